Source: an optimization exercise on an open RTL-to-GDS flow (aim: small area, a short achievable clock period and few clock cycles). Production flows keep margins and buffers that such runs may drop. At most, simulation tests tie the RTL to the original design; equivalence was not proved. Runs are listed by start time; runs that overlapped did not see each other's results, and the first one shown may already differ from the original design. Some runs may be left out. An edit can pass the tests and still lose a function that they never use. No functional check of the RTL was part of runs 2 to 7, 9 to 11, 13, 15, 19 to 21, 23, 24 and 27. No driver is modelled on the clock port, so clocking that relies on it looks cheaper here than on a real chip.

$ cat design.v
`timescale 1ns/1ps
module PC(clk, rst, PCNext, PC);
	input clk, rst;
	input [31:0] PCNext;
	output reg [31:0] PC;
	always @ (posedge clk or posedge rst)
	begin
		if (rst) PC <= 0;
		else 
		begin
			PC <= PCNext;
		end
	end
endmodule
`timescale 1ns/1ps
module mainDecoder(RegWrite, ImmSrc, ALUSrc, MemWrite, ResultSrc, Branch, jump, ALUOp, opcode);
	input [6:0] opcode;	
	output reg RegWrite;
	output reg [1:0] ALUOp;
	output reg [1:0] ImmSrc;
	output reg ALUSrc;
	output reg MemWrite;
	output reg [1:0] ResultSrc;
	output reg Branch;
	output reg jump;
	always @ (*)    
	begin
	RegWrite = 1'b0;
	ImmSrc = 2'b00;
	ALUSrc = 1'b0;
	MemWrite = 1'b0;
	ResultSrc = 2'b00;
	Branch = 1'b0;
	jump = 1'b0;
	ALUOp = 2'b00;
	if (opcode == 7'b0000011)   
	begin
		RegWrite = 1;
		ImmSrc = 2'b00;
		ALUSrc = 1'b1;
		MemWrite = 1'b0;
		ResultSrc = 2'b01;
		ALUOp = 2'b00;
	end
	else if (opcode == 7'b0100011)   
	begin
		RegWrite = 0;
		ImmSrc = 2'b01;
		ALUSrc = 1'b1;
		MemWrite = 1'b1;
		ALUOp = 2'b00;
	end	
	else if (opcode == 7'b0110011)   
	begin
		RegWrite = 1;
		ALUSrc = 1'b0;
		MemWrite = 1'b0;
		ResultSrc = 2'b00;
		ALUOp = 2'b10;
	end
	else if (opcode == 7'b1100011)   
	begin 
		RegWrite = 0;
		ImmSrc = 2'b10;
		ALUSrc = 1'b0;
		MemWrite = 1'b0;
		Branch = 1'b1;
		ALUOp = 2'b01;
	end
	else if (opcode == 7'b0010011)   
	begin
		RegWrite = 1;
		ImmSrc = 2'b00;
		ALUSrc = 1'b1;
		MemWrite = 1'b0;
		ResultSrc = 2'b00;
		ALUOp = 2'b10;
	end
	else if (opcode == 7'b1101111)   
	begin
		RegWrite = 1;
		ImmSrc = 2'b11;
		MemWrite = 1'b0;
		ResultSrc = 2'b10;
		ALUOp = 2'b10;     
		jump = 1'b1;
		Branch = 1'b0;
	end
	end
endmodule
`timescale 1ns/1ps
module signExt(in, out, ImmSrc);
	input [31:0] in;    
	input [1:0] ImmSrc;
	output reg [31:0] out;
	always @ (*)
	begin
	case (ImmSrc)
	2'b00:           
		out = {{20{in[31]}}, in[31:20]};
	2'b01:             
		out = {{20{in[31]}}, in[31:25], in[11:7]};
	2'b10:     
		out = {{20{in[31]}}, in[7], in[30:25], in[11:8], 1'b1};
	default:  
		out = {{12{in[31]}}, in[19:12], in[20], in[30:21], 1'b0};
	endcase
	end
endmodule
`timescale 1ns/1ps
module ALUDecoder(ALUop, func3, op5, func7_5, ALUControl);
	input [1:0] ALUop;
	input [2:0] func3;
	input op5;
	input func7_5;
	output reg [2:0] ALUControl;
	always @ (*)
	begin
	if (ALUop == 2'b10) 
	begin
		if (func3 == 3'b000)
		begin
			if ({op5, func7_5} == 2'b11)
				ALUControl = 3'b001;   
			else
				ALUControl = 3'b000;    
		end	
		else if (func3 == 3'b010)
		begin
			ALUControl = 3'b101;   
		end	
		else if (func3 == 3'b100)
		begin
			ALUControl = 3'b110;   
		end	
		else if (func3 == 3'b110)
		begin
			ALUControl = 3'b011;   
		end	
		else if (func3 == 3'b111)
		begin
			ALUControl = 3'b010;   
		end	
		else
		begin
			ALUControl = 3'b111;   
		end
	end
	else 
	begin
		ALUControl = 3'b111;   
	end
	end
endmodule
`timescale 1ns/1ps
module RegFile(clk, rst, data_in, writeEn, addr, data_out1, data_out2, readAddr1, readAddr2);       
	input clk, rst, writeEn;
	input [4:0] addr, readAddr1, readAddr2;             
	input [31:0] data_in;
	output reg [31:0] data_out1, data_out2;
	parameter noOfReg = 32;
	parameter sizeofOneReg = 32;        
	wire [0:sizeofOneReg - 1] GPRs [0:noOfReg - 1];
	genvar j;
	always @ (*)
	begin
		data_out1 = GPRs[readAddr1];
		data_out2 = GPRs[readAddr2];
	end
	generate
	for (j = 0; j < noOfReg; j = j + 1)
	begin : gpr
		reg [0:sizeofOneReg - 1] r;
		assign GPRs[j] = r;
		always @ (posedge clk or posedge rst)
		begin
			if (rst == 1) 
			begin
				r <= 32'b0;
			end
			else
			begin
				if (writeEn) 
				begin 
					if (addr != 5'b00000 && addr == j)     
						r <= data_in;
				end
			end
		end
	end
	endgenerate
endmodule
`timescale 1ns/1ps
module ALU(ALUout, ALUin1, ALUin2, control, zFlag);
	input [2:0] control;
	input [31:0] ALUin1, ALUin2;
	output reg [31:0] ALUout;
	output reg zFlag;
	always @ (*)
	begin
		zFlag = (ALUin1 == ALUin2);
		case (control)
			3'b000: begin
					ALUout <= ALUin1 + ALUin2;     
			end
			3'b001: begin                           
					ALUout <= ALUin1 - ALUin2;
			end			
			3'b010: begin
			       ALUout <= ALUin1 & ALUin2;      
			end
			3'b011: begin
					ALUout <= ALUin1 | ALUin2;      
			end
			3'b101: begin  
					if((ALUin1 - ALUin2) >= 32'h80000000) ALUout <= 32'b1; 			                 
					else ALUout <= 32'b0;                  
			end
			3'b100: begin
					if ((ALUin1 - ALUin2) >= 32'b0) ALUout <= 32'b0;
					else ALUout <= 32'b1;
			end
			3'b110: begin
					ALUout <= ALUin1 ^ ALUin2;            
			end 
			default: begin ALUout <= ALUin1 + ALUin2; end
		endcase
	end
endmodule
`timescale 1ns/1ps
module mux_2x1(in0, in1, out, s);
	input [31:0] in0, in1;
	input s;
	output [31:0] out;
	assign out = (s) ? in1 : in0;
endmodule
`timescale 1ns/1ps
module mux_2x1_2_bit(in0, in1, in2, out, s);
	input [31:0] in0, in1, in2;
	input [1:0] s;
	output reg [31:0] out;
	always @ (*)
	begin
		if (s == 2'b00) out = in0;
		else if (s == 2'b01) out = in1;
		else out = in2;     
	end
endmodule
`timescale 1ns/1ps
module adder(in, out);
	input [31:0] in;
	output [31:0] out;
	assign out = in + 1;
endmodule
`timescale 1ns/1ps
module normalAdder(in1, in2, out);
	input [31:0] in1, in2;
	output [31:0] out;
	assign out = in1 + in2;
endmodule
`timescale 1ns/1ps
module RISC(clk, rst, imem_addr, imem_rdata, dmem_addr, dmem_wdata, dmem_we, dmem_rdata);
	input clk, rst;
	output [31:0] imem_addr;     
	input  [31:0] imem_rdata;    
	output [31:0] dmem_addr;     
	output [31:0] dmem_wdata;    
	output        dmem_we;       
	input  [31:0] dmem_rdata;    
	wire [31:0] ALUout;    
	wire PCSrc;
	wire [31:0] PCNext;
	wire [31:0] PC;
	wire [31:0] PCPlus4;
	wire [31:0] PCTarget;
	wire [31:0] InsOut;   
	wire [31:0] ALUin2;
	wire [6:0] opcode;
	wire op5;
	wire RegWrite;    
	wire [2:0] func3;
	wire func7_5;
	wire [2:0] ALUControl;
	assign func3 = InsOut[14:12];
	assign opcode = InsOut[6:0];
	assign op5 = InsOut[5];
	assign func7_5 = InsOut[30];
	wire [1:0] ALUOp;
	wire [31:0] ImmExt;
	wire [1:0] ImmSrc;
	wire [31:0] RD1;    
	wire [31:0] RD2;	 
	wire [31:0] WD3;    
	wire ALUSrc;
	wire [31:0] RD;     
	wire MemWrite;
	wire [1:0] ResultSrc;
	wire Branch;
	wire jump;
	wire zFlag;
	PC pc1(clk, rst, PCNext, PC);
	assign imem_addr = PC;
	assign InsOut = rst ? 32'b0 : imem_rdata;    
	mainDecoder main_decoder(.RegWrite(RegWrite), .ImmSrc(ImmSrc), .ALUSrc(ALUSrc), .MemWrite(MemWrite), .ResultSrc(ResultSrc), .Branch(Branch), .jump(jump), .ALUOp(ALUOp), .opcode(opcode));
	assign PCSrc = (Branch & zFlag) | jump;    
	signExt extend(.in(InsOut), .out(ImmExt), .ImmSrc(ImmSrc));
	ALUDecoder aluDecod(.ALUop(ALUOp), .func3(func3), .op5(op5), .func7_5(func7_5), .ALUControl(ALUControl));
	assign dmem_addr = ALUout;     
	assign dmem_wdata = RD2;
	assign dmem_we = MemWrite;
	assign RD = dmem_rdata;
	RegFile regFile(.clk(clk), .rst(rst), .data_in(WD3), .writeEn(RegWrite), .addr(InsOut[11:7]), .data_out1(RD1), .data_out2(RD2), .readAddr1(InsOut[19:15]), .readAddr2(InsOut[24:20]));
	ALU alu(.ALUout(ALUout), .ALUin1(RD1), .ALUin2(ALUin2), .control(ALUControl), .zFlag(zFlag));
	mux_2x1 mux1(.in0(RD2), .in1(ImmExt), .out(ALUin2), .s(ALUSrc));
	mux_2x1_2_bit mux2(.in0(ALUout), .in1(RD), .in2(PCPlus4), .out(WD3), .s(ResultSrc));
	adder ADDER_for_PC(.in(PC), .out(PCPlus4));    
	normalAdder adder_beq(.in1(PC), .in2(ImmExt), .out(PCTarget));         
	mux_2x1 mux3(.in0(PCPlus4), .in1(PCTarget), .out(PCNext), .s(PCSrc));    
endmodule
$ cat run.sh
#!/bin/bash
# synth_recipe.tcl (not shown) runs the flow's synth.tcl, then flattens the netlist and writes it again
# the make line also repeats each setting of config.mk as NAME=value (left out here)
make -C /OpenROAD-flow-scripts/flow DESIGN_CONFIG=/design/flow/config.mk WORK_HOME=/design/flow/orfs CLKGATE_MAP_FILE= SYNTH_SCRIPT=/design/flow/synth_recipe.tcl finish
$ cat config.mk
export PLATFORM = sky130hd
export DESIGN_NAME = RISC
export DESIGN_NICKNAME = RISC
export VERILOG_FILES = /design/flow/design.v
export SDC_FILE = /design/flow/constraint.sdc
export NUM_CORES = 8
export LEC_CHECK = 0
export CAP_MARGIN = 20
export CORE_MARGIN = 2
export CORE_UTILIZATION = 40
export SETUP_SLACK_MARGIN = 1.0
export SLEW_MARGIN = 20
$ cat constraint.sdc
create_clock -name core_clock -period 11.0 [get_ports {clk}]
set_input_delay 2.2000 -clock core_clock [delete_from_list [all_inputs] [get_ports {clk}]]
set_output_delay 2.2000 -clock core_clock [all_outputs]
set_load 0.01 [all_outputs]
==> metrics.md, run 1 <==
| Metric | Value |
|---|---|
| Crit end category | output pin |
| CTS root buf | clkbuf_16 |
| Wirelength, routed | 326 mm |
| Register Area | 25600 um^2 |
| Slew Viols, Final | 0 |
| Mean Syn Cell Area | 8.87 um^2 |
| Post-synth EDFFs | 0 |
| Clk latency of the worst-skew pair | 800 ps |
| Routed Antenna Nets | 0 |
| Core Region | 140000 um^2 |
| RSZ-0062 raised after global routing | false |
| Vias/cell | 6.92 |
| Post-detail-place hpwl | 214 mm |
| # rows | 137 |
| Clock buffer depth | 3 |
| Worst-path clk slew | 60 ps |
| Worst path most repeated cell | buf_4 |
| Buf/Inv on CP | 7 |
| Finished Layout Cells | 8752 |
| FF-to-FF End | regFile.gpr[14].r[2] |
| # port buffers | 162 |
| Reg-to-reg slack, setup | 5220 ps |
| Crit Path Category | primary input to output pin |
| CP max stage delay | 780 ps |
| Top cell family by delay on the critical path | buffers and inverters |
| CTS tree | done |
| GRT overflow | 0 |
| Cell count after synthesis | 6371 |
| # IOs | 163 |
| Top_reg_cell synth | dfrtp_1 |
| Residual DRC | 0 |
| Dpl cells | 8411 |
| R2R cell count | 23 |
| Setup TNS | 0 ps |
| Outcome | no timing/DRC/antenna violations |
| CTS sink count | 1024 |
| Vert. Die Dim | 380 um |
| Worst EP arrival | 7770 ps |
| Count of final setup violators | 0 |
| Layout fillers | 13300 |
| Crit-path slowest cell | nor2_4 |
| Max cap viols | 0 |
| Setup WS pre-CTS | 58.1 ps |
| End-of-flow core utilization | 0.502 |
| Fmax | 0.100 GHz |
| Synth area leaders | dfrtp_1, a22oi_1, o21ai_0, nand2_1, a221oi_1 |
| Tcrit/Tclk final | 0.906 |
| Vias in the first global route | 56800 |
| Layout area overhead | 24.3% |
| Final #Nets | 6964 |
| Critical path launch point type | primary input |
| Starting Density | 0.404 |
| Largest net degree at the start of global routing | 161 |
| Initial drt markers | 10700 |
| First-pass GRT wire length | 449 mm |
| Slew headroom | 0.166 |
| RePlAce Congestion | 1.03 |
| Die ar. | 144000 um^2 |
| Synth Register Bits | 1024 |
| H-tree depth | 3 |
| Pre-antenna DRT Iters | 10 |
| Reg2reg start | regFile.gpr[31].r[27] |
| Area of the multi-input gates | 30000 um^2 |
| Post-synth ARST share | 1.00 |
| Cells on Worst Hold Path | 2 |
| Area leader, netlist | dfrtp_1 |
| Post-synth cell types | 85 |
| Critical-path cell list | clkbuf_2, inv_1, or3_4, nor2_4, buf_4, a22oi_1, nand3_1, buf_12, mux2i_2, ha_1, buf_4, nand2_1, o21bai_1, a211oi_2, nor2_1, o21ai_0, buf_4, mux2i_1, o21ai_1, clkdlybuf4s50_1 |
| Worst hold path endpoint | regFile.gpr[27].r[29] |
| Worst-path maximum fanout | 12 |
| CTS hold repair buffers | 0 |
| Hold Vio Cnt, Final | 0 |
| Min cycle time layout | 9970 ps |
| CTS buffer count | 112 |
| Skew final | 65.6 ps |
| Hold path start | regFile.gpr[27].r[29] |
| Initial antenna violation count | 9 |
| Seq/Total Area, Yosys | 0.453 |
| Yosys Warn Count | 7 |
| Overall routing resource usage | 0.437 |
| Per-cell routed wire length | 37.2 um |
| Layout cells sized above 1 | 0.195 |
| Final setup margin | 1030 ps |
| Worst path required time | 8800 ps |
| Synth top area share | 0.453 |
| Worst-Margin Slew | 1250 ps |
| Routed via count | 60600 |
| Die width | 380 um |
| Hold WC Path Type | flop to flop |
| Synthesized area | 56500 um^2 |
-- layer usage --
metal | global-route usage | routed length (um)
met1 | 0.579 | 126000
met2 | 0.592 | 126000
met3 | 0.176 | 47800
met4 | 0.267 | 25800
met5 | 0.00397 | 109
-- flip-flops by register name (all words and copies together), names as in the netlist --
signal,count
regFile.gpr.r,992
pc1.PC,32
-- kinds of logic after synthesis --
family / Yosys count / share of synthesized area
XOR/XNOR: 72 / 0.0112
AO/OA/AOI/OAI: 2438 / 0.290
flip-flops: 1024 / 0.453
AND/OR/NAND/NOR: 1908 / 0.146
buffers and inverters: 679 / 0.0470
multiplexers: 120 / 0.0235
adder cells (fa/ha/maj): 130 / 0.0292
-- worst max-delay path by stage --
stage | from | endpoint | slack [ps] | cells past startpoint
after floorplan | rst | dmem_addr[27] | -730 | 22
after detailed placement | imem_rdata[24] | dmem_addr[25] | 60 | 24
final | imem_rdata[20] | dmem_addr[13] | 1030 | 20
after CTS | rst | dmem_addr[25] | 970 | 26
after global routing | imem_rdata[20] | dmem_addr[27] | 1000 | 29
after global placement | imem_rdata[24] | dmem_addr[25] | -20 | 24
-- final cells by class --
cell class	instances	share of cell area
antenna	11	0.000392
clock buffer	152	0.0455
clock inverter	59	0.0111
inverter	117	0.00666
multi-input combinational	4668	0.428
sequential	1024	0.365
tap	1876	0.0334
timing repair buffer	844	0.110
timing repair inverter	1	0.000232
-- timing repair --
action | 4_1_cts | 5_1_grt
endpoints found under the hold margin | 0 | 0
gates cloned | 1 | 0
endpoints found under the setup margin | 26 | 22
resized for setup | 125 | 103
pin swaps | 59 | 37
setup buffers | 101 | 16
-- synthesized netlist by cell type (all sizes together) (102+ instances only) --
master and instances:
a221oi 274, clkbuf 478, a21oi 504, dfrtp 1024
mux2 102, a22oi 442, a22o 269, inv 117
nor2 628, nand3 204, o21ai 663, ha 127
nand2 747
-- through the flow --
step                cell area (um^2)  hold WS (ps)
finish                         70200           515
global route                   70200           535
CTS                            69600           510
detailed placement             64100           495
global placement               64100           487
floorplan                      57200           471
-- worst reg2reg max path: stages, from the launching register on --
cell,delay (ps)
dfrtp_1,420
a22o_1,230
a221oi_2,260
nand4_1,160
nor3_2,300
nand3_2,210
o21ai_2,200
ha_1,280
buf_4,170
nor2_4,150
o211ai_1,110
buf_4,170
a211oi_4,290
nor4_4,70
buf_4,170
a211oi_4,280
buf_6,150
nand3_2,120
o41ai_4,270
buf_4,170
nand3b_1,90
o211a_1,790
buf_4,420
a21oi_1,100
-- cell usage in the layout, fill, tap and decap left out, types with 22 or more instances in the layout --
cell type / instances
a21oi_1: 459
nor2b_1: 23
buf_4: 586
clkdlybuf4s50_1: 149
nor3_1: 43
a21oi_2: 45
nor2_4: 68
nand3_1: 171
xor2_1: 24
a22o_1: 269
nand2_2: 23
a21o_1: 37
buf_12: 71
nand4_1: 97
nand3_2: 28
mux2_4: 30
ha_1: 115
nor3_2: 23
clkbuf_8: 22
o21ai_1: 32
mux2_2: 72
inv_1: 112
dfrtp_1: 1024
xnor2_1: 48
a22oi_1: 436
buf_6: 24
a221oi_1: 250
clkbuf_16: 113
nor2_2: 27
nor2_1: 533
o21ai_0: 615
clkinv_2: 25
nand2_1: 719
o31ai_1: 67
and3_1: 53
Testbench counts, summed over its fixed seeds: cycles 96,876.
Power of run 1 is not shown: the default activity estimate is doubtful for this run.
==> inputs of run 2 (changes only) <==
==> design.v (replaced) <==
`timescale 1ns/1ps
module RegFile(clk, rst, we, wa, wd, ra1, ra2, rd1, rd2);
	input clk, rst, we;
	input [4:0] wa, ra1, ra2;
	input [31:0] wd;
	output reg [31:0] rd1, rd2;
	wire [31:0] r [0:31];
	assign r[0] = 32'b0;
	genvar i;
	generate
	for (i = 1; i < 32; i = i + 1)
	begin : gpr
		reg [31:0] q;
		always @(posedge clk)
			if (rst | (we & (wa == i)))
				q <= wd;
		assign r[i] = q;
	end
	endgenerate
	integer k;
	always @(*)
	begin
		rd1 = 32'b0;
		rd2 = 32'b0;
		for (k = 1; k < 32; k = k + 1)
		begin
			rd1 = rd1 | (r[k] & {32{ra1 == k}});
			rd2 = rd2 | (r[k] & {32{ra2 == k}});
		end
	end
endmodule
`timescale 1ns/1ps
module RISC(clk, rst, imem_addr, imem_rdata, dmem_addr, dmem_wdata, dmem_we, dmem_rdata);
	input clk, rst;
	output [31:0] imem_addr;
	input  [31:0] imem_rdata;
	output [31:0] dmem_addr;
	output [31:0] dmem_wdata;
	output        dmem_we;
	input  [31:0] dmem_rdata;
	localparam [6:0] OP_LOAD = 7'b0000011, OP_STORE = 7'b0100011, OP_R = 7'b0110011,
	                 OP_I = 7'b0010011, OP_B = 7'b1100011, OP_J = 7'b1101111;
	reg  [9:0]  fpc;           
	reg         e_valid;       
	reg  [31:0] e_pc;          
	reg  [31:0] e_a, e_b;      
	reg  [24:0] e_ins;         
	reg         e_load, e_store, e_br, e_jal, e_wr, e_pt, e_imm;
	reg         e_sub, e_slt, e_xor, e_or, e_and;
	reg         e_fa, e_fb;    
	reg  [31:0] m_res;         
	reg  [31:0] m_sd;          
	reg  [4:0]  m_rd;
	reg         m_we, m_wr, m_load;
	wire [31:0] ins = imem_rdata;
	wire [6:0]  f_op  = ins[6:0];
	wire [4:0]  f_rd  = ins[11:7];
	wire [2:0]  f_f3  = ins[14:12];
	wire [4:0]  f_rs1 = ins[19:15];
	wire [4:0]  f_rs2 = ins[24:20];
	wire f_load  = (f_op == OP_LOAD);
	wire f_store = (f_op == OP_STORE);
	wire f_r     = (f_op == OP_R);
	wire f_i     = (f_op == OP_I);
	wire f_br    = (f_op == OP_B);
	wire f_jal   = (f_op == OP_J);
	wire f_use1  = f_load | f_store | f_r | f_i | f_br;
	wire f_use2  = f_store | f_r | f_br;
	wire f_wr    = (f_load | f_r | f_i | f_jal) & (f_rd != 5'd0);
	wire f_pt    = f_jal | (f_br & (f_rs1 == f_rs2));    
	wire f_alu   = f_r | f_i;
	wire [4:0]  e_rd = e_ins[4:0];
	wire        e_w  = e_valid & e_wr;                   
	wire stall = e_valid & e_load & e_wr &
	             ((f_use1 & (f_rs1 == e_rd)) | (f_use2 & (f_rs2 == e_rd)));
	wire        e_mis;
	wire [31:0] e_tgt;
	wire [9:0] fpc_seq = fpc + 10'd1;
	wire [9:0] fpc_jal = fpc + {ins[29:21], 1'b0};
	wire [9:0] fpc_br  = fpc + {ins[29:25], ins[11:8], 1'b1};
	always @(posedge clk or posedge rst)
		if (rst)
			fpc <= 10'd0;
		else if (e_mis)
			fpc <= e_tgt[9:0];
		else if (!stall)
			fpc <= f_jal ? fpc_jal : (f_pt ? fpc_br : fpc_seq);
	assign imem_addr = {22'd0, fpc};
	wire [31:0] m_wd = m_load ? dmem_rdata : m_res;
	wire [31:0] rf1, rf2;
	RegFile regFile(.clk(clk), .rst(rst), .we(m_wr), .wa(m_rd), .wd(m_wd),
	                .ra1(f_rs1), .ra2(f_rs2), .rd1(rf1), .rd2(rf2));
	wire [31:0] f_a = (m_wr & (m_rd == f_rs1)) ? m_wd : rf1;
	wire [31:0] f_b = (m_wr & (m_rd == f_rs2)) ? m_wd : rf2;
	always @(posedge clk or posedge rst)
		if (rst)
			e_valid <= 1'b0;
		else
			e_valid <= ~e_mis & ~stall;
	always @(posedge clk)
	begin
		e_a     <= f_a;
		e_b     <= f_b;
		e_ins   <= ins[31:7];
		e_load  <= f_load;
		e_store <= f_store;
		e_br    <= f_br;
		e_jal   <= f_jal;
		e_wr    <= f_wr;
		e_pt    <= f_pt;
		e_imm   <= f_i | f_load | f_store;
		e_sub   <= (f_r & (f_f3 == 3'b000) & ins[30]) | (f_alu & (f_f3 == 3'b010));
		e_slt   <= f_alu & (f_f3 == 3'b010);
		e_xor   <= f_alu & (f_f3 == 3'b100);
		e_or    <= f_alu & (f_f3 == 3'b110);
		e_and   <= f_alu & (f_f3 == 3'b111);
		e_fa    <= e_w & (e_rd == f_rs1);
		e_fb    <= e_w & (e_rd == f_rs2);
	end
	wire [31:0] immI = {{20{e_ins[24]}}, e_ins[24:13]};
	wire [31:0] immS = {{20{e_ins[24]}}, e_ins[24:18], e_ins[4:0]};
	wire [31:0] immB = {{20{e_ins[24]}}, e_ins[0], e_ins[23:18], e_ins[4:1], 1'b1};
	wire [31:0] immJ = {{12{e_ins[24]}}, e_ins[12:5], e_ins[13], e_ins[23:14], 1'b0};
	wire [31:0] A   = e_fa ? m_res : e_a;
	wire [31:0] Bv  = e_fb ? m_res : e_b;
	wire [31:0] B   = e_imm ? (e_store ? immS : immI) : Bv;
	wire [31:0] sum = A + (e_sub ? ~B : B) + {31'd0, e_sub};
	wire        eq  = (A == Bv);
	wire [31:0] pc_inc = e_pc + 32'd1;
	assign      e_tgt  = e_pc + (e_jal ? immJ : immB);
	wire        taken  = e_jal | (e_br & eq);
	assign      e_mis  = e_valid & e_br & ~e_pt & eq;
	wire [31:0] res = e_jal ? pc_inc :
	                  e_xor ? (A ^ B) :
	                  e_or  ? (A | B) :
	                  e_and ? (A & B) :
	                  e_slt ? {31'd0, sum[31]} : sum;
	always @(posedge clk or posedge rst)
		if (rst)
			e_pc <= 32'd0;
		else if (e_valid)
			e_pc <= taken ? e_tgt : pc_inc;
	always @(posedge clk or posedge rst)
		if (rst)
		begin
			m_res  <= 32'd0;       
			m_we   <= 1'b0;
			m_wr   <= 1'b0;
			m_load <= 1'b0;
		end
		else
		begin
			m_res  <= res;
			m_we   <= e_valid & e_store;
			m_wr   <= e_w;
			m_load <= e_load;
		end
	always @(posedge clk)
	begin
		m_sd <= Bv;
		m_rd <= e_rd;
	end
	assign dmem_addr  = m_res;
	assign dmem_wdata = m_sd;
	assign dmem_we    = m_we;
endmodule
==> run 2 against run 1 <==
Critical path depth is 3 lower. Non-clock buffer count is 578 lower. Critical path type is now primary input to flop. First-iteration DRC count is 5.8% higher. Global-route usage is 8.1 points lower. Sequential cell count is 186 higher. Still clean on timing, DRC and antenna. Area after synthesis is 0.66% higher. Maximum frequency is 68% higher. Register-to-register slack better by 600 ps. Largest cell class is now flip-flops and latches. Clock skew is 21 ps lower. Utilization is 4.0 points lower. Cell count is 26% lower. Sequential share of layout area is 16 points higher.
==> metrics.md, run 2 <==
| Metric | Value |
|---|---|
| Per-cell routed wire length | 41.5 um (+12%) |
| Tcrit/Tclk final | 0.540 (-0.366) |
| Synth area leaders | edfxtp_1, a221oi_1, a22o_1, dfxtp_1, dfrtp_1 |
| Worst-Margin Slew | 1210 ps (-37.1 ps) |
| Layout area overhead | 14.8% |
| Setup Buffers After CTS | 0 (-100%) |
| Fmax | 0.168 GHz (+68%) |
| Overall routing resource usage | 0.357 (-0.0808) |
| Crit Path Category | primary input to flop |
| RSZ-0062 raised after global routing | false |
| Synth Register Bits | 1210 (+18%) |
| Post-synth ARST share | 0.0645 (-0.936) |
| # rows | 138 (+0.73%) |
| Synthesized area | 56900 um^2 (+0.66%) |
| # IOs | 163 (unchanged) |
| Most frequent cells in the layout | edfxtp_1, a221oi_1, a22o_1 |
| Routed via count | 47600 (-21%) |
| Max cap viols | 0 (unchanged) |
| Post-synth EDFFs | 992 (+992) |
| Commonest cells post-synth | edfxtp_1, a221oi_1, a22o_1 |
| Setup TNS | 0 ps (unchanged) |
| Slew Viols, Final | 0 (unchanged) |
| Vert. Die Dim | 381 um (+0.32%) |
| Die width | 381 um (+0.32%) |
| # port buffers | 140 (-14%) |
| Clock buffer depth | 3 (unchanged) |
| Critical path launch point type | primary input |
| Count of final setup violators | 0 (unchanged) |
| Skew final | 44.2 ps (-21.4 ps) |
| Outcome | no timing/DRC/antenna violations |
| Layout cells sized above 1 | 0.112 (-0.0832) |
| Vias/cell | 7.37 (+6.4%) |
| CTS hold repair buffers | 0 (unchanged) |
| Area leader, netlist | edfxtp_1 |
| Post-detail-place hpwl | 145 mm (-32%) |
| Count leader, synth | edfxtp_1 |
| RePlAce Congestion | 0.952 (-7.7%) |
| CTS root buf | clkbuf_16 |
| Yosys Warn Count | 2 (-5) |
| Clk latency of the worst-skew pair | 790 ps (about the same) |
| Post-synth cell types | 83 (-2.4%) |
| Commonest non-fill, non-tap cell in the layout | edfxtp_1 |
| GRT overflow | 0 (unchanged) |
| Initial drt markers | 11400 (+5.8%) |
| Vias in the first global route | 44200 (-22%) |
| Starting Density | 0.402 (-0.00178) |
| Crit end category | flop |
| First-pass GRT wire length | 361 mm (-20%) |
| Pre-antenna DRT Iters | 13 (+3) |
| Core Region | 141000 um^2 (+1.1%) |
| Max reg flops | 992 (unchanged) |
| Slew headroom | 0.169 (+0.00331) |
| Mean Syn Cell Area | 13.0 um^2 (+47%) |
| Cell count after synthesis | 4363 (-32%) |
| Worst-path maximum fanout | 13 (+1) |
| Hold WC Path Type | flop to flop |
| CTS buffer count | 120 (+7.1%) |
| Top_reg_cell synth | edfxtp_1 |
| CTS sink count | 1210 (+18%) |
| Routed Antenna Nets | 0 (unchanged) |
| Initial antenna violation count | 10 (+1) |
| Seq/Total Area, Yosys | 0.607 (+0.154) |
| Layout fillers | 12500 (-6.1%) |
| Residual DRC | 0 (unchanged) |
| Worst EP arrival | 6590 ps (-1180 ps) |
| Reg with most FFs | regFile.gpr.q |
| Wirelength, routed | 268 mm (-18%) |
| Worst path required time | 11640 ps (+2840 ps) |
| CTS tree | done |
| H-tree depth | 3 (unchanged) |
| Synth top area share | 0.524 (+0.0703) |
| Hold Vio Cnt, Final | 0 (unchanged) |
| Min cycle time layout | 5940 ps (-4020 ps) |
| PostCTS Resize Cnt | 0 (-100%) |
| Largest net degree at the start of global routing | 75 (-53%) |
| Die ar. | 145000 um^2 (+0.65%) |
| Final #Nets | 4662 (-33%) |
| Worst-path clk slew | 70 ps (about the same) |
-- run 2: changes by cell type in the layout (fill, tap and decap cells not counted), moves of 69 or more --
cell	previous run	this run
nand3_1	171	40
buf_12	71	2
a221oi_1	250	470
o21ai_0	615	93
edfxtp_1	0	992
nor2_1	533	99
a21oi_1	459	231
dfrtp_1	1024	76
nand2_1	719	144
a22oi_1	436	6
mux2i_1	12	88
a22o_1	269	454
buf_4	586	123
dfxtp_1	0	133
-- run 2: logic make-up after synthesis --
group | synth area share
and+or+nand+nor | 0.0642
AOI/OAI and AO/OA | 0.208
other | 0.0000659
adders and majority gates | 0.0326
DFF | 0.607
muxes | 0.0268
xor gates and xnor gates | 0.0285
buffers and inverters | 0.0329
-- run 2: final timing paths --
check / startpoint / endpoint / slack [ps] / cells after the start
worst max-delay path: imem_rdata[21] / fpc[9] / 5060 / 17
worst min-delay path: e_load / m_load / 370 / 0
worst max register to register: e_fb / m_res[27] / 5820 / 15
worst min register to register: e_load / m_load / 370 / 0
max in group asynchronous: rst / m_res[21] / 7640 / 3
min in group asynchronous: rst / fpc[5] / 2190 / 2
-- run 2: layer usage --
metal / vias up / share of wire / track usage
met2: 5119 / 0.40 / 0.510
met5: - / 0.0010 / 0.00893
met4: 19 / 0.092 / 0.246
met3: 1525 / 0.17 / 0.160
met1: 22900 / 0.33 / 0.428
li1: 18000 / - / -
-- run 2: worst max-delay path: stages --
cell and delay [ps]:
clkdlybuf4s50_1 820, xor2_1 220, nor3_1 80, nand4_1 130, nor2b_1 680, nor2b_1 170, ha_1 310, a21o_1 170
a21oi_1 240, o21bai_1 120, a2111oi_0 570, o31ai_1 260, nor2_1 140, o21ai_0 70, a31oi_1 180, xnor2_1 140
a21oi_1 90
-- run 2: layout make-up --
class / count / area, um^2 / area share
Timing Repair Buffer: 266 / 2390 / 0.0366
Clock buffer: 167 / 3390 / 0.0519
Multi-Input combinational cell: 2715 / 21300 / 0.326
Sequential cell: 1210 / 34600 / 0.529
Antenna cell: 11 / 27.5 / 0.000422
Clock inverter: 63 / 769 / 0.0118
Tap cell: 1890 / 2360 / 0.0362
Inverter: 137 / 519 / 0.00795
-- run 2: per-stage QoR --
step / hold slack [ps] / utilization / worst slack (ps) / area, um^2 / cells
2_1_floorplan: 332 / - / 3960 / 57000 / 4384
3_3_place_gp: 351 / 0.432 / 4380 / 61000 / 6215
3_5_place_dp: 365 / 0.432 / 4330 / 61000 / 6215
4_1_cts: 369 / 0.461 / 5140 / 65200 / 6445
5_1_grt: 371 / 0.462 / 4680 / 65300 / 6452
6_report: 369 / 0.462 / 5060 / 65300 / 6459
Power of run 2 is not shown: the default activity estimate is doubtful for this run.
==> inputs of run 3 (changes only) <==
--- a/design.v
+++ b/design.v
@@ -1,33 +1,61 @@
 `timescale 1ns/1ps
-module RegFile(clk, rst, we, wa, wd, ra1, ra2, rd1, rd2);
-	input clk, rst, we;
+module aoi222(a0, s0, a1, s1, a2, s2, y);
+	input a0, s0, a1, s1, a2, s2;
+	output y;
+	assign y = ~((a0 & s0) | (a1 & s1) | (a2 & s2));
+endmodule
+module nand2c(a, b, y);
+	input a, b;
+	output y;
+	assign y = ~(a & b);
+endmodule
+module or_nand11(y, z);
+	input [10:0] y;
+	output z;
+	assign z = ~(y[0] & y[1] & y[2] & y[3]) | ~(y[4] & y[5] & y[6] & y[7]) | ~(y[8] & y[9] & y[10]);
+endmodule
+module rdport(q, sel, d);
+	input [31*32-1:0] q;     
+	input [31:1] sel;        
+	output [31:0] d;
+	genvar b, g;
+	generate
+	for (b = 0; b < 32; b = b + 1)
+	begin : bt
+		wire [10:0] y;
+		for (g = 0; g < 10; g = g + 1)
+		begin : grp
+			aoi222 u(.a0(q[32*(3*g) + b]),   .s0(sel[3*g+1]),
+			         .a1(q[32*(3*g+1) + b]), .s1(sel[3*g+2]),
+			         .a2(q[32*(3*g+2) + b]), .s2(sel[3*g+3]), .y(y[g]));
+		end
+		nand2c u31(.a(q[32*30 + b]), .b(sel[31]), .y(y[10]));
+		or_nand11 o(.y(y), .z(d[b]));
+	end
+	endgenerate
+endmodule
+module RegFile(clk, clr, we, wa, wd, ra1, ra2, rd1, rd2);
+	input clk, clr, we;
 	input [4:0] wa, ra1, ra2;
 	input [31:0] wd;
-	output reg [31:0] rd1, rd2;
-	wire [31:0] r [0:31];
-	assign r[0] = 32'b0;
+	output [31:0] rd1, rd2;
+	wire [31*32-1:0] q;
+	wire [31:1] s1, s2;
 	genvar i;
 	generate
 	for (i = 1; i < 32; i = i + 1)
 	begin : gpr
-		reg [31:0] q;
+		reg [31:0] r;
 		always @(posedge clk)
-			if (rst | (we & (wa == i)))
-				q <= wd;
-		assign r[i] = q;
+			if (clr | (we & (wa == i)))
+				r <= wd;
+		assign q[32*(i-1) +: 32] = r;
+		assign s1[i] = (ra1 == i);
+		assign s2[i] = (ra2 == i);
 	end
 	endgenerate
-	integer k;
-	always @(*)
-	begin
-		rd1 = 32'b0;
-		rd2 = 32'b0;
-		for (k = 1; k < 32; k = k + 1)
-		begin
-			rd1 = rd1 | (r[k] & {32{ra1 == k}});
-			rd2 = rd2 | (r[k] & {32{ra2 == k}});
-		end
-	end
+	rdport p1(.q(q), .sel(s1), .d(rd1));
+	rdport p2(.q(q), .sel(s2), .d(rd2));
 endmodule
 `timescale 1ns/1ps
 module RISC(clk, rst, imem_addr, imem_rdata, dmem_addr, dmem_wdata, dmem_we, dmem_rdata);
@@ -88,7 +116,13 @@
 	assign imem_addr = {22'd0, fpc};
 	wire [31:0] m_wd = m_load ? dmem_rdata : m_res;
 	wire [31:0] rf1, rf2;
-	RegFile regFile(.clk(clk), .rst(rst), .we(m_wr), .wa(m_rd), .wd(m_wd),
+	reg rf_clr;
+	always @(posedge clk or posedge rst)
+		if (rst)
+			rf_clr <= 1'b1;
+		else
+			rf_clr <= 1'b0;
+	RegFile regFile(.clk(clk), .clr(rf_clr), .we(m_wr), .wa(m_rd), .wd(m_wd),
 	                .ra1(f_rs1), .ra2(f_rs2), .rd1(rf1), .rd2(rf2));
 	wire [31:0] f_a = (m_wr & (m_rd == f_rs1)) ? m_wd : rf1;
 	wire [31:0] f_b = (m_wr & (m_rd == f_rs2)) ? m_wd : rf2;
--- a/config.mk
+++ b/config.mk
@@ -5,8 +5,10 @@
 export SDC_FILE = /design/flow/constraint.sdc
 export NUM_CORES = 8
 export LEC_CHECK = 0
+export ABC_CLOCK_PERIOD_IN_PS = 3000
 export CAP_MARGIN = 20
 export CORE_MARGIN = 2
 export CORE_UTILIZATION = 40
-export SETUP_SLACK_MARGIN = 1.0
+export SETUP_SLACK_MARGIN = 5
 export SLEW_MARGIN = 20
+export SYNTH_HIERARCHICAL = 1
==> run 3 against run 2 <==
Still clean on timing, DRC and antenna. Register-to-register slack better by 100 ps. Critical path type unchanged. Global-route usage down 6.0 points. Critical path depth down 1. Hold slack worse by 7.4 ps. Non-clock buffer count down 7. Die area down 2.0%. Clock-buffer cell count up 3. Cell count down 2.3%. Area after synthesis down 2.0%.
==> metrics.md, run 3 <==
| Metric | Value |
|---|---|
| Outcome | no timing/DRC/antenna violations |
| Overall routing resource usage | 0.296 (-0.0605) |
| Layout fillers | 12100 (-3.2%) |
| Min cycle time layout | 5660 ps (-280 ps) |
| Residual DRC | 0 (unchanged) |
| Vias/cell | 6.88 (-6.6%) |
| CTS hold repair buffers | 0 (unchanged) |
| Yosys Warn Count | 8 (+6) |
| Slew headroom | 0.161 (-0.00798) |
| RSZ-0062 raised after global routing | false |
| Post-detail-place hpwl | 135 mm (-6.6%) |
| Initial drt markers | 9447 (-17%) |
| Commonest cells post-synth | edfxtp_1, a222oi_1, nor2_1 |
| Clock buffer depth | 3 (unchanged) |
| Most frequent cells in the layout | edfxtp_1, a222oi_1, a21oi_1 |
| Layout cells sized above 1 | 0.109 (-0.00255) |
| Synth top area share | 0.535 (+0.0109) |
| Final #Nets | 4623 (-0.84%) |
| Crit end category | flop |
| Post-synth EDFFs | 992 (unchanged) |
| Tcrit/Tclk final | 0.515 (-0.0254) |
| Synth Register Bits | 1211 (+0.083%) |
| H-tree depth | 4 (+1) |
| CTS buffer count | 133 (+11%) |
| Routed Antenna Nets | 0 (unchanged) |
| M1 wire length | 79.7 mm (-9.9%) |
| Vias in the first global route | 40700 (-7.8%) |
| Met2 wire len | 94.7 mm (-13%) |
| First-pass GRT wire length | 301 mm (-17%) |
| Highest metal used | met5 |
| Cell count after synthesis | 4125 (-5.5%) |
| Setup TNS | 0 ps (unchanged) |
| # rows | 136 (-1.4%) |
| Layout area overhead | 16.3% |
| Hold WC Path Type | flop to flop |
| Skew final | 44.3 ps (+0.0726 ps) |
| RePlAce Congestion | 0.974 (+2.3%) |
| # IOs | 163 (unchanged) |
| Reg with most FFs | regFile.gpr.r |
| Synthesized area | 55700 um^2 (-2.0%) |
| Clk latency of the worst-skew pair | 800 ps (about the same) |
| Met3 wire len | 30.1 mm (-35%) |
| Count leader, synth | edfxtp_1 |
| Worst-Margin Slew | 1240 ps (+27.1 ps) |
| End-of-flow core utilization | 0.470 (+0.00827) |
| Worst-path maximum fanout | 12 (-1) |
| Fmax | 0.177 GHz (+4.9%) |
| Initial antenna violation count | 14 (+4) |
| Routed via count | 43400 (-8.8%) |
| GRT overflow | 0 (unchanged) |
| Area leader, netlist | edfxtp_1 |
| Max cap viols | 0 (unchanged) |
| Worst-path clk slew | 60 ps (about the same) |
| CTS sink count | 1211 (+0.083%) |
| Largest net degree at the start of global routing | 66 (-12%) |
| Post-synth ARST share | 0.0652 (+0.000773) |
| Commonest non-fill, non-tap cell in the layout | edfxtp_1 |
| Mean Syn Cell Area | 13.5 um^2 (+3.6%) |
| Top_reg_cell synth | edfxtp_1 |
| Finished Layout Cells | 6309 (-2.3%) |
| Worst path required time | 11680 ps (+40 ps) |
| Worst EP arrival | 6350 ps (-240 ps) |
| Post-synth cell types | 86 (+3.6%) |
| Die width | 377 um (-1.0%) |
| Dpl cells | 6058 (-2.5%) |
| Hold Vio Cnt, Final | 0 (unchanged) |
| Per-cell routed wire length | 34.5 um (-17%) |
| Register Area | 34600 um^2 (about the same) |
| Wirelength, routed | 218 mm (-19%) |
| Crit Path Category | primary input to flop |
| CTS root buf | clkbuf_16 |
| Count of final setup violators | 0 (unchanged) |
| Starting Density | 0.404 (+0.00204) |
| # port buffers | 140 (unchanged) |
| Seq/Total Area, Yosys | 0.620 (+0.0131) |
| Core Region | 138000 um^2 (-2.5%) |
| Pre-antenna DRT Iters | 17 (+4) |
| Synth area leaders | edfxtp_1, a222oi_1, dfxtp_1, dfrtp_1, ha_1 |
| Critical path launch point type | primary input |
| CTS tree | done |
| Setup Buffers After CTS | 0 (unchanged) |
| Die ar. | 142000 um^2 (-2.0%) |
| Vert. Die Dim | 377 um (-1.0%) |
| Slew Viols, Final | 0 (unchanged) |
| Max reg flops | 992 (unchanged) |
| Area of the multi-input gates | 20600 um^2 (-3.2%) |
## run 3: cell count changes in the layout (fill, tap and decap cells not counted), sizes merged, moves of 44 or more
cell	before	now
nand2	153	197
a22o	454	7
a222oi	64	641
nand3	40	104
nor2	162	212
or3	11	74
a221oi	470	23
nor3	93	41
## run 3: what timing repair did
action | CTS | global route
endpoints found under the hold margin | 0 | 0
endpoints found under the setup margin | 0 | 1
gates resized for setup | 0 | 1
## run 3: routing by layer
layer,track usage,vias to the layer above
met5,0,-
met1,0.384,21400
met2,0.440,3319
met3,0.0884,551
met4,0.170,10
li1,-,18200
## run 3: modules after synthesis, one instance, submodules excluded, a selection
| module | area, um^2 | cells | flops+latches |
|---|---|---|---|
| RISC | 16900 | 2029 | 219 |
| RegFile | 30600 | 1136 | 992 |
| aoi222 | 10.0 | 1 | 0 |
| nand2c | 3.75 | 1 | 0 |
| or_nand11 | 23.8 | 4 | 0 |
## run 3: path summary, 6_finish.rpt
kind	from	endpoint	slack, ps	depth (start not counted)
worst max-delay path	imem_rdata[16]	fpc[9]	5340	16
worst min-delay path	e_load	m_load	360	0
worst max register to register	e_fb	m_res[31]	5920	14
worst min register to register	e_load	m_load	360	0
max in group asynchronous	rst	m_load	7880	3
min in group asynchronous	rst	fpc[5]	1860	2
## run 3: area by class of cell
class                           count  area share
Sequential cell                  1211       0.534
Multi-Input combinational cell   2644       0.318
Clock buffer                      170      0.0551
Timing Repair Buffer              259      0.0381
Tap cell                         1794      0.0346
Clock inverter                     68      0.0111
Inverter                          157     0.00912
Antenna cell                        6    0.000232
## run 3: stage by stage
| stage | setup slack (ps) | area [um^2] | hold WS, ps |
|---|---|---|---|
| 5_1_grt | 5100 | 64800 | 371 |
| 4_1_cts | 5320 | 64600 | 358 |
| 6_report | 5340 | 64800 | 362 |
| 3_5_place_dp | 4490 | 60300 | 350 |
| 3_3_place_gp | 4430 | 60200 | 350 |
| 2_1_floorplan | 5770 | 55800 | 332 |
## run 3: worst max-delay path, stage by stage
cell,delay [ps]
clkdlybuf4s50_1,690
xor2_1,280
nor3_1,250
a41oi_1,180
buf_4,210
nor2b_1,160
ha_1,270
a211oi_1,260
o21ai_0,190
a2111oi_1,590
o31ai_1,230
nand2_1,110
nor2_1,50
a311oi_1,320
xnor2_1,100
mux2_4,250
## run 3: cell families after synthesis
group	synth area share
xor+xnor	0.0319
flops	0.620
buf+inv	0.0222
compound gates	0.182
other cells	0.0000673
fa+ha+maj	0.0344
mux	0.0258
simple gates	0.0828
Power of run 3 is not shown: the default activity estimate is doubtful for this run.
==> inputs of run 4 (changes only) <==
--- a/design.v
+++ b/design.v
@@ -70,7 +70,8 @@
 	                 OP_I = 7'b0010011, OP_B = 7'b1100011, OP_J = 7'b1101111;
 	reg  [9:0]  fpc;           
 	reg         e_valid;       
-	reg  [31:0] e_pc;          
+	reg  [31:0] e_pcn;         
+	reg  [9:0]  e_btgt;        
 	reg  [31:0] e_a, e_b;      
 	reg  [24:0] e_ins;         
 	reg         e_load, e_store, e_br, e_jal, e_wr, e_pt, e_imm;
@@ -102,17 +103,15 @@
 	wire stall = e_valid & e_load & e_wr &
 	             ((f_use1 & (f_rs1 == e_rd)) | (f_use2 & (f_rs2 == e_rd)));
 	wire        e_mis;
-	wire [31:0] e_tgt;
 	wire [9:0] fpc_seq = fpc + 10'd1;
-	wire [9:0] fpc_jal = fpc + {ins[29:21], 1'b0};
-	wire [9:0] fpc_br  = fpc + {ins[29:25], ins[11:8], 1'b1};
+	wire [9:0] fpc_tgt = fpc + {ins[29:25], (f_jal ? {ins[24:21], 1'b0} : {ins[11:8], 1'b1})};
 	always @(posedge clk or posedge rst)
 		if (rst)
 			fpc <= 10'd0;
 		else if (e_mis)
-			fpc <= e_tgt[9:0];
+			fpc <= e_btgt;
 		else if (!stall)
-			fpc <= f_jal ? fpc_jal : (f_pt ? fpc_br : fpc_seq);
+			fpc <= f_pt ? fpc_tgt : fpc_seq;
 	assign imem_addr = {22'd0, fpc};
 	wire [31:0] m_wd = m_load ? dmem_rdata : m_res;
 	wire [31:0] rf1, rf2;
@@ -136,6 +135,7 @@
 		e_a     <= f_a;
 		e_b     <= f_b;
 		e_ins   <= ins[31:7];
+		e_btgt  <= fpc_tgt;
 		e_load  <= f_load;
 		e_store <= f_store;
 		e_br    <= f_br;
@@ -160,20 +160,19 @@
 	wire [31:0] B   = e_imm ? (e_store ? immS : immI) : Bv;
 	wire [31:0] sum = A + (e_sub ? ~B : B) + {31'd0, e_sub};
 	wire        eq  = (A == Bv);
-	wire [31:0] pc_inc = e_pc + 32'd1;
-	assign      e_tgt  = e_pc + (e_jal ? immJ : immB);
 	wire        taken  = e_jal | (e_br & eq);
+	wire [31:0] pcn_next = e_pcn + (taken ? (e_jal ? immJ : immB) : 32'd1);
 	assign      e_mis  = e_valid & e_br & ~e_pt & eq;
-	wire [31:0] res = e_jal ? pc_inc :
+	wire [31:0] res = e_jal ? e_pcn :
 	                  e_xor ? (A ^ B) :
 	                  e_or  ? (A | B) :
 	                  e_and ? (A & B) :
 	                  e_slt ? {31'd0, sum[31]} : sum;
 	always @(posedge clk or posedge rst)
 		if (rst)
-			e_pc <= 32'd0;
+			e_pcn <= 32'd1;
 		else if (e_valid)
-			e_pc <= taken ? e_tgt : pc_inc;
+			e_pcn <= pcn_next;
 	always @(posedge clk or posedge rst)
 		if (rst)
 		begin
==> flow/run.sh (new file) <==
#!/bin/bash
# Layout flow: the standard synthesis, then the standard ORFS steps with
# timing repair aimed below the clock period (SETUP_SLACK_MARGIN, in ns) and
# plain buffers on the ports, and standard.sh to write out/final.def.
# Each tool's output goes to a log file here; ORFS's per-step logs are under
# orfs/logs.
set -euo pipefail
MARGIN=$(cat flow/margin.txt)
bash standard.sh synth > synth_standard.log 2>&1
make -C "$FLOW_HOME" DESIGN_CONFIG="$FLOW_CONFIG" WORK_HOME="$PWD/orfs" \
  CLKGATE_MAP_FILE= SYNTH_SCRIPT="$PWD/synth_recipe.tcl" \
  SETUP_SLACK_MARGIN="$MARGIN" \
  BUFFER_PORTS_ARGS="-buffer_cell sky130_fd_sc_hd__buf_2" \
  finish > make_finish.log 2>&1
bash standard.sh finish > write_def.log 2>&1
==> flow/margin.txt (new file) <==
7.5
==> standard.sh (new file) <==
#!/bin/bash
# synth_recipe.tcl (not shown) runs the flow's synth.tcl, then flattens the netlist and writes it again
# the make line also repeats each setting of config.mk as NAME=value (left out here)
make -C /OpenROAD-flow-scripts/flow DESIGN_CONFIG=/design/flow/config.mk WORK_HOME=/design/flow/orfs CLKGATE_MAP_FILE= SYNTH_SCRIPT=/design/flow/synth_recipe.tcl "${@:-finish}"
==> config.mk (replaced) <==
export PLATFORM = sky130hd
export DESIGN_NAME = RISC
export DESIGN_NICKNAME = RISC
export VERILOG_FILES = /design/flow/design.v
export SDC_FILE = /design/flow/constraint.sdc
export NUM_CORES = 8
export LEC_CHECK = 0
export CAP_MARGIN = 20
export CORE_MARGIN = 2
export CORE_UTILIZATION = 40
export CTS_CLUSTER_DIAMETER = 80
export CTS_CLUSTER_SIZE = 25
export SETUP_SLACK_MARGIN = 1.0
export SLEW_MARGIN = 20
export SYNTH_HIERARCHICAL = 1
removed: run.sh
==> run 4 against run 3 <==
Critical path type is now flop to flop. Critical endpoint is now e_pcn[26]. Area after synthesis fell by 2.2%. First-iteration DRC count rose by 28%. Clock skew rose by 7.4 ps.
==> metrics.md, run 4 <==
| Metric | Value |
|---|---|
| Setup WS pre-CTS | 5420 ps (+933 ps) |
| Crit Path Category | flop to flop |
| Initial antenna violation count | 17 (+3) |
| Synth Register Bits | 1221 (+0.83%) |
| # IOs | 163 (unchanged) |
| Synth area leaders | edfxtp_1, a222oi_1, dfxtp_1, dfrtp_1, ha_1 |
| Seq/Total Area, Yosys | 0.638 (+0.0173) |
| CTS tree | done |
| Initial drt markers | 12100 (+28%) |
| Layout area overhead | 26.5% |
| GRT overflow | 0 (unchanged) |
| Synth top area share | 0.546 (+0.0118) |
| Largest net degree at the start of global routing | 65 (-1.5%) |
| Max cap viols | 0 (unchanged) |
| Post-synth ARST share | 0.0647 (-0.000534) |
| Outcome | no timing/DRC/antenna violations |
| Hold Vio Cnt, Final | 0 (unchanged) |
| Worst EP arrival | 5490 ps (-860 ps) |
| RSZ-0062 raised after global routing | true |
| Hold_ws | 431 ps (+69.3 ps) |
| H-tree depth | 3 (-1) |
| Hold WC Path Type | flop to flop |
| Pre-antenna DRT Iters | 13 (-4) |
| Crit end category | flop |
| Skew final | 51.7 ps (+7.42 ps) |
| Post-synth cell types | 85 (-1.2%) |
| Cell count after synthesis | 3913 (-5.1%) |
| CTS buffer count | 70 (-47%) |
| RePlAce Congestion | 0.989 (+1.5%) |
| Per-cell routed wire length | 38.1 um (+10%) |
| Slew headroom | 0.127 (-0.0341) |
| Max reg flops | 992 (unchanged) |
| Commonest non-fill, non-tap cell in the layout | edfxtp_1 |
| Top_reg_cell synth | edfxtp_1 |
| Area leader, netlist | edfxtp_1 |
| Setup TNS | 0 ps (unchanged) |
| Most frequent cells in the layout | edfxtp_1, a222oi_1, buf_4 |
| Worst-path clk slew | 100 ps (+40 ps) |
| Commonest cells post-synth | edfxtp_1, a222oi_1, nor2_1 |
| Die width | 373 um (-1.1%) |
| Reg with most FFs | regFile.gpr.r |
| CTS root buf | clkbuf_16 |
| Starting Density | 0.403 (-0.00129) |
| Post-synth EDFFs | 992 (unchanged) |
| Count of final setup violators | 0 (unchanged) |
| Final #Nets | 4727 (+2.2%) |
| Count leader, synth | edfxtp_1 |
| Residual DRC | 0 (unchanged) |
| Vert. Die Dim | 373 um (-1.1%) |
| Min cycle time layout | 4910 ps (-753 ps) |
| Mean Syn Cell Area | 13.9 um^2 (+3.1%) |
| Die ar. | 139000 um^2 (-2.1%) |
| Core Region | 135000 um^2 (-1.8%) |
| Clock buffer depth | 3 (unchanged) |
| First-pass GRT wire length | 322 mm (+6.9%) |
| Worst-path maximum fanout | 4 (-8) |
| Overall routing resource usage | 0.324 (+0.0275) |
| Vias in the first global route | 42100 (+3.3%) |
| Post-detail-place hpwl | 131 mm (-3.4%) |
| Clk latency of the worst-skew pair | 730 ps (-70 ps) |
| Routed Antenna Nets | 0 (unchanged) |
| # port buffers | 140 (unchanged) |
| Slew Viols, Final | 0 (unchanged) |
| Yosys Warn Count | 8 (unchanged) |
| Synthesized area | 54500 um^2 (-2.2%) |
| Worst-Margin Slew | 1310 ps (+69.4 ps) |
| Worst path required time | 11580 ps (-100 ps) |
| Vias/cell | 7.20 (+4.7%) |
| CTS hold repair buffers | 0 (unchanged) |
| CTS sink count | 1221 (+0.83%) |
| Routed via count | 45900 (+5.8%) |
| # rows | 135 (-0.74%) |
| Final setup margin | 6090 ps (+753 ps) |
| Fmax | 0.204 GHz (+15%) |
| Wirelength, routed | 243 mm (+11%) |
| Layout cells sized above 1 | 0.274 (+0.165) |
| Tcrit/Tclk final | 0.447 (-0.0685) |
| Critical path launch point type | flop |
[run 4: cell count changes in the layout (fill, tap and decap cells not counted), moves of 36 or more]
cell and delta:
a21oi_1 -49, buf_12 +77, buf_16 +46, buf_2 +117, buf_4 +141, buf_6 +84, clkbuf_16 -50, clkdlybuf4s50_1 -140
clkinv_1 -36, dfrtp_1 -41, dfrtp_2 +40, nand2_1 -55, o21ai_0 -71, xnor2_1 -44
[run 4: timing repair]
action                     4_1_cts  5_1_grt
pin swaps                      312      226
resized for setup              512      208
setup endpoints to repair      235      471
cloned                          60       15
buffers inserted               179      132
[run 4: area by class of cell]
cell class	instances	area [um^2]
clock buffer	97	1990
tap	1781	2230
sequential	1221	34800
clock inverter	33	427
inverter	158	637
multi-input combinational	2451	21600
antenna	15	37.5
fill	11200	66400
timing repair buffer	615	7190
timing repair inverter	6	42.5
[run 4: cell families (layout without fill, tap and decap cells)]
family	count (synthesis)	after routing	synth area share
buffers and inverters	275	909	0.0215
AOI/OAI and AO/OA	1195	1198	0.184
and+or+nand+nor	796	805	0.0740
xor gates and xnor gates	160	160	0.0257
DFF	1221	1221	0.638
adders and majority gates	138	138	0.0321
other	1	38	0.0000688
muxes	127	127	0.0252
[run 4: path summary, 6_finish.rpt]
check	from	to	slack, ps	cells after the start
setup / recovery	e_fb	e_pcn[26]	6090	21
min in group asynchronous	rst	e_pcn[26]	1680	2
max in group asynchronous	rst	fpc[2]	8050	3
setup reg to reg	e_fb	e_pcn[26]	6090	21
hold reg to reg	e_btgt[1]	fpc[1]	430	2
hold / removal	e_btgt[1]	fpc[1]	430	2
[run 4: per-stage QoR]
| stage | instances | cell area (um^2) | utilization |
|---|---|---|---|
| floorplan | 3935 | 55600 | - |
| global placement | 5832 | 58800 | 0.435 |
| detailed placement | 5834 | 58900 | 0.435 |
| CTS | 6203 | 66300 | 0.490 |
| global route | 6364 | 68900 | 0.509 |
| finish | 6377 | 68900 | 0.510 |
[run 4: metal layers]
layer,track usage,vias up,share of wire
li1,-,18000,-
met1,0.410,22600,0.34
met2,0.473,4384,0.42
met3,0.118,868,0.16
met4,0.193,16,0.073
met5,0.00480,-,0.00091
[run 4: modules after synthesis, one instance, submodules excluded, excerpt]
module	cell area [um^2]	times used	flip-flops and latches
RISC	15700	1	229
aoi222	10.0	640	0
or_nand11	23.8	64	0
nand2c	3.75	64	0
RegFile	30600	1	992
[run 4: worst max-delay path, cell delays in order, from the launching register on]
cell and delay, ps:
dfxtp_4 390, buf_12 130, buf_12 120, buf_4 140, mux2_4 330, a2111oi_4 290
nand4_2 200, a2111oi_4 460, buf_4 210, o221ai_4 120, o21a_1 240, fa_2 390
nor2b_4 140, o31a_1 210, o21ai_2 110, a211oi_2 320, nor2_4 100, o221ai_4 180
a41oi_4 160, nor2b_4 160, xnor2_1 120, mux2_2 260
Power of run 4 is not shown: the default activity estimate is doubtful for this run.
==> inputs of run 5 (changes only) <==
--- a/design.v
+++ b/design.v
@@ -56,6 +56,45 @@
 	endgenerate
 	rdport p1(.q(q), .sel(s1), .d(rd1));
 	rdport p2(.q(q), .sel(s2), .d(rd2));
+endmodule
+`timescale 1ns/1ps
+module addc32(a, b, ci, s);
+	input  [31:0] a, b;
+	input         ci;
+	output [31:0] s;
+	wire   [32:0] t = {a, 1'b1} + {b, ci};
+	assign s = t[32:1];
+endmodule
+module add32(a, b, s);
+	input  [31:0] a, b;
+	output [31:0] s;
+	assign s = a + b;
+endmodule
+module sel32(s, x, y, r);
+	input         s;
+	input  [31:0] x, y;
+	output [31:0] r;
+	assign r = s ? x : y;
+endmodule
+module inc32(a, s);
+	input  [31:0] a;
+	output [31:0] s;
+	assign s = a + 32'd1;
+endmodule
+module add10(a, b, s);
+	input  [9:0] a, b;
+	output [9:0] s;
+	assign s = a + b;
+endmodule
+module inc10(a, s);
+	input  [9:0] a;
+	output [9:0] s;
+	assign s = a + 10'd1;
+endmodule
+module eq32(a, b, eq);
+	input  [31:0] a, b;
+	output        eq;
+	assign eq = (a == b);
 endmodule
 `timescale 1ns/1ps
 module RISC(clk, rst, imem_addr, imem_rdata, dmem_addr, dmem_wdata, dmem_we, dmem_rdata);
@@ -103,15 +142,17 @@
 	wire stall = e_valid & e_load & e_wr &
 	             ((f_use1 & (f_rs1 == e_rd)) | (f_use2 & (f_rs2 == e_rd)));
 	wire        e_mis;
-	wire [9:0] fpc_seq = fpc + 10'd1;
-	wire [9:0] fpc_tgt = fpc + {ins[29:25], (f_jal ? {ins[24:21], 1'b0} : {ins[11:8], 1'b1})};
+	wire [9:0] fpc_seq, fpc_jal, fpc_br;
+	inc10 u_fseq(.a(fpc), .s(fpc_seq));
+	add10 u_fjal(.a(fpc), .b({ins[29:21], 1'b0}), .s(fpc_jal));
+	add10 u_fbr (.a(fpc), .b({ins[29:25], ins[11:8], 1'b1}), .s(fpc_br));
 	always @(posedge clk or posedge rst)
 		if (rst)
 			fpc <= 10'd0;
 		else if (e_mis)
 			fpc <= e_btgt;
 		else if (!stall)
-			fpc <= f_pt ? fpc_tgt : fpc_seq;
+			fpc <= f_jal ? fpc_jal : (f_pt ? fpc_br : fpc_seq);
 	assign imem_addr = {22'd0, fpc};
 	wire [31:0] m_wd = m_load ? dmem_rdata : m_res;
 	wire [31:0] rf1, rf2;
@@ -135,7 +176,7 @@
 		e_a     <= f_a;
 		e_b     <= f_b;
 		e_ins   <= ins[31:7];
-		e_btgt  <= fpc_tgt;
+		e_btgt  <= fpc_br;
 		e_load  <= f_load;
 		e_store <= f_store;
 		e_br    <= f_br;
@@ -158,16 +199,23 @@
 	wire [31:0] A   = e_fa ? m_res : e_a;
 	wire [31:0] Bv  = e_fb ? m_res : e_b;
 	wire [31:0] B   = e_imm ? (e_store ? immS : immI) : Bv;
-	wire [31:0] sum = A + (e_sub ? ~B : B) + {31'd0, e_sub};
-	wire        eq  = (A == Bv);
+	wire [31:0] sum;
+	wire        eq;
+	addc32 u_alu(.a(A), .b(B ^ {32{e_sub}}), .ci(e_sub), .s(sum));
+	eq32  u_eq(.a(A), .b(Bv), .eq(eq));
 	wire        taken  = e_jal | (e_br & eq);
-	wire [31:0] pcn_next = e_pcn + (taken ? (e_jal ? immJ : immB) : 32'd1);
+	wire [31:0] pcn_off, pcn_inc;
+	add32 u_pcoff(.a(e_pcn), .b(e_jal ? immJ : immB), .s(pcn_off));
+	inc32 u_pcinc(.a(e_pcn), .s(pcn_inc));
+	wire [31:0] pcn_next = taken ? pcn_off : pcn_inc;
 	assign      e_mis  = e_valid & e_br & ~e_pt & eq;
-	wire [31:0] res = e_jal ? e_pcn :
-	                  e_xor ? (A ^ B) :
-	                  e_or  ? (A | B) :
-	                  e_and ? (A & B) :
-	                  e_slt ? {31'd0, sum[31]} : sum;
+	wire        e_logic = e_jal | e_xor | e_or | e_and;
+	wire [31:0] lres = e_jal ? e_pcn :
+	                   e_xor ? (A ^ B) :
+	                   e_or  ? (A | B) : (A & B);
+	wire [31:0] ares = e_slt ? {31'd0, sum[31]} : sum;
+	wire [31:0] res;
+	sel32 u_res(.s(e_logic), .x(lres), .y(ares), .r(res));
 	always @(posedge clk or posedge rst)
 		if (rst)
 			e_pcn <= 32'd1;
==> run 5 against run 4 <==
Area after synthesis rose by 3.2%. Register-to-register slack improved by 980 ps. Cell count rose by 3.7%. Critical path type unchanged.
==> metrics.md, run 5 <==
| Metric | Value |
|---|---|
| Pre-antenna DRT Iters | 14 (+1) |
| Layout area overhead | 22.8% |
| Top_reg_cell synth | edfxtp_1 |
| Commonest cells post-synth | edfxtp_1, a222oi_1, nor2_1 |
| Yosys Warn Count | 8 (unchanged) |
| Vias/cell | 7.10 (-1.4%) |
| Fmax | 0.254 GHz (+25%) |
| Synth area leaders | edfxtp_1, a222oi_1, dfxtp_1, dfrtp_1, ha_1 |
| CTS buffer count | 60 (-14%) |
| Tcrit/Tclk final | 0.357 (-0.0892) |
| Xor and xnor area share after synthesis | 0.0319 (+0.00621) |
| Cell count after synthesis | 4117 (+5.2%) |
| Wirelength, routed | 250 mm (+2.9%) |
| Routed Antenna Nets | 0 (unchanged) |
| Die ar. | 144000 um^2 (+3.1%) |
| Vert. Die Dim | 379 um (+1.6%) |
| First-pass GRT wire length | 333 mm (+3.6%) |
| Worst-path clk slew | 100 ps (about the same) |
| CTS tree | done |
| Combinational family with the most area after synthesis | compound AO/OA/AOI/OAI gates |
| Largest net degree at the start of global routing | 70 (+7.7%) |
| Min cycle time layout | 3930 ps (-981 ps) |
| Post-synth ARST share | 0.0647 (unchanged) |
| Commonest non-fill, non-tap cell in the layout | edfxtp_1 |
| # port buffers | 140 (unchanged) |
| CTS sink count | 1221 (unchanged) |
| M1 wire length | 83.0 mm (-0.19%) |
| Compound-Gate Fraction of Synth Area | 0.167 (-0.0168) |
| Top cell family by delay on the critical path | compound AO/OA/AOI/OAI gates |
| Vias in the first global route | 42900 (+2.0%) |
| Worst path most repeated cell | mux2_4 |
| Setup WS pre-CTS | 5720 ps (+301 ps) |
| Fin area | 69100 um^2 (+0.20%) |
| Post-synth cell types | 105 (+24%) |
| # rows | 137 (+1.5%) |
| Dpl cell area | 60300 um^2 (+2.4%) |
| End-of-flow core utilization | 0.495 (-0.0145) |
| Slew Viols, Final | 0 (unchanged) |
| Final setup margin | 7070 ps (+981 ps) |
| RSZ-0062 raised after global routing | true |
| Max cap viols | 0 (unchanged) |
| Reg with most FFs | regFile.gpr.r |
| Outcome | no timing/DRC/antenna violations |
| Portion of netlist area occupied by mux cells | 0.0399 (+0.0147) |
| Post-Synth Simple-Gate Area | 0.0855 (+0.0114) |
| Max reg flops | 992 (unchanged) |
| Critical-path cell list | buf_12, buf_12, mux2_4, o21ai_2, xnor2_1, ha_2, nand4_1, nor2_4, a221oi_2, nand3_2, a31o_4, a21oi_4, o21ai_2, xnor2_2, mux2_4, mux2_4 |
| Residual DRC | 0 (unchanged) |
| Synth Register Bits | 1221 (unchanged) |
| Critical path launch point type | flop |
| Overall routing resource usage | 0.328 (+0.00489) |
| # IOs | 163 (unchanged) |
| Met2 wire len | 109 mm (+6.2%) |
| Die width | 379 um (+1.6%) |
| Hold WC Path Type | flop to flop |
| Mean Syn Cell Area | 13.7 um^2 (-1.9%) |
| Area leader, netlist | edfxtp_1 |
| Adder-cell share of the synthesized area | 0.0339 (+0.00181) |
| Final #Nets | 4888 (+3.4%) |
| Count of final setup violators | 0 (unchanged) |
| RePlAce Congestion | 0.968 (-2.2%) |
| Setup TNS | 0 ps (unchanged) |
| Per-cell routed wire length | 37.8 um (-0.78%) |
| Synth top area share | 0.530 (-0.0168) |
| Most frequent cells in the layout | edfxtp_1, a222oi_1, buf_4 |
| Count leader, synth | edfxtp_1 |
| Hold Vio Cnt, Final | 0 (unchanged) |
| Worst path required time | 11600 ps (+20 ps) |
| Starting Density | 0.403 (about the same) |
| H-tree depth | 2 (-1) |
| Initial drt markers | 12100 (+0.31%) |
| Buf/Inv on CP | 2 (-2) |
| Post-detail-place hpwl | 133 mm (+1.5%) |
| CP max stage delay | 410 ps (-50 ps) |
| Crit-path slowest cell | dfxtp_4 |
| GRT overflow | 0 (unchanged) |
| Routed via count | 47000 (+2.2%) |
| CTS root buf | clkbuf_16 |
| Layout cells sized above 1 | 0.240 (-0.0342) |
| Clock buffer depth | 3 (unchanged) |
| Crit end category | flop |
| Seq/Total Area, Yosys | 0.618 (-0.0197) |
| Highest metal used | met5 |
| Core Region | 140000 um^2 (+3.1%) |
| Clk latency of the worst-skew pair | 750 ps (+20 ps) |
| Slew headroom | 0.237 (+0.110) |
| Met3 wire len | 38.8 mm (-1.7%) |
| Post-synth EDFFs | 992 (unchanged) |
| Worst-path maximum fanout | 7 (+3) |
| Worst EP arrival | 4530 ps (-960 ps) |
| Skew final | 62.6 ps (+10.9 ps) |
| Initial antenna violation count | 23 (+6) |
| Synthesized area | 56300 um^2 (+3.2%) |
| Crit Path Category | flop to flop |
| Worst-Margin Slew | 1120 ps (-186 ps) |
run 5: worst reg2reg max path, cell delays in order (launching register included):
cell,delay (ps)
dfxtp_4,410
buf_12,170
buf_12,170
mux2_4,360
o21ai_2,180
xnor2_1,150
ha_2,340
nand4_1,200
nor2_4,70
a221oi_2,290
nand3_2,190
a31o_4,290
a21oi_4,150
o21ai_2,100
xnor2_2,210
mux2_4,280
mux2_4,260
run 5: area by class of cell:
class	instances	area [um^2]
antenna	13	32.5
clock buffer	97	1670
clock inverter	15	228
fill	11900	70500
inverter	164	642
multi-input combinational	2621	22200
sequential	1221	34800
tap	1876	2350
timing repair buffer	599	7050
timing repair inverter	5	35.0
run 5: cell families after synthesis:
group / Yosys count
and+or+nand+nor: 930
xor gates and xnor gates: 205
buffers and inverters: 299
DFF: 1221
adders and majority gates: 150
other: 2
muxes: 204
AOI/OAI and AO/OA: 1106
run 5: through the flow:
stage / cells / hold WS [ps]
after CTS: 6515 / 375
after detailed placement: 6127 / 355
after floorplan: 4140 / 332
after global routing: 6599 / 391
final: 6611 / 382
after global placement: 6127 / 362
run 5: Yosys stat by module (local to each module, per instance), excerpt:
module     flip-flops and latches  times used
or_nand11                       0          64
inc10                           0           1
inc32                           0           1
sel32                           0           1
RegFile                       992           1
add32                           0           1
addc32                          0           1
eq32                            0           1
nand2c                          0          64
aoi222                          0         640
add10                           0           2
RISC                          229           1
run 5: repair_timing:
item | CTS | global route
hold buffers | 0 | 0
setup buffers | 230 | 73
pin swaps | 293 | 188
resized for setup | 534 | 116
cloned | 46 | 10
endpoints found under the setup margin | 250 | 266
run 5: path summary, 6_finish.rpt:
| kind | depth (start not counted) | to | slack, ps | from |
|---|---|---|---|---|
| hold reg to reg | 0 | m_load | 380 | e_load |
| hold / removal | 0 | m_load | 380 | e_load |
| setup / recovery | 16 | m_res[0] | 7070 | e_fb |
| setup reg to reg | 16 | m_res[0] | 7070 | e_fb |
| min in group asynchronous | 2 | m_res[22] | 1580 | rst |
| max in group asynchronous | 3 | fpc[8] | 8060 | rst |
run 5: per-layer routing:
metal	vias up	global-route usage
li1	18500	-
met1	23000	0.404
met2	4481	0.496
met3	939	0.110
met4	20	0.206
met5	-	0
Power of run 5 is not shown: the default activity estimate is doubtful for this run.
==> inputs of run 6 (changes only) <==
--- a/design.v
+++ b/design.v
@@ -9,15 +9,15 @@
 	output y;
 	assign y = ~(a & b);
 endmodule
-module or_nand11(y, z);
+module and11(y, zn);
 	input [10:0] y;
-	output z;
-	assign z = ~(y[0] & y[1] & y[2] & y[3]) | ~(y[4] & y[5] & y[6] & y[7]) | ~(y[8] & y[9] & y[10]);
-endmodule
-module rdport(q, sel, d);
+	output zn;
+	assign zn = ~(~(y[0] & y[1] & y[2] & y[3]) | ~(y[4] & y[5] & y[6] & y[7]) | ~(y[8] & y[9] & y[10]));
+endmodule
+module rdport(q, sel, dn);
 	input [31*32-1:0] q;     
 	input [31:1] sel;        
-	output [31:0] d;
+	output [31:0] dn;        
 	genvar b, g;
 	generate
 	for (b = 0; b < 32; b = b + 1)
@@ -30,15 +30,15 @@
 			         .a2(q[32*(3*g+2) + b]), .s2(sel[3*g+3]), .y(y[g]));
 		end
 		nand2c u31(.a(q[32*30 + b]), .b(sel[31]), .y(y[10]));
-		or_nand11 o(.y(y), .z(d[b]));
+		and11 o(.y(y), .zn(dn[b]));
 	end
 	endgenerate
 endmodule
-module RegFile(clk, clr, we, wa, wd, ra1, ra2, rd1, rd2);
+module RegFile(clk, clr, we, wa, wd, ra1, ra2, rd1n, rd2n);
 	input clk, clr, we;
 	input [4:0] wa, ra1, ra2;
 	input [31:0] wd;
-	output [31:0] rd1, rd2;
+	output [31:0] rd1n, rd2n;    
 	wire [31*32-1:0] q;
 	wire [31:1] s1, s2;
 	genvar i;
@@ -54,8 +54,8 @@
 		assign s2[i] = (ra2 == i);
 	end
 	endgenerate
-	rdport p1(.q(q), .sel(s1), .d(rd1));
-	rdport p2(.q(q), .sel(s2), .d(rd2));
+	rdport p1(.q(q), .sel(s1), .dn(rd1n));
+	rdport p2(.q(q), .sel(s2), .dn(rd2n));
 endmodule
 `timescale 1ns/1ps
 module addc32(a, b, ci, s);
@@ -70,12 +70,6 @@
 	output [31:0] s;
 	assign s = a + b;
 endmodule
-module sel32(s, x, y, r);
-	input         s;
-	input  [31:0] x, y;
-	output [31:0] r;
-	assign r = s ? x : y;
-endmodule
 module inc32(a, s);
 	input  [31:0] a;
 	output [31:0] s;
@@ -95,6 +89,13 @@
 	input  [31:0] a, b;
 	output        eq;
 	assign eq = (a == b);
+endmodule
+module resmux(lg, slt, lres, sum, res);
+	input         lg, slt;
+	input  [31:0] lres, sum;
+	output [31:0] res;
+	assign res[0]    = lg ? lres[0] : (slt ? sum[31] : sum[0]);
+	assign res[31:1] = lg ? lres[31:1] : (sum[31:1] & {31{~slt}});
 endmodule
 `timescale 1ns/1ps
 module RISC(clk, rst, imem_addr, imem_rdata, dmem_addr, dmem_wdata, dmem_we, dmem_rdata);
@@ -111,11 +112,15 @@
 	reg         e_valid;       
 	reg  [31:0] e_pcn;         
 	reg  [9:0]  e_btgt;        
-	reg  [31:0] e_a, e_b;      
-	reg  [24:0] e_ins;         
-	reg         e_load, e_store, e_br, e_jal, e_wr, e_pt, e_imm;
-	reg         e_sub, e_slt, e_xor, e_or, e_and;
-	reg         e_fa, e_fb;    
+	reg  [31:0] e_a;           
+	reg  [31:0] e_b;           
+	reg         e_binv;        
+	reg  [31:0] e_s;           
+	reg  [20:0] e_off;         
+	reg  [4:0]  e_rd;
+	reg         e_load, e_store, e_br, e_jal, e_wr, e_pt;
+	reg         e_sub, e_slt, e_xor, e_or, e_and, e_logic;
+	reg         e_fa, e_fb, e_fs;  
 	reg  [31:0] m_res;         
 	reg  [31:0] m_sd;          
 	reg  [4:0]  m_rd;
@@ -134,11 +139,13 @@
 	wire f_jal   = (f_op == OP_J);
 	wire f_use1  = f_load | f_store | f_r | f_i | f_br;
 	wire f_use2  = f_store | f_r | f_br;
+	wire f_imm   = f_i | f_load | f_store;
 	wire f_wr    = (f_load | f_r | f_i | f_jal) & (f_rd != 5'd0);
 	wire f_pt    = f_jal | (f_br & (f_rs1 == f_rs2));    
 	wire f_alu   = f_r | f_i;
-	wire [4:0]  e_rd = e_ins[4:0];
-	wire        e_w  = e_valid & e_wr;                   
+	wire f_slt   = f_alu & (f_f3 == 3'b010);
+	wire f_sub   = (f_r & (f_f3 == 3'b000) & ins[30]) | f_slt;
+	wire        e_w = e_valid & e_wr;                    
 	wire stall = e_valid & e_load & e_wr &
 	             ((f_use1 & (f_rs1 == e_rd)) | (f_use2 & (f_rs2 == e_rd)));
 	wire        e_mis;
@@ -155,7 +162,7 @@
 			fpc <= f_jal ? fpc_jal : (f_pt ? fpc_br : fpc_seq);
 	assign imem_addr = {22'd0, fpc};
 	wire [31:0] m_wd = m_load ? dmem_rdata : m_res;
-	wire [31:0] rf1, rf2;
+	wire [31:0] rf1n, rf2n;    
 	reg rf_clr;
 	always @(posedge clk or posedge rst)
 		if (rst)
@@ -163,9 +170,12 @@
 		else
 			rf_clr <= 1'b0;
 	RegFile regFile(.clk(clk), .clr(rf_clr), .we(m_wr), .wa(m_rd), .wd(m_wd),
-	                .ra1(f_rs1), .ra2(f_rs2), .rd1(rf1), .rd2(rf2));
-	wire [31:0] f_a = (m_wr & (m_rd == f_rs1)) ? m_wd : rf1;
-	wire [31:0] f_b = (m_wr & (m_rd == f_rs2)) ? m_wd : rf2;
+	                .ra1(f_rs1), .ra2(f_rs2), .rd1n(rf1n), .rd2n(rf2n));
+	wire [31:0] f_a = (m_wr & (m_rd == f_rs1)) ? m_wd : ~rf1n;
+	wire [31:0] f_b = (m_wr & (m_rd == f_rs2)) ? m_wd : ~rf2n;
+	wire [31:0] f_immI = {{20{ins[31]}}, ins[31:20]};
+	wire [31:0] f_immS = {{20{ins[31]}}, ins[31:25], ins[11:7]};
+	wire [31:0] f_imm32 = f_store ? f_immS : f_immI;
 	always @(posedge clk or posedge rst)
 		if (rst)
 			e_valid <= 1'b0;
@@ -174,8 +184,12 @@
 	always @(posedge clk)
 	begin
 		e_a     <= f_a;
-		e_b     <= f_b;
-		e_ins   <= ins[31:7];
+		e_b     <= f_imm ? (f_imm32 ^ {32{f_sub}}) : f_b;
+		e_binv  <= f_sub & ~f_imm;
+		e_s     <= f_b;
+		e_off   <= f_jal ? {ins[31], ins[19:12], ins[20], ins[30:21], 1'b0}
+		                 : {{9{ins[31]}}, ins[7], ins[30:25], ins[11:8], 1'b1};
+		e_rd    <= f_rd;
 		e_btgt  <= fpc_br;
 		e_load  <= f_load;
 		e_store <= f_store;
@@ -183,39 +197,34 @@
 		e_jal   <= f_jal;
 		e_wr    <= f_wr;
 		e_pt    <= f_pt;
-		e_imm   <= f_i | f_load | f_store;
-		e_sub   <= (f_r & (f_f3 == 3'b000) & ins[30]) | (f_alu & (f_f3 == 3'b010));
-		e_slt   <= f_alu & (f_f3 == 3'b010);
+		e_sub   <= f_sub;
+		e_slt   <= f_slt;
 		e_xor   <= f_alu & (f_f3 == 3'b100);
 		e_or    <= f_alu & (f_f3 == 3'b110);
 		e_and   <= f_alu & (f_f3 == 3'b111);
+		e_logic <= f_jal | (f_alu & f_f3[2] & (f_f3 != 3'b101));
 		e_fa    <= e_w & (e_rd == f_rs1);
-		e_fb    <= e_w & (e_rd == f_rs2);
-	end
-	wire [31:0] immI = {{20{e_ins[24]}}, e_ins[24:13]};
-	wire [31:0] immS = {{20{e_ins[24]}}, e_ins[24:18], e_ins[4:0]};
-	wire [31:0] immB = {{20{e_ins[24]}}, e_ins[0], e_ins[23:18], e_ins[4:1], 1'b1};
-	wire [31:0] immJ = {{12{e_ins[24]}}, e_ins[12:5], e_ins[13], e_ins[23:14], 1'b0};
-	wire [31:0] A   = e_fa ? m_res : e_a;
-	wire [31:0] Bv  = e_fb ? m_res : e_b;
-	wire [31:0] B   = e_imm ? (e_store ? immS : immI) : Bv;
+		e_fb    <= e_w & (e_rd == f_rs2) & ~f_imm;
+		e_fs    <= e_w & (e_rd == f_rs2);
+	end
+	wire [31:0] A  = e_fa ? m_res : e_a;
+	wire [31:0] B  = e_fb ? (m_res ^ {32{e_sub}}) : (e_b ^ {32{e_binv}});    
+	wire [31:0] R2 = e_fs ? m_res : e_s;                     
 	wire [31:0] sum;
 	wire        eq;
-	addc32 u_alu(.a(A), .b(B ^ {32{e_sub}}), .ci(e_sub), .s(sum));
-	eq32  u_eq(.a(A), .b(Bv), .eq(eq));
+	addc32 u_alu(.a(A), .b(B), .ci(e_sub), .s(sum));
+	eq32  u_eq(.a(A), .b(R2), .eq(eq));
 	wire        taken  = e_jal | (e_br & eq);
 	wire [31:0] pcn_off, pcn_inc;
-	add32 u_pcoff(.a(e_pcn), .b(e_jal ? immJ : immB), .s(pcn_off));
+	add32 u_pcoff(.a(e_pcn), .b({{11{e_off[20]}}, e_off}), .s(pcn_off));
 	inc32 u_pcinc(.a(e_pcn), .s(pcn_inc));
 	wire [31:0] pcn_next = taken ? pcn_off : pcn_inc;
 	assign      e_mis  = e_valid & e_br & ~e_pt & eq;
-	wire        e_logic = e_jal | e_xor | e_or | e_and;
 	wire [31:0] lres = e_jal ? e_pcn :
 	                   e_xor ? (A ^ B) :
 	                   e_or  ? (A | B) : (A & B);
-	wire [31:0] ares = e_slt ? {31'd0, sum[31]} : sum;
 	wire [31:0] res;
-	sel32 u_res(.s(e_logic), .x(lres), .y(ares), .r(res));
+	resmux u_res(.lg(e_logic), .slt(e_slt), .lres(lres), .sum(sum), .res(res));
 	always @(posedge clk or posedge rst)
 		if (rst)
 			e_pcn <= 32'd1;
@@ -238,7 +247,7 @@
 		end
 	always @(posedge clk)
 	begin
-		m_sd <= Bv;
+		m_sd <= R2;
 		m_rd <= e_rd;
 	end
 	assign dmem_addr  = m_res;
==> run 6 against run 5 <==
Die area is 2.2% higher. Sequential cell count is 34 higher. Synthesized cell count is 1.5% higher. Utilization is 1.3 points lower. Still clean. Clock skew is 16 ps lower. Clock-buffer cell count is 15 lower. Maximum frequency is 0.82% higher. Worst setup slack better by 32 ps.
==> metrics.md, run 6 <==
| Metric | Value |
|---|---|
| Pre-antenna DRT Iters | 15 (+1) |
| Min cycle time layout | 3900 ps (-31.8 ps) |
| RSZ-0062 raised after global routing | true |
| Worst EP arrival | 4450 ps (-80 ps) |
| Max reg flops | 992 (unchanged) |
| Synth area leaders | edfxtp_1, a222oi_1, dfxtp_1, dfrtp_1, mux2i_1 |
| Die ar. | 147000 um^2 (+2.2%) |
| Fmax | 0.257 GHz (+0.82%) |
| # rows | 139 (+1.5%) |
| CTS sink count | 1255 (+2.8%) |
| Outcome | no timing/DRC/antenna violations |
| Slew Viols, Final | 0 (unchanged) |
| Crit-path slowest cell | nand3_1 |
| Crit Path Category | primary input to flop |
| Layout area overhead | 19.9% |
| Mean Syn Cell Area | 13.8 um^2 (+0.81%) |
| Starting Density | 0.402 (-0.00120) |
| First-pass GRT wire length | 306 mm (-8.1%) |
| Synth Register Bits | 1255 (+2.8%) |
| Critical-path cell list | buf_12, nand2b_4, buf_4, nor3_4, buf_4, a222oi_1, nand3_1, nor3_2, mux2i_1, nand2_1, o21ai_1 |
| RePlAce Congestion | 0.927 (-4.2%) |
| # port buffers | 140 (unchanged) |
| Per-cell routed wire length | 34.5 um (-8.6%) |
| Post-synth cell types | 104 (-0.95%) |
| Post-synth EDFFs | 992 (unchanged) |
| Synthesized area | 57500 um^2 (+2.3%) |
| Clk latency of the worst-skew pair | 700 ps (-50 ps) |
| Post-detail-place hpwl | 129 mm (-2.4%) |
| Crit end category | flop |
| Tcrit/Tclk final | 0.354 (-0.00289) |
| Wirelength, routed | 227 mm (-9.0%) |
| Worst-path maximum fanout | 11 (+4) |
| Count of final setup violators | 0 (unchanged) |
| Commonest cells post-synth | edfxtp_1, a222oi_1, nand2_1 |
| Final #Nets | 4857 (-0.63%) |
| GRT overflow | 0 (unchanged) |
| Reg-to-reg slack, setup | 7510 ps (+440 ps) |
| Hold path start | e_load |
| CP max stage delay | 400 ps (about the same) |
| Initial drt markers | 10900 (-10%) |
| Vias/cell | 6.84 (-3.7%) |
| Synth top area share | 0.518 (-0.0118) |
| Residual DRC | 0 (unchanged) |
| Largest net degree at the start of global routing | 69 (-1.4%) |
| Count leader, synth | edfxtp_1 |
| Vert. Die Dim | 383 um (+1.1%) |
| Clock buffer depth | 3 (unchanged) |
| CTS root buf | clkbuf_16 |
| Cells on Worst Hold Path | 0 (unchanged) |
| Reg with most FFs | regFile.gpr.r |
| FF-to-FF End | m_res[0] |
| Routed via count | 45000 (-4.1%) |
| Skew final | 46.3 ps (-16.3 ps) |
| Max cap viols | 0 (unchanged) |
| Seq/Total Area, Yosys | 0.616 (-0.00192) |
| Initial antenna violation count | 2 (-91%) |
| Cell count after synthesis | 4177 (+1.5%) |
| Area leader, netlist | edfxtp_1 |
| Most frequent cells in the layout | edfxtp_1, a222oi_1, nand2_1 |
| CTS buffer count | 67 (+12%) |
| CTS tree | done |
| H-tree depth | 3 (+1) |
| Setup TNS | 0 ps (unchanged) |
| Layout cells sized above 1 | 0.221 (-0.0184) |
| Post-synth ARST share | 0.0629 (-0.00175) |
| Vias in the first global route | 41500 (-3.2%) |
| Die width | 383 um (+1.1%) |
| Worst path most repeated cell | buf_4 |
| Worst-Margin Slew | 1100 ps (-17.9 ps) |
| Yosys Warn Count | 8 (unchanged) |
| Overall routing resource usage | 0.288 (-0.0407) |
| # IOs | 163 (unchanged) |
| Routed Antenna Nets | 0 (unchanged) |
| R2R cell count | 15 (-1) |
| Commonest non-fill, non-tap cell in the layout | edfxtp_1 |
| Reg2reg start | e_fa |
| Worst hold path endpoint | m_load |
| Hold_ws | 348 ps (-33.8 ps) |
| Hold WC Path Type | flop to flop |
| Worst-path clk slew | 100 ps (about the same) |
| Slew headroom | 0.263 (+0.0260) |
| Core Region | 143000 um^2 (+2.6%) |
| Top_reg_cell synth | edfxtp_1 |
| Critical path launch point type | primary input |
| Hold Vio Cnt, Final | 0 (unchanged) |
| Worst path required time | 11550 ps (-50 ps) |
run 6: cell types whose count changed after synthesis, sizes merged, moves of 34 or more:
cell	change
nand2	+80
nor2	-73
a21oi	-67
nor3	+67
or3	-64
mux2i	+56
dfxtp	+34
run 6: cell families (layout without fill, tap and decap cells):
family | count (synthesis) | after routing | share of synthesized area
fa+ha+maj | 150 | 150 | 0.0331
simple gates | 883 | 884 | 0.0826
compound gates | 1102 | 1102 | 0.166
mux | 231 | 231 | 0.0411
flops | 1255 | 1255 | 0.616
buf+inv | 306 | 781 | 0.0229
other cells | 2 | 27 | 0.000131
xor+xnor | 248 | 248 | 0.0379
run 6: worst max-delay path, delay by kind of cell:
kind	cells	cell delay, ps
AO/OA/AOI/OAI	2	450
buffers and inverters	3	510
multiplexers	1	150
AND/OR/NAND/NOR	5	1120
run 6: layout make-up:
type	instances	area, um^2
Antenna cell	2	5.00
Tap cell	1903	2380
Multi-Input combinational cell	2640	22500
Inverter	163	643
Clock inverter	22	335
Fill cell	12300	74100
Clock buffer	82	1820
Timing Repair Buffer	511	5720
Timing Repair inverter	3	20.0
Sequential cell	1255	35500
run 6: timing repair:
action                     4_1_cts  5_1_grt
hold endpoints to repair         0        0
hold buffers                     0        0
gates resized for setup        325      173
gates cloned                    31       20
setup endpoints to repair      229      208
pin swaps                      191      135
buffers inserted               122       90
run 6: metrics by stage:
stage               setup slack, ps  utilization  cells  area, um^2
detailed placement             5700        0.431   6210       61700
floorplan                      6970            -   4200       58200
global route                   7110        0.482   6580       69000
CTS                            7300        0.468   6467       67000
finish                         7100        0.482   6581       69000
global placement               5730        0.431   6210       61700
run 6: metal layers:
| layer | up-vias | track usage | part of all wire |
|---|---|---|---|
| met2 | 3656 | 0.457 | 0.46 |
| met5 | - | 0 | 0 |
| met1 | 22200 | 0.373 | 0.36 |
| met3 | 698 | 0.0684 | 0.13 |
| li1 | 18500 | - | - |
| met4 | 0 | 0.129 | 0.057 |
run 6: how the worst max path moves through the flow:
| stage | endpoint | slack [ps] | start | depth (start not counted) |
|---|---|---|---|---|
| after global placement | e_b[12] | 5730 | imem_rdata[23] | 10 |
| after floorplan | e_b[10] | 6970 | imem_rdata[23] | 8 |
| after global routing | e_b[5] | 7110 | imem_rdata[20] | 11 |
| after CTS | e_b[31] | 7300 | imem_rdata[20] | 11 |
| final | e_b[6] | 7100 | imem_rdata[22] | 11 |
| after detailed placement | e_b[30] | 5700 | imem_rdata[23] | 10 |
run 6: per-module statistics from Yosys, one instance, submodules excluded, excerpt:
module	flops+latches	cell area, um^2	times used
inc32	0	611	1
eq32	0	347	1
add32	0	1710	1
and11	0	27.5	64
aoi222	0	10.0	640
nand2c	0	3.75	64
RegFile	992	30600	1
RISC	263	12800	1
resmux	0	364	1
inc10	0	164	1
add10	0	404	2
Power of run 6 is not shown: the default activity estimate is doubtful for this run.
==> inputs of run 7 (changes only) <==
--- a/design.v
+++ b/design.v
@@ -4,32 +4,74 @@
 	output y;
 	assign y = ~((a0 & s0) | (a1 & s1) | (a2 & s2));
 endmodule
-module nand2c(a, b, y);
-	input a, b;
+module aoi22(a0, s0, a1, s1, y);
+	input a0, s0, a1, s1;
 	output y;
-	assign y = ~(a & b);
+	assign y = ~((a0 & s0) | (a1 & s1));
 endmodule
 module and11(y, zn);
 	input [10:0] y;
 	output zn;
 	assign zn = ~(~(y[0] & y[1] & y[2] & y[3]) | ~(y[4] & y[5] & y[6] & y[7]) | ~(y[8] & y[9] & y[10]));
 endmodule
-module rdport(q, sel, dn);
-	input [31*32-1:0] q;     
-	input [31:1] sel;        
-	output [31:0] dn;        
+module dec2(a, y);
+	input  [1:0] a;
+	output [3:0] y;
+	assign y[0] = ~a[1] & ~a[0];
+	assign y[1] = ~a[1] &  a[0];
+	assign y[2] =  a[1] & ~a[0];
+	assign y[3] =  a[1] &  a[0];
+endmodule
+module dec3(a, y);
+	input  [2:0] a;
+	output [7:0] y;
+	genvar k;
+	generate
+	for (k = 0; k < 8; k = k + 1)
+	begin : d
+		assign y[k] = (a == k);
+	end
+	endgenerate
+endmodule
+module selx(lo, hi, x, sel);
+	input  [3:0] lo;
+	input  [7:0] hi;
+	input  [31:1] x;
+	output [31:1] sel;
+	genvar k;
+	generate
+	for (k = 1; k < 32; k = k + 1)
+	begin : s
+		assign sel[k] = lo[k % 4] & hi[k / 4] & ~x[k];
+	end
+	endgenerate
+endmodule
+module rdgrp(q, ra, wen, we, wa, wd, dn);
+	input [31*8-1:0] q;      
+	input [4:0] ra, wa;
+	input [31:1] wen;        
+	input we;
+	input [7:0] wd;
+	output [7:0] dn;
+	wire [3:0] lo;
+	wire [7:0] hi;
+	wire [31:1] sel;
+	dec2 dl(.a(ra[1:0]), .y(lo));
+	dec3 dh(.a(ra[4:2]), .y(hi));
+	selx dx(.lo(lo), .hi(hi), .x(wen), .sel(sel));
+	wire xs = we & (ra == wa);
 	genvar b, g;
 	generate
-	for (b = 0; b < 32; b = b + 1)
+	for (b = 0; b < 8; b = b + 1)
 	begin : bt
 		wire [10:0] y;
 		for (g = 0; g < 10; g = g + 1)
 		begin : grp
-			aoi222 u(.a0(q[32*(3*g) + b]),   .s0(sel[3*g+1]),
-			         .a1(q[32*(3*g+1) + b]), .s1(sel[3*g+2]),
-			         .a2(q[32*(3*g+2) + b]), .s2(sel[3*g+3]), .y(y[g]));
+			aoi222 u(.a0(q[8*(3*g) + b]),   .s0(sel[3*g+1]),
+			         .a1(q[8*(3*g+1) + b]), .s1(sel[3*g+2]),
+			         .a2(q[8*(3*g+2) + b]), .s2(sel[3*g+3]), .y(y[g]));
 		end
-		nand2c u31(.a(q[32*30 + b]), .b(sel[31]), .y(y[10]));
+		aoi22 u31(.a0(q[8*30 + b]), .s0(sel[31]), .a1(wd[b]), .s1(xs), .y(y[10]));
 		and11 o(.y(y), .zn(dn[b]));
 	end
 	endgenerate
@@ -40,22 +82,32 @@
 	input [31:0] wd;
 	output [31:0] rd1n, rd2n;    
 	wire [31*32-1:0] q;
-	wire [31:1] s1, s2;
+	wire [31:1] wen;
 	genvar i;
 	generate
 	for (i = 1; i < 32; i = i + 1)
 	begin : gpr
 		reg [31:0] r;
+		assign wen[i] = we & (wa == i);
 		always @(posedge clk)
-			if (clr | (we & (wa == i)))
+			if (clr | wen[i])
 				r <= wd;
 		assign q[32*(i-1) +: 32] = r;
-		assign s1[i] = (ra1 == i);
-		assign s2[i] = (ra2 == i);
-	end
-	endgenerate
-	rdport p1(.q(q), .sel(s1), .dn(rd1n));
-	rdport p2(.q(q), .sel(s2), .dn(rd2n));
+	end
+	endgenerate
+	genvar g2, k2;
+	generate
+	for (g2 = 0; g2 < 4; g2 = g2 + 1)
+	begin : rg
+		wire [31*8-1:0] qg;
+		for (k2 = 1; k2 < 32; k2 = k2 + 1)
+		begin : rk
+			assign qg[8*(k2-1) +: 8] = q[32*(k2-1) + 8*g2 +: 8];
+		end
+		rdgrp p1(.q(qg), .ra(ra1), .wen(wen), .we(we), .wa(wa), .wd(wd[8*g2 +: 8]), .dn(rd1n[8*g2 +: 8]));
+		rdgrp p2(.q(qg), .ra(ra2), .wen(wen), .we(we), .wa(wa), .wd(wd[8*g2 +: 8]), .dn(rd2n[8*g2 +: 8]));
+	end
+	endgenerate
 endmodule
 `timescale 1ns/1ps
 module addc32(a, b, ci, s);
@@ -96,6 +148,12 @@
 	output [31:0] res;
 	assign res[0]    = lg ? lres[0] : (slt ? sum[31] : sum[0]);
 	assign res[31:1] = lg ? lres[31:1] : (sum[31:1] & {31{~slt}});
+endmodule
+module sel5x10(s0, d0, s1, d1, s2, d2, s3, d3, s4, d4, y);
+	input        s0, s1, s2, s3, s4;
+	input  [9:0] d0, d1, d2, d3, d4;
+	output [9:0] y;
+	assign y = (d0 & {10{s0}}) | (d1 & {10{s1}}) | (d2 & {10{s2}}) | (d3 & {10{s3}}) | (d4 & {10{s4}});
 endmodule
 `timescale 1ns/1ps
 module RISC(clk, rst, imem_addr, imem_rdata, dmem_addr, dmem_wdata, dmem_we, dmem_rdata);
@@ -115,8 +173,8 @@
 	reg  [31:0] e_a;           
 	reg  [31:0] e_b;           
 	reg         e_binv;        
-	reg  [31:0] e_s;           
 	reg  [20:0] e_off;         
+	reg         e_imm;         
 	reg  [4:0]  e_rd;
 	reg         e_load, e_store, e_br, e_jal, e_wr, e_pt;
 	reg         e_sub, e_slt, e_xor, e_or, e_and, e_logic;
@@ -141,26 +199,38 @@
 	wire f_use2  = f_store | f_r | f_br;
 	wire f_imm   = f_i | f_load | f_store;
 	wire f_wr    = (f_load | f_r | f_i | f_jal) & (f_rd != 5'd0);
-	wire f_pt    = f_jal | (f_br & (f_rs1 == f_rs2));    
+	wire f_same  = (f_rs1 == f_rs2);
+	wire f_pt    = f_jal | (f_br & f_same);              
 	wire f_alu   = f_r | f_i;
 	wire f_slt   = f_alu & (f_f3 == 3'b010);
 	wire f_sub   = (f_r & (f_f3 == 3'b000) & ins[30]) | f_slt;
 	wire        e_w = e_valid & e_wr;                    
 	wire stall = e_valid & e_load & e_wr &
-	             ((f_use1 & (f_rs1 == e_rd)) | (f_use2 & (f_rs2 == e_rd)));
+	             ((f_rs1 == e_rd) | (f_rs2 == e_rd));
 	wire        e_mis;
 	wire [9:0] fpc_seq, fpc_jal, fpc_br;
 	inc10 u_fseq(.a(fpc), .s(fpc_seq));
 	add10 u_fjal(.a(fpc), .b({ins[29:21], 1'b0}), .s(fpc_jal));
 	add10 u_fbr (.a(fpc), .b({ins[29:25], ins[11:8], 1'b1}), .s(fpc_br));
+	wire       s_mis  = e_mis;
+	wire       s_hold = ~e_mis & stall;
+	wire       s_go   = ~e_mis & ~stall;
+	wire [9:0] fpc_next;
+	sel5x10 u_fnext(.s0(s_mis), .d0(e_btgt), .s1(s_hold), .d1(fpc),
+	                .s2(s_go & f_jal), .d2(fpc_jal), .s3(s_go & f_br & f_same), .d3(fpc_br),
+	                .s4(s_go & ~f_pt), .d4(fpc_seq), .y(fpc_next));
 	always @(posedge clk or posedge rst)
 		if (rst)
 			fpc <= 10'd0;
-		else if (e_mis)
-			fpc <= e_btgt;
-		else if (!stall)
-			fpc <= f_jal ? fpc_jal : (f_pt ? fpc_br : fpc_seq);
-	assign imem_addr = {22'd0, fpc};
+		else
+			fpc <= fpc_next;
+	reg  [9:0]  fpc_o;
+	always @(posedge clk)
+		if (rst)
+			fpc_o <= 10'd0;
+		else
+			fpc_o <= fpc_next;
+	assign imem_addr = {22'd0, fpc_o};
 	wire [31:0] m_wd = m_load ? dmem_rdata : m_res;
 	wire [31:0] rf1n, rf2n;    
 	reg rf_clr;
@@ -171,11 +241,6 @@
 			rf_clr <= 1'b0;
 	RegFile regFile(.clk(clk), .clr(rf_clr), .we(m_wr), .wa(m_rd), .wd(m_wd),
 	                .ra1(f_rs1), .ra2(f_rs2), .rd1n(rf1n), .rd2n(rf2n));
-	wire [31:0] f_a = (m_wr & (m_rd == f_rs1)) ? m_wd : ~rf1n;
-	wire [31:0] f_b = (m_wr & (m_rd == f_rs2)) ? m_wd : ~rf2n;
-	wire [31:0] f_immI = {{20{ins[31]}}, ins[31:20]};
-	wire [31:0] f_immS = {{20{ins[31]}}, ins[31:25], ins[11:7]};
-	wire [31:0] f_imm32 = f_store ? f_immS : f_immI;
 	always @(posedge clk or posedge rst)
 		if (rst)
 			e_valid <= 1'b0;
@@ -183,12 +248,14 @@
 			e_valid <= ~e_mis & ~stall;
 	always @(posedge clk)
 	begin
-		e_a     <= f_a;
-		e_b     <= f_imm ? (f_imm32 ^ {32{f_sub}}) : f_b;
+		e_a     <= ~rf1n;
+		e_b     <= ~rf2n;
 		e_binv  <= f_sub & ~f_imm;
-		e_s     <= f_b;
-		e_off   <= f_jal ? {ins[31], ins[19:12], ins[20], ins[30:21], 1'b0}
-		                 : {{9{ins[31]}}, ins[7], ins[30:25], ins[11:8], 1'b1};
+		e_off   <= f_jal   ? {ins[31], ins[19:12], ins[20], ins[30:21], 1'b0} :
+		           f_store ? {{9{ins[31]}}, ins[31:25], ins[11:7]} :
+		           f_imm   ? {{9{ins[31]}}, ins[31:20]} ^ {21{f_sub}}
+		                   : {{9{ins[31]}}, ins[7], ins[30:25], ins[11:8], 1'b1};
+		e_imm   <= f_imm;
 		e_rd    <= f_rd;
 		e_btgt  <= fpc_br;
 		e_load  <= f_load;
@@ -208,8 +275,9 @@
 		e_fs    <= e_w & (e_rd == f_rs2);
 	end
 	wire [31:0] A  = e_fa ? m_res : e_a;
-	wire [31:0] B  = e_fb ? (m_res ^ {32{e_sub}}) : (e_b ^ {32{e_binv}});    
-	wire [31:0] R2 = e_fs ? m_res : e_s;                     
+	wire [31:0] B  = e_imm   ? {{11{e_off[20]}}, e_off} :
+	                 e_fb    ? (m_res ^ {32{e_sub}}) : (e_b ^ {32{e_binv}});
+	wire [31:0] R2 = e_fs ? m_res : e_b;                     
 	wire [31:0] sum;
 	wire        eq;
 	addc32 u_alu(.a(A), .b(B), .ci(e_sub), .s(sum));
@@ -245,12 +313,14 @@
 			m_wr   <= e_w;
 			m_load <= e_load;
 		end
+	reg  [31:0] m_addr;
 	always @(posedge clk)
 	begin
-		m_sd <= R2;
-		m_rd <= e_rd;
-	end
-	assign dmem_addr  = m_res;
+		m_sd   <= R2;
+		m_rd   <= e_rd;
+		m_addr <= res;
+	end
+	assign dmem_addr  = m_addr;
 	assign dmem_wdata = m_sd;
 	assign dmem_we    = m_we;
 endmodule
==> run 7 against run 6 <==
Maximum frequency increased by 3.4%. First-iteration DRC count up 10%. Utilization is 0.16 points lower. Clock-buffer cell count rose by 13. Critical path depth shrank 3. Worst setup slack better by 130 ps. Hold slack improved by 13 ps. Clock skew up 31 ps. Global-route usage grew 2.4 points. Register-to-register slack worse by 200 ps. Sequential share of layout area is 2.0 points lower. Via count grew 10%. Critical path type unchanged. Largest cell class unchanged. Highest routed layer is now met5.
==> metrics.md, run 7 <==
| Metric | Value |
|---|---|
| Clock buffer depth | 3 (unchanged) |
| RePlAce Congestion | 1.01 (+9.2%) |
| # port buffers | 140 (unchanged) |
| Per-cell routed wire length | 36.2 um (+4.9%) |
| Worst-path clk slew | 100 ps (about the same) |
| Clk latency of the worst-skew pair | 760 ps (+60 ps) |
| Routed via count | 49600 (+10%) |
| Die width | 393 um (+2.7%) |
| Crit Path Category | primary input to flop |
| Most frequent cells in the layout | edfxtp_1, a222oi_1, buf_4 |
| Top_reg_cell synth | edfxtp_1 |
| Commonest non-fill, non-tap cell in the layout | edfxtp_1 |
| Post-synth ARST share | 0.0624 (-0.000547) |
| Hold_ws | 361 ps (+13.3 ps) |
| H-tree depth | 3 (unchanged) |
| Overall routing resource usage | 0.312 (+0.0241) |
| # rows | 142 (+2.2%) |
| Synthesized area | 60700 um^2 (+5.5%) |
| GRT overflow | 0 (unchanged) |
| Count leader, synth | edfxtp_1 |
| Synth area leaders | edfxtp_1, a222oi_1, dfxtp_1, and3b_1, dfrtp_1 |
| CTS buffer count | 75 (+12%) |
| # IOs | 163 (unchanged) |
| Core Region | 150000 um^2 (+5.0%) |
| Slew Viols, Final | 0 (unchanged) |
| Hold Vio Cnt, Final | 0 (unchanged) |
| Area leader, netlist | edfxtp_1 |
| Reg with most FFs | regFile.gpr.r |
| Skew final | 77.4 ps (+31.1 ps) |
| Final #Nets | 5122 (+5.5%) |
| Post-synth cell types | 108 (+3.8%) |
| Hold WC Path Type | flop to flop |
| Initial drt markers | 12000 (+10%) |
| Crit end category | flop |
| Layout area overhead | 19.0% |
| Vias/cell | 7.03 (+2.8%) |
| Max cap viols | 0 (unchanged) |
| Commonest cells post-synth | edfxtp_1, a222oi_1, and3b_1 |
| Count of final setup violators | 0 (unchanged) |
| Critical path launch point type | primary input |
| Tcrit/Tclk final | 0.343 (-0.0117) |
| Vias in the first global route | 44500 (+7.1%) |
| Initial antenna violation count | 43 (+41) |
| Vert. Die Dim | 393 um (+2.7%) |
| Die ar. | 155000 um^2 (+5.4%) |
| Max reg flops | 992 (unchanged) |
| First-pass GRT wire length | 345 mm (+13%) |
| Post-synth EDFFs | 992 (unchanged) |
| Post-detail-place hpwl | 161 mm (+24%) |
| Pre-antenna DRT Iters | 20 (+5) |
| CTS root buf | clkbuf_16 |
| Slew headroom | 0.319 (+0.0563) |
| Worst-path maximum fanout | 7 (-4) |
| Residual DRC | 0 (unchanged) |
| Worst EP arrival | 4400 ps (-50 ps) |
| Seq/Total Area, Yosys | 0.588 (-0.0283) |
| Mean Syn Cell Area | 13.5 um^2 (-1.6%) |
| Starting Density | 0.404 (+0.00173) |
| Fmax | 0.265 GHz (+3.4%) |
| Layout cells sized above 1 | 0.253 (+0.0313) |
| Wirelength, routed | 255 mm (+12%) |
| Synth Register Bits | 1266 (+0.88%) |
| CTS hold repair buffers | 0 (unchanged) |
| CTS tree | done |
| Yosys Warn Count | 8 (unchanged) |
| Worst-Margin Slew | 1020 ps (-85.7 ps) |
| Outcome | no timing/DRC/antenna violations |
| Worst path required time | 11640 ps (+90 ps) |
| Min cycle time layout | 3770 ps (-129 ps) |
| RSZ-0062 raised after global routing | true |
| Largest net degree at the start of global routing | 68 (-1.4%) |
| CTS sink count | 1266 (+0.88%) |
| Setup TNS | 0 ps (unchanged) |
| Routed Antenna Nets | 0 (unchanged) |
| Synth top area share | 0.491 (-0.0268) |
| Cell count after synthesis | 4478 (+7.2%) |
## run 7: changes by cell type after synthesis, sizes merged, moves of 13 or more
cell | previous run | this run
mux2i | 189 | 83
inv | 161 | 201
a22oi | 7 | 75
and3b | 0 | 272
nor2b | 11 | 24
mux2 | 42 | 64
a21oi | 139 | 172
nor3b | 1 | 25
o21bai | 24 | 39
nand2 | 241 | 108
nor2 | 173 | 196
xor2 | 118 | 137
## run 7: critical path: stages
cell      delay [ps]
buf_16           140
buf_16           160
and2_4           200
and3b_2          280
a222oi_1         800
nand4_1          320
nor3_2           230
inv_1             60
## run 7: per-module statistics from Yosys (local to each module, per instance), excerpt
module,cells,area (um^2)
inc10,24,164
dec3,8,65.1
sel5x10,35,246
RegFile,1084,30300
selx,31,272
aoi22,1,12.5
## run 7: routing by layer
metal / track usage / part of all wire / vias to the layer above
met5: 0.00246 / 0.00025 / -
met4: 0.178 / 0.071 / 4
met3: 0.112 / 0.15 / 955
met2: 0.451 / 0.42 / 4337
met1: 0.403 / 0.36 / 24500
li1: - / - / 19800
## run 7: final timing paths
path                                start  slack, ps   endpoint  depth (start not counted)
hold reg to reg                    e_load        360     m_load                          0
hold / removal                     e_load        360     m_load                          0
setup reg to reg                     m_wr       7310     e_a[8]                          8
max in group asynchronous             rst       7970  e_pcn[31]                          4
setup / recovery           imem_rdata[15]       7230     e_a[4]                          8
min in group asynchronous             rst       1760     fpc[1]                          3
## run 7: kinds of logic (layout without fill, tap and decap cells)
family                   after synthesis  in the layout  synth area share
other                                  2             93          0.000124
buffers and inverters                340            806            0.0241
flip-flops                          1266           1266             0.588
XOR/XNOR                             275            275            0.0397
multiplexers                         147            147            0.0256
adder cells (fa/ha/maj)              150            150            0.0314
AO/OA/AOI/OAI                       1202           1202             0.174
AND/OR/NAND/NOR                     1096           1097             0.117
## run 7: area by class of cell
| cell class | instances | area [um^2] |
|---|---|---|
| well taps | 2016 | 2520 |
| diodes | 68 | 170 |
| multi-input cells | 2896 | 25700 |
| clock inverters | 44 | 536 |
| inverters | 201 | 762 |
| repair buffers | 466 | 4820 |
| flip-flops and latches | 1266 | 35700 |
| fillers | 13000 | 78100 |
| clock buffers | 95 | 1990 |
## run 7: stage by stage
step | setup WS [ps] | utilization | cell area (um^2) | std cells
floorplan | 7030 | - | 60800 | 4501
global placement | 5990 | 0.427 | 64200 | 6587
detailed placement | 5860 | 0.427 | 64200 | 6587
CTS | 7390 | 0.467 | 70200 | 6878
global route | 7280 | 0.479 | 72100 | 6995
finish | 7230 | 0.480 | 72200 | 7052
## run 7: repair_timing
action,CTS,global route
buffers inserted,120,99
resized for setup,422,185
endpoints found under the setup margin,174,132
cloned,32,7
pin swaps,155,265
Power of run 7 is not shown: the default activity estimate is doubtful for this run.
==> inputs of run 8 (changes only) <==
--- a/design.v
+++ b/design.v
@@ -14,64 +14,24 @@
 	output zn;
 	assign zn = ~(~(y[0] & y[1] & y[2] & y[3]) | ~(y[4] & y[5] & y[6] & y[7]) | ~(y[8] & y[9] & y[10]));
 endmodule
-module dec2(a, y);
-	input  [1:0] a;
-	output [3:0] y;
-	assign y[0] = ~a[1] & ~a[0];
-	assign y[1] = ~a[1] &  a[0];
-	assign y[2] =  a[1] & ~a[0];
-	assign y[3] =  a[1] &  a[0];
-endmodule
-module dec3(a, y);
-	input  [2:0] a;
-	output [7:0] y;
-	genvar k;
-	generate
-	for (k = 0; k < 8; k = k + 1)
-	begin : d
-		assign y[k] = (a == k);
-	end
-	endgenerate
-endmodule
-module selx(lo, hi, x, sel);
-	input  [3:0] lo;
-	input  [7:0] hi;
-	input  [31:1] x;
-	output [31:1] sel;
-	genvar k;
-	generate
-	for (k = 1; k < 32; k = k + 1)
-	begin : s
-		assign sel[k] = lo[k % 4] & hi[k / 4] & ~x[k];
-	end
-	endgenerate
-endmodule
-module rdgrp(q, ra, wen, we, wa, wd, dn);
-	input [31*8-1:0] q;      
-	input [4:0] ra, wa;
-	input [31:1] wen;        
-	input we;
-	input [7:0] wd;
-	output [7:0] dn;
-	wire [3:0] lo;
-	wire [7:0] hi;
-	wire [31:1] sel;
-	dec2 dl(.a(ra[1:0]), .y(lo));
-	dec3 dh(.a(ra[4:2]), .y(hi));
-	selx dx(.lo(lo), .hi(hi), .x(wen), .sel(sel));
-	wire xs = we & (ra == wa);
+module rdport1(q, sel, xd, xs, dn);
+	input [31*32-1:0] q;     
+	input [31:1] sel;        
+	input [31:0] xd;
+	input xs;
+	output [31:0] dn;
 	genvar b, g;
 	generate
-	for (b = 0; b < 8; b = b + 1)
+	for (b = 0; b < 32; b = b + 1)
 	begin : bt
 		wire [10:0] y;
 		for (g = 0; g < 10; g = g + 1)
 		begin : grp
-			aoi222 u(.a0(q[8*(3*g) + b]),   .s0(sel[3*g+1]),
-			         .a1(q[8*(3*g+1) + b]), .s1(sel[3*g+2]),
-			         .a2(q[8*(3*g+2) + b]), .s2(sel[3*g+3]), .y(y[g]));
+			aoi222 u(.a0(q[32*(3*g) + b]),   .s0(sel[3*g+1]),
+			         .a1(q[32*(3*g+1) + b]), .s1(sel[3*g+2]),
+			         .a2(q[32*(3*g+2) + b]), .s2(sel[3*g+3]), .y(y[g]));
 		end
-		aoi22 u31(.a0(q[8*30 + b]), .s0(sel[31]), .a1(wd[b]), .s1(xs), .y(y[10]));
+		aoi22 u31(.a0(q[32*30 + b]), .s0(sel[31]), .a1(xd[b]), .s1(xs), .y(y[10]));
 		and11 o(.y(y), .zn(dn[b]));
 	end
 	endgenerate
@@ -82,7 +42,7 @@
 	input [31:0] wd;
 	output [31:0] rd1n, rd2n;    
 	wire [31*32-1:0] q;
-	wire [31:1] wen;
+	wire [31:1] s1, s2, wen;
 	genvar i;
 	generate
 	for (i = 1; i < 32; i = i + 1)
@@ -93,21 +53,14 @@
 			if (clr | wen[i])
 				r <= wd;
 		assign q[32*(i-1) +: 32] = r;
+		assign s1[i] = (ra1 == i) & ~wen[i];
+		assign s2[i] = (ra2 == i) & ~wen[i];
 	end
 	endgenerate
-	genvar g2, k2;
-	generate
-	for (g2 = 0; g2 < 4; g2 = g2 + 1)
-	begin : rg
-		wire [31*8-1:0] qg;
-		for (k2 = 1; k2 < 32; k2 = k2 + 1)
-		begin : rk
-			assign qg[8*(k2-1) +: 8] = q[32*(k2-1) + 8*g2 +: 8];
-		end
-		rdgrp p1(.q(qg), .ra(ra1), .wen(wen), .we(we), .wa(wa), .wd(wd[8*g2 +: 8]), .dn(rd1n[8*g2 +: 8]));
-		rdgrp p2(.q(qg), .ra(ra2), .wen(wen), .we(we), .wa(wa), .wd(wd[8*g2 +: 8]), .dn(rd2n[8*g2 +: 8]));
-	end
-	endgenerate
+	wire byp1 = we & (ra1 == wa);
+	wire byp2 = we & (ra2 == wa);
+	rdport1 p1(.q(q), .sel(s1), .xd(wd), .xs(byp1), .dn(rd1n));
+	rdport1 p2(.q(q), .sel(s2), .xd(wd), .xs(byp2), .dn(rd2n));
 endmodule
 `timescale 1ns/1ps
 module addc32(a, b, ci, s);
@@ -148,12 +101,6 @@
 	output [31:0] res;
 	assign res[0]    = lg ? lres[0] : (slt ? sum[31] : sum[0]);
 	assign res[31:1] = lg ? lres[31:1] : (sum[31:1] & {31{~slt}});
-endmodule
-module sel5x10(s0, d0, s1, d1, s2, d2, s3, d3, s4, d4, y);
-	input        s0, s1, s2, s3, s4;
-	input  [9:0] d0, d1, d2, d3, d4;
-	output [9:0] y;
-	assign y = (d0 & {10{s0}}) | (d1 & {10{s1}}) | (d2 & {10{s2}}) | (d3 & {10{s3}}) | (d4 & {10{s4}});
 endmodule
 `timescale 1ns/1ps
 module RISC(clk, rst, imem_addr, imem_rdata, dmem_addr, dmem_wdata, dmem_we, dmem_rdata);
@@ -199,38 +146,26 @@
 	wire f_use2  = f_store | f_r | f_br;
 	wire f_imm   = f_i | f_load | f_store;
 	wire f_wr    = (f_load | f_r | f_i | f_jal) & (f_rd != 5'd0);
-	wire f_same  = (f_rs1 == f_rs2);
-	wire f_pt    = f_jal | (f_br & f_same);              
+	wire f_pt    = f_jal | (f_br & (f_rs1 == f_rs2));    
 	wire f_alu   = f_r | f_i;
 	wire f_slt   = f_alu & (f_f3 == 3'b010);
 	wire f_sub   = (f_r & (f_f3 == 3'b000) & ins[30]) | f_slt;
 	wire        e_w = e_valid & e_wr;                    
 	wire stall = e_valid & e_load & e_wr &
-	             ((f_rs1 == e_rd) | (f_rs2 == e_rd));
+	             ((f_use1 & (f_rs1 == e_rd)) | (f_use2 & (f_rs2 == e_rd)));
 	wire        e_mis;
 	wire [9:0] fpc_seq, fpc_jal, fpc_br;
 	inc10 u_fseq(.a(fpc), .s(fpc_seq));
 	add10 u_fjal(.a(fpc), .b({ins[29:21], 1'b0}), .s(fpc_jal));
 	add10 u_fbr (.a(fpc), .b({ins[29:25], ins[11:8], 1'b1}), .s(fpc_br));
-	wire       s_mis  = e_mis;
-	wire       s_hold = ~e_mis & stall;
-	wire       s_go   = ~e_mis & ~stall;
-	wire [9:0] fpc_next;
-	sel5x10 u_fnext(.s0(s_mis), .d0(e_btgt), .s1(s_hold), .d1(fpc),
-	                .s2(s_go & f_jal), .d2(fpc_jal), .s3(s_go & f_br & f_same), .d3(fpc_br),
-	                .s4(s_go & ~f_pt), .d4(fpc_seq), .y(fpc_next));
 	always @(posedge clk or posedge rst)
 		if (rst)
 			fpc <= 10'd0;
-		else
-			fpc <= fpc_next;
-	reg  [9:0]  fpc_o;
-	always @(posedge clk)
-		if (rst)
-			fpc_o <= 10'd0;
-		else
-			fpc_o <= fpc_next;
-	assign imem_addr = {22'd0, fpc_o};
+		else if (e_mis)
+			fpc <= e_btgt;
+		else if (!stall)
+			fpc <= f_jal ? fpc_jal : (f_pt ? fpc_br : fpc_seq);
+	assign imem_addr = {22'd0, fpc};
 	wire [31:0] m_wd = m_load ? dmem_rdata : m_res;
 	wire [31:0] rf1n, rf2n;    
 	reg rf_clr;
@@ -313,14 +248,12 @@
 			m_wr   <= e_w;
 			m_load <= e_load;
 		end
-	reg  [31:0] m_addr;
 	always @(posedge clk)
 	begin
-		m_sd   <= R2;
-		m_rd   <= e_rd;
-		m_addr <= res;
-	end
-	assign dmem_addr  = m_addr;
+		m_sd <= R2;
+		m_rd <= e_rd;
+	end
+	assign dmem_addr  = m_res;
 	assign dmem_wdata = m_sd;
 	assign dmem_we    = m_we;
 endmodule
==> run 8 against run 7 <==
Area after synthesis fell by 5.9%. Non-clock buffer count rose by 89. Via count fell by 7.8%. Cell count fell by 6.7%. Utilization rose by 0.64 points. Die area fell by 5.8%. Sequential cell count fell by 42. Sequential share of layout area rose by 1.2 points. Clock-buffer cell count rose by 1. Critical path type unchanged.
==> metrics.md, run 8 <==
| Metric | Value |
|---|---|
| Count leader, synth | edfxtp_1 |
| Core Region | 142000 um^2 (-5.8%) |
| R2R cell count | 17 (+9) |
| Worst EP arrival | 4380 ps (-20 ps) |
| Met2 wire len | 106 mm (-1.5%) |
| Die ar. | 146000 um^2 (-5.8%) |
| Commonest non-fill, non-tap cell in the layout | edfxtp_1 |
| Starting Density | 0.403 (about the same) |
| Routed Antenna Nets | 0 (unchanged) |
| Crit Path Category | primary input to flop |
| Post-synth ARST share | 0.0645 (+0.00214) |
| Die width | 382 um (-3.0%) |
| Worst Setup SP | imem_rdata[16] |
| Vert. Die Dim | 382 um (-3.0%) |
| Critical path launch point type | primary input |
| H-tree depth | 3 (unchanged) |
| Overall routing resource usage | 0.303 (-0.00922) |
| Cell count after synthesis | 4131 (-7.7%) |
| Reg with most FFs | regFile.gpr.r |
| Seq/Total Area, Yosys | 0.610 (+0.0221) |
| Setup TNS | 0 ps (unchanged) |
| Worst-Margin Slew | 1140 ps (+125 ps) |
| Layout area overhead | 20.7% |
| # IOs | 163 (unchanged) |
| Crit end category | flop |
| Outcome | no timing/DRC/antenna violations |
| Max cap viols | 0 (unchanged) |
| Cells on Worst Hold Path | 0 (unchanged) |
| Fmax | 0.262 GHz (-1.4%) |
| CTS sink count | 1224 (-3.3%) |
| Worst hold path endpoint | m_load |
| M1 wire length | 82.4 mm (-10%) |
| Yosys Warn Count | 8 (unchanged) |
| Highest metal used | met5 |
| Met3 wire len | 32.6 mm (-14%) |
| Post-detail-place hpwl | 128 mm (-20%) |
| RSZ-0062 raised after global routing | true |
| RePlAce Congestion | 0.928 (-8.3%) |
| Layout cells sized above 1 | 0.257 (+0.00442) |
| Largest net degree at the start of global routing | 66 (-2.9%) |
| Synth area leaders | edfxtp_1, a222oi_1, dfxtp_1, dfrtp_1, ha_1 |
| FF-to-FF End | m_res[0] |
| First-pass GRT wire length | 317 mm (-8.1%) |
| Post-synth EDFFs | 992 (unchanged) |
| Tcrit/Tclk final | 0.347 (+0.00484) |
| Worst-path clk slew | 100 ps (about the same) |
| Initial antenna violation count | 5 (-88%) |
| Slew Viols, Final | 0 (unchanged) |
| Count of final setup violators | 0 (unchanged) |
| Vias in the first global route | 42800 (-3.9%) |
| Mean Syn Cell Area | 13.8 um^2 (+2.0%) |
| Clk latency of the worst-skew pair | 680 ps (-80 ps) |
| Final #Nets | 4852 (-5.3%) |
| Pre-antenna DRT Iters | 14 (-30%) |
| End-of-flow core utilization | 0.487 (+0.00645) |
| # rows | 138 (-2.8%) |
| Per-cell routed wire length | 36.1 um (-0.44%) |
| Post-synth cell types | 107 (-0.93%) |
| Clock buffer depth | 3 (unchanged) |
| Skew final | 35.1 ps (-42.3 ps) |
| Synthesized area | 57100 um^2 (-5.9%) |
| CTS buffer count | 66 (-12%) |
| Hold path start | e_load |
| Hold WC Path Type | flop to flop |
| Area leader, netlist | edfxtp_1 |
| Slew headroom | 0.237 (-0.0815) |
| Initial drt markers | 10500 (-12%) |
| Most frequent cells in the layout | edfxtp_1, a222oi_1, buf_4 |
| Vias/cell | 6.95 (-1.2%) |
| Synth top area share | 0.522 (+0.0308) |
| Residual DRC | 0 (unchanged) |
| Top_reg_cell synth | edfxtp_1 |
| Reg2reg start | e_binv |
| Reg-to-reg slack, setup | 7470 ps (+160 ps) |
| GRT overflow | 0 (unchanged) |
| Hold Vio Cnt, Final | 0 (unchanged) |
| CTS tree | done |
| # port buffers | 140 (unchanged) |
| Wirelength, routed | 237 mm (-7.1%) |
| Worst-path maximum fanout | 6 (-1) |
| Max reg flops | 992 (unchanged) |
| Commonest cells post-synth | edfxtp_1, a222oi_1, inv_1 |
| Min cycle time layout | 3820 ps (+53.3 ps) |
| Routed via count | 45700 (-7.8%) |
| CTS root buf | clkbuf_16 |
| Worst path required time | 11560 ps (-80 ps) |
| Synth Register Bits | 1224 (-3.3%) |
run 8: cell count changes after synthesis, sizes merged, moves of 15 or more:
cell / delta
dfxtp: -42
nor2b: -15
nor3: +44
or2: +38
o21bai: -30
xor2: -19
nor3b: -23
and3b: -272
run 8: kinds of logic after synthesis:
logic type,synth area share
flip-flops,0.610
AO/OA/AOI/OAI,0.180
AND/OR/NAND/NOR,0.0837
buffers and inverters,0.0252
XOR/XNOR,0.0382
multiplexers,0.0292
adder cells (fa/ha/maj),0.0334
other,0.000132
run 8: worst max-delay path: stages:
cell and delay [ps]:
buf_16 110, nand2b_4 150, or2_4 160, buf_6 120
nor3_4 40, buf_12 150, buf_12 150, a222oi_1 340
nand4_1 490, nor3_4 380, inv_1 60
run 8: modules after synthesis, one instance, submodules excluded, a selection:
module,area [um^2],copies in the design
add32,1710,1
aoi22,12.5,64
inc10,164,1
RISC,11500,1
eq32,347,1
inc32,611,1
aoi222,10.0,640
add10,404,2
addc32,1680,1
RegFile,30900,1
and11,27.5,64
resmux,364,1
run 8: layout make-up:
class	count	area, um^2
Tap cell	1890	2360
Antenna cell	1	2.50
Clock inverter	24	282
Inverter	198	763
Sequential cell	1224	34900
Multi-Input combinational cell	2591	22800
Fill cell	12100	72700
Clock buffer	96	1850
Timing Repair Buffer	555	6000
run 8: worst max path at each step:
stage	slack, ps	cells after the start	to
after floorplan	6730	8	e_a[0]
after global placement	5990	9	e_b[25]
after detailed placement	5980	9	e_b[25]
after CTS	7440	1	dmem_addr[9]
after global routing	7250	11	e_a[25]
final	7180	11	e_a[25]
run 8: timing repair:
item,in CTS,in global routing
endpoints found under the setup margin,195,94
buffers inserted,151,108
hold buffers,0,0
hold endpoints to repair,0,0
pin swaps,69,196
gates resized for setup,322,164
gates cloned,23,16
run 8: per-layer routing:
| layer | vias to the layer above | track usage |
|---|---|---|
| li1 | 18500 | - |
| met2 | 3818 | 0.472 |
| met1 | 22500 | 0.379 |
| met3 | 847 | 0.0809 |
| met4 | 4 | 0.173 |
| met5 | - | 0.00331 |
run 8: metrics by stage:
step           instance area, um^2  cells  hold WS (ps)  setup slack [ps]
5_1_grt                      68900   6578           374              7250
2_1_floorplan                58300   4154           332              6730
3_3_place_gp                 61600   6159           332              5990
4_1_cts                      66900   6453           357              7440
3_5_place_dp                 61600   6159           335              5980
6_report                     68900   6579           359              7180
Testbench counts for the RTL of run 8, summed over its fixed seeds: cycles 102,949.
Power of run 8 is not shown: the default activity estimate is doubtful for this run.
==> inputs of run 9 (changes only) <==
--- a/design.v
+++ b/design.v
@@ -14,24 +14,64 @@
 	output zn;
 	assign zn = ~(~(y[0] & y[1] & y[2] & y[3]) | ~(y[4] & y[5] & y[6] & y[7]) | ~(y[8] & y[9] & y[10]));
 endmodule
-module rdport1(q, sel, xd, xs, dn);
-	input [31*32-1:0] q;     
-	input [31:1] sel;        
-	input [31:0] xd;
-	input xs;
-	output [31:0] dn;
+module dec2(a, y);
+	input  [1:0] a;
+	output [3:0] y;
+	assign y[0] = ~a[1] & ~a[0];
+	assign y[1] = ~a[1] &  a[0];
+	assign y[2] =  a[1] & ~a[0];
+	assign y[3] =  a[1] &  a[0];
+endmodule
+module dec3(a, y);
+	input  [2:0] a;
+	output [7:0] y;
+	genvar k;
+	generate
+	for (k = 0; k < 8; k = k + 1)
+	begin : d
+		assign y[k] = (a == k);
+	end
+	endgenerate
+endmodule
+module selx(lo, hi, x, sel);
+	input  [3:0] lo;
+	input  [7:0] hi;
+	input  [31:1] x;
+	output [31:1] sel;
+	genvar k;
+	generate
+	for (k = 1; k < 32; k = k + 1)
+	begin : s
+		assign sel[k] = lo[k % 4] & hi[k / 4] & ~x[k];
+	end
+	endgenerate
+endmodule
+module rdgrp(q, ra, wen, we, wa, wd, dn);
+	input [31*8-1:0] q;      
+	input [4:0] ra, wa;
+	input [31:1] wen;        
+	input we;
+	input [7:0] wd;
+	output [7:0] dn;
+	wire [3:0] lo;
+	wire [7:0] hi;
+	wire [31:1] sel;
+	dec2 dl(.a(ra[1:0]), .y(lo));
+	dec3 dh(.a(ra[4:2]), .y(hi));
+	selx dx(.lo(lo), .hi(hi), .x(wen), .sel(sel));
+	wire xs = we & (ra == wa);
 	genvar b, g;
 	generate
-	for (b = 0; b < 32; b = b + 1)
+	for (b = 0; b < 8; b = b + 1)
 	begin : bt
 		wire [10:0] y;
 		for (g = 0; g < 10; g = g + 1)
 		begin : grp
-			aoi222 u(.a0(q[32*(3*g) + b]),   .s0(sel[3*g+1]),
-			         .a1(q[32*(3*g+1) + b]), .s1(sel[3*g+2]),
-			         .a2(q[32*(3*g+2) + b]), .s2(sel[3*g+3]), .y(y[g]));
+			aoi222 u(.a0(q[8*(3*g) + b]),   .s0(sel[3*g+1]),
+			         .a1(q[8*(3*g+1) + b]), .s1(sel[3*g+2]),
+			         .a2(q[8*(3*g+2) + b]), .s2(sel[3*g+3]), .y(y[g]));
 		end
-		aoi22 u31(.a0(q[32*30 + b]), .s0(sel[31]), .a1(xd[b]), .s1(xs), .y(y[10]));
+		aoi22 u31(.a0(q[8*30 + b]), .s0(sel[31]), .a1(wd[b]), .s1(xs), .y(y[10]));
 		and11 o(.y(y), .zn(dn[b]));
 	end
 	endgenerate
@@ -42,7 +82,7 @@
 	input [31:0] wd;
 	output [31:0] rd1n, rd2n;    
 	wire [31*32-1:0] q;
-	wire [31:1] s1, s2, wen;
+	wire [31:1] wen;
 	genvar i;
 	generate
 	for (i = 1; i < 32; i = i + 1)
@@ -53,14 +93,21 @@
 			if (clr | wen[i])
 				r <= wd;
 		assign q[32*(i-1) +: 32] = r;
-		assign s1[i] = (ra1 == i) & ~wen[i];
-		assign s2[i] = (ra2 == i) & ~wen[i];
-	end
-	endgenerate
-	wire byp1 = we & (ra1 == wa);
-	wire byp2 = we & (ra2 == wa);
-	rdport1 p1(.q(q), .sel(s1), .xd(wd), .xs(byp1), .dn(rd1n));
-	rdport1 p2(.q(q), .sel(s2), .xd(wd), .xs(byp2), .dn(rd2n));
+	end
+	endgenerate
+	genvar g2, k2;
+	generate
+	for (g2 = 0; g2 < 4; g2 = g2 + 1)
+	begin : rg
+		wire [31*8-1:0] qg;
+		for (k2 = 1; k2 < 32; k2 = k2 + 1)
+		begin : rk
+			assign qg[8*(k2-1) +: 8] = q[32*(k2-1) + 8*g2 +: 8];
+		end
+		rdgrp p1(.q(qg), .ra(ra1), .wen(wen), .we(we), .wa(wa), .wd(wd[8*g2 +: 8]), .dn(rd1n[8*g2 +: 8]));
+		rdgrp p2(.q(qg), .ra(ra2), .wen(wen), .we(we), .wa(wa), .wd(wd[8*g2 +: 8]), .dn(rd2n[8*g2 +: 8]));
+	end
+	endgenerate
 endmodule
 `timescale 1ns/1ps
 module addc32(a, b, ci, s);
@@ -101,6 +148,27 @@
 	output [31:0] res;
 	assign res[0]    = lg ? lres[0] : (slt ? sum[31] : sum[0]);
 	assign res[31:1] = lg ? lres[31:1] : (sum[31:1] & {31{~slt}});
+endmodule
+module sel5x10(s0, d0, s1, d1, s2, d2, s3, d3, s4, d4, y);
+	input        s0, s1, s2, s3, s4;
+	input  [9:0] d0, d1, d2, d3, d4;
+	output [9:0] y;
+	assign y = (d0 & {10{s0}}) | (d1 & {10{s1}}) | (d2 & {10{s2}}) | (d3 & {10{s3}}) | (d4 & {10{s4}});
+endmodule
+module fctl(op, rs1, rs2, e_rd, e_ld, e_mis, stall, s_mis, s_hold, s_jal, s_br, s_seq, go);
+	input  [6:0] op;
+	input  [4:0] rs1, rs2, e_rd;
+	input        e_ld, e_mis;
+	output       stall, s_mis, s_hold, s_jal, s_br, s_seq, go;
+	wire jal  = (op == 7'b1101111);
+	wire br   = (op == 7'b1100011) & (rs1 == rs2);
+	assign stall  = e_ld & ((rs1 == e_rd) | (rs2 == e_rd));
+	assign go     = ~e_mis & ~stall;
+	assign s_mis  = e_mis;
+	assign s_hold = ~e_mis & stall;
+	assign s_jal  = go & jal;
+	assign s_br   = go & br;
+	assign s_seq  = go & ~jal & ~br;
 endmodule
 `timescale 1ns/1ps
 module RISC(clk, rst, imem_addr, imem_rdata, dmem_addr, dmem_wdata, dmem_we, dmem_rdata);
@@ -146,25 +214,31 @@
 	wire f_use2  = f_store | f_r | f_br;
 	wire f_imm   = f_i | f_load | f_store;
 	wire f_wr    = (f_load | f_r | f_i | f_jal) & (f_rd != 5'd0);
-	wire f_pt    = f_jal | (f_br & (f_rs1 == f_rs2));    
+	wire f_same  = (f_rs1 == f_rs2);
+	wire f_pt    = f_jal | (f_br & f_same);              
 	wire f_alu   = f_r | f_i;
 	wire f_slt   = f_alu & (f_f3 == 3'b010);
 	wire f_sub   = (f_r & (f_f3 == 3'b000) & ins[30]) | f_slt;
 	wire        e_w = e_valid & e_wr;                    
-	wire stall = e_valid & e_load & e_wr &
-	             ((f_use1 & (f_rs1 == e_rd)) | (f_use2 & (f_rs2 == e_rd)));
+	wire stall, s_mis, s_hold, s_jal, s_br, s_seq, s_go;
 	wire        e_mis;
 	wire [9:0] fpc_seq, fpc_jal, fpc_br;
 	inc10 u_fseq(.a(fpc), .s(fpc_seq));
 	add10 u_fjal(.a(fpc), .b({ins[29:21], 1'b0}), .s(fpc_jal));
-	add10 u_fbr (.a(fpc), .b({ins[29:25], ins[11:8], 1'b1}), .s(fpc_br));
+	add10 u_fbr (.a(fpc_seq), .b({ins[29:25], ins[11:8], 1'b0}), .s(fpc_br));
+	fctl u_fctl(.op(f_op), .rs1(f_rs1), .rs2(f_rs2), .e_rd(e_rd),
+	            .e_ld(e_valid & e_load & e_wr), .e_mis(e_mis),
+	            .stall(stall), .s_mis(s_mis), .s_hold(s_hold), .s_jal(s_jal),
+	            .s_br(s_br), .s_seq(s_seq), .go(s_go));
+	wire [9:0] fpc_next;
+	sel5x10 u_fnext(.s0(s_mis), .d0(e_btgt), .s1(s_hold), .d1(fpc),
+	                .s2(s_jal), .d2(fpc_jal), .s3(s_br), .d3(fpc_br),
+	                .s4(s_seq), .d4(fpc_seq), .y(fpc_next));
 	always @(posedge clk or posedge rst)
 		if (rst)
 			fpc <= 10'd0;
-		else if (e_mis)
-			fpc <= e_btgt;
-		else if (!stall)
-			fpc <= f_jal ? fpc_jal : (f_pt ? fpc_br : fpc_seq);
+		else
+			fpc <= fpc_next;
 	assign imem_addr = {22'd0, fpc};
 	wire [31:0] m_wd = m_load ? dmem_rdata : m_res;
 	wire [31:0] rf1n, rf2n;    
@@ -180,7 +254,7 @@
 		if (rst)
 			e_valid <= 1'b0;
 		else
-			e_valid <= ~e_mis & ~stall;
+			e_valid <= s_go;
 	always @(posedge clk)
 	begin
 		e_a     <= ~rf1n;
@@ -248,12 +322,14 @@
 			m_wr   <= e_w;
 			m_load <= e_load;
 		end
+	reg  [31:0] m_addr;
 	always @(posedge clk)
 	begin
-		m_sd <= R2;
-		m_rd <= e_rd;
-	end
-	assign dmem_addr  = m_res;
+		m_sd   <= R2;
+		m_rd   <= e_rd;
+		m_addr <= res;
+	end
+	assign dmem_addr  = m_addr;
 	assign dmem_wdata = m_sd;
 	assign dmem_we    = m_we;
 endmodule
==> run 9 against run 8 <==
Still clean. Hold slack gained 77 ps. Maximum frequency is 1.3% higher. Area after synthesis rose by 6.4%. Cell count up 5.9%. Clock-buffer cell count rose by 3. Sequential share of layout area decreased by 0.96 points. First-iteration DRC count fell by 3.1%. Critical path depth down 3. Non-clock buffer count shrank 130. Die area is 6.3% higher. Wire length rose by 6.0%. Clock skew increased by 2.6 ps. Critical endpoint is now e_b[2].
==> metrics.md, run 9 <==
| Metric | Value |
|---|---|
| Hold WC Path Type | flop to flop |
| Xor and xnor area share after synthesis | 0.0412 (+0.00304) |
| Clk latency of the worst-skew pair | 740 ps (+60 ps) |
| # rows | 143 (+3.6%) |
| Synth Register Bits | 1256 (+2.6%) |
| Register Area | 35500 um^2 (+1.8%) |
| Die ar. | 155000 um^2 (+6.3%) |
| Synth area leaders | edfxtp_1, a222oi_1, dfxtp_1, and3b_1, dfrtp_1 |
| Routed Antenna Nets | 0 (unchanged) |
| CTS sink count | 1256 (+2.6%) |
| Critical path launch point type | flop |
| Seq/Total Area, Yosys | 0.584 (-0.0261) |
| Outcome | no timing/DRC/antenna violations |
| Critical-path cell list | nand4bb_2, nor2_2, buf_4, and3b_2, a222oi_1, nand4_1, nor3_2, inv_1 |
| Count of final setup violators | 0 (unchanged) |
| Crit end category | flop |
| Layout area overhead | 17.7% |
| Post-synth cell types | 112 (+4.7%) |
| Synthesized area | 60800 um^2 (+6.4%) |
| Synth top area share | 0.490 (-0.0314) |
| Initial antenna violation count | 25 (+20) |
| Crit-path slowest cell | dfrtp_2 |
| Pre-antenna DRT Iters | 17 (+3) |
| Layout fillers | 13300 (+10%) |
| Skew final | 37.8 ps (+2.65 ps) |
| Fmax | 0.265 GHz (+1.3%) |
| CTS root buf | clkbuf_16 |
| First-pass GRT wire length | 345 mm (+8.8%) |
| Layout cells sized above 1 | 0.244 (-0.0132) |
| Area leader, netlist | edfxtp_1 |
| Yosys Warn Count | 8 (unchanged) |
| GRT overflow | 0 (unchanged) |
| Reg with most FFs | regFile.gpr.r |
| Largest net degree at the start of global routing | 69 (+4.5%) |
| Tcrit/Tclk final | 0.343 (-0.00451) |
| Vias/cell | 6.99 (+0.56%) |
| Wirelength, routed | 251 mm (+6.0%) |
| Max cap viols | 0 (unchanged) |
| # IOs | 163 (unchanged) |
| Hold_ws | 436 ps (+76.6 ps) |
| H-tree depth | 3 (unchanged) |
| Routed via count | 48700 (+6.5%) |
| Top cell family by delay on the critical path | simple AND/OR/NAND/NOR gates |
| Area of the multi-input gates | 25800 um^2 (+13%) |
| Top_reg_cell synth | edfxtp_1 |
| Hold Vio Cnt, Final | 0 (unchanged) |
| Vias in the first global route | 45200 (+5.6%) |
| Setup TNS | 0 ps (unchanged) |
| CP max stage delay | 710 ps (+220 ps) |
| Crit Path Category | flop to flop |
| Initial drt markers | 10200 (-3.1%) |
| Commonest cells post-synth | edfxtp_1, a222oi_1, and3b_1 |
| Count leader, synth | edfxtp_1 |
| Die width | 394 um (+3.1%) |
| Post-synth ARST share | 0.0629 (-0.00164) |
| Most frequent cells in the layout | edfxtp_1, a222oi_1, buf_4 |
| RePlAce Congestion | 1.06 (+15%) |
| Final #Nets | 5075 (+4.6%) |
| Worst-path maximum fanout | 16 (+10) |
| RSZ-0062 raised after global routing | true |
| Portion of netlist area occupied by mux cells | 0.0229 (-0.00626) |
| Slew Viols, Final | 0 (unchanged) |
| CTS hold repair buffers | 0 (unchanged) |
| Per-cell routed wire length | 36.1 um (about the same) |
| Compound-Gate Fraction of Synth Area | 0.179 (-0.000701) |
| Post-synth EDFFs | 992 (unchanged) |
| Cell count after synthesis | 4474 (+8.3%) |
| Max reg flops | 992 (unchanged) |
| Post-detail-place hpwl | 165 mm (+29%) |
| Commonest non-fill, non-tap cell in the layout | edfxtp_1 |
| Worst-path clk slew | 100 ps (about the same) |
| Starting Density | 0.401 (-0.00192) |
| Slew headroom | 0.238 (+0.000540) |
| Buf/Inv on CP | 2 (-3) |
| Overall routing resource usage | 0.309 (+0.00643) |
| Post-Synth Simple-Gate Area | 0.120 (+0.0360) |
| Adder-cell share of the synthesized area | 0.0314 (-0.00201) |
| CTS buffer count | 78 (+18%) |
| Core Region | 151000 um^2 (+6.9%) |
| Residual DRC | 0 (unchanged) |
| Vert. Die Dim | 394 um (+3.1%) |
| Worst EP arrival | 4400 ps (+20 ps) |
| Mean Syn Cell Area | 13.6 um^2 (-1.8%) |
| Worst path required time | 11630 ps (+70 ps) |
| Worst-Margin Slew | 1140 ps (-0.811 ps) |
| # port buffers | 140 (unchanged) |
| Clock buffer depth | 3 (unchanged) |
| Combinational family with the most area after synthesis | compound AO/OA/AOI/OAI gates |
| Min cycle time layout | 3770 ps (-49.6 ps) |
| CTS tree | done |
-- run 9: cell count changes after synthesis, sizes merged, moves of 24 or more --
cell    previous run  this run
o21a               7        37
and3b              0       272
nor3b              2        26
mux2i             92        67
dfxtp            153       185
inv              197       152
or2               40         2
nor3             134        91
o21bai             9        39
nand2b            17        43
-- run 9: what timing repair did --
action	4_1_cts	5_1_grt
buffers inserted	109	52
endpoints found under the setup margin	173	107
cloned	25	6
pin swaps	181	240
resized for setup	395	165
-- run 9: worst paths after layout --
kind	slack [ps]	start	cells past startpoint	endpoint
worst max-delay path	7230	m_wr	8	e_b[2]
worst min-delay path	440	e_load	0	m_load
worst max register to register	7230	m_wr	8	e_b[2]
worst min register to register	440	e_load	0	m_load
max in group asynchronous	8780	rst	3	m_res[2]
min in group asynchronous	1660	rst	3	m_we
-- run 9: Yosys stat by module, one instance, submodules excluded, a selection --
module | cell area [um^2] | copies in the design
RISC | 11900 | 1
inc10 | 164 | 1
rdgrp | 56.3 | 8
selx | 272 | 8
aoi222 | 10.0 | 640
aoi22 | 12.5 | 64
-- run 9: area by class of cell --
type                    count  share of cell area
clock inverters            44             0.00872
well taps                2030              0.0355
repair buffers            425              0.0608
inverters                 152             0.00807
diodes                     15            0.000525
multi-input cells        2946               0.360
flip-flops and latches   1256               0.497
clock buffers              99              0.0293
-- run 9: cells by family (layout without fill, tap and decap cells) --
family	count (synthesis)	after routing
flip-flops	1256	1256
XOR/XNOR	286	286
AO/OA/AOI/OAI	1245	1245
other	1	40
AND/OR/NAND/NOR	1108	1109
buffers and inverters	297	720
adder cells (fa/ha/maj)	150	150
multiplexers	131	131
-- run 9: per-stage QoR --
stage / util / worst slack (ps) / cell area, um^2 / std cells
after floorplan: - / 7440 / 60900 / 4498
after global placement: 0.426 / 5730 / 64500 / 6617
after detailed placement: 0.426 / 5850 / 64500 / 6617
after CTS: 0.465 / 7400 / 70300 / 6894
after global routing: 0.472 / 7310 / 71500 / 6953
final: 0.472 / 7230 / 71500 / 6967
-- run 9: routing by layer --
metal | global-route usage | vias up | share of wire
li1 | - | 19800 | -
met1 | 0.406 | 24300 | 0.38
met2 | 0.459 | 3845 | 0.43
met3 | 0.0973 | 719 | 0.14
met4 | 0.154 | 25 | 0.060
met5 | 0.00400 | - | 0.00094
Power of run 9 is not shown: the default activity estimate is doubtful for this run.
==> inputs of run 10 (changes only) <==
==> design.v (replaced) <==
`timescale 1ns/1ps
module aoi222(a0, s0, a1, s1, a2, s2, y);
	input a0, s0, a1, s1, a2, s2;
	output y;
	assign y = ~((a0 & s0) | (a1 & s1) | (a2 & s2));
endmodule
module aoi22(a0, s0, a1, s1, y);
	input a0, s0, a1, s1;
	output y;
	assign y = ~((a0 & s0) | (a1 & s1));
endmodule
module and11(y, zn);
	input [10:0] y;
	output zn;
	assign zn = ~(~(y[0] & y[1] & y[2] & y[3]) | ~(y[4] & y[5] & y[6] & y[7]) | ~(y[8] & y[9] & y[10]));
endmodule
module rdport1(q, sel, xd, xs, dn);
	input [31*32-1:0] q;     
	input [31:1] sel;        
	input [31:0] xd;
	input xs;
	output [31:0] dn;
	genvar b, g;
	generate
	for (b = 0; b < 32; b = b + 1)
	begin : bt
		wire [10:0] y;
		for (g = 0; g < 10; g = g + 1)
		begin : grp
			aoi222 u(.a0(q[32*(3*g) + b]),   .s0(sel[3*g+1]),
			         .a1(q[32*(3*g+1) + b]), .s1(sel[3*g+2]),
			         .a2(q[32*(3*g+2) + b]), .s2(sel[3*g+3]), .y(y[g]));
		end
		aoi22 u31(.a0(q[32*30 + b]), .s0(sel[31]), .a1(xd[b]), .s1(xs), .y(y[10]));
		and11 o(.y(y), .zn(dn[b]));
	end
	endgenerate
endmodule
module RegFile(clk, clr, we, wa, wd, ra1, ra2, rd1n, rd2n);
	input clk, clr, we;
	input [4:0] wa, ra1, ra2;
	input [31:0] wd;
	output [31:0] rd1n, rd2n;    
	wire [31*32-1:0] q;
	wire [31:1] s1, s2, wen;
	genvar i;
	generate
	for (i = 1; i < 32; i = i + 1)
	begin : gpr
		reg [31:0] r;
		assign wen[i] = we & (wa == i);
		always @(posedge clk)
			if (clr | wen[i])
				r <= wd;
		assign q[32*(i-1) +: 32] = r;
		assign s1[i] = (ra1 == i) & ~wen[i];
		assign s2[i] = (ra2 == i) & ~wen[i];
	end
	endgenerate
	wire byp1 = we & (ra1 == wa);
	wire byp2 = we & (ra2 == wa);
	rdport1 p1(.q(q), .sel(s1), .xd(wd), .xs(byp1), .dn(rd1n));
	rdport1 p2(.q(q), .sel(s2), .xd(wd), .xs(byp2), .dn(rd2n));
endmodule
`timescale 1ns/1ps
module g_xor2(a, b, y);
	input a, b;
	output y;
	assign y = a ^ b;
endmodule
module g_xnor2(a, b, y);
	input a, b;
	output y;
	assign y = ~(a ^ b);
endmodule
module g_and2(a, b, y);
	input a, b;
	output y;
	assign y = a & b;
endmodule
module g_a21o(a1, a2, b1, y);
	input a1, a2, b1;
	output y;
	assign y = (a1 & a2) | b1;
endmodule
module g_a21oi(a1, a2, b1, y);
	input a1, a2, b1;
	output y;
	assign y = ~((a1 & a2) | b1);
endmodule
module g_o21ai(a1, a2, b1, y);
	input a1, a2, b1;
	output y;
	assign y = ~((a1 | a2) & b1);
endmodule
module g_nand2(a, b, y);
	input a, b;
	output y;
	assign y = ~(a & b);
endmodule
module g_nor2(a, b, y);
	input a, b;
	output y;
	assign y = ~(a | b);
endmodule
module g_inv(a, y);
	input a;
	output y;
	assign y = ~a;
endmodule
module addc32(a, b, ci, s);
	input  [31:0] a, b;
	input         ci;
	output [31:0] s;
	wire p0_0, p0_1, p0_2, p0_3, p0_4, p0_5, p0_6, p0_7, p0_8, p0_9, p0_10, p0_11, p0_12, p0_13, p0_14, p0_15, p0_16, p0_17, p0_18, p0_19, p0_20, p0_21, p0_22, p0_23, p0_24, p0_25, p0_26, p0_27, p0_28, p0_29, p0_30, p0_31, g0_0, g0_1, g0_2, g0_3, g0_4, g0_5, g0_6, g0_7, g0_8, g0_9, g0_10, g0_11, g0_12, g0_13, g0_14, g0_15, g0_16, g0_17, g0_18, g0_19, g0_20, g0_21, g0_22, g0_23, g0_24, g0_25, g0_26, g0_27, g0_28, g0_29, g0_30, g0_31, g0c, g1_0, g1_1, g1_2, p1_2, g1_3, p1_3, g1_4, p1_4, g1_5, p1_5, g1_6, p1_6, g1_7, p1_7, g1_8, p1_8, g1_9, p1_9, g1_10, p1_10, g1_11, p1_11, g1_12, p1_12, g1_13, p1_13, g1_14, p1_14, g1_15, p1_15, g1_16, p1_16, g1_17, p1_17, g1_18, p1_18, g1_19, p1_19, g1_20, p1_20, g1_21, p1_21, g1_22, p1_22, g1_23, p1_23, g1_24, p1_24, g1_25, p1_25, g1_26, p1_26, g1_27, p1_27, g1_28, p1_28, g1_29, p1_29, g1_30, p1_30, g1_31, p1_31, g2_0, g2_1, g2_2, g2_3, g2_4, p2_4, g2_5, p2_5, g2_6, p2_6, g2_7, p2_7, g2_8, p2_8, g2_9, p2_9, g2_10, p2_10, g2_11, p2_11, g2_12, p2_12, g2_13, p2_13, g2_14, p2_14, g2_15, p2_15, g2_16, p2_16, g2_17, p2_17, g2_18, p2_18, g2_19, p2_19, g2_20, p2_20, g2_21, p2_21, g2_22, p2_22, g2_23, p2_23, g2_24, p2_24, g2_25, p2_25, g2_26, p2_26, g2_27, p2_27, g2_28, p2_28, g2_29, p2_29, g2_30, p2_30, g2_31, p2_31, g3_0, g3_1, g3_2, g3_3, g3_4, g3_5, g3_6, g3_7, g3_8, p3_8, g3_9, p3_9, g3_10, p3_10, g3_11, p3_11, g3_12, p3_12, g3_13, p3_13, g3_14, p3_14, g3_15, p3_15, g3_16, p3_16, g3_17, p3_17, g3_18, p3_18, g3_19, p3_19, g3_20, p3_20, g3_21, p3_21, g3_22, p3_22, g3_23, p3_23, g3_24, p3_24, g3_25, p3_25, g3_26, p3_26, g3_27, p3_27, g3_28, p3_28, g3_29, p3_29, g3_30, p3_30, g3_31, p3_31, g4_0, g4_1, g4_2, g4_3, g4_4, g4_5, g4_6, g4_7, g4_8, g4_9, g4_10, g4_11, g4_12, g4_13, g4_14, g4_15, g4_16, p4_16, g4_17, p4_17, g4_18, p4_18, g4_19, p4_19, g4_20, p4_20, g4_21, p4_21, g4_22, p4_22, g4_23, p4_23, g4_24, p4_24, g4_25, p4_25, g4_26, p4_26, g4_27, p4_27, g4_28, p4_28, g4_29, p4_29, g4_30, p4_30, g4_31, p4_31, g5_0, g5_1, g5_2, g5_3, g5_4, g5_5, g5_6, g5_7, g5_8, g5_9, g5_10, g5_11, g5_12, g5_13, g5_14, g5_15, g5_16, g5_17, g5_18, g5_19, g5_20, g5_21, g5_22, g5_23, g5_24, g5_25, g5_26, g5_27, g5_28, g5_29, g5_30, g5_31;
	g_xor2 u1(.a(a[0]), .b(b[0]), .y(p0_0));
	g_and2 u2(.a(a[0]), .b(b[0]), .y(g0_0));
	g_xor2 u3(.a(a[1]), .b(b[1]), .y(p0_1));
	g_and2 u4(.a(a[1]), .b(b[1]), .y(g0_1));
	g_xor2 u5(.a(a[2]), .b(b[2]), .y(p0_2));
	g_and2 u6(.a(a[2]), .b(b[2]), .y(g0_2));
	g_xor2 u7(.a(a[3]), .b(b[3]), .y(p0_3));
	g_and2 u8(.a(a[3]), .b(b[3]), .y(g0_3));
	g_xor2 u9(.a(a[4]), .b(b[4]), .y(p0_4));
	g_and2 u10(.a(a[4]), .b(b[4]), .y(g0_4));
	g_xor2 u11(.a(a[5]), .b(b[5]), .y(p0_5));
	g_and2 u12(.a(a[5]), .b(b[5]), .y(g0_5));
	g_xor2 u13(.a(a[6]), .b(b[6]), .y(p0_6));
	g_and2 u14(.a(a[6]), .b(b[6]), .y(g0_6));
	g_xor2 u15(.a(a[7]), .b(b[7]), .y(p0_7));
	g_and2 u16(.a(a[7]), .b(b[7]), .y(g0_7));
	g_xor2 u17(.a(a[8]), .b(b[8]), .y(p0_8));
	g_and2 u18(.a(a[8]), .b(b[8]), .y(g0_8));
	g_xor2 u19(.a(a[9]), .b(b[9]), .y(p0_9));
	g_and2 u20(.a(a[9]), .b(b[9]), .y(g0_9));
	g_xor2 u21(.a(a[10]), .b(b[10]), .y(p0_10));
	g_and2 u22(.a(a[10]), .b(b[10]), .y(g0_10));
	g_xor2 u23(.a(a[11]), .b(b[11]), .y(p0_11));
	g_and2 u24(.a(a[11]), .b(b[11]), .y(g0_11));
	g_xor2 u25(.a(a[12]), .b(b[12]), .y(p0_12));
	g_and2 u26(.a(a[12]), .b(b[12]), .y(g0_12));
	g_xor2 u27(.a(a[13]), .b(b[13]), .y(p0_13));
	g_and2 u28(.a(a[13]), .b(b[13]), .y(g0_13));
	g_xor2 u29(.a(a[14]), .b(b[14]), .y(p0_14));
	g_and2 u30(.a(a[14]), .b(b[14]), .y(g0_14));
	g_xor2 u31(.a(a[15]), .b(b[15]), .y(p0_15));
	g_and2 u32(.a(a[15]), .b(b[15]), .y(g0_15));
	g_xor2 u33(.a(a[16]), .b(b[16]), .y(p0_16));
	g_and2 u34(.a(a[16]), .b(b[16]), .y(g0_16));
	g_xor2 u35(.a(a[17]), .b(b[17]), .y(p0_17));
	g_and2 u36(.a(a[17]), .b(b[17]), .y(g0_17));
	g_xor2 u37(.a(a[18]), .b(b[18]), .y(p0_18));
	g_and2 u38(.a(a[18]), .b(b[18]), .y(g0_18));
	g_xor2 u39(.a(a[19]), .b(b[19]), .y(p0_19));
	g_and2 u40(.a(a[19]), .b(b[19]), .y(g0_19));
	g_xor2 u41(.a(a[20]), .b(b[20]), .y(p0_20));
	g_and2 u42(.a(a[20]), .b(b[20]), .y(g0_20));
	g_xor2 u43(.a(a[21]), .b(b[21]), .y(p0_21));
	g_and2 u44(.a(a[21]), .b(b[21]), .y(g0_21));
	g_xor2 u45(.a(a[22]), .b(b[22]), .y(p0_22));
	g_and2 u46(.a(a[22]), .b(b[22]), .y(g0_22));
	g_xor2 u47(.a(a[23]), .b(b[23]), .y(p0_23));
	g_and2 u48(.a(a[23]), .b(b[23]), .y(g0_23));
	g_xor2 u49(.a(a[24]), .b(b[24]), .y(p0_24));
	g_and2 u50(.a(a[24]), .b(b[24]), .y(g0_24));
	g_xor2 u51(.a(a[25]), .b(b[25]), .y(p0_25));
	g_and2 u52(.a(a[25]), .b(b[25]), .y(g0_25));
	g_xor2 u53(.a(a[26]), .b(b[26]), .y(p0_26));
	g_and2 u54(.a(a[26]), .b(b[26]), .y(g0_26));
	g_xor2 u55(.a(a[27]), .b(b[27]), .y(p0_27));
	g_and2 u56(.a(a[27]), .b(b[27]), .y(g0_27));
	g_xor2 u57(.a(a[28]), .b(b[28]), .y(p0_28));
	g_and2 u58(.a(a[28]), .b(b[28]), .y(g0_28));
	g_xor2 u59(.a(a[29]), .b(b[29]), .y(p0_29));
	g_and2 u60(.a(a[29]), .b(b[29]), .y(g0_29));
	g_xor2 u61(.a(a[30]), .b(b[30]), .y(p0_30));
	g_and2 u62(.a(a[30]), .b(b[30]), .y(g0_30));
	g_xor2 u63(.a(a[31]), .b(b[31]), .y(p0_31));
	g_and2 u64(.a(a[31]), .b(b[31]), .y(g0_31));
	g_a21o u65(.a1(p0_0), .a2(ci), .b1(g0_0), .y(g0c));
	g_inv u66(.a(g0c), .y(g1_0));
	g_a21oi u67(.a1(p0_1), .a2(g0c), .b1(g0_1), .y(g1_1));
	g_a21oi u68(.a1(p0_2), .a2(g0_1), .b1(g0_2), .y(g1_2));
	g_nand2 u69(.a(p0_2), .b(p0_1), .y(p1_2));
	g_a21oi u70(.a1(p0_3), .a2(g0_2), .b1(g0_3), .y(g1_3));
	g_nand2 u71(.a(p0_3), .b(p0_2), .y(p1_3));
	g_a21oi u72(.a1(p0_4), .a2(g0_3), .b1(g0_4), .y(g1_4));
	g_nand2 u73(.a(p0_4), .b(p0_3), .y(p1_4));
	g_a21oi u74(.a1(p0_5), .a2(g0_4), .b1(g0_5), .y(g1_5));
	g_nand2 u75(.a(p0_5), .b(p0_4), .y(p1_5));
	g_a21oi u76(.a1(p0_6), .a2(g0_5), .b1(g0_6), .y(g1_6));
	g_nand2 u77(.a(p0_6), .b(p0_5), .y(p1_6));
	g_a21oi u78(.a1(p0_7), .a2(g0_6), .b1(g0_7), .y(g1_7));
	g_nand2 u79(.a(p0_7), .b(p0_6), .y(p1_7));
	g_a21oi u80(.a1(p0_8), .a2(g0_7), .b1(g0_8), .y(g1_8));
	g_nand2 u81(.a(p0_8), .b(p0_7), .y(p1_8));
	g_a21oi u82(.a1(p0_9), .a2(g0_8), .b1(g0_9), .y(g1_9));
	g_nand2 u83(.a(p0_9), .b(p0_8), .y(p1_9));
	g_a21oi u84(.a1(p0_10), .a2(g0_9), .b1(g0_10), .y(g1_10));
	g_nand2 u85(.a(p0_10), .b(p0_9), .y(p1_10));
	g_a21oi u86(.a1(p0_11), .a2(g0_10), .b1(g0_11), .y(g1_11));
	g_nand2 u87(.a(p0_11), .b(p0_10), .y(p1_11));
	g_a21oi u88(.a1(p0_12), .a2(g0_11), .b1(g0_12), .y(g1_12));
	g_nand2 u89(.a(p0_12), .b(p0_11), .y(p1_12));
	g_a21oi u90(.a1(p0_13), .a2(g0_12), .b1(g0_13), .y(g1_13));
	g_nand2 u91(.a(p0_13), .b(p0_12), .y(p1_13));
	g_a21oi u92(.a1(p0_14), .a2(g0_13), .b1(g0_14), .y(g1_14));
	g_nand2 u93(.a(p0_14), .b(p0_13), .y(p1_14));
	g_a21oi u94(.a1(p0_15), .a2(g0_14), .b1(g0_15), .y(g1_15));
	g_nand2 u95(.a(p0_15), .b(p0_14), .y(p1_15));
	g_a21oi u96(.a1(p0_16), .a2(g0_15), .b1(g0_16), .y(g1_16));
	g_nand2 u97(.a(p0_16), .b(p0_15), .y(p1_16));
	g_a21oi u98(.a1(p0_17), .a2(g0_16), .b1(g0_17), .y(g1_17));
	g_nand2 u99(.a(p0_17), .b(p0_16), .y(p1_17));
	g_a21oi u100(.a1(p0_18), .a2(g0_17), .b1(g0_18), .y(g1_18));
	g_nand2 u101(.a(p0_18), .b(p0_17), .y(p1_18));
	g_a21oi u102(.a1(p0_19), .a2(g0_18), .b1(g0_19), .y(g1_19));
	g_nand2 u103(.a(p0_19), .b(p0_18), .y(p1_19));
	g_a21oi u104(.a1(p0_20), .a2(g0_19), .b1(g0_20), .y(g1_20));
	g_nand2 u105(.a(p0_20), .b(p0_19), .y(p1_20));
	g_a21oi u106(.a1(p0_21), .a2(g0_20), .b1(g0_21), .y(g1_21));
	g_nand2 u107(.a(p0_21), .b(p0_20), .y(p1_21));
	g_a21oi u108(.a1(p0_22), .a2(g0_21), .b1(g0_22), .y(g1_22));
	g_nand2 u109(.a(p0_22), .b(p0_21), .y(p1_22));
	g_a21oi u110(.a1(p0_23), .a2(g0_22), .b1(g0_23), .y(g1_23));
	g_nand2 u111(.a(p0_23), .b(p0_22), .y(p1_23));
	g_a21oi u112(.a1(p0_24), .a2(g0_23), .b1(g0_24), .y(g1_24));
	g_nand2 u113(.a(p0_24), .b(p0_23), .y(p1_24));
	g_a21oi u114(.a1(p0_25), .a2(g0_24), .b1(g0_25), .y(g1_25));
	g_nand2 u115(.a(p0_25), .b(p0_24), .y(p1_25));
	g_a21oi u116(.a1(p0_26), .a2(g0_25), .b1(g0_26), .y(g1_26));
	g_nand2 u117(.a(p0_26), .b(p0_25), .y(p1_26));
	g_a21oi u118(.a1(p0_27), .a2(g0_26), .b1(g0_27), .y(g1_27));
	g_nand2 u119(.a(p0_27), .b(p0_26), .y(p1_27));
	g_a21oi u120(.a1(p0_28), .a2(g0_27), .b1(g0_28), .y(g1_28));
	g_nand2 u121(.a(p0_28), .b(p0_27), .y(p1_28));
	g_a21oi u122(.a1(p0_29), .a2(g0_28), .b1(g0_29), .y(g1_29));
	g_nand2 u123(.a(p0_29), .b(p0_28), .y(p1_29));
	g_a21oi u124(.a1(p0_30), .a2(g0_29), .b1(g0_30), .y(g1_30));
	g_nand2 u125(.a(p0_30), .b(p0_29), .y(p1_30));
	g_a21oi u126(.a1(p0_31), .a2(g0_30), .b1(g0_31), .y(g1_31));
	g_nand2 u127(.a(p0_31), .b(p0_30), .y(p1_31));
	g_inv u128(.a(g1_0), .y(g2_0));
	g_inv u129(.a(g1_1), .y(g2_1));
	g_o21ai u130(.a1(p1_2), .a2(g1_0), .b1(g1_2), .y(g2_2));
	g_o21ai u131(.a1(p1_3), .a2(g1_1), .b1(g1_3), .y(g2_3));
	g_o21ai u132(.a1(p1_4), .a2(g1_2), .b1(g1_4), .y(g2_4));
	g_nor2 u133(.a(p1_4), .b(p1_2), .y(p2_4));
	g_o21ai u134(.a1(p1_5), .a2(g1_3), .b1(g1_5), .y(g2_5));
	g_nor2 u135(.a(p1_5), .b(p1_3), .y(p2_5));
	g_o21ai u136(.a1(p1_6), .a2(g1_4), .b1(g1_6), .y(g2_6));
	g_nor2 u137(.a(p1_6), .b(p1_4), .y(p2_6));
	g_o21ai u138(.a1(p1_7), .a2(g1_5), .b1(g1_7), .y(g2_7));
	g_nor2 u139(.a(p1_7), .b(p1_5), .y(p2_7));
	g_o21ai u140(.a1(p1_8), .a2(g1_6), .b1(g1_8), .y(g2_8));
	g_nor2 u141(.a(p1_8), .b(p1_6), .y(p2_8));
	g_o21ai u142(.a1(p1_9), .a2(g1_7), .b1(g1_9), .y(g2_9));
	g_nor2 u143(.a(p1_9), .b(p1_7), .y(p2_9));
	g_o21ai u144(.a1(p1_10), .a2(g1_8), .b1(g1_10), .y(g2_10));
	g_nor2 u145(.a(p1_10), .b(p1_8), .y(p2_10));
	g_o21ai u146(.a1(p1_11), .a2(g1_9), .b1(g1_11), .y(g2_11));
	g_nor2 u147(.a(p1_11), .b(p1_9), .y(p2_11));
	g_o21ai u148(.a1(p1_12), .a2(g1_10), .b1(g1_12), .y(g2_12));
	g_nor2 u149(.a(p1_12), .b(p1_10), .y(p2_12));
	g_o21ai u150(.a1(p1_13), .a2(g1_11), .b1(g1_13), .y(g2_13));
	g_nor2 u151(.a(p1_13), .b(p1_11), .y(p2_13));
	g_o21ai u152(.a1(p1_14), .a2(g1_12), .b1(g1_14), .y(g2_14));
	g_nor2 u153(.a(p1_14), .b(p1_12), .y(p2_14));
	g_o21ai u154(.a1(p1_15), .a2(g1_13), .b1(g1_15), .y(g2_15));
	g_nor2 u155(.a(p1_15), .b(p1_13), .y(p2_15));
	g_o21ai u156(.a1(p1_16), .a2(g1_14), .b1(g1_16), .y(g2_16));
	g_nor2 u157(.a(p1_16), .b(p1_14), .y(p2_16));
	g_o21ai u158(.a1(p1_17), .a2(g1_15), .b1(g1_17), .y(g2_17));
	g_nor2 u159(.a(p1_17), .b(p1_15), .y(p2_17));
	g_o21ai u160(.a1(p1_18), .a2(g1_16), .b1(g1_18), .y(g2_18));
	g_nor2 u161(.a(p1_18), .b(p1_16), .y(p2_18));
	g_o21ai u162(.a1(p1_19), .a2(g1_17), .b1(g1_19), .y(g2_19));
	g_nor2 u163(.a(p1_19), .b(p1_17), .y(p2_19));
	g_o21ai u164(.a1(p1_20), .a2(g1_18), .b1(g1_20), .y(g2_20));
	g_nor2 u165(.a(p1_20), .b(p1_18), .y(p2_20));
	g_o21ai u166(.a1(p1_21), .a2(g1_19), .b1(g1_21), .y(g2_21));
	g_nor2 u167(.a(p1_21), .b(p1_19), .y(p2_21));
	g_o21ai u168(.a1(p1_22), .a2(g1_20), .b1(g1_22), .y(g2_22));
	g_nor2 u169(.a(p1_22), .b(p1_20), .y(p2_22));
	g_o21ai u170(.a1(p1_23), .a2(g1_21), .b1(g1_23), .y(g2_23));
	g_nor2 u171(.a(p1_23), .b(p1_21), .y(p2_23));
	g_o21ai u172(.a1(p1_24), .a2(g1_22), .b1(g1_24), .y(g2_24));
	g_nor2 u173(.a(p1_24), .b(p1_22), .y(p2_24));
	g_o21ai u174(.a1(p1_25), .a2(g1_23), .b1(g1_25), .y(g2_25));
	g_nor2 u175(.a(p1_25), .b(p1_23), .y(p2_25));
	g_o21ai u176(.a1(p1_26), .a2(g1_24), .b1(g1_26), .y(g2_26));
	g_nor2 u177(.a(p1_26), .b(p1_24), .y(p2_26));
	g_o21ai u178(.a1(p1_27), .a2(g1_25), .b1(g1_27), .y(g2_27));
	g_nor2 u179(.a(p1_27), .b(p1_25), .y(p2_27));
	g_o21ai u180(.a1(p1_28), .a2(g1_26), .b1(g1_28), .y(g2_28));
	g_nor2 u181(.a(p1_28), .b(p1_26), .y(p2_28));
	g_o21ai u182(.a1(p1_29), .a2(g1_27), .b1(g1_29), .y(g2_29));
	g_nor2 u183(.a(p1_29), .b(p1_27), .y(p2_29));
	g_o21ai u184(.a1(p1_30), .a2(g1_28), .b1(g1_30), .y(g2_30));
	g_nor2 u185(.a(p1_30), .b(p1_28), .y(p2_30));
	g_o21ai u186(.a1(p1_31), .a2(g1_29), .b1(g1_31), .y(g2_31));
	g_nor2 u187(.a(p1_31), .b(p1_29), .y(p2_31));
	g_inv u188(.a(g2_0), .y(g3_0));
	g_inv u189(.a(g2_1), .y(g3_1));
	g_inv u190(.a(g2_2), .y(g3_2));
	g_inv u191(.a(g2_3), .y(g3_3));
	g_a21oi u192(.a1(p2_4), .a2(g2_0), .b1(g2_4), .y(g3_4));
	g_a21oi u193(.a1(p2_5), .a2(g2_1), .b1(g2_5), .y(g3_5));
	g_a21oi u194(.a1(p2_6), .a2(g2_2), .b1(g2_6), .y(g3_6));
	g_a21oi u195(.a1(p2_7), .a2(g2_3), .b1(g2_7), .y(g3_7));
	g_a21oi u196(.a1(p2_8), .a2(g2_4), .b1(g2_8), .y(g3_8));
	g_nand2 u197(.a(p2_8), .b(p2_4), .y(p3_8));
	g_a21oi u198(.a1(p2_9), .a2(g2_5), .b1(g2_9), .y(g3_9));
	g_nand2 u199(.a(p2_9), .b(p2_5), .y(p3_9));
	g_a21oi u200(.a1(p2_10), .a2(g2_6), .b1(g2_10), .y(g3_10));
	g_nand2 u201(.a(p2_10), .b(p2_6), .y(p3_10));
	g_a21oi u202(.a1(p2_11), .a2(g2_7), .b1(g2_11), .y(g3_11));
	g_nand2 u203(.a(p2_11), .b(p2_7), .y(p3_11));
	g_a21oi u204(.a1(p2_12), .a2(g2_8), .b1(g2_12), .y(g3_12));
	g_nand2 u205(.a(p2_12), .b(p2_8), .y(p3_12));
	g_a21oi u206(.a1(p2_13), .a2(g2_9), .b1(g2_13), .y(g3_13));
	g_nand2 u207(.a(p2_13), .b(p2_9), .y(p3_13));
	g_a21oi u208(.a1(p2_14), .a2(g2_10), .b1(g2_14), .y(g3_14));
	g_nand2 u209(.a(p2_14), .b(p2_10), .y(p3_14));
	g_a21oi u210(.a1(p2_15), .a2(g2_11), .b1(g2_15), .y(g3_15));
	g_nand2 u211(.a(p2_15), .b(p2_11), .y(p3_15));
	g_a21oi u212(.a1(p2_16), .a2(g2_12), .b1(g2_16), .y(g3_16));
	g_nand2 u213(.a(p2_16), .b(p2_12), .y(p3_16));
	g_a21oi u214(.a1(p2_17), .a2(g2_13), .b1(g2_17), .y(g3_17));
	g_nand2 u215(.a(p2_17), .b(p2_13), .y(p3_17));
	g_a21oi u216(.a1(p2_18), .a2(g2_14), .b1(g2_18), .y(g3_18));
	g_nand2 u217(.a(p2_18), .b(p2_14), .y(p3_18));
	g_a21oi u218(.a1(p2_19), .a2(g2_15), .b1(g2_19), .y(g3_19));
	g_nand2 u219(.a(p2_19), .b(p2_15), .y(p3_19));
	g_a21oi u220(.a1(p2_20), .a2(g2_16), .b1(g2_20), .y(g3_20));
	g_nand2 u221(.a(p2_20), .b(p2_16), .y(p3_20));
	g_a21oi u222(.a1(p2_21), .a2(g2_17), .b1(g2_21), .y(g3_21));
	g_nand2 u223(.a(p2_21), .b(p2_17), .y(p3_21));
	g_a21oi u224(.a1(p2_22), .a2(g2_18), .b1(g2_22), .y(g3_22));
	g_nand2 u225(.a(p2_22), .b(p2_18), .y(p3_22));
	g_a21oi u226(.a1(p2_23), .a2(g2_19), .b1(g2_23), .y(g3_23));
	g_nand2 u227(.a(p2_23), .b(p2_19), .y(p3_23));
	g_a21oi u228(.a1(p2_24), .a2(g2_20), .b1(g2_24), .y(g3_24));
	g_nand2 u229(.a(p2_24), .b(p2_20), .y(p3_24));
	g_a21oi u230(.a1(p2_25), .a2(g2_21), .b1(g2_25), .y(g3_25));
	g_nand2 u231(.a(p2_25), .b(p2_21), .y(p3_25));
	g_a21oi u232(.a1(p2_26), .a2(g2_22), .b1(g2_26), .y(g3_26));
	g_nand2 u233(.a(p2_26), .b(p2_22), .y(p3_26));
	g_a21oi u234(.a1(p2_27), .a2(g2_23), .b1(g2_27), .y(g3_27));
	g_nand2 u235(.a(p2_27), .b(p2_23), .y(p3_27));
	g_a21oi u236(.a1(p2_28), .a2(g2_24), .b1(g2_28), .y(g3_28));
	g_nand2 u237(.a(p2_28), .b(p2_24), .y(p3_28));
	g_a21oi u238(.a1(p2_29), .a2(g2_25), .b1(g2_29), .y(g3_29));
	g_nand2 u239(.a(p2_29), .b(p2_25), .y(p3_29));
	g_a21oi u240(.a1(p2_30), .a2(g2_26), .b1(g2_30), .y(g3_30));
	g_nand2 u241(.a(p2_30), .b(p2_26), .y(p3_30));
	g_a21oi u242(.a1(p2_31), .a2(g2_27), .b1(g2_31), .y(g3_31));
	g_nand2 u243(.a(p2_31), .b(p2_27), .y(p3_31));
	g_inv u244(.a(g3_0), .y(g4_0));
	g_inv u245(.a(g3_1), .y(g4_1));
	g_inv u246(.a(g3_2), .y(g4_2));
	g_inv u247(.a(g3_3), .y(g4_3));
	g_inv u248(.a(g3_4), .y(g4_4));
	g_inv u249(.a(g3_5), .y(g4_5));
	g_inv u250(.a(g3_6), .y(g4_6));
	g_inv u251(.a(g3_7), .y(g4_7));
	g_o21ai u252(.a1(p3_8), .a2(g3_0), .b1(g3_8), .y(g4_8));
	g_o21ai u253(.a1(p3_9), .a2(g3_1), .b1(g3_9), .y(g4_9));
	g_o21ai u254(.a1(p3_10), .a2(g3_2), .b1(g3_10), .y(g4_10));
	g_o21ai u255(.a1(p3_11), .a2(g3_3), .b1(g3_11), .y(g4_11));
	g_o21ai u256(.a1(p3_12), .a2(g3_4), .b1(g3_12), .y(g4_12));
	g_o21ai u257(.a1(p3_13), .a2(g3_5), .b1(g3_13), .y(g4_13));
	g_o21ai u258(.a1(p3_14), .a2(g3_6), .b1(g3_14), .y(g4_14));
	g_o21ai u259(.a1(p3_15), .a2(g3_7), .b1(g3_15), .y(g4_15));
	g_o21ai u260(.a1(p3_16), .a2(g3_8), .b1(g3_16), .y(g4_16));
	g_nor2 u261(.a(p3_16), .b(p3_8), .y(p4_16));
	g_o21ai u262(.a1(p3_17), .a2(g3_9), .b1(g3_17), .y(g4_17));
	g_nor2 u263(.a(p3_17), .b(p3_9), .y(p4_17));
	g_o21ai u264(.a1(p3_18), .a2(g3_10), .b1(g3_18), .y(g4_18));
	g_nor2 u265(.a(p3_18), .b(p3_10), .y(p4_18));
	g_o21ai u266(.a1(p3_19), .a2(g3_11), .b1(g3_19), .y(g4_19));
	g_nor2 u267(.a(p3_19), .b(p3_11), .y(p4_19));
	g_o21ai u268(.a1(p3_20), .a2(g3_12), .b1(g3_20), .y(g4_20));
	g_nor2 u269(.a(p3_20), .b(p3_12), .y(p4_20));
	g_o21ai u270(.a1(p3_21), .a2(g3_13), .b1(g3_21), .y(g4_21));
	g_nor2 u271(.a(p3_21), .b(p3_13), .y(p4_21));
	g_o21ai u272(.a1(p3_22), .a2(g3_14), .b1(g3_22), .y(g4_22));
	g_nor2 u273(.a(p3_22), .b(p3_14), .y(p4_22));
	g_o21ai u274(.a1(p3_23), .a2(g3_15), .b1(g3_23), .y(g4_23));
	g_nor2 u275(.a(p3_23), .b(p3_15), .y(p4_23));
	g_o21ai u276(.a1(p3_24), .a2(g3_16), .b1(g3_24), .y(g4_24));
	g_nor2 u277(.a(p3_24), .b(p3_16), .y(p4_24));
	g_o21ai u278(.a1(p3_25), .a2(g3_17), .b1(g3_25), .y(g4_25));
	g_nor2 u279(.a(p3_25), .b(p3_17), .y(p4_25));
	g_o21ai u280(.a1(p3_26), .a2(g3_18), .b1(g3_26), .y(g4_26));
	g_nor2 u281(.a(p3_26), .b(p3_18), .y(p4_26));
	g_o21ai u282(.a1(p3_27), .a2(g3_19), .b1(g3_27), .y(g4_27));
	g_nor2 u283(.a(p3_27), .b(p3_19), .y(p4_27));
	g_o21ai u284(.a1(p3_28), .a2(g3_20), .b1(g3_28), .y(g4_28));
	g_nor2 u285(.a(p3_28), .b(p3_20), .y(p4_28));
	g_o21ai u286(.a1(p3_29), .a2(g3_21), .b1(g3_29), .y(g4_29));
	g_nor2 u287(.a(p3_29), .b(p3_21), .y(p4_29));
	g_o21ai u288(.a1(p3_30), .a2(g3_22), .b1(g3_30), .y(g4_30));
	g_nor2 u289(.a(p3_30), .b(p3_22), .y(p4_30));
	g_o21ai u290(.a1(p3_31), .a2(g3_23), .b1(g3_31), .y(g4_31));
	g_nor2 u291(.a(p3_31), .b(p3_23), .y(p4_31));
	g_inv u292(.a(g4_0), .y(g5_0));
	g_inv u293(.a(g4_1), .y(g5_1));
	g_inv u294(.a(g4_2), .y(g5_2));
	g_inv u295(.a(g4_3), .y(g5_3));
	g_inv u296(.a(g4_4), .y(g5_4));
	g_inv u297(.a(g4_5), .y(g5_5));
	g_inv u298(.a(g4_6), .y(g5_6));
	g_inv u299(.a(g4_7), .y(g5_7));
	g_inv u300(.a(g4_8), .y(g5_8));
	g_inv u301(.a(g4_9), .y(g5_9));
	g_inv u302(.a(g4_10), .y(g5_10));
	g_inv u303(.a(g4_11), .y(g5_11));
	g_inv u304(.a(g4_12), .y(g5_12));
	g_inv u305(.a(g4_13), .y(g5_13));
	g_inv u306(.a(g4_14), .y(g5_14));
	g_inv u307(.a(g4_15), .y(g5_15));
	g_a21oi u308(.a1(p4_16), .a2(g4_0), .b1(g4_16), .y(g5_16));
	g_a21oi u309(.a1(p4_17), .a2(g4_1), .b1(g4_17), .y(g5_17));
	g_a21oi u310(.a1(p4_18), .a2(g4_2), .b1(g4_18), .y(g5_18));
	g_a21oi u311(.a1(p4_19), .a2(g4_3), .b1(g4_19), .y(g5_19));
	g_a21oi u312(.a1(p4_20), .a2(g4_4), .b1(g4_20), .y(g5_20));
	g_a21oi u313(.a1(p4_21), .a2(g4_5), .b1(g4_21), .y(g5_21));
	g_a21oi u314(.a1(p4_22), .a2(g4_6), .b1(g4_22), .y(g5_22));
	g_a21oi u315(.a1(p4_23), .a2(g4_7), .b1(g4_23), .y(g5_23));
	g_a21oi u316(.a1(p4_24), .a2(g4_8), .b1(g4_24), .y(g5_24));
	g_a21oi u317(.a1(p4_25), .a2(g4_9), .b1(g4_25), .y(g5_25));
	g_a21oi u318(.a1(p4_26), .a2(g4_10), .b1(g4_26), .y(g5_26));
	g_a21oi u319(.a1(p4_27), .a2(g4_11), .b1(g4_27), .y(g5_27));
	g_a21oi u320(.a1(p4_28), .a2(g4_12), .b1(g4_28), .y(g5_28));
	g_a21oi u321(.a1(p4_29), .a2(g4_13), .b1(g4_29), .y(g5_29));
	g_a21oi u322(.a1(p4_30), .a2(g4_14), .b1(g4_30), .y(g5_30));
	g_a21oi u323(.a1(p4_31), .a2(g4_15), .b1(g4_31), .y(g5_31));
	g_xor2 u324(.a(p0_0), .b(ci), .y(s[0]));
	g_xnor2 u325(.a(p0_1), .b(g5_0), .y(s[1]));
	g_xnor2 u326(.a(p0_2), .b(g5_1), .y(s[2]));
	g_xnor2 u327(.a(p0_3), .b(g5_2), .y(s[3]));
	g_xnor2 u328(.a(p0_4), .b(g5_3), .y(s[4]));
	g_xnor2 u329(.a(p0_5), .b(g5_4), .y(s[5]));
	g_xnor2 u330(.a(p0_6), .b(g5_5), .y(s[6]));
	g_xnor2 u331(.a(p0_7), .b(g5_6), .y(s[7]));
	g_xnor2 u332(.a(p0_8), .b(g5_7), .y(s[8]));
	g_xnor2 u333(.a(p0_9), .b(g5_8), .y(s[9]));
	g_xnor2 u334(.a(p0_10), .b(g5_9), .y(s[10]));
	g_xnor2 u335(.a(p0_11), .b(g5_10), .y(s[11]));
	g_xnor2 u336(.a(p0_12), .b(g5_11), .y(s[12]));
	g_xnor2 u337(.a(p0_13), .b(g5_12), .y(s[13]));
	g_xnor2 u338(.a(p0_14), .b(g5_13), .y(s[14]));
	g_xnor2 u339(.a(p0_15), .b(g5_14), .y(s[15]));
	g_xnor2 u340(.a(p0_16), .b(g5_15), .y(s[16]));
	g_xnor2 u341(.a(p0_17), .b(g5_16), .y(s[17]));
	g_xnor2 u342(.a(p0_18), .b(g5_17), .y(s[18]));
	g_xnor2 u343(.a(p0_19), .b(g5_18), .y(s[19]));
	g_xnor2 u344(.a(p0_20), .b(g5_19), .y(s[20]));
	g_xnor2 u345(.a(p0_21), .b(g5_20), .y(s[21]));
	g_xnor2 u346(.a(p0_22), .b(g5_21), .y(s[22]));
	g_xnor2 u347(.a(p0_23), .b(g5_22), .y(s[23]));
	g_xnor2 u348(.a(p0_24), .b(g5_23), .y(s[24]));
	g_xnor2 u349(.a(p0_25), .b(g5_24), .y(s[25]));
	g_xnor2 u350(.a(p0_26), .b(g5_25), .y(s[26]));
	g_xnor2 u351(.a(p0_27), .b(g5_26), .y(s[27]));
	g_xnor2 u352(.a(p0_28), .b(g5_27), .y(s[28]));
	g_xnor2 u353(.a(p0_29), .b(g5_28), .y(s[29]));
	g_xnor2 u354(.a(p0_30), .b(g5_29), .y(s[30]));
	g_xnor2 u355(.a(p0_31), .b(g5_30), .y(s[31]));
endmodule
module add10(a, b, s);
	input  [9:0] a, b;
	output [9:0] s;
	wire p0_0, p0_1, p0_2, p0_3, p0_4, p0_5, p0_6, p0_7, p0_8, p0_9, g0_0, g0_1, g0_2, g0_3, g0_4, g0_5, g0_6, g0_7, g0_8, g0_9, g1_0, g1_1, g1_2, p1_2, g1_3, p1_3, g1_4, p1_4, g1_5, p1_5, g1_6, p1_6, g1_7, p1_7, g1_8, p1_8, g1_9, p1_9, g2_0, g2_1, g2_2, g2_3, g2_4, p2_4, g2_5, p2_5, g2_6, p2_6, g2_7, p2_7, g2_8, p2_8, g2_9, p2_9, g3_0, g3_1, g3_2, g3_3, g3_4, g3_5, g3_6, g3_7, g3_8, p3_8, g3_9, p3_9, g4_0, g4_1, g4_2, g4_3, g4_4, g4_5, g4_6, g4_7, g4_8, g4_9;
	g_xor2 u1(.a(a[0]), .b(b[0]), .y(p0_0));
	g_and2 u2(.a(a[0]), .b(b[0]), .y(g0_0));
	g_xor2 u3(.a(a[1]), .b(b[1]), .y(p0_1));
	g_and2 u4(.a(a[1]), .b(b[1]), .y(g0_1));
	g_xor2 u5(.a(a[2]), .b(b[2]), .y(p0_2));
	g_and2 u6(.a(a[2]), .b(b[2]), .y(g0_2));
	g_xor2 u7(.a(a[3]), .b(b[3]), .y(p0_3));
	g_and2 u8(.a(a[3]), .b(b[3]), .y(g0_3));
	g_xor2 u9(.a(a[4]), .b(b[4]), .y(p0_4));
	g_and2 u10(.a(a[4]), .b(b[4]), .y(g0_4));
	g_xor2 u11(.a(a[5]), .b(b[5]), .y(p0_5));
	g_and2 u12(.a(a[5]), .b(b[5]), .y(g0_5));
	g_xor2 u13(.a(a[6]), .b(b[6]), .y(p0_6));
	g_and2 u14(.a(a[6]), .b(b[6]), .y(g0_6));
	g_xor2 u15(.a(a[7]), .b(b[7]), .y(p0_7));
	g_and2 u16(.a(a[7]), .b(b[7]), .y(g0_7));
	g_xor2 u17(.a(a[8]), .b(b[8]), .y(p0_8));
	g_and2 u18(.a(a[8]), .b(b[8]), .y(g0_8));
	g_xor2 u19(.a(a[9]), .b(b[9]), .y(p0_9));
	g_and2 u20(.a(a[9]), .b(b[9]), .y(g0_9));
	g_inv u21(.a(g0_0), .y(g1_0));
	g_a21oi u22(.a1(p0_1), .a2(g0_0), .b1(g0_1), .y(g1_1));
	g_a21oi u23(.a1(p0_2), .a2(g0_1), .b1(g0_2), .y(g1_2));
	g_nand2 u24(.a(p0_2), .b(p0_1), .y(p1_2));
	g_a21oi u25(.a1(p0_3), .a2(g0_2), .b1(g0_3), .y(g1_3));
	g_nand2 u26(.a(p0_3), .b(p0_2), .y(p1_3));
	g_a21oi u27(.a1(p0_4), .a2(g0_3), .b1(g0_4), .y(g1_4));
	g_nand2 u28(.a(p0_4), .b(p0_3), .y(p1_4));
	g_a21oi u29(.a1(p0_5), .a2(g0_4), .b1(g0_5), .y(g1_5));
	g_nand2 u30(.a(p0_5), .b(p0_4), .y(p1_5));
	g_a21oi u31(.a1(p0_6), .a2(g0_5), .b1(g0_6), .y(g1_6));
	g_nand2 u32(.a(p0_6), .b(p0_5), .y(p1_6));
	g_a21oi u33(.a1(p0_7), .a2(g0_6), .b1(g0_7), .y(g1_7));
	g_nand2 u34(.a(p0_7), .b(p0_6), .y(p1_7));
	g_a21oi u35(.a1(p0_8), .a2(g0_7), .b1(g0_8), .y(g1_8));
	g_nand2 u36(.a(p0_8), .b(p0_7), .y(p1_8));
	g_a21oi u37(.a1(p0_9), .a2(g0_8), .b1(g0_9), .y(g1_9));
	g_nand2 u38(.a(p0_9), .b(p0_8), .y(p1_9));
	g_inv u39(.a(g1_0), .y(g2_0));
	g_inv u40(.a(g1_1), .y(g2_1));
	g_o21ai u41(.a1(p1_2), .a2(g1_0), .b1(g1_2), .y(g2_2));
	g_o21ai u42(.a1(p1_3), .a2(g1_1), .b1(g1_3), .y(g2_3));
	g_o21ai u43(.a1(p1_4), .a2(g1_2), .b1(g1_4), .y(g2_4));
	g_nor2 u44(.a(p1_4), .b(p1_2), .y(p2_4));
	g_o21ai u45(.a1(p1_5), .a2(g1_3), .b1(g1_5), .y(g2_5));
	g_nor2 u46(.a(p1_5), .b(p1_3), .y(p2_5));
	g_o21ai u47(.a1(p1_6), .a2(g1_4), .b1(g1_6), .y(g2_6));
	g_nor2 u48(.a(p1_6), .b(p1_4), .y(p2_6));
	g_o21ai u49(.a1(p1_7), .a2(g1_5), .b1(g1_7), .y(g2_7));
	g_nor2 u50(.a(p1_7), .b(p1_5), .y(p2_7));
	g_o21ai u51(.a1(p1_8), .a2(g1_6), .b1(g1_8), .y(g2_8));
	g_nor2 u52(.a(p1_8), .b(p1_6), .y(p2_8));
	g_o21ai u53(.a1(p1_9), .a2(g1_7), .b1(g1_9), .y(g2_9));
	g_nor2 u54(.a(p1_9), .b(p1_7), .y(p2_9));
	g_inv u55(.a(g2_0), .y(g3_0));
	g_inv u56(.a(g2_1), .y(g3_1));
	g_inv u57(.a(g2_2), .y(g3_2));
	g_inv u58(.a(g2_3), .y(g3_3));
	g_a21oi u59(.a1(p2_4), .a2(g2_0), .b1(g2_4), .y(g3_4));
	g_a21oi u60(.a1(p2_5), .a2(g2_1), .b1(g2_5), .y(g3_5));
	g_a21oi u61(.a1(p2_6), .a2(g2_2), .b1(g2_6), .y(g3_6));
	g_a21oi u62(.a1(p2_7), .a2(g2_3), .b1(g2_7), .y(g3_7));
	g_a21oi u63(.a1(p2_8), .a2(g2_4), .b1(g2_8), .y(g3_8));
	g_nand2 u64(.a(p2_8), .b(p2_4), .y(p3_8));
	g_a21oi u65(.a1(p2_9), .a2(g2_5), .b1(g2_9), .y(g3_9));
	g_nand2 u66(.a(p2_9), .b(p2_5), .y(p3_9));
	g_inv u67(.a(g3_0), .y(g4_0));
	g_inv u68(.a(g3_1), .y(g4_1));
	g_inv u69(.a(g3_2), .y(g4_2));
	g_inv u70(.a(g3_3), .y(g4_3));
	g_inv u71(.a(g3_4), .y(g4_4));
	g_inv u72(.a(g3_5), .y(g4_5));
	g_inv u73(.a(g3_6), .y(g4_6));
	g_inv u74(.a(g3_7), .y(g4_7));
	g_o21ai u75(.a1(p3_8), .a2(g3_0), .b1(g3_8), .y(g4_8));
	g_o21ai u76(.a1(p3_9), .a2(g3_1), .b1(g3_9), .y(g4_9));
	assign s[0] = p0_0;
	g_xor2 u77(.a(p0_1), .b(g4_0), .y(s[1]));
	g_xor2 u78(.a(p0_2), .b(g4_1), .y(s[2]));
	g_xor2 u79(.a(p0_3), .b(g4_2), .y(s[3]));
	g_xor2 u80(.a(p0_4), .b(g4_3), .y(s[4]));
	g_xor2 u81(.a(p0_5), .b(g4_4), .y(s[5]));
	g_xor2 u82(.a(p0_6), .b(g4_5), .y(s[6]));
	g_xor2 u83(.a(p0_7), .b(g4_6), .y(s[7]));
	g_xor2 u84(.a(p0_8), .b(g4_7), .y(s[8]));
	g_xor2 u85(.a(p0_9), .b(g4_8), .y(s[9]));
endmodule
`timescale 1ns/1ps
module add32(a, b, s);
	input  [31:0] a, b;
	output [31:0] s;
	assign s = a + b;
endmodule
module inc32(a, s);
	input  [31:0] a;
	output [31:0] s;
	assign s = a + 32'd1;
endmodule
module inc10(a, s);
	input  [9:0] a;
	output [9:0] s;
	assign s = a + 10'd1;
endmodule
module eq32(a, b, eq);
	input  [31:0] a, b;
	output        eq;
	assign eq = (a == b);
endmodule
module resmux(lg, slt, lres, sum, res);
	input         lg, slt;
	input  [31:0] lres, sum;
	output [31:0] res;
	assign res[0]    = lg ? lres[0] : (slt ? sum[31] : sum[0]);
	assign res[31:1] = lg ? lres[31:1] : (sum[31:1] & {31{~slt}});
endmodule
module sel4x10(s0, d0, s1, d1, s2, d2, s3, d3, y);
	input        s0, s1, s2, s3;
	input  [9:0] d0, d1, d2, d3;
	output [9:0] y;
	assign y = (d0 & {10{s0}}) | (d1 & {10{s1}}) | (d2 & {10{s2}}) | (d3 & {10{s3}});
endmodule
module mux10(s, d1, d0, y);
	input        s;
	input  [9:0] d1, d0;
	output [9:0] y;
	assign y = s ? d1 : d0;
endmodule
`timescale 1ns/1ps
module RISC(clk, rst, imem_addr, imem_rdata, dmem_addr, dmem_wdata, dmem_we, dmem_rdata);
	input clk, rst;
	output [31:0] imem_addr;
	input  [31:0] imem_rdata;
	output [31:0] dmem_addr;
	output [31:0] dmem_wdata;
	output        dmem_we;
	input  [31:0] dmem_rdata;
	localparam [6:0] OP_LOAD = 7'b0000011, OP_STORE = 7'b0100011, OP_R = 7'b0110011,
	                 OP_I = 7'b0010011, OP_B = 7'b1100011, OP_J = 7'b1101111;
	reg  [9:0]  fpc;           
	reg         d_valid;       
	reg  [31:0] d_ins;         
	reg  [9:0]  d_btgt;        
	reg         d_pt;          
	reg         e_valid;       
	reg  [31:0] e_pcn;         
	reg  [9:0]  e_btgt;        
	reg  [31:0] e_a;           
	reg  [31:0] e_b;           
	reg         e_binv;        
	reg  [20:0] e_off;         
	reg         e_imm;         
	reg  [4:0]  e_rd;
	reg         e_load, e_store, e_br, e_jal, e_wr, e_pt;
	reg         e_sub, e_slt, e_xor, e_or, e_and, e_logic;
	reg         e_fa, e_fb, e_fs;  
	reg  [31:0] m_res;         
	reg  [31:0] m_addr;        
	reg  [31:0] m_sd;          
	reg  [4:0]  m_rd;
	reg         m_we, m_wr, m_load;
	wire        e_mis;         
	wire        stall;         
	wire [31:0] ins = imem_rdata;
	wire f_jal = (ins[6:0] == OP_J);
	wire f_bs  = (ins[6:0] == OP_B) & (ins[19:15] == ins[24:20]);
	wire [9:0] fpc_seq, fpc_jal, fpc_br;
	inc10 u_fseq(.a(fpc), .s(fpc_seq));
	add10 u_fjal(.a(fpc), .b({ins[29:21], 1'b0}), .s(fpc_jal));
	add10 u_fbr (.a(fpc_seq), .b({ins[29:25], ins[11:8], 1'b0}), .s(fpc_br));
	wire [9:0] fpc_pred, fpc_next;
	sel4x10 u_fpred(.s0(stall), .d0(fpc),
	                .s1(~stall & f_jal), .d1(fpc_jal), .s2(~stall & f_bs), .d2(fpc_br),
	                .s3(~stall & ~f_jal & ~f_bs), .d3(fpc_seq), .y(fpc_pred));
	mux10 u_fnext(.s(e_mis), .d1(e_btgt), .d0(fpc_pred), .y(fpc_next));
	always @(posedge clk or posedge rst)
		if (rst)
			fpc <= 10'd0;
		else
			fpc <= fpc_next;
	assign imem_addr = {22'd0, fpc};
	always @(posedge clk or posedge rst)
		if (rst)
			d_valid <= 1'b0;
		else if (e_mis | ~stall)
			d_valid <= ~e_mis;
	always @(posedge clk)
		if (!stall)
		begin
			d_ins  <= ins;
			d_btgt <= fpc_br;
			d_pt   <= f_jal | f_bs;
		end
	wire [6:0]  d_op  = d_ins[6:0];
	wire [4:0]  d_rd  = d_ins[11:7];
	wire [2:0]  d_f3  = d_ins[14:12];
	wire [4:0]  d_rs1 = d_ins[19:15];
	wire [4:0]  d_rs2 = d_ins[24:20];
	wire d_load  = (d_op == OP_LOAD);
	wire d_store = (d_op == OP_STORE);
	wire d_r     = (d_op == OP_R);
	wire d_i     = (d_op == OP_I);
	wire d_br    = (d_op == OP_B);
	wire d_jal   = (d_op == OP_J);
	wire d_imm   = d_i | d_load | d_store;
	wire d_wr    = (d_load | d_r | d_i | d_jal) & (d_rd != 5'd0);
	wire d_alu   = d_r | d_i;
	wire d_slt   = d_alu & (d_f3 == 3'b010);
	wire d_sub   = (d_r & (d_f3 == 3'b000) & d_ins[30]) | d_slt;
	wire        e_w = e_valid & e_wr;                    
	assign stall = d_valid & e_valid & e_load & e_wr &
	               ((d_rs1 == e_rd) | (d_rs2 == e_rd));
	wire [31:0] m_wd = m_load ? dmem_rdata : m_res;
	wire [31:0] rf1n, rf2n;    
	reg rf_clr;
	always @(posedge clk or posedge rst)
		if (rst)
			rf_clr <= 1'b1;
		else
			rf_clr <= 1'b0;
	RegFile regFile(.clk(clk), .clr(rf_clr), .we(m_wr), .wa(m_rd), .wd(m_wd),
	                .ra1(d_rs1), .ra2(d_rs2), .rd1n(rf1n), .rd2n(rf2n));
	always @(posedge clk or posedge rst)
		if (rst)
			e_valid <= 1'b0;
		else
			e_valid <= d_valid & ~e_mis & ~stall;
	always @(posedge clk)
	begin
		e_a     <= ~rf1n;
		e_b     <= ~rf2n;
		e_binv  <= d_sub & ~d_imm;
		e_off   <= d_jal   ? {d_ins[31], d_ins[19:12], d_ins[20], d_ins[30:21], 1'b0} :
		           d_store ? {{9{d_ins[31]}}, d_ins[31:25], d_ins[11:7]} :
		           d_imm   ? {{9{d_ins[31]}}, d_ins[31:20]} ^ {21{d_sub}}
		                   : {{9{d_ins[31]}}, d_ins[7], d_ins[30:25], d_ins[11:8], 1'b1};
		e_imm   <= d_imm;
		e_rd    <= d_rd;
		e_btgt  <= d_btgt;
		e_load  <= d_load;
		e_store <= d_store;
		e_br    <= d_br;
		e_jal   <= d_jal;
		e_wr    <= d_wr;
		e_pt    <= d_pt;
		e_sub   <= d_sub;
		e_slt   <= d_slt;
		e_xor   <= d_alu & (d_f3 == 3'b100);
		e_or    <= d_alu & (d_f3 == 3'b110);
		e_and   <= d_alu & (d_f3 == 3'b111);
		e_logic <= d_jal | (d_alu & d_f3[2] & (d_f3 != 3'b101));
		e_fa    <= e_w & (e_rd == d_rs1);
		e_fb    <= e_w & (e_rd == d_rs2) & ~d_imm;
		e_fs    <= e_w & (e_rd == d_rs2);
	end
	wire [31:0] A  = e_fa ? m_res : e_a;
	wire [31:0] B  = e_imm   ? {{11{e_off[20]}}, e_off} :
	                 e_fb    ? (m_res ^ {32{e_sub}}) : (e_b ^ {32{e_binv}});
	wire [31:0] R2 = e_fs ? m_res : e_b;                     
	wire [31:0] sum;
	wire        eq;
	addc32 u_alu(.a(A), .b(B), .ci(e_sub), .s(sum));
	wire        eq_ab, eq_mb, eq_am;
	eq32  u_eqab(.a(e_a), .b(e_b), .eq(eq_ab));
	eq32  u_eqmb(.a(m_res), .b(e_b), .eq(eq_mb));
	eq32  u_eqam(.a(e_a), .b(m_res), .eq(eq_am));
	assign eq = e_fa ? (e_fs | eq_mb) : (e_fs ? eq_am : eq_ab);
	wire        taken  = e_jal | (e_br & eq);
	wire [31:0] pcn_off, pcn_inc;
	add32 u_pcoff(.a(e_pcn), .b({{11{e_off[20]}}, e_off}), .s(pcn_off));
	inc32 u_pcinc(.a(e_pcn), .s(pcn_inc));
	wire [31:0] pcn_next = taken ? pcn_off : pcn_inc;
	assign      e_mis  = e_valid & e_br & ~e_pt & eq;
	wire [31:0] lres = e_jal ? e_pcn :
	                   e_xor ? (A ^ B) :
	                   e_or  ? (A | B) : (A & B);
	wire [31:0] res;
	resmux u_res(.lg(e_logic), .slt(e_slt), .lres(lres), .sum(sum), .res(res));
	always @(posedge clk or posedge rst)
		if (rst)
			e_pcn <= 32'd1;
		else if (e_valid)
			e_pcn <= pcn_next;
	always @(posedge clk or posedge rst)
		if (rst)
		begin
			m_res  <= 32'd0;       
			m_we   <= 1'b0;
			m_wr   <= 1'b0;
			m_load <= 1'b0;
		end
		else
		begin
			m_res  <= res;
			m_we   <= e_valid & e_store;
			m_wr   <= e_w;
			m_load <= e_load;
		end
	always @(posedge clk)
	begin
		m_sd   <= R2;
		m_rd   <= e_rd;
		m_addr <= res;
	end
	assign dmem_addr  = m_addr;
	assign dmem_wdata = m_sd;
	assign dmem_we    = m_we;
endmodule
==> flow/run.sh (replaced) <==
#!/bin/bash
# Layout flow: the standard synthesis, then the standard ORFS steps with
# timing repair aimed below the clock period (SETUP_SLACK_MARGIN, in ns),
# one more repair pass after CTS (flow/post_cts.tcl), plain buffers on the
# ports, and standard.sh to write out/final.def. Each tool's output
# goes to a log file here; ORFS's per-step logs are under orfs/logs.
set -euo pipefail
MARGIN=$(cat flow/margin.txt)
EXTRA=$(cat flow/extra_margin.txt)
bash standard.sh synth > synth_standard.log 2>&1
make -C "$FLOW_HOME" DESIGN_CONFIG="$FLOW_CONFIG" WORK_HOME="$PWD/orfs" \
  CLKGATE_MAP_FILE= SYNTH_SCRIPT="$PWD/synth_recipe.tcl" \
  SETUP_SLACK_MARGIN="$MARGIN" \
  BUFFER_PORTS_ARGS="-buffer_cell sky130_fd_sc_hd__buf_2" \
  POST_CTS_TCL="$PWD/flow/post_cts.tcl" EXTRA_MARGIN="$EXTRA" \
  finish > make_finish.log 2>&1
bash standard.sh finish > write_def.log 2>&1
==> flow/extra_margin.txt (new file) <==
7.7
==> flow/post_cts.tcl (new file) <==
# One more setup-repair pass after CTS, aimed EXTRA_MARGIN ns below the
# clock period: the standard pass stops early on this design.
set_propagated_clock [all_clocks]
estimate_parasitics -placement
repair_timing -setup -setup_margin $::env(EXTRA_MARGIN) -verbose
detailed_placement
check_placement -verbose
==> run 10 against run 9 <==
Critical endpoint is now e_a[13]. Sequential cell count rose by 44. Still clean on timing, DRC and antenna. Largest cell class unchanged. Die area is 0.26% lower. Sequential share of layout area increased by 4.4 points.
==> metrics.md, run 10 <==
| Metric | Value |
|---|---|
| Fmax | 0.285 GHz (+7.7%) |
| Residual DRC | 0 (unchanged) |
| Post-synth cell types | 89 (-21%) |
| Layout area overhead | 12.5% |
| Worst-path clk slew | 100 ps (about the same) |
| Hold Vio Cnt, Final | 0 (unchanged) |
| Crit end category | flop |
| RSZ-0062 raised after global routing | true |
| Layout cells sized above 1 | 0.196 (-0.0474) |
| Worst path required time | 11590 ps (-40 ps) |
| Worst-Margin Slew | 1130 ps (-15.7 ps) |
| Outcome | no timing/DRC/antenna violations |
| Yosys Warn Count | 8 (unchanged) |
| # IOs | 163 (unchanged) |
| Min cycle time layout | 3500 ps (-270 ps) |
| Synth area leaders | edfxtp_1, a222oi_1, dfxtp_1, xor2_1, dfrtp_1 |
| Count of final setup violators | 0 (unchanged) |
| Met3 usage | 0.0624 (-0.0349) |
| Vias in the first global route | 43700 (-3.3%) |
| Cell count after synthesis | 4519 (+1.0%) |
| Grt met2 use | 0.437 (-0.0218) |
| Core Region | 150000 um^2 (-0.82%) |
| First-pass GRT wire length | 316 mm (-8.4%) |
| Synth top area share | 0.513 (+0.0226) |
| M1 GR Usage | 0.383 (-0.0234) |
| Vias/cell | 6.70 (-4.1%) |
| Synth Register Bits | 1300 (+3.5%) |
| Peak-usage layer in the global routing report | met2 |
| R2R cell count | 8 (unchanged) |
| Reg2reg start | m_rd[3] |
| Initial drt markers | 9188 (-10%) |
| Worst Setup SP | m_rd[3] |
| Hold WC Path Type | flop to flop |
| Wirelength, routed | 227 mm (-9.6%) |
| Pre-antenna DRT Iters | 14 (-3) |
| Max cap viols | 0 (unchanged) |
| CTS tree | done |
| # port buffers | 140 (unchanged) |
| Tcrit/Tclk final | 0.318 (-0.0245) |
| Mean Syn Cell Area | 13.4 um^2 (-1.3%) |
| Routed Antenna Nets | 0 (unchanged) |
| Overall routing resource usage | 0.285 (-0.0238) |
| Cells on Worst Hold Path | 0 (unchanged) |
| Skew final | 45.5 ps (+7.72 ps) |
| Per-cell routed wire length | 33.1 um (-8.2%) |
| Die ar. | 155000 um^2 (-0.26%) |
| Commonest cells post-synth | edfxtp_1, a222oi_1, xor2_1 |
| Count leader, synth | edfxtp_1 |
| Top_reg_cell synth | edfxtp_1 |
| Commonest non-fill, non-tap cell in the layout | edfxtp_1 |
| Largest net degree at the start of global routing | 68 (-1.4%) |
| Hold path start | d_btgt[3] |
| Crit Path Category | flop to flop |
| Most frequent cells in the layout | edfxtp_1, a222oi_1, nand2_1 |
| Die width | 393 um (-0.13%) |
| Clk latency of the worst-skew pair | 740 ps (about the same) |
| Post-synth ARST share | 0.0615 (-0.00136) |
| Seq/Total Area, Yosys | 0.607 (+0.0233) |
| Max reg flops | 992 (unchanged) |
| Worst-path maximum fanout | 32 (+16) |
| Area leader, netlist | edfxtp_1 |
| Post-synth EDFFs | 1035 (+4.3%) |
| Initial antenna violation count | 10 (-60%) |
| Slew Viols, Final | 0 (unchanged) |
| Vert. Die Dim | 393 um (-0.13%) |
| Final #Nets | 4952 (-2.4%) |
| Worst EP arrival | 4090 ps (-310 ps) |
| Slew headroom | 0.248 (+0.0105) |
| Starting Density | 0.404 (+0.00225) |
| Reg with most FFs | regFile.gpr.r |
| # rows | 142 (-0.70%) |
| GRT overflow | 0 (unchanged) |
| Setup TNS | 0 ps (unchanged) |
| Synthesized area | 60600 um^2 (-0.26%) |
| Critical path launch point type | flop |
| Post-detail-place hpwl | 143 mm (-13%) |
| CTS sink count | 1300 (+3.5%) |
| Routed via count | 46000 (-5.6%) |
| RePlAce Congestion | 0.941 (-11%) |
==> run 10: worst paths after layout <==
path / to / slack, ps
worst max-delay path: e_a[13] / 7500
worst min-delay path: e_btgt[3] / 350
worst max register to register: e_a[13] / 7500
worst min register to register: e_btgt[3] / 350
max in group asynchronous: fpc[2] / 8080
min in group asynchronous: m_we / 1630
==> run 10: worst max-delay path: stages (launching register included) <==
cell,delay [ps]
dfxtp_1,540
nand4b_1,580
nor2_1,460
nor3_2,60
buf_4,290
a222oi_1,400
nand4_1,410
nor3_2,430
inv_1,170
==> run 10: per-module statistics from Yosys, one instance, submodules excluded, a selection <==
module	cells	times used	area [um^2]
eq32	43	3	347
g_xor2	1	71	8.76
inc10	24	1	164
resmux	46	1	364
RegFile	1192	1	30900
g_and2	1	49	6.26
g_o21ai	1	68	5.00
aoi222	1	640	10.0
mux10	11	1	161
g_nor2	1	52	3.75
g_a21oi	1	98	8.76
g_a21o	1	1	7.51
inc32	86	1	611
sel4x10	34	1	233
RISC	1304	1	13400
==> run 10: area by class of cell <==
class	instances	area, um^2
Fill cell	13400	82000
Clock buffer	90	2000
Clock inverter	40	522
Multi-Input combinational cell	2907	23200
Tap cell	2016	2520
Antenna cell	2	5.00
Inverter	195	739
Timing Repair Buffer	309	2340
Sequential cell	1300	36900
==> run 10: logic make-up (layout without fill, tap and decap cells) <==
| logic type | count (synthesis) | after routing | share of synthesized area |
|---|---|---|---|
| xor+xnor | 363 | 363 | 0.0525 |
| buf+inv | 338 | 634 | 0.0245 |
| other cells | 1 | 29 | 0.0000619 |
| mux | 109 | 109 | 0.0202 |
| flops | 1300 | 1300 | 0.607 |
| fa+ha+maj | 98 | 98 | 0.0204 |
| compound gates | 1270 | 1270 | 0.182 |
| simple gates | 1040 | 1040 | 0.0929 |
==> run 10: metrics by stage <==
stage	hold slack [ps]	instance area [um^2]	worst slack [ps]	instances	utilization
floorplan	323	60800	7360	4545	-
global placement	323	64500	6470	6669	0.430
detailed placement	328	64600	6420	6671	0.430
global route	351	68200	7470	6858	0.454
finish	349	68200	7500	6859	0.454
==> run 10: routing by layer <==
layer,part of all wire,vias up
met1,0.38,23000
met5,0.00018,-
met3,0.12,467
met4,0.050,6
li1,-,19300
met2,0.44,3233
Power of run 10 is not shown: the default activity estimate is doubtful for this run.
==> inputs of run 11 (changes only) <==
--- a/design.v
+++ b/design.v
@@ -734,11 +734,7 @@
 	wire [31:0] sum;
 	wire        eq;
 	addc32 u_alu(.a(A), .b(B), .ci(e_sub), .s(sum));
-	wire        eq_ab, eq_mb, eq_am;
-	eq32  u_eqab(.a(e_a), .b(e_b), .eq(eq_ab));
-	eq32  u_eqmb(.a(m_res), .b(e_b), .eq(eq_mb));
-	eq32  u_eqam(.a(e_a), .b(m_res), .eq(eq_am));
-	assign eq = e_fa ? (e_fs | eq_mb) : (e_fs ? eq_am : eq_ab);
+	eq32  u_eq(.a(A), .b(R2), .eq(eq));
 	wire        taken  = e_jal | (e_br & eq);
 	wire [31:0] pcn_off, pcn_inc;
 	add32 u_pcoff(.a(e_pcn), .b({{11{e_off[20]}}, e_off}), .s(pcn_off));
==> run 11 against run 10 <==
Die area fell by 1.2%. Still clean on timing, DRC and antenna. Worst setup slack improved by 6.8 ps. Wire length fell by 1.0%. Critical path type is now flop to output pin. Area after synthesis fell by 1.2%. Sequential cell count did not move.
==> metrics.md, run 11 <==
| Metric | Value |
|---|---|
| Synth area leaders | edfxtp_1, a222oi_1, dfxtp_1, dfrtp_1, xor2_1 |
| Initial antenna violation count | 9 (-1) |
| Synthesized area | 59900 um^2 (-1.2%) |
| Critical path launch point type | flop |
| Slew headroom | 0.318 (+0.0697) |
| Starting Density | 0.404 (about the same) |
| First-pass GRT wire length | 313 mm (-0.89%) |
| Largest net degree at the start of global routing | 67 (-1.5%) |
| Outcome | no timing/DRC/antenna violations |
| Routed via count | 45500 (-1.1%) |
| Top cell family by delay on the critical path | flip-flops |
| Count leader, synth | edfxtp_1 |
| Layout fillers | 13200 (-1.8%) |
| Crit Path Category | flop to output pin |
| Reg-to-reg slack, setup | 7540 ps (+40 ps) |
| Area leader, netlist | edfxtp_1 |
| Wirelength, routed | 225 mm (-1.0%) |
| Hold_ws | 346 ps (-2.29 ps) |
| Clk latency of the worst-skew pair | 730 ps (about the same) |
| Crit-path slowest cell | dfrtp_2 |
| Post-synth cell types | 91 (+2.2%) |
| Most frequent cells in the layout | edfxtp_1, a222oi_1, nor2_1 |
| Layout cells sized above 1 | 0.205 (+0.00823) |
| Worst hold path endpoint | e_btgt[3] |
| Post-detail-place hpwl | 141 mm (-1.5%) |
| Tcrit/Tclk final | 0.318 (-0.000618) |
| Slew Viols, Final | 0 (unchanged) |
| Reg2reg start | d_ins[18] |
| Synth Register Bits | 1300 (unchanged) |
| Top_reg_cell synth | edfxtp_1 |
| Mean Syn Cell Area | 13.6 um^2 (+1.7%) |
| Residual DRC | 0 (unchanged) |
| Commonest cells post-synth | edfxtp_1, a222oi_1, nor2_1 |
| Skew final | 68.0 ps (+22.5 ps) |
| Vias/cell | 6.85 (+2.3%) |
| # port buffers | 140 (unchanged) |
| Cells on Worst Hold Path | 0 (unchanged) |
| Hold path start | d_btgt[3] |
| Setup TNS | 0 ps (unchanged) |
| Layout area overhead | 12.5% (about the same) |
| Die width | 391 um (-0.61%) |
| Worst-Margin Slew | 1020 ps (-105 ps) |
| Fmax | 0.286 GHz (+0.19%) |
| Pre-antenna DRT Iters | 14 (unchanged) |
| Routed Antenna Nets | 0 (unchanged) |
| Buf/Inv on CP | 1 (-1) |
| Worst path required time | 8800 ps (-2790 ps) |
| Crit end category | output pin |
| CTS sink count | 1300 (unchanged) |
| Commonest non-fill, non-tap cell in the layout | edfxtp_1 |
| Hold WC Path Type | flop to flop |
| Synth top area share | 0.519 (+0.00635) |
| Per-cell routed wire length | 33.9 um (+2.3%) |
| Post-synth EDFFs | 1035 (unchanged) |
| Worst-path maximum fanout | 2 (-94%) |
| CP max stage delay | 460 ps (-120 ps) |
| Vias in the first global route | 43400 (-0.65%) |
| Vert. Die Dim | 391 um (-0.61%) |
| # IOs | 163 (unchanged) |
| Post-synth ARST share | 0.0615 (unchanged) |
| Critical-path cell list | buf_6 |
| Reg with most FFs | regFile.gpr.r |
| Yosys Warn Count | 8 (unchanged) |
| Worst EP arrival | 1300 ps (-2790 ps) |
| Seq/Total Area, Yosys | 0.615 (+0.00751) |
| CTS tree | done |
| GRT overflow | 0 (unchanged) |
| R2R cell count | 7 (-1) |
| Min cycle time layout | 3500 ps (-6.80 ps) |
| Max reg flops | 992 (unchanged) |
| Initial drt markers | 9739 (+6.0%) |
| Count of final setup violators | 0 (unchanged) |
| Area of the multi-input gates | 22500 um^2 (-3.0%) |
| # rows | 141 (-0.70%) |
| Core Region | 148000 um^2 (-1.3%) |
| Die ar. | 153000 um^2 (-1.2%) |
| Hold Vio Cnt, Final | 0 (unchanged) |
| Final #Nets | 4819 (-2.7%) |
| Cell count after synthesis | 4389 (-2.9%) |
| Worst-path clk slew | 90 ps (about the same) |
| Overall routing resource usage | 0.284 (-0.00111) |
| RSZ-0062 raised after global routing | true |
| RePlAce Congestion | 0.996 (+5.9%) |
| Max cap viols | 0 (unchanged) |
| Register Area | 36900 um^2 (+0.12%) |
| FF-to-FF End | e_a[14] |
[run 11: cell types whose count changed in the layout (fill, tap and decap cells not counted), moves of 13 or more]
cell | previous run | this run
a21oi_1 | 105 | 139
a31oi_1 | 35 | 3
buf_2 | 108 | 85
buf_6 | 34 | 57
dfxtp_1 | 148 | 131
mux2i_1 | 34 | 60
nand2_1 | 221 | 160
nor4_1 | 22 | 9
xor2_1 | 218 | 147
[run 11: area by class of cell]
class	count	area share
tap	1930	0.0358
inverter	194	0.0109
clock buffer	88	0.0301
timing repair buffer	303	0.0349
sequential	1300	0.548
antenna	2	0.0000743
multi-input combinational	2781	0.334
clock inverter	34	0.00646
[run 11: cells by family after synthesis]
logic type               count (synthesis)  share of synthesized area
AO/OA/AOI/OAI                         1265                      0.183
XOR/XNOR                               299                     0.0438
adder cells (fa/ha/maj)                 98                     0.0206
buffers and inverters                  334                     0.0245
flip-flops                            1300                      0.615
multiplexers                           140                     0.0256
other                                    1                  0.0000627
AND/OR/NAND/NOR                        952                     0.0874
[run 11: how the worst max path moves through the flow]
stage          slack (ps)  depth (start not counted)     startpoint            to
6_report             7500                          1         fpc[7]  imem_addr[7]
5_1_grt              7450                         12          e_sub     m_res[13]
3_5_place_dp         6900                         10           e_fa        fpc[5]
3_3_place_gp         6870                         10           e_fa        fpc[2]
2_1_floorplan        7430                          9  imem_rdata[9]        fpc[7]
[run 11: modules after synthesis (local to each module, per instance), a selection]
module   cells  copies in the design  area (um^2)  flip-flops and latches
g_o21ai      1                    68         5.00                       0
g_and2       1                    49         6.26                       0
resmux      46                     1          364                       0
RegFile   1192                     1        30900                     992
inc32       86                     1          611                       0
add10        1                     2         7.51                       0
g_a21oi      1                    98         8.76                       0
and11        4                    64         27.5                       0
g_nor2       1                    52         3.75                       0
g_a21o       1                     1         7.51                       0
sel4x10     34                     1          233                       0
mux10       11                     1          161                       0
add32      232                     1         1690                       0
[run 11: through the flow]
stage	area, um^2	instances	utilization	setup WS, ps
6_report	67400	6632	0.455	7500
5_1_grt	67400	6631	0.455	7450
3_5_place_dp	63800	6461	0.431	6900
3_3_place_gp	63800	6461	0.431	6870
2_1_floorplan	60200	4415	-	7430
[run 11: per-layer routing]
layer | vias to the layer above | global-route usage | part of all wire
met5 | - | 0 | 0.00023
met2 | 3450 | 0.416 | 0.43
met1 | 22700 | 0.394 | 0.38
met4 | 8 | 0.153 | 0.057
li1 | 18800 | - | -
met3 | 504 | 0.0605 | 0.13
Power of run 11 is not shown: the default activity estimate is doubtful for this run.
==> inputs of run 12 (changes only) <==
--- a/design.v
+++ b/design.v
@@ -108,6 +108,21 @@
 	output y;
 	assign y = ~a;
 endmodule
+module g_or2(a, b, y);
+	input a, b;
+	output y;
+	assign y = a | b;
+endmodule
+module g_nor4(a, b, c, d, y);
+	input a, b, c, d;
+	output y;
+	assign y = ~(a | b | c | d);
+endmodule
+module g_nand4(a, b, c, d, y);
+	input a, b, c, d;
+	output y;
+	assign y = ~(a & b & c & d);
+endmodule
 module addc32(a, b, ci, s);
 	input  [31:0] a, b;
 	input         ci;
@@ -600,6 +615,43 @@
 	output [9:0] y;
 	assign y = s ? d1 : d0;
 endmodule
+module zero32(a, b, ci, an, z);
+	input  [31:0] a, b;
+	input         ci, an;
+	output        z;
+	wire   [31:0] x, o, d, c;
+	wire   [7:0]  n, nc;
+	wire   [1:0]  m, mc;
+	wire          za, zc;
+	genvar i;
+	generate
+	for (i = 0; i < 32; i = i + 1)
+	begin : bt
+		g_xor2 ux(.a(a[i]), .b(b[i]), .y(x[i]));
+		g_and2 uc(.a(a[i]), .b(b[i]), .y(c[i]));
+		if (i < 31)
+			g_or2 uo(.a(a[i]), .b(b[i]), .y(o[i]));
+		if (i == 0)
+			g_xor2 ud(.a(x[0]), .b(ci), .y(d[0]));
+		else
+			g_xor2 ud(.a(x[i]), .b(o[i-1]), .y(d[i]));
+	end
+	for (i = 0; i < 8; i = i + 1)
+	begin : r1
+		g_nor4 un(.a(d[4*i]), .b(d[4*i+1]), .c(d[4*i+2]), .d(d[4*i+3]), .y(n[i]));
+		g_nor4 uc(.a(c[4*i]), .b(c[4*i+1]), .c(c[4*i+2]), .d(c[4*i+3]), .y(nc[i]));
+	end
+	for (i = 0; i < 2; i = i + 1)
+	begin : r2
+		g_nand4 un(.a(n[4*i]), .b(n[4*i+1]), .c(n[4*i+2]), .d(n[4*i+3]), .y(m[i]));
+		g_nand4 uc(.a(nc[4*i]), .b(nc[4*i+1]), .c(nc[4*i+2]), .d(nc[4*i+3]), .y(mc[i]));
+	end
+	endgenerate
+	g_nor2 uza(.a(m[0]), .b(m[1]), .y(za));
+	g_nor2 uzc(.a(mc[0]), .b(mc[1]), .y(zc));
+	assign o[31] = 1'b0;
+	assign z = an ? zc : za;
+endmodule
 `timescale 1ns/1ps
 module RISC(clk, rst, imem_addr, imem_rdata, dmem_addr, dmem_wdata, dmem_we, dmem_rdata);
 	input clk, rst;
@@ -635,6 +687,9 @@
 	reg         m_we, m_wr, m_load;
 	wire        e_mis;         
 	wire        stall;         
+	wire        d_take;        
+	wire        e_zero;        
+	reg         e_zok;         
 	wire [31:0] ins = imem_rdata;
 	wire f_jal = (ins[6:0] == OP_J);
 	wire f_bs  = (ins[6:0] == OP_B) & (ins[19:15] == ins[24:20]);
@@ -646,7 +701,11 @@
 	sel4x10 u_fpred(.s0(stall), .d0(fpc),
 	                .s1(~stall & f_jal), .d1(fpc_jal), .s2(~stall & f_bs), .d2(fpc_br),
 	                .s3(~stall & ~f_jal & ~f_bs), .d3(fpc_seq), .y(fpc_pred));
-	mux10 u_fnext(.s(e_mis), .d1(e_btgt), .d0(fpc_pred), .y(fpc_next));
+	wire [9:0] fpc_alt;
+	wire       f_own;
+	mux10 u_falt(.s(e_mis), .d1(e_btgt), .d0(d_btgt), .y(fpc_alt));
+	g_nor2 u_fown(.a(e_mis), .b(d_take), .y(f_own));
+	mux10 u_fnext(.s(f_own), .d1(fpc_pred), .d0(fpc_alt), .y(fpc_next));
 	always @(posedge clk or posedge rst)
 		if (rst)
 			fpc <= 10'd0;
@@ -657,7 +716,7 @@
 		if (rst)
 			d_valid <= 1'b0;
 		else if (e_mis | ~stall)
-			d_valid <= ~e_mis;
+			d_valid <= ~e_mis & ~d_take;
 	always @(posedge clk)
 		if (!stall)
 		begin
@@ -682,6 +741,10 @@
 	wire d_slt   = d_alu & (d_f3 == 3'b010);
 	wire d_sub   = (d_r & (d_f3 == 3'b000) & d_ins[30]) | d_slt;
 	wire        e_w = e_valid & e_wr;                    
+	wire [4:0]  d_rz  = (d_rs2 == 5'd0) ? d_rs1 : d_rs2;
+	wire        d_bz  = d_valid & d_br & ~d_pt & ((d_rs1 == 5'd0) | (d_rs2 == 5'd0)) &
+	                    e_w & e_zok & (e_rd == d_rz);
+	g_and2 u_dtake(.a(d_bz), .b(e_zero), .y(d_take));    
 	assign stall = d_valid & e_valid & e_load & e_wr &
 	               ((d_rs1 == e_rd) | (d_rs2 == e_rd));
 	wire [31:0] m_wd = m_load ? dmem_rdata : m_res;
@@ -716,7 +779,8 @@
 		e_br    <= d_br;
 		e_jal   <= d_jal;
 		e_wr    <= d_wr;
-		e_pt    <= d_pt;
+		e_pt    <= d_pt | d_take;
+		e_zok   <= d_alu & ((d_f3 == 3'b111) | ((d_f3 != 3'b010) & ~d_f3[2]));    
 		e_sub   <= d_sub;
 		e_slt   <= d_slt;
 		e_xor   <= d_alu & (d_f3 == 3'b100);
@@ -731,17 +795,18 @@
 	wire [31:0] B  = e_imm   ? {{11{e_off[20]}}, e_off} :
 	                 e_fb    ? (m_res ^ {32{e_sub}}) : (e_b ^ {32{e_binv}});
 	wire [31:0] R2 = e_fs ? m_res : e_b;                     
-	wire [31:0] sum;
+	wire [31:0] sum, lres;
 	wire        eq;
 	addc32 u_alu(.a(A), .b(B), .ci(e_sub), .s(sum));
 	eq32  u_eq(.a(A), .b(R2), .eq(eq));
+	zero32 u_zero(.a(A), .b(B), .ci(e_sub), .an(e_and), .z(e_zero));
 	wire        taken  = e_jal | (e_br & eq);
 	wire [31:0] pcn_off, pcn_inc;
 	add32 u_pcoff(.a(e_pcn), .b({{11{e_off[20]}}, e_off}), .s(pcn_off));
 	inc32 u_pcinc(.a(e_pcn), .s(pcn_inc));
 	wire [31:0] pcn_next = taken ? pcn_off : pcn_inc;
-	assign      e_mis  = e_valid & e_br & ~e_pt & eq;
-	wire [31:0] lres = e_jal ? e_pcn :
+	g_and2 u_emis(.a(e_valid & e_br & ~e_pt), .b(eq), .y(e_mis));    
+	assign      lres = e_jal ? e_pcn :
 	                   e_xor ? (A ^ B) :
 	                   e_or  ? (A | B) : (A & B);
 	wire [31:0] res;
==> run 12 against run 11 <==
Maximum frequency fell by 0.14%. Clock skew fell by 12 ps. Clock-buffer cell count did not move. Sequential share of layout area fell by 1.6 points. Utilization rose by 0.22 points. Still clean. Via count rose by 3.9%. Non-clock buffer count rose by 18. Hold slack improved by 29 ps. Synthesized cell count rose by 4.4%.
==> metrics.md, run 12 <==
| Metric | Value |
|---|---|
| Outcome | no timing/DRC/antenna violations |
| Skew final | 55.8 ps (-12.2 ps) |
| Top cell family by delay on the critical path | flip-flops |
| CP max stage delay | 460 ps (about the same) |
| Post-synth EDFFs | 1035 (unchanged) |
| Pre-antenna DRT Iters | 13 (-1) |
| Largest net degree at the start of global routing | 69 (+3.0%) |
| Routed Antenna Nets | 0 (unchanged) |
| Vias/cell | 6.79 (-0.94%) |
| RePlAce Congestion | 0.973 (-2.4%) |
| Reg2reg start | e_sub |
| RSZ-0062 raised after global routing | true |
| Layout fillers | 13600 (+3.2%) |
| Hold WC Path Type | flop to flop |
| Vias in the first global route | 45300 (+4.4%) |
| Area of the multi-input gates | 23900 um^2 (+6.1%) |
| Count of final setup violators | 0 (unchanged) |
| Worst-path clk slew | 100 ps (about the same) |
| # port buffers | 140 (unchanged) |
| Worst-path maximum fanout | 2 (unchanged) |
| Vert. Die Dim | 395 um (+1.2%) |
| Fmax | 0.286 GHz (-0.14%) |
| Layout area overhead | 13.4% |
| Post-synth cell types | 94 (+3.3%) |
| Yosys Warn Count | 8 (unchanged) |
| Hold path start | d_btgt[1] |
| # rows | 143 (+1.4%) |
| GRT overflow | 0 (unchanged) |
| Clk latency of the worst-skew pair | 740 ps (about the same) |
| Synth top area share | 0.507 (-0.0119) |
| Crit Path Category | flop to output pin |
| CTS sink count | 1302 (+0.15%) |
| Wirelength, routed | 236 mm (+4.9%) |
| Post-detail-place hpwl | 146 mm (+3.5%) |
| Die ar. | 156000 um^2 (+2.3%) |
| Commonest non-fill, non-tap cell in the layout | edfxtp_1 |
| End-of-flow core utilization | 0.457 (+0.00220) |
| Initial drt markers | 9763 (+0.25%) |
| Synth Register Bits | 1302 (+0.15%) |
| Core Region | 152000 um^2 (+2.6%) |
| Die width | 395 um (+1.2%) |
| Worst EP arrival | 1300 ps (about the same) |
| Residual DRC | 0 (unchanged) |
| Setup TNS | 0 ps (unchanged) |
| Crit-path slowest cell | dfrtp_2 |
| Register Area | 36900 um^2 (about the same) |
| Synth area leaders | edfxtp_1, a222oi_1, dfxtp_1, xor2_1, dfrtp_1 |
| Hold_ws | 375 ps (+28.9 ps) |
| First-pass GRT wire length | 328 mm (+4.8%) |
| Critical-path cell list | buf_6 |
| Worst path required time | 8800 ps (about the same) |
| Top_reg_cell synth | edfxtp_1 |
| Crit end category | output pin |
| Cell count after synthesis | 4581 (+4.4%) |
| Layout cells sized above 1 | 0.215 (+0.00987) |
| Slew headroom | 0.274 (-0.0441) |
| Hold Vio Cnt, Final | 0 (unchanged) |
| Critical path launch point type | flop |
| Routed via count | 47200 (+3.9%) |
| # IOs | 163 (unchanged) |
| Commonest cells post-synth | edfxtp_1, a222oi_1, inv_1 |
| Max cap viols | 0 (unchanged) |
| Final #Nets | 5036 (+4.5%) |
| Per-cell routed wire length | 33.9 um (about the same) |
| Most frequent cells in the layout | edfxtp_1, a222oi_1, inv_1 |
| Mean Syn Cell Area | 13.4 um^2 (-1.9%) |
| Synthesized area | 61300 um^2 (+2.3%) |
| Tcrit/Tclk final | 0.318 (+0.000434) |
| Overall routing resource usage | 0.290 (+0.00577) |
| Starting Density | 0.403 (-0.00111) |
| Seq/Total Area, Yosys | 0.601 (-0.0134) |
| CP Depth | 1 (unchanged) |
| Worst Setup SP | fpc[6] |
| Max reg flops | 992 (unchanged) |
| Min cycle time layout | 3500 ps (+4.77 ps) |
| CTS tree | done |
| Post-synth ARST share | 0.0614 (-0.0000945) |
| Initial antenna violation count | 9 (unchanged) |
| Worst-Margin Slew | 1090 ps (+66.1 ps) |
| Buf/Inv on CP | 1 (unchanged) |
| Count leader, synth | edfxtp_1 |
| Cells on Worst Hold Path | 0 (unchanged) |
| Reg with most FFs | regFile.gpr.r |
| R2R cell count | 15 (+8) |
| Area leader, netlist | edfxtp_1 |
| Slew Viols, Final | 0 (unchanged) |
## run 12: changes by cell type in the layout (fill, tap and decap cells not counted), moves of 20 or more
| cell | before | now |
|---|---|---|
| o21a_1 | 41 | 3 |
| xor2_1 | 147 | 210 |
| inv_1 | 192 | 238 |
| nor2_1 | 200 | 220 |
| and2_1 | 55 | 86 |
| o21ai_0 | 53 | 28 |
| or2_1 | 1 | 31 |
| o21ai_2 | 6 | 27 |
## run 12: final cells by class
| class | count | area share |
|---|---|---|
| Inverter | 254 | 0.0138 |
| Clock buffer | 88 | 0.0283 |
| Antenna cell | 3 | 0.000108 |
| Clock inverter | 40 | 0.00895 |
| Multi-Input combinational cell | 2917 | 0.343 |
| Sequential cell | 1302 | 0.532 |
| Tap cell | 2030 | 0.0366 |
| Timing Repair Buffer | 321 | 0.0374 |
## run 12: path summary, 6_finish.rpt
| kind | slack, ps | end |
|---|---|---|
| max | 7500 | imem_addr[6] |
| max reg2reg | 7530 | fpc[0] |
| min | 380 | e_btgt[1] |
| min in group asynchronous | 1490 | m_wr |
| min reg2reg | 380 | e_btgt[1] |
| max in group asynchronous | 8440 | e_valid |
## run 12: per-stage QoR
| step | setup slack (ps) | instance area (um^2) | std cells |
|---|---|---|---|
| floorplan | 7420 | 61600 | 4607 |
| global placement | 6430 | 65400 | 6758 |
| detailed placement | 6400 | 65400 | 6758 |
| global route | 7480 | 69500 | 6952 |
| finish | 7500 | 69500 | 6955 |
## run 12: modules after synthesis, one instance, submodules excluded, excerpt
module	copies in the design	cell area, um^2	flops+latches
inc32	1	611	0
eq32	1	347	0
sel4x10	1	233	0
inc10	1	164	0
mux10	2	161	0
zero32	1	15.0	0
aoi222	640	10.0	0
g_a21o	1	7.51	0
g_nand4	4	6.26	0
g_o21ai	68	5.00	0
g_inv	61	3.75	0
g_nand2	68	3.75	0
## run 12: logic make-up after synthesis
family / Yosys count / synth area share
flip-flops: 1302 / 0.601
AO/OA/AOI/OAI: 1232 / 0.176
AND/OR/NAND/NOR: 1042 / 0.0950
buffers and inverters: 389 / 0.0274
XOR/XNOR: 355 / 0.0508
multiplexers: 162 / 0.0296
adder cells (fa/ha/maj): 98 / 0.0201
other: 1 / 0.0000612
## run 12: routing by layer
| layer | share of wire | wire length, um | up-vias | global-route usage |
|---|---|---|---|---|
| li1 | - | - | 19400 | - |
| met1 | 0.38 | 90100 | 23500 | 0.402 |
| met2 | 0.43 | 102000 | 3741 | 0.432 |
| met3 | 0.13 | 31100 | 511 | 0.0578 |
| met4 | 0.053 | 12500 | 2 | 0.145 |
| met5 | 0.000055 | 13 | - | 0 |
Testbench counts for the RTL of run 12, summed over its fixed seeds: cycles 103,618.
Power of run 12 is not shown: the default activity estimate is doubtful for this run.
==> inputs of run 13 (changes only) <==
--- a/design.v
+++ b/design.v
@@ -36,6 +36,50 @@
 	end
 	endgenerate
 endmodule
+module dec2(a, y);
+	input  [1:0] a;
+	output [3:0] y;
+	assign y[0] = ~a[1] & ~a[0];
+	assign y[1] = ~a[1] &  a[0];
+	assign y[2] =  a[1] & ~a[0];
+	assign y[3] =  a[1] &  a[0];
+endmodule
+module dec3(a, y);
+	input  [2:0] a;
+	output [7:0] y;
+	genvar k;
+	generate
+	for (k = 0; k < 8; k = k + 1)
+	begin : d
+		assign y[k] = (a == k);
+	end
+	endgenerate
+endmodule
+module wdec(lo, hi, wen);
+	input  [3:0] lo;
+	input  [7:0] hi;
+	output [31:1] wen;
+	genvar k;
+	generate
+	for (k = 1; k < 32; k = k + 1)
+	begin : w
+		assign wen[k] = lo[k % 4] & hi[k / 4];
+	end
+	endgenerate
+endmodule
+module selx(lo, hi, x, sel);
+	input  [3:0] lo;
+	input  [7:0] hi;
+	input  [31:1] x;
+	output [31:1] sel;
+	genvar k;
+	generate
+	for (k = 1; k < 32; k = k + 1)
+	begin : s
+		assign sel[k] = lo[k % 4] & hi[k / 4] & ~x[k];
+	end
+	endgenerate
+endmodule
 module RegFile(clk, clr, we, wa, wd, ra1, ra2, rd1n, rd2n);
 	input clk, clr, we;
 	input [4:0] wa, ra1, ra2;
@@ -43,20 +87,31 @@
 	output [31:0] rd1n, rd2n;    
 	wire [31*32-1:0] q;
 	wire [31:1] s1, s2, wen;
+	wire [3:0] wlo, wlo_d;
+	wire [7:0] whi;
+	dec2 wdl(.a(wa[1:0]), .y(wlo_d));
+	dec3 wdh(.a(wa[4:2]), .y(whi));
+	assign wlo = wlo_d & {4{we}};
+	wdec wd0(.lo(wlo), .hi(whi), .wen(wen));
 	genvar i;
 	generate
 	for (i = 1; i < 32; i = i + 1)
 	begin : gpr
 		reg [31:0] r;
-		assign wen[i] = we & (wa == i);
 		always @(posedge clk)
 			if (clr | wen[i])
 				r <= wd;
 		assign q[32*(i-1) +: 32] = r;
-		assign s1[i] = (ra1 == i) & ~wen[i];
-		assign s2[i] = (ra2 == i) & ~wen[i];
 	end
 	endgenerate
+	wire [3:0] lo1, lo2;
+	wire [7:0] hi1, hi2;
+	dec2 d1l(.a(ra1[1:0]), .y(lo1));
+	dec3 d1h(.a(ra1[4:2]), .y(hi1));
+	dec2 d2l(.a(ra2[1:0]), .y(lo2));
+	dec3 d2h(.a(ra2[4:2]), .y(hi2));
+	selx x1(.lo(lo1), .hi(hi1), .x(wen), .sel(s1));
+	selx x2(.lo(lo2), .hi(hi2), .x(wen), .sel(s2));
 	wire byp1 = we & (ra1 == wa);
 	wire byp2 = we & (ra2 == wa);
 	rdport1 p1(.q(q), .sel(s1), .xd(wd), .xs(byp1), .dn(rd1n));
==> run 13 against run 12 <==
Sequential share of layout area is 0.53 points higher. Non-clock buffer count is 43 lower. Register-to-register slack worse by 20 ps. Die area is 0.43% higher. Cell area is 1.0% lower. Critical endpoint is now imem_addr[2]. Critical path depth stayed put. Clock skew is 24 ps higher. Critical path type unchanged. Hold slack better by 2.8 ps. Highest routed layer unchanged. Synthesized cell count is 0.44% lower. Global-route usage is 0.10 points lower. Area after synthesis is 0.44% higher. First-iteration DRC count is 4.1% higher.
==> metrics.md, run 13 <==
| Metric | Value |
|---|---|
| Max cap viols | 0 (unchanged) |
| Critical-path cell list | buf_6 |
| Finished Layout Cells | 6906 (-0.70%) |
| Hold Vio Cnt, Final | 0 (unchanged) |
| Setup TNS | 0 ps (unchanged) |
| # rows | 143 (unchanged) |
| Die ar. | 157000 um^2 (+0.43%) |
| # port buffers | 140 (unchanged) |
| Layout fillers | 13600 (-0.23%) |
| Yosys Warn Count | 8 (unchanged) |
| Post-synth EDFFs | 1035 (unchanged) |
| CTS tree | done |
| Worst-path clk slew | 100 ps (about the same) |
| Fin area | 68700 um^2 (-1.0%) |
| Worst path required time | 8800 ps (about the same) |
| Xor and xnor area share after synthesis | 0.0505 (-0.000221) |
| Top_reg_cell synth | edfxtp_1 |
| Synth top area share | 0.505 (-0.00221) |
| Portion of netlist area occupied by mux cells | 0.0299 (+0.000298) |
| Wirelength, routed | 236 mm (-0.12%) |
| Crit-path slowest cell | dfrtp_2 |
| First-pass GRT wire length | 326 mm (-0.79%) |
| Worst EP arrival | 1310 ps (about the same) |
| RSZ-0062 raised after global routing | true |
| Reg with most FFs | regFile.gpr.r |
| Mean Syn Cell Area | 13.5 um^2 (+0.88%) |
| Clk latency of the worst-skew pair | 750 ps (about the same) |
| Max reg flops | 992 (unchanged) |
| Area of the multi-input gates | 23700 um^2 (-0.81%) |
| Starting Density | 0.404 (+0.00129) |
| Critical path launch point type | flop |
| Tcrit/Tclk final | 0.319 (+0.00108) |
| RePlAce Congestion | 0.955 (-1.8%) |
| Adder-cell share of the synthesized area | 0.0201 (-0.0000877) |
| Worst-Margin Slew | 1160 ps (+75.5 ps) |
| Slew Viols, Final | 0 (unchanged) |
| Commonest non-fill, non-tap cell in the layout | edfxtp_1 |
| Synthesized area | 61500 um^2 (+0.44%) |
| Vias in the first global route | 44100 (-2.7%) |
| CTS sink count | 1302 (unchanged) |
| CP max stage delay | 470 ps (about the same) |
| Outcome | no timing/DRC/antenna violations |
| Commonest cells post-synth | edfxtp_1, a222oi_1, inv_1 |
| Overall routing resource usage | 0.289 (-0.00101) |
| Per-cell routed wire length | 34.1 um (+0.59%) |
| Largest net degree at the start of global routing | 68 (-1.4%) |
| Buf/Inv on CP | 1 (unchanged) |
| Synth area leaders | edfxtp_1, a222oi_1, dfxtp_1, xor2_1, dfrtp_1 |
| Min cycle time layout | 3510 ps (+11.9 ps) |
| Initial drt markers | 10200 (+4.1%) |
| Worst-path maximum fanout | 2 (unchanged) |
| Layout area overhead | 11.7% |
| Area leader, netlist | edfxtp_1 |
| Routed via count | 46400 (-1.7%) |
| Layout cells sized above 1 | 0.194 (-0.0209) |
| Skew final | 79.6 ps (+23.9 ps) |
| Count leader, synth | edfxtp_1 |
| Seq/Total Area, Yosys | 0.599 (-0.00262) |
| Vias/cell | 6.73 (-0.96%) |
| Routed Antenna Nets | 0 (unchanged) |
| Cell count after synthesis | 4561 (-0.44%) |
| Pre-antenna DRT Iters | 13 (unchanged) |
| Synth Register Bits | 1302 (unchanged) |
| GRT overflow | 0 (unchanged) |
| Compound-Gate Fraction of Synth Area | 0.175 (-0.00125) |
| Post-detail-place hpwl | 147 mm (+0.40%) |
| Dpl cell area | 65200 um^2 (-0.31%) |
| Most frequent cells in the layout | edfxtp_1, a222oi_1, inv_1 |
| Crit Path Category | flop to output pin |
| Post-synth cell types | 97 (+3.2%) |
| Top cell family by delay on the critical path | flip-flops |
| # IOs | 163 (unchanged) |
| Slew headroom | 0.224 (-0.0504) |
| Die width | 396 um (+0.22%) |
| Combinational family with the most area after synthesis | compound AO/OA/AOI/OAI gates |
| Vert. Die Dim | 396 um (+0.22%) |
| Post-synth ARST share | 0.0614 (unchanged) |
| Final #Nets | 4989 (-0.93%) |
| Fmax | 0.285 GHz (-0.34%) |
| Residual DRC | 0 (unchanged) |
| Dpl cells | 6743 (-0.22%) |
| Hold WC Path Type | flop to flop |
| Register Area | 36900 um^2 (about the same) |
| Count of final setup violators | 0 (unchanged) |
| Core Region | 152000 um^2 (+0.12%) |
| Post-Synth Simple-Gate Area | 0.100 (+0.00542) |
| Initial antenna violation count | 14 (+5) |
| Crit end category | output pin |
[run 13: cell types whose count changed in the layout (fill, tap and decap cells not counted), moves of 14 or more]
cell	before	now
and3b_1	0	57
nor3_2	106	59
buf_4	162	122
and2_1	86	117
nor2_1	220	191
and3b_2	0	14
nor4_4	16	2
[run 13: cell type report]
class,count,share of cell area
Clock inverter,33,0.00728
Tap cell,2030,0.0370
Clock buffer,94,0.0296
Sequential cell,1302,0.537
Inverter,252,0.0140
Timing Repair Buffer,278,0.0311
Multi-Input combinational cell,2916,0.344
Antenna cell,1,0.0000364
[run 13: final timing paths]
path	from	to	slack, ps	depth (start not counted)
setup / recovery	fpc[2]	imem_addr[2]	7490	1
hold / removal	d_btgt[2]	e_btgt[2]	380	0
setup reg to reg	m_rd[4]	e_a[25]	7510	8
hold reg to reg	d_btgt[2]	e_btgt[2]	380	0
max in group asynchronous	rst	e_pcn[31]	7980	3
min in group asynchronous	rst	fpc[8]	1660	2
[run 13: logic make-up (layout without fill, tap and decap cells)]
family,Yosys count,after routing
multiplexers,165,165
XOR/XNOR,355,355
flip-flops,1302,1302
adder cells (fa/ha/maj),98,98
AND/OR/NAND/NOR,1043,1044
other,1,28
buffers and inverters,370,657
AO/OA/AOI/OAI,1227,1227
[run 13: Yosys stat by module, one instance, submodules excluded, excerpt]
| module | flip-flops and latches | copies in the design | area (um^2) | cells inside |
|---|---|---|---|---|
| inc10 | 0 | 1 | 164 | 24 |
| resmux | 0 | 1 | 364 | 46 |
| dec2 | 0 | 3 | 26.3 | 4 |
| g_xnor2 | 0 | 31 | 8.76 | 1 |
| selx | 0 | 2 | 272 | 31 |
| aoi22 | 0 | 64 | 12.5 | 1 |
| g_xor2 | 0 | 135 | 8.76 | 1 |
[run 13: through the flow]
step | utilization | hold WS, ps | setup slack, ps
detailed placement | 0.428 | 359 | 6490
floorplan | - | 332 | 7420
global placement | 0.428 | 352 | 6140
global route | 0.451 | 396 | 7470
finish | 0.451 | 378 | 7490
[run 13: per-layer routing]
layer  GRT usage  part of all wire
met1       0.387              0.38
met5           0           0.00032
met2       0.435              0.44
met3      0.0928              0.14
met4       0.110             0.041
Power of run 13 is not shown: the default activity estimate is doubtful for this run.
==> inputs of run 14 (changes only) <==
--- a/design.v
+++ b/design.v
@@ -36,50 +36,6 @@
 	end
 	endgenerate
 endmodule
-module dec2(a, y);
-	input  [1:0] a;
-	output [3:0] y;
-	assign y[0] = ~a[1] & ~a[0];
-	assign y[1] = ~a[1] &  a[0];
-	assign y[2] =  a[1] & ~a[0];
-	assign y[3] =  a[1] &  a[0];
-endmodule
-module dec3(a, y);
-	input  [2:0] a;
-	output [7:0] y;
-	genvar k;
-	generate
-	for (k = 0; k < 8; k = k + 1)
-	begin : d
-		assign y[k] = (a == k);
-	end
-	endgenerate
-endmodule
-module wdec(lo, hi, wen);
-	input  [3:0] lo;
-	input  [7:0] hi;
-	output [31:1] wen;
-	genvar k;
-	generate
-	for (k = 1; k < 32; k = k + 1)
-	begin : w
-		assign wen[k] = lo[k % 4] & hi[k / 4];
-	end
-	endgenerate
-endmodule
-module selx(lo, hi, x, sel);
-	input  [3:0] lo;
-	input  [7:0] hi;
-	input  [31:1] x;
-	output [31:1] sel;
-	genvar k;
-	generate
-	for (k = 1; k < 32; k = k + 1)
-	begin : s
-		assign sel[k] = lo[k % 4] & hi[k / 4] & ~x[k];
-	end
-	endgenerate
-endmodule
 module RegFile(clk, clr, we, wa, wd, ra1, ra2, rd1n, rd2n);
 	input clk, clr, we;
 	input [4:0] wa, ra1, ra2;
@@ -87,31 +43,20 @@
 	output [31:0] rd1n, rd2n;    
 	wire [31*32-1:0] q;
 	wire [31:1] s1, s2, wen;
-	wire [3:0] wlo, wlo_d;
-	wire [7:0] whi;
-	dec2 wdl(.a(wa[1:0]), .y(wlo_d));
-	dec3 wdh(.a(wa[4:2]), .y(whi));
-	assign wlo = wlo_d & {4{we}};
-	wdec wd0(.lo(wlo), .hi(whi), .wen(wen));
 	genvar i;
 	generate
 	for (i = 1; i < 32; i = i + 1)
 	begin : gpr
 		reg [31:0] r;
+		assign wen[i] = we & (wa == i);
 		always @(posedge clk)
 			if (clr | wen[i])
 				r <= wd;
 		assign q[32*(i-1) +: 32] = r;
+		assign s1[i] = (ra1 == i) & ~wen[i];
+		assign s2[i] = (ra2 == i) & ~wen[i];
 	end
 	endgenerate
-	wire [3:0] lo1, lo2;
-	wire [7:0] hi1, hi2;
-	dec2 d1l(.a(ra1[1:0]), .y(lo1));
-	dec3 d1h(.a(ra1[4:2]), .y(hi1));
-	dec2 d2l(.a(ra2[1:0]), .y(lo2));
-	dec3 d2h(.a(ra2[4:2]), .y(hi2));
-	selx x1(.lo(lo1), .hi(hi1), .x(wen), .sel(s1));
-	selx x2(.lo(lo2), .hi(hi2), .x(wen), .sel(s2));
 	wire byp1 = we & (ra1 == wa);
 	wire byp2 = we & (ra2 == wa);
 	rdport1 p1(.q(q), .sel(s1), .xd(wd), .xs(byp1), .dn(rd1n));
--- a/config.mk
+++ b/config.mk
@@ -7,9 +7,10 @@
 export LEC_CHECK = 0
 export CAP_MARGIN = 20
 export CORE_MARGIN = 2
-export CORE_UTILIZATION = 40
+export CORE_UTILIZATION = 50
 export CTS_CLUSTER_DIAMETER = 80
 export CTS_CLUSTER_SIZE = 25
+export PLACE_DENSITY = 0.7
 export SETUP_SLACK_MARGIN = 1.0
 export SLEW_MARGIN = 20
 export SYNTH_HIERARCHICAL = 1
==> run 14 against run 13 <==
Maximum frequency up 0.12%. Non-clock buffer count rose by 20. Sequential cell count unchanged. Register-to-register slack worse by 20 ps. Utilization is 11 points higher. Highest routed layer unchanged. Worst setup slack improved by 4.2 ps. First-iteration DRC count rose by 17%. Critical endpoint is now e_b[25]. Clock-buffer cell count shrank 3. Critical path depth rose by 7. Global-route usage increased by 6.1 points. Still clean. Hold slack worse by 11 ps. Cell area is 0.60% lower.
==> metrics.md, run 14 <==
| Metric | Value |
|---|---|
| Pre-antenna DRT Iters | 14 (+1) |
| Hold_ws | 367 ps (-10.8 ps) |
| Crit Path Category | flop to flop |
| Synth area leaders | edfxtp_1, a222oi_1, dfxtp_1, xor2_1, dfrtp_1 |
| # port buffers | 140 (unchanged) |
| Routed Antenna Nets | 0 (unchanged) |
| Slew headroom | 0.217 (-0.00699) |
| Hold WC Path Type | flop to flop |
| Area leader, netlist | edfxtp_1 |
| First-pass GRT wire length | 318 mm (-2.4%) |
| Post-detail-place hpwl | 137 mm (-6.4%) |
| Residual DRC | 0 (unchanged) |
| Crit end category | flop |
| Vert. Die Dim | 354 um (-11%) |
| Post-synth cell types | 94 (-3.1%) |
| Yosys Warn Count | 8 (unchanged) |
| Clk latency of the worst-skew pair | 710 ps (-40 ps) |
| Worst Setup SP | m_wr |
| Count of final setup violators | 0 (unchanged) |
| Post-synth ARST share | 0.0614 (unchanged) |
| Commonest non-fill, non-tap cell in the layout | edfxtp_1 |
| Worst-path clk slew | 100 ps (about the same) |
| Min cycle time layout | 3510 ps (-4.22 ps) |
| Outcome | no timing/DRC/antenna violations |
| Worst path required time | 11580 ps (+2780 ps) |
| End-of-flow core utilization | 0.561 (+0.110) |
| RePlAce Congestion | 0.996 (+4.3%) |
| Fmax | 0.285 GHz (+0.12%) |
| Starting Density | 0.503 (+0.0992) |
| Seq/Total Area, Yosys | 0.601 (+0.00262) |
| Worst EP arrival | 4090 ps (+2780 ps) |
| Commonest cells post-synth | edfxtp_1, a222oi_1, inv_1 |
| Post-synth EDFFs | 1035 (unchanged) |
| CTS tree | done |
| M1 GR Usage | 0.458 (+0.0707) |
| Max reg flops | 992 (unchanged) |
| Per-cell routed wire length | 34.8 um (+2.1%) |
| Die width | 354 um (-11%) |
| Met3 usage | 0.120 (+0.0275) |
| Skew final | 48.3 ps (-31.3 ps) |
| Hold path start | d_btgt[0] |
| Initial drt markers | 11900 (+17%) |
| Setup TNS | 0 ps (unchanged) |
| Tcrit/Tclk final | 0.319 (-0.000384) |
| Most frequent cells in the layout | edfxtp_1, a222oi_1, inv_1 |
| Vias/cell | 7.30 (+8.6%) |
| Synth top area share | 0.507 (+0.00221) |
| Mean Syn Cell Area | 13.4 um^2 (-0.87%) |
| Final #Nets | 5006 (+0.34%) |
| Grt met2 use | 0.517 (+0.0819) |
| Core Region | 122000 um^2 (-20%) |
| Top_reg_cell synth | edfxtp_1 |
| Synthesized area | 61300 um^2 (-0.44%) |
| Peak-usage layer in the global routing report | met2 |
| Initial antenna violation count | 8 (-6) |
| Largest net degree at the start of global routing | 67 (-1.5%) |
| Routed via count | 47600 (+2.4%) |
| Max cap viols | 0 (unchanged) |
| GRT overflow | 0 (unchanged) |
| Worst-path maximum fanout | 32 (+30) |
| Hold Vio Cnt, Final | 0 (unchanged) |
| Synth Register Bits | 1302 (unchanged) |
| Worst-Margin Slew | 1170 ps (+10.5 ps) |
| Count leader, synth | edfxtp_1 |
| Critical path launch point type | flop |
| Reg2reg start | m_wr |
| # rows | 128 (-10%) |
| Overall routing resource usage | 0.349 (+0.0605) |
| RSZ-0062 raised after global routing | true |
| CTS sink count | 1302 (unchanged) |
| Slew Viols, Final | 0 (unchanged) |
| Layout area overhead | 11.5% |
| Reg with most FFs | regFile.gpr.r |
| Die ar. | 125000 um^2 (-20%) |
| Wirelength, routed | 227 mm (-3.8%) |
| Vias in the first global route | 45200 (+2.5%) |
| Layout cells sized above 1 | 0.204 (+0.0101) |
| # IOs | 163 (unchanged) |
| Cell count after synthesis | 4581 (+0.44%) |
[run 14: changes by cell type in the layout (fill, tap and decap cells not counted), moves of 14 or more]
cell,change
xor2_1,-22
nor3_2,+47
and3b_2,-14
nor2_1,+28
and2_1,-31
and3b_1,-57
buf_4,+18
[run 14: stage by stage]
stage,worst slack [ps],cells,area [um^2]
floorplan,7420,4607,61600
global placement,6500,6342,64800
detailed placement,6650,6343,64800
finish,7490,6511,68300
global route,7480,6508,68300
[run 14: path summary, 6_finish.rpt]
check | slack [ps] | to | cells past startpoint
worst min-delay path | 370 | e_btgt[0] | 0
min in group asynchronous | 1690 | m_res[13] | 2
max in group asynchronous | 7960 | m_res[28] | 3
worst max register to register | 7490 | e_b[25] | 8
worst max-delay path | 7490 | e_b[25] | 8
worst min register to register | 370 | e_btgt[0] | 0
[run 14: area by class of cell]
type	instances	area, um^2
well taps	1625	2030
inverters	254	961
diodes	3	7.51
fillers	9822	53400
multi-input cells	2916	24000
clock buffers	91	1890
repair buffers	298	2280
clock inverters	21	304
repair inverters	1	5.00
flip-flops and latches	1302	36900
[run 14: logic make-up after synthesis]
group	count (synthesis)	share of synthesized area
DFF	1302	0.601
and+or+nand+nor	1042	0.0950
AOI/OAI and AO/OA	1232	0.176
other	1	0.0000612
buffers and inverters	389	0.0274
xor gates and xnor gates	355	0.0508
adders and majority gates	98	0.0201
muxes	162	0.0296
[run 14: modules after synthesis (local to each module, per instance), a selection]
module / flip-flops and latches / cells inside
add10: 0 / 1
aoi22: 0 / 1
aoi222: 0 / 1
g_a21o: 0 / 1
g_a21oi: 0 / 1
g_inv: 0 / 1
g_xnor2: 0 / 1
mux10: 0 / 11
resmux: 0 / 46
zero32: 0 / 1
[run 14: critical path: stages (launching register included)]
cell and delay, ps:
dfrtp_1 530, or4b_4 530, nor2_1 350, nor4_4 70, buf_4 290, a222oi_1 370, nand4_1 510, nor3_2 610
inv_1 70
[run 14: metal layers]
metal	wire length (um)	part of all wire
met1	79400	0.35
met2	96400	0.43
met3	36700	0.16
met4	14100	0.062
met5	134	0.00059
Testbench counts for the RTL of run 14, summed over its fixed seeds: cycles 103,618.
Power of run 14 is not shown: the default activity estimate is doubtful for this run.
==> inputs of run 15 (changes only) <==
--- a/design.v
+++ b/design.v
@@ -745,8 +745,10 @@
 	wire        d_bz  = d_valid & d_br & ~d_pt & ((d_rs1 == 5'd0) | (d_rs2 == 5'd0)) &
 	                    e_w & e_zok & (e_rd == d_rz);
 	g_and2 u_dtake(.a(d_bz), .b(e_zero), .y(d_take));    
+	wire d_use1 = d_load | d_store | d_r | d_i | d_br;
+	wire d_use2 = d_store | d_r | d_br;
 	assign stall = d_valid & e_valid & e_load & e_wr &
-	               ((d_rs1 == e_rd) | (d_rs2 == e_rd));
+	               ((d_use1 & (d_rs1 == e_rd)) | (d_use2 & (d_rs2 == e_rd)));
 	wire [31:0] m_wd = m_load ? dmem_rdata : m_res;
 	wire [31:0] rf1n, rf2n;    
 	reg rf_clr;
--- a/config.mk
+++ b/config.mk
@@ -7,10 +7,9 @@
 export LEC_CHECK = 0
 export CAP_MARGIN = 20
 export CORE_MARGIN = 2
-export CORE_UTILIZATION = 50
+export CORE_UTILIZATION = 40
 export CTS_CLUSTER_DIAMETER = 80
 export CTS_CLUSTER_SIZE = 25
-export PLACE_DENSITY = 0.7
 export SETUP_SLACK_MARGIN = 1.0
 export SLEW_MARGIN = 20
 export SYNTH_HIERARCHICAL = 1
==> run 15 against run 14 <==
Maximum frequency fell by 2.0%. Clock skew increased by 37 ps. Non-clock buffer count is 37 higher. Critical path type unchanged. Still clean. Critical path depth shrank 1. Cell count up 7.2%.
==> metrics.md, run 15 <==
| Metric | Value |
|---|---|
| Outcome | no timing/DRC/antenna violations |
| Commonest cells post-synth | edfxtp_1, a222oi_1, inv_1 |
| Tcrit/Tclk final | 0.326 (+0.00657) |
| Vias/cell | 6.68 (-8.5%) |
| Setup WS pre-CTS | 6370 ps (-280 ps) |
| Worst EP arrival | 4240 ps (+150 ps) |
| Die width | 396 um (+12%) |
| # IOs | 163 (unchanged) |
| Worst Setup SP | d_ins[19] |
| Worst path required time | 11660 ps (+80 ps) |
| M1 GR Usage | 0.392 (-0.0654) |
| Synth area leaders | edfxtp_1, a222oi_1, dfxtp_1, xor2_1, dfrtp_1 |
| First-pass GRT wire length | 326 mm (+2.5%) |
| Final #Nets | 5065 (+1.2%) |
| Per-cell routed wire length | 33.2 um (-4.6%) |
| Pre-antenna DRT Iters | 14 (unchanged) |
| Grt met2 use | 0.437 (-0.0804) |
| Count leader, synth | edfxtp_1 |
| Starting Density | 0.403 (-0.100) |
| Die ar. | 157000 um^2 (+25%) |
| RePlAce Congestion | 0.976 (-2.0%) |
| Initial antenna violation count | 13 (+5) |
| GRT overflow | 0 (unchanged) |
| Layout cells sized above 1 | 0.220 (+0.0163) |
| CTS tree | done |
| Mean Syn Cell Area | 13.3 um^2 (-0.21%) |
| R2R cell count | 7 (-1) |
| Core Region | 152000 um^2 (+25%) |
| Final antenna diode count | 0 (-3) |
| Hold Vio Cnt, Final | 0 (unchanged) |
| Post-synth cell types | 95 (+1.1%) |
| Post-synth ARST share | 0.0614 (unchanged) |
| FF-to-FF End | e_a[29] |
| Worst-Margin Slew | 1340 ps (+169 ps) |
| Overall routing resource usage | 0.287 (-0.0625) |
| Post-synth EDFFs | 1035 (unchanged) |
| Max cap viols | 0 (unchanged) |
| Fmax | 0.279 GHz (-2.0%) |
| Hold_ws | 345 ps (-22.1 ps) |
| Wirelength, routed | 232 mm (+2.2%) |
| Min cycle time layout | 3580 ps (+72.3 ps) |
| Reg-to-reg slack, setup | 7420 ps (-70 ps) |
| Setup TNS | 0 ps (unchanged) |
| Post-detail-place hpwl | 150 mm (+9.2%) |
| Area leader, netlist | edfxtp_1 |
| Slew headroom | 0.0977 (-0.119) |
| Reg with most FFs | regFile.gpr.r |
| Max reg flops | 992 (unchanged) |
| Crit Path Category | flop to flop |
| CTS sink count | 1302 (unchanged) |
| Hold path start | e_load |
| Vias in the first global route | 44800 (-0.88%) |
| Peak-usage layer in the global routing report | met2 |
| RSZ-0062 raised after global routing | true |
| Synth Register Bits | 1302 (unchanged) |
| Count of final setup violators | 0 (unchanged) |
| Slew Viols, Final | 0 (unchanged) |
| Vert. Die Dim | 396 um (+12%) |
| Routed via count | 46600 (-2.0%) |
| Cells on Worst Hold Path | 0 (unchanged) |
| Most frequent cells in the layout | edfxtp_1, a222oi_1, inv_1 |
| Skew final | 85.8 ps (+37.5 ps) |
| Worst-path clk slew | 100 ps (about the same) |
| Cell count after synthesis | 4602 (+0.46%) |
| # rows | 143 (+12%) |
| Seq/Total Area, Yosys | 0.600 (-0.00147) |
| Routed Antenna Nets | 0 (unchanged) |
| Clk latency of the worst-skew pair | 760 ps (+50 ps) |
| Top_reg_cell synth | edfxtp_1 |
| Worst hold path endpoint | m_load |
| Crit end category | flop |
| Final setup margin | 7420 ps (-72.3 ps) |
| Residual DRC | 0 (unchanged) |
| Initial drt markers | 9788 (-18%) |
| Worst-path maximum fanout | 22 (-31%) |
| # port buffers | 140 (unchanged) |
| Synth top area share | 0.506 (-0.00124) |
| Met3 usage | 0.0588 (-0.0615) |
| Hold WC Path Type | flop to flop |
| Yosys Warn Count | 8 (unchanged) |
| Commonest non-fill, non-tap cell in the layout | edfxtp_1 |
| Layout area overhead | 13.5% |
| Critical path launch point type | flop |
| Largest net degree at the start of global routing | 68 (+1.5%) |
| Reg2reg start | d_ins[19] |
| Synthesized area | 61400 um^2 (+0.25%) |
## run 15: cell types whose count changed in the layout (fill, tap and decap cells not counted), moves of 11 or more
cell | previous run | this run
dfxtp_1 | 161 | 141
buf_6 | 31 | 54
mux2i_1 | 72 | 55
buf_4 | 140 | 175
inv_1 | 244 | 226
buf_2 | 112 | 92
xor2_1 | 193 | 204
## run 15: worst max path at each step
| stage | endpoint | slack [ps] | depth (start not counted) |
|---|---|---|---|
| finish | e_a[29] | 7420 | 7 |
| detailed placement | fpc[4] | 6370 | 11 |
| global placement | fpc[1] | 6390 | 11 |
| floorplan | fpc[2] | 7420 | 8 |
| global route | fpc[7] | 7390 | 17 |
## run 15: area by class of cell
type	count	area (um^2)
clock inverter	39	512
multi-input combinational	2942	24200
sequential	1302	36900
fill	13500	82600
tap	2030	2540
clock buffer	84	1890
timing repair buffer	335	2680
inverter	246	930
## run 15: modules after synthesis, one instance, submodules excluded, a selection
module	cell area [um^2]	cells
sel4x10	233	34
inc10	164	24
mux10	161	11
zero32	15.0	1
aoi222	10.0	1
g_xor2	8.76	1
g_xnor2	8.76	1
add10	7.51	1
g_and2	6.26	1
g_nand4	6.26	1
## run 15: metrics by stage
step            util  cells  instance area [um^2]
6_report       0.458   6978                 69700
5_1_grt        0.458   6978                 69700
3_5_place_dp   0.431   6787                 65600
3_3_place_gp   0.431   6787                 65500
2_1_floorplan      -   4628                 61700
## run 15: logic make-up after synthesis
group | Yosys count | synth area share
compound gates | 1237 | 0.176
xor+xnor | 359 | 0.0512
flops | 1302 | 0.600
fa+ha+maj | 98 | 0.0201
other cells | 1 | 0.0000611
simple gates | 1060 | 0.0968
mux | 160 | 0.0291
buf+inv | 385 | 0.0271
## run 15: metal layers
| metal | part of all wire | wire [um] |
|---|---|---|
| met1 | 0.38 | 89100 |
| met2 | 0.44 | 102000 |
| met3 | 0.12 | 28300 |
| met4 | 0.052 | 12100 |
| met5 | 0.000095 | 22 |
## run 15: worst max-delay path: stages (launching register included)
cell and delay, ps:
edfxtp_1 850, nand3b_1 390, nor4_4 1100, buf_4 580, a222oi_1 160, nand4_1 190
nor3_4 90, inv_1 150
Power of run 15 is not shown: the default activity estimate is doubtful for this run.
==> inputs of run 16 (changes only) <==
--- a/design.v
+++ b/design.v
@@ -615,13 +615,11 @@
 	output [9:0] y;
 	assign y = s ? d1 : d0;
 endmodule
-module zero32(a, b, ci, an, z);
+module zero32(a, b, an, z);
 	input  [31:0] a, b;
-	input         ci, an;
+	input         an;
 	output        z;
 	wire   [31:0] x, o, d, c;
-	wire   [7:0]  n, nc;
-	wire   [1:0]  m, mc;
 	wire          za, zc;
 	genvar i;
 	generate
@@ -632,25 +630,43 @@
 		if (i < 31)
 			g_or2 uo(.a(a[i]), .b(b[i]), .y(o[i]));
 		if (i == 0)
-			g_xor2 ud(.a(x[0]), .b(ci), .y(d[0]));
+			assign d[0] = x[0];
 		else
 			g_xor2 ud(.a(x[i]), .b(o[i-1]), .y(d[i]));
 	end
+	endgenerate
+	nor32 tza(.x(d), .z(za));
+	nor32 tzc(.x(c), .z(zc));
+	assign o[31] = 1'b0;
+	assign z = an ? zc : za;
+endmodule
+module nor32(x, z);
+	input  [31:0] x;
+	output        z;
+	wire   [15:0] l1;
+	wire   [7:0]  l2;
+	wire   [3:0]  l3;
+	wire   [1:0]  l4;
+	genvar i;
+	generate
+	for (i = 0; i < 16; i = i + 1)
+	begin : a
+		g_nor2 u(.a(x[2*i]), .b(x[2*i+1]), .y(l1[i]));
+	end
 	for (i = 0; i < 8; i = i + 1)
-	begin : r1
-		g_nor4 un(.a(d[4*i]), .b(d[4*i+1]), .c(d[4*i+2]), .d(d[4*i+3]), .y(n[i]));
-		g_nor4 uc(.a(c[4*i]), .b(c[4*i+1]), .c(c[4*i+2]), .d(c[4*i+3]), .y(nc[i]));
+	begin : b
+		g_nand2 u(.a(l1[2*i]), .b(l1[2*i+1]), .y(l2[i]));
+	end
+	for (i = 0; i < 4; i = i + 1)
+	begin : c
+		g_nor2 u(.a(l2[2*i]), .b(l2[2*i+1]), .y(l3[i]));
 	end
 	for (i = 0; i < 2; i = i + 1)
-	begin : r2
-		g_nand4 un(.a(n[4*i]), .b(n[4*i+1]), .c(n[4*i+2]), .d(n[4*i+3]), .y(m[i]));
-		g_nand4 uc(.a(nc[4*i]), .b(nc[4*i+1]), .c(nc[4*i+2]), .d(nc[4*i+3]), .y(mc[i]));
+	begin : d
+		g_nand2 u(.a(l3[2*i]), .b(l3[2*i+1]), .y(l4[i]));
 	end
 	endgenerate
-	g_nor2 uza(.a(m[0]), .b(m[1]), .y(za));
-	g_nor2 uzc(.a(mc[0]), .b(mc[1]), .y(zc));
-	assign o[31] = 1'b0;
-	assign z = an ? zc : za;
+	g_nor2 ue(.a(l4[0]), .b(l4[1]), .y(z));
 endmodule
 `timescale 1ns/1ps
 module RISC(clk, rst, imem_addr, imem_rdata, dmem_addr, dmem_wdata, dmem_we, dmem_rdata);
@@ -782,7 +798,7 @@
 		e_jal   <= d_jal;
 		e_wr    <= d_wr;
 		e_pt    <= d_pt | d_take;
-		e_zok   <= d_alu & ((d_f3 == 3'b111) | ((d_f3 != 3'b010) & ~d_f3[2]));    
+		e_zok   <= d_i & ((d_f3 == 3'b111) | ((d_f3 != 3'b010) & ~d_f3[2]));    
 		e_sub   <= d_sub;
 		e_slt   <= d_slt;
 		e_xor   <= d_alu & (d_f3 == 3'b100);
@@ -801,7 +817,7 @@
 	wire        eq;
 	addc32 u_alu(.a(A), .b(B), .ci(e_sub), .s(sum));
 	eq32  u_eq(.a(A), .b(R2), .eq(eq));
-	zero32 u_zero(.a(A), .b(B), .ci(e_sub), .an(e_and), .z(e_zero));
+	zero32 u_zero(.a(A), .b({{11{e_off[20]}}, e_off}), .an(e_and), .z(e_zero));
 	wire        taken  = e_jal | (e_br & eq);
 	wire [31:0] pcn_off, pcn_inc;
 	add32 u_pcoff(.a(e_pcn), .b({{11{e_off[20]}}, e_off}), .s(pcn_off));
==> run 16 against run 15 <==
Sequential cell count unchanged. Non-clock buffer count decreased by 55. Utilization down 0.49 points. Wire length down 0.86%. Hold slack gained 14 ps. Clock-buffer cell count grew 5. Maximum frequency grew 1.1%. Via count down 0.88%. Die area down 0.19%. Register-to-register slack improved by 100 ps. Critical endpoint is now dmem_addr[11]. Largest cell class unchanged.
==> metrics.md, run 16 <==
| Metric | Value |
|---|---|
| Post-synth cell types | 90 (-5.3%) |
| Yosys Warn Count | 8 (unchanged) |
| CTS tree | done |
| Die ar. | 156000 um^2 (-0.19%) |
| Post-synth EDFFs | 1035 (unchanged) |
| Crit end category | output pin |
| CTS sink count | 1302 (unchanged) |
| Per-cell routed wire length | 33.1 um (-0.45%) |
| # rows | 143 (unchanged) |
| Hold path start | d_btgt[6] |
| Layout area overhead | 12.4% |
| Worst-path clk slew | 100 ps (about the same) |
| Cell count after synthesis | 4629 (+0.59%) |
| Hold_ws | 360 ps (+14.4 ps) |
| Buf/Inv on CP | 1 (-1) |
| Area of the multi-input gates | 23800 um^2 (-1.5%) |
| Skew final | 73.0 ps (-12.8 ps) |
| Register Area | 37000 um^2 (+0.14%) |
| RePlAce Congestion | 0.969 (-0.66%) |
| Critical-path cell list | buf_6 |
| Worst EP arrival | 1340 ps (-2900 ps) |
| Crit-path slowest cell | dfxtp_4 |
| Seq/Total Area, Yosys | 0.601 (+0.00114) |
| Worst hold path endpoint | e_btgt[6] |
| Layout fillers | 13700 (+1.3%) |
| Tcrit/Tclk final | 0.322 (-0.00355) |
| Worst-Margin Slew | 1200 ps (-140 ps) |
| Post-detail-place hpwl | 147 mm (-1.7%) |
| GRT overflow | 0 (unchanged) |
| Largest net degree at the start of global routing | 67 (-1.5%) |
| Routed via count | 46200 (-0.88%) |
| Clk latency of the worst-skew pair | 750 ps (about the same) |
| Pre-antenna DRT Iters | 13 (-1) |
| Vias in the first global route | 43600 (-2.7%) |
| Final setup margin | 7460 ps (+39.1 ps) |
| Fmax | 0.282 GHz (+1.1%) |
| Setup TNS | 0 ps (unchanged) |
| Vert. Die Dim | 395 um (about the same) |
| Routed Antenna Nets | 0 (unchanged) |
| Cells on Worst Hold Path | 0 (unchanged) |
| Wirelength, routed | 230 mm (-0.86%) |
| Most frequent cells in the layout | edfxtp_1, a222oi_1, nor2_1 |
| Commonest non-fill, non-tap cell in the layout | edfxtp_1 |
| Reg2reg start | m_rd[1] |
| Synth Register Bits | 1302 (unchanged) |
| Mean Syn Cell Area | 13.2 um^2 (-0.77%) |
| Worst-path maximum fanout | 1 (-95%) |
| Hold WC Path Type | flop to flop |
| Synth top area share | 0.507 (+0.000961) |
| Top cell family by delay on the critical path | flip-flops |
| Crit Path Category | flop to output pin |
| Count of final setup violators | 0 (unchanged) |
| Commonest cells post-synth | edfxtp_1, a222oi_1, nor2_1 |
| Reg with most FFs | regFile.gpr.r |
| Top_reg_cell synth | edfxtp_1 |
| Initial drt markers | 9305 (-4.9%) |
| Hold Vio Cnt, Final | 0 (unchanged) |
| Worst path required time | 8800 ps (-2860 ps) |
| # IOs | 163 (unchanged) |
| Initial antenna violation count | 3 (-10) |
| Residual DRC | 0 (unchanged) |
| Post-synth ARST share | 0.0614 (unchanged) |
| Critical path launch point type | flop |
| Core Region | 152000 um^2 (-0.12%) |
| Layout cells sized above 1 | 0.197 (-0.0231) |
| Min cycle time layout | 3540 ps (-39.1 ps) |
| Final antenna diode count | 0 (unchanged) |
| FF-to-FF End | e_b[15] |
| First-pass GRT wire length | 321 mm (-1.5%) |
| Max reg flops | 992 (unchanged) |
| Area leader, netlist | edfxtp_1 |
| Starting Density | 0.403 (about the same) |
| Die width | 395 um (about the same) |
| Setup WS pre-CTS | 6560 ps (+184 ps) |
| CP max stage delay | 460 ps (-640 ps) |
| R2R cell count | 8 (+1) |
| Final #Nets | 5036 (-0.57%) |
| Vias/cell | 6.65 (-0.47%) |
| Max cap viols | 0 (unchanged) |
| Outcome | no timing/DRC/antenna violations |
| Overall routing resource usage | 0.284 (-0.00300) |
| RSZ-0062 raised after global routing | true |
| Count leader, synth | edfxtp_1 |
| Synthesized area | 61300 um^2 (-0.19%) |
| Reg-to-reg slack, setup | 7520 ps (+100 ps) |
| Slew Viols, Final | 0 (unchanged) |
| Synth area leaders | edfxtp_1, a222oi_1, dfxtp_1, xor2_1, dfrtp_1 |
| Slew headroom | 0.194 (+0.0959) |
| # port buffers | 140 (unchanged) |
[run 16: cell types whose count changed in the layout (fill, tap and decap cells not counted), moves of 14 or more]
cell | before | now
buf_2 | 92 | 78
buf_4 | 175 | 132
dfxtp_1 | 141 | 125
dfxtp_4 | 14 | 28
inv_1 | 226 | 245
inv_2 | 18 | 0
mux2i_1 | 55 | 73
nor2_1 | 219 | 265
nor4_2 | 18 | 2
[run 16: worst max-delay path by stage]
| stage | startpoint | end | cells past startpoint |
|---|---|---|---|
| floorplan | imem_rdata[15] | fpc[3] | 9 |
| detailed placement | e_fs | fpc[1] | 8 |
| global placement | e_fs | fpc[5] | 8 |
| finish | m_addr[11] | dmem_addr[11] | 1 |
| global route | m_addr[11] | dmem_addr[11] | 1 |
[run 16: cell type report]
class                           instances  share of cell area
Sequential cell                      1302               0.537
Multi-Input combinational cell       2968               0.346
Tap cell                             2030              0.0369
Timing Repair Buffer                  280              0.0321
Clock buffer                           89              0.0279
Inverter                              247              0.0136
Clock inverter                         33             0.00643
[run 16: cell families (layout without fill, tap and decap cells)]
group,count (synthesis),after routing,share of synthesized area
multiplexers,158,158,0.0288
other,1,27,0.0000612
flip-flops,1302,1302,0.601
buffers and inverters,385,649,0.0270
AO/OA/AOI/OAI,1234,1234,0.176
AND/OR/NAND/NOR,1089,1089,0.0956
adder cells (fa/ha/maj),98,98,0.0201
XOR/XNOR,362,362,0.0519
[run 16: metrics by stage]
stage          instance area, um^2  utilization  std cells
3_5_place_dp                 65400        0.430       6812
2_1_floorplan                61500            -       4655
6_report                     68900        0.453       6949
5_1_grt                      68900        0.453       6949
3_3_place_gp                 65400        0.430       6812
[run 16: layer usage]
metal | vias up | GRT usage | wire length (um)
li1 | 19400 | - | -
met1 | 23000 | 0.387 | 89400
met3 | 475 | 0.0553 | 26400
met5 | - | 0 | 0
met4 | 0 | 0.131 | 11700
met2 | 3272 | 0.437 | 102000
[run 16: Yosys stat by module, one instance, submodules excluded, a selection]
module | flops+latches | copies in the design | cells
zero32 | 0 | 1 | 1
g_a21oi | 0 | 98 | 1
RegFile | 992 | 1 | 1192
g_nand2 | 0 | 88 | 1
g_o21ai | 0 | 68 | 1
add32 | 0 | 1 | 232
and11 | 0 | 64 | 4
g_inv | 0 | 61 | 1
g_a21o | 0 | 1 | 1
RISC | 310 | 1 | 1297
Testbench counts for the RTL of run 16, summed over its fixed seeds: cycles 103,493.
Power of run 16 is not shown: the default activity estimate is doubtful for this run.
==> inputs of run 17 (changes only) <==
==> flow/extra_margin.txt (replaced) <==
8.2
==> flow/margin.txt (replaced) <==
8.0
==> run 17 against run 16 <==
Still clean. Clock skew fell by 5.7 ps. Die area did not move. Register-to-register slack improved by 230 ps. Cell count rose by 2.7%. Hold slack improved by 20 ps. Worst setup slack improved by 45 ps. Critical path type unchanged.
==> metrics.md, run 17 <==
| Metric | Value |
|---|---|
| Outcome | no timing/DRC/antenna violations |
| RSZ-0062 raised after global routing | true |
| Slew Viols, Final | 0 (unchanged) |
| Hold Vio Cnt, Final | 0 (unchanged) |
| Count leader, synth | edfxtp_1 |
| Per-cell routed wire length | 32.9 um (-0.59%) |
| Routed via count | 47500 (+2.8%) |
| CTS tree | done |
| Layout cells sized above 1 | 0.292 (+0.0948) |
| Wirelength, routed | 235 mm (+2.1%) |
| Largest net degree at the start of global routing | 67 (unchanged) |
| Post-detail-place hpwl | 142 mm (-3.6%) |
| Buf/Inv on CP | 1 (unchanged) |
| Yosys Warn Count | 8 (unchanged) |
| Slew headroom | 0.232 (+0.0384) |
| Layout fillers | 13100 (-4.4%) |
| Min cycle time layout | 3500 ps (-44.5 ps) |
| Residual DRC | 0 (unchanged) |
| Post-synth EDFFs | 1035 (unchanged) |
| Critical path launch point type | flop |
| Worst-Margin Slew | 1150 ps (-51.0 ps) |
| # port buffers | 140 (unchanged) |
| Synth Register Bits | 1302 (unchanged) |
| Vert. Die Dim | 395 um (unchanged) |
| Final antenna diode count | 0 (unchanged) |
| Top cell family by delay on the critical path | flip-flops |
| Commonest non-fill, non-tap cell in the layout | edfxtp_1 |
| Die width | 395 um (unchanged) |
| Max reg flops | 992 (unchanged) |
| Setup TNS | 0 ps (unchanged) |
| Pre-antenna DRT Iters | 13 (unchanged) |
| Max cap viols | 0 (unchanged) |
| Starting Density | 0.403 (unchanged) |
| Top_reg_cell synth | edfxtp_1 |
| Worst-path clk slew | 90 ps (about the same) |
| Synthesized area | 61300 um^2 (unchanged) |
| Final setup margin | 7500 ps (+44.5 ps) |
| Overall routing resource usage | 0.287 (+0.00307) |
| Count of final setup violators | 0 (unchanged) |
| Tcrit/Tclk final | 0.318 (-0.00405) |
| Vias in the first global route | 45200 (+3.7%) |
| # IOs | 163 (unchanged) |
| Final #Nets | 5225 (+3.8%) |
| Synth area leaders | edfxtp_1, a222oi_1, dfxtp_1, xor2_1, dfrtp_1 |
| Worst EP arrival | 1300 ps (-40 ps) |
| Seq/Total Area, Yosys | 0.601 (unchanged) |
| Synth top area share | 0.507 (unchanged) |
| Cell count after synthesis | 4629 (unchanged) |
| Skew final | 67.3 ps (-5.72 ps) |
| Mean Syn Cell Area | 13.2 um^2 (unchanged) |
| RePlAce Congestion | 0.965 (-0.42%) |
| Commonest cells post-synth | edfxtp_1, a222oi_1, nor2_1 |
| Setup WS pre-CTS | 6620 ps (+63.0 ps) |
| Vias/cell | 6.66 (about the same) |
| CP max stage delay | 450 ps (about the same) |
| Crit-path slowest cell | dfrtp_2 |
| Layout area overhead | 21.1% |
| Worst-path maximum fanout | 2 (+1) |
| Clk latency of the worst-skew pair | 740 ps (about the same) |
| Post-synth ARST share | 0.0614 (unchanged) |
| Crit end category | output pin |
| Core Region | 152000 um^2 (unchanged) |
| Hold WC Path Type | flop to flop |
| Routed Antenna Nets | 0 (unchanged) |
| Reg with most FFs | regFile.gpr.r |
| Initial antenna violation count | 9 (+6) |
| GRT overflow | 0 (unchanged) |
| # rows | 143 (unchanged) |
| Post-synth cell types | 90 (unchanged) |
| Initial drt markers | 9417 (+1.2%) |
| Die ar. | 156000 um^2 (unchanged) |
| Critical-path cell list | buf_6 |
| CTS sink count | 1302 (unchanged) |
| Fmax | 0.286 GHz (+1.3%) |
| Worst path required time | 8800 ps (about the same) |
| Crit Path Category | flop to output pin |
| Hold_ws | 379 ps (+19.8 ps) |
| Most frequent cells in the layout | edfxtp_1, a222oi_1, buf_4 |
| Area leader, netlist | edfxtp_1 |
| First-pass GRT wire length | 326 mm (+1.6%) |
-- run 17: cell count changes in the layout (fill, tap and decap cells not counted), moves of 49 or more --
| cell | before | now |
|---|---|---|
| nor2_1 | 265 | 202 |
| o21ai_1 | 81 | 32 |
| nor3_4 | 11 | 64 |
| buf_6 | 64 | 114 |
| buf_4 | 132 | 217 |
| nor3_2 | 103 | 50 |
-- run 17: layout make-up --
| class | instances | area [um^2] | share of cell area |
|---|---|---|---|
| Inverter | 247 | 981 | 0.0132 |
| Sequential cell | 1302 | 37000 | 0.499 |
| Clock inverter | 42 | 632 | 0.00851 |
| Timing Repair Buffer | 460 | 4380 | 0.0591 |
| Tap cell | 2030 | 2540 | 0.0342 |
| Timing Repair inverter | 1 | 5.00 | 0.0000674 |
| Multi-Input combinational cell | 2972 | 26600 | 0.359 |
| Clock buffer | 85 | 2020 | 0.0272 |
-- run 17: kinds of logic after synthesis --
kind of cell	count (synthesis)	share of synthesized area
adders and majority gates	98	0.0201
buffers and inverters	385	0.0270
AOI/OAI and AO/OA	1234	0.176
xor gates and xnor gates	362	0.0519
and+or+nand+nor	1089	0.0956
DFF	1302	0.601
muxes	158	0.0288
other	1	0.0000612
-- run 17: per-module statistics from Yosys, one instance, submodules excluded, excerpt --
module | flip-flops and latches | area [um^2]
RegFile | 992 | 30900
add10 | 0 | 7.51
add32 | 0 | 1690
and11 | 0 | 27.5
g_a21o | 0 | 7.51
g_a21oi | 0 | 8.76
g_and2 | 0 | 6.26
g_inv | 0 | 3.75
g_nor2 | 0 | 3.75
g_or2 | 0 | 6.26
g_xnor2 | 0 | 8.76
g_xor2 | 0 | 8.76
inc32 | 0 | 611
mux10 | 0 | 161
resmux | 0 | 364
zero32 | 0 | 15.0
-- run 17: final timing paths --
| path | from | end | cells after the start | slack (ps) |
|---|---|---|---|---|
| setup / recovery | fpc[3] | imem_addr[3] | 1 | 7500 |
| hold / removal | d_btgt[6] | e_btgt[6] | 0 | 380 |
| setup reg to reg | e_fa | fpc[2] | 18 | 7750 |
| hold reg to reg | d_btgt[6] | e_btgt[6] | 0 | 380 |
| max in group asynchronous | rst | e_pcn[24] | 3 | 8380 |
| min in group asynchronous | rst | m_load | 2 | 1610 |
-- run 17: through the flow --
step	util	std cells	cell area, um^2
floorplan	-	4655	62100
finish	0.488	7139	74200
detailed placement	0.433	6791	65800
global placement	0.432	6790	65800
global route	0.488	7139	74200
-- run 17: metal layers --
metal  GRT usage  up-vias  wire [um]
met2       0.431     3313     103000
met4       0.148        8      13400
met1       0.395    23900      90900
met5           0        -         54
li1            -    19800          -
met3      0.0554      476      26800
-- run 17: worst register-to-register path, cell delays in order, from the launching register on --
cell	delay [ps]
dfxtp_4	390
buf_12	140
buf_16	150
buf_4	130
mux2i_4	290
inv_4	70
buf_4	130
or2_1	210
xor2_1	190
nor2_1	60
nand2_1	70
nor2_1	50
nand2_2	150
nor2_2	60
mux2_4	280
and2_4	160
nor2_4	120
buf_6	160
mux2_4	300
Power of run 17 is not shown: the default activity estimate is doubtful for this run.
==> inputs of run 18 (changes only) <==
==> flow/extra_margin.txt (replaced) <==
7.9
==> flow/margin.txt (replaced) <==
7.7
==> run 18 against run 17 <==
Still clean on timing, DRC and antenna. Wire length down 0.75%. First-iteration DRC count down 1.1%. Worst setup slack better by 5.3 ps. Clock-buffer cell count up 4. Cell count down 2.4%. Utilization down 2.9 points. Die area unchanged. Via count down 2.2%. Hold slack worse by 4.2 ps. Cell area down 6.0%. Clock skew down 11 ps. Non-clock buffer count down 161. Critical endpoint unchanged.
==> metrics.md, run 18 <==
| Metric | Value |
|---|---|
| Top_reg_cell synth | edfxtp_1 |
| End-of-flow core utilization | 0.459 (-0.0294) |
| Post-synth cell types | 90 (unchanged) |
| Vert. Die Dim | 395 um (unchanged) |
| Critical-path cell list | buf_6 |
| Crit Path Category | flop to output pin |
| Final #Nets | 5054 (-3.3%) |
| Vias/cell | 6.67 (+0.23%) |
| Per-cell routed wire length | 33.4 um (+1.7%) |
| Tcrit/Tclk final | 0.317 (-0.000478) |
| Fmax | 0.286 GHz (+0.15%) |
| Post-synth EDFFs | 1035 (unchanged) |
| # rows | 143 (unchanged) |
| Hold WC Path Type | flop to flop |
| Critical path launch point type | flop |
| GRT overflow | 0 (unchanged) |
| CTS tree | done |
| Initial drt markers | 9318 (-1.1%) |
| Worst-path maximum fanout | 2 (unchanged) |
| Routed via count | 46500 (-2.2%) |
| Worst path required time | 8800 ps (about the same) |
| CTS sink count | 1302 (unchanged) |
| Wirelength, routed | 233 mm (-0.75%) |
| RePlAce Congestion | 0.976 (+1.1%) |
| Synth Register Bits | 1302 (unchanged) |
| Top cell family by delay on the critical path | flip-flops |
| Worst EP arrival | 1290 ps (about the same) |
| Setup TNS | 0 ps (unchanged) |
| Commonest cells post-synth | edfxtp_1, a222oi_1, nor2_1 |
| Synth top area share | 0.507 (unchanged) |
| Mean Syn Cell Area | 13.2 um^2 (unchanged) |
| Max reg flops | 992 (unchanged) |
| Buf/Inv on CP | 1 (unchanged) |
| Layout fillers | 13600 (+3.7%) |
| Worst-Margin Slew | 1200 ps (+47.0 ps) |
| Slew headroom | 0.201 (-0.0313) |
| Most frequent cells in the layout | edfxtp_1, a222oi_1, nor2_1 |
| Crit end category | output pin |
| Yosys Warn Count | 8 (unchanged) |
| CP max stage delay | 450 ps (about the same) |
| Pre-antenna DRT Iters | 14 (+1) |
| Synthesized area | 61300 um^2 (unchanged) |
| Starting Density | 0.403 (unchanged) |
| M1 GR Usage | 0.383 (-0.0113) |
| Met3 usage | 0.0628 (+0.00737) |
| Core Region | 152000 um^2 (unchanged) |
| Count leader, synth | edfxtp_1 |
| Count of final setup violators | 0 (unchanged) |
| # port buffers | 140 (unchanged) |
| RSZ-0062 raised after global routing | true |
| Reg with most FFs | regFile.gpr.r |
| Hold Vio Cnt, Final | 0 (unchanged) |
| Seq/Total Area, Yosys | 0.601 (unchanged) |
| Slew Viols, Final | 0 (unchanged) |
| Residual DRC | 0 (unchanged) |
| Synth area leaders | edfxtp_1, a222oi_1, dfxtp_1, xor2_1, dfrtp_1 |
| Skew final | 55.9 ps (-11.4 ps) |
| Commonest non-fill, non-tap cell in the layout | edfxtp_1 |
| First-pass GRT wire length | 324 mm (-0.64%) |
| Grt met2 use | 0.436 (+0.00516) |
| Worst-path clk slew | 100 ps (about the same) |
| Finished Layout Cells | 6966 (-2.4%) |
| # IOs | 163 (unchanged) |
| Layout cells sized above 1 | 0.214 (-0.0776) |
| Die ar. | 156000 um^2 (unchanged) |
| Largest net degree at the start of global routing | 67 (unchanged) |
| Layout area overhead | 13.8% |
| Peak-usage layer in the global routing report | met2 |
| Initial antenna violation count | 5 (-4) |
| Outcome | no timing/DRC/antenna violations |
| Vias in the first global route | 44400 (-1.6%) |
| Min cycle time layout | 3490 ps (-5.26 ps) |
| Dpl cells | 6799 (+0.12%) |
| Die width | 395 um (unchanged) |
| Overall routing resource usage | 0.287 (about the same) |
| Crit-path slowest cell | dfrtp_2 |
| Clk latency of the worst-skew pair | 750 ps (about the same) |
| Routed Antenna Nets | 0 (unchanged) |
| Reg-to-reg slack, setup | 7670 ps (-80 ps) |
| Area leader, netlist | edfxtp_1 |
| Post-detail-place hpwl | 147 mm (+3.1%) |
| Cell count after synthesis | 4629 (unchanged) |
| Max cap viols | 0 (unchanged) |
| Post-synth ARST share | 0.0614 (unchanged) |
run 18: per-stage QoR:
step	setup slack (ps)	area (um^2)	hold slack (ps)
detailed placement	6570	65400	360
global route	7480	69700	386
finish	7510	69700	375
floorplan	7400	61600	333
global placement	6550	65400	353
run 18: kinds of logic (layout without fill, tap and decap cells):
logic type               Yosys count  count (layout)  synth area share
AND/OR/NAND/NOR                 1089            1091            0.0956
AO/OA/AOI/OAI                   1234            1234             0.176
adder cells (fa/ha/maj)           98              98            0.0201
other                              1              30         0.0000612
flip-flops                      1302            1302             0.601
buffers and inverters            385             661            0.0270
multiplexers                     158             158            0.0288
XOR/XNOR                         362             362            0.0519
run 18: routing by layer:
| metal | vias up | share of wire |
|---|---|---|
| met5 | - | 0.000056 |
| met4 | 2 | 0.060 |
| met3 | 568 | 0.12 |
| met2 | 3372 | 0.44 |
| met1 | 23000 | 0.38 |
| li1 | 19500 | - |
run 18: area by class of cell:
class / count / area, um^2 / share of cell area
Tap cell: 2030 / 2540 / 0.0364
Sequential cell: 1302 / 37000 / 0.531
Timing Repair Buffer: 299 / 2590 / 0.0372
Antenna cell: 3 / 7.51 / 0.000108
Multi-Input combinational cell: 2970 / 24400 / 0.350
Inverter: 247 / 932 / 0.0134
Clock buffer: 89 / 1900 / 0.0272
Clock inverter: 26 / 374 / 0.00536
run 18: path summary, 6_finish.rpt:
check / from / to / cells after the start
hold / removal: d_btgt[0] / e_btgt[0] / 0
max in group asynchronous: rst / e_pcn[29] / 3
hold reg to reg: d_btgt[0] / e_btgt[0] / 0
min in group asynchronous: rst / m_we / 2
setup reg to reg: d_ins[24] / e_b[4] / 7
setup / recovery: fpc[3] / imem_addr[3] / 1
run 18: modules after synthesis (local to each module, per instance), a selection:
| module | times used | cells inside | cell area [um^2] | flip-flops and latches |
|---|---|---|---|---|
| eq32 | 1 | 43 | 347 | 0 |
| g_a21o | 1 | 1 | 7.51 | 0 |
| RISC | 1 | 1297 | 13400 | 310 |
| zero32 | 1 | 1 | 15.0 | 0 |
| g_nor2 | 95 | 1 | 3.75 | 0 |
| resmux | 1 | 46 | 364 | 0 |
| g_o21ai | 68 | 1 | 5.00 | 0 |
| sel4x10 | 1 | 34 | 233 | 0 |
| g_and2 | 83 | 1 | 6.26 | 0 |
| g_or2 | 31 | 1 | 6.26 | 0 |
| mux10 | 2 | 11 | 161 | 0 |
Power of run 18 is not shown: the default activity estimate is doubtful for this run.
==> inputs of run 19 (changes only) <==
--- a/design.v
+++ b/design.v
@@ -727,7 +727,13 @@
 			fpc <= 10'd0;
 		else
 			fpc <= fpc_next;
-	assign imem_addr = {22'd0, fpc};
+	reg  [9:0]  fpc_o;
+	always @(posedge clk)
+		if (rst)
+			fpc_o <= 10'd0;
+		else
+			fpc_o <= fpc_next;
+	assign imem_addr = {22'd0, fpc_o};
 	always @(posedge clk or posedge rst)
 		if (rst)
 			d_valid <= 1'b0;
==> run 19 against run 18 <==
Utilization is 0.88 points higher. Clock skew is 12 ps lower. Non-clock buffer count is 33 higher. Area after synthesis is 0.45% higher. Cell area is 2.2% higher. Wire length is 1.3% lower. Sequential share of layout area is 0.86 points lower. Clock-buffer cell count is 3 lower. Worst setup slack better by 14 ps. Global-route usage is 0.45 points lower. Via count is 1.3% higher. Highest routed layer unchanged.
==> metrics.md, run 19 <==
| Metric | Value |
|---|---|
| Buf/Inv on CP | 1 (unchanged) |
| Skew final | 43.7 ps (-12.2 ps) |
| Clk latency of the worst-skew pair | 730 ps (-20 ps) |
| Slew headroom | 0.196 (-0.00441) |
| CTS tree | done |
| Routed Antenna Nets | 0 (unchanged) |
| Seq/Total Area, Yosys | 0.601 (about the same) |
| Overall routing resource usage | 0.283 (-0.00452) |
| Vert. Die Dim | 396 um (+0.22%) |
| Residual DRC | 0 (unchanged) |
| Crit Path Category | flop to output pin |
| Die ar. | 157000 um^2 (+0.45%) |
| First-pass GRT wire length | 324 mm (about the same) |
| Synthesized area | 61600 um^2 (+0.45%) |
| Commonest cells post-synth | edfxtp_1, a222oi_1, nor2_1 |
| Critical path launch point type | flop |
| Core Region | 152000 um^2 (+0.24%) |
| Worst-Margin Slew | 1210 ps (+6.62 ps) |
| Layout cells sized above 1 | 0.241 (+0.0263) |
| Die width | 396 um (+0.22%) |
| Worst EP arrival | 1280 ps (about the same) |
| Slew Viols, Final | 0 (unchanged) |
| Starting Density | 0.404 (+0.000860) |
| Hold WC Path Type | flop to flop |
| CP max stage delay | 430 ps (-20 ps) |
| Tcrit/Tclk final | 0.316 (-0.00125) |
| RePlAce Congestion | 0.954 (-2.2%) |
| Initial antenna violation count | 13 (+8) |
| Final #Nets | 5107 (+1.0%) |
| Post-synth cell types | 90 (unchanged) |
| Hold path start | d_btgt[6] |
| Layout fillers | 13500 (-0.77%) |
| Yosys Warn Count | 8 (unchanged) |
| GRT overflow | 0 (unchanged) |
| Wirelength, routed | 230 mm (-1.3%) |
| Crit end category | output pin |
| Routed via count | 47100 (+1.3%) |
| Max cap viols | 0 (unchanged) |
| Count of final setup violators | 0 (unchanged) |
| Largest net degree at the start of global routing | 67 (unchanged) |
| Layout area overhead | 15.7% |
| Synth Register Bits | 1312 (+0.77%) |
| Post-synth EDFFs | 1035 (unchanged) |
| Initial drt markers | 9832 (+5.5%) |
| Reg with most FFs | regFile.gpr.r |
| Mean Syn Cell Area | 13.3 um^2 (+0.21%) |
| # port buffers | 140 (unchanged) |
| Per-cell routed wire length | 32.7 um (-2.2%) |
| Worst-path clk slew | 100 ps (about the same) |
| Post-synth ARST share | 0.0610 (-0.000468) |
| # rows | 143 (unchanged) |
| Pre-antenna DRT Iters | 14 (unchanged) |
| Max reg flops | 992 (unchanged) |
| RSZ-0062 raised after global routing | true |
| Critical-path cell list | buf_6 |
| Hold Vio Cnt, Final | 0 (unchanged) |
| Fmax | 0.287 GHz (+0.40%) |
| Outcome | no timing/DRC/antenna violations |
| Setup TNS | 0 ps (unchanged) |
| Vias/cell | 6.69 (+0.33%) |
| Setup WS pre-CTS | 6430 ps (-141 ps) |
| Worst path required time | 8800 ps (about the same) |
| Vias in the first global route | 45100 (+1.6%) |
| CTS sink count | 1312 (+0.77%) |
| Final setup margin | 7520 ps (+13.8 ps) |
| Commonest non-fill, non-tap cell in the layout | edfxtp_1 |
| Crit-path slowest cell | dfxtp_4 |
| Worst-path maximum fanout | 1 (-1) |
| Worst Setup SP | m_sd[7] |
| Top cell family by delay on the critical path | flip-flops |
| Synth area leaders | edfxtp_1, a222oi_1, dfxtp_1, xor2_1, dfrtp_1 |
| Reg2reg start | m_rd[3] |
| Synth top area share | 0.505 (-0.00227) |
| Top_reg_cell synth | edfxtp_1 |
| # IOs | 163 (unchanged) |
| Count leader, synth | edfxtp_1 |
| Area leader, netlist | edfxtp_1 |
| Min cycle time layout | 3480 ps (-13.8 ps) |
| Most frequent cells in the layout | edfxtp_1, a222oi_1, nor2_1 |
| Post-detail-place hpwl | 143 mm (-2.1%) |
| Cell count after synthesis | 4640 (+0.24%) |
run 19: cell count changes after synthesis, sizes merged, moves of 2 or more:
cell    change
nor2b      +11
dfxtp      +10
nor2        -9
a211oi      -4
o221a       +4
clkbuf      -3
buf         +2
inv         -2
nand2       +2
nor3        -2
o21ai       +2
run 19: logic make-up after synthesis:
group	synth area share
compound gates	0.175
xor+xnor	0.0516
mux	0.0287
fa+ha+maj	0.0200
flops	0.601
buf+inv	0.0268
simple gates	0.0961
other cells	0.0000609
run 19: final cells by class:
cell class,instances,area (um^2),area share
tap,2030,2540,0.0357
multi-input combinational,2974,25000,0.351
antenna,3,7.51,0.000105
sequential,1312,37200,0.522
clock buffer,86,2000,0.0281
timing repair buffer,332,2890,0.0405
inverter,245,953,0.0134
clock inverter,48,638,0.00896
run 19: worst paths after layout:
path,end,slack [ps],cells past startpoint
max reg2reg,e_a[6],7680,8
max,dmem_wdata[7],7520,1
min reg2reg,e_btgt[6],370,0
max in group asynchronous,e_pcn[14],7930,4
min in group asynchronous,m_wr,1680,2
min,e_btgt[6],370,0
run 19: modules after synthesis, one instance, submodules excluded, a selection:
| module | cell area (um^2) | cells | flops+latches | times used |
|---|---|---|---|---|
| g_nor2 | 3.75 | 1 | 0 | 95 |
| g_or2 | 6.26 | 1 | 0 | 31 |
| g_a21oi | 8.76 | 1 | 0 | 98 |
| and11 | 27.5 | 4 | 0 | 64 |
| aoi222 | 10.0 | 1 | 0 | 640 |
| g_xnor2 | 8.76 | 1 | 0 | 31 |
| aoi22 | 12.5 | 1 | 0 | 64 |
| sel4x10 | 233 | 34 | 0 | 1 |
| g_o21ai | 5.00 | 1 | 0 | 68 |
| add10 | 7.51 | 1 | 0 | 2 |
run 19: metal layers:
metal / part of all wire / vias up / track usage
li1: - / 19700 / -
met1: 0.38 / 23500 / 0.391
met2: 0.45 / 3378 / 0.430
met3: 0.12 / 485 / 0.0489
met4: 0.053 / 12 / 0.140
met5: 0.00033 / - / 0
run 19: per-stage QoR:
stage | area (um^2) | hold WS [ps] | instances | utilization
6_report | 71200 | 367 | 7030 | 0.467
3_3_place_gp | 65800 | 352 | 6815 | 0.431
5_1_grt | 71200 | 368 | 7027 | 0.467
3_5_place_dp | 65800 | 357 | 6816 | 0.432
2_1_floorplan | 62000 | 333 | 4666 | -
Power of run 19 is not shown: the default activity estimate is doubtful for this run.
==> inputs of run 20 (changes only) <==
--- a/design.v
+++ b/design.v
@@ -581,11 +581,6 @@
 	output [31:0] s;
 	assign s = a + b;
 endmodule
-module inc32(a, s);
-	input  [31:0] a;
-	output [31:0] s;
-	assign s = a + 32'd1;
-endmodule
 module inc10(a, s);
 	input  [9:0] a;
 	output [9:0] s;
@@ -727,13 +722,7 @@
 			fpc <= 10'd0;
 		else
 			fpc <= fpc_next;
-	reg  [9:0]  fpc_o;
-	always @(posedge clk)
-		if (rst)
-			fpc_o <= 10'd0;
-		else
-			fpc_o <= fpc_next;
-	assign imem_addr = {22'd0, fpc_o};
+	assign imem_addr = {22'd0, fpc};
 	always @(posedge clk or posedge rst)
 		if (rst)
 			d_valid <= 1'b0;
@@ -791,10 +780,11 @@
 		e_a     <= ~rf1n;
 		e_b     <= ~rf2n;
 		e_binv  <= d_sub & ~d_imm;
-		e_off   <= d_jal   ? {d_ins[31], d_ins[19:12], d_ins[20], d_ins[30:21], 1'b0} :
-		           d_store ? {{9{d_ins[31]}}, d_ins[31:25], d_ins[11:7]} :
-		           d_imm   ? {{9{d_ins[31]}}, d_ins[31:20]} ^ {21{d_sub}}
-		                   : {{9{d_ins[31]}}, d_ins[7], d_ins[30:25], d_ins[11:8], 1'b1};
+		if (!e_mis)    
+			e_off <= d_jal   ? {d_ins[31], d_ins[19:12], d_ins[20], d_ins[30:21], 1'b0} :
+			         d_store ? {{9{d_ins[31]}}, d_ins[31:25], d_ins[11:7]} :
+			         d_imm   ? {{9{d_ins[31]}}, d_ins[31:20]} ^ {21{d_sub}}
+			                 : {{9{d_ins[31]}}, d_ins[7], d_ins[30:25], d_ins[11:8], 1'b1};
 		e_imm   <= d_imm;
 		e_rd    <= d_rd;
 		e_btgt  <= d_btgt;
@@ -824,11 +814,11 @@
 	addc32 u_alu(.a(A), .b(B), .ci(e_sub), .s(sum));
 	eq32  u_eq(.a(A), .b(R2), .eq(eq));
 	zero32 u_zero(.a(A), .b({{11{e_off[20]}}, e_off}), .an(e_and), .z(e_zero));
-	wire        taken  = e_jal | (e_br & eq);
-	wire [31:0] pcn_off, pcn_inc;
-	add32 u_pcoff(.a(e_pcn), .b({{11{e_off[20]}}, e_off}), .s(pcn_off));
-	inc32 u_pcinc(.a(e_pcn), .s(pcn_inc));
-	wire [31:0] pcn_next = taken ? pcn_off : pcn_inc;
+	reg         e_fix;
+	wire [31:0] pcn_add = e_fix ? {{11{e_off[20]}}, e_off[20:1], 1'b0} :
+	                      e_pt  ? {{11{e_off[20]}}, e_off} : 32'd1;
+	wire [31:0] pcn_next;
+	add32 u_pcadd(.a(e_pcn), .b(pcn_add), .s(pcn_next));
 	g_and2 u_emis(.a(e_valid & e_br & ~e_pt), .b(eq), .y(e_mis));    
 	assign      lres = e_jal ? e_pcn :
 	                   e_xor ? (A ^ B) :
@@ -837,9 +827,16 @@
 	resmux u_res(.lg(e_logic), .slt(e_slt), .lres(lres), .sum(sum), .res(res));
 	always @(posedge clk or posedge rst)
 		if (rst)
+		begin
 			e_pcn <= 32'd1;
-		else if (e_valid)
-			e_pcn <= pcn_next;
+			e_fix <= 1'b0;
+		end
+		else
+		begin
+			if (e_valid | e_fix)
+				e_pcn <= pcn_next;
+			e_fix <= e_mis;
+		end
 	always @(posedge clk or posedge rst)
 		if (rst)
 		begin
==> run 20 against run 19 <==
Utilization down 0.62 points. Cell area shrank 2.0%. First-iteration DRC count fell by 5.1%. Sequential share of layout area up 1.0 points. Largest cell class unchanged. Worst setup slack lost 34 ps. Hold slack improved by 8.5 ps.
==> metrics.md, run 20 <==
| Metric | Value |
|---|---|
| Dpl cells | 6674 (-2.1%) |
| Hold_ws | 375 ps (+8.47 ps) |
| Slew headroom | 0.226 (+0.0301) |
| Die width | 394 um (-0.62%) |
| Skew final | 52.5 ps (+8.83 ps) |
| Min cycle time layout | 3510 ps (+34.1 ps) |
| Starting Density | 0.402 (-0.00219) |
| # rows | 143 (unchanged) |
| Worst-Margin Slew | 1160 ps (-45.2 ps) |
| Residual DRC | 0 (unchanged) |
| Worst EP arrival | 1310 ps (+30 ps) |
| Initial drt markers | 9331 (-5.1%) |
| Crit end category | output pin |
| Vias in the first global route | 44100 (-2.3%) |
| # IOs | 163 (unchanged) |
| Synth Register Bits | 1303 (-0.69%) |
| Cell count after synthesis | 4490 (-3.2%) |
| Area leader, netlist | edfxtp_1 |
| Most frequent cells in the layout | edfxtp_1, a222oi_1, inv_1 |
| CP endpoint | imem_addr[0] |
| Finished Layout Cells | 6884 (-2.1%) |
| Crit-path slowest cell | dfrtp_2 |
| Seq/Total Area, Yosys | 0.610 (+0.00814) |
| Top_reg_cell synth | edfxtp_1 |
| First-pass GRT wire length | 327 mm (+0.85%) |
| RSZ-0062 raised after global routing | true |
| R2R cell count | 7 (-1) |
| Critical path launch point type | flop |
| Worst Setup SP | fpc[0] |
| Post-synth EDFFs | 1056 (+2.0%) |
| Vert. Die Dim | 394 um (-0.62%) |
| Die ar. | 155000 um^2 (-1.2%) |
| Setup TNS | 0 ps (unchanged) |
| CTS sink count | 1303 (-0.69%) |
| Area of the multi-input gates | 23800 um^2 (-4.8%) |
| Register Area | 37200 um^2 (about the same) |
| Synth top area share | 0.522 (+0.0167) |
| Synthesized area | 60800 um^2 (-1.2%) |
| Critical-path cell list | buf_6 |
| End-of-flow core utilization | 0.461 (-0.00622) |
| Overall routing resource usage | 0.293 (+0.00988) |
| Hold WC Path Type | flop to flop |
| Initial antenna violation count | 17 (+4) |
| Top cell family by delay on the critical path | flip-flops |
| GRT overflow | 0 (unchanged) |
| Buf/Inv on CP | 1 (unchanged) |
| # port buffers | 140 (unchanged) |
| Synth area leaders | edfxtp_1, a222oi_1, dfxtp_1, xor2_1, dfrtp_1 |
| Slew Viols, Final | 0 (unchanged) |
| Hold path start | e_load |
| CTS tree | done |
| Yosys Warn Count | 8 (unchanged) |
| Reg with most FFs | regFile.gpr.r |
| Fmax | 0.285 GHz (-0.97%) |
| Reg-to-reg slack, setup | 7710 ps (+30 ps) |
| Pre-antenna DRT Iters | 13 (-1) |
| Count of final setup violators | 0 (unchanged) |
| Post-synth cell types | 88 (-2.2%) |
| Final #Nets | 4965 (-2.8%) |
| Post-synth ARST share | 0.0622 (+0.00119) |
| Wirelength, routed | 235 mm (+2.3%) |
| Tcrit/Tclk final | 0.319 (+0.00310) |
| Vias/cell | 6.66 (-0.52%) |
| Layout cells sized above 1 | 0.238 (-0.00250) |
| CP max stage delay | 460 ps (+30 ps) |
| FF-to-FF End | e_a[16] |
| Layout fillers | 13500 (+0.12%) |
| Commonest cells post-synth | edfxtp_1, a222oi_1, inv_1 |
| Worst-path clk slew | 100 ps (about the same) |
| Crit Path Category | flop to output pin |
| Routed via count | 45800 (-2.6%) |
| Max cap viols | 0 (unchanged) |
| Layout area overhead | 14.8% |
| Post-detail-place hpwl | 147 mm (+2.4%) |
| RePlAce Congestion | 1.02 (+7.1%) |
| Mean Syn Cell Area | 13.5 um^2 (+2.1%) |
| Routed Antenna Nets | 0 (unchanged) |
| Hold Vio Cnt, Final | 0 (unchanged) |
| Worst path required time | 8800 ps (about the same) |
| Worst-path maximum fanout | 2 (+1) |
| Core Region | 151000 um^2 (-0.70%) |
| Per-cell routed wire length | 34.2 um (+4.4%) |
| Outcome | no timing/DRC/antenna violations |
| Commonest non-fill, non-tap cell in the layout | edfxtp_1 |
| Max reg flops | 992 (unchanged) |
| Clk latency of the worst-skew pair | 750 ps (+20 ps) |
| Reg2reg start | d_ins[18] |
| CP Depth | 1 (unchanged) |
| Count leader, synth | edfxtp_1 |
| Largest net degree at the start of global routing | 65 (-3.0%) |
## run 20: cell types whose count changed after synthesis, sizes merged, moves of 29 or more
cell and delta:
mux2 +32, dfxtp -31, mux2i -31, nor2 -31, a21oi -30, xnor2 -29
## run 20: logic make-up (layout without fill, tap and decap cells)
kind of cell	after synthesis	count (layout)	share of synthesized area
other cells	1	29	0.0000617
flops	1303	1303	0.610
compound gates	1200	1200	0.175
xor+xnor	330	330	0.0475
buf+inv	378	713	0.0268
mux	159	159	0.0299
simple gates	1022	1023	0.0915
fa+ha+maj	97	97	0.0201
## run 20: metal layers
layer	track usage	wire length [um]
met1	0.381	87800
met2	0.445	104000
met3	0.0928	31300
met4	0.133	12000
met5	0.00123	77
## run 20: per-stage QoR
| stage | worst slack (ps) | area (um^2) |
|---|---|---|
| finish | 7490 | 69800 |
| global route | 7460 | 69800 |
| detailed placement | 6670 | 65100 |
| global placement | 6220 | 65000 |
| floorplan | 7420 | 61200 |
## run 20: worst min-delay path by stage
stage	end	slack, ps	cells after the start
global placement	e_btgt[6]	350	0
floorplan	m_load	330	0
global route	m_load	380	0
detailed placement	e_btgt[6]	360	0
finish	m_load	380	0
## run 20: final cells by class
cell class / count / share of cell area
Timing Repair inverter: 1 / 0.000108
Antenna cell: 2 / 0.0000717
Timing Repair Buffer: 338 / 0.0402
Tap cell: 2030 / 0.0364
Inverter: 247 / 0.0134
Sequential cell: 1303 / 0.532
Clock inverter: 42 / 0.00825
Multi-Input combinational cell: 2836 / 0.341
Clock buffer: 85 / 0.0279
## run 20: modules after synthesis, one instance, submodules excluded, a selection
| module | flops+latches | cells |
|---|---|---|
| g_a21oi | 0 | 1 |
| g_nor2 | 0 | 1 |
| g_nand2 | 0 | 1 |
| g_and2 | 0 | 1 |
| add32 | 0 | 232 |
| g_xor2 | 0 | 1 |
| aoi22 | 0 | 1 |
| mux10 | 0 | 11 |
| g_a21o | 0 | 1 |
| g_o21ai | 0 | 1 |
| and11 | 0 | 4 |
| add10 | 0 | 1 |
| RegFile | 992 | 1192 |
| resmux | 0 | 46 |
| g_xnor2 | 0 | 1 |
| zero32 | 0 | 1 |
Power of run 20 is not shown: the default activity estimate is doubtful for this run.
==> inputs of run 21 (changes only) <==
--- a/design.v
+++ b/design.v
@@ -36,11 +36,13 @@
 	end
 	endgenerate
 endmodule
-module RegFile(clk, clr, we, wa, wd, ra1, ra2, rd1n, rd2n);
+module RegFile(clk, clr, we, wa, wd, ra1, ra2, rd1n, rd2n, one);
 	input clk, clr, we;
 	input [4:0] wa, ra1, ra2;
 	input [31:0] wd;
 	output [31:0] rd1n, rd2n;    
+	output [31:1] one;           
+	wire wd1 = (wd == 32'd1);
 	wire [31*32-1:0] q;
 	wire [31:1] s1, s2, wen;
 	genvar i;
@@ -48,11 +50,16 @@
 	for (i = 1; i < 32; i = i + 1)
 	begin : gpr
 		reg [31:0] r;
+		reg        r1;
 		assign wen[i] = we & (wa == i);
 		always @(posedge clk)
 			if (clr | wen[i])
-				r <= wd;
+			begin
+				r  <= wd;
+				r1 <= wd1;
+			end
 		assign q[32*(i-1) +: 32] = r;
+		assign one[i] = r1;
 		assign s1[i] = (ra1 == i) & ~wen[i];
 		assign s2[i] = (ra2 == i) & ~wen[i];
 	end
@@ -113,6 +120,16 @@
 	output y;
 	assign y = a | b;
 endmodule
+module g_or3(a, b, c, y);
+	input a, b, c;
+	output y;
+	assign y = a | b | c;
+endmodule
+module g_nand3(a, b, c, y);
+	input a, b, c;
+	output y;
+	assign y = ~(a & b & c);
+endmodule
 module g_nor4(a, b, c, d, y);
 	input a, b, c, d;
 	output y;
@@ -581,6 +598,11 @@
 	output [31:0] s;
 	assign s = a + b;
 endmodule
+module inc32(a, s);
+	input  [31:0] a;
+	output [31:0] s;
+	assign s = a + 32'd1;
+endmodule
 module inc10(a, s);
 	input  [9:0] a;
 	output [9:0] s;
@@ -663,6 +685,33 @@
 	endgenerate
 	g_nor2 ue(.a(l4[0]), .b(l4[1]), .y(z));
 endmodule
+module fbt(op, rs1, rs2, drd, lp, bt);
+	input  [6:0] op;
+	input  [4:0] rs1, rs2, drd;
+	input        lp;
+	output       bt;
+	wire [4:0] x1, x2;
+	wire a1, a2, e1, b1, b2, c1, c2, c3, e2, isb, n1, n2;
+	genvar i;
+	generate
+	for (i = 0; i < 5; i = i + 1)
+	begin : x
+		g_xnor2 u1(.a(rs1[i]), .b(rs2[i]), .y(x1[i]));
+		g_xnor2 u2(.a(rs1[i]), .b(drd[i]), .y(x2[i]));
+	end
+	endgenerate
+	g_nand3 ua1(.a(x1[0]), .b(x1[1]), .c(x1[2]), .y(a1));
+	g_nand2 ua2(.a(x1[3]), .b(x1[4]), .y(a2));
+	g_nor2  ue1(.a(a1), .b(a2), .y(e1));                        
+	g_nand3 ub1(.a(x2[0]), .b(x2[1]), .c(x2[2]), .y(b1));
+	g_nand3 ub2(.a(x2[3]), .b(x2[4]), .c(lp), .y(b2));
+	g_or3   uc1(.a(rs2[0]), .b(rs2[1]), .c(rs2[2]), .y(c1));
+	g_or2   uc2(.a(rs2[3]), .b(rs2[4]), .y(c2));
+	g_nor4  ue2(.a(b1), .b(b2), .c(c1), .d(c2), .y(e2));       
+	assign isb = (op == 7'b1100011);
+	g_nor2  un1(.a(e1), .b(e2), .y(n1));
+	g_nor2  un2(.a(n1), .b(~isb), .y(bt));
+endmodule
 `timescale 1ns/1ps
 module RISC(clk, rst, imem_addr, imem_rdata, dmem_addr, dmem_wdata, dmem_we, dmem_rdata);
 	input clk, rst;
@@ -679,6 +728,7 @@
 	reg  [31:0] d_ins;         
 	reg  [9:0]  d_btgt;        
 	reg         d_pt;          
+	reg         d_lp;          
 	reg         e_valid;       
 	reg  [31:0] e_pcn;         
 	reg  [9:0]  e_btgt;        
@@ -697,13 +747,16 @@
 	reg  [4:0]  m_rd;
 	reg         m_we, m_wr, m_load;
 	wire        e_mis;         
+	wire [31:1] rf_one;        
 	wire        stall;         
 	wire        d_take;        
 	wire        e_zero;        
 	reg         e_zok;         
 	wire [31:0] ins = imem_rdata;
 	wire f_jal = (ins[6:0] == OP_J);
-	wire f_bs  = (ins[6:0] == OP_B) & (ins[19:15] == ins[24:20]);
+	wire f_bs;
+	fbt u_fbt(.op(ins[6:0]), .rs1(ins[19:15]), .rs2(ins[24:20]), .drd(d_ins[11:7]),
+	          .lp(d_valid & d_lp), .bt(f_bs));
 	wire [9:0] fpc_seq, fpc_jal, fpc_br;
 	inc10 u_fseq(.a(fpc), .s(fpc_seq));
 	add10 u_fjal(.a(fpc), .b({ins[29:21], 1'b0}), .s(fpc_jal));
@@ -714,7 +767,8 @@
 	                .s3(~stall & ~f_jal & ~f_bs), .d3(fpc_seq), .y(fpc_pred));
 	wire [9:0] fpc_alt;
 	wire       f_own;
-	mux10 u_falt(.s(e_mis), .d1(e_btgt), .d0(d_btgt), .y(fpc_alt));
+	wire [9:0] e_redir = e_pt ? e_pcn[9:0] : e_btgt;
+	mux10 u_falt(.s(e_mis), .d1(e_redir), .d0(d_btgt), .y(fpc_alt));
 	g_nor2 u_fown(.a(e_mis), .b(d_take), .y(f_own));
 	mux10 u_fnext(.s(f_own), .d1(fpc_pred), .d0(fpc_alt), .y(fpc_next));
 	always @(posedge clk or posedge rst)
@@ -734,6 +788,7 @@
 			d_ins  <= ins;
 			d_btgt <= fpc_br;
 			d_pt   <= f_jal | f_bs;
+			d_lp   <= f_lp;
 		end
 	wire [6:0]  d_op  = d_ins[6:0];
 	wire [4:0]  d_rd  = d_ins[11:7];
@@ -752,6 +807,11 @@
 	wire d_slt   = d_alu & (d_f3 == 3'b010);
 	wire d_sub   = (d_r & (d_f3 == 3'b000) & d_ins[30]) | d_slt;
 	wire        e_w = e_valid & e_wr;                    
+	wire [4:0]  f_rd = ins[11:7];
+	wire        f_lp = (ins[6:0] == OP_I) & (ins[14:12] == 3'b000) & (ins[31:20] == 12'hfff) &
+	                   (ins[19:15] == f_rd) & (f_rd != 5'd0) & rf_one[f_rd] &
+	                   ~(d_valid & d_wr & (d_rd == f_rd)) & ~(e_w & (e_rd == f_rd)) &
+	                   ~(m_wr & (m_rd == f_rd));
 	wire [4:0]  d_rz  = (d_rs2 == 5'd0) ? d_rs1 : d_rs2;
 	wire        d_bz  = d_valid & d_br & ~d_pt & ((d_rs1 == 5'd0) | (d_rs2 == 5'd0)) &
 	                    e_w & e_zok & (e_rd == d_rz);
@@ -769,7 +829,7 @@
 		else
 			rf_clr <= 1'b0;
 	RegFile regFile(.clk(clk), .clr(rf_clr), .we(m_wr), .wa(m_rd), .wd(m_wd),
-	                .ra1(d_rs1), .ra2(d_rs2), .rd1n(rf1n), .rd2n(rf2n));
+	                .ra1(d_rs1), .ra2(d_rs2), .rd1n(rf1n), .rd2n(rf2n), .one(rf_one));
 	always @(posedge clk or posedge rst)
 		if (rst)
 			e_valid <= 1'b0;
@@ -780,11 +840,10 @@
 		e_a     <= ~rf1n;
 		e_b     <= ~rf2n;
 		e_binv  <= d_sub & ~d_imm;
-		if (!e_mis)    
-			e_off <= d_jal   ? {d_ins[31], d_ins[19:12], d_ins[20], d_ins[30:21], 1'b0} :
-			         d_store ? {{9{d_ins[31]}}, d_ins[31:25], d_ins[11:7]} :
-			         d_imm   ? {{9{d_ins[31]}}, d_ins[31:20]} ^ {21{d_sub}}
-			                 : {{9{d_ins[31]}}, d_ins[7], d_ins[30:25], d_ins[11:8], 1'b1};
+		e_off   <= d_jal   ? {d_ins[31], d_ins[19:12], d_ins[20], d_ins[30:21], 1'b0} :
+		           d_store ? {{9{d_ins[31]}}, d_ins[31:25], d_ins[11:7]} :
+		           d_imm   ? {{9{d_ins[31]}}, d_ins[31:20]} ^ {21{d_sub}}
+		                   : {{9{d_ins[31]}}, d_ins[7], d_ins[30:25], d_ins[11:8], 1'b1};
 		e_imm   <= d_imm;
 		e_rd    <= d_rd;
 		e_btgt  <= d_btgt;
@@ -814,12 +873,14 @@
 	addc32 u_alu(.a(A), .b(B), .ci(e_sub), .s(sum));
 	eq32  u_eq(.a(A), .b(R2), .eq(eq));
 	zero32 u_zero(.a(A), .b({{11{e_off[20]}}, e_off}), .an(e_and), .z(e_zero));
-	reg         e_fix;
-	wire [31:0] pcn_add = e_fix ? {{11{e_off[20]}}, e_off[20:1], 1'b0} :
-	                      e_pt  ? {{11{e_off[20]}}, e_off} : 32'd1;
-	wire [31:0] pcn_next;
-	add32 u_pcadd(.a(e_pcn), .b(pcn_add), .s(pcn_next));
-	g_and2 u_emis(.a(e_valid & e_br & ~e_pt), .b(eq), .y(e_mis));    
+	wire        taken  = e_jal | (e_br & eq);
+	wire [31:0] pcn_off, pcn_inc;
+	add32 u_pcoff(.a(e_pcn), .b({{11{e_off[20]}}, e_off}), .s(pcn_off));
+	inc32 u_pcinc(.a(e_pcn), .s(pcn_inc));
+	wire [31:0] pcn_next = taken ? pcn_off : pcn_inc;
+	wire eqx;    
+	g_xor2 u_eqx(.a(eq), .b(e_pt), .y(eqx));
+	g_and2 u_emis(.a(e_valid & e_br), .b(eqx), .y(e_mis));    
 	assign      lres = e_jal ? e_pcn :
 	                   e_xor ? (A ^ B) :
 	                   e_or  ? (A | B) : (A & B);
@@ -827,16 +888,9 @@
 	resmux u_res(.lg(e_logic), .slt(e_slt), .lres(lres), .sum(sum), .res(res));
 	always @(posedge clk or posedge rst)
 		if (rst)
-		begin
 			e_pcn <= 32'd1;
-			e_fix <= 1'b0;
-		end
-		else
-		begin
-			if (e_valid | e_fix)
-				e_pcn <= pcn_next;
-			e_fix <= e_mis;
-		end
+		else if (e_valid)
+			e_pcn <= pcn_next;
 	always @(posedge clk or posedge rst)
 		if (rst)
 		begin
==> run 21 against run 20 <==
Via count increased by 4.8%. Critical path depth unchanged. Die area increased by 4.5%. Global-route usage decreased by 1.5 points. Hold slack improved by 1.2 ps. First-iteration DRC count increased by 1.1%. Wire length about the same. Cell area increased by 4.9%.
==> metrics.md, run 21 <==
| Metric | Value |
|---|---|
| Outcome | no timing/DRC/antenna violations |
| Yosys Warn Count | 8 (unchanged) |
| Synth top area share | 0.504 (-0.0175) |
| Critical-path cell list | buf_6 |
| Area of the multi-input gates | 26100 um^2 (+9.6%) |
| Worst-Margin Slew | 1080 ps (-83.7 ps) |
| Worst Setup SP | fpc[5] |
| Synth Register Bits | 1334 (+2.4%) |
| Final #Nets | 5293 (+6.6%) |
| CTS sink count | 1334 (+2.4%) |
| Fmax | 0.286 GHz (+0.47%) |
| CP endpoint | imem_addr[5] |
| Commonest non-fill, non-tap cell in the layout | edfxtp_1 |
| R2R cell count | 12 (+5) |
| Core Region | 158000 um^2 (+4.4%) |
| CTS tree | done |
| Commonest cells post-synth | edfxtp_1, a222oi_1, nor2_1 |
| Register Area | 38000 um^2 (+2.1%) |
| # rows | 146 (+2.1%) |
| Max cap viols | 0 (unchanged) |
| Worst-path maximum fanout | 2 (unchanged) |
| Skew final | 51.9 ps (-0.673 ps) |
| Starting Density | 0.402 (+0.000644) |
| Tcrit/Tclk final | 0.318 (-0.00149) |
| Count of final setup violators | 0 (unchanged) |
| Largest net degree at the start of global routing | 67 (+3.1%) |
| Max reg flops | 992 (unchanged) |
| Per-cell routed wire length | 32.5 um (-5.0%) |
| Reg2reg start | e_fa |
| GRT overflow | 0 (unchanged) |
| Crit Path Category | flop to output pin |
| Mean Syn Cell Area | 13.2 um^2 (-2.6%) |
| Synthesized area | 63600 um^2 (+4.6%) |
| Routed via count | 48000 (+4.8%) |
| Post-synth cell types | 104 (+18%) |
| Layout fillers | 13900 (+2.7%) |
| End-of-flow core utilization | 0.463 (+0.00206) |
| Residual DRC | 0 (unchanged) |
| RSZ-0062 raised after global routing | true |
| Initial antenna violation count | 7 (-10) |
| Setup TNS | 0 ps (unchanged) |
| CP Depth | 1 (unchanged) |
| Synth area leaders | edfxtp_1, a222oi_1, dfxtp_1, xor2_1, dfrtp_1 |
| Reg-to-reg slack, setup | 7720 ps (about the same) |
| Pre-antenna DRT Iters | 13 (unchanged) |
| Post-detail-place hpwl | 146 mm (-0.86%) |
| Seq/Total Area, Yosys | 0.594 (-0.0152) |
| RePlAce Congestion | 0.941 (-7.9%) |
| Layout cells sized above 1 | 0.239 (+0.00112) |
| First-pass GRT wire length | 329 mm (+0.48%) |
| Crit end category | output pin |
| Wirelength, routed | 235 mm (about the same) |
| Top_reg_cell synth | edfxtp_1 |
| Die ar. | 162000 um^2 (+4.5%) |
| Reg with most FFs | regFile.gpr.r |
| Post-synth EDFFs | 1067 (+1.0%) |
| Worst EP arrival | 1300 ps (about the same) |
| Hold Vio Cnt, Final | 0 (unchanged) |
| Vias in the first global route | 46000 (+4.3%) |
| Setup WS pre-CTS | 6160 ps (-508 ps) |
| Post-synth ARST share | 0.0600 (-0.00219) |
| Final setup margin | 7500 ps (+16.3 ps) |
| Overall routing resource usage | 0.278 (-0.0147) |
| # port buffers | 140 (unchanged) |
| CP max stage delay | 450 ps (about the same) |
| Vias/cell | 6.63 (-0.40%) |
| Count leader, synth | edfxtp_1 |
| FF-to-FF End | fpc[1] |
| Routed Antenna Nets | 0 (unchanged) |
| Clk latency of the worst-skew pair | 730 ps (-20 ps) |
| Die width | 403 um (+2.2%) |
| Vert. Die Dim | 403 um (+2.2%) |
| Cell count after synthesis | 4819 (+7.3%) |
| Crit-path slowest cell | dfrtp_2 |
| Min cycle time layout | 3500 ps (-16.3 ps) |
| Buf/Inv on CP | 1 (unchanged) |
| Hold WC Path Type | flop to flop |
| Layout area overhead | 15.1% |
| Most frequent cells in the layout | edfxtp_1, a222oi_1, nor2_1 |
| Top cell family by delay on the critical path | flip-flops |
| Slew headroom | 0.282 (+0.0558) |
| Area leader, netlist | edfxtp_1 |
| Initial drt markers | 9431 (+1.1%) |
| Worst path required time | 8800 ps (about the same) |
| Worst-path clk slew | 100 ps (about the same) |
| Critical path launch point type | flop |
| Slew Viols, Final | 0 (unchanged) |
| # IOs | 163 (unchanged) |
[run 21: changes by cell type in the layout (fill, tap and decap cells not counted), moves of 19 or more]
| cell | delta |
|---|---|
| a21oi_1 | +38 |
| buf_4 | +32 |
| mux2_2 | -40 |
| mux2_4 | +27 |
| mux2i_4 | +26 |
| nand4_1 | +19 |
| nor2_1 | +48 |
| xnor2_1 | +54 |
[run 21: through the flow]
step	cell area (um^2)	cells	hold WS, ps
global route	73200	7240	377
detailed placement	67600	7002	356
global placement	67600	7002	353
floorplan	64100	4845	329
finish	73200	7241	376
[run 21: cell families (layout without fill, tap and decap cells)]
| kind of cell | after synthesis | after routing | share of synthesized area |
|---|---|---|---|
| flops | 1334 | 1334 | 0.594 |
| compound gates | 1252 | 1252 | 0.172 |
| simple gates | 1136 | 1138 | 0.0973 |
| buf+inv | 425 | 737 | 0.0305 |
| xor+xnor | 388 | 388 | 0.0535 |
| mux | 184 | 193 | 0.0331 |
| fa+ha+maj | 99 | 99 | 0.0196 |
| other cells | 1 | 28 | 0.0000590 |
[run 21: layer usage]
| metal | vias to the layer above | global-route usage | routed length [um] |
|---|---|---|---|
| met3 | 524 | 0.0598 | 25900 |
| li1 | 20300 | - | - |
| met1 | 24100 | 0.358 | 88900 |
| met5 | - | 0 | 40 |
| met2 | 3146 | 0.453 | 110000 |
| met4 | 6 | 0.118 | 9810 |
[run 21: final cells by class]
| cell class | instances | area share |
|---|---|---|
| Sequential cell | 1334 | 0.519 |
| Multi-Input combinational cell | 3097 | 0.357 |
| Timing Repair Buffer | 373 | 0.0434 |
| Tap cell | 2072 | 0.0354 |
| Clock buffer | 88 | 0.0266 |
| Inverter | 250 | 0.0136 |
| Clock inverter | 26 | 0.00578 |
| Antenna cell | 1 | 0.0000342 |
[run 21: worst min path at each step]
stage / endpoint / slack [ps] / startpoint / cells past startpoint
after floorplan: m_rd[1] / 330 / e_rd[1] / 0
final: e_btgt[5] / 380 / d_btgt[5] / 0
after detailed placement: e_btgt[7] / 360 / d_btgt[7] / 0
after global routing: m_load / 380 / e_load / 0
after global placement: e_btgt[3] / 350 / d_btgt[3] / 0
[run 21: per-module statistics from Yosys (local to each module, per instance), excerpt]
module	cell area (um^2)	copies in the design
g_xor2	8.76	135
g_o21ai	5.00	68
g_or3	6.26	1
g_a21oi	8.76	98
inc32	611	1
aoi222	10.0	640
g_and2	6.26	83
g_or2	6.26	32
g_nor2	3.75	98
RegFile	32100	1
zero32	15.0	1
resmux	364	1
g_a21o	7.51	1
eq32	347	1
Power of run 21 is not shown: the default activity estimate is doubtful for this run.
==> inputs of run 22 (changes only) <==
==> design.v: back to that of run 16 <==
--- a/config.mk
+++ b/config.mk
@@ -7,9 +7,10 @@
 export LEC_CHECK = 0
 export CAP_MARGIN = 20
 export CORE_MARGIN = 2
-export CORE_UTILIZATION = 40
+export CORE_UTILIZATION = 50
 export CTS_CLUSTER_DIAMETER = 80
 export CTS_CLUSTER_SIZE = 25
+export PLACE_DENSITY = 0.7
 export SETUP_SLACK_MARGIN = 1.0
 export SLEW_MARGIN = 20
 export SYNTH_HIERARCHICAL = 1
==> run 22 against run 21 <==
Synthesized cell count fell by 3.9%. First-iteration DRC count grew 17%. Sequential share of layout area up 1.7 points. Sequential cell count decreased by 32. Critical path depth did not move. Non-clock buffer count decreased by 67.
==> metrics.md, run 22 <==
| Metric | Value |
|---|---|
| Outcome | no timing/DRC/antenna violations |
| Commonest non-fill, non-tap cell in the layout | edfxtp_1 |
| GRT overflow | 0 (unchanged) |
| Core Region | 122000 um^2 (-23%) |
| Area leader, netlist | edfxtp_1 |
| Vias/cell | 7.24 (+9.2%) |
| Reg-to-reg slack, setup | 7660 ps (-60 ps) |
| Slew Viols, Final | 0 (unchanged) |
| Max reg flops | 992 (unchanged) |
| Wirelength, routed | 226 mm (-4.0%) |
| Vert. Die Dim | 354 um (-12%) |
| Largest net degree at the start of global routing | 66 (-1.5%) |
| Synth Register Bits | 1302 (-2.4%) |
| Count leader, synth | edfxtp_1 |
| Worst path required time | 8800 ps (about the same) |
| Per-cell routed wire length | 34.4 um (+5.9%) |
| Seq/Total Area, Yosys | 0.601 (+0.00646) |
| Critical path launch point type | flop |
| Starting Density | 0.504 (+0.101) |
| Initial drt markers | 11000 (+17%) |
| Min cycle time layout | 3480 ps (-20.4 ps) |
| CTS sink count | 1302 (-2.4%) |
| Yosys Warn Count | 8 (unchanged) |
| Count of final setup violators | 0 (unchanged) |
| Reg2reg start | d_ins[16] |
| Mean Syn Cell Area | 13.2 um^2 (+0.37%) |
| Slew headroom | 0.212 (-0.0698) |
| CTS tree | done |
| Layout cells sized above 1 | 0.213 (-0.0257) |
| R2R cell count | 9 (-3) |
| Clk latency of the worst-skew pair | 720 ps (about the same) |
| Hold WC Path Type | flop to flop |
| Register Area | 36900 um^2 (-2.7%) |
| Crit-path slowest cell | dfrtp_2 |
| Residual DRC | 0 (unchanged) |
| Initial antenna violation count | 8 (+1) |
| Buf/Inv on CP | 1 (unchanged) |
| Commonest cells post-synth | edfxtp_1, a222oi_1, nor2_1 |
| Layout fillers | 9915 (-29%) |
| Post-synth ARST share | 0.0614 (+0.00147) |
| CP endpoint | imem_addr[2] |
| Worst-path maximum fanout | 2 (unchanged) |
| Post-synth EDFFs | 1035 (-3.0%) |
| Hold Vio Cnt, Final | 0 (unchanged) |
| Overall routing resource usage | 0.347 (+0.0697) |
| Area of the multi-input gates | 24300 um^2 (-6.8%) |
| Crit Path Category | flop to output pin |
| Setup TNS | 0 ps (unchanged) |
| Max cap viols | 0 (unchanged) |
| # IOs | 163 (unchanged) |
| RePlAce Congestion | 1.01 (+7.1%) |
| Synth top area share | 0.507 (+0.00309) |
| Skew final | 60.0 ps (+8.14 ps) |
| RSZ-0062 raised after global routing | true |
| Synthesized area | 61300 um^2 (-3.6%) |
| Most frequent cells in the layout | edfxtp_1, a222oi_1, nor2_1 |
| Die width | 354 um (-12%) |
| First-pass GRT wire length | 317 mm (-3.5%) |
| Routed Antenna Nets | 0 (unchanged) |
| Cell count after synthesis | 4629 (-3.9%) |
| Die ar. | 125000 um^2 (-23%) |
| Post-detail-place hpwl | 139 mm (-4.5%) |
| Routed via count | 47500 (-1.0%) |
| Vias in the first global route | 45600 (-0.84%) |
| Worst-Margin Slew | 1180 ps (+105 ps) |
| Tcrit/Tclk final | 0.316 (-0.00186) |
| Fmax | 0.288 GHz (+0.59%) |
| Worst EP arrival | 1280 ps (-20 ps) |
| Post-synth cell types | 90 (-13%) |
| Worst-path clk slew | 90 ps (about the same) |
| CP Depth | 1 (unchanged) |
| Reg with most FFs | regFile.gpr.r |
| Synth area leaders | edfxtp_1, a222oi_1, dfxtp_1, xor2_1, dfrtp_1 |
| Pre-antenna DRT Iters | 13 (unchanged) |
| Layout area overhead | 12.5% |
| Top_reg_cell synth | edfxtp_1 |
| # port buffers | 140 (unchanged) |
| Worst Setup SP | fpc[2] |
| Critical-path cell list | buf_6 |
| Crit end category | output pin |
| Top cell family by delay on the critical path | flip-flops |
| Final #Nets | 5060 (-4.4%) |
| FF-to-FF End | e_a[21] |
| CP max stage delay | 460 ps (about the same) |
| # rows | 128 (-12%) |
==> run 22: per-layer routing <==
metal  GRT usage  part of all wire  vias to the layer above
met1       0.449              0.35                    23200
met4       0.168             0.056                        4
met3       0.130              0.16                      740
li1            -                 -                    19500
met5     0.00189          0.000098                        -
met2       0.517              0.43                     4082
==> run 22: cells by family (layout without fill, tap and decap cells) <==
family                     Yosys count  in the layout  synth area share
buffers and inverters              385            665            0.0270
adders and majority gates           98             98            0.0201
muxes                              158            158            0.0288
DFF                               1302           1302             0.601
and+or+nand+nor                   1089           1091            0.0956
AOI/OAI and AO/OA                 1234           1234             0.176
other                                1             29         0.0000612
xor gates and xnor gates           362            362            0.0519
==> run 22: metrics by stage <==
step | area (um^2) | utilization | hold slack [ps] | setup WS [ps] | instances
6_report | 69000 | 0.567 | 355 | 7520 | 6564
5_1_grt | 69000 | 0.567 | 364 | 7500 | 6563
3_5_place_dp | 64900 | 0.533 | 341 | 6570 | 6394
3_3_place_gp | 64900 | 0.533 | 345 | 6680 | 6393
2_1_floorplan | 61600 | - | 333 | 7400 | 4655
==> run 22: area by class of cell <==
class,count,area share
antenna,2,0.0000726
clock buffer,83,0.0261
clock inverter,29,0.00600
inverter,247,0.0136
multi-input combinational,2970,0.353
sequential,1302,0.536
tap,1625,0.0295
timing repair buffer,306,0.0365
==> run 22: Yosys stat by module, one instance, submodules excluded, a selection <==
module,flip-flops and latches,cell area [um^2],cells inside
sel4x10,0,233,34
g_xor2,0,8.76,1
g_nand2,0,3.75,1
g_and2,0,6.26,1
g_a21o,0,7.51,1
zero32,0,15.0,1
g_a21oi,0,8.76,1
RegFile,992,30900,1192
g_nor2,0,3.75,1
g_inv,0,3.75,1
g_or2,0,6.26,1
==> run 22: worst min-delay path by stage <==
| stage | from | end | slack (ps) | cells past startpoint |
|---|---|---|---|---|
| 3_5_place_dp | e_load | m_load | 340 | 0 |
| 3_3_place_gp | e_load | m_load | 350 | 0 |
| 5_1_grt | e_load | m_load | 360 | 0 |
| 2_1_floorplan | e_load | m_load | 330 | 0 |
| 6_report | e_load | m_load | 350 | 0 |
Testbench counts for the RTL of run 22, summed over its fixed seeds: cycles 103,493.
Power of run 22 is not shown: the default activity estimate is doubtful for this run.
==> inputs of run 23 (changes only) <==
--- a/design.v
+++ b/design.v
@@ -722,7 +722,7 @@
 	mux10 u_falt(.s(e_mis), .d1(e_btgt), .d0(d_btgt), .y(fpc_alt));
 	g_nor2 u_fown(.a(e_mis), .b(d_take), .y(f_own));
 	mux10 u_fnext(.s(f_own), .d1(fpc_pred), .d0(fpc_alt), .y(fpc_next));
-	always @(posedge clk or posedge rst)
+	always @(posedge clk)
 		if (rst)
 			fpc <= 10'd0;
 		else
==> run 23 against run 22 <==
Synthesized cell count about the same. Utilization down 0.18 points. Hold slack improved by 25 ps. First-iteration DRC count is 5.0% lower. Area after synthesis grew 0.11%. Highest routed layer unchanged. Cell area down 0.32%. Non-clock buffer count fell by 13. Cell count is 0.11% lower.
==> metrics.md, run 23 <==
| Metric | Value |
|---|---|
| Cell count after synthesis | 4633 (+0.086%) |
| Post-synth ARST share | 0.0538 (-0.00768) |
| Min cycle time layout | 3400 ps (-78.3 ps) |
| Max cap viols | 0 (unchanged) |
| Layout cells sized above 1 | 0.207 (-0.00692) |
| Final #Nets | 5052 (-0.16%) |
| Buf/Inv on CP | 1 (unchanged) |
| Starting Density | 0.504 (+0.000576) |
| Tcrit/Tclk final | 0.309 (-0.00712) |
| Pre-antenna DRT Iters | 15 (+2) |
| Fmax | 0.294 GHz (+2.3%) |
| Hold Vio Cnt, Final | 0 (unchanged) |
| Worst-Margin Slew | 1190 ps (+4.53 ps) |
| # IOs | 163 (unchanged) |
| Outcome | no timing/DRC/antenna violations |
| End-of-flow core utilization | 0.565 (-0.00179) |
| # port buffers | 140 (unchanged) |
| Die width | 354 um (about the same) |
| Area leader, netlist | edfxtp_1 |
| Post-synth cell types | 97 (+7.8%) |
| Commonest non-fill, non-tap cell in the layout | edfxtp_1 |
| Mean Syn Cell Area | 13.2 um^2 (about the same) |
| Count of final setup violators | 0 (unchanged) |
| Synthesized area | 61400 um^2 (+0.11%) |
| Hold WC Path Type | flop to flop |
| Layout area overhead | 12.0% |
| Critical-path cell list | buf_6, a222oi_1, nand4_1, a21oi_4, nor2_4, a22oi_2, nand2_1, mux2_4, nor2b_1 |
| Top cell family by delay on the critical path | compound AO/OA/AOI/OAI gates |
| Top_reg_cell synth | edfxtp_1 |
| Finished Layout Cells | 6557 (-0.11%) |
| Synth Register Bits | 1302 (unchanged) |
| CTS tree | done |
| Worst-path clk slew | 100 ps (about the same) |
| Post-detail-place hpwl | 140 mm (+0.59%) |
| Max reg flops | 992 (unchanged) |
| Die ar. | 126000 um^2 (+0.11%) |
| CTS sink count | 1302 (unchanged) |
| Vert. Die Dim | 354 um (about the same) |
| Routed via count | 47300 (-0.56%) |
| Worst EP arrival | 3950 ps (+2670 ps) |
| Initial antenna violation count | 6 (-2) |
| Residual DRC | 0 (unchanged) |
| CP max stage delay | 330 ps (-130 ps) |
| GRT overflow | 0 (unchanged) |
| Core Region | 122000 um^2 (unchanged) |
| Overall routing resource usage | 0.344 (-0.00325) |
| Routed Antenna Nets | 0 (unchanged) |
| RSZ-0062 raised after global routing | true |
| Most frequent cells in the layout | edfxtp_1, a222oi_1, nor2_1 |
| Reg with most FFs | regFile.gpr.r |
| # rows | 128 (unchanged) |
| Crit Path Category | primary input to flop |
| Wirelength, routed | 225 mm (-0.26%) |
| Clk latency of the worst-skew pair | 710 ps (about the same) |
| Worst path required time | 11550 ps (+2750 ps) |
| Slew Viols, Final | 0 (unchanged) |
| Crit end category | flop |
| Synth top area share | 0.507 (-0.000579) |
| Vias in the first global route | 44700 (-2.0%) |
| Vias/cell | 7.21 (-0.46%) |
| Crit-path slowest cell | a222oi_1 |
| Skew final | 67.7 ps (+7.69 ps) |
| Synth area leaders | edfxtp_1, a222oi_1, dfxtp_1, xor2_1, dfrtp_1 |
| First-pass GRT wire length | 313 mm (-1.4%) |
| Worst-path maximum fanout | 5 (+3) |
| Slew headroom | 0.209 (-0.00302) |
| Critical path launch point type | primary input |
| Post-synth EDFFs | 1035 (unchanged) |
| Largest net degree at the start of global routing | 67 (+1.5%) |
| Setup TNS | 0 ps (unchanged) |
| Initial drt markers | 10500 (-5.0%) |
| Yosys Warn Count | 8 (unchanged) |
| Commonest cells post-synth | edfxtp_1, a222oi_1, nor2_1 |
| Seq/Total Area, Yosys | 0.599 (-0.00150) |
| Dpl cells | 6397 (+0.047%) |
| Count leader, synth | edfxtp_1 |
| RePlAce Congestion | 1.02 (+0.88%) |
| Per-cell routed wire length | 34.3 um (-0.15%) |
-- run 23: routing by layer --
layer / track usage / vias up / part of all wire / routed length [um]
met5: 0.0155 / - / 0.0019 / 429
met4: 0.158 / 16 / 0.052 / 11600
met3: 0.135 / 657 / 0.16 / 36300
met2: 0.512 / 3963 / 0.43 / 97600
met1: 0.443 / 23200 / 0.35 / 79100
li1: - / 19500 / - / -
-- run 23: cell type report --
cell class                 instances  area [um^2]
antenna                            4         10.0
clock inverter                    23          307
multi-input combinational       2975        24400
tap                             1625         2030
sequential                      1302        36900
clock buffer                      88         1840
inverter                         247          936
timing repair buffer             293         2340
fill                            9892        53000
-- run 23: cell families (layout without fill, tap and decap cells) --
family	after synthesis	after routing	share of synthesized area
compound gates	1235	1235	0.176
xor+xnor	359	359	0.0512
fa+ha+maj	98	98	0.0201
buf+inv	384	651	0.0273
flops	1302	1302	0.599
mux	159	159	0.0290
other cells	1	31	0.0000611
simple gates	1095	1097	0.0966
-- run 23: worst paths after layout --
check / start / endpoint / slack (ps) / cells after the start
setup / recovery: imem_rdata[20] / fpc[6] / 7600 / 9
hold / removal: e_load / m_load / 380 / 0
setup reg to reg: d_ins[21] / e_b[3] / 7620 / 9
hold reg to reg: e_load / m_load / 380 / 0
max in group asynchronous: rst / m_res[31] / 8050 / 3
min in group asynchronous: rst / m_res[18] / 1720 / 2
-- run 23: worst register-to-register path: stages, from the launching register on --
cell,delay [ps]
edfxtp_1,350
buf_4,300
nand2b_2,330
or2_2,310
nor3_4,60
buf_4,320
a222oi_1,520
nand4_1,480
nor3_2,520
inv_1,80
-- run 23: per-stage QoR --
| step | setup slack, ps | cell area [um^2] | hold slack (ps) |
|---|---|---|---|
| after global routing | 7520 | 68700 | 391 |
| after detailed placement | 6240 | 64900 | 360 |
| after floorplan | 7300 | 61700 | 333 |
| after global placement | 6340 | 64900 | 355 |
| final | 7600 | 68800 | 380 |
-- run 23: Yosys stat by module (local to each module, per instance), a selection --
module	cell area, um^2	times used	cells
RISC	13400	1	1301
RegFile	30900	1	1192
add10	7.51	2	1
add32	1690	1	232
and11	27.5	64	4
aoi22	12.5	64	1
eq32	347	1	43
g_a21oi	8.76	98	1
g_and2	6.26	83	1
g_inv	3.75	61	1
g_o21ai	5.00	68	1
g_xor2	8.76	134	1
inc10	164	1	24
mux10	161	2	11
sel4x10	233	1	34
zero32	15.0	1	1
Power of run 23 is not shown: the default activity estimate is doubtful for this run.
==> inputs of run 24 (changes only) <==
--- a/config.mk
+++ b/config.mk
@@ -7,10 +7,10 @@
 export LEC_CHECK = 0
 export CAP_MARGIN = 20
 export CORE_MARGIN = 2
-export CORE_UTILIZATION = 50
+export CORE_UTILIZATION = 55
 export CTS_CLUSTER_DIAMETER = 80
 export CTS_CLUSTER_SIZE = 25
-export PLACE_DENSITY = 0.7
+export PLACE_DENSITY = 0.75
 export SETUP_SLACK_MARGIN = 1.0
 export SLEW_MARGIN = 20
 export SYNTH_HIERARCHICAL = 1
==> run 24 against run 23 <==
Critical path depth is 1 lower. Synthesized cell count unchanged. Wire length fell by 1.2%. Cell area up 0.22%. Die area is 9.0% lower. Clock skew decreased by 8.5 ps. Sequential cell count is the same. Sequential share of layout area is 0.13 points lower.
==> metrics.md, run 24 <==
| Metric | Value |
|---|---|
| Outcome | no timing/DRC/antenna violations |
| RePlAce Congestion | 1.02 (+0.27%) |
| Crit end category | flop |
| Tcrit/Tclk final | 0.316 (+0.00712) |
| Overall routing resource usage | 0.380 (+0.0360) |
| Slew headroom | 0.170 (-0.0392) |
| Routed Antenna Nets | 0 (unchanged) |
| Critical path launch point type | flop |
| Slew Viols, Final | 0 (unchanged) |
| Worst-path clk slew | 90 ps (about the same) |
| CTS sink count | 1302 (unchanged) |
| Layout area overhead | 12.3% |
| Wirelength, routed | 222 mm (-1.2%) |
| Per-cell routed wire length | 34.5 um (+0.47%) |
| Worst EP arrival | 4030 ps (+80 ps) |
| Worst-path maximum fanout | 18 (+13) |
| Reg with most FFs | regFile.gpr.r |
| Synthesized area | 61400 um^2 (unchanged) |
| Initial antenna violation count | 5 (-1) |
| Max reg flops | 992 (unchanged) |
| Hold WC Path Type | flop to flop |
| Synth top area share | 0.507 (unchanged) |
| First-pass GRT wire length | 313 mm (about the same) |
| Post-synth ARST share | 0.0538 (unchanged) |
| Most frequent cells in the layout | edfxtp_1, a222oi_1, nor2_1 |
| Skew final | 59.2 ps (-8.51 ps) |
| Mean Syn Cell Area | 13.2 um^2 (unchanged) |
| Vias/cell | 7.47 (+3.6%) |
| Reg-to-reg slack, setup | 7520 ps (-100 ps) |
| Worst-Margin Slew | 1240 ps (+58.8 ps) |
| Layout cells sized above 1 | 0.213 (+0.00614) |
| Cells on Worst Hold Path | 0 (unchanged) |
| Setup TNS | 0 ps (unchanged) |
| Vias in the first global route | 45900 (+2.6%) |
| # port buffers | 140 (unchanged) |
| Die ar. | 114000 um^2 (-9.0%) |
| R2R cell count | 8 (-1) |
| Final #Nets | 5078 (+0.51%) |
| Clk latency of the worst-skew pair | 710 ps (about the same) |
| Seq/Total Area, Yosys | 0.599 (unchanged) |
| Post-detail-place hpwl | 137 mm (-1.9%) |
| RSZ-0062 raised after global routing | true |
| Min cycle time layout | 3480 ps (+78.3 ps) |
| Worst path required time | 11550 ps (about the same) |
| Top_reg_cell synth | edfxtp_1 |
| GRT overflow | 0 (unchanged) |
| Hold Vio Cnt, Final | 0 (unchanged) |
| Count of final setup violators | 0 (unchanged) |
| Synth area leaders | edfxtp_1, a222oi_1, dfxtp_1, xor2_1, dfrtp_1 |
| Largest net degree at the start of global routing | 67 (unchanged) |
| Post-synth EDFFs | 1035 (unchanged) |
| Synth Register Bits | 1302 (unchanged) |
| Initial drt markers | 12200 (+16%) |
| Vert. Die Dim | 338 um (-4.6%) |
| Commonest non-fill, non-tap cell in the layout | edfxtp_1 |
| # IOs | 163 (unchanged) |
| Die width | 338 um (-4.6%) |
| # rows | 122 (-4.7%) |
| Count leader, synth | edfxtp_1 |
| Area leader, netlist | edfxtp_1 |
| Residual DRC | 0 (unchanged) |
| CTS tree | done |
| Routed via count | 48100 (+1.8%) |
| Layout fillers | 8202 (-17%) |
| Crit Path Category | flop to flop |
| Starting Density | 0.554 (+0.0503) |
| Yosys Warn Count | 8 (unchanged) |
| Commonest cells post-synth | edfxtp_1, a222oi_1, nor2_1 |
| Cell count after synthesis | 4633 (unchanged) |
| Core Region | 111000 um^2 (-9.1%) |
| Fmax | 0.288 GHz (-2.3%) |
| Pre-antenna DRT Iters | 17 (+2) |
| Post-synth cell types | 97 (unchanged) |
| Max cap viols | 0 (unchanged) |
## run 24: path summary, 6_finish.rpt
check                           startpoint        end
worst max-delay path               m_rd[1]    e_a[21]
worst min-delay path             d_btgt[3]  e_btgt[3]
min in group asynchronous              rst    d_valid
max in group asynchronous              rst  m_res[18]
worst min register to register   d_btgt[3]  e_btgt[3]
worst max register to register     m_rd[1]    e_a[21]
## run 24: final cells by class
cell class	count	area [um^2]	area share
repair buffers	321	2630	0.0382
multi-input cells	2974	24400	0.355
flip-flops and latches	1302	36900	0.535
clock buffers	89	1820	0.0265
well taps	1488	1860	0.0270
clock inverters	22	305	0.00443
diodes	4	10.0	0.000145
inverters	247	936	0.0136
## run 24: Yosys stat by module (local to each module, per instance), a selection
module | flops+latches | times used | cells inside
RegFile | 992 | 1 | 1192
add32 | 0 | 1 | 232
inc32 | 0 | 1 | 86
sel4x10 | 0 | 1 | 34
mux10 | 0 | 2 | 11
and11 | 0 | 64 | 4
zero32 | 0 | 1 | 1
aoi22 | 0 | 64 | 1
g_xnor2 | 0 | 31 | 1
g_a21o | 0 | 1 | 1
g_o21ai | 0 | 68 | 1
g_nor2 | 0 | 95 | 1
## run 24: cells by family after synthesis
kind of cell    share of synthesized area
xor+xnor                           0.0512
simple gates                       0.0966
compound gates                      0.176
other cells                     0.0000611
mux                                0.0290
fa+ha+maj                          0.0201
buf+inv                            0.0273
flops                               0.599
## run 24: worst max-delay path, cell delays in order (launching register included)
cell and delay, ps:
dfxtp_1 490, nand2b_1 370, nor2_1 480, nor3_4 110, buf_4 270, a222oi_1 330
nand4_1 650, nor3_4 490, inv_1 140
## run 24: layer usage
metal  global-route usage  wire [um]
met5               0.0106        196
met2                0.551      94500
met3                0.156      37500
met4                0.214      14700
met1                0.482      75400
## run 24: metrics by stage
stage               std cells  utilization  worst slack [ps]  hold slack [ps]  instance area (um^2)
floorplan                4659            -              7300              333                 61700
global placement         6253        0.585              6590              352                 64700
detailed placement       6254        0.585              6560              362                 64700
global route             6443        0.622              7530              360                 68900
finish                   6447        0.623              7520              360                 68900
Power of run 24 is not shown: the default activity estimate is doubtful for this run.
==> inputs of run 25 (changes only) <==
--- a/design.v
+++ b/design.v
@@ -36,19 +36,19 @@
 	end
 	endgenerate
 endmodule
-module RegFile(clk, clr, we, wa, wd, ra1, ra2, rd1n, rd2n);
+module RegFile(clk, clr, wen, we, wa, wd, ra1, ra2, rd1n, rd2n);
 	input clk, clr, we;
+	input [31:1] wen;            
 	input [4:0] wa, ra1, ra2;
 	input [31:0] wd;
 	output [31:0] rd1n, rd2n;    
 	wire [31*32-1:0] q;
-	wire [31:1] s1, s2, wen;
+	wire [31:1] s1, s2;
 	genvar i;
 	generate
 	for (i = 1; i < 32; i = i + 1)
 	begin : gpr
 		reg [31:0] r;
-		assign wen[i] = we & (wa == i);
 		always @(posedge clk)
 			if (clr | wen[i])
 				r <= wd;
@@ -113,6 +113,21 @@
 	output y;
 	assign y = a | b;
 endmodule
+module g_nor3(a, b, c, y);
+	input a, b, c;
+	output y;
+	assign y = ~(a | b | c);
+endmodule
+module g_or3(a, b, c, y);
+	input a, b, c;
+	output y;
+	assign y = a | b | c;
+endmodule
+module g_nand3(a, b, c, y);
+	input a, b, c;
+	output y;
+	assign y = ~(a & b & c);
+endmodule
 module g_nor4(a, b, c, d, y);
 	input a, b, c, d;
 	output y;
@@ -719,14 +734,11 @@
 	                .s3(~stall & ~f_jal & ~f_bs), .d3(fpc_seq), .y(fpc_pred));
 	wire [9:0] fpc_alt;
 	wire       f_own;
-	mux10 u_falt(.s(e_mis), .d1(e_btgt), .d0(d_btgt), .y(fpc_alt));
-	g_nor2 u_fown(.a(e_mis), .b(d_take), .y(f_own));
+	mux10 u_falt(.s(e_mis), .d1(e_btgt), .d0(d_btgt & {10{~rst}}), .y(fpc_alt));
+	g_nor3 u_fown(.a(e_mis), .b(d_take), .c(rst), .y(f_own));
 	mux10 u_fnext(.s(f_own), .d1(fpc_pred), .d0(fpc_alt), .y(fpc_next));
 	always @(posedge clk)
-		if (rst)
-			fpc <= 10'd0;
-		else
-			fpc <= fpc_next;
+		fpc <= fpc_next;
 	assign imem_addr = {22'd0, fpc};
 	always @(posedge clk or posedge rst)
 		if (rst)
@@ -773,7 +785,16 @@
 			rf_clr <= 1'b1;
 		else
 			rf_clr <= 1'b0;
-	RegFile regFile(.clk(clk), .clr(rf_clr), .we(m_wr), .wa(m_rd), .wd(m_wd),
+	reg  [31:1] m_wen;
+	genvar wk;
+	generate
+	for (wk = 1; wk < 32; wk = wk + 1)
+	begin : mw
+		always @(posedge clk)
+			m_wen[wk] <= e_w & (e_rd == wk);
+	end
+	endgenerate
+	RegFile regFile(.clk(clk), .clr(rf_clr), .wen(m_wen), .we(m_wr), .wa(m_rd), .wd(m_wd),
 	                .ra1(d_rs1), .ra2(d_rs2), .rd1n(rf1n), .rd2n(rf2n));
 	always @(posedge clk or posedge rst)
 		if (rst)
--- a/config.mk
+++ b/config.mk
@@ -7,10 +7,10 @@
 export LEC_CHECK = 0
 export CAP_MARGIN = 20
 export CORE_MARGIN = 2
-export CORE_UTILIZATION = 55
+export CORE_UTILIZATION = 50
 export CTS_CLUSTER_DIAMETER = 80
 export CTS_CLUSTER_SIZE = 25
-export PLACE_DENSITY = 0.75
+export PLACE_DENSITY = 0.7
 export SETUP_SLACK_MARGIN = 1.0
 export SLEW_MARGIN = 20
 export SYNTH_HIERARCHICAL = 1
==> run 25 against run 24 <==
Still clean. Die area up 11%. Clock skew shrank 14 ps. Hold slack got worse by 1.2 ps. Sequential share of layout area is 0.65 points higher. Synthesized cell count grew 0.63%. Critical path depth down 7. Non-clock buffer count is 36 lower. Critical path type is now flop to output pin. Highest routed layer unchanged.
==> metrics.md, run 25 <==
| Metric | Value |
|---|---|
| Seq/Total Area, Yosys | 0.603 (+0.00349) |
| # rows | 129 (+5.7%) |
| Vert. Die Dim | 356 um (+5.4%) |
| Cell count after synthesis | 4662 (+0.63%) |
| Initial drt markers | 11000 (-9.4%) |
| Most frequent cells in the layout | edfxtp_1, a222oi_1, nor2_1 |
| Area leader, netlist | edfxtp_1 |
| Post-detail-place hpwl | 138 mm (+0.94%) |
| Top cell family by delay on the critical path | flip-flops |
| Clk latency of the worst-skew pair | 710 ps (about the same) |
| Min cycle time layout | 3380 ps (-91.8 ps) |
| Max cap viols | 0 (unchanged) |
| Post-synth ARST share | 0.0525 (-0.00125) |
| Count leader, synth | edfxtp_1 |
| Crit end category | output pin |
| Die ar. | 127000 um^2 (+11%) |
| Core Region | 123000 um^2 (+12%) |
| Wirelength, routed | 226 mm (+1.8%) |
| Initial antenna violation count | 12 (+7) |
| Crit-path slowest cell | dfrtp_1 |
| Starting Density | 0.502 (-0.0520) |
| # IOs | 163 (unchanged) |
| Hold Vio Cnt, Final | 0 (unchanged) |
| Crit Path Category | flop to output pin |
| Synth Register Bits | 1333 (+2.4%) |
| Fin area | 69200 um^2 (+0.44%) |
| GRT overflow | 0 (unchanged) |
| Highest metal used | met5 |
| Critical-path cell list | buf_2 |
| Buf/Inv on CP | 1 (-1) |
| Commonest cells post-synth | edfxtp_1, a222oi_1, nor2_1 |
| Top_reg_cell synth | edfxtp_1 |
| Skew final | 45.3 ps (-13.8 ps) |
| Count of final setup violators | 0 (unchanged) |
| Mean Syn Cell Area | 13.3 um^2 (+0.47%) |
| Post-synth EDFFs | 1035 (unchanged) |
| Final #Nets | 5072 (-0.12%) |
| Worst-path clk slew | 90 ps (about the same) |
| Layout cells sized above 1 | 0.205 (-0.00763) |
| Commonest non-fill, non-tap cell in the layout | edfxtp_1 |
| Worst-Margin Slew | 1220 ps (-24.1 ps) |
| First-pass GRT wire length | 316 mm (+0.91%) |
| Worst path required time | 8800 ps (-2750 ps) |
| Reg-to-reg slack, setup | 7710 ps (+190 ps) |
| Met2 wire len | 95.7 mm (+1.3%) |
| Die width | 356 um (+5.4%) |
| Max reg flops | 992 (unchanged) |
| Post-synth cell types | 94 (-3.1%) |
| Pre-antenna DRT Iters | 15 (-2) |
| Yosys Warn Count | 8 (unchanged) |
| M1 wire length | 80.7 mm (+7.0%) |
| Routed Antenna Nets | 0 (unchanged) |
| Synth area leaders | edfxtp_1, a222oi_1, dfxtp_1, xor2_1, dfrtp_1 |
| Routed via count | 47700 (-0.97%) |
| Slew Viols, Final | 0 (unchanged) |
| Synth top area share | 0.501 (-0.00551) |
| Residual DRC | 0 (unchanged) |
| Hold WC Path Type | flop to flop |
| CP max stage delay | 370 ps (-280 ps) |
| Setup TNS | 0 ps (unchanged) |
| RePlAce Congestion | 0.964 (-5.5%) |
| RSZ-0062 raised after global routing | true |
| Vias in the first global route | 45500 (-0.97%) |
| End-of-flow core utilization | 0.560 (-0.0621) |
| Overall routing resource usage | 0.345 (-0.0355) |
| Fmax | 0.296 GHz (+2.7%) |
| Outcome | no timing/DRC/antenna violations |
| Slew headroom | 0.186 (+0.0161) |
| Critical path launch point type | flop |
| Layout area overhead | 11.6% |
| CTS tree | done |
| Reg with most FFs | regFile.gpr.r |
| Per-cell routed wire length | 34.3 um (-0.56%) |
| Tcrit/Tclk final | 0.308 (-0.00835) |
| Worst EP arrival | 1180 ps (-2850 ps) |
| Vias/cell | 7.22 (-3.2%) |
| CTS sink count | 1333 (+2.4%) |
| Met3 wire len | 36.6 mm (-2.3%) |
| Synthesized area | 62000 um^2 (+1.1%) |
| Largest net degree at the start of global routing | 67 (unchanged) |
| Dpl cell area | 65400 um^2 (+0.98%) |
| Worst-path maximum fanout | 1 (-17) |
| # port buffers | 140 (unchanged) |
## run 25: cell count changes in the layout (fill, tap and decap cells not counted), sizes merged, moves of 3 or more
cell / previous run / this run
dfxtp: 197 / 228
a21boi: 3 / 0
clkbuf: 91 / 98
nand4b: 3 / 0
nand2b: 19 / 14
nor4: 31 / 25
buf: 319 / 285
nand2: 180 / 184
nor3: 128 / 138
## run 25: stage by stage
| stage | std cells | hold WS [ps] | setup slack [ps] |
|---|---|---|---|
| 5_1_grt | 6597 | 380 | 7560 |
| 3_3_place_gp | 6427 | 344 | 6530 |
| 2_1_floorplan | 4688 | 326 | 7260 |
| 3_5_place_dp | 6427 | 347 | 6420 |
| 6_report | 6598 | 359 | 7620 |
## run 25: path summary, 6_finish.rpt
path	start	end	cells past startpoint
min in group asynchronous	rst	m_res[31]	2
hold / removal	d_btgt[9]	e_btgt[9]	0
max in group asynchronous	rst	m_res[25]	3
setup / recovery	m_we	dmem_we	1
setup reg to reg	d_ins[23]	e_b[7]	7
hold reg to reg	d_btgt[9]	e_btgt[9]	0
## run 25: cell type report
type                            count  area (um^2)
Clock buffer                       98         1890
Tap cell                         1637         2050
Clock inverter                     25          322
Inverter                          242          915
Timing Repair Buffer              285         2290
Sequential cell                  1333        37500
Multi-Input combinational cell   2976        24200
Fill cell                       10000        54300
Antenna cell                        2         5.00
## run 25: worst register-to-register path, stage by stage, from the launching register on
cell and delay (ps):
edfxtp_1 720, nand2b_1 610, nor3_2 60, buf_4 390, a222oi_1 520, nand4_1 270
nor3_4 500, inv_1 110
## run 25: per-layer routing
| layer | track usage | vias up |
|---|---|---|
| met4 | 0.168 | 4 |
| met5 | 0.00963 | - |
| met3 | 0.135 | 761 |
| met2 | 0.503 | 3958 |
| li1 | - | 19500 |
| met1 | 0.448 | 23400 |
## run 25: cell families (layout without fill, tap and decap cells)
group	after synthesis	in the layout	share of synthesized area
other cells	1	29	0.0000605
xor+xnor	360	360	0.0509
fa+ha+maj	98	98	0.0199
compound gates	1231	1231	0.174
simple gates	1097	1099	0.0966
buf+inv	381	650	0.0270
flops	1333	1333	0.603
mux	161	161	0.0290
## run 25: modules after synthesis (local to each module, per instance), a selection
module	flops+latches	copies in the design	cells	cell area (um^2)
g_nor3	0	1	1	10.0
sel4x10	0	1	34	233
g_a21o	0	1	1	7.51
mux10	0	2	11	161
and11	0	64	4	27.5
resmux	0	1	46	364
g_xor2	0	134	1	8.76
Testbench counts for the RTL of run 25, summed over its fixed seeds: cycles 103,493.
Power of run 25 is not shown: the default activity estimate is doubtful for this run.
==> inputs of run 26 (changes only) <==
==> flow/extra_margin.txt (replaced) <==
8.0
==> flow/margin.txt (replaced) <==
7.8
==> run 26 against run 25 <==
Area after synthesis stayed put. Critical path type unchanged. Die area stayed put. Wire length is 1.8% higher. Hold slack worse by 11 ps. First-iteration DRC count is 1.7% lower. Clock-buffer cell count is 9 lower. Clock skew is 3.8 ps lower. Register-to-register slack better by 40 ps. Largest cell class unchanged.
==> metrics.md, run 26 <==
| Metric | Value |
|---|---|
| Outcome | no timing/DRC/antenna violations |
| Starting Density | 0.502 (unchanged) |
| Setup TNS | 0 ps (unchanged) |
| Min cycle time layout | 3410 ps (+27.4 ps) |
| Critical path launch point type | flop |
| Worst-path clk slew | 100 ps (about the same) |
| Overall routing resource usage | 0.349 (+0.00438) |
| Slew Viols, Final | 0 (unchanged) |
| # IOs | 163 (unchanged) |
| Fmax | 0.293 GHz (-0.80%) |
| Largest net degree at the start of global routing | 67 (unchanged) |
| Tcrit/Tclk final | 0.310 (+0.00250) |
| FF-to-FF End | e_b[27] |
| Per-cell routed wire length | 34.8 um (+1.4%) |
| Top cell family by delay on the critical path | flip-flops |
| R2R cell count | 10 (+3) |
| CP Depth | 1 (unchanged) |
| Portion of netlist area occupied by mux cells | 0.0290 (unchanged) |
| Buf/Inv on CP | 1 (unchanged) |
| Count of final setup violators | 0 (unchanged) |
| M1 GR Usage | 0.443 (-0.00513) |
| Reg-to-reg slack, setup | 7750 ps (+40 ps) |
| Synthesized area | 62000 um^2 (unchanged) |
| Area leader, netlist | edfxtp_1 |
| RePlAce Congestion | 1.01 (+4.9%) |
| Worst EP arrival | 1210 ps (+30 ps) |
| Synth area leaders | edfxtp_1, a222oi_1, dfxtp_1, xor2_1, dfrtp_1 |
| Setup WS pre-CTS | 6420 ps (+4.22 ps) |
| RSZ-0062 raised after global routing | true |
| Xor and xnor area share after synthesis | 0.0509 (unchanged) |
| Synth Register Bits | 1333 (unchanged) |
| Commonest cells post-synth | edfxtp_1, a222oi_1, nor2_1 |
| Yosys Warn Count | 8 (unchanged) |
| Vert. Die Dim | 356 um (unchanged) |
| Wirelength, routed | 230 mm (+1.8%) |
| Combinational family with the most area after synthesis | compound AO/OA/AOI/OAI gates |
| Initial drt markers | 10800 (-1.7%) |
| Reg2reg start | d_ins[20] |
| CTS tree | done |
| Reg with most FFs | regFile.gpr.r |
| Grt met2 use | 0.505 (+0.00151) |
| Slew headroom | 0.236 (+0.0499) |
| Layout fillers | 9942 (-0.65%) |
| Worst path required time | 8800 ps (about the same) |
| Post-Synth Simple-Gate Area | 0.0966 (unchanged) |
| Mean Syn Cell Area | 13.3 um^2 (unchanged) |
| Worst-Margin Slew | 1150 ps (-74.9 ps) |
| Initial antenna violation count | 6 (-6) |
| Max reg flops | 992 (unchanged) |
| Crit end category | output pin |
| Met3 usage | 0.150 (+0.0150) |
| Post-detail-place hpwl | 137 mm (-1.0%) |
| Hold Vio Cnt, Final | 0 (unchanged) |
| Compound-Gate Fraction of Synth Area | 0.174 (unchanged) |
| Layout area overhead | 12.4% |
| Commonest non-fill, non-tap cell in the layout | edfxtp_1 |
| Vias/cell | 7.22 (about the same) |
| Most frequent cells in the layout | edfxtp_1, a222oi_1, nor2_1 |
| Hold WC Path Type | flop to flop |
| Clk latency of the worst-skew pair | 710 ps (about the same) |
| Pre-antenna DRT Iters | 15 (unchanged) |
| Vias in the first global route | 45400 (-0.15%) |
| Die width | 356 um (unchanged) |
| CTS sink count | 1333 (unchanged) |
| Count leader, synth | edfxtp_1 |
| Critical-path cell list | buf_6 |
| CP endpoint | imem_addr[7] |
| Residual DRC | 0 (unchanged) |
| Cell count after synthesis | 4662 (unchanged) |
| Crit-path slowest cell | dfxtp_4 |
| CP max stage delay | 410 ps (+40 ps) |
| Seq/Total Area, Yosys | 0.603 (unchanged) |
| Final setup margin | 7590 ps (-27.4 ps) |
| Worst Setup SP | fpc[7] |
| Die ar. | 127000 um^2 (unchanged) |
| Peak-usage layer in the global routing report | met2 |
| First-pass GRT wire length | 317 mm (+0.59%) |
| Routed via count | 47900 (+0.39%) |
| GRT overflow | 0 (unchanged) |
| Skew final | 41.6 ps (-3.79 ps) |
| Post-synth cell types | 94 (unchanged) |
| Worst-path maximum fanout | 6 (+5) |
| Routed Antenna Nets | 0 (unchanged) |
| Synth top area share | 0.501 (unchanged) |
| Post-synth ARST share | 0.0525 (unchanged) |
| Core Region | 123000 um^2 (unchanged) |
| Layout cells sized above 1 | 0.215 (+0.00961) |
| Post-synth EDFFs | 1035 (unchanged) |
| Crit Path Category | flop to output pin |
| Adder-cell share of the synthesized area | 0.0199 (unchanged) |
| # rows | 129 (unchanged) |
| Final #Nets | 5107 (+0.69%) |
| Max cap viols | 0 (unchanged) |
| # port buffers | 140 (unchanged) |
| Top_reg_cell synth | edfxtp_1 |
## run 26: cell counts after synthesis
No cell type changed its count.
## run 26: final cells by class
class,count,area [um^2],area share
Sequential cell,1333,37500,0.538
Multi-Input combinational cell,2978,24500,0.352
Timing Repair Buffer,320,2630,0.0378
Tap cell,1637,2050,0.0294
Clock buffer,89,1780,0.0255
Inverter,242,917,0.0132
Clock inverter,22,290,0.00416
Antenna cell,3,7.51,0.000108
## run 26: how the worst min path moves through the flow
stage	startpoint	to	slack, ps	cells past startpoint
after floorplan	e_rd[1]	m_rd[1]	330	0
after global placement	d_btgt[4]	e_btgt[4]	340	0
after detailed placement	d_btgt[6]	e_btgt[6]	350	0
after global routing	d_btgt[6]	e_btgt[6]	370	0
final	d_btgt[6]	e_btgt[6]	350	0
## run 26: cells by family (layout without fill, tap and decap cells)
group           after synthesis  after routing
compound gates             1231           1231
xor+xnor                    360            360
fa+ha+maj                    98             98
buf+inv                     381            673
flops                      1333           1333
mux                         161            163
other cells                   1             30
simple gates               1097           1099
## run 26: per-stage QoR
stage	hold slack (ps)	area, um^2	cells	utilization
6_report	348	69700	6624	0.565
5_1_grt	370	69700	6621	0.565
3_5_place_dp	350	65400	6419	0.530
3_3_place_gp	344	65400	6418	0.529
2_1_floorplan	326	62300	4688	-
## run 26: Yosys stat by module, one instance, submodules excluded, excerpt
| module | times used | area [um^2] | flip-flops and latches |
|---|---|---|---|
| resmux | 1 | 364 | 0 |
| g_and2 | 83 | 6.26 | 0 |
| g_inv | 61 | 3.75 | 0 |
| g_nand2 | 88 | 3.75 | 0 |
| g_nor3 | 1 | 10.0 | 0 |
| g_or2 | 31 | 6.26 | 0 |
| eq32 | 1 | 347 | 0 |
| RISC | 1 | 14200 | 341 |
| g_xor2 | 134 | 8.76 | 0 |
| add10 | 2 | 7.51 | 0 |
| aoi222 | 640 | 10.0 | 0 |
| g_a21oi | 98 | 8.76 | 0 |
| g_nor2 | 94 | 3.75 | 0 |
| mux10 | 2 | 161 | 0 |
## run 26: metal layers
metal	part of all wire	wire length (um)
met1	0.35	79900
met2	0.42	97400
met3	0.17	38800
met4	0.062	14200
met5	0.00025	58
Power of run 26 is not shown: the default activity estimate is doubtful for this run.
==> inputs of run 27 (changes only) <==
--- a/design.v
+++ b/design.v
@@ -859,19 +859,18 @@
 		if (rst)
 		begin
 			m_res  <= 32'd0;       
-			m_we   <= 1'b0;
 			m_wr   <= 1'b0;
 			m_load <= 1'b0;
 		end
 		else
 		begin
 			m_res  <= res;
-			m_we   <= e_valid & e_store;
 			m_wr   <= e_w;
 			m_load <= e_load;
 		end
 	always @(posedge clk)
 	begin
+		m_we   <= e_valid & e_store;
 		m_sd   <= R2;
 		m_rd   <= e_rd;
 		m_addr <= res;
==> flow/extra_margin.txt (replaced) <==
7.9
==> flow/margin.txt (replaced) <==
7.7
==> run 27 against run 26 <==
Global-route usage is 0.074 points higher. Clock skew grew 2.6 ps. Cell area down 0.29%. Critical path type unchanged. Critical endpoint is now dmem_addr[0]. Largest cell class unchanged. Highest routed layer unchanged.
==> metrics.md, run 27 <==
| Metric | Value |
|---|---|
| Worst path required time | 8800 ps (about the same) |
| Overall routing resource usage | 0.350 (+0.000745) |
| Max cap viols | 0 (unchanged) |
| Synth area leaders | edfxtp_1, a222oi_1, dfxtp_1, xor2_1, dfrtp_1 |
| Worst-Margin Slew | 1160 ps (+14.5 ps) |
| Yosys Warn Count | 8 (unchanged) |
| Residual DRC | 0 (unchanged) |
| Worst Setup SP | m_addr[0] |
| Critical path launch point type | flop |
| Hold WC Path Type | flop to flop |
| Hold path start | d_btgt[2] |
| Top cell family by delay on the critical path | flip-flops |
| Commonest non-fill, non-tap cell in the layout | edfxtp_1 |
| Post-synth ARST share | 0.0518 (-0.000750) |
| Initial drt markers | 11200 (+3.7%) |
| # port buffers | 140 (unchanged) |
| # rows | 129 (unchanged) |
| Max reg flops | 992 (unchanged) |
| Hold_ws | 354 ps (+5.41 ps) |
| Largest net degree at the start of global routing | 67 (unchanged) |
| Clk latency of the worst-skew pair | 710 ps (about the same) |
| Hold Vio Cnt, Final | 0 (unchanged) |
| Routed via count | 47900 (+0.021%) |
| Routed Antenna Nets | 0 (unchanged) |
| Reg-to-reg slack, setup | 7690 ps (-60 ps) |
| Reg2reg start | d_ins[19] |
| Mean Syn Cell Area | 13.3 um^2 (about the same) |
| Count leader, synth | edfxtp_1 |
| Commonest cells post-synth | edfxtp_1, a222oi_1, nor2_1 |
| Count of final setup violators | 0 (unchanged) |
| Crit end category | output pin |
| Post-synth cell types | 94 (unchanged) |
| Vias/cell | 7.24 (+0.23%) |
| # IOs | 163 (unchanged) |
| Critical-path cell list | buf_6 |
| Min cycle time layout | 3410 ps (+1.32 ps) |
| Setup TNS | 0 ps (unchanged) |
| RePlAce Congestion | 1.01 (-0.42%) |
| Core Region | 123000 um^2 (unchanged) |
| Die width | 356 um (about the same) |
| Skew final | 44.2 ps (+2.61 ps) |
| CTS tree | done |
| GRT overflow | 0 (unchanged) |
| Layout fillers | 9994 (+0.52%) |
| Vert. Die Dim | 356 um (about the same) |
| Crit Path Category | flop to output pin |
| Starting Density | 0.502 (about the same) |
| Slew headroom | 0.226 (-0.00968) |
| Worst-path clk slew | 90 ps (about the same) |
| Worst-path maximum fanout | 1 (-5) |
| Post-synth EDFFs | 1035 (unchanged) |
| Buf/Inv on CP | 1 (unchanged) |
| CTS sink count | 1333 (unchanged) |
| Most frequent cells in the layout | edfxtp_1, a222oi_1, nor2_1 |
| Slew Viols, Final | 0 (unchanged) |
| Area leader, netlist | edfxtp_1 |
| Cell count after synthesis | 4662 (unchanged) |
| First-pass GRT wire length | 320 mm (+0.67%) |
| Pre-antenna DRT Iters | 15 (unchanged) |
| Vias in the first global route | 44900 (-1.1%) |
| Initial antenna violation count | 3 (-3) |
| RSZ-0062 raised after global routing | true |
| Fmax | 0.293 GHz (about the same) |
| Die ar. | 127000 um^2 (about the same) |
| Per-cell routed wire length | 34.7 um (-0.12%) |
| Synthesized area | 62000 um^2 (about the same) |
| Layout cells sized above 1 | 0.210 (-0.00503) |
| Layout area overhead | 12.1% |
| Post-detail-place hpwl | 141 mm (+3.2%) |
| Crit-path slowest cell | dfxtp_4 |
| Synth top area share | 0.501 (about the same) |
| Reg with most FFs | regFile.gpr.r |
| Seq/Total Area, Yosys | 0.603 (about the same) |
| Worst EP arrival | 1210 ps (about the same) |
| Tcrit/Tclk final | 0.310 (about the same) |
| Final #Nets | 5088 (-0.37%) |
| Wirelength, routed | 230 mm (-0.34%) |
| Outcome | no timing/DRC/antenna violations |
| Synth Register Bits | 1333 (unchanged) |
| Top_reg_cell synth | edfxtp_1 |
| CP max stage delay | 400 ps (about the same) |
[run 27: changes by cell type after synthesis]
cell     before  now
dfxtp_1     228  229
dfrtp_1      68   67
[run 27: per-stage QoR]
| stage | setup WS (ps) | cell area (um^2) | instances | utilization |
|---|---|---|---|---|
| floorplan | 7260 | 62200 | 4688 | - |
| global placement | 6490 | 65400 | 6429 | 0.529 |
| detailed placement | 6640 | 65400 | 6430 | 0.529 |
| global route | 7560 | 69500 | 6607 | 0.563 |
| finish | 7590 | 69500 | 6610 | 0.563 |
[run 27: path summary, 6_finish.rpt]
| path | to | depth (start not counted) |
|---|---|---|
| setup / recovery | dmem_addr[0] | 1 |
| hold reg to reg | e_btgt[2] | 0 |
| setup reg to reg | e_a[17] | 9 |
| hold / removal | e_btgt[2] | 0 |
| min in group asynchronous | m_res[1] | 2 |
| max in group asynchronous | m_res[28] | 3 |
[run 27: cells by family (layout without fill, tap and decap cells)]
group,after synthesis,count (layout),share of synthesized area
xor+xnor,360,360,0.0510
compound gates,1231,1231,0.174
flops,1333,1333,0.603
mux,161,161,0.0290
other cells,1,30,0.0000605
buf+inv,381,661,0.0270
simple gates,1097,1099,0.0966
fa+ha+maj,98,98,0.0199
[run 27: final cells by class]
| class | count | area (um^2) | share of cell area |
|---|---|---|---|
| tap | 1637 | 2050 | 0.0295 |
| clock inverter | 28 | 425 | 0.00612 |
| multi-input combinational | 2976 | 24300 | 0.349 |
| inverter | 242 | 915 | 0.0132 |
| sequential | 1333 | 37500 | 0.540 |
| antenna | 3 | 7.51 | 0.000108 |
| timing repair buffer | 299 | 2420 | 0.0348 |
| clock buffer | 92 | 1920 | 0.0276 |
[run 27: metal layers]
| metal | part of all wire | vias to the layer above | GRT usage |
|---|---|---|---|
| li1 | - | 19600 | - |
| met1 | 0.35 | 23400 | 0.458 |
| met2 | 0.43 | 4138 | 0.518 |
| met3 | 0.17 | 739 | 0.139 |
| met4 | 0.054 | 4 | 0.147 |
| met5 | 0.00014 | - | 0.00222 |
[run 27: per-module statistics from Yosys (local to each module, per instance), excerpt]
module | area (um^2) | copies in the design | flip-flops and latches | cells inside
add10 | 7.51 | 2 | 0 | 1
eq32 | 347 | 1 | 0 | 43
mux10 | 161 | 2 | 0 | 11
sel4x10 | 233 | 1 | 0 | 34
g_xor2 | 8.76 | 134 | 0 | 1
and11 | 27.5 | 64 | 0 | 4
add32 | 1690 | 1 | 0 | 232
RegFile | 30800 | 1 | 992 | 1142
aoi222 | 10.0 | 640 | 0 | 1
g_nand2 | 3.75 | 88 | 0 | 1
g_xnor2 | 8.76 | 31 | 0 | 1
aoi22 | 12.5 | 64 | 0 | 1
g_nor3 | 10.0 | 1 | 0 | 1
inc32 | 611 | 1 | 0 | 86
Power of run 27 is not shown: the default activity estimate is doubtful for this run.
==> inputs of run 28 (changes only) <==
--- a/design.v
+++ b/design.v
@@ -859,18 +859,19 @@
 		if (rst)
 		begin
 			m_res  <= 32'd0;       
+			m_we   <= 1'b0;
 			m_wr   <= 1'b0;
 			m_load <= 1'b0;
 		end
 		else
 		begin
 			m_res  <= res;
+			m_we   <= e_valid & e_store;
 			m_wr   <= e_w;
 			m_load <= e_load;
 		end
 	always @(posedge clk)
 	begin
-		m_we   <= e_valid & e_store;
 		m_sd   <= R2;
 		m_rd   <= e_rd;
 		m_addr <= res;
--- a/config.mk
+++ b/config.mk
@@ -10,6 +10,7 @@
 export CORE_UTILIZATION = 50
 export CTS_CLUSTER_DIAMETER = 80
 export CTS_CLUSTER_SIZE = 25
+export GPL_ROUTABILITY_DRIVEN = 0
 export PLACE_DENSITY = 0.7
 export SETUP_SLACK_MARGIN = 1.0
 export SLEW_MARGIN = 20
==> run 28 against run 27 <==
Cell count is essentially flat. Critical path depth grew 8. Clock skew grew 3.3 ps. Critical path type is now primary input to flop. Critical endpoint is now fpc[1]. Wire length shrank 1.1%. Cell area shrank 0.26%. Largest cell class unchanged. Clock-buffer cell count grew 1.
==> metrics.md, run 28 <==
| Metric | Value |
|---|---|
| Die width | 356 um (about the same) |
| Per-cell routed wire length | 34.3 um (-1.1%) |
| Wirelength, routed | 227 mm (-1.1%) |
| Final #Nets | 5089 (+0.020%) |
| Fmax | 0.293 GHz (about the same) |
| Synth top area share | 0.501 (about the same) |
| Vert. Die Dim | 356 um (about the same) |
| Clk latency of the worst-skew pair | 700 ps (about the same) |
| Dpl cells | 6426 (-0.062%) |
| Hold Vio Cnt, Final | 0 (unchanged) |
| Worst-Margin Slew | 1160 ps (-2.31 ps) |
| Setup TNS | 0 ps (unchanged) |
| Hold WC Path Type | flop to flop |
| Largest net degree at the start of global routing | 67 (unchanged) |
| First-pass GRT wire length | 316 mm (-1.1%) |
| Worst EP arrival | 3960 ps (+2750 ps) |
| # IOs | 163 (unchanged) |
| Yosys Warn Count | 8 (unchanged) |
| Synth Register Bits | 1333 (unchanged) |
| Initial drt markers | 11100 (-1.1%) |
| Reg2reg start | d_ins[20] |
| Critical path launch point type | primary input |
| Slew Viols, Final | 0 (unchanged) |
| Slew headroom | 0.228 (+0.00154) |
| Min cycle time layout | 3410 ps (-0.170 ps) |
| R2R cell count | 9 (unchanged) |
| # rows | 129 (unchanged) |
| Post-synth ARST share | 0.0525 (+0.000750) |
| Tcrit/Tclk final | 0.310 (about the same) |
| Routed Antenna Nets | 0 (unchanged) |
| Commonest non-fill, non-tap cell in the layout | edfxtp_1 |
| Synth area leaders | edfxtp_1, a222oi_1, dfxtp_1, xor2_1, dfrtp_1 |
| Outcome | no timing/DRC/antenna violations |
| Finished Layout Cells | 6614 (+0.061%) |
| Mean Syn Cell Area | 13.3 um^2 (about the same) |
| Seq/Total Area, Yosys | 0.603 (about the same) |
| Reg-to-reg slack, setup | 7630 ps (-60 ps) |
| Commonest cells post-synth | edfxtp_1, a222oi_1, nor2_1 |
| GRT overflow | 0 (unchanged) |
| CTS tree | done |
| Cell count after synthesis | 4662 (unchanged) |
| Skew final | 47.4 ps (+3.26 ps) |
| Residual DRC | 0 (unchanged) |
| Top_reg_cell synth | edfxtp_1 |
| Routed via count | 47800 (-0.23%) |
| Max cap viols | 0 (unchanged) |
| Post-detail-place hpwl | 137 mm (-3.3%) |
| Vias in the first global route | 45700 (+1.7%) |
| Crit end category | flop |
| Worst-path clk slew | 100 ps (about the same) |
| Count leader, synth | edfxtp_1 |
| Max reg flops | 992 (unchanged) |
| CTS sink count | 1333 (unchanged) |
| Vias/cell | 7.22 (-0.29%) |
| Layout fillers | 9893 (-1.0%) |
| Reg with most FFs | regFile.gpr.r |
| FF-to-FF End | e_b[18] |
| Worst-path maximum fanout | 5 (+4) |
| Count of final setup violators | 0 (unchanged) |
| Core Region | 123000 um^2 (unchanged) |
| Post-synth cell types | 94 (unchanged) |
| Starting Density | 0.502 (about the same) |
| Initial antenna violation count | 5 (+2) |
| Post-synth EDFFs | 1035 (unchanged) |
| Layout area overhead | 11.8% |
| Area leader, netlist | edfxtp_1 |
| Most frequent cells in the layout | edfxtp_1, a222oi_1, nor2_1 |
| # port buffers | 140 (unchanged) |
| Synthesized area | 62000 um^2 (about the same) |
| CP endpoint | fpc[1] |
| Worst Setup SP | imem_rdata[16] |
| Crit Path Category | primary input to flop |
| RSZ-0062 raised after global routing | true |
| Die ar. | 127000 um^2 (about the same) |
| Worst path required time | 11550 ps (+2750 ps) |
| Overall routing resource usage | 0.346 (-0.00342) |
| Pre-antenna DRT Iters | 13 (-2) |
| Layout cells sized above 1 | 0.202 (-0.00716) |
run 28: critical path: stages:
cell	delay (ps)
buf_4	130
xnor2_2	130
nand4_1	120
or4_4	480
a21oi_4	250
nor2_4	100
a22oi_1	190
nand2_1	90
mux2_4	260
run 28: how the worst min path moves through the flow:
| stage | from | end | slack, ps | depth (start not counted) |
|---|---|---|---|---|
| after floorplan | e_rd[1] | m_rd[1] | 330 | 0 |
| after global placement | d_btgt[0] | e_btgt[0] | 340 | 0 |
| after detailed placement | e_load | m_load | 340 | 0 |
| after global routing | e_load | m_load | 370 | 0 |
| final | e_load | m_load | 360 | 0 |
run 28: kinds of logic (layout without fill, tap and decap cells):
group                      Yosys count  count (layout)  synth area share
AOI/OAI and AO/OA                 1231            1231             0.174
xor gates and xnor gates           360             360            0.0509
adders and majority gates           98              98            0.0199
buffers and inverters              381             660            0.0270
DFF                               1333            1333             0.603
muxes                              161             161            0.0290
other                                1              36         0.0000605
and+or+nand+nor                   1097            1098            0.0966
run 28: per-stage QoR:
| stage | worst slack (ps) | util | hold slack [ps] | cell area [um^2] |
|---|---|---|---|---|
| after detailed placement | 6520 | 0.529 | 342 | 65400 |
| after floorplan | 7260 | - | 326 | 62200 |
| after global placement | 6560 | 0.529 | 344 | 65300 |
| final | 7590 | 0.561 | 357 | 69300 |
| after global routing | 7580 | 0.561 | 367 | 69300 |
run 28: layout make-up:
| type | count | area, um^2 | share of cell area |
|---|---|---|---|
| sequential | 1333 | 37500 | 0.541 |
| multi-input combinational | 2975 | 24200 | 0.349 |
| timing repair buffer | 303 | 2450 | 0.0353 |
| tap | 1637 | 2050 | 0.0295 |
| clock buffer | 93 | 1870 | 0.0270 |
| inverter | 242 | 915 | 0.0132 |
| clock inverter | 22 | 302 | 0.00435 |
| antenna | 9 | 22.5 | 0.000325 |
run 28: per-layer routing:
layer / vias up / part of all wire / GRT usage
li1: 19600 / - / -
met1: 23300 / 0.34 / 0.437
met2: 4118 / 0.43 / 0.503
met3: 791 / 0.17 / 0.158
met4: 2 / 0.058 / 0.173
met5: - / 0.000070 / 0
run 28: Yosys stat by module, one instance, submodules excluded, excerpt:
module / flip-flops and latches / copies in the design / cells / area [um^2]
RegFile: 992 / 1 / 1142 / 30800
aoi22: 0 / 64 / 1 / 12.5
eq32: 0 / 1 / 43 / 347
g_inv: 0 / 61 / 1 / 3.75
g_nand2: 0 / 88 / 1 / 3.75
g_nor2: 0 / 94 / 1 / 3.75
g_o21ai: 0 / 68 / 1 / 5.00
inc10: 0 / 1 / 24 / 164
mux10: 0 / 2 / 11 / 161
zero32: 0 / 1 / 1 / 15.0
Testbench counts for the RTL of run 28, summed over its fixed seeds: cycles 103,493.
Power of run 28 is not shown: the default activity estimate is doubtful for this run.

[static timing again, ports no longer ideal]
The results above use ideal ports. As a check the final layouts listed here were re-extracted and re-timed, cells and wires unchanged.
Step 1: set_driving_cell puts a clkbuf_16 on clk and a buf_2 on each other input, an assumption about the parent block.
Step 2, shift: input delay + t, output delay - t, t = (earliest + latest rising clock arrival at the registers) / 2. This alone moves slack from input paths to output paths.
Three values: ideal, step 1, step 2; two values: the first two.
run | t, ns | slack for setup (ns) | worst hold slack (ns) | clock arrival spread, ns | cell pins on the clock port's net
run 1 | 0.845 | 1.035 / 1.000 / 1.000 | 0.515 / 0.515 / 0.515 | 0.066 / 0.066 | 1
run 2 | 0.845 | 5.055 / 5.096 / 4.251 | 0.369 / 0.369 / 0.369 | 0.045 / 0.045 | 1
run 3 | 0.851 | 5.335 / 5.379 / 4.528 | 0.362 / 0.362 / 0.362 | 0.048 / 0.049 | 1
run 4 | 0.780 | 6.088 / 6.088 / 5.604 | 0.431 / 0.431 / 0.431 | 0.055 / 0.055 | 1
run 5 | 0.809 | 7.070 / 7.043 / 6.233 | 0.382 / 0.382 / 0.382 | 0.063 / 0.063 | 1
run 6 | 0.750 | 7.102 / 7.033 / 6.283 | 0.348 / 0.348 / 0.348 | 0.047 / 0.047 | 1
run 7 | 0.812 | 7.231 / 7.204 / 6.391 | 0.361 / 0.361 / 0.361 | 0.077 / 0.077 | 1
run 8 | 0.746 | 7.178 / 7.070 / 6.324 | 0.359 / 0.359 / 0.359 | 0.036 / 0.036 | 1
run 9 | 0.793 | 7.227 / 7.101 / 6.307 | 0.436 / 0.436 / 0.436 | 0.050 / 0.049 | 1
run 10 | 0.794 | 7.497 / 7.425 / 6.912 | 0.349 / 0.349 / 0.349 | 0.048 / 0.049 | 1
run 11 | 0.773 | 7.504 / 7.427 / 6.960 | 0.346 / 0.346 / 0.346 | 0.068 / 0.068 | 1
run 12 | 0.786 | 7.499 / 7.425 / 6.868 | 0.375 / 0.375 / 0.375 | 0.065 / 0.065 | 1
run 13 | 0.796 | 7.487 / 7.407 / 6.905 | 0.378 / 0.378 / 0.378 | 0.086 / 0.087 | 1
run 14 | 0.758 | 7.491 / 7.469 / 6.967 | 0.367 / 0.367 / 0.367 | 0.053 / 0.054 | 1
run 15 | 0.792 | 7.419 / 7.419 / 6.893 | 0.345 / 0.345 / 0.345 | 0.102 / 0.101 | 1
run 16 | 0.794 | 7.458 / 7.380 / 6.893 | 0.360 / 0.360 / 0.360 | 0.074 / 0.074 | 1
run 17 | 0.784 | 7.503 / 7.423 / 7.023 | 0.379 / 0.379 / 0.379 | 0.072 / 0.073 | 1
run 18 | 0.788 | 7.508 / 7.431 / 7.068 | 0.375 / 0.375 / 0.375 | 0.068 / 0.067 | 1
run 19 | 0.788 | 7.522 / 7.445 / 6.928 | 0.367 / 0.367 / 0.367 | 0.048 / 0.047 | 1
run 20 | 0.804 | 7.488 / 7.405 / 6.984 | 0.375 / 0.375 / 0.375 | 0.054 / 0.054 | 1
run 21 | 0.795 | 7.504 / 7.416 / 6.913 | 0.376 / 0.376 / 0.376 | 0.056 / 0.057 | 1
run 22 | 0.773 | 7.524 / 7.445 / 6.975 | 0.355 / 0.355 / 0.355 | 0.062 / 0.062 | 1
run 23 | 0.758 | 7.603 / 7.526 / 6.879 | 0.380 / 0.380 / 0.380 | 0.069 / 0.069 | 1
run 24 | 0.758 | 7.524 / 7.506 / 6.887 | 0.360 / 0.360 / 0.360 | 0.061 / 0.061 | 1
run 25 | 0.761 | 7.616 / 7.548 / 6.932 | 0.359 / 0.359 / 0.359 | 0.060 / 0.060 | 1
run 26 | 0.765 | 7.589 / 7.512 / 6.936 | 0.348 / 0.348 / 0.348 | 0.046 / 0.046 | 1
run 27 | 0.765 | 7.587 / 7.513 / 6.940 | 0.354 / 0.354 / 0.354 | 0.045 / 0.044 | 1
run 28 | 0.758 | 7.588 / 7.548 / 6.866 | 0.357 / 0.357 / 0.357 | 0.050 / 0.051 | 1
After both steps setup and hold are still met in every run listed. For run 9, which loses most, drivers alone change the setup slack by -0.126 ns; drivers and shift together by -0.920 ns.
